This design comes from an exercise in tuning for small area, a short achievable clock period and few clock cycles per item on the open sky130 flow, not from production work. At most, simulation tests tie the RTL to the original design; equivalence was not proved. The runs stand in the order in which they began. Some may have run side by side, so a run need not build on the results above it, and the first need not be the original design. Some runs may be left out. An edit can pass the tests and still lose a function that they never use. The RTL of runs 2 to 10, 15, 23 to 27, 51 and 53 was laid out without a check of its function.

File: flow/run.sh
#!/bin/bash
# synth_recipe.tcl (not shown) runs the flow's synth.tcl, then flattens the netlist and writes it again
# the make line also repeats each setting of config.mk as NAME=value (left out here)
make -C /OpenROAD-flow-scripts/flow DESIGN_CONFIG=/design/flow/config.mk WORK_HOME=/design/flow/orfs CLKGATE_MAP_FILE= SYNTH_SCRIPT=/design/flow/synth_recipe.tcl finish
File: flow/config.mk
export PLATFORM = sky130hd
export DESIGN_NAME = AES
export DESIGN_NICKNAME = AES
export VERILOG_FILES = /design/flow/design.v
export SDC_FILE = /design/flow/constraint.sdc
export NUM_CORES = 4
export LEC_CHECK = 0
export CAP_MARGIN = 20
export CORE_MARGIN = 2
export CORE_UTILIZATION = 40
export SLEW_MARGIN = 20
File: flow/design.v
module NibbleSub(
    input  [3:0] a,
    output reg [3:0] b
    );
    always @(*) begin
        case (a)
            4'h0: b = 4'he; 4'h1: b = 4'h4; 4'h2: b = 4'hd; 4'h3: b = 4'h1;
            4'h4: b = 4'h2; 4'h5: b = 4'hf; 4'h6: b = 4'hb; 4'h7: b = 4'h8;
            4'h8: b = 4'h3; 4'h9: b = 4'ha; 4'ha: b = 4'h6; 4'hb: b = 4'hc;
            4'hc: b = 4'h5; 4'hd: b = 4'h9; 4'he: b = 4'h0; default: b = 4'h7;
        endcase
    end
endmodule
module AES(
    input clk,nrst,load,
    input [15:0] data_input,input_vector,key,
    input  [3:0] round_number,
    output [15:0] data_output,
    output finish
    );
    reg [15:0] s, k;
    reg [3:0]  r;
    reg        last, busy, fin;
    wire [15:0] sb;
    NibbleSub ns0(.a(s[15:12]), .b(sb[15:12]));
    NibbleSub ns1(.a(s[11:8]),  .b(sb[11:8]));
    NibbleSub ns2(.a(s[7:4]),   .b(sb[7:4]));
    NibbleSub ns3(.a(s[3:0]),   .b(sb[3:0]));
    wire [3:0] t0 = sb[15:12], t1 = sb[3:0], t2 = sb[7:4], t3 = sb[11:8];
    function [3:0] x2(input [3:0] a);
        x2 = {a[2:0], 1'b0} ^ {2'b00, a[3], a[3]};
    endfunction
    wire [15:0] t  = {t0, t1, t2, t3};
    wire [15:0] mc = {x2(t0) ^ t0 ^ x2(t1), x2(t0) ^ x2(t1) ^ t1,
                      x2(t2) ^ t2 ^ x2(t3), x2(t2) ^ x2(t3) ^ t3};
    wire [3:0] sk;
    NibbleSub ns4(.a(k[3:0]), .b(sk));
    wire [3:0] w4 = k[15:12] ^ sk ^ r;
    wire [3:0] w5 = k[11:8] ^ w4;
    wire [3:0] w6 = k[7:4] ^ w5;
    wire [3:0] w7 = k[3:0] ^ w6;
    wire [15:0] kn = {w4, w5, w6, w7};
    wire [15:0] sn = (last ? t : mc) ^ kn;
    wire [3:0]  rn1 = load ? 4'd1 : r + 4'd1;
    always @(posedge clk) begin
        if (load) begin
            s <= data_input ^ input_vector ^ key;
            k <= key;
        end else begin
            if (busy) s <= sn;
            k <= kn;
        end
        r    <= rn1;
        last <= (rn1 == round_number);
    end
    always @(posedge clk or negedge nrst) begin
        if (!nrst) begin
            busy <= 1'b0;
            fin  <= 1'b0;
        end else if (load) begin
            busy <= 1'b1;
            fin  <= 1'b0;
        end else if (busy & last) begin
            busy <= 1'b0;
            fin  <= 1'b1;
        end
    end
    assign data_output = s;
    assign finish = fin;
endmodule
File: flow/constraint.sdc
create_clock -name core_clock -period 5.0 [get_ports {clk}]
set_input_delay 1.0000 -clock core_clock [delete_from_list [all_inputs] [get_ports {clk}]]
set_output_delay 1.0000 -clock core_clock [all_outputs]
set_load 0.01 [all_outputs]
==> out/metrics.yaml, run 1 <==
core-area_sq_um: 10700
timing.rr.start: "busy"
synth_compound_gate_area_share_pct: 13.2
cts_root_buf: "clkbuf_8"
drt-vias-per-instance: 5.03
max_freq_mhz: 306
fin_nets: 587
ctsHtreeMaxLevel: 3
cts.clk_slew.worst_paths_ns: 0.07
clock_sinks: 59
netlist-cell-type-count: 67
fin_tns_setup_ns: 0
r2r_end: "t1[0]"
synth_top_family_by_area: "XOR/XNOR gates"
vias: 3287
die-area_sq_um: 11800
muxShareOfSynthArea_pct: 7.94
cp-end-kind: "flop"
drive_gt1_share_pct: 10.5
finalHoldViolCount: 0
ys_ff_latch: 59
holdCritStartpoint: "fin"
worst_r2r_path_depth: 9
synthArstFlopShare_pct: 3.39
timing.critical_path.from: "busy"
io_pins: 72
synthesis.nets: 516
cts_buffer_depth: 2
start_kind: "flop"
ys_warn_count: 2
first_pass_iters: 4
synth_ff_type: "dfxtp_1"
cts_hold_buf: 0
min_period_ns: 3.27
final_common_cell: "clkdlybuf4s50_1"
skew_ns: 0.0153
cts_setup_buffers: 0
overflow: 0
rows: 38
finalSetupViolCount: 0
period_share_pct: 65.3
antenna_found_initial: 0
fillers: 1023
synthSimpleGateAreaFrac_pct: 12.4
rsz0062_at_grt: "no"
relSlewSlack_pct: 36.3
avgSynthCellArea_sq_um: 9.97
port_buffers: 71
final_cells: 654
start_util_pct: 40.6
placed_cells: 638
die-width_microns: 108
grt_pass1_vias: 3251
gp_congestion: 0.835
grt_usage_pct: 18.7
critical_path_required_ns: 5.22
synthAdderAreaFrac_pct: 6.59
path_class: "reg -> reg"
wl_per_cell_microns: 15.8
grt_max_degree: 34
dp_hpwl_microns: 7860
area.growth.synth_to_final_pct: 23.6
syn_inst: 438
drcViolationCount: 0
cp.arrival_ns: 3.48
antenna_left: 0
cts_made_buffers: 9
critPathMaxFanout: 17
final_core_util_pct: 50.2
post_cts_resized: 0
endpoint: "t1[0]"
multi_input_area_sq_um: 2880
r2r_setup_slack_ns: 1.73
cts_tree: "done"
die_h_microns: 108
hp-class: "reg -> reg"
synth-xor-area-share_pct: 25.9
antenna_cells: 0
tightest_slew_ns: 0.953
grt_pass1_wl_microns: 16500
synth_area_sq_um: 4370
mostFrequentLayoutCells: "70 x clkdlybuf4s50_1, 44 x xnor2_1, 41 x dfxtp_1"
wirelength_microns: 10400
slew_violations: 0
maxCapViolCount: 0
seq_area_sq_um: 1350
drt_iter0_markers: 99
status: "complete, no violations"
synth_edf_count: 16
clock_latency_ns: 0.35
synth_sequential_area_ratio_pct: 31.0
[through the flow]
step / hold WS (ns) / setup WS, ns / cell area [sq um]
floorplan: 0.438 / 2.21 / 4370
global placement: 0.480 / 1.67 / 5200
detailed placement: 0.490 / 1.65 / 5200
CTS: 0.510 / 1.75 / 5400
global route: 0.542 / 1.51 / 5400
finish: 0.502 / 1.73 / 5400
[cells by family (layout without fill, tap and decap cells)]
group           count (synthesis)  count (layout)
simple gates                  114             114
xor+xnor                       97              97
compound gates                 82              82
flops                          59              59
mux                            32              32
buf+inv                        31             107
fa+ha+maj                      23              23
[worst max-delay path, cell delays in order (launching register included)]
cell and delay [ns]:
dfrtp_1 0.79, inv_1 0.52, nor2_1 0.45, o21ai_1 0.20, nand2_1 0.21, inv_1 0.11
ha_1 0.34, and3_1 0.18, o31ai_1 0.23, o211ai_1 0.11
[area by class of cell]
type / instances / share of cell area, %
multi-input combinational: 348 / 53.4
sequential: 59 / 25.0
timing repair buffer: 73 / 13.4
tap: 140 / 3.25
clock buffer: 10 / 2.76
inverter: 18 / 1.34
clock inverter: 6 / 0.858
[cells in the mapped netlist, drive strengths merged, types with 4 or more instances]
library cell  number  area (sq um)
o21ai             27           143
buf                6          33.8
mux2i             20           204
edfxtp            16           480
xnor3             12           273
and3               6          37.5
xor3               5           120
nand2             42           168
and2               6          40.0
a211oi             7          52.6
ha                23           288
dfxtp             41           821
xnor2             47           434
xor2              33           304
a21o               5          37.5
nor3              10          50.1
clkbuf             7          26.3
a21oi             16          83.8
nor2b              4          25.0
inv               16          60.1
nor2              27           101
or3                4          25.0
mux2              12           143
nand3              7          35.0
[how the worst min path moves through the flow]
stage	end	cells past startpoint
3_5_place_dp	fin	2
3_3_place_gp	fin	2
6_report	fin	2
2_1_floorplan	r[0]	1
4_1_cts	fin	2
5_1_grt	r[0]	1
[per-layer routing]
| metal | GRT usage (%) | routed length (microns) |
|---|---|---|
| met5 | 0 | 0 |
| met4 | 6.78 | 146 |
| met3 | 2.77 | 420 |
| met2 | 31.5 | 4950 |
| met1 | 24.2 | 4830 |
[registers in the layout, indices dropped and copies added (netlist names)]
signal and cells:
k 16, s 16, r 4, sk 4
t0 4, t1 4, t2 4, t3 4
busy 1, fin 1, last 1
Testbench counts, summed over its fixed seeds: cycles 1,935, items 192.
Power of run 1 is not shown: default switching activity piles up to over one toggle a cycle in this logic, so the estimate is an artifact.
==> run 2, diff against run 1 <==
--- a/flow/design.v
+++ b/flow/design.v
@@ -1,14 +1,8 @@
 module NibbleSub(
     input  [3:0] a,
-    output reg [3:0] b
+    output [3:0] b
     );
-    always @(*) begin
-        case (a)
-            4'h0: b = 4'he; 4'h1: b = 4'h4; 4'h2: b = 4'hd; 4'h3: b = 4'h1;
-            4'h4: b = 4'h2; 4'h5: b = 4'hf; 4'h6: b = 4'hb; 4'h7: b = 4'h8;
-            4'h8: b = 4'h3; 4'h9: b = 4'ha; 4'ha: b = 4'h6; 4'hb: b = 4'hc;
-            4'hc: b = 4'h5; 4'hd: b = 4'h9; 4'he: b = 4'h0; default: b = 4'h7;
-        endcase
-    end
+    localparam [63:0] SBOX = 64'h7_0_9_5_C_6_A_3_8_B_F_2_1_D_4_E;
+    assign b = SBOX >> {a, 2'b00};
 endmodule
 module AES(
==> run 2 against run 1 <==
Net effect:
- area after synthesis fell by 21%
- sequential cell count fell by 20
- maximum frequency rose by 7.2%
- non-clock buffer count fell by 1
- synthesized cell count fell by 21%
- final area fell by 20%
- worst hold slack improved by 0.0068 ns
- via count fell by 21%
- register-to-register slack improved by 0.22 ns
- final cell count fell by 21%
- critical path depth did not move
- clock skew fell by 0.0047 ns
- critical path type unchanged
- highest routed layer unchanged
==> out/metrics.yaml, run 2 <==
setup_slack_ns: 1.95
synth_common_cells: "60 x xnor2_1, 27 x ha_1, 27 x xor2_1"
synth_edf_count: 16
yosysTopAreaCellShare_pct: 15.3
fin_nets: 494
synthesis.nets: 429
clock_latency_ns: 0.30
wirelength_microns: 7790
antenna_cells: 0
mostFrequentLayoutCells: "70 x clkdlybuf4s50_1, 60 x xnor2_1, 27 x xor2_1, 27 x ha_1, 24 x nand2_1"
critical_path_required_ns: 5.15
netlist-cell-type-count: 49
core-area_sq_um: 8260
overflow: 0
hp-class: "reg -> reg"
antenna_found_initial: 0
syn_inst: 347
cts_buffer_depth: 2
place_ws_ns: 1.98
ys_ff_latch: 39
finalSetupViolCount: 0
dp_hpwl_microns: 6190
synth_sequential_area_ratio_pct: 27.7
wl_per_cell_microns: 15.0
path_cells: "inv_1, ha_1, or2_2, mux4_2, xor2_1, xnor3_1, nor2_2, xnor3_1, o21ai_1"
synth_most_common_cell: "xnor2_1"
relSlewSlack_pct: 58.5
max_freq_mhz: 328
slew_violations: 0
drcViolationCount: 0
drive_gt1_share_pct: 7.26
cts_root_buf: "clkbuf_8"
cts_setup_buffers: 0
fillers: 781
path_class: "reg -> reg"
cts.clk_slew.worst_paths_ns: 0.09
first_pass_iters: 4
period_share_pct: 60.9
fin_tns_setup_ns: 0
grt_pass1_wl_microns: 12900
yosys.area.top_type: "xnor2_1"
ctsHtreeMaxLevel: 2
area.growth.synth_to_final_pct: 25.0
tightest_slew_ns: 0.622
grt_usage_pct: 16.9
avgSynthCellArea_sq_um: 9.89
cp_common_cell: "xnor3_1"
post_cts_resized: 0
die_h_microns: 96.6
drt-vias-per-instance: 5.03
finalHoldViolCount: 0
cts_tree: "done"
port_buffers: 71
rows: 33
critPathMaxFanout: 6
maxCapViolCount: 0
cts_hold_buf: 0
start_kind: "flop"
ys_warn_count: 1
reg_top3: "k (16), s (16), r (4)"
status: "complete, no violations"
io_pins: 72
die-width_microns: 96.6
die-area_sq_um: 9340
cp-end-kind: "flop"
start_util_pct: 41.6
cts_made_buffers: 5
drt_iter0_markers: 59
min_period_ns: 3.05
cp_slowest_cell: "edfxtp_1"
synthArstFlopShare_pct: 5.13
skew_ns: 0.0106
rsz0062_at_grt: "no"
grt_pass1_vias: 2609
cp.arrival_ns: 3.20
vias: 2606
gp_congestion: 0.770
max_stage_delay_ns: 0.53
synth_ff_type: "dfxtp_1"
final_common_cell: "clkdlybuf4s50_1"
grt_max_degree: 33
ys_top_cells_by_area: "xnor2_1 15%, edfxtp_1 14%, dfxtp_1 12%, ha_1 9.8%, xor2_1 6.9%"
synth_area_sq_um: 3430
antenna_left: 0
clock_sinks: 39
==> run 2: cell count changes after synthesis, moves of 6 or more <==
cell | previous run | this run
and3_1 | 6 | 0
o21ai_1 | 7 | 1
dfxtp_1 | 41 | 21
xnor2_1 | 44 | 60
nor3_1 | 10 | 4
nand2_1 | 40 | 24
mux2i_1 | 19 | 5
nor2_1 | 27 | 18
==> run 2: final timing paths <==
path / end / startpoint / slack [ns] / depth (start not counted)
worst max-delay path: s[5] / s[9] / 1.95 / 9
worst min-delay path: r[0] / r[0] / 0.51 / 1
worst max register to register: s[5] / s[9] / 1.95 / 9
worst min register to register: r[0] / r[0] / 0.51 / 1
max in group asynchronous: fin / nrst / 4.04 / 1
min in group asynchronous: busy / nrst / 0.85 / 1
==> run 2: layer usage <==
layer	GRT usage [%]	wire, microns
met2	27.6	3590
met3	3.40	281
met5	0	0
met4	5.63	174
met1	22.5	3750
==> run 2: worst max-delay path, delay by kind of cell (launching register included) <==
kind | cells | cell delay [ns]
buffers and inverters | 1 | 0.12
multiplexers | 1 | 0.51
flip-flops | 1 | 0.53
AO/OA/AOI/OAI | 1 | 0.12
AND/OR/NAND/NOR | 2 | 0.44
XOR/XNOR | 3 | 0.95
adder cells (fa/ha/maj) | 1 | 0.23
==> run 2: cell families (layout without fill, tap and decap cells) <==
family / Yosys count / in the layout / synth area share (%)
buf+inv: 32 / 98 / 4.41
fa+ha+maj: 27 / 27 / 9.84
compound gates: 62 / 62 / 11.2
mux: 16 / 16 / 6.38
simple gates: 71 / 71 / 9.81
flops: 39 / 39 / 27.7
xor+xnor: 100 / 100 / 30.7
==> run 2: stage by stage <==
step	instances	utilization (%)	area, sq um	hold WS (ns)
after floorplan	347	-	3430	0.452
final	518	52.0	4290	0.509
after global placement	510	50.9	4210	0.476
after detailed placement	510	50.9	4210	0.496
after global routing	518	52.0	4290	0.531
after CTS	518	52.0	4290	0.516
==> run 2: layout make-up <==
type	instances	area, sq um	area share, %
Multi-Input combinational cell	276	2330	54.3
Timing Repair Buffer	72	713	16.6
Tap cell	105	131	3.06
Inverter	18	80.1	1.87
Clock inverter	3	17.5	0.408
Clock buffer	5	68.8	1.60
Sequential cell	39	951	22.2
Power of run 2 is not shown: the default activity estimate is doubtful for this run.
==> run 3, diff against run 2 <==
--- a/flow/config.mk
+++ b/flow/config.mk
@@ -9,3 +9,4 @@
 export CORE_MARGIN = 2
 export CORE_UTILIZATION = 40
+export SETUP_SLACK_MARGIN = 3.0
 export SLEW_MARGIN = 20
==> run 3 against run 2 <==
Net effect:
- still clean
- clock skew decreased by 0.0054 ns
- routed wire length increased by 12%
- sequential share of layout area decreased by 3.6 points
- core utilization increased by 11 points
- sequential cell count unchanged
- register-to-register slack improved by 0.51 ns
- via count increased by 11%
- final area increased by 21%
- highest routed layer unchanged
==> out/metrics.yaml, run 3 <==
dp_hpwl_microns: 5840
syn_inst: 347
fin_tns_setup_ns: 0
vias: 2898
drt_iter0_markers: 130
first_pass_iters: 4
cp.depth: 9
cts_buffer_depth: 2
synth_area_sq_um: 3430
hp-class: "reg -> reg"
cp_slowest_cell: "mux4_2"
port_buffers: 71
yosys.area.top_type: "xnor2_1"
start_kind: "flop"
ys_warn_count: 1
path_class: "reg -> reg"
clock_sinks: 39
drt-vias-per-instance: 4.94
holdPathEnd: "fin"
slew_violations: 0
finalSetupViolCount: 0
holdCritStartpoint: "fin"
worst_r2r_path_depth: 9
grt_max_degree: 40
synth_edf_count: 16
cts_made_buffers: 5
r2r_end: "s[9]"
netlist-cell-type-count: 49
relSlewSlack_pct: 63.7
clock_latency_ns: 0.29
grt_pass1_vias: 2888
avgSynthCellArea_sq_um: 9.89
yosysTopAreaCellShare_pct: 15.3
max_freq_mhz: 393
timing.rr.start: "s[0]"
wl_per_cell_microns: 14.9
reg_top3: "k (16), s (16), r (4)"
die-width_microns: 96.6
synth_sequential_area_ratio_pct: 27.7
grt_pass1_wl_microns: 14100
ys_ff_latch: 39
core-area_sq_um: 8260
grt_busiest_layer: "met2"
antenna_left: 0
antenna_found_initial: 0
drcViolationCount: 0
grt_usage_pct: 18.4
cts_tree: "done"
max_stage_delay_ns: 0.50
status: "complete, no violations"
path_cells: "inv_2, ha_2, or2_4, mux4_2, xor2_2, xnor3_1, nor2_2, xnor2_1, o21ai_2"
tightest_slew_ns: 0.544
fin_nets: 563
r2r_setup_slack_ns: 2.46
ctsHtreeMaxLevel: 2
mostFrequentLayoutCells: "54 x xnor2_1, 54 x clkdlybuf4s50_1, 50 x buf_4"
synthesis.nets: 429
grt_use_met2_pct: 31.6
period_share_pct: 50.8
die-area_sq_um: 9340
die_h_microns: 96.6
met1_usage_pct: 23.9
hold_path_depth: 2
synth_common_cells: "60 x xnor2_1, 27 x ha_1, 27 x xor2_1"
rsz0062_at_grt: "yes"
cp.arrival_ns: 2.58
rows: 33
start_util_pct: 41.6
overflow: 0
skew_ns: 0.00516
io_pins: 72
area.growth.synth_to_final_pct: 51.0
min_period_ns: 2.54
ys_top_cells_by_area: "xnor2_1 15%, edfxtp_1 14%, dfxtp_1 12%, ha_1 9.8%, xor2_1 6.9%"
drive_gt1_share_pct: 35.3
antenna_cells: 0
fillers: 691
cp-end-kind: "flop"
cpLargestDelayFamily: "XOR/XNOR gates"
maxCapViolCount: 0
cts.clk_slew.worst_paths_ns: 0.08
synth_ff_type: "dfxtp_1"
cts_root_buf: "clkbuf_8"
synthArstFlopShare_pct: 5.13
grt_use_met3_pct: 3.61
finalHoldViolCount: 0
critical_path_required_ns: 5.04
gp_congestion: 0.835
critPathBufInv: 1
synth_most_common_cell: "xnor2_1"
critPathMaxFanout: 5
wirelength_microns: 8730
==> run 3: changes by cell type in the layout (fill, tap and decap cells not counted), sizes merged <==
cell,previous run,this run
buf,2,82
clkdlybuf4s15,0,1
inv,19,17
dlygate4sd2,0,2
clkdlybuf4s50,70,54
clkbuf,5,6
clkinv,2,4
or2,5,6
==> run 3: through the flow <==
stage               setup slack (ns)  utilization, %  std cells  hold slack, ns  instance area [sq um]
global route                    2.34            62.7        587           0.527                   5180
detailed placement              2.23            52.0        510           0.491                   4290
floorplan                       2.47               -        347           0.452                   3520
global placement                2.28            52.0        510           0.474                   4290
finish                          2.46            62.7        587           0.500                   5180
CTS                             2.49            59.8        567           0.509                   4940
==> run 3: metal layers <==
| metal | routed length, microns | part of all wire (%) |
|---|---|---|
| met1 | 4000 | 46 |
| met5 | 0 | 0 |
| met4 | 98 | 1.1 |
| met3 | 313 | 3.6 |
| met2 | 4320 | 49 |
==> run 3: area by class of cell <==
type | instances | area, sq um | area share (%)
timing repair buffer | 140 | 1290 | 24.9
clock inverter | 3 | 15.0 | 0.290
sequential | 39 | 960 | 18.5
tap | 105 | 131 | 2.54
inverter | 18 | 85.1 | 1.64
multi-input combinational | 277 | 2630 | 50.7
clock buffer | 5 | 68.8 | 1.33
==> run 3: logic make-up after synthesis <==
group	count (synthesis)	share of synthesized area (%)
buffers and inverters	32	4.41
DFF	39	27.7
AOI/OAI and AO/OA	62	11.2
xor gates and xnor gates	100	30.7
adders and majority gates	27	9.84
muxes	16	6.38
and+or+nand+nor	71	9.81
==> run 3: repair_timing <==
| action | 4_1_cts | 5_1_grt |
|---|---|---|
| gates cloned | 0 | 1 |
| setup endpoints to repair | 53 | 48 |
| hold endpoints to repair | 0 | 0 |
| setup buffers | 49 | 19 |
| hold buffers | 0 | 0 |
| gates resized for setup | 101 | 29 |
| pin swaps | 24 | 18 |
==> run 3: worst max path at each step <==
stage             to  startpoint  slack [ns]
5_1_grt         s[9]        s[0]        2.34
4_1_cts         s[9]        s[1]        2.49
2_1_floorplan  s[13]       s[12]        2.47
6_report        s[9]        s[0]        2.46
3_5_place_dp    s[9]       s[12]        2.23
3_3_place_gp    s[1]        s[8]        2.28
==> run 3: worst register-to-register path, cell delays in order, from the launching register on <==
cell and delay [ns]:
edfxtp_1 0.40, inv_2 0.09, ha_2 0.19, or2_4 0.23
mux4_2 0.50, xor2_2 0.21, xnor3_1 0.27, nor2_2 0.15
xnor2_1 0.15, o21ai_2 0.10
Power of run 3 is not shown: the default activity estimate is doubtful for this run.
==> run 4, diff against run 3 <==
--- a/flow/config.mk
+++ b/flow/config.mk
@@ -6,4 +6,5 @@
 export NUM_CORES = 4
 export LEC_CHECK = 0
+export ABC_CLOCK_PERIOD_IN_PS = 1500
 export CAP_MARGIN = 20
 export CORE_MARGIN = 2
==> run 4 against run 3 <==
Net effect:
- final area is the same
- final cell count stayed put
- global-route usage did not move
- critical endpoint unchanged
- highest routed layer unchanged
- synthesized cell count is the same
==> out/metrics.yaml, run 4 <==
status: "complete, no violations"
clock_latency_ns: 0.29
antenna_found_initial: 0
port_buffers: 71
gp_congestion: 0.835
max_freq_mhz: 393
cts_tree: "done"
synthArstFlopShare_pct: 5.13
wl_per_cell_microns: 14.9
cts_buffer_depth: 2
synth_ff_type: "dfxtp_1"
die-width_microns: 96.6
io_pins: 72
placed_cells: 510
die_h_microns: 96.6
overflow: 0
drive_gt1_share_pct: 35.3
synth_area_sq_um: 3430
die-area_sq_um: 9340
path_class: "reg -> reg"
cp.arrival_ns: 2.58
antenna_left: 0
finalHoldViolCount: 0
grt_pass1_vias: 2888
grt_usage_pct: 18.4
synth_most_common_cell: "xnor2_1"
ctsHtreeMaxLevel: 2
critPathMaxFanout: 5
drt-vias-per-instance: 4.94
grt_max_degree: 40
yosys.area.top_type: "xnor2_1"
avgSynthCellArea_sq_um: 9.89
worst_r2r_path_depth: 9
start_util_pct: 41.6
rsz0062_at_grt: "yes"
finalSetupViolCount: 0
maxCapViolCount: 0
cp-end-kind: "flop"
area.growth.synth_to_final_pct: 51.0
yosysTopAreaCellShare_pct: 15.3
fin_nets: 563
reg_top3: "k (16), s (16), r (4)"
tightest_slew_ns: 0.544
ys_top_cells_by_area: "xnor2_1 15%, edfxtp_1 14%, dfxtp_1 12%, ha_1 9.8%, xor2_1 6.9%"
clock_sinks: 39
drcViolationCount: 0
syn_inst: 347
min_period_ns: 2.54
rows: 33
antenna_cells: 0
fin_tns_setup_ns: 0
synth_edf_count: 16
critical_path_required_ns: 5.04
grt_pass1_wl_microns: 14100
ys_warn_count: 1
mostFrequentLayoutCells: "54 x xnor2_1, 54 x clkdlybuf4s50_1, 50 x buf_4"
core-area_sq_um: 8260
cts_made_buffers: 5
wirelength_microns: 8730
synth_sequential_area_ratio_pct: 27.7
ys_ff_latch: 39
final_cells: 587
vias: 2898
relSlewSlack_pct: 63.7
skew_ns: 0.00516
hold_path_depth: 2
cts_root_buf: "clkbuf_8"
slew_violations: 0
synthesis.nets: 429
hp-class: "reg -> reg"
drt_iter0_markers: 130
netlist-cell-type-count: 49
period_share_pct: 50.8
dp_hpwl_microns: 5840
start_kind: "flop"
cts.clk_slew.worst_paths_ns: 0.08
synth_common_cells: "60 x xnor2_1, 27 x ha_1, 27 x xor2_1"
first_pass_iters: 4
run 4: cell counts in the layout (fill, tap and decap cells not counted):
No cell type changed its count.
run 4: layout make-up:
class / count / area [sq um]
clock buffer: 5 / 68.8
clock inverter: 3 / 15.0
fill: 691 / 3080
inverter: 18 / 85.1
multi-input combinational: 277 / 2630
sequential: 39 / 960
tap: 105 / 131
timing repair buffer: 140 / 1290
run 4: metal layers:
layer | up-vias | GRT usage [%] | part of all wire [%]
li1 | 1449 | - | -
met1 | 1379 | 23.9 | 46
met2 | 61 | 31.6 | 49
met3 | 9 | 3.61 | 3.6
met4 | 0 | 4.44 | 1.1
met5 | - | 0 | 0
run 4: per-stage QoR:
step | utilization (%) | setup slack (ns) | area (sq um) | hold WS [ns]
final | 62.7 | 2.46 | 5180 | 0.500
after CTS | 59.8 | 2.49 | 4940 | 0.509
after global placement | 52.0 | 2.28 | 4290 | 0.474
after detailed placement | 52.0 | 2.23 | 4290 | 0.491
after floorplan | - | 2.47 | 3520 | 0.452
after global routing | 62.7 | 2.34 | 5180 | 0.527
run 4: worst max-delay path: stages (launching register included):
cell and delay (ns):
edfxtp_1 0.40, inv_2 0.09, ha_2 0.19, or2_4 0.23, mux4_2 0.50, xor2_2 0.21
xnor3_1 0.27, nor2_2 0.15, xnor2_1 0.15, o21ai_2 0.10
run 4: what timing repair did:
action,4_1_cts,5_1_grt
setup endpoints to repair,53,48
hold buffers,0,0
pin swaps,24,18
buffers inserted,49,19
cloned,0,1
gates resized for setup,101,29
run 4: cells by family (layout without fill, tap and decap cells):
kind of cell | count (synthesis) | count (layout) | share of synthesized area [%]
multiplexers | 16 | 16 | 6.38
flip-flops | 39 | 39 | 27.7
XOR/XNOR | 100 | 100 | 30.7
buffers and inverters | 32 | 166 | 4.41
AO/OA/AOI/OAI | 62 | 62 | 11.2
adder cells (fa/ha/maj) | 27 | 27 | 9.84
AND/OR/NAND/NOR | 71 | 72 | 9.81
run 4: worst paths after layout:
path	start	slack (ns)	end
max	s[0]	2.46	s[9]
min	fin	0.50	fin
max reg2reg	s[0]	2.46	s[9]
min reg2reg	fin	0.50	fin
max in group asynchronous	nrst	4.00	busy
min in group asynchronous	nrst	0.87	fin
Power of run 4 is not shown: the default activity estimate is doubtful for this run.
==> run 5, diff against run 4 <==
==> flow/design.v (replaced) <==
module NibbleSub(
    input  [3:0] a,
    output [3:0] b
    );
    assign b[0] = (~a[3] & ~a[2] & a[1] & ~a[0])
                 | (~a[3] & ~a[2] & a[1] & a[0])
                 | (~a[3] & a[2] & ~a[1] & a[0])
                 | (~a[3] & a[2] & a[1] & ~a[0])
                 | (a[3] & ~a[2] & ~a[1] & ~a[0])
                 | (a[3] & a[2] & ~a[1] & ~a[0])
                 | (a[3] & a[2] & ~a[1] & a[0])
                 | (a[3] & a[2] & a[1] & a[0]);
    assign b[1] = (~a[3] & ~a[2] & ~a[1] & ~a[0])
                 | (~a[3] & a[2] & ~a[1] & ~a[0])
                 | (~a[3] & a[2] & ~a[1] & a[0])
                 | (~a[3] & a[2] & a[1] & ~a[0])
                 | (a[3] & ~a[2] & ~a[1] & ~a[0])
                 | (a[3] & ~a[2] & ~a[1] & a[0])
                 | (a[3] & ~a[2] & a[1] & ~a[0])
                 | (a[3] & a[2] & a[1] & a[0]);
    assign b[2] = (~a[3] & ~a[2] & ~a[1] & ~a[0])
                 | (~a[3] & ~a[2] & ~a[1] & a[0])
                 | (~a[3] & ~a[2] & a[1] & ~a[0])
                 | (~a[3] & a[2] & ~a[1] & a[0])
                 | (a[3] & ~a[2] & a[1] & ~a[0])
                 | (a[3] & ~a[2] & a[1] & a[0])
                 | (a[3] & a[2] & ~a[1] & ~a[0])
                 | (a[3] & a[2] & a[1] & a[0]);
    assign b[3] = (~a[3] & ~a[2] & ~a[1] & ~a[0])
                 | (~a[3] & ~a[2] & a[1] & ~a[0])
                 | (~a[3] & a[2] & ~a[1] & a[0])
                 | (~a[3] & a[2] & a[1] & ~a[0])
                 | (~a[3] & a[2] & a[1] & a[0])
                 | (a[3] & ~a[2] & ~a[1] & a[0])
                 | (a[3] & ~a[2] & a[1] & a[0])
                 | (a[3] & a[2] & ~a[1] & a[0]);
endmodule
module key_generation(
    input  [15:0] k,
    input  [3:0]  r,
    output [15:0] p
    );
    wire [3:0] p4 = k[15:12] ^ r;
    wire [3:0] p5 = p4 ^ k[11:8];
    wire [3:0] p6 = p5 ^ k[7:4];
    wire [3:0] p7 = p6 ^ k[3:0];
    assign p = {p4, p5, p6, p7};
endmodule
module AES_datapath(
    input         load, last,
    input  [15:0] t, p,
    input  [3:0]  sk,
    input  [15:0] data_input, input_vector, key,
    output [15:0] s_d, k_d
    );
    function [3:0] x2(input [3:0] a);
        x2 = {a[2:0], 1'b0} ^ {2'b00, a[3], a[3]};
    endfunction
    wire [3:0] u01 = x2(t[15:12] ^ t[11:8]) & {4{~last}};
    wire [3:0] u23 = x2(t[7:4] ^ t[3:0]) & {4{~last}};
    wire [15:0] kn = p ^ {4{sk}};
    wire [15:0] sn = t ^ kn ^ {u01, u01, u23, u23};
    assign k_d = load ? key : kn;
    assign s_d = load ? (data_input ^ input_vector ^ key) : sn;
endmodule
module AES(
    input clk,nrst,load,
    input [15:0] data_input,input_vector,key,
    input  [3:0] round_number,
    output [15:0] data_output,
    output finish
    );
    reg [15:0] s, k;
    reg [3:0]  r;
    reg        last, busy, fin;
    wire [3:0] t0, t1, t2, t3;
    NibbleSub ns0(.a(s[15:12]), .b(t0));
    NibbleSub ns1(.a(s[3:0]),   .b(t1));
    NibbleSub ns2(.a(s[7:4]),   .b(t2));
    NibbleSub ns3(.a(s[11:8]),  .b(t3));
    wire [3:0] sk;
    NibbleSub ns4(.a(k[3:0]), .b(sk));
    wire [15:0] p;
    key_generation kp(.k(k), .r(r), .p(p));
    wire [15:0] s_d, k_d;
    AES_datapath dp(.load(load), .last(last), .t({t0, t1, t2, t3}), .sk(sk), .p(p),
                    .data_input(data_input), .input_vector(input_vector), .key(key),
                    .s_d(s_d), .k_d(k_d));
    wire [3:0]  r_d = load ? 4'd1 : r + 4'd1;
    always @(posedge clk) begin
        if (load | busy) s <= s_d;
        k    <= k_d;
        r    <= r_d;
        last <= (r_d == round_number);
    end
    always @(posedge clk or negedge nrst) begin
        if (!nrst) begin
            busy <= 1'b0;
            fin  <= 1'b0;
        end else if (load) begin
            busy <= 1'b1;
            fin  <= 1'b0;
        end else if (busy & last) begin
            busy <= 1'b0;
            fin  <= 1'b1;
        end
    end
    assign data_output = s;
    assign finish = fin;
endmodule
--- a/flow/config.mk
+++ b/flow/config.mk
@@ -6,8 +6,8 @@
 export NUM_CORES = 4
 export LEC_CHECK = 0
-export ABC_CLOCK_PERIOD_IN_PS = 1500
 export CAP_MARGIN = 20
 export CORE_MARGIN = 2
 export CORE_UTILIZATION = 40
-export SETUP_SLACK_MARGIN = 3.0
 export SLEW_MARGIN = 20
+export SYNTH_HIERARCHICAL = 1
+export SYNTH_MINIMUM_KEEP_SIZE = 0
==> run 5 against run 4 <==
Net effect:
- synthesized cell count shrank 0.58%
- worst hold slack gained 0.0024 ns
- non-clock buffer count shrank 68
- sequential cell count is the same
- global-route usage shrank 1.4 points
- setup slack gained 0.0053 ns
- clock skew shrank 0.0011 ns
- maximum frequency grew 0.21%
- sequential share of layout area grew 4.7 points
- critical path type unchanged
- highest routed layer unchanged
==> out/metrics.yaml, run 5 <==
status: "complete, no violations"
antenna_found_initial: 0
yosys.area.top_type: "xnor2_1"
synth_ff_type: "dfxtp_1"
ys_ff_latch: 39
gp_congestion: 0.778
maxCapViolCount: 0
core-area_sq_um: 7810
path_class: "reg -> reg"
io_pins: 72
cp.arrival_ns: 2.66
start_util_pct: 41.8
antenna_cells: 0
cts_root_buf: "clkbuf_8"
cts_setup_buffers: 0
cts_hold_buf: 0
grt_pass1_vias: 2404
clock_sinks: 39
grt_max_degree: 53
synth_edf_count: 16
drive_gt1_share_pct: 9.09
synthesis.nets: 401
ctsHtreeMaxLevel: 2
drcViolationCount: 0
area.growth.synth_to_final_pct: 25.2
ys_warn_count: 8
die_h_microns: 94.4
post_cts_resized: 0
netlist-cell-type-count: 38
dp_hpwl_microns: 5650
cts.clk_slew.worst_paths_ns: 0.08
drt-vias-per-instance: 4.96
first_pass_iters: 4
clock_latency_ns: 0.28
skew_ns: 0.00404
finalHoldViolCount: 0
slew_violations: 0
synthArstFlopShare_pct: 5.13
mostFrequentLayoutCells: "71 x clkdlybuf4s50_1, 68 x xnor2_1, 43 x xor2_1"
overflow: 0
max_freq_mhz: 394
start_kind: "flop"
synth_area_sq_um: 3270
period_share_pct: 50.7
rsz0062_at_grt: "no"
fin_nets: 462
cts_tree: "done"
critical_path_required_ns: 5.13
ys_top_cells_by_area: "xnor2_1 18%, edfxtp_1 15%, dfxtp_1 13%, xor2_1 12%, a21oi_1 4.1%"
final_common_cell: "clkdlybuf4s50_1"
syn_inst: 345
port_buffers: 71
grt_usage_pct: 17.0
grt_pass1_wl_microns: 11700
drt_iter0_markers: 91
yosysTopAreaCellShare_pct: 18.2
cts_made_buffers: 5
reg_top3: "k (16), s (16), r (4)"
die-width_microns: 94.4
avgSynthCellArea_sq_um: 9.47
min_period_ns: 2.54
fin_tns_setup_ns: 0
rows: 32
cp-end-kind: "flop"
wirelength_microns: 7160
tightest_slew_ns: 0.845
hold_path_depth: 1
synth_most_common_cell: "xnor2_1"
relSlewSlack_pct: 43.4
worst_r2r_path_depth: 7
synth_common_cells: "68 x xnor2_1, 43 x xor2_1, 31 x nor2_1"
die-area_sq_um: 8900
synth_sequential_area_ratio_pct: 29.1
finalSetupViolCount: 0
hp-class: "reg -> reg"
vias: 2523
critPathMaxFanout: 10
cts_buffer_depth: 2
antenna_left: 0
wl_per_cell_microns: 14.1
==> run 5: cells by family (layout without fill, tap and decap cells) <==
family / Yosys count / in the layout / share of synthesized area (%)
fa+ha+maj: 1 / 1 / 0.383
mux: 18 / 18 / 6.13
xor+xnor: 120 / 120 / 35.0
buf+inv: 25 / 87 / 3.95
simple gates: 83 / 83 / 14.3
flops: 39 / 39 / 29.1
compound gates: 59 / 59 / 11.1
==> run 5: critical path: stages, from the launching register on <==
cell      delay [ns]
dfxtp_1         0.52
nand2_1         0.11
xor2_1          0.15
a211oi_1        0.67
xnor2_1         0.22
xnor2_1         0.18
or4_1           0.42
o211ai_1        0.11
==> run 5: final cells by class <==
type | instances | area (sq um)
multi-input cells | 281 | 2190
clock buffers | 7 | 76.3
clock inverters | 1 | 5.00
inverters | 7 | 26.3
repair buffers | 72 | 718
fillers | 721 | 3720
well taps | 102 | 128
flip-flops and latches | 39 | 951
==> run 5: Yosys stat by module, one instance, submodules excluded <==
module	times used	flip-flops and latches	cells inside	area [sq um]
AES_datapath	1	0	156	1180
AES	1	39	64	1130
NibbleSub	5	0	21	139
key_generation	1	0	20	260
==> run 5: worst paths after layout <==
kind,endpoint,startpoint,slack [ns]
worst min register to register,busy,busy,0.50
worst max register to register,s[5],k[2],2.46
worst min-delay path,busy,busy,0.50
worst max-delay path,s[5],k[2],2.46
min in group asynchronous,fin,nrst,0.88
max in group asynchronous,busy,nrst,4.00
==> run 5: metal layers <==
metal	track usage (%)	vias up	wire length, microns
li1	-	1285	-
met4	5.19	0	97
met2	29.5	52	3470
met1	22.3	1178	3360
met3	2.08	8	227
met5	0	-	0
==> run 5: through the flow <==
| stage | cell area, sq um | setup WS [ns] | utilization [%] | cells | hold slack, ns |
|---|---|---|---|---|---|
| CTS | 4090 | 2.44 | 52.4 | 509 | 0.510 |
| floorplan | 3270 | 2.95 | - | 345 | 0.467 |
| finish | 4090 | 2.46 | 52.4 | 509 | 0.503 |
| detailed placement | 4010 | 2.18 | 51.3 | 501 | 0.493 |
| global placement | 4010 | 2.22 | 51.3 | 501 | 0.481 |
| global route | 4090 | 2.23 | 52.4 | 509 | 0.542 |
Power of run 5 is not shown: the default activity estimate is doubtful for this run.
==> run 6, diff against run 5 <==
--- a/flow/design.v
+++ b/flow/design.v
@@ -36,32 +36,4 @@
                  | (a[3] & a[2] & ~a[1] & a[0]);
 endmodule
-module key_generation(
-    input  [15:0] k,
-    input  [3:0]  r,
-    output [15:0] p
-    );
-    wire [3:0] p4 = k[15:12] ^ r;
-    wire [3:0] p5 = p4 ^ k[11:8];
-    wire [3:0] p6 = p5 ^ k[7:4];
-    wire [3:0] p7 = p6 ^ k[3:0];
-    assign p = {p4, p5, p6, p7};
-endmodule
-module AES_datapath(
-    input         load, last,
-    input  [15:0] t, p,
-    input  [3:0]  sk,
-    input  [15:0] data_input, input_vector, key,
-    output [15:0] s_d, k_d
-    );
-    function [3:0] x2(input [3:0] a);
-        x2 = {a[2:0], 1'b0} ^ {2'b00, a[3], a[3]};
-    endfunction
-    wire [3:0] u01 = x2(t[15:12] ^ t[11:8]) & {4{~last}};
-    wire [3:0] u23 = x2(t[7:4] ^ t[3:0]) & {4{~last}};
-    wire [15:0] kn = p ^ {4{sk}};
-    wire [15:0] sn = t ^ kn ^ {u01, u01, u23, u23};
-    assign k_d = load ? key : kn;
-    assign s_d = load ? (data_input ^ input_vector ^ key) : sn;
-endmodule
 module AES(
     input clk,nrst,load,
@@ -79,12 +51,19 @@
     NibbleSub ns2(.a(s[7:4]),   .b(t2));
     NibbleSub ns3(.a(s[11:8]),  .b(t3));
+    function [3:0] x2(input [3:0] a);
+        x2 = {a[2:0], 1'b0} ^ {2'b00, a[3], a[3]};
+    endfunction
+    wire [3:0] u01 = x2(t0 ^ t1) & {4{~last}};
+    wire [3:0] u23 = x2(t2 ^ t3) & {4{~last}};
+    wire [15:0] m = {t0 ^ u01, t1 ^ u01, t2 ^ u23, t3 ^ u23};
     wire [3:0] sk;
     NibbleSub ns4(.a(k[3:0]), .b(sk));
-    wire [15:0] p;
-    key_generation kp(.k(k), .r(r), .p(p));
-    wire [15:0] s_d, k_d;
-    AES_datapath dp(.load(load), .last(last), .t({t0, t1, t2, t3}), .sk(sk), .p(p),
-                    .data_input(data_input), .input_vector(input_vector), .key(key),
-                    .s_d(s_d), .k_d(k_d));
+    wire [3:0] p4 = k[15:12] ^ r;
+    wire [3:0] p5 = p4 ^ k[11:8];
+    wire [3:0] p6 = p5 ^ k[7:4];
+    wire [3:0] p7 = p6 ^ k[3:0];
+    wire [15:0] kn = {p4 ^ sk, p5 ^ sk, p6 ^ sk, p7 ^ sk};
+    wire [15:0] k_d = load ? key : kn;
+    wire [15:0] s_d = (load ? (data_input ^ input_vector) : m) ^ k_d;
     wire [3:0]  r_d = load ? 4'd1 : r + 4'd1;
     always @(posedge clk) begin
==> run 6 against run 5 <==
Net effect:
- sequential cell count did not move
- non-clock buffer count unchanged
- sequential share of layout area increased by 1.4 points
- core utilization grew 0.46 points
- global-route usage decreased by 0.75 points
- critical endpoint is now s[6]
- die area decreased by 7.0%
- critical path depth is 1 higher
- clock-buffer cell count stayed put
- register-to-register slack lost 0.07 ns
==> out/metrics.yaml, run 6 <==
status: "complete, no violations"
holdCritStartpoint: "fin"
cts_made_buffers: 5
wl_per_cell_microns: 13.3
rsz0062_at_grt: "no"
port_buffers: 71
synth_sequential_area_ratio_pct: 31.4
cp_common_cell: "xnor2_1"
skew_ns: 0.00567
start_kind: "flop"
final_common_cell: "clkdlybuf4s50_1"
final_cells: 490
drive_gt1_share_pct: 7.42
synth_common_cells: "65 x xnor2_1, 33 x xor2_1, 28 x nand2_1"
path_class: "reg -> reg"
post_cts_resized: 0
max_freq_mhz: 383
max_stage_delay_ns: 0.54
maxCapViolCount: 0
synthArstFlopShare_pct: 5.13
core-area_sq_um: 7290
cts_root_buf: "clkbuf_8"
finalHoldViolCount: 0
timing.rr.start: "k[1]"
rows: 31
clock_sinks: 39
grt_pass1_vias: 2242
min_period_ns: 2.61
reg_top3: "k (16), s (16), r (4)"
grt_usage_pct: 16.3
finalSetupViolCount: 0
hp-class: "reg -> reg"
fin_tns_setup_ns: 0
start_util_pct: 41.5
netlist-cell-type-count: 37
critPathBufInv: 0
area.growth.synth_to_final_pct: 27.3
timing.critical_path.from: "k[1]"
synthesis.nets: 385
cts_setup_buffers: 0
synth_most_common_cell: "xnor2_1"
ys_top_cells_by_area: "xnor2_1 19%, edfxtp_1 16%, dfxtp_1 14%, xor2_1 9.5%, nand2b_1 4.1%"
placed_cells: 482
ys_warn_count: 7
drt_iter0_markers: 110
cp_slowest_cell: "dfxtp_1"
synth_ff_type: "dfxtp_1"
cp-end-kind: "flop"
fin_nets: 446
cts_tree: "done"
wirelength_microns: 6500
first_pass_iters: 4
antenna_left: 0
vias: 2382
synth_area_sq_um: 3030
period_share_pct: 52.2
grt_pass1_wl_microns: 10800
tightest_slew_ns: 0.821
setup_slack_ns: 2.39
drcViolationCount: 0
place_ws_ns: 2.22
yosys.area.top_type: "xnor2_1"
path_cells: "nand2b_1, mux2i_1, a21oi_1, xor2_1, xor3_1, xnor2_1, xnor2_1, o21ai_0"
clock_latency_ns: 0.29
die_h_microns: 91.0
relSlewSlack_pct: 45.3
cts_hold_buf: 0
die-width_microns: 91.0
yosysTopAreaCellShare_pct: 18.8
critPathMaxFanout: 9
cts.clk_slew.worst_paths_ns: 0.08
die-area_sq_um: 8280
cpLargestDelayFamily: "XOR/XNOR gates"
dp_hpwl_microns: 5100
overflow: 0
whs_ns: 0.509
ctsHtreeMaxLevel: 2
cp.arrival_ns: 2.65
grt_max_degree: 50
cts_buffer_depth: 2
slew_violations: 0
avgSynthCellArea_sq_um: 9.20
antenna_found_initial: 0
synth_edf_count: 16
antenna_cells: 0
gp_congestion: 0.768
critical_path_required_ns: 5.04
ys_ff_latch: 39
syn_inst: 329
mostFrequentLayoutCells: "70 x clkdlybuf4s50_1, 65 x xnor2_1, 33 x xor2_1"
io_pins: 72
drt-vias-per-instance: 4.86
## run 6: cell types whose count changed in the layout (fill, tap and decap cells not counted), sizes merged, moves of 4 or more
cell / before / now
xor2: 47 / 33
mux2: 13 / 7
o211ai: 13 / 5
o21ai: 2 / 20
or4: 4 / 0
a21oi: 27 / 11
nand2: 10 / 33
nor3: 0 / 4
nor2: 31 / 17
## run 6: kinds of logic after synthesis
group,synth area share [%]
AND/OR/NAND/NOR,15.1
XOR/XNOR,32.1
multiplexers,5.25
adder cells (fa/ha/maj),0.413
AO/OA/AOI/OAI,11.7
buffers and inverters,3.93
flip-flops,31.4
## run 6: worst register-to-register path: stages, from the launching register on
cell and delay, ns:
dfxtp_1 0.54, nand2b_1 0.18, mux2i_1 0.08, a21oi_1 0.19
xor2_1 0.39, xor3_1 0.46, xnor2_1 0.29, xnor2_1 0.15
o21ai_0 0.08
## run 6: cell type report
cell class,count,area (sq um)
multi-input combinational,265,1960
clock buffer,7,76.3
tap,99,124
fill,722,3440
inverter,7,26.3
sequential,39,951
timing repair buffer,72,713
clock inverter,1,5.00
## run 6: metrics by stage
stage	instance area (sq um)	util, %
after global placement	3770	51.7
after global routing	3850	52.8
after CTS	3850	52.8
after floorplan	3030	-
final	3850	52.8
after detailed placement	3770	51.7
## run 6: Yosys stat by module (local to each module, per instance)
module     cell area, sq um  cells
AES                    2330    224
NibbleSub               139     21
## run 6: path summary, 6_finish.rpt
path                         to  slack [ns]  cells after the start
setup / recovery           s[6]        2.39                      8
hold / removal              fin        0.51                      2
setup reg to reg           s[6]        2.39                      8
hold reg to reg             fin        0.51                      2
max in group asynchronous   fin        4.02                      1
min in group asynchronous  busy        0.87                      1
## run 6: routing by layer
layer,global-route usage [%],vias up,share of wire (%)
li1,-,1222,-
met1,22.9,1101,48
met2,25.7,57,47
met3,3.32,2,5.2
met4,3.79,0,0.45
met5,0,-,0
Power of run 6 is not shown: the default activity estimate is doubtful for this run.
==> run 7, diff against run 6 <==
==> flow/flow/run.sh (new file) <==
#!/bin/bash
# The standard layout (standard.sh, standard synthesis included), with the
# ports buffered by plain buffers instead of the delay buffers buffer_ports picks.
set -euo pipefail
export BUFFER_PORTS_ARGS="-buffer_cell sky130_fd_sc_hd__buf_1"
bash standard.sh > standard.log 2>&1
==> flow/standard.sh (new file) <==
#!/bin/bash
# synth_recipe.tcl (not shown) runs the flow's synth.tcl, then flattens the netlist and writes it again
# the make line also repeats each setting of config.mk as NAME=value (left out here)
make -C /OpenROAD-flow-scripts/flow DESIGN_CONFIG=/design/flow/config.mk WORK_HOME=/design/flow/orfs CLKGATE_MAP_FILE= SYNTH_SCRIPT=/design/flow/synth_recipe.tcl "${@:-finish}"
removed: flow/run.sh
==> run 7 against run 6 <==
Net effect:
- still clean on timing, DRC and antenna
- routed wire length decreased by 1.4%
- sequential share of layout area increased by 3.1 points
- clock skew increased by 0.00081 ns
- via count decreased by 2.0%
- worst hold slack got worse by 0.041 ns
- core utilization decreased by 6.0 points
- setup slack got worse by 0.060 ns
- synthesized cell count unchanged
- clock-buffer cell count decreased by 1
- critical path type unchanged
==> out/metrics.yaml, run 7 <==
status: "complete, no violations"
cts_setup_buffers: 0
r2r_end: "s[2]"
wirelength_microns: 6410
clock_sinks: 39
die-area_sq_um: 8280
yosys.area.top_type: "xnor2_1"
path_class: "reg -> reg"
start_util_pct: 41.5
synth_area_sq_um: 3030
fin_nets: 446
post_cts_resized: 0
clock_latency_ns: 0.30
cts_root_buf: "clkbuf_8"
first_pass_iters: 4
min_period_ns: 2.67
synth_most_common_cell: "xnor2_1"
whs_ns: 0.468
hp-class: "in -> async"
synth_common_cells: "65 x xnor2_1, 33 x xor2_1, 28 x nand2_1"
timing.rr.start: "k[1]"
ys_ff_latch: 39
cts_buffer_depth: 2
timing.critical_path.from: "k[1]"
grt_pass1_wl_microns: 10600
relSlewSlack_pct: 45.8
cts_tree: "done"
worst_r2r_path_depth: 8
cts_made_buffers: 5
avgSynthCellArea_sq_um: 9.20
finalSetupViolCount: 0
drive_gt1_share_pct: 7.67
synth_sequential_area_ratio_pct: 31.4
synthArstFlopShare_pct: 5.13
core-area_sq_um: 7290
syn_inst: 329
io_pins: 72
drt-vias-per-instance: 4.76
cp-end-kind: "flop"
maxCapViolCount: 0
mostFrequentLayoutCells: "70 x buf_1, 65 x xnor2_1, 33 x xor2_1"
antenna_left: 0
dp_hpwl_microns: 4930
die-width_microns: 91.0
wl_per_cell_microns: 13.1
endpoint: "s[2]"
drcViolationCount: 0
start_kind: "flop"
path_cells: "nand2b_1, mux2i_1, a21oi_1, xor2_1, xor3_1, xnor2_1, xnor2_1, mux2i_1"
die_h_microns: 91.0
cp.arrival_ns: 2.69
final_common_cell: "buf_1"
yosysTopAreaCellShare_pct: 18.8
finalHoldViolCount: 0
overflow: 0
skew_ns: 0.00648
final_core_util_pct: 46.9
vias: 2334
max_freq_mhz: 375
drt_iter0_markers: 89
grt_usage_pct: 16.1
reg_top3: "k (16), s (16), r (4)"
synth_ff_type: "dfxtp_1"
area.growth.synth_to_final_pct: 12.9
period_share_pct: 53.4
cts_hold_buf: 0
antenna_found_initial: 0
cts.clk_slew.worst_paths_ns: 0.08
max_stage_delay_ns: 0.54
ctsHtreeMaxLevel: 2
rows: 31
rsz0062_at_grt: "no"
gp_congestion: 0.793
r2r_setup_slack_ns: 2.33
netlist-cell-type-count: 37
synthesis.nets: 385
ys_warn_count: 7
ys_top_cells_by_area: "xnor2_1 19%, edfxtp_1 16%, dfxtp_1 14%, xor2_1 9.5%, nand2b_1 4.1%"
slew_violations: 0
synth_edf_count: 16
dpl_cell_area_sq_um: 3330
critical_path_required_ns: 5.02
fin_tns_setup_ns: 0
grt_pass1_vias: 2256
port_buffers: 71
tightest_slew_ns: 0.813
grt_max_degree: 47
antenna_cells: 0
finalInstanceArea_sq_um: 3420
critPathMaxFanout: 9
cp_slowest_cell: "dfxtp_1"
-- run 7: final cells by class --
| class | instances | area (sq um) |
|---|---|---|
| timing repair buffer | 72 | 275 |
| inverter | 7 | 26.3 |
| multi-input combinational | 265 | 1960 |
| clock inverter | 2 | 12.5 |
| sequential | 39 | 951 |
| fill | 748 | 3870 |
| tap | 99 | 124 |
| clock buffer | 6 | 72.6 |
-- run 7: routing by layer --
metal / track usage [%] / vias up / routed length, microns / part of all wire, %
met4: 4.55 / 0 / 74 / 1.2
met1: 22.2 / 1059 / 3170 / 49
met3: 3.07 / 6 / 266 / 4.2
met5: 0 / - / 0 / 0
li1: - / 1219 / - / -
met2: 25.6 / 50 / 2900 / 45
-- run 7: how the worst min path moves through the flow --
stage,start,cells past startpoint,to
2_1_floorplan,busy,1,busy
3_3_place_gp,busy,1,busy
3_5_place_dp,busy,1,busy
4_1_cts,nrst,1,fin
5_1_grt,nrst,1,fin
6_report,nrst,1,fin
-- run 7: Yosys stat by module, one instance, submodules excluded --
module / cells inside / flops+latches / area, sq um
AES: 224 / 39 / 2330
NibbleSub: 21 / 0 / 139
-- run 7: kinds of logic (layout without fill, tap and decap cells) --
| family | after synthesis | count (layout) | share of synthesized area (%) |
|---|---|---|---|
| buffers and inverters | 25 | 87 | 3.93 |
| muxes | 15 | 15 | 5.25 |
| adders and majority gates | 1 | 1 | 0.413 |
| and+or+nand+nor | 88 | 88 | 15.1 |
| DFF | 39 | 39 | 31.4 |
| xor gates and xnor gates | 103 | 103 | 32.1 |
| AOI/OAI and AO/OA | 58 | 58 | 11.7 |
-- run 7: stage by stage --
stage	cells	setup slack [ns]
global route	490	2.09
floorplan	329	2.67
CTS	490	2.31
detailed placement	482	2.22
finish	490	2.33
global placement	482	2.23
-- run 7: worst max-delay path: cells and delay by family, from the launching register on --
| kind | cells | cell delay, ns |
|---|---|---|
| XOR/XNOR | 4 | 1.34 |
| AO/OA/AOI/OAI | 1 | 0.17 |
| multiplexers | 2 | 0.17 |
| flip-flops | 1 | 0.54 |
| AND/OR/NAND/NOR | 1 | 0.18 |
Power of run 7 is left out: the tool's default activity adds up to more than one toggle a clock period on the data nets, which glitch-free logic cannot reach.
==> run 8, diff against run 7 <==
--- a/flow/config.mk
+++ b/flow/config.mk
@@ -9,4 +9,5 @@
 export CORE_MARGIN = 2
 export CORE_UTILIZATION = 40
+export SETUP_SLACK_MARGIN = 2.6
 export SLEW_MARGIN = 20
 export SYNTH_HIERARCHICAL = 1
==> run 8 against run 7 <==
Net effect:
- final cell count grew 3.9%
- final area rose by 6.5%
- area after synthesis unchanged
- largest cell class unchanged
==> out/metrics.yaml, run 8 <==
wl_per_cell_microns: 13.0
ys_top_cells_by_area: "xnor2_1 19%, edfxtp_1 16%, dfxtp_1 14%, xor2_1 9.5%, nand2b_1 4.1%"
cts.clk_slew.worst_paths_ns: 0.08
status: "complete, no violations"
synth_area_sq_um: 3030
rows: 31
clock_sinks: 39
synth_sequential_area_ratio_pct: 31.4
final_cells: 509
path_cells: "nand2b_1, mux2i_1, a21oi_1, xor2_2, xor3_2, xnor2_2, xnor2_1, mux2i_1"
relSlewSlack_pct: 66.2
max_freq_mhz: 428
start_kind: "flop"
place_ws_ns: 2.22
syn_inst: 329
critPathMaxFanout: 9
die_h_microns: 91.0
antenna_found_initial: 0
synth_common_cells: "65 x xnor2_1, 33 x xor2_1, 28 x nand2_1"
first_pass_iters: 6
ys_warn_count: 7
critPathBufInv: 0
avgSynthCellArea_sq_um: 9.20
area.growth.synth_to_final_pct: 20.2
finalHoldViolCount: 0
maxCapViolCount: 0
yosysTopAreaCellShare_pct: 18.8
fillers: 737
synthesis.nets: 385
grt_max_degree: 47
final_common_cell: "buf_1"
cp_slowest_cell: "xor3_2"
ctsHtreeMaxLevel: 2
period_share_pct: 46.7
antenna_left: 0
yosys.area.top_type: "xnor2_1"
dp_hpwl_microns: 4930
setup_slack_ns: 2.67
start_util_pct: 41.5
path_class: "reg -> reg"
synthArstFlopShare_pct: 5.13
cp_common_cell: "mux2i_1"
fin_nets: 465
cts_tree: "done"
skew_ns: 0.00754
fin_tns_setup_ns: 0
cts_root_buf: "clkbuf_8"
placed_cells: 482
io_pins: 72
critical_path_required_ns: 5.04
hp-class: "in -> async"
die-area_sq_um: 8280
drcViolationCount: 0
clock_latency_ns: 0.30
antenna_cells: 0
die-width_microns: 91.0
mostFrequentLayoutCells: "70 x buf_1, 60 x xnor2_1, 31 x xor2_1"
grt_pass1_wl_microns: 10700
grt_pass1_vias: 2260
reg_top3: "k (16), s (16), r (4)"
wirelength_microns: 6630
netlist-cell-type-count: 37
cts_buffer_depth: 2
cp.arrival_ns: 2.37
final_core_util_pct: 49.9
min_period_ns: 2.33
ys_ff_latch: 39
max_stage_delay_ns: 0.44
finalSetupViolCount: 0
tightest_slew_ns: 0.507
drt-vias-per-instance: 4.72
overflow: 0
rsz0062_at_grt: "yes"
slew_violations: 0
port_buffers: 71
drive_gt1_share_pct: 15.4
synth_most_common_cell: "xnor2_1"
gp_congestion: 0.793
cpLargestDelayFamily: "XOR/XNOR gates"
grt_usage_pct: 16.1
synth_edf_count: 16
vias: 2402
drt_iter0_markers: 65
cp-end-kind: "flop"
core-area_sq_um: 7290
synth_ff_type: "dfxtp_1"
cts_made_buffers: 5
[run 8: cell counts after synthesis]
No cell type changed its count.
[run 8: worst paths after layout]
path	from	to	slack, ns	cells past startpoint
max	k[1]	s[2]	2.67	8
min	nrst	fin	0.47	1
max reg2reg	k[1]	s[2]	2.67	8
min reg2reg	fin	fin	0.51	2
max in group asynchronous	nrst	busy	4.41	1
min in group core_clock	fin	fin	0.51	2
[run 8: cell families (layout without fill, tap and decap cells)]
family	Yosys count	count (layout)	synth area share (%)
buffers and inverters	25	106	3.93
flip-flops	39	39	31.4
multiplexers	15	15	5.25
AO/OA/AOI/OAI	58	58	11.7
XOR/XNOR	103	103	32.1
AND/OR/NAND/NOR	88	88	15.1
adder cells (fa/ha/maj)	1	1	0.413
[run 8: metrics by stage]
stage | hold WS [ns] | cell area, sq um
CTS | 0.462 | 3470
global placement | 0.490 | 3330
global route | 0.461 | 3640
floorplan | 0.468 | 3030
detailed placement | 0.495 | 3330
finish | 0.466 | 3640
[run 8: area by class of cell]
type                       count  area, sq um  area share [%]
clock inverter                 2         12.5           0.344
clock buffer                   6         72.6            1.99
tap                           99          124            3.40
inverter                       7         26.3           0.722
sequential                    39          963            26.5
multi-input combinational    265         2020            55.5
timing repair buffer          91          420            11.5
[run 8: what timing repair did]
action,in CTS,in global routing
resized for setup,8,10
endpoints found under the setup margin,12,11
setup buffers,2,17
pin swaps,2,4
hold buffers,0,0
[run 8: routing by layer]
layer  GRT usage (%)  wire [microns]  part of all wire, %
met5               0               0                    0
met4            4.55              74                  1.1
met3            3.07             240                  3.6
met2            25.6            3040                   46
met1            22.3            3270                   49
[run 8: per-module statistics from Yosys (local to each module, per instance)]
module	area [sq um]	cells	flip-flops and latches	times used
AES	2330	224	39	1
NibbleSub	139	21	0	5
[run 8: worst reg2reg max path, stage by stage (launching register included)]
cell and delay [ns]:
dfxtp_4 0.39, nand2b_1 0.16, mux2i_1 0.12, a21oi_1 0.22, xor2_2 0.28, xor3_2 0.44
xnor2_2 0.24, xnor2_1 0.15, mux2i_1 0.09
Power of run 8 is left out for the same reason.
==> run 9, diff against run 8 <==
--- a/flow/config.mk
+++ b/flow/config.mk
@@ -9,5 +9,5 @@
 export CORE_MARGIN = 2
 export CORE_UTILIZATION = 40
-export SETUP_SLACK_MARGIN = 2.6
+export SETUP_SLACK_MARGIN = 2.9
 export SLEW_MARGIN = 20
 export SYNTH_HIERARCHICAL = 1
==> run 9 against run 8 <==
Net effect:
- sequential share of layout area fell by 3.7 points
- still clean on timing, DRC and antenna
- first-iteration DRC count up 82%
- largest cell class unchanged
- routed wire length grew 12%
- critical endpoint is now s[9]
- critical path type unchanged
==> out/metrics.yaml, run 9 <==
clock_latency_ns: 0.29
fin_nets: 513
drcViolationCount: 0
rows: 31
cts_tree: "done"
path_class: "reg -> reg"
hp-class: "in -> async"
fin_tns_setup_ns: 0
tightest_slew_ns: 0.632
grt_max_degree: 54
start_kind: "flop"
overflow: 0
routed-wl-met2_microns: 3660
avgSynthCellArea_sq_um: 9.20
timing.critical_path.from: "s[15]"
synth_ff_type: "dfxtp_1"
wl_met1_microns: 3430
synth_most_common_cell: "xnor2_1"
top_layer_used: "met4"
synth_edf_count: 16
cp_common_cell: "xor2_1"
synthArstFlopShare_pct: 5.13
dp_hpwl_microns: 4900
slew_violations: 0
path_cells: "buf_4, xor2_1, nand2b_1, o211ai_1, xnor2_1, xnor2_2, nor3_1, o31a_1, xor2_1"
relSlewSlack_pct: 57.8
synth_area_sq_um: 3030
max_stage_delay_ns: 0.50
port_buffers: 71
cp.arrival_ns: 2.36
die-width_microns: 91.0
period_share_pct: 46.3
worst_r2r_path_depth: 9
finalHoldViolCount: 0
min_period_ns: 2.31
timing.rr.start: "s[15]"
final_common_cell: "buf_1"
wirelength_microns: 7400
cts_hold_buf: 0
drt_iter0_markers: 118
io_pins: 72
ys_ff_latch: 39
synthesis.nets: 385
cts_made_buffers: 5
synth_sequential_area_ratio_pct: 31.4
r2r_setup_slack_ns: 2.69
area.growth.synth_to_final_pct: 40.3
critPathMaxFanout: 6
status: "complete, no violations"
die-area_sq_um: 8280
ys_top_cells_by_area: "xnor2_1 19%, edfxtp_1 16%, dfxtp_1 14%, xor2_1 9.5%, nand2b_1 4.1%"
maxCapViolCount: 0
endpoint: "s[9]"
route.met3.wl_microns: 213
clock_sinks: 39
cp-end-kind: "flop"
skew_ns: 0.00379
rsz0062_at_grt: "yes"
finalSetupViolCount: 0
cts_root_buf: "clkbuf_8"
antenna_left: 0
cp_slowest_cell: "edfxtp_1"
drt-vias-per-instance: 4.70
grt_pass1_wl_microns: 11400
die_h_microns: 91.0
ctsHtreeMaxLevel: 2
drive_gt1_share_pct: 31.7
max_freq_mhz: 432
antenna_found_initial: 0
ys_warn_count: 7
vias: 2618
wl_per_cell_microns: 13.3
synth_common_cells: "65 x xnor2_1, 33 x xor2_1, 28 x nand2_1"
r2r_end: "s[9]"
yosys.area.top_type: "xnor2_1"
antenna_cells: 0
first_pass_iters: 4
core-area_sq_um: 7290
grt_pass1_vias: 2491
cts_buffer_depth: 2
yosysTopAreaCellShare_pct: 18.8
reg_top3: "k (16), s (16), r (4)"
syn_inst: 329
netlist-cell-type-count: 37
gp_congestion: 0.812
critical_path_required_ns: 5.05
cts.clk_slew.worst_paths_ns: 0.08
grt_usage_pct: 17.3
mostFrequentLayoutCells: "66 x buf_1, 58 x buf_4, 54 x xnor2_1"
start_util_pct: 41.5
run 9: cell counts after synthesis:
No cell type changed its count.
run 9: what timing repair did:
action                                 CTS  global route
pin swaps                               25            25
endpoints found under the hold margin    0             0
setup endpoints to repair               36            41
setup buffers                           49            18
gates resized for setup                 33            39
run 9: worst min-delay path by stage:
stage,slack (ns),from,depth (start not counted),end
finish,0.47,nrst,1,fin
global route,0.46,nrst,1,fin
CTS,0.47,nrst,1,fin
global placement,0.51,fin,2,fin
floorplan,0.48,busy,1,busy
detailed placement,0.50,fin,2,fin
run 9: critical path, delay by kind of cell, from the launching register on:
family | cells | cell delay (ns)
compound gates | 2 | 0.47
simple gates | 2 | 0.16
xor+xnor | 4 | 0.74
flops | 1 | 0.50
buf+inv | 1 | 0.19
run 9: final cells by class:
cell class                      count  area, sq um
Clock inverter                      1         5.00
Clock buffer                        7         86.3
Inverter                            7         26.3
Timing Repair Buffer              139          840
Multi-Input combinational cell    265         2200
Tap cell                           99          124
Fill cell                         656         3040
Sequential cell                    39          966
run 9: kinds of logic (layout without fill, tap and decap cells):
family	after synthesis	in the layout	share of synthesized area, %
DFF	39	39	31.4
AOI/OAI and AO/OA	58	58	11.7
muxes	15	15	5.25
xor gates and xnor gates	103	103	32.1
buffers and inverters	25	154	3.93
and+or+nand+nor	88	88	15.1
adders and majority gates	1	1	0.413
run 9: Yosys stat by module (local to each module, per instance):
module,area (sq um),copies in the design,flip-flops and latches,cells inside
AES,2330,1,39,224
NibbleSub,139,5,0,21
run 9: layer usage:
metal	global-route usage [%]	vias up
met1	21.7	1209
li1	-	1356
met5	0	-
met3	3.57	9
met4	4.92	0
met2	29.9	44
run 9: stage by stage:
step	utilization [%]	cells	hold WS (ns)	instance area [sq um]	setup WS, ns
floorplan	-	329	0.477	3080	2.85
global placement	46.2	482	0.508	3370	2.37
detailed placement	46.2	482	0.496	3370	2.35
CTS	54.3	539	0.469	3960	2.75
global route	58.3	557	0.461	4250	2.54
finish	58.3	557	0.472	4250	2.69
Power of run 9 is left out for the same reason.
==> run 10, diff against run 9 <==
--- a/flow/design.v
+++ b/flow/design.v
@@ -36,4 +36,32 @@
                  | (a[3] & a[2] & ~a[1] & a[0]);
 endmodule
+module key_generation(
+    input  [15:0] k,
+    input  [3:0]  r,
+    output [15:0] p
+    );
+    wire [3:0] p4 = k[15:12] ^ r;
+    wire [3:0] p5 = p4 ^ k[11:8];
+    wire [3:0] p6 = p5 ^ k[7:4];
+    wire [3:0] p7 = p6 ^ k[3:0];
+    assign p = {p4, p5, p6, p7};
+endmodule
+module AES_datapath(
+    input         load, last,
+    input  [15:0] t, p,
+    input  [3:0]  sk,
+    input  [15:0] data_input, input_vector, key,
+    output [15:0] s_d, k_d
+    );
+    function [3:0] x2(input [3:0] a);
+        x2 = {a[2:0], 1'b0} ^ {2'b00, a[3], a[3]};
+    endfunction
+    wire [3:0] u01 = x2(t[15:12] ^ t[11:8]) & {4{~last}};
+    wire [3:0] u23 = x2(t[7:4] ^ t[3:0]) & {4{~last}};
+    wire [15:0] kn = p ^ {4{sk}};
+    wire [15:0] sn = t ^ kn ^ {u01, u01, u23, u23};
+    assign k_d = load ? key : kn;
+    assign s_d = load ? (data_input ^ input_vector ^ key) : sn;
+endmodule
 module AES(
     input clk,nrst,load,
@@ -51,19 +79,12 @@
     NibbleSub ns2(.a(s[7:4]),   .b(t2));
     NibbleSub ns3(.a(s[11:8]),  .b(t3));
-    function [3:0] x2(input [3:0] a);
-        x2 = {a[2:0], 1'b0} ^ {2'b00, a[3], a[3]};
-    endfunction
-    wire [3:0] u01 = x2(t0 ^ t1) & {4{~last}};
-    wire [3:0] u23 = x2(t2 ^ t3) & {4{~last}};
-    wire [15:0] m = {t0 ^ u01, t1 ^ u01, t2 ^ u23, t3 ^ u23};
     wire [3:0] sk;
     NibbleSub ns4(.a(k[3:0]), .b(sk));
-    wire [3:0] p4 = k[15:12] ^ r;
-    wire [3:0] p5 = p4 ^ k[11:8];
-    wire [3:0] p6 = p5 ^ k[7:4];
-    wire [3:0] p7 = p6 ^ k[3:0];
-    wire [15:0] kn = {p4 ^ sk, p5 ^ sk, p6 ^ sk, p7 ^ sk};
-    wire [15:0] k_d = load ? key : kn;
-    wire [15:0] s_d = (load ? (data_input ^ input_vector) : m) ^ k_d;
+    wire [15:0] p;
+    key_generation kp(.k(k), .r(r), .p(p));
+    wire [15:0] s_d, k_d;
+    AES_datapath dp(.load(load), .last(last), .t({t0, t1, t2, t3}), .sk(sk), .p(p),
+                    .data_input(data_input), .input_vector(input_vector), .key(key),
+                    .s_d(s_d), .k_d(k_d));
     wire [3:0]  r_d = load ? 4'd1 : r + 4'd1;
     always @(posedge clk) begin
--- a/flow/config.mk
+++ b/flow/config.mk
@@ -9,5 +9,5 @@
 export CORE_MARGIN = 2
 export CORE_UTILIZATION = 40
-export SETUP_SLACK_MARGIN = 2.9
+export SETUP_SLACK_MARGIN = 2.6
 export SLEW_MARGIN = 20
 export SYNTH_HIERARCHICAL = 1
==> run 10 against run 9 <==
Net effect:
- setup slack gained 0.066 ns
- first-iteration DRC count shrank 34%
- die area grew 7.5%
- final cell count shrank 8.6%
- core utilization shrank 11 points
- via count shrank 4.9%
- synthesized cell count grew 4.9%
- clock-buffer cell count grew 1
- sequential cell count is the same
- critical endpoint is now s[5]
- highest routed layer unchanged
- register-to-register slack gained 0.07 ns
==> out/metrics.yaml, run 10 <==
status: "complete, no violations"
cts_setup_buffers: 0
critPathMaxFanout: 9
synthesis.nets: 401
drt-vias-per-instance: 4.89
grt_max_degree: 44
min_period_ns: 2.25
start_util_pct: 41.8
skew_ns: 0.00671
cp-end-kind: "flop"
finalSetupViolCount: 0
slew_violations: 0
clock_latency_ns: 0.29
yosys.area.top_type: "xnor2_1"
path_class: "reg -> reg"
overflow: 0
first_pass_iters: 4
core-area_sq_um: 7810
gp_congestion: 0.765
fillers: 776
final_common_cell: "buf_1"
avgSynthCellArea_sq_um: 9.47
synth_edf_count: 16
die-area_sq_um: 8900
ys_ff_latch: 39
critical_path_required_ns: 5.13
drcViolationCount: 0
dp_hpwl_microns: 5630
wirelength_microns: 7150
cts_root_buf: "clkbuf_8"
synth_most_common_cell: "xnor2_1"
timing.critical_path.from: "s[11]"
ctsHtreeMaxLevel: 2
antenna_left: 0
syn_inst: 345
finalHoldViolCount: 0
ys_top_cells_by_area: "xnor2_1 18%, edfxtp_1 15%, dfxtp_1 13%, xor2_1 12%, a21oi_1 4.1%"
synthArstFlopShare_pct: 5.13
yosysTopAreaCellShare_pct: 18.2
start_kind: "flop"
synth_sequential_area_ratio_pct: 29.1
die-width_microns: 94.4
relSlewSlack_pct: 58.1
synth_common_cells: "68 x xnor2_1, 43 x xor2_1, 31 x nor2_1"
area.growth.synth_to_final_pct: 12.8
port_buffers: 71
hp-class: "in -> async"
cts_hold_buf: 0
io_pins: 72
clock_sinks: 39
synth_area_sq_um: 3270
cts_buffer_depth: 2
grt_pass1_wl_microns: 12000
ys_warn_count: 8
period_share_pct: 44.9
timing.rr.start: "s[11]"
synth_ff_type: "dfxtp_1"
maxCapViolCount: 0
fin_tns_setup_ns: 0
vias: 2491
drt_iter0_markers: 78
reg_top3: "k (16), s (16), r (4)"
fin_nets: 462
cts_tree: "done"
netlist-cell-type-count: 38
cts.clk_slew.worst_paths_ns: 0.08
grt_pass1_vias: 2491
antenna_cells: 0
antenna_found_initial: 0
rows: 32
drive_gt1_share_pct: 10.1
cp.arrival_ns: 2.38
cts_made_buffers: 5
rsz0062_at_grt: "no"
tightest_slew_ns: 0.625
die_h_microns: 94.4
grt_usage_pct: 17.5
wl_per_cell_microns: 14.0
mostFrequentLayoutCells: "70 x buf_1, 68 x xnor2_1, 43 x xor2_1"
max_freq_mhz: 445
run 10: worst max-delay path: stages, from the launching register on:
cell	delay, ns
edfxtp_1	0.53
nand2b_1	0.23
o211ai_1	0.36
xnor2_1	0.14
xnor2_1	0.21
or4_1	0.50
o211ai_1	0.11
run 10: worst paths after layout:
path | endpoint | depth (start not counted) | slack [ns]
max | s[5] | 6 | 2.75
min | fin | 1 | 0.48
max reg2reg | s[5] | 6 | 2.75
min reg2reg | fin | 2 | 0.50
max in group asynchronous | busy | 1 | 4.39
min in group core_clock | fin | 2 | 0.50
run 10: through the flow:
step | std cells | setup slack, ns | instance area, sq um | hold slack [ns] | utilization, %
final | 509 | 2.75 | 3680 | 0.480 | 47.2
after global routing | 509 | 2.62 | 3680 | 0.481 | 47.2
after CTS | 509 | 2.74 | 3670 | 0.472 | 47.0
after detailed placement | 501 | 2.21 | 3560 | 0.487 | 45.7
after global placement | 501 | 2.34 | 3560 | 0.483 | 45.7
after floorplan | 345 | 2.95 | 3270 | 0.467 | -
run 10: Yosys stat by module, one instance, submodules excluded:
module,flops+latches,copies in the design,cell area (sq um)
AES,39,1,1130
AES_datapath,0,1,1180
NibbleSub,0,5,139
key_generation,0,1,260
run 10: final cells by class:
| cell class | instances | area [sq um] | share of cell area, % |
|---|---|---|---|
| Inverter | 7 | 26.3 | 0.714 |
| Multi-Input combinational cell | 281 | 2200 | 59.8 |
| Tap cell | 102 | 128 | 3.47 |
| Timing Repair Buffer | 72 | 275 | 7.48 |
| Clock buffer | 8 | 100 | 2.72 |
| Sequential cell | 39 | 951 | 25.8 |
run 10: kinds of logic after synthesis:
| kind of cell | share of synthesized area [%] |
|---|---|
| adder cells (fa/ha/maj) | 0.383 |
| AO/OA/AOI/OAI | 11.1 |
| multiplexers | 6.13 |
| buffers and inverters | 3.95 |
| flip-flops | 29.1 |
| AND/OR/NAND/NOR | 14.3 |
| XOR/XNOR | 35.0 |
run 10: per-layer routing:
metal / GRT usage [%] / up-vias / wire (microns)
met3: 2.47 / 6 / 200
li1: - / 1278 / -
met1: 22.7 / 1165 / 3350
met5: 0 / - / 0
met4: 5.19 / 0 / 85
met2: 30.3 / 42 / 3510
run 10: what timing repair did:
item                                    4_1_cts  5_1_grt
endpoints found under the hold margin         0        0
resized for setup                             2        2
endpoints found under the setup margin       11        5
Power of run 10 is left out for the same reason.
==> run 11, diff against run 10 <==
--- a/flow/design.v
+++ b/flow/design.v
@@ -59,8 +59,8 @@
     wire [3:0] u01 = x2(t[15:12] ^ t[11:8]) & {4{~last}};
     wire [3:0] u23 = x2(t[7:4] ^ t[3:0]) & {4{~last}};
+    wire [15:0] m = t ^ {u01, u01, u23, u23};
     wire [15:0] kn = p ^ {4{sk}};
-    wire [15:0] sn = t ^ kn ^ {u01, u01, u23, u23};
     assign k_d = load ? key : kn;
-    assign s_d = load ? (data_input ^ input_vector ^ key) : sn;
+    assign s_d = (load ? (data_input ^ input_vector) : m) ^ k_d;
 endmodule
 module AES(
==> run 11 against run 10 <==
Net effect:
- via count is 2.9% lower
- sequential share of layout area is 0.96 points higher
- final cell count is 0.20% lower
==> out/metrics.yaml, run 11 <==
max_freq_mhz: 445
antenna_cells: 0
slew_violations: 0
avgSynthCellArea_sq_um: 9.01
drive_gt1_share_pct: 9.61
cts.clk_slew.worst_paths_ns: 0.08
period_share_pct: 44.9
final_core_util_pct: 46.2
wirelength_microns: 6560
start_util_pct: 40.9
grt_pass1_wl_microns: 10100
max_stage_delay_ns: 0.53
synthesis.nets: 405
die-area_sq_um: 8590
cp_common_cell: "xnor2_1"
grt_use_met2_pct: 23.8
critical_path_required_ns: 5.05
met1_usage_pct: 21.7
dp_hpwl_microns: 5030
cts_tree: "done"
clock_latency_ns: 0.30
ys_warn_count: 8
drt-vias-per-instance: 4.76
ys_top_cells_by_area: "xnor2_1 18%, edfxtp_1 15%, dfxtp_1 13%, xor2_1 7.5%, o21ai_0 4.6%"
path_cells: "nand2b_1, mux2i_1, a21oi_1, xnor2_1, nor2_1, xor2_1, o21ai_0, xnor2_1"
die-width_microns: 92.7
hp-class: "in -> async"
netlist-cell-type-count: 38
clock_sinks: 39
io_pins: 72
critPathBufInv: 0
ctsHtreeMaxLevel: 2
yosysTopAreaCellShare_pct: 18.4
synth_common_cells: "66 x xnor2_1, 37 x nand2_1, 29 x o21ai_0"
ys_ff_latch: 39
final_cells: 508
cts_root_buf: "clkbuf_8"
start_kind: "flop"
cts_setup_buffers: 0
vias: 2419
skew_ns: 0.00818
cts_hold_buf: 0
grt_busiest_layer: "met2"
antenna_left: 0
placed_cells: 500
gp_congestion: 0.771
port_buffers: 71
finalSetupViolCount: 0
fin_tns_setup_ns: 0
grt_usage_pct: 15.1
antenna_found_initial: 0
finalHoldViolCount: 0
reg_top3: "k (16), s (16), r (4)"
status: "complete, no violations"
cts_made_buffers: 5
maxCapViolCount: 0
area.growth.synth_to_final_pct: 12.9
synth_sequential_area_ratio_pct: 30.2
synth_most_common_cell: "xnor2_1"
synth_ff_type: "dfxtp_1"
final_common_cell: "buf_1"
synth_area_sq_um: 3140
wl_per_cell_microns: 12.9
drcViolationCount: 0
yosys.area.top_type: "xnor2_1"
rsz0062_at_grt: "yes"
core-area_sq_um: 7690
min_period_ns: 2.25
relSlewSlack_pct: 58.0
cp_slowest_cell: "edfxtp_1"
cp.arrival_ns: 2.29
synth_edf_count: 16
fin_nets: 461
cpLargestDelayFamily: "flip-flops"
drt_iter0_markers: 89
mostFrequentLayoutCells: "70 x buf_1, 65 x xnor2_1, 37 x nand2_1"
grt_max_degree: 40
first_pass_iters: 4
cp-end-kind: "flop"
cts_buffer_depth: 2
syn_inst: 349
critPathMaxFanout: 8
die_h_microns: 92.7
path_class: "reg -> reg"
overflow: 0
tightest_slew_ns: 0.629
synthArstFlopShare_pct: 5.13
grt_pass1_vias: 2131
rows: 32
grt_use_met3_pct: 2.85
[run 11: modules after synthesis, one instance, submodules excluded]
module          cells inside  times used  flip-flops and latches
NibbleSub                 21           5                       0
AES_datapath             160           1                       0
key_generation            20           1                       0
AES                       64           1                      39
[run 11: logic make-up after synthesis]
| group | count (synthesis) | synth area share, % |
|---|---|---|
| AOI/OAI and AO/OA | 71 | 14.1 |
| muxes | 6 | 2.07 |
| xor gates and xnor gates | 104 | 32.4 |
| buffers and inverters | 29 | 4.38 |
| DFF | 39 | 30.2 |
| adders and majority gates | 1 | 0.398 |
| and+or+nand+nor | 99 | 16.4 |
[run 11: final timing paths]
| path | startpoint | endpoint | slack [ns] | cells past startpoint |
|---|---|---|---|---|
| worst min-delay path | nrst | fin | 0.48 | 1 |
| worst min register to register | busy | busy | 0.51 | 1 |
| worst max-delay path | s[13] | s[15] | 2.75 | 8 |
| max in group asynchronous | nrst | busy | 4.39 | 1 |
| min in group core_clock | busy | busy | 0.51 | 1 |
| worst max register to register | s[13] | s[15] | 2.75 | 8 |
[run 11: timing repair]
action	CTS	global route
pin swaps	0	0
setup endpoints to repair	1	6
gates resized for setup	1	5
[run 11: final cells by class]
type | instances | area [sq um]
tap | 102 | 128
timing repair buffer | 72 | 278
sequential | 39 | 951
fill | 754 | 4140
clock buffer | 5 | 68.8
inverter | 6 | 22.5
clock inverter | 3 | 20.0
multi-input combinational | 281 | 2080
[run 11: stage by stage]
step	hold slack, ns	setup slack (ns)	cell area [sq um]
6_report	0.479	2.75	3550
5_1_grt	0.471	2.57	3550
4_1_cts	0.469	2.64	3520
3_5_place_dp	0.488	2.25	3430
3_3_place_gp	0.480	2.28	3430
2_1_floorplan	0.467	2.94	3140
[run 11: worst register-to-register path: cells and delay by family (launching register included)]
family,cells,cell delay [ns]
multiplexers,1,0.13
XOR/XNOR,3,0.51
AO/OA/AOI/OAI,2,0.41
flip-flops,1,0.53
AND/OR/NAND/NOR,2,0.41
[run 11: layer usage]
layer	up-vias	routed length (microns)	share of wire, %
met1	1093	3280	50
met5	-	0	0
li1	1268	-	-
met2	54	2990	46
met3	4	255	3.9
met4	0	36	0.55
Testbench counts for the RTL of run 11, summed over its fixed seeds: cycles 1,935, items 192.
Power of run 11 is not shown: the default activity estimate is doubtful for this run.
==> run 12, diff against run 11 <==
--- a/flow/config.mk
+++ b/flow/config.mk
@@ -9,5 +9,5 @@
 export CORE_MARGIN = 2
 export CORE_UTILIZATION = 40
-export SETUP_SLACK_MARGIN = 2.6
+export SETUP_SLACK_MARGIN = 2.8
 export SLEW_MARGIN = 20
 export SYNTH_HIERARCHICAL = 1
==> run 12 against run 11 <==
Net effect:
- still clean on timing, DRC and antenna
- core utilization is 5.6 points higher
- routed wire length is 9.4% higher
- area after synthesis stayed put
- synthesized cell count stayed put
- sequential share of layout area is 2.9 points lower
- sequential cell count stayed put
- final cell count is 8.9% higher
- global-route usage is 0.68 points higher
==> out/metrics.yaml, run 12 <==
rsz0062_at_grt: "yes"
cts.clk_slew.worst_paths_ns: 0.08
final_common_cell: "buf_1"
synth_sequential_area_ratio_pct: 30.2
r2r_setup_slack_ns: 2.77
avgSynthCellArea_sq_um: 9.01
grt_pass1_wl_microns: 10600
wirelength_microns: 7180
ctsHtreeMaxLevel: 2
gp_congestion: 0.771
cp.arrival_ns: 2.28
path_class: "reg -> reg"
start_util_pct: 40.9
grt_max_degree: 40
relSlewSlack_pct: 55.4
first_pass_iters: 4
dp_hpwl_microns: 5030
drcViolationCount: 0
finalHoldViolCount: 0
slew_violations: 0
critical_path_required_ns: 5.05
io_pins: 72
drive_gt1_share_pct: 21.5
die-area_sq_um: 8590
synth_ff_type: "dfxtp_1"
cts_buffer_depth: 2
grt_pass1_vias: 2211
yosys.area.top_type: "xnor2_1"
period_share_pct: 44.5
maxCapViolCount: 0
setup_slack_ns: 2.77
hp-class: "in -> async"
max_freq_mhz: 449
synth_most_common_cell: "xnor2_1"
ys_top_cells_by_area: "xnor2_1 18%, edfxtp_1 15%, dfxtp_1 13%, xor2_1 7.5%, o21ai_0 4.6%"
yosysTopAreaCellShare_pct: 18.4
tightest_slew_ns: 0.668
finalSetupViolCount: 0
synthArstFlopShare_pct: 5.13
port_buffers: 71
antenna_found_initial: 0
core-area_sq_um: 7690
cp-end-kind: "flop"
seq_area_sq_um: 951
die-width_microns: 92.7
wl_per_cell_microns: 13.0
place_ws_ns: 2.25
start_kind: "flop"
antenna_left: 0
synth_area_sq_um: 3140
synth_edf_count: 16
clock_latency_ns: 0.30
overflow: 0
area.growth.synth_to_final_pct: 26.7
cts_root_buf: "clkbuf_8"
drt_iter0_markers: 110
synthesis.nets: 405
mostFrequentLayoutCells: "70 x buf_1, 64 x xnor2_1, 41 x buf_4"
skew_ns: 0.00803
antenna_cells: 0
cts_hold_buf: 0
netlist-cell-type-count: 38
status: "complete, no violations"
reg_top3: "k (16), s (16), r (4)"
cts_tree: "done"
synth_common_cells: "66 x xnor2_1, 37 x nand2_1, 29 x o21ai_0"
critPathMaxFanout: 5
die_h_microns: 92.7
clock_sinks: 39
fin_tns_setup_ns: 0
min_period_ns: 2.23
rows: 32
syn_inst: 349
cts_made_buffers: 5
fillers: 730
fin_nets: 506
drt-vias-per-instance: 4.73
multi_input_area_sq_um: 2160
ys_warn_count: 8
ys_ff_latch: 39
vias: 2617
grt_usage_pct: 15.7
==> run 12: cell counts after synthesis <==
Identical to the previous run, type by type.
==> run 12: cell type report <==
class / count / area share, %
Clock inverter: 3 / 0.503
Timing Repair Buffer: 117 / 15.8
Clock buffer: 5 / 1.73
Tap cell: 102 / 3.20
Sequential cell: 39 / 23.9
Inverter: 6 / 0.566
Multi-Input combinational cell: 281 / 54.4
==> run 12: through the flow <==
stage	hold WS, ns	std cells	instance area, sq um	utilization, %
3_3_place_gp	0.480	500	3430	44.6
4_1_cts	0.469	517	3630	47.2
5_1_grt	0.471	553	3980	51.8
2_1_floorplan	0.467	349	3140	-
3_5_place_dp	0.488	500	3430	44.6
6_report	0.480	553	3980	51.8
==> run 12: kinds of logic after synthesis <==
| logic type | share of synthesized area [%] |
|---|---|
| DFF | 30.2 |
| adders and majority gates | 0.398 |
| buffers and inverters | 4.38 |
| and+or+nand+nor | 16.4 |
| muxes | 2.07 |
| xor gates and xnor gates | 32.4 |
| AOI/OAI and AO/OA | 14.1 |
==> run 12: final timing paths <==
| check | endpoint | from | depth (start not counted) |
|---|---|---|---|
| setup / recovery | s[13] | s[15] | 9 |
| hold reg to reg | busy | busy | 1 |
| max in group asynchronous | busy | nrst | 1 |
| setup reg to reg | s[13] | s[15] | 9 |
| min in group core_clock | busy | busy | 1 |
| hold / removal | fin | nrst | 1 |
==> run 12: metal layers <==
| metal | vias up | routed length [microns] | GRT usage (%) |
|---|---|---|---|
| li1 | 1359 | - | - |
| met1 | 1193 | 3370 | 22.4 |
| met2 | 58 | 3430 | 25.3 |
| met3 | 7 | 336 | 2.85 |
| met4 | 0 | 42 | 2.94 |
| met5 | - | 0 | 0 |
==> run 12: critical path, stage by stage (launching register included) <==
cell and delay, ns:
edfxtp_1 0.49, buf_4 0.19, xor2_2 0.15, nand2b_1 0.08, o211ai_1 0.14, xnor2_1 0.30
xnor2_2 0.19, nor3_1 0.09, o31ai_2 0.28, xnor2_1 0.09
==> run 12: timing repair <==
item / CTS / global route
setup buffers: 9 / 36
pin swaps: 6 / 19
resized for setup: 8 / 24
endpoints found under the setup margin: 15 / 17
==> run 12: Yosys stat by module, one instance, submodules excluded <==
module / cells / area, sq um / flops+latches / copies in the design
AES_datapath: 160 / 1060 / 0 / 1
AES: 64 / 1130 / 39 / 1
key_generation: 20 / 260 / 0 / 1
NibbleSub: 21 / 139 / 0 / 5
Power of run 12 is not shown: the default activity estimate is doubtful for this run.
==> run 13, diff against run 12 <==
==> flow/flow/run.sh (replaced) <==
#!/bin/bash
# The standard layout (standard.sh, with the standard flow's synthesis script), except:
#  - ports are buffered by plain buffers instead of the delay buffers buffer_ports picks;
#  - ABC maps the logic with flow/abc.script instead of ORFS's abc_speed.script
#    (a copy of ORFS's scripts folder with only that file replaced).
set -euo pipefail
cp -r "$FLOW_HOME/scripts" scripts_abc
cp flow/abc.script scripts_abc/abc_speed.script
export SCRIPTS_DIR="$PWD/scripts_abc"
export BUFFER_PORTS_ARGS="-buffer_cell sky130_fd_sc_hd__buf_1"
bash standard.sh > standard.log 2>&1
==> flow/flow/abc.script (new file) <==
&get -n
&st
&dch
&nf
&st
&syn2
&if -g -K 6
&synch2
&nf
&st
&syn2
&if -g -K 6
&synch2
&nf
&put
--- a/flow/config.mk
+++ b/flow/config.mk
@@ -9,5 +9,5 @@
 export CORE_MARGIN = 2
 export CORE_UTILIZATION = 40
-export SETUP_SLACK_MARGIN = 2.8
+export SETUP_SLACK_MARGIN = 2.6
 export SLEW_MARGIN = 20
 export SYNTH_HIERARCHICAL = 1
==> run 13 against run 12 <==
Net effect:
- global-route usage increased by 1.1 points
- clock-buffer cell count rose by 3
- worst hold slack better by 0.011 ns
- die area fell by 7.2%
- area after synthesis decreased by 7.5%
- sequential share of layout area rose by 2.3 points
==> out/metrics.yaml, run 13 <==
area.growth.synth_to_final_pct: 24.9
avgSynthCellArea_sq_um: 8.92
final_core_util_pct: 50.9
clock_sinks: 39
fin_tns_setup_ns: 0
die-area_sq_um: 7970
whs_ns: 0.491
hp-class: "in -> async"
cts.clk_slew.worst_paths_ns: 0.07
cp-end-kind: "flop"
cts_hold_buf: 0
drt_iter0_markers: 72
fin_nets: 484
relSlewSlack_pct: 57.0
reg_top3: "k (16), s (16), r (4)"
synth_sequential_area_ratio_pct: 32.7
clock_latency_ns: 0.29
grt_usage_pct: 16.8
ctsHtreeMaxLevel: 2
die_h_microns: 89.3
finalSetupViolCount: 0
cts_tree: "done"
antenna_left: 0
wl_per_cell_microns: 12.7
maxCapViolCount: 0
port_buffers: 71
synthesis.nets: 382
synth_area_sq_um: 2910
cts_made_buffers: 5
core-area_sq_um: 7140
dp_hpwl_microns: 4770
yosysTopAreaCellShare_pct: 20.8
gp_congestion: 0.802
min_period_ns: 2.30
final_common_cell: "buf_1"
netlist-cell-type-count: 28
tightest_slew_ns: 0.644
finalHoldViolCount: 0
critical_path_required_ns: 5.04
cp.arrival_ns: 2.34
overflow: 0
critPathMaxFanout: 8
synth_edf_count: 16
slew_violations: 0
max_freq_mhz: 435
start_kind: "flop"
io_pins: 72
grt_pass1_wl_microns: 10300
synthArstFlopShare_pct: 5.13
mostFrequentLayoutCells: "70 x buf_1, 65 x xnor2_1, 42 x nand2_1"
grt_max_degree: 75
antenna_cells: 0
ys_top_cells_by_area: "xnor2_1 21%, edfxtp_1 17%, dfxtp_1 14%, xor2_1 9.3%, nand2_1 5.4%"
drt-vias-per-instance: 4.77
synth_ff_type: "dfxtp_1"
synth_common_cells: "69 x xnor2_1, 42 x nand2_1, 31 x xor2_1"
syn_inst: 326
first_pass_iters: 4
final_cells: 528
cts_root_buf: "clkbuf_8"
wirelength_microns: 6690
status: "complete, no violations"
placed_cells: 497
vias: 2519
die-width_microns: 89.3
antenna_found_initial: 0
drcViolationCount: 0
cts_buffer_depth: 2
rsz0062_at_grt: "yes"
ys_ff_latch: 39
synth_most_common_cell: "xnor2_1"
path_class: "reg -> reg"
start_util_pct: 40.8
ys_warn_count: 8
period_share_pct: 46.0
skew_ns: 0.00812
drive_gt1_share_pct: 10.3
fillers: 731
rows: 31
yosys.area.top_type: "xnor2_1"
grt_pass1_vias: 2272
## run 13: changes by cell type after synthesis, moves of 5 or more
cell | previous run | this run
buf_2 | 8 | 0
nor3b_2 | 5 | 0
buf_4 | 5 | 0
clkbuf_1 | 9 | 0
nor3b_1 | 0 | 5
nand2_1 | 37 | 42
clkinv_1 | 0 | 6
nand2_2 | 5 | 0
inv_1 | 6 | 0
## run 13: cells by family (layout without fill, tap and decap cells)
logic type / after synthesis / count (layout) / synth area share, %
xor gates and xnor gates: 104 / 104 / 33.2
and+or+nand+nor: 99 / 99 / 16.3
AOI/OAI and AO/OA: 71 / 71 / 14.5
DFF: 39 / 39 / 32.7
muxes: 6 / 6 / 2.11
buffers and inverters: 6 / 109 / 0.774
adders and majority gates: 1 / 1 / 0.430
## run 13: worst max-delay path: stages (launching register included)
cell and delay [ns]:
edfxtp_1 0.49, nand2_1 0.10, xor2_1 0.17, a211oi_1 0.46
xnor2_1 0.14, nor2_1 0.20, xor2_1 0.19, o21ai_0 0.13
xnor2_1 0.16
## run 13: final cells by class
class | instances | area, sq um | area share [%]
Clock buffer | 8 | 80.1 | 2.20
Inverter | 6 | 22.5 | 0.620
Multi-Input combinational cell | 281 | 2010 | 55.3
Sequential cell | 39 | 951 | 26.2
Tap cell | 99 | 124 | 3.41
Timing Repair Buffer | 95 | 445 | 12.3
## run 13: what timing repair did
action	CTS	global route
endpoints found under the setup margin	16	26
resized for setup	1	14
gates cloned	0	0
pin swaps	0	2
buffers inserted	0	23
## run 13: modules after synthesis, one instance, submodules excluded
module          times used  cell area [sq um]
AES                      1               1110
AES_datapath             1                976
NibbleSub                5                119
key_generation           1                230
## run 13: path summary, 6_finish.rpt
path	startpoint	to	slack, ns	depth (start not counted)
worst max-delay path	s[1]	s[14]	2.70	8
worst min register to register	fin	fin	0.51	2
min in group core_clock	fin	fin	0.51	2
worst min-delay path	nrst	busy	0.49	1
max in group asynchronous	nrst	fin	4.38	1
worst max register to register	s[1]	s[14]	2.70	8
## run 13: routing by layer
layer  part of all wire (%)  GRT usage [%]  wire length (microns)  vias up
li1                       -              -                      -     1320
met1                     48           22.4                   3230     1145
met2                     47           27.9                   3140       44
met3                    3.6           3.23                    239       10
met4                    1.3           4.75                     89        0
met5                      0              0                      0        -
## run 13: stage by stage
stage	setup slack [ns]	instance area, sq um
6_report	2.70	3630
4_1_cts	2.61	3390
3_5_place_dp	2.06	3310
2_1_floorplan	2.88	2910
5_1_grt	2.53	3630
3_3_place_gp	2.12	3310
Power of run 13 is not shown: the default activity estimate is doubtful for this run.
==> run 14, diff against run 13 <==
==> flow/flow/abc.script (replaced) <==
strash
dch -f
map -a
topo
==> run 14 against run 13 <==
Net effect:
- via count increased by 9.6%
- sequential share of layout area decreased by 1.1 points
- clock skew about the same
- setup slack got worse by 0.058 ns
- final cell count increased by 7.6%
- area after synthesis decreased by 3.2%
- critical path depth decreased by 1
- worst hold slack got worse by 0.012 ns
- non-clock buffer count increased by 8
- sequential cell count unchanged
- clock-buffer cell count decreased by 1
- global-route usage increased by 0.18 points
==> out/metrics.yaml, run 14 <==
synth_common_cells: "66 x xor2_1, 50 x nand2_1, 48 x o21ai_0"
clock_sinks: 39
drt_iter0_markers: 99
start_util_pct: 41.5
rsz0062_at_grt: "yes"
cts_made_buffers: 5
reg_top3: "k (16), s (16), r (4)"
critPathMaxFanout: 4
ys_ff_latch: 39
fin_tns_setup_ns: 0
period_share_pct: 47.2
cts.clk_slew.worst_paths_ns: 0.08
syn_inst: 361
port_buffers: 71
synth_edf_count: 16
die-width_microns: 87.9
slew_violations: 0
grt_pass1_vias: 2312
ys_warn_count: 8
synth_sequential_area_ratio_pct: 33.8
cts_root_buf: "clkbuf_8"
critical_path_required_ns: 5.02
avgSynthCellArea_sq_um: 7.80
maxCapViolCount: 0
drcViolationCount: 0
final_common_cell: "buf_1"
ys_top_cells_by_area: "xor2_1 21%, edfxtp_1 17%, dfxtp_1 15%, o21ai_0 8.5%, xnor2_1 8.4%"
finalSetupViolCount: 0
die-area_sq_um: 7730
r2r_setup_slack_ns: 2.64
synth_area_sq_um: 2820
mostFrequentLayoutCells: "70 x buf_1, 63 x xor2_1, 48 x nand2_1"
status: "complete, no violations"
hp-class: "in -> async"
rows: 30
start_kind: "flop"
fin_nets: 527
wirelength_microns: 7120
cp-end-kind: "flop"
drt-vias-per-instance: 4.86
wl_per_cell_microns: 12.5
grt_pass1_wl_microns: 10400
vias: 2762
antenna_found_initial: 0
die_h_microns: 87.9
finalHoldViolCount: 0
clock_latency_ns: 0.29
synth_ff_type: "dfxtp_1"
core-area_sq_um: 6790
synthArstFlopShare_pct: 5.13
overflow: 0
ctsHtreeMaxLevel: 2
antenna_left: 0
cts_buffer_depth: 2
relSlewSlack_pct: 61.4
netlist-cell-type-count: 17
cts_tree: "done"
io_pins: 72
skew_ns: 0.00789
tightest_slew_ns: 0.578
cp.arrival_ns: 2.38
grt_max_degree: 68
grt_usage_pct: 17.0
drive_gt1_share_pct: 18.0
yosys.area.top_type: "xor2_1"
synth_most_common_cell: "xor2_1"
gp_congestion: 0.911
path_class: "reg -> reg"
dp_hpwl_microns: 5020
area.growth.synth_to_final_pct: 34.9
cts_hold_buf: 0
yosysTopAreaCellShare_pct: 20.5
synthesis.nets: 417
max_freq_mhz: 424
min_period_ns: 2.36
antenna_cells: 0
first_pass_iters: 4
fillers: 640
run 14: cell types whose count changed after synthesis, sizes merged, moves of 18 or more:
cell	previous run	this run
nand2b	21	0
clkinv	6	37
o21ai	30	48
xor2	31	66
xnor2	69	27
nor2	15	43
run 14: final timing paths:
path | cells past startpoint | from | to
hold / removal | 1 | nrst | fin
setup reg to reg | 7 | r[2] | s[2]
max in group asynchronous | 1 | nrst | busy
min in group core_clock | 2 | fin | fin
setup / recovery | 7 | r[2] | s[2]
hold reg to reg | 2 | fin | fin
run 14: per-layer routing:
layer,global-route usage (%),wire [microns],vias to the layer above
met4,3.36,111,0
met5,0,0,-
li1,-,-,1435
met2,28.2,3310,76
met1,23.6,3390,1234
met3,2.54,313,17
run 14: cell families after synthesis:
group,share of synthesized area (%)
buffers and inverters,4.93
adders and majority gates,0.444
DFF,33.8
AOI/OAI and AO/OA,13.6
and+or+nand+nor,18.3
xor gates and xnor gates,28.9
run 14: repair_timing:
action	CTS	global route
resized for setup	5	66
gates cloned	0	0
endpoints found under the setup margin	25	32
pin swaps	3	15
setup buffers	12	20
run 14: worst max-delay path, cell delays in order (launching register included):
cell,delay [ns]
dfxtp_1,0.39
xor2_1,0.26
xor2_1,0.32
xor2_1,0.28
xor2_1,0.22
xnor2_1,0.08
o21ai_0,0.42
xor2_1,0.13
run 14: modules after synthesis (local to each module, per instance):
module	copies in the design	area, sq um	cells inside
key_generation	1	140	16
AES	1	1070	62
NibbleSub	5	126	26
AES_datapath	1	970	153
run 14: cell type report:
type	instances	area [sq um]	area share [%]
Clock buffer	7	119	3.13
Clock inverter	1	6.26	0.165
Timing Repair Buffer	103	510	13.4
Sequential cell	39	951	25.0
Inverter	37	139	3.66
Tap cell	96	120	3.16
Multi-Input combinational cell	285	1950	51.4
run 14: stage by stage:
step	cell area [sq um]	utilization [%]	setup WS (ns)	std cells	hold slack, ns
4_1_cts	3430	50.5	2.58	548	0.472
5_1_grt	3800	55.9	2.54	568	0.468
6_report	3800	55.9	2.64	568	0.479
3_5_place_dp	3200	47.2	1.78	528	0.488
2_1_floorplan	2820	-	2.79	361	0.444
3_3_place_gp	3200	47.2	1.87	528	0.481
Power of run 14 is not shown: the default activity estimate is doubtful for this run.
==> run 15, diff against run 14 <==
--- a/flow/design.v
+++ b/flow/design.v
@@ -36,18 +36,8 @@
                  | (a[3] & a[2] & ~a[1] & a[0]);
 endmodule
-module key_generation(
-    input  [15:0] k,
-    input  [3:0]  r,
-    output [15:0] p
-    );
-    wire [3:0] p4 = k[15:12] ^ r;
-    wire [3:0] p5 = p4 ^ k[11:8];
-    wire [3:0] p6 = p5 ^ k[7:4];
-    wire [3:0] p7 = p6 ^ k[3:0];
-    assign p = {p4, p5, p6, p7};
-endmodule
 module AES_datapath(
     input         load, last,
-    input  [15:0] t, p,
+    input  [15:0] t, k,
+    input  [3:0]  r,
     input  [3:0]  sk,
     input  [15:0] data_input, input_vector, key,
@@ -60,5 +50,9 @@
     wire [3:0] u23 = x2(t[7:4] ^ t[3:0]) & {4{~last}};
     wire [15:0] m = t ^ {u01, u01, u23, u23};
-    wire [15:0] kn = p ^ {4{sk}};
+    wire [3:0] w4 = k[15:12] ^ r ^ sk;
+    wire [3:0] w5 = w4 ^ k[11:8];
+    wire [3:0] w6 = w5 ^ k[7:4];
+    wire [3:0] w7 = w6 ^ k[3:0];
+    wire [15:0] kn = {w4, w5, w6, w7};
     assign k_d = load ? key : kn;
     assign s_d = (load ? (data_input ^ input_vector) : m) ^ k_d;
@@ -81,8 +75,6 @@
     wire [3:0] sk;
     NibbleSub ns4(.a(k[3:0]), .b(sk));
-    wire [15:0] p;
-    key_generation kp(.k(k), .r(r), .p(p));
     wire [15:0] s_d, k_d;
-    AES_datapath dp(.load(load), .last(last), .t({t0, t1, t2, t3}), .sk(sk), .p(p),
+    AES_datapath dp(.load(load), .last(last), .t({t0, t1, t2, t3}), .sk(sk), .k(k), .r(r),
                     .data_input(data_input), .input_vector(input_vector), .key(key),
                     .s_d(s_d), .k_d(k_d));
==> flow/flow/run.sh (replaced) <==
#!/bin/bash
# The standard layout (standard.sh, standard synthesis included), with the
# ports buffered by plain buffers instead of the delay buffers buffer_ports picks.
set -euo pipefail
export BUFFER_PORTS_ARGS="-buffer_cell sky130_fd_sc_hd__buf_1"
bash standard.sh > standard.log 2>&1
removed: flow/flow/abc.script
==> run 15 against run 14 <==
Net effect:
- final cell count fell by 12%
- synthesized cell count fell by 8.9%
- global-route usage fell by 1.3 points
- clock-buffer cell count fell by 2
- area after synthesis rose by 8.4%
- largest cell class unchanged
- non-clock buffer count fell by 19
- still clean on timing, DRC and antenna
==> out/metrics.yaml, run 15 <==
die_h_microns: 91.4
rows: 31
final_cells: 502
first_pass_iters: 4
antenna_found_initial: 0
die-area_sq_um: 8350
critPathMaxFanout: 8
cp.arrival_ns: 2.36
cp_slowest_cell: "dfxtp_2"
grt_pass1_wl_microns: 10500
clock_latency_ns: 0.30
finalHoldViolCount: 0
wirelength_microns: 6640
area.growth.synth_to_final_pct: 19.8
synth_most_common_cell: "xnor2_1"
setup_slack_ns: 2.69
avgSynthCellArea_sq_um: 9.28
skew_ns: 0.00818
port_buffers: 71
start_kind: "flop"
cts.clk_slew.worst_paths_ns: 0.08
ys_warn_count: 8
cts_made_buffers: 5
dp_hpwl_microns: 5030
max_freq_mhz: 433
cts_root_buf: "clkbuf_8"
whs_ns: 0.477
dpl_cell_area_sq_um: 3360
ctsHtreeMaxLevel: 2
maxCapViolCount: 0
relSlewSlack_pct: 67.1
antenna_left: 0
grt_max_degree: 38
synthAdderAreaFrac_pct: 0.410
gp_congestion: 0.782
overflow: 0
io_pins: 72
synthSimpleGateAreaFrac_pct: 15.5
ys_ff_latch: 39
final_common_cell: "buf_1"
core-area_sq_um: 7330
synth_ff_type: "dfxtp_1"
cp-end-kind: "flop"
path_cells: "nor3b_2, a31oi_1, o21a_1, xnor2_1, xnor2_1, xnor2_1, xnor2_1, mux2_2"
seq_area_sq_um: 958
fin_tns_setup_ns: 0
synthArstFlopShare_pct: 5.13
mostFrequentLayoutCells: "70 x buf_1, 63 x xnor2_1, 27 x nand2_1"
placed_cells: 482
synth_top_family_by_area: "XOR/XNOR gates"
grt_pass1_vias: 2207
synth_edf_count: 16
clock_sinks: 39
drt_iter0_markers: 96
die-width_microns: 91.4
cts_tree: "done"
critical_path_required_ns: 5.05
status: "complete, no violations"
yosys.area.top_type: "xnor2_1"
fin_nets: 458
start_util_pct: 41.7
grt_usage_pct: 15.7
yosysTopAreaCellShare_pct: 19.5
synth_sequential_area_ratio_pct: 31.1
synth_area_sq_um: 3050
path_class: "reg -> reg"
synthesis.nets: 385
drcViolationCount: 0
slew_violations: 0
antenna_cells: 0
final_core_util_pct: 49.9
tightest_slew_ns: 0.493
syn_inst: 329
reg_top3: "k (16), s (16), r (4)"
drt-vias-per-instance: 4.78
netlist-cell-type-count: 38
finalInstanceArea_sq_um: 3660
cts_hold_buf: 0
multi_input_area_sq_um: 2080
rsz0062_at_grt: "yes"
period_share_pct: 46.2
fillers: 709
hp-class: "in -> async"
synth_compound_gate_area_share_pct: 11.6
finalSetupViolCount: 0
drive_gt1_share_pct: 15.6
cp_common_cell: "xnor2_1"
muxShareOfSynthArea_pct: 5.69
ys_top_cells_by_area: "xnor2_1 20%, edfxtp_1 16%, dfxtp_1 14%, xor2_1 7.7%, nand2b_1 4.1%"
min_period_ns: 2.31
cts_buffer_depth: 2
synth-xor-area-share_pct: 31.9
vias: 2402
synth_common_cells: "68 x xnor2_1, 27 x nand2_1, 27 x xor2_1"
place_ws_ns: 2.30
wl_per_cell_microns: 13.2
max_stage_delay_ns: 0.43
==> run 15: cell types whose count changed in the layout (fill, tap and decap cells not counted), sizes merged, moves of 6 or more <==
cell / change
nand4: -15
mux2i: +8
buf: -21
o21a: +7
xnor2: +43
o21ai: -26
nand2b: +20
nor2: -27
a31oi: +6
clkinv: -26
nand2: -18
xor2: -38
mux2: +8
==> run 15: layer usage <==
| layer | GRT usage [%] | part of all wire, % |
|---|---|---|
| met2 | 25.4 | 46 |
| met1 | 21.7 | 48 |
| met5 | 0 | 0 |
| met4 | 3.79 | 1.0 |
| met3 | 2.82 | 4.4 |
==> run 15: worst paths after layout <==
path,startpoint,endpoint,slack [ns],depth (start not counted)
max in group asynchronous,nrst,busy,4.40,1
worst max-delay path,k[0],s[3],2.69,8
worst max register to register,k[0],s[3],2.69,8
worst min-delay path,nrst,fin,0.48,1
worst min register to register,fin,fin,0.50,2
min in group core_clock,fin,fin,0.50,2
==> run 15: worst max-delay path, delay by kind of cell (launching register included) <==
kind,cells,cell delay [ns]
xor+xnor,4,0.90
mux,1,0.26
flops,1,0.43
simple gates,1,0.24
compound gates,2,0.23
==> run 15: Yosys stat by module, one instance, submodules excluded <==
module	flops+latches	cell area (sq um)	cells
AES_datapath	0	1230	160
AES	39	1130	64
NibbleSub	0	139	21
==> run 15: timing repair <==
action | CTS | global route
pin swaps | 0 | 4
gates resized for setup | 7 | 15
endpoints found under the setup margin | 6 | 30
setup buffers | 0 | 12
==> run 15: kinds of logic after synthesis <==
| kind of cell | Yosys count |
|---|---|
| buf+inv | 24 |
| fa+ha+maj | 1 |
| mux | 16 |
| simple gates | 88 |
| flops | 39 |
| xor+xnor | 102 |
| compound gates | 59 |
==> run 15: layout make-up <==
| type | instances | share of cell area [%] |
|---|---|---|
| Multi-Input combinational cell | 266 | 56.7 |
| Sequential cell | 39 | 26.2 |
| Timing Repair Buffer | 84 | 9.99 |
| Tap cell | 99 | 3.39 |
| Clock buffer | 5 | 1.88 |
| Clock inverter | 3 | 1.20 |
| Inverter | 6 | 0.616 |
Power of run 15 is not shown: default switching activity piles up to over one toggle a cycle in this logic, so the estimate is an artifact.
==> run 16, diff against run 15 <==
--- a/flow/design.v
+++ b/flow/design.v
@@ -36,8 +36,18 @@
                  | (a[3] & a[2] & ~a[1] & a[0]);
 endmodule
+module key_generation(
+    input  [15:0] k,
+    input  [3:0]  r,
+    output [15:0] p
+    );
+    wire [3:0] p4 = k[15:12] ^ r;
+    wire [3:0] p5 = p4 ^ k[11:8];
+    wire [3:0] p6 = p5 ^ k[7:4];
+    wire [3:0] p7 = p6 ^ k[3:0];
+    assign p = {p4, p5, p6, p7};
+endmodule
 module AES_datapath(
     input         load, last,
-    input  [15:0] t, k,
-    input  [3:0]  r,
+    input  [15:0] t, p,
     input  [3:0]  sk,
     input  [15:0] data_input, input_vector, key,
@@ -50,9 +60,5 @@
     wire [3:0] u23 = x2(t[7:4] ^ t[3:0]) & {4{~last}};
     wire [15:0] m = t ^ {u01, u01, u23, u23};
-    wire [3:0] w4 = k[15:12] ^ r ^ sk;
-    wire [3:0] w5 = w4 ^ k[11:8];
-    wire [3:0] w6 = w5 ^ k[7:4];
-    wire [3:0] w7 = w6 ^ k[3:0];
-    wire [15:0] kn = {w4, w5, w6, w7};
+    wire [15:0] kn = p ^ {4{sk}};
     assign k_d = load ? key : kn;
     assign s_d = (load ? (data_input ^ input_vector) : m) ^ k_d;
@@ -75,6 +81,8 @@
     wire [3:0] sk;
     NibbleSub ns4(.a(k[3:0]), .b(sk));
+    wire [15:0] p;
+    key_generation kp(.k(k), .r(r), .p(p));
     wire [15:0] s_d, k_d;
-    AES_datapath dp(.load(load), .last(last), .t({t0, t1, t2, t3}), .sk(sk), .k(k), .r(r),
+    AES_datapath dp(.load(load), .last(last), .t({t0, t1, t2, t3}), .sk(sk), .p(p),
                     .data_input(data_input), .input_vector(input_vector), .key(key),
                     .s_d(s_d), .k_d(k_d));
--- a/flow/config.mk
+++ b/flow/config.mk
@@ -9,5 +9,5 @@
 export CORE_MARGIN = 2
 export CORE_UTILIZATION = 40
-export SETUP_SLACK_MARGIN = 2.6
+export SETUP_SLACK_MARGIN = 2.4
 export SLEW_MARGIN = 20
 export SYNTH_HIERARCHICAL = 1
==> run 16 against run 15 <==
Net effect:
- non-clock buffer count is 12 lower
- via count is 0.79% higher
- synthesized cell count is 6.1% higher
- area after synthesis is 2.9% higher
- core utilization is 4.0 points lower
- first-iteration DRC count is 10% higher
- global-route usage is 0.62 points lower
- clock skew is 0.00083 ns lower
- sequential cell count stayed put
- sequential share of layout area is 0.77 points higher
- routed wire length is 2.4% lower
==> out/metrics.yaml, run 16 <==
grt_max_degree: 40
clock_sinks: 39
ctsHtreeMaxLevel: 2
status: "complete, no violations"
drt-vias-per-instance: 4.77
post_cts_resized: 0
synth_sequential_area_ratio_pct: 30.2
drive_gt1_share_pct: 8.62
rsz0062_at_grt: "no"
netlist-cell-type-count: 38
area.growth.synth_to_final_pct: 12.1
overflow: 0
io_pins: 72
yosys.area.top_type: "xnor2_1"
vias: 2421
path_class: "in -> reg"
yosysTopAreaCellShare_pct: 18.4
synth_edf_count: 16
start_kind: "input pin"
hp-class: "in -> async"
synth_common_cells: "66 x xnor2_1, 37 x nand2_1, 29 x o21ai_0"
first_pass_iters: 4
antenna_found_initial: 0
ys_top_cells_by_area: "xnor2_1 18%, edfxtp_1 15%, dfxtp_1 13%, xor2_1 7.5%, o21ai_0 4.6%"
cp_slowest_cell: "clkbuf_2"
critPathMaxFanout: 39
die-area_sq_um: 8590
synth-xor-area-share_pct: 32.4
dp_hpwl_microns: 5030
die_h_microns: 92.7
drcViolationCount: 0
grt_usage_pct: 15.1
avgSynthCellArea_sq_um: 9.01
min_period_ns: 2.43
muxShareOfSynthArea_pct: 2.07
cts_buffer_depth: 2
reg_top3: "k (16), s (16), r (4)"
maxCapViolCount: 0
core-area_sq_um: 7690
cts_tree: "done"
cts.clk_slew.worst_paths_ns: 0.08
fin_nets: 461
wirelength_microns: 6480
ys_warn_count: 8
path_cells: "clkbuf_2, buf_4, nor2_1, mux2_4, xnor2_2, and3_1"
synthArstFlopShare_pct: 5.13
period_share_pct: 48.5
synth_top_family_by_area: "XOR/XNOR gates"
port_buffers: 71
synth_ff_type: "dfxtp_1"
cts_setup_buffers: 0
final_common_cell: "buf_1"
start_util_pct: 40.9
gp_congestion: 0.771
antenna_cells: 0
max_stage_delay_ns: 0.48
finalSetupViolCount: 0
critical_path_required_ns: 5.19
skew_ns: 0.00735
synthSimpleGateAreaFrac_pct: 16.4
cp-end-kind: "flop"
drt_iter0_markers: 106
ys_ff_latch: 39
max_freq_mhz: 412
fin_tns_setup_ns: 0
timing.rr.start: "s[2]"
cp.arrival_ns: 2.62
slew_violations: 0
relSlewSlack_pct: 45.5
synth_area_sq_um: 3140
syn_inst: 349
clock_latency_ns: 0.29
synthesis.nets: 405
cts_hold_buf: 0
synth_most_common_cell: "xnor2_1"
wl_per_cell_microns: 12.8
synthAdderAreaFrac_pct: 0.398
fillers: 758
antenna_left: 0
timing.critical_path.from: "load"
mostFrequentLayoutCells: "70 x buf_1, 66 x xnor2_1, 37 x nand2_1"
finalHoldViolCount: 0
die-width_microns: 92.7
r2r_setup_slack_ns: 2.73
grt_pass1_vias: 2131
rows: 32
cts_root_buf: "clkbuf_8"
cts_made_buffers: 5
synth_compound_gate_area_share_pct: 14.1
tightest_slew_ns: 0.813
grt_pass1_wl_microns: 10100
==> run 16: cell types whose count changed after synthesis, moves of 3 or more <==
cell,previous run,this run
nand2_1,27,37
o21ai_0,22,29
xor2_2,1,4
o31ai_2,0,4
xnor3_1,1,4
mux2i_1,8,5
xor3_1,3,0
mux2_2,7,0
==> run 16: cells by family (layout without fill, tap and decap cells) <==
kind of cell	count (synthesis)	after routing
muxes	6	6
buffers and inverters	29	86
and+or+nand+nor	99	99
AOI/OAI and AO/OA	71	71
xor gates and xnor gates	104	104
adders and majority gates	1	1
DFF	39	39
==> run 16: area by class of cell <==
type / count / area, sq um / area share, %
clock buffer: 5 / 68.8 / 1.95
clock inverter: 3 / 20.0 / 0.568
inverter: 6 / 22.5 / 0.639
multi-input combinational: 281 / 2060 / 58.4
sequential: 39 / 951 / 27.0
tap: 102 / 128 / 3.62
timing repair buffer: 72 / 275 / 7.81
==> run 16: per-layer routing <==
metal,part of all wire [%],track usage (%),vias to the layer above
met5,0,0,-
met4,0.15,2.94,0
met3,4.5,2.85,2
met2,46,23.8,52
met1,50,21.7,1096
li1,-,-,1271
==> run 16: final timing paths <==
| path | to | depth (start not counted) |
|---|---|---|
| max | last | 6 |
| min reg2reg | busy | 1 |
| max in group asynchronous | busy | 1 |
| min | fin | 1 |
| max reg2reg | s[14] | 8 |
| min in group core_clock | busy | 1 |
==> run 16: worst max-delay path, delay by kind of cell <==
| family | cells | cell delay, ns |
|---|---|---|
| XOR/XNOR | 1 | 0.13 |
| buffers and inverters | 2 | 0.93 |
| multiplexers | 1 | 0.29 |
| AND/OR/NAND/NOR | 2 | 0.26 |
==> run 16: Yosys stat by module (local to each module, per instance) <==
module	area, sq um	cells	flip-flops and latches
AES_datapath	1060	160	0
AES	1130	64	39
NibbleSub	139	21	0
key_generation	260	20	0
==> run 16: stage by stage <==
step / setup WS [ns] / std cells / hold WS, ns / util [%] / area [sq um]
finish: 2.57 / 508 / 0.483 / 45.9 / 3530
global route: 2.47 / 508 / 0.471 / 45.9 / 3530
CTS: 2.57 / 508 / 0.469 / 45.8 / 3520
detailed placement: 2.25 / 500 / 0.488 / 44.6 / 3430
global placement: 2.28 / 500 / 0.480 / 44.6 / 3430
floorplan: 2.94 / 349 / 0.467 / - / 3140
Testbench counts for the RTL of run 16, summed over its fixed seeds: cycles 1,935, items 192.
Power of run 16 is not shown: the default activity estimate is doubtful for this run.
==> run 17, diff against run 16 <==
--- a/flow/config.mk
+++ b/flow/config.mk
@@ -6,8 +6,9 @@
 export NUM_CORES = 4
 export LEC_CHECK = 0
+export ABC_AREA = 1
 export CAP_MARGIN = 20
 export CORE_MARGIN = 2
 export CORE_UTILIZATION = 40
-export SETUP_SLACK_MARGIN = 2.4
+export SETUP_SLACK_MARGIN = 2.6
 export SLEW_MARGIN = 20
 export SYNTH_HIERARCHICAL = 1
==> run 17 against run 16 <==
Net effect:
- non-clock buffer count down 1
- critical path depth fell by 3
- worst hold slack got worse by 0.014 ns
- die area is 24% higher
- critical path type unchanged
==> out/metrics.yaml, run 17 <==
clock_latency_ns: 0.30
synth_area_sq_um: 3930
reg_top3: "k (16), s (16), r (4)"
path_class: "in -> reg"
cts_root_buf: "clkbuf_8"
min_period_ns: 2.22
status: "complete, no violations"
drive_gt1_share_pct: 16.2
die-area_sq_um: 10600
yosysTopAreaCellShare_pct: 20.2
core-area_sq_um: 9640
grt_pass1_vias: 3520
critPathMaxFanout: 39
seq_area_sq_um: 951
max_freq_mhz: 450
area.growth.synth_to_final_pct: 10.8
setup_slack_ns: 2.78
relSlewSlack_pct: 52.7
dp_hpwl_microns: 7650
netlist-cell-type-count: 28
drcViolationCount: 0
first_pass_iters: 5
cts.clk_slew.worst_paths_ns: 0.08
final_common_cell: "nand2_1"
hp-class: "in -> async"
finalInstanceArea_sq_um: 4350
wl_per_cell_microns: 11.3
synth_edf_count: 16
drt-vias-per-instance: 4.80
antenna_left: 0
synth_most_common_cell: "nand2_1"
ys_ff_latch: 39
mostFrequentLayoutCells: "211 x nand2_1, 99 x nand3_1, 70 x buf_1"
cts_setup_buffers: 0
tightest_slew_ns: 0.707
synth_common_cells: "211 x nand2_1, 99 x nand3_1, 57 x inv_1"
grt_usage_pct: 18.1
synth_ff_type: "dfxtp_1"
grt_pass1_wl_microns: 15300
drt_iter0_markers: 168
grt_max_degree: 45
slew_violations: 0
cts_buffer_depth: 2
gp_congestion: 0.847
cp.arrival_ns: 2.15
final_cells: 830
rsz0062_at_grt: "no"
syn_inst: 631
period_share_pct: 44.4
fillers: 1030
start_kind: "input pin"
antenna_found_initial: 0
ys_top_cells_by_area: "nand2_1 20%, nand3_1 13%, edfxtp_1 12%, dfxtp_1 11%, xnor2_1 7.1%"
critical_path_required_ns: 4.92
synthesis.nets: 687
fin_nets: 752
port_buffers: 71
skew_ns: 0.0100
die-width_microns: 103
cp-end-kind: "flop"
vias: 3984
yosys.area.top_type: "nand2_1"
antenna_cells: 0
io_pins: 72
ys_warn_count: 8
cts_tree: "done"
rows: 36
multi_input_area_sq_um: 2540
wirelength_microns: 9400
maxCapViolCount: 0
placed_cells: 822
overflow: 0
ctsHtreeMaxLevel: 2
clock_sinks: 39
finalSetupViolCount: 0
synthArstFlopShare_pct: 5.13
place_ws_ns: 2.04
start_util_pct: 40.7
die_h_microns: 103
finalHoldViolCount: 0
fin_tns_setup_ns: 0
dpl_cell_area_sq_um: 4260
cts_hold_buf: 0
synth_sequential_area_ratio_pct: 24.2
avgSynthCellArea_sq_um: 6.22
cts_made_buffers: 5
[run 17: cell count changes in the layout (fill, tap and decap cells not counted), sizes merged, moves of 6 or more]
cell	previous run	this run
a21oi	11	1
a31oi	6	0
inv	6	90
nand2	42	250
nand2b	20	0
nand3	6	109
nand3b	0	6
nor2	15	38
o21a	9	0
xnor2	69	32
xor2	31	9
[run 17: path summary, 6_finish.rpt]
path | from | cells after the start | endpoint | slack, ns
worst max-delay path | load | 3 | s[8] | 2.78
worst min-delay path | nrst | 1 | fin | 0.47
worst max register to register | s[9] | 13 | s[1] | 2.86
worst min register to register | fin | 2 | fin | 0.50
max in group asynchronous | nrst | 1 | busy | 4.41
min in group core_clock | fin | 2 | fin | 0.50
[run 17: through the flow]
step | hold WS, ns | util [%]
2_1_floorplan | 0.485 | -
5_1_grt | 0.467 | 45.1
3_3_place_gp | 0.483 | 44.2
6_report | 0.469 | 45.1
4_1_cts | 0.465 | 45.1
3_5_place_dp | 0.488 | 44.2
[run 17: layer usage]
layer | global-route usage [%] | routed length [microns]
met1 | 23.5 | 4480
met5 | 0 | 0
met4 | 2.94 | 63
met2 | 32.5 | 4510
met3 | 2.37 | 344
[run 17: final cells by class]
| type | count | area share (%) |
|---|---|---|
| clock buffers | 6 | 1.67 |
| clock inverters | 2 | 0.259 |
| inverters | 89 | 7.79 |
| multi-input cells | 490 | 58.4 |
| flip-flops and latches | 39 | 21.9 |
| well taps | 133 | 3.83 |
| repair buffers | 71 | 6.21 |
[run 17: modules after synthesis (local to each module, per instance)]
| module | area (sq um) | flops+latches |
|---|---|---|
| AES_datapath | 1540 | 0 |
| AES | 1130 | 39 |
| NibbleSub | 151 | 0 |
| key_generation | 503 | 0 |
[run 17: repair_timing]
action	CTS	global route
hold endpoints to repair	0	0
setup endpoints to repair	32	0
gates resized for setup	1	0
[run 17: kinds of logic after synthesis]
logic type,after synthesis,synth area share (%)
AO/OA/AOI/OAI,38,7.07
XOR/XNOR,41,9.14
adder cells (fa/ha/maj),1,0.319
buffers and inverters,102,11.1
flip-flops,39,24.2
AND/OR/NAND/NOR,410,48.1
[run 17: worst max-delay path, cell delays in order]
cell and delay [ns]:
clkbuf_4 0.45, inv_4 0.12, nand2_1 0.56
Power of run 17 is not shown: the default activity estimate is doubtful for this run.
==> run 18, diff against run 17 <==
--- a/flow/design.v
+++ b/flow/design.v
@@ -48,6 +48,6 @@
 endmodule
 module AES_datapath(
-    input         load, last,
-    input  [15:0] t, p,
+    input         load, busy, last,
+    input  [15:0] s, t, p,
     input  [3:0]  sk,
     input  [15:0] data_input, input_vector, key,
@@ -62,5 +62,6 @@
     wire [15:0] kn = p ^ {4{sk}};
     assign k_d = load ? key : kn;
-    assign s_d = (load ? (data_input ^ input_vector) : m) ^ k_d;
+    wire [15:0] sn = (load ? (data_input ^ input_vector) : m) ^ k_d;
+    assign s_d = (load | busy) ? sn : s;
 endmodule
 module AES(
@@ -84,10 +85,10 @@
     key_generation kp(.k(k), .r(r), .p(p));
     wire [15:0] s_d, k_d;
-    AES_datapath dp(.load(load), .last(last), .t({t0, t1, t2, t3}), .sk(sk), .p(p),
+    AES_datapath dp(.load(load), .busy(busy), .last(last), .s(s), .t({t0, t1, t2, t3}), .sk(sk), .p(p),
                     .data_input(data_input), .input_vector(input_vector), .key(key),
                     .s_d(s_d), .k_d(k_d));
     wire [3:0]  r_d = load ? 4'd1 : r + 4'd1;
     always @(posedge clk) begin
-        if (load | busy) s <= s_d;
+        s    <= s_d;
         k    <= k_d;
         r    <= r_d;
--- a/flow/config.mk
+++ b/flow/config.mk
@@ -6,5 +6,4 @@
 export NUM_CORES = 4
 export LEC_CHECK = 0
-export ABC_AREA = 1
 export CAP_MARGIN = 20
 export CORE_MARGIN = 2
==> run 18 against run 17 <==
Net effect:
- still clean on timing, DRC and antenna
- critical path depth grew 4
- final cell count fell by 38%
- routed wire length is 24% lower
- maximum frequency is 2.4% higher
- global-route usage is 1.2 points lower
- final area is 18% lower
- first-iteration DRC count down 43%
- via count fell by 36%
- clock-buffer cell count unchanged
- synthesized cell count is 43% lower
- sequential share of layout area grew 0.28 points
- critical path type is now reg -> reg
==> out/metrics.yaml, run 18 <==
ctsHtreeMaxLevel: 2
max_stage_delay_ns: 0.56
clock_sinks: 39
grt_pass1_vias: 2440
antenna_cells: 0
yosysTopAreaCellShare_pct: 23.5
maxCapViolCount: 0
drcViolationCount: 0
worst_r2r_path_depth: 7
syn_inst: 358
relSlewSlack_pct: 57.6
fin_tns_setup_ns: 0
hp-class: "in -> async"
synthesis.nets: 414
synth_ff_type: "dfxtp_1"
synthArstFlopShare_pct: 5.13
cts.clk_slew.worst_paths_ns: 0.08
cp_common_cell: "xor2_1"
slew_violations: 0
min_period_ns: 2.17
cts_tree: "done"
cts_buffer_depth: 2
grt_usage_pct: 16.9
io_pins: 72
die_h_microns: 92.8
start_util_pct: 41.1
drive_gt1_share_pct: 7.69
wirelength_microns: 7100
start_kind: "flop"
endpoint: "s[13]"
critPathBufInv: 0
r2r_end: "s[13]"
drt-vias-per-instance: 4.96
cts_hold_buf: 0
max_freq_mhz: 461
status: "complete, no violations"
tightest_slew_ns: 0.637
overflow: 0
rsz0062_at_grt: "no"
finalSetupViolCount: 0
dp_hpwl_microns: 5440
whs_ns: 0.489
cp.arrival_ns: 2.32
path_class: "reg -> reg"
first_pass_iters: 4
rows: 32
timing.rr.start: "k[2]"
skew_ns: 0.0100
cp.depth: 7
gp_congestion: 0.743
die-width_microns: 92.8
ys_top_cells_by_area: "dfxtp_1 23%, xnor2_1 21%, xor2_1 11%, nand2b_1 4.2%, a22oi_1 3.8%"
cp-end-kind: "flop"
ys_warn_count: 8
fin_nets: 471
antenna_found_initial: 0
dpl_cell_area_sq_um: 3430
reg_top3: "k (16), s (16), r (4)"
port_buffers: 71
synth_sequential_area_ratio_pct: 25.0
grt_max_degree: 56
synth_area_sq_um: 3160
mostFrequentLayoutCells: "77 x xnor2_1, 70 x buf_1, 39 x xor2_1"
synth_most_common_cell: "xnor2_1"
grt_pass1_wl_microns: 11600
cpLargestDelayFamily: "XOR/XNOR gates"
path_cells: "nand2_1, xor2_1, a211oi_2, xor2_1, xor2_1, xnor2_1, o21ai_1"
final_common_cell: "xnor2_1"
antenna_left: 0
r2r_setup_slack_ns: 2.83
cp_slowest_cell: "dfxtp_1"
avgSynthCellArea_sq_um: 8.82
finalInstanceArea_sq_um: 3580
finalHoldViolCount: 0
synth_common_cells: "77 x xnor2_1, 39 x xor2_1, 37 x dfxtp_1"
timing.critical_path.from: "k[2]"
critPathMaxFanout: 10
core-area_sq_um: 7690
die-area_sq_um: 8620
yosys.area.top_type: "dfxtp_1"
drt_iter0_markers: 95
cts_made_buffers: 5
cts_setup_buffers: 0
synth_edf_count: 0
ys_ff_latch: 39
critical_path_required_ns: 5.15
vias: 2567
clock_latency_ns: 0.29
period_share_pct: 43.4
area.growth.synth_to_final_pct: 13.3
netlist-cell-type-count: 38
wl_per_cell_microns: 13.7
cts_root_buf: "clkbuf_8"
==> run 18: cell types whose count changed after synthesis, sizes merged, moves of 21 or more <==
cell | previous run | this run
nand2b | 0 | 21
nand2 | 250 | 22
xnor2 | 32 | 77
nand3 | 109 | 6
xor2 | 9 | 43
inv | 89 | 6
nor2 | 38 | 16
==> run 18: Yosys stat by module (local to each module, per instance) <==
module | cells inside | area (sq um)
NibbleSub | 21 | 139
AES_datapath | 170 | 1240
key_generation | 20 | 260
AES | 63 | 957
==> run 18: kinds of logic after synthesis <==
family          Yosys count  synth area share [%]
xor+xnor                124                  37.1
compound gates           79                  15.3
simple gates             78                  14.0
flops                    39                  25.0
buf+inv                  27                  4.64
mux                      10                  3.49
fa+ha+maj                 1                 0.396
==> run 18: worst min path at each step <==
stage          start  endpoint  slack, ns  depth (start not counted)
2_1_floorplan   busy      busy       0.50                          1
3_3_place_gp     fin       fin       0.49                          2
3_5_place_dp     fin       fin       0.50                          2
4_1_cts         nrst       fin       0.48                          1
5_1_grt         nrst      busy       0.48                          1
6_report        nrst       fin       0.49                          1
==> run 18: what timing repair did <==
item | in CTS | in global routing
resized for setup | 4 | 1
cloned | 0 | 0
hold endpoints to repair | 0 | 0
setup endpoints to repair | 16 | 1
pin swaps | 0 | 0
==> run 18: layer usage <==
| layer | vias to the layer above | track usage, % | wire length, microns |
|---|---|---|---|
| met2 | 67 | 28.7 | 3330 |
| met1 | 1184 | 22.3 | 3340 |
| met5 | - | 0 | 0 |
| li1 | 1312 | - | - |
| met3 | 4 | 3.01 | 385 |
| met4 | 0 | 4.04 | 41 |
==> run 18: through the flow <==
step	worst slack [ns]	cells	util [%]
2_1_floorplan	3.08	358	-
3_3_place_gp	1.94	510	44.6
3_5_place_dp	1.78	510	44.6
4_1_cts	2.78	518	46.5
5_1_grt	2.64	518	46.5
6_report	2.83	518	46.5
==> run 18: area by class of cell <==
type	count	area [sq um]
Tap cell	102	128
Timing Repair Buffer	71	270
Sequential cell	39	792
Clock buffer	6	72.6
Inverter	6	22.5
Fill cell	801	4110
Clock inverter	2	60.1
Multi-Input combinational cell	292	2230
==> run 18: worst register-to-register path: cells and delay by family, from the launching register on <==
| kind | cells | cell delay [ns] |
|---|---|---|
| AOI/OAI and AO/OA | 2 | 0.54 |
| and+or+nand+nor | 1 | 0.14 |
| DFF | 1 | 0.56 |
| xor gates and xnor gates | 4 | 0.79 |
Testbench counts for the RTL of run 18, summed over its fixed seeds: cycles 1,935, items 192.
Power of run 18 is not shown: the default activity estimate is doubtful for this run.
==> run 19, diff against run 18 <==
--- a/flow/config.mk
+++ b/flow/config.mk
@@ -9,5 +9,5 @@
 export CORE_MARGIN = 2
 export CORE_UTILIZATION = 40
-export SETUP_SLACK_MARGIN = 2.6
+export SETUP_SLACK_MARGIN = 2.8
 export SLEW_MARGIN = 20
 export SYNTH_HIERARCHICAL = 1
==> run 19 against run 18 <==
Net effect:
- still clean
- final area increased by 0.80%
- synthesized cell count unchanged
- sequential share of layout area increased by 0.066 points
==> out/metrics.yaml, run 19 <==
status: "complete, no violations"
ys_top_cells_by_area: "dfxtp_1 23%, xnor2_1 21%, xor2_1 11%, nand2b_1 4.2%, a22oi_1 3.8%"
ys_ff_latch: 39
syn_inst: 358
period_share_pct: 41.4
core-area_sq_um: 7690
critPathMaxFanout: 8
max_stage_delay_ns: 0.57
start_util_pct: 41.1
rows: 32
slew_violations: 0
yosys.area.top_type: "dfxtp_1"
fillers: 796
cts.clk_slew.worst_paths_ns: 0.08
synth_edf_count: 0
maxCapViolCount: 0
grt_pass1_vias: 2437
skew_ns: 0.00895
drt-vias-per-instance: 4.97
clock_sinks: 39
area.growth.synth_to_final_pct: 14.2
finalHoldViolCount: 0
path_cells: "nand2b_1, mux2i_1, a21oi_1, xnor2_1, o21ai_1, xnor2_1, o21ai_0"
final_common_cell: "xnor2_1"
cp_common_cell: "xnor2_1"
reg_top3: "k (16), s (16), r (4)"
rsz0062_at_grt: "yes"
synthArstFlopShare_pct: 5.13
drcViolationCount: 0
synth_ff_type: "dfxtp_1"
cts_tree: "done"
antenna_cells: 0
first_pass_iters: 4
start_kind: "flop"
synth_common_cells: "77 x xnor2_1, 39 x xor2_1, 37 x dfxtp_1"
ys_warn_count: 8
critical_path_required_ns: 5.16
synthesis.nets: 414
cp.arrival_ns: 2.23
grt_pass1_wl_microns: 11600
port_buffers: 71
min_period_ns: 2.07
cts_setup_buffers: 0
ctsHtreeMaxLevel: 2
path_class: "reg -> reg"
cp-end-kind: "flop"
mostFrequentLayoutCells: "77 x xnor2_1, 70 x buf_1, 39 x xor2_1"
synth_area_sq_um: 3160
grt_max_degree: 56
dp_hpwl_microns: 5440
relSlewSlack_pct: 60.4
fin_nets: 471
cts_root_buf: "clkbuf_8"
drive_gt1_share_pct: 10.1
die-area_sq_um: 8620
grt_usage_pct: 17.0
gp_congestion: 0.743
cts_buffer_depth: 2
wl_per_cell_microns: 13.7
multi_input_area_sq_um: 2250
antenna_found_initial: 0
cp_slowest_cell: "dfxtp_1"
antenna_left: 0
die_h_microns: 92.8
synth_most_common_cell: "xnor2_1"
seq_area_sq_um: 801
netlist-cell-type-count: 38
cts_made_buffers: 5
vias: 2573
synth_sequential_area_ratio_pct: 25.0
tightest_slew_ns: 0.595
drt_iter0_markers: 84
overflow: 0
avgSynthCellArea_sq_um: 8.82
clock_latency_ns: 0.29
yosysTopAreaCellShare_pct: 23.5
finalSetupViolCount: 0
die-width_microns: 92.8
wirelength_microns: 7110
hp-class: "in -> async"
max_freq_mhz: 483
fin_tns_setup_ns: 0
io_pins: 72
==> run 19: timing repair <==
action,CTS,global route
pin swaps,0,0
hold endpoints to repair,0,0
hold buffers,0,0
gates cloned,0,0
setup endpoints to repair,21,8
resized for setup,6,10
==> run 19: logic make-up (layout without fill, tap and decap cells) <==
family                     count (synthesis)  in the layout  synth area share (%)
xor gates and xnor gates                 124            124                  37.1
AOI/OAI and AO/OA                         79             79                  15.3
and+or+nand+nor                           78             78                  14.0
DFF                                       39             39                  25.0
buffers and inverters                     27             85                  4.64
muxes                                     10             10                  3.49
adders and majority gates                  1              1                 0.396
==> run 19: per-module statistics from Yosys, one instance, submodules excluded <==
module / cells inside / cell area, sq um / flip-flops and latches / times used
AES: 63 / 957 / 39 / 1
NibbleSub: 21 / 139 / 0 / 5
key_generation: 20 / 260 / 0 / 1
AES_datapath: 170 / 1240 / 0 / 1
==> run 19: critical path: cells and delay by family, from the launching register on <==
kind | cells | cell delay, ns
flops | 1 | 0.57
simple gates | 1 | 0.18
compound gates | 3 | 0.80
mux | 1 | 0.07
xor+xnor | 2 | 0.32
==> run 19: final cells by class <==
class	count	area share, %
Tap cell	102	3.54
Sequential cell	39	22.2
Clock inverter	2	1.67
Inverter	6	0.625
Multi-Input combinational cell	292	62.5
Clock buffer	6	2.01
Timing Repair Buffer	71	7.49
==> run 19: metrics by stage <==
stage | worst slack (ns) | util (%) | std cells | hold slack [ns] | cell area, sq um
after detailed placement | 1.78 | 44.6 | 510 | 0.496 | 3430
after floorplan | 3.08 | - | 358 | 0.499 | 3160
after CTS | 2.82 | 46.6 | 518 | 0.481 | 3580
after global placement | 1.94 | 44.6 | 510 | 0.493 | 3430
after global routing | 2.79 | 46.9 | 518 | 0.478 | 3610
final | 2.93 | 46.9 | 518 | 0.485 | 3610
==> run 19: worst paths after layout <==
check | start | end | slack [ns] | depth (start not counted)
min reg2reg | fin | fin | 0.51 | 2
min in group core_clock | fin | fin | 0.51 | 2
max reg2reg | k[1] | s[14] | 2.93 | 7
max | k[1] | s[14] | 2.93 | 7
max in group asynchronous | nrst | busy | 4.39 | 1
min | nrst | fin | 0.48 | 1
==> run 19: metal layers <==
layer	part of all wire, %	track usage [%]
met4	1.9	3.92
met2	46	29.0
met5	0	0
met1	47	22.3
met3	5.3	3.01
Power of run 19 is not shown: the default activity estimate is doubtful for this run.
==> run 20, diff against run 19 <==
--- a/flow/config.mk
+++ b/flow/config.mk
@@ -9,5 +9,5 @@
 export CORE_MARGIN = 2
 export CORE_UTILIZATION = 40
-export SETUP_SLACK_MARGIN = 2.8
+export SETUP_SLACK_MARGIN = 3.2
 export SLEW_MARGIN = 20
 export SYNTH_HIERARCHICAL = 1
==> run 20 against run 19 <==
Net effect:
- synthesized cell count stayed put
- setup slack better by 0.16 ns
- critical endpoint is now s[13]
- clock-buffer cell count is 1 lower
- clock skew is 0.0030 ns lower
==> out/metrics.yaml, run 20 <==
status: "complete, no violations"
max_freq_mhz: 524
clock_latency_ns: 0.29
relSlewSlack_pct: 61.2
grt_pass1_vias: 2631
finalHoldViolCount: 0
fin_tns_setup_ns: 0
skew_ns: 0.00596
min_period_ns: 1.91
cts_made_buffers: 5
synth_sequential_area_ratio_pct: 25.0
grt_usage_pct: 18.5
grt_max_degree: 56
hp-class: "in -> async"
synthArstFlopShare_pct: 5.13
yosys.area.top_type: "dfxtp_1"
ys_ff_latch: 39
die-width_microns: 92.8
final_core_util_pct: 58.7
drive_gt1_share_pct: 36.5
start_util_pct: 41.1
final_common_cell: "xnor2_1"
synth_most_common_cell: "xnor2_1"
reg_top3: "k (16), s (16), r (4)"
cts_tree: "done"
cp-end-kind: "flop"
ys_warn_count: 8
overflow: 0
synth_common_cells: "77 x xnor2_1, 39 x xor2_1, 37 x dfxtp_1"
path_class: "reg -> reg"
grt_pass1_wl_microns: 12600
yosysTopAreaCellShare_pct: 23.5
setup_slack_ns: 3.09
ctsHtreeMaxLevel: 2
routed-wl-met2_microns: 4380
slew_violations: 0
top_layer_used: "met4"
timing.rr.start: "k[1]"
mostFrequentLayoutCells: "73 x xnor2_1, 53 x buf_1, 43 x buf_4"
ys_top_cells_by_area: "dfxtp_1 23%, xnor2_1 21%, xor2_1 11%, nand2b_1 4.2%, a22oi_1 3.8%"
port_buffers: 71
dp_hpwl_microns: 5470
gp_congestion: 0.781
antenna_found_initial: 0
area.growth.synth_to_final_pct: 43.0
drt-vias-per-instance: 4.88
place_ws_ns: 2.19
maxCapViolCount: 0
timing.critical_path.from: "k[1]"
cp.arrival_ns: 2.08
avgSynthCellArea_sq_um: 8.82
cts_buffer_depth: 2
die-area_sq_um: 8620
tightest_slew_ns: 0.582
cts_root_buf: "clkbuf_8"
antenna_cells: 0
synth_edf_count: 0
wirelength_microns: 8450
critPathMaxFanout: 8
rsz0062_at_grt: "yes"
first_pass_iters: 4
whs_ns: 0.484
synth_ff_type: "dfxtp_1"
netlist-cell-type-count: 38
period_share_pct: 38.2
critical_path_required_ns: 5.17
clock_sinks: 39
antenna_left: 0
io_pins: 72
drt_iter0_markers: 97
rows: 32
wl_met1_microns: 3630
syn_inst: 358
drcViolationCount: 0
core-area_sq_um: 7690
cts.clk_slew.worst_paths_ns: 0.08
fillers: 669
synth_area_sq_um: 3160
wl_per_cell_microns: 14.7
start_kind: "flop"
vias: 2799
synthesis.nets: 414
finalSetupViolCount: 0
fin_nets: 526
route.met3.wl_microns: 312
die_h_microns: 92.8
==> run 20: through the flow <==
step / cells / area (sq um)
global placement: 510 / 3460
finish: 573 / 4510
floorplan: 358 / 3210
global route: 573 / 4510
detailed placement: 510 / 3460
CTS: 554 / 4140
==> run 20: logic make-up after synthesis <==
group | count (synthesis) | share of synthesized area [%]
compound gates | 79 | 15.3
buf+inv | 27 | 4.64
fa+ha+maj | 1 | 0.396
xor+xnor | 124 | 37.1
mux | 10 | 3.49
flops | 39 | 25.0
simple gates | 78 | 14.0
==> run 20: metal layers <==
layer	global-route usage, %	up-vias
met5	0	-
met4	4.41	0
met3	2.69	14
met2	33.1	65
met1	23.3	1314
li1	-	1406
==> run 20: path summary, 6_finish.rpt <==
path                       cells past startpoint  slack (ns)     to
hold / removal                                 1        0.48    fin
max in group asynchronous                      1        4.39   busy
setup reg to reg                               8        3.09  s[13]
min in group core_clock                        2        0.57   s[8]
hold reg to reg                                2        0.57   s[8]
setup / recovery                               8        3.09  s[13]
==> run 20: critical path, cell delays in order (launching register included) <==
cell	delay, ns
dfxtp_4	0.41
nand2_2	0.07
xor2_1	0.18
a211oi_4	0.22
buf_6	0.19
xor2_1	0.27
xor2_1	0.23
xnor2_1	0.14
o21ai_1	0.07
==> run 20: area by class of cell <==
class,count,area [sq um],area share [%]
repair buffers,126,846,18.7
inverters,6,22.5,0.499
well taps,102,128,2.83
clock inverters,3,15.0,0.333
flip-flops and latches,39,871,19.3
multi-input cells,292,2560,56.8
clock buffers,5,68.8,1.52
==> run 20: modules after synthesis, one instance, submodules excluded <==
module / cells inside / copies in the design
NibbleSub: 21 / 5
AES: 63 / 1
AES_datapath: 170 / 1
key_generation: 20 / 1
==> run 20: what timing repair did <==
item,4_1_cts,5_1_grt
pin swaps,14,31
endpoints found under the setup margin,53,33
setup buffers,36,19
hold buffers,0,0
resized for setup,100,51
Power of run 20 is not shown: default switching activity piles up to over one toggle a cycle in this logic, so the estimate is an artifact.
==> run 21, diff against run 20 <==
--- a/flow/config.mk
+++ b/flow/config.mk
@@ -9,5 +9,5 @@
 export CORE_MARGIN = 2
 export CORE_UTILIZATION = 40
-export SETUP_SLACK_MARGIN = 3.2
+export SETUP_SLACK_MARGIN = 3.4
 export SLEW_MARGIN = 20
 export SYNTH_HIERARCHICAL = 1
==> run 21 against run 20 <==
Net effect:
- still clean on timing, DRC and antenna
- synthesized cell count unchanged
- final area grew 4.1%
- register-to-register slack lost 0.02 ns
- maximum frequency down 1.2%
- worst hold slack got worse by 0.015 ns
- die area unchanged
==> out/metrics.yaml, run 21 <==
status: "complete, no violations"
start_util_pct: 41.1
reg_top3: "k (16), s (16), r (4)"
skew_ns: 0.0101
tightest_slew_ns: 0.563
dp_hpwl_microns: 5520
drt_iter0_markers: 82
synthesis.nets: 414
synthArstFlopShare_pct: 5.13
dpl_cell_area_sq_um: 3540
antenna_found_initial: 0
port_buffers: 71
yosysTopAreaCellShare_pct: 23.5
path_class: "reg -> reg"
r2r_setup_slack_ns: 3.07
clock_latency_ns: 0.30
grt_pass1_vias: 2806
grt_max_degree: 28
cts_made_buffers: 5
grt_usage_pct: 20.8
timing.critical_path.from: "s[11]"
finalHoldViolCount: 0
synth_sequential_area_ratio_pct: 25.0
yosys.area.top_type: "dfxtp_1"
max_freq_mhz: 518
period_share_pct: 38.6
antenna_cells: 0
hp-class: "in -> async"
syn_inst: 358
relSlewSlack_pct: 62.4
antenna_left: 0
cp.arrival_ns: 2.10
finalInstanceArea_sq_um: 4700
cts_tree: "done"
cts.clk_slew.worst_paths_ns: 0.09
timing.rr.start: "s[11]"
cp_common_cell: "xor2_2"
gp_congestion: 0.774
path_cells: "buf_6, a31oi_1, o21a_1, xor2_2, and2b_2, xor2_2, xnor2_1, o21ai_1"
critPathMaxFanout: 6
rows: 32
fin_nets: 529
overflow: 0
maxCapViolCount: 0
synth_most_common_cell: "xnor2_1"
synth_common_cells: "77 x xnor2_1, 39 x xor2_1, 37 x dfxtp_1"
ctsHtreeMaxLevel: 2
cts_root_buf: "clkbuf_8"
r2r_end: "s[0]"
cp-end-kind: "flop"
endpoint: "s[0]"
first_pass_iters: 4
ys_ff_latch: 39
cts_buffer_depth: 2
io_pins: 72
final_core_util_pct: 61.1
synth_area_sq_um: 3160
drcViolationCount: 0
clock_sinks: 39
rsz0062_at_grt: "yes"
finalSetupViolCount: 0
avgSynthCellArea_sq_um: 8.82
final_common_cell: "xnor2_1"
mostFrequentLayoutCells: "74 x xnor2_1, 55 x buf_1, 39 x buf_4"
ys_top_cells_by_area: "dfxtp_1 23%, xnor2_1 21%, xor2_1 11%, nand2b_1 4.2%, a22oi_1 3.8%"
cp_slowest_cell: "dfxtp_4"
area.growth.synth_to_final_pct: 48.9
worst_r2r_path_depth: 8
vias: 2853
grt_pass1_wl_microns: 14000
cts_hold_buf: 0
synth_edf_count: 0
synth_ff_type: "dfxtp_1"
die_h_microns: 92.8
netlist-cell-type-count: 38
core-area_sq_um: 7690
max_stage_delay_ns: 0.40
whs_ns: 0.469
critical_path_required_ns: 5.17
die-width_microns: 92.8
wl_per_cell_microns: 16.0
min_period_ns: 1.93
fillers: 679
die-area_sq_um: 8620
drt-vias-per-instance: 4.95
slew_violations: 0
wirelength_microns: 9210
fin_tns_setup_ns: 0
drive_gt1_share_pct: 39.0
ys_warn_count: 8
start_kind: "flop"
run 21: cell counts after synthesis:
No cell type changed its count.
run 21: cell type report:
class	instances	area, sq um	share of cell area, %
Multi-Input combinational cell	292	2620	55.8
Inverter	6	22.5	0.479
Clock inverter	2	35.0	0.745
Timing Repair Buffer	129	940	20.0
Tap cell	102	128	2.72
Clock buffer	6	82.6	1.76
Sequential cell	39	868	18.5
run 21: worst min-delay path by stage:
stage                     start    end  slack (ns)
after global placement      fin    fin        0.49
after global routing       nrst   busy        0.46
final                      nrst   busy        0.47
after CTS                  nrst   busy        0.46
after floorplan           s[14]  s[14]        0.51
after detailed placement    fin    fin        0.49
run 21: kinds of logic after synthesis:
| kind of cell | share of synthesized area, % |
|---|---|
| AOI/OAI and AO/OA | 15.3 |
| xor gates and xnor gates | 37.1 |
| adders and majority gates | 0.396 |
| buffers and inverters | 4.64 |
| DFF | 25.0 |
| muxes | 3.49 |
| and+or+nand+nor | 14.0 |
run 21: per-stage QoR:
step	worst slack [ns]	cells
after global routing	3.03	576
after global placement	2.58	511
after floorplan	3.22	358
after CTS	3.13	566
after detailed placement	2.51	511
final	3.07	576
run 21: modules after synthesis (local to each module, per instance):
module          flops+latches  cells inside  times used
AES                        39            63           1
AES_datapath                0           170           1
NibbleSub                   0            21           5
key_generation              0            20           1
run 21: routing by layer:
layer / GRT usage [%] / share of wire (%)
met5: 0 / 0
met3: 3.34 / 4.2
met4: 6.25 / 2.4
met1: 25.6 / 41
met2: 37.3 / 53
run 21: what timing repair did:
item	in CTS	in global routing
buffers inserted	46	9
resized for setup	88	43
setup endpoints to repair	47	40
hold endpoints to repair	0	0
pin swaps	35	34
gates cloned	1	1
run 21: worst max-delay path: cells and delay by family, from the launching register on:
family | cells | cell delay [ns]
buffers and inverters | 1 | 0.15
DFF | 1 | 0.40
AOI/OAI and AO/OA | 3 | 0.47
xor gates and xnor gates | 3 | 0.56
and+or+nand+nor | 1 | 0.24
Power of run 21 is left out for the same reason.
==> run 22, diff against run 21 <==
--- a/flow/config.mk
+++ b/flow/config.mk
@@ -9,5 +9,5 @@
 export CORE_MARGIN = 2
 export CORE_UTILIZATION = 40
-export SETUP_SLACK_MARGIN = 3.4
+export SETUP_SLACK_MARGIN = 3.0
 export SLEW_MARGIN = 20
 export SYNTH_HIERARCHICAL = 1
==> run 22 against run 21 <==
Net effect:
- routed wire length fell by 21%
- global-route usage decreased by 3.7 points
- first-iteration DRC count decreased by 3.7%
- sequential cell count unchanged
- non-clock buffer count shrank 57
- final area fell by 21%
- critical path depth is 7 lower
- synthesized cell count unchanged
==> out/metrics.yaml, run 22 <==
grt_pass1_vias: 2480
start_kind: "flop"
synth_common_cells: "77 x xnor2_1, 39 x xor2_1, 37 x dfxtp_1"
r2r_setup_slack_ns: 3.15
synthesis.nets: 414
wirelength_microns: 7230
cp_slowest_cell: "dfxtp_2"
grt_usage_pct: 17.2
rsz0062_at_grt: "yes"
ctsHtreeMaxLevel: 2
area.growth.synth_to_final_pct: 17.2
fillers: 785
synth_sequential_area_ratio_pct: 25.0
critical_path_required_ns: 4.00
antenna_found_initial: 0
netlist-cell-type-count: 38
period_share_pct: 38.8
io_pins: 72
drt-vias-per-instance: 4.99
final_common_cell: "xnor2_1"
max_stage_delay_ns: 0.44
tightest_slew_ns: 0.531
dp_hpwl_microns: 5440
finalSetupViolCount: 0
relSlewSlack_pct: 64.4
gp_congestion: 0.743
wl_per_cell_microns: 13.9
yosys.area.top_type: "dfxtp_1"
cpLargestDelayFamily: "flip-flops"
r2r_end: "s[2]"
reg_top3: "k (16), s (16), r (4)"
critPathBufInv: 1
status: "complete, no violations"
start_util_pct: 41.1
worst_r2r_path_depth: 6
ys_warn_count: 8
grt_pass1_wl_microns: 11800
skew_ns: 0.00748
cts_root_buf: "clkbuf_8"
overflow: 0
die_h_microns: 92.8
synth_most_common_cell: "xnor2_1"
synth_area_sq_um: 3160
fin_tns_setup_ns: 0
die-width_microns: 92.8
timing.critical_path.from: "s[3]"
drcViolationCount: 0
avgSynthCellArea_sq_um: 8.82
drive_gt1_share_pct: 15.3
yosysTopAreaCellShare_pct: 23.5
first_pass_iters: 4
cts_tree: "done"
mostFrequentLayoutCells: "77 x xnor2_1, 70 x buf_1, 37 x xor2_1"
synth_edf_count: 0
critPathMaxFanout: 10
dpl_cell_area_sq_um: 3430
grt_max_degree: 56
path_class: "reg -> out"
cts_buffer_depth: 2
maxCapViolCount: 0
vias: 2590
synth_ff_type: "dfxtp_1"
timing.rr.start: "r[2]"
cp-end-kind: "primary output"
syn_inst: 358
clock_sinks: 39
ys_top_cells_by_area: "dfxtp_1 23%, xnor2_1 21%, xor2_1 11%, nand2b_1 4.2%, a22oi_1 3.8%"
cp.arrival_ns: 0.94
cts_made_buffers: 5
synthArstFlopShare_pct: 5.13
clock_latency_ns: 0.29
finalInstanceArea_sq_um: 3700
antenna_cells: 0
final_core_util_pct: 48.1
ys_ff_latch: 39
fin_nets: 472
port_buffers: 71
antenna_left: 0
cts.clk_slew.worst_paths_ns: 0.08
path_cells: "buf_1"
core-area_sq_um: 7690
slew_violations: 0
rows: 32
die-area_sq_um: 8620
max_freq_mhz: 516
finalHoldViolCount: 0
min_period_ns: 1.94
drt_iter0_markers: 79
hp-class: "in -> async"
-- run 22: layout make-up --
| cell class | count | area, sq um | share of cell area, % |
|---|---|---|---|
| multi-input cells | 292 | 2300 | 62.1 |
| flip-flops and latches | 39 | 836 | 22.6 |
| repair buffers | 72 | 284 | 7.67 |
| well taps | 102 | 128 | 3.45 |
| clock buffers | 6 | 72.6 | 1.96 |
| clock inverters | 2 | 60.1 | 1.62 |
| inverters | 6 | 22.5 | 0.609 |
-- run 22: cells by family after synthesis --
logic type / Yosys count / synth area share [%]
mux: 10 / 3.49
simple gates: 78 / 14.0
fa+ha+maj: 1 / 0.396
compound gates: 79 / 15.3
flops: 39 / 25.0
buf+inv: 27 / 4.64
xor+xnor: 124 / 37.1
-- run 22: how the worst max path moves through the flow --
stage                      to  slack (ns)  cells past startpoint
2_1_floorplan           k[13]        3.08                      4
3_3_place_gp             s[5]        1.94                      4
3_5_place_dp             s[4]        1.78                      4
4_1_cts        data_output[5]        2.99                      1
5_1_grt                  s[0]        2.97                      8
6_report       data_output[3]        3.06                      1
-- run 22: metrics by stage --
step / std cells / worst slack, ns / hold slack (ns)
2_1_floorplan: 358 / 3.08 / 0.499
3_3_place_gp: 510 / 1.94 / 0.493
3_5_place_dp: 510 / 1.78 / 0.496
4_1_cts: 518 / 2.99 / 0.481
5_1_grt: 519 / 2.97 / 0.478
6_report: 519 / 3.06 / 0.487
-- run 22: per-module statistics from Yosys (local to each module, per instance) --
module          copies in the design  cell area (sq um)
AES                                1                957
key_generation                     1                260
NibbleSub                          5                139
AES_datapath                       1               1240
-- run 22: worst reg2reg max path: cells and delay by family, from the launching register on --
kind	cells	cell delay, ns
DFF	1	0.43
AOI/OAI and AO/OA	2	0.30
xor gates and xnor gates	4	1.00
-- run 22: what timing repair did --
action,in CTS,in global routing
endpoints found under the setup margin,38,18
gates resized for setup,27,21
pin swaps,0,2
buffers inserted,0,1
hold buffers,0,0
-- run 22: layer usage --
| layer | GRT usage [%] | share of wire, % |
|---|---|---|
| met4 | 5.02 | 1.5 |
| met1 | 22.5 | 47 |
| met2 | 28.8 | 46 |
| met5 | 0 | 0 |
| met3 | 3.09 | 5.8 |
Power of run 22 is not shown: the default activity estimate is doubtful for this run.
==> run 23, diff against run 22 <==
--- a/flow/design.v
+++ b/flow/design.v
@@ -1,38 +1,52 @@
+module g_a21oi(input A1, A2, B1, output Y);
+    assign Y = (~A1&~B1) | (~A2&~B1);
+endmodule
+module g_a32oi(input A1, A2, A3, B1, B2, output Y);
+    assign Y = (~A1&~B1) | (~A1&~B2) | (~A2&~B1) | (~A3&~B1) | (~A2&~B2) | (~A3&~B2);
+endmodule
+module g_clkinv(input A, output Y);
+    assign Y = (~A);
+endmodule
+module g_nand2(input A, B, output Y);
+    assign Y = (~A) | (~B);
+endmodule
+module g_nand2b(input A_N, B, output Y);
+    assign Y = (A_N) | (~B);
+endmodule
+module g_nor2(input A, B, output Y);
+    assign Y = (~A&~B);
+endmodule
+module g_o21ai(input A1, A2, B1, output Y);
+    assign Y = (~A1&~A2) | (~B1);
+endmodule
+module g_o22ai(input A1, A2, B1, B2, output Y);
+    assign Y = (~B1&~B2) | (~A1&~A2);
+endmodule
+module g_xor2(input A, B, output X);
+    assign X = A ^ B;
+endmodule
 module NibbleSub(
-    input  [3:0] a,
+    input [3:0] a,
     output [3:0] b
     );
-    assign b[0] = (~a[3] & ~a[2] & a[1] & ~a[0])
-                 | (~a[3] & ~a[2] & a[1] & a[0])
-                 | (~a[3] & a[2] & ~a[1] & a[0])
-                 | (~a[3] & a[2] & a[1] & ~a[0])
-                 | (a[3] & ~a[2] & ~a[1] & ~a[0])
-                 | (a[3] & a[2] & ~a[1] & ~a[0])
-                 | (a[3] & a[2] & ~a[1] & a[0])
-                 | (a[3] & a[2] & a[1] & a[0]);
-    assign b[1] = (~a[3] & ~a[2] & ~a[1] & ~a[0])
-                 | (~a[3] & a[2] & ~a[1] & ~a[0])
-                 | (~a[3] & a[2] & ~a[1] & a[0])
-                 | (~a[3] & a[2] & a[1] & ~a[0])
-                 | (a[3] & ~a[2] & ~a[1] & ~a[0])
-                 | (a[3] & ~a[2] & ~a[1] & a[0])
-                 | (a[3] & ~a[2] & a[1] & ~a[0])
-                 | (a[3] & a[2] & a[1] & a[0]);
-    assign b[2] = (~a[3] & ~a[2] & ~a[1] & ~a[0])
-                 | (~a[3] & ~a[2] & ~a[1] & a[0])
-                 | (~a[3] & ~a[2] & a[1] & ~a[0])
-                 | (~a[3] & a[2] & ~a[1] & a[0])
-                 | (a[3] & ~a[2] & a[1] & ~a[0])
-                 | (a[3] & ~a[2] & a[1] & a[0])
-                 | (a[3] & a[2] & ~a[1] & ~a[0])
-                 | (a[3] & a[2] & a[1] & a[0]);
-    assign b[3] = (~a[3] & ~a[2] & ~a[1] & ~a[0])
-                 | (~a[3] & ~a[2] & a[1] & ~a[0])
-                 | (~a[3] & a[2] & ~a[1] & a[0])
-                 | (~a[3] & a[2] & a[1] & ~a[0])
-                 | (~a[3] & a[2] & a[1] & a[0])
-                 | (a[3] & ~a[2] & ~a[1] & a[0])
-                 | (a[3] & ~a[2] & a[1] & a[0])
-                 | (a[3] & a[2] & ~a[1] & a[0]);
+    wire _00_, _01_, _02_, _03_, _04_, _05_, _06_, _07_, _08_, _09_, _10_, _11_, _12_, _13_;
+    g_nand2b u0(.A_N(a[1]), .B(a[3]), .Y(_13_));
+    g_clkinv u1(.A(a[0]), .Y(_00_));
+    g_nand2 u2(.A(_00_), .B(a[2]), .Y(_01_));
+    g_clkinv u3(.A(a[3]), .Y(_02_));
+    g_nand2 u4(.A(_02_), .B(a[1]), .Y(_03_));
+    g_nor2 u5(.A(_00_), .B(_03_), .Y(_04_));
+    g_nand2 u6(.A(_13_), .B(_01_), .Y(_05_));
+    g_o22ai u7(.A1(_13_), .A2(_01_), .B1(_04_), .B2(_05_), .Y(b[2]));
+    g_nor2 u8(.A(_00_), .B(a[2]), .Y(_06_));
+    g_a21oi u9(.A1(_00_), .A2(_13_), .B1(_06_), .Y(_07_));
+    g_a21oi u10(.A1(_02_), .A2(a[1]), .B1(_07_), .Y(_08_));
+    g_a21oi u11(.A1(a[2]), .A2(_04_), .B1(_08_), .Y(b[0]));
+    g_o21ai u12(.A1(_00_), .A2(a[2]), .B1(_03_), .Y(_09_));
+    g_o22ai u13(.A1(a[3]), .A2(a[2]), .B1(_00_), .B2(a[1]), .Y(_10_));
+    g_nor2 u14(.A(_09_), .B(_10_), .Y(_11_));
+    g_a21oi u15(.A1(_02_), .A2(_06_), .B1(_11_), .Y(b[3]));
+    g_clkinv u16(.A(_05_), .Y(_12_));
+    g_a32oi u17(.A1(a[3]), .A2(a[2]), .A3(_05_), .B1(_12_), .B2(_09_), .Y(b[1]));
 endmodule
 module key_generation(
@@ -41,8 +55,10 @@
     output [15:0] p
     );
-    wire [3:0] p4 = k[15:12] ^ r;
-    wire [3:0] p5 = p4 ^ k[11:8];
-    wire [3:0] p6 = p5 ^ k[7:4];
-    wire [3:0] p7 = p6 ^ k[3:0];
+    wire [3:0] p4, p5, p6, p7, q23;
+    g_xor2 x0[3:0] (.A(k[15:12]), .B(r),       .X(p4));
+    g_xor2 x1[3:0] (.A(p4),       .B(k[11:8]), .X(p5));
+    g_xor2 x2[3:0] (.A(p5),       .B(k[7:4]),  .X(p6));
+    g_xor2 x3[3:0] (.A(k[7:4]),   .B(k[3:0]),  .X(q23));
+    g_xor2 x4[3:0] (.A(p5),       .B(q23),     .X(p7));
     assign p = {p4, p5, p6, p7};
 endmodule
==> run 23 against run 22 <==
Net effect:
- still clean
- clock skew grew 0.0022 ns
- non-clock buffer count grew 5
- final area shrank 1.4%
- register-to-register slack lost 0.12 ns
- sequential share of layout area shrank 0.23 points
- global-route usage grew 0.24 points
- via count shrank 2.0%
- critical endpoint is now s[12]
- highest routed layer unchanged
==> out/metrics.yaml, run 23 <==
status: "complete, no violations"
max_freq_mhz: 509
synth_edf_count: 0
antenna_found_initial: 0
cts_tree: "done"
synth_ff_type: "dfxtp_1"
grt_busiest_layer: "met2"
hp-class: "in -> async"
met1_usage_pct: 24.4
cts.clk_slew.worst_paths_ns: 0.09
antenna_left: 0
area.growth.synth_to_final_pct: 26.6
setup_slack_ns: 3.03
critical_path_required_ns: 5.18
cts_made_buffers: 5
clock_latency_ns: 0.30
critPathMaxFanout: 6
synth_most_common_cell: "xnor2_1"
placed_cells: 500
fin_tns_setup_ns: 0
synth_sequential_area_ratio_pct: 27.4
timing.critical_path.from: "s[15]"
die_h_microns: 88.9
clock_sinks: 39
drt-vias-per-instance: 4.95
drt_iter0_markers: 78
yosys.area.top_type: "dfxtp_1"
place_ws_ns: 2.22
port_buffers: 71
maxCapViolCount: 0
cp.arrival_ns: 2.15
skew_ns: 0.00968
tightest_slew_ns: 0.499
cp_slowest_cell: "dfxtp_2"
cts_root_buf: "clkbuf_8"
final_common_cell: "buf_1"
drcViolationCount: 0
grt_use_met3_pct: 3.14
rsz0062_at_grt: "yes"
relSlewSlack_pct: 66.7
critPathBufInv: 1
finalHoldViolCount: 0
syn_inst: 343
reg_top3: "k (16), s (16), r (4)"
wl_per_cell_microns: 13.6
finalSetupViolCount: 0
cp.depth: 10
min_period_ns: 1.97
avgSynthCellArea_sq_um: 8.41
overflow: 0
synthesis.nets: 399
slew_violations: 0
timing.rr.start: "s[15]"
cp-end-kind: "flop"
ys_ff_latch: 39
synth_area_sq_um: 2880
yosysTopAreaCellShare_pct: 25.7
wirelength_microns: 7000
worst_r2r_path_depth: 10
path_cells: "inv_1, nand2_1, o21ai_1, nor2_1, a21oi_2, xor2_1, and2b_2, xor2_2, xnor2_1, o21ai_1"
path_class: "reg -> reg"
cp_common_cell: "o21ai_1"
grt_pass1_vias: 2250
mostFrequentLayoutCells: "70 x buf_1, 69 x xnor2_1, 30 x xor2_1"
antenna_cells: 0
first_pass_iters: 5
drive_gt1_share_pct: 24.2
io_pins: 72
start_util_pct: 42.0
whs_ns: 0.466
netlist-cell-type-count: 32
core-area_sq_um: 6870
start_kind: "flop"
grt_use_met2_pct: 28.4
final_cells: 513
vias: 2538
ys_warn_count: 8
die-area_sq_um: 7900
cpLargestDelayFamily: "XOR/XNOR gates"
gp_congestion: 0.788
synthArstFlopShare_pct: 5.13
cts_buffer_depth: 2
period_share_pct: 39.3
fin_nets: 472
fillers: 657
ctsHtreeMaxLevel: 2
grt_max_degree: 56
die-width_microns: 88.9
synth_common_cells: "69 x xnor2_1, 45 x xor2_1, 37 x dfxtp_1"
grt_pass1_wl_microns: 10500
grt_usage_pct: 17.4
ys_top_cells_by_area: "dfxtp_1 26%, xnor2_1 21%, xor2_1 14%, a21oi_2 6.1%, a22oi_1 4.2%"
dp_hpwl_microns: 5290
max_stage_delay_ns: 0.36
rows: 30
==> run 23: per-layer routing <==
metal  vias to the layer above  wire length [microns]
li1                       1289                      -
met1                      1190                   3280
met2                        57                   3410
met3                         2                    298
met4                         0                     17
met5                         -                      0
==> run 23: path summary, 6_finish.rpt <==
kind	to	slack [ns]
setup / recovery	s[12]	3.03
hold / removal	busy	0.47
setup reg to reg	s[12]	3.03
hold reg to reg	fin	0.50
max in group asynchronous	fin	4.40
min in group core_clock	fin	0.50
==> run 23: logic make-up (layout without fill, tap and decap cells) <==
logic type / after synthesis / in the layout / synth area share [%]
AND/OR/NAND/NOR: 68 / 68 / 10.6
buffers and inverters: 27 / 101 / 4.21
AO/OA/AOI/OAI: 89 / 89 / 20.7
adder cells (fa/ha/maj): 1 / 1 / 0.434
multiplexers: 5 / 5 / 2.08
XOR/XNOR: 114 / 114 / 34.6
flip-flops: 39 / 39 / 27.4
==> run 23: through the flow <==
stage	utilization, %	instance area, sq um
floorplan	-	2880
global placement	46.8	3220
detailed placement	46.8	3220
CTS	49.1	3370
global route	53.1	3650
finish	53.1	3650
==> run 23: cell type report <==
class	count	area (sq um)	share of cell area, %
multi-input combinational	277	2220	60.9
sequential	39	816	22.4
timing repair buffer	77	329	9.02
tap	96	120	3.29
clock buffer	7	96.3	2.64
inverter	16	60.1	1.65
clock inverter	1	7.51	0.206
==> run 23: timing repair <==
action,CTS,global route
hold buffers,0,0
buffers inserted,0,5
hold endpoints to repair,0,0
gates resized for setup,11,58
setup endpoints to repair,17,20
pin swaps,0,7
==> run 23: Yosys stat by module (local to each module, per instance), a selection <==
module,flip-flops and latches,copies in the design
g_nand2b,0,5
g_nor2,0,15
AES,39,1
g_a21oi,0,20
g_xor2,0,20
g_nand2,0,15
g_clkinv,0,15
g_o22ai,0,10
AES_datapath,0,1
g_a32oi,0,5
g_o21ai,0,5
Power of run 23 is not shown: the default activity estimate is doubtful for this run.
==> run 24, diff against run 23 <==
--- a/flow/config.mk
+++ b/flow/config.mk
@@ -9,5 +9,5 @@
 export CORE_MARGIN = 2
 export CORE_UTILIZATION = 40
-export SETUP_SLACK_MARGIN = 3.0
+export SETUP_SLACK_MARGIN = 3.1
 export SLEW_MARGIN = 20
 export SYNTH_HIERARCHICAL = 1
==> run 24 against run 23 <==
Net effect:
- core utilization is 5.9 points higher
- via count is 1.3% higher
- final cell count is 2.7% higher
- maximum frequency is 3.9% higher
- register-to-register slack better by 0.09 ns
- highest routed layer unchanged
==> out/metrics.yaml, run 24 <==
relSlewSlack_pct: 68.0
cts_made_buffers: 5
cts_root_buf: "clkbuf_8"
grt_pass1_wl_microns: 11400
seq_area_sq_um: 855
drive_gt1_share_pct: 38.7
reg_top3: "k (16), s (16), r (4)"
fin_tns_setup_ns: 0
grt_usage_pct: 19.1
timing.rr.start: "s[9]"
placed_cells: 500
min_period_ns: 1.89
status: "complete, no violations"
start_kind: "flop"
port_buffers: 71
cp.arrival_ns: 0.89
ys_ff_latch: 39
slew_violations: 0
grt_max_degree: 56
avgSynthCellArea_sq_um: 8.41
rsz0062_at_grt: "yes"
die_h_microns: 88.9
cpLargestDelayFamily: "flip-flops"
final_common_cell: "xnor2_1"
antenna_left: 0
critPathBufInv: 1
ctsHtreeMaxLevel: 2
ys_top_cells_by_area: "dfxtp_1 26%, xnor2_1 21%, xor2_1 14%, a21oi_2 6.1%, a22oi_1 4.2%"
skew_ns: 0.0106
grt_pass1_vias: 2307
antenna_found_initial: 0
max_stage_delay_ns: 0.42
netlist-cell-type-count: 32
io_pins: 72
drcViolationCount: 0
dp_hpwl_microns: 5450
maxCapViolCount: 0
fin_nets: 486
finalSetupViolCount: 0
hp-class: "in -> async"
synth_common_cells: "69 x xnor2_1, 45 x xor2_1, 37 x dfxtp_1"
syn_inst: 343
synthArstFlopShare_pct: 5.13
clock_latency_ns: 0.31
area.growth.synth_to_final_pct: 40.6
cp-end-kind: "primary output"
synth_most_common_cell: "xnor2_1"
critPathMaxFanout: 6
cts_hold_buf: 0
drt_iter0_markers: 100
yosysTopAreaCellShare_pct: 25.7
vias: 2572
timing.critical_path.from: "s[1]"
die-width_microns: 88.9
wirelength_microns: 7660
ys_warn_count: 8
yosys.area.top_type: "dfxtp_1"
path_class: "reg -> out"
core-area_sq_um: 6870
cts.clk_slew.worst_paths_ns: 0.09
period_share_pct: 37.9
wl_per_cell_microns: 14.5
rows: 30
fillers: 609
critical_path_required_ns: 4.00
tightest_slew_ns: 0.480
max_freq_mhz: 528
mostFrequentLayoutCells: "68 x xnor2_1, 64 x buf_1, 22 x xor2_1"
cts_tree: "done"
path_cells: "buf_1"
cts_buffer_depth: 2
synth_ff_type: "dfxtp_1"
cp_slowest_cell: "dfxtp_2"
synth_sequential_area_ratio_pct: 27.4
synth_area_sq_um: 2880
first_pass_iters: 4
clock_sinks: 39
overflow: 0
multi_input_area_sq_um: 2460
antenna_cells: 0
synth_edf_count: 0
gp_congestion: 0.746
synthesis.nets: 399
start_util_pct: 42.0
final_cells: 527
die-area_sq_um: 7900
finalHoldViolCount: 0
drt-vias-per-instance: 4.88
## run 24: changes by cell type in the layout (fill, tap and decap cells not counted), moves of 8 or more
cell and change:
nand2_2 +10, nand2_1 -12, xor2_1 -8, dfxtp_4 +13
buf_4 +14, dfxtp_2 -8
## run 24: worst paths after layout
path                       slack [ns]  cells after the start             end
max reg2reg                      3.12                      9            s[2]
min reg2reg                      0.50                      2             fin
min in group core_clock          0.50                      2             fin
max                              3.11                      1  data_output[1]
min                              0.47                      1             fin
max in group asynchronous        4.40                      1            busy
## run 24: modules after synthesis, one instance, submodules excluded, a selection
module | flops+latches | copies in the design
AES_datapath | 0 | 1
g_a32oi | 0 | 5
g_xor2 | 0 | 20
g_nand2b | 0 | 5
g_nor2 | 0 | 15
g_nand2 | 0 | 15
g_clkinv | 0 | 15
## run 24: logic make-up after synthesis
kind of cell / share of synthesized area [%]
xor gates and xnor gates: 34.6
AOI/OAI and AO/OA: 20.7
and+or+nand+nor: 10.6
DFF: 27.4
buffers and inverters: 4.21
muxes: 2.08
adders and majority gates: 0.434
## run 24: what timing repair did
item                       in CTS  in global routing
pin swaps                       7                 27
gates resized for setup        57                103
cloned                          0                  0
setup endpoints to repair      33                 26
setup buffers                   7                 12
## run 24: layout make-up
cell class | instances | area share, %
multi-input combinational | 277 | 60.6
tap | 96 | 2.96
timing repair buffer | 91 | 11.4
sequential | 39 | 21.1
clock buffer | 5 | 1.70
clock inverter | 3 | 0.370
inverter | 16 | 1.85
## run 24: metal layers
layer	up-vias	track usage (%)	routed length, microns
li1	1319	-	-
met1	1196	27.0	3580
met2	49	30.6	3760
met3	8	2.31	222
met4	0	6.20	96
met5	-	0	0
## run 24: stage by stage
stage,hold WS [ns],util [%],cell area [sq um],setup slack [ns]
3_3_place_gp,0.491,46.8,3220,2.38
6_report,0.474,59.0,4060,3.11
3_5_place_dp,0.493,46.8,3220,2.26
2_1_floorplan,0.499,-,2890,3.12
5_1_grt,0.471,59.0,4060,3.00
4_1_cts,0.473,52.2,3590,3.06
## run 24: worst register-to-register path, stage by stage (launching register included)
cell and delay (ns):
dfxtp_4 0.38, nand2b_2 0.23, nand2_4 0.09, inv_1 0.06
a32oi_2 0.25, xnor2_1 0.14, nor2_2 0.19, xor2_1 0.23
xnor2_1 0.15, o21ai_1 0.07
Power of run 24 is left out: the tool's default activity adds up to more than one toggle a clock period on the data nets, which glitch-free logic cannot reach.
==> run 25, diff against run 24 <==
--- a/flow/config.mk
+++ b/flow/config.mk
@@ -9,5 +9,5 @@
 export CORE_MARGIN = 2
 export CORE_UTILIZATION = 40
-export SETUP_SLACK_MARGIN = 3.1
+export SETUP_SLACK_MARGIN = 2.8
 export SLEW_MARGIN = 20
 export SYNTH_HIERARCHICAL = 1
==> run 25 against run 24 <==
Net effect:
- still clean
- area after synthesis did not move
- clock skew fell by 0.0037 ns
- sequential share of layout area rose by 2.5 points
- register-to-register slack got worse by 0.17 ns
- critical path depth rose by 9
- routed wire length fell by 12%
- core utilization fell by 10 points
- highest routed layer unchanged
==> out/metrics.yaml, run 25 <==
synth_area_sq_um: 2880
path_class: "reg -> reg"
clock_latency_ns: 0.30
clock_sinks: 39
synth_edf_count: 0
drt-vias-per-instance: 4.94
ys_top_cells_by_area: "dfxtp_1 26%, xnor2_1 21%, xor2_1 14%, a21oi_2 6.1%, a22oi_1 4.2%"
syn_inst: 343
antenna_left: 0
synth_most_common_cell: "xnor2_1"
cts_setup_buffers: 0
die_h_microns: 88.9
cp_slowest_cell: "dfxtp_1"
first_pass_iters: 5
wirelength_microns: 6750
period_share_pct: 41.0
antenna_cells: 0
critical_path_required_ns: 5.18
max_stage_delay_ns: 0.37
grt_max_degree: 56
critPathMaxFanout: 6
mostFrequentLayoutCells: "70 x buf_1, 69 x xnor2_1, 44 x xor2_1"
cts_made_buffers: 5
ys_warn_count: 8
start_util_pct: 42.0
reg_top3: "k (16), s (16), r (4)"
min_period_ns: 2.05
antenna_found_initial: 0
place_ws_ns: 2.22
finalSetupViolCount: 0
hp-class: "in -> async"
slew_violations: 0
grt_usage_pct: 17.2
grt_pass1_wl_microns: 10500
worst_r2r_path_depth: 10
placed_cells: 500
dp_hpwl_microns: 5290
drt_iter0_markers: 94
relSlewSlack_pct: 64.5
ys_ff_latch: 39
gp_congestion: 0.788
drive_gt1_share_pct: 10.2
vias: 2511
core-area_sq_um: 6870
synthesis.nets: 399
max_freq_mhz: 487
netlist-cell-type-count: 32
r2r_setup_slack_ns: 2.95
avgSynthCellArea_sq_um: 8.41
fin_nets: 467
area.growth.synth_to_final_pct: 16.3
drcViolationCount: 0
synth_sequential_area_ratio_pct: 27.4
final_common_cell: "buf_1"
yosys.area.top_type: "dfxtp_1"
cts.clk_slew.worst_paths_ns: 0.08
finalHoldViolCount: 0
synth_ff_type: "dfxtp_1"
io_pins: 72
post_cts_resized: 1
synth_common_cells: "69 x xnor2_1, 45 x xor2_1, 37 x dfxtp_1"
cts_tree: "done"
cts_hold_buf: 0
setup_slack_ns: 2.95
cts_buffer_depth: 2
final_cells: 508
port_buffers: 71
die-width_microns: 88.9
grt_pass1_vias: 2237
rows: 30
overflow: 0
maxCapViolCount: 0
yosysTopAreaCellShare_pct: 25.7
wl_per_cell_microns: 13.3
path_cells: "inv_1, nand2_1, o21ai_1, nor2_1, a21oi_2, xor2_1, and2b_1, xor2_1, xnor2_1, o21ai_1"
synthArstFlopShare_pct: 5.13
tightest_slew_ns: 0.532
ctsHtreeMaxLevel: 2
cp-end-kind: "flop"
fin_tns_setup_ns: 0
start_kind: "flop"
rsz0062_at_grt: "yes"
cp.arrival_ns: 2.23
skew_ns: 0.00685
status: "complete, no violations"
die-area_sq_um: 7900
cts_root_buf: "clkbuf_8"
-- run 25: kinds of logic (layout without fill, tap and decap cells) --
| kind of cell | Yosys count | in the layout | synth area share [%] |
|---|---|---|---|
| AO/OA/AOI/OAI | 89 | 89 | 20.7 |
| multiplexers | 5 | 5 | 2.08 |
| XOR/XNOR | 114 | 114 | 34.6 |
| buffers and inverters | 27 | 96 | 4.21 |
| flip-flops | 39 | 39 | 27.4 |
| AND/OR/NAND/NOR | 68 | 68 | 10.6 |
| adder cells (fa/ha/maj) | 1 | 1 | 0.434 |
-- run 25: layout make-up --
| cell class | instances | area, sq um |
|---|---|---|
| fillers | 693 | 3510 |
| well taps | 96 | 120 |
| inverters | 16 | 60.1 |
| repair buffers | 72 | 275 |
| clock buffers | 7 | 96.3 |
| multi-input cells | 277 | 2000 |
| clock inverters | 1 | 7.51 |
| flip-flops and latches | 39 | 791 |
-- run 25: per-stage QoR --
stage / hold slack [ns] / util, % / instance area, sq um
finish: 0.467 / 48.8 / 3350
global placement: 0.495 / 46.8 / 3220
CTS: 0.467 / 48.4 / 3320
detailed placement: 0.498 / 46.8 / 3220
floorplan: 0.499 / - / 2880
global route: 0.478 / 48.8 / 3350
-- run 25: path summary, 6_finish.rpt --
| path | startpoint | end |
|---|---|---|
| setup / recovery | s[11] | s[4] |
| hold / removal | nrst | busy |
| setup reg to reg | s[11] | s[4] |
| hold reg to reg | fin | fin |
| max in group asynchronous | nrst | fin |
| min in group core_clock | fin | fin |
-- run 25: per-module statistics from Yosys, one instance, submodules excluded, a selection --
module / times used / cells inside / flip-flops and latches / cell area [sq um]
AES_datapath: 1 / 170 / 0 / 1240
g_xor2: 20 / 1 / 0 / 8.76
g_a21oi: 20 / 1 / 0 / 8.76
AES: 1 / 63 / 39 / 957
g_o22ai: 10 / 1 / 0 / 6.26
g_nand2: 15 / 1 / 0 / 3.75
g_o21ai: 5 / 1 / 0 / 5.00
g_nand2b: 5 / 1 / 0 / 6.26
-- run 25: critical path: cells and delay by family, from the launching register on --
family                 cells  cell delay (ns)
buffers and inverters      1             0.14
AND/OR/NAND/NOR            3             0.37
AO/OA/AOI/OAI              3             0.39
flip-flops                 1             0.37
XOR/XNOR                   3             0.67
-- run 25: metal layers --
metal / GRT usage, % / vias up / share of wire (%)
li1: - / 1294 / -
met2: 28.0 / 55 / 48
met5: 0 / - / 0
met1: 24.2 / 1158 / 47
met4: 3.31 / 0 / 0.53
met3: 3.14 / 4 / 4.3
Power of run 25 is not shown: the default activity estimate is doubtful for this run.
==> run 26, diff against run 25 <==
--- a/flow/config.mk
+++ b/flow/config.mk
@@ -9,5 +9,5 @@
 export CORE_MARGIN = 2
 export CORE_UTILIZATION = 40
-export SETUP_SLACK_MARGIN = 2.8
+export SETUP_SLACK_MARGIN = 2.6
 export SLEW_MARGIN = 20
 export SYNTH_HIERARCHICAL = 1
==> run 26 against run 25 <==
Net effect:
- global-route usage unchanged
- clock-buffer cell count did not move
- sequential cell count stayed put
- routed wire length is 0.22% lower
- clock skew grew 0.0035 ns
- non-clock buffer count unchanged
- worst hold slack got worse by 0.0028 ns
- setup slack got worse by 0.11 ns
- final area decreased by 0.67%
- die area did not move
- largest cell class unchanged
==> out/metrics.yaml, run 26 <==
status: "complete, no violations"
vias: 2501
cts_tree: "done"
first_pass_iters: 4
cp-end-kind: "flop"
cts_setup_buffers: 0
die-width_microns: 88.9
gp_congestion: 0.788
maxCapViolCount: 0
finalHoldViolCount: 0
io_pins: 72
rsz0062_at_grt: "no"
grt_pass1_wl_microns: 10500
die_h_microns: 88.9
cts_made_buffers: 5
skew_ns: 0.0103
grt_pass1_vias: 2237
start_util_pct: 42.0
drt_iter0_markers: 104
synth_ff_type: "dfxtp_1"
final_common_cell: "buf_1"
antenna_found_initial: 0
ys_ff_latch: 39
critPathMaxFanout: 55
area.growth.synth_to_final_pct: 15.5
hp-class: "in -> async"
reg_top3: "k (16), s (16), r (4)"
relSlewSlack_pct: 50.8
yosys.area.top_type: "dfxtp_1"
syn_inst: 343
avgSynthCellArea_sq_um: 8.41
tightest_slew_ns: 0.737
drcViolationCount: 0
cp.arrival_ns: 2.32
grt_max_degree: 56
grt_usage_pct: 17.2
period_share_pct: 43.2
clock_sinks: 39
rows: 30
critical_path_required_ns: 5.16
fin_nets: 467
synthesis.nets: 399
cts_hold_buf: 0
core-area_sq_um: 6870
path_class: "in -> reg"
start_kind: "input pin"
ys_warn_count: 8
r2r_setup_slack_ns: 2.87
wirelength_microns: 6730
synth_area_sq_um: 2880
ctsHtreeMaxLevel: 2
finalSetupViolCount: 0
cts_buffer_depth: 2
dp_hpwl_microns: 5290
ys_top_cells_by_area: "dfxtp_1 26%, xnor2_1 21%, xor2_1 14%, a21oi_2 6.1%, a22oi_1 4.2%"
slew_violations: 0
yosysTopAreaCellShare_pct: 25.7
synth_edf_count: 0
synthArstFlopShare_pct: 5.13
drive_gt1_share_pct: 9.47
die-area_sq_um: 7900
clock_latency_ns: 0.30
cts_root_buf: "clkbuf_8"
wl_per_cell_microns: 13.3
fin_tns_setup_ns: 0
netlist-cell-type-count: 32
synth_sequential_area_ratio_pct: 27.4
synth_common_cells: "69 x xnor2_1, 45 x xor2_1, 37 x dfxtp_1"
antenna_left: 0
max_freq_mhz: 463
mostFrequentLayoutCells: "70 x buf_1, 69 x xnor2_1, 44 x xor2_1"
seq_area_sq_um: 791
multi_input_area_sq_um: 1980
overflow: 0
cts.clk_slew.worst_paths_ns: 0.09
min_period_ns: 2.16
port_buffers: 71
drt-vias-per-instance: 4.92
fillers: 688
antenna_cells: 0
synth_most_common_cell: "xnor2_1"
-- run 26: critical path, stage by stage --
cell	delay (ns)
clkbuf_2	0.08
buf_4	0.43
nand2b_1	0.59
o21ai_0	0.21
-- run 26: logic make-up after synthesis --
logic type / count (synthesis) / synth area share (%)
AOI/OAI and AO/OA: 89 / 20.7
xor gates and xnor gates: 114 / 34.6
adders and majority gates: 1 / 0.434
buffers and inverters: 27 / 4.21
DFF: 39 / 27.4
muxes: 5 / 2.08
and+or+nand+nor: 68 / 10.6
-- run 26: worst paths after layout --
check / start / end / cells past startpoint
setup / recovery: load / s[14] / 4
hold / removal: nrst / busy / 1
setup reg to reg: k[1] / s[13] / 7
hold reg to reg: fin / fin / 2
max in group asynchronous: nrst / fin / 1
min in group core_clock: fin / fin / 2
-- run 26: final cells by class --
type | count | area share, %
multi-input combinational | 277 | 59.5
sequential | 39 | 23.7
timing repair buffer | 72 | 8.26
tap | 96 | 3.60
clock buffer | 7 | 2.89
inverter | 16 | 1.80
clock inverter | 1 | 0.225
-- run 26: repair_timing --
item / CTS / global route
endpoints found under the setup margin: 15 / 1
gates resized for setup: 1 / 1
hold endpoints to repair: 0 / 0
-- run 26: per-module statistics from Yosys, one instance, submodules excluded, excerpt --
module | cell area (sq um) | copies in the design | flops+latches | cells
AES_datapath | 1240 | 1 | 0 | 170
AES | 957 | 1 | 39 | 63
g_xor2 | 8.76 | 20 | 0 | 1
g_a32oi | 8.76 | 5 | 0 | 1
g_nand2b | 6.26 | 5 | 0 | 1
g_o22ai | 6.26 | 10 | 0 | 1
g_o21ai | 5.00 | 5 | 0 | 1
g_nor2 | 3.75 | 15 | 0 | 1
g_clkinv | 3.75 | 15 | 0 | 1
-- run 26: stage by stage --
step                hold slack (ns)  setup WS, ns  util [%]  cell area, sq um  cells
finish                        0.464          2.84      48.5              3330    508
global placement              0.495          2.32      46.8              3220    500
detailed placement            0.498          2.22      46.8              3220    500
CTS                           0.467          2.83      48.4              3320    508
floorplan                     0.499          3.08         -              2880    343
global route                  0.478          2.65      48.5              3330    508
-- run 26: metal layers --
metal	track usage, %	wire (microns)
met5	0	0
met4	3.31	39
met3	3.14	275
met2	28.0	3200
met1	24.2	3220
Power of run 26 is not shown: the default activity estimate is doubtful for this run.
==> run 27, diff against run 26 <==
--- a/flow/config.mk
+++ b/flow/config.mk
@@ -9,5 +9,5 @@
 export CORE_MARGIN = 2
 export CORE_UTILIZATION = 40
-export SETUP_SLACK_MARGIN = 2.6
+export SETUP_SLACK_MARGIN = 2.9
 export SLEW_MARGIN = 20
 export SYNTH_HIERARCHICAL = 1
==> run 27 against run 26 <==
Net effect:
- register-to-register slack improved by 0.15 ns
- die area unchanged
- critical path type is now reg -> out
- sequential cell count unchanged
- first-iteration DRC count decreased by 25%
- final area increased by 3.9%
- clock-buffer cell count unchanged
- non-clock buffer count unchanged
- sequential share of layout area decreased by 0.67 points
- still clean on timing, DRC and antenna
- via count increased by 0.72%
==> out/metrics.yaml, run 27 <==
status: "complete, no violations"
synthesis.nets: 399
fin_nets: 467
synth_common_cells: "69 x xnor2_1, 45 x xor2_1, 37 x dfxtp_1"
timing.rr.start: "s[8]"
tightest_slew_ns: 0.537
rows: 30
whs_ns: 0.468
cts_root_buf: "clkbuf_8"
synthArstFlopShare_pct: 5.13
final_cells: 508
max_freq_mhz: 491
cts_setup_buffers: 0
die-area_sq_um: 7900
clock_latency_ns: 0.30
grt_max_degree: 56
finalSetupViolCount: 0
ys_ff_latch: 39
final_common_cell: "buf_1"
synthAdderAreaFrac_pct: 0.434
cts_made_buffers: 5
slew_violations: 0
wirelength_microns: 6810
r2r_setup_slack_ns: 3.02
muxShareOfSynthArea_pct: 2.08
period_share_pct: 40.7
core-area_sq_um: 6870
io_pins: 72
synth_sequential_area_ratio_pct: 27.4
final_core_util_pct: 50.4
area.growth.synth_to_final_pct: 20.0
grt_pass1_vias: 2244
path_class: "reg -> out"
cp_slowest_cell: "dfxtp_1"
ctsHtreeMaxLevel: 2
cpLargestDelayFamily: "flip-flops"
port_buffers: 71
synth-xor-area-share_pct: 34.6
clock_sinks: 39
critPathMaxFanout: 8
drt-vias-per-instance: 4.96
wl_per_cell_microns: 13.4
overflow: 0
drive_gt1_share_pct: 15.0
vias: 2519
relSlewSlack_pct: 64.2
placed_cells: 500
die-width_microns: 88.9
synthSimpleGateAreaFrac_pct: 10.6
hp-class: "in -> async"
synth_ff_type: "dfxtp_1"
cts_hold_buf: 0
yosys.area.top_type: "dfxtp_1"
grt_usage_pct: 17.3
avgSynthCellArea_sq_um: 8.41
synth_compound_gate_area_share_pct: 20.7
dp_hpwl_microns: 5290
ys_top_cells_by_area: "dfxtp_1 26%, xnor2_1 21%, xor2_1 14%, a21oi_2 6.1%, a22oi_1 4.2%"
cp.arrival_ns: 1.04
maxCapViolCount: 0
die_h_microns: 88.9
mostFrequentLayoutCells: "70 x buf_1, 69 x xnor2_1, 37 x xor2_1"
synth_edf_count: 0
start_util_pct: 42.0
skew_ns: 0.00688
ys_warn_count: 8
antenna_cells: 0
finalHoldViolCount: 0
fin_tns_setup_ns: 0
antenna_found_initial: 0
yosysTopAreaCellShare_pct: 25.7
fillers: 680
path_cells: "buf_1"
max_stage_delay_ns: 0.53
synth_most_common_cell: "xnor2_1"
start_kind: "flop"
cp-end-kind: "primary output"
first_pass_iters: 4
cts_tree: "done"
gp_congestion: 0.788
netlist-cell-type-count: 32
synth_area_sq_um: 2880
drt_iter0_markers: 78
drcViolationCount: 0
min_period_ns: 2.04
cts.clk_slew.worst_paths_ns: 0.08
timing.critical_path.from: "s[2]"
critPathBufInv: 1
grt_pass1_wl_microns: 10500
synth_top_family_by_area: "XOR/XNOR gates"
reg_top3: "k (16), s (16), r (4)"
critical_path_required_ns: 4.00
syn_inst: 343
rsz0062_at_grt: "yes"
antenna_left: 0
cts_buffer_depth: 2
## run 27: layout make-up
| type | count | area [sq um] | share of cell area (%) |
|---|---|---|---|
| multi-input cells | 277 | 2100 | 60.8 |
| flip-flops and latches | 39 | 798 | 23.1 |
| repair buffers | 72 | 275 | 7.95 |
| well taps | 96 | 120 | 3.47 |
| clock buffers | 7 | 96.3 | 2.78 |
| inverters | 16 | 60.1 | 1.74 |
| clock inverters | 1 | 7.51 | 0.217 |
## run 27: timing repair
action                     CTS  global route
gates cloned                 0             0
gates resized for setup      4            25
pin swaps                    0             1
setup endpoints to repair   16            16
## run 27: modules after synthesis (local to each module, per instance), a selection
module	flip-flops and latches	area [sq um]	copies in the design	cells inside
g_nand2b	0	6.26	5	1
g_clkinv	0	3.75	15	1
g_nand2	0	3.75	15	1
g_nor2	0	3.75	15	1
g_o21ai	0	5.00	5	1
g_a32oi	0	8.76	5	1
AES	39	957	1	63
AES_datapath	0	1240	1	170
g_o22ai	0	6.26	10	1
g_xor2	0	8.76	20	1
## run 27: cells by family (layout without fill, tap and decap cells)
| kind of cell | count (synthesis) | count (layout) |
|---|---|---|
| xor gates and xnor gates | 114 | 114 |
| AOI/OAI and AO/OA | 89 | 89 |
| and+or+nand+nor | 68 | 68 |
| DFF | 39 | 39 |
| buffers and inverters | 27 | 96 |
| muxes | 5 | 5 |
| adders and majority gates | 1 | 1 |
## run 27: worst paths after layout
| kind | end | depth (start not counted) |
|---|---|---|
| worst max register to register | s[4] | 9 |
| worst max-delay path | data_output[2] | 1 |
| min in group core_clock | fin | 2 |
| worst min-delay path | busy | 1 |
| max in group asynchronous | fin | 1 |
| worst min register to register | fin | 2 |
## run 27: per-stage QoR
| step | instance area [sq um] | setup slack, ns |
|---|---|---|
| after floorplan | 2880 | 3.08 |
| after global placement | 3220 | 2.32 |
| after detailed placement | 3220 | 2.22 |
| after CTS | 3340 | 2.91 |
| after global routing | 3460 | 2.86 |
| final | 3460 | 2.96 |
## run 27: metal layers
metal	vias to the layer above	part of all wire (%)	global-route usage, %	wire [microns]
met4	0	0.71	3.31	48
li1	1287	-	-	-
met3	4	3.9	3.14	267
met1	1178	48	24.3	3250
met2	50	48	28.2	3250
met5	-	0	0	0
Power of run 27 is not shown: the default activity estimate is doubtful for this run.
==> run 28, diff against run 27 <==
--- a/flow/design.v
+++ b/flow/design.v
@@ -77,7 +77,8 @@
     wire [15:0] m = t ^ {u01, u01, u23, u23};
     wire [15:0] kn = p ^ {4{sk}};
-    assign k_d = load ? key : kn;
-    wire [15:0] sn = (load ? (data_input ^ input_vector) : m) ^ k_d;
-    assign s_d = (load | busy) ? sn : s;
+    wire        run = load | busy;
+    assign k_d = (load ? key : kn) & {16{run}};
+    wire [15:0] x = load ? (data_input ^ input_vector) : (busy ? m : s);
+    assign s_d = x ^ k_d;
 endmodule
 module AES(
==> run 28 against run 27 <==
Net effect:
- non-clock buffer count grew 6
- sequential share of layout area rose by 0.091 points
- core utilization increased by 0.79 points
- register-to-register slack is essentially flat
- routed wire length is 6.1% higher
- maximum frequency up 2.1%
- still clean
- global-route usage grew 1.0 points
- worst hold slack better by 0.020 ns
- synthesized cell count rose by 0.87%
- clock-buffer cell count fell by 1
- die area fell by 1.5%
==> out/metrics.yaml, run 28 <==
fin_tns_setup_ns: 0
ys_warn_count: 8
relSlewSlack_pct: 58.8
critPathMaxFanout: 6
die_h_microns: 88.2
core-area_sq_um: 6830
die-area_sq_um: 7780
grt_pass1_vias: 2335
synthSimpleGateAreaFrac_pct: 15.0
syn_inst: 346
clock_sinks: 39
synth_sequential_area_ratio_pct: 27.9
io_pins: 72
cts_root_buf: "clkbuf_8"
synth_ff_type: "dfxtp_1"
start_util_pct: 41.5
cts_buffer_depth: 2
wl_per_cell_microns: 14.1
synth_top_family_by_area: "XOR/XNOR gates"
muxShareOfSynthArea_pct: 0.529
first_pass_iters: 4
yosysTopAreaCellShare_pct: 26.1
cp_common_cell: "xnor2_1"
critical_path_required_ns: 5.17
reg_top3: "k (16), s (16), r (4)"
cp.arrival_ns: 2.16
path_cells: "nand2b_1, nand2_2, inv_1, a32oi_4, xnor2_1, nor2_1, xor2_1, o221ai_1, xnor2_1"
antenna_found_initial: 0
drive_gt1_share_pct: 20.9
seq_area_sq_um: 810
skew_ns: 0.00438
synth-xor-area-share_pct: 29.0
die-width_microns: 88.2
path_class: "reg -> reg"
synth_area_sq_um: 2840
ys_ff_latch: 39
start_kind: "flop"
cts_tree: "done"
max_stage_delay_ns: 0.36
drt_iter0_markers: 100
max_freq_mhz: 502
overflow: 0
ys_top_cells_by_area: "dfxtp_1 26%, xnor2_1 17%, xor2_1 12%, nand2_1 6.9%, a21oi_2 6.2%"
cp_slowest_cell: "dfxtp_2"
multi_input_area_sq_um: 2100
netlist-cell-type-count: 35
synthArstFlopShare_pct: 5.13
min_period_ns: 1.99
drcViolationCount: 0
maxCapViolCount: 0
hp-class: "in -> async"
synth_most_common_cell: "xnor2_1"
clock_latency_ns: 0.28
finalSetupViolCount: 0
antenna_left: 0
slew_violations: 0
synthAdderAreaFrac_pct: 0.441
grt_usage_pct: 18.4
fillers: 700
period_share_pct: 39.9
yosys.area.top_type: "dfxtp_1"
antenna_cells: 0
rsz0062_at_grt: "yes"
avgSynthCellArea_sq_um: 8.20
rows: 30
synth_compound_gate_area_share_pct: 21.2
cts_made_buffers: 5
drt-vias-per-instance: 5.00
gp_congestion: 0.821
synthesis.nets: 402
dp_hpwl_microns: 5340
status: "complete, no violations"
final_common_cell: "buf_1"
mostFrequentLayoutCells: "70 x buf_1, 53 x xnor2_1, 50 x nand2_1"
synth_edf_count: 0
ctsHtreeMaxLevel: 2
synth_common_cells: "55 x xnor2_1, 52 x nand2_1, 39 x xor2_1"
wirelength_microns: 7230
vias: 2563
port_buffers: 71
finalHoldViolCount: 0
cp-end-kind: "flop"
cts.clk_slew.worst_paths_ns: 0.07
tightest_slew_ns: 0.618
grt_max_degree: 49
grt_pass1_wl_microns: 11200
fin_nets: 473
area.growth.synth_to_final_pct: 23.2
run 28: cell count changes after synthesis, sizes merged, moves of 3 or more:
| cell | delta |
|---|---|
| a22oi | -16 |
| clkbuf | +3 |
| mux2 | -4 |
| nand2 | +25 |
| nor2 | -3 |
| nor3b | +4 |
| o21ai | -8 |
| o221ai | +12 |
| o22ai | +4 |
| o311ai | +4 |
| xnor2 | -14 |
| xor2 | -6 |
run 28: final timing paths:
path / startpoint / end / slack (ns) / cells after the start
min in group core_clock: fin / fin / 0.51 / 2
setup reg to reg: s[13] / s[10] / 3.01 / 9
max in group asynchronous: nrst / busy / 4.39 / 1
setup / recovery: s[13] / s[10] / 3.01 / 9
hold / removal: nrst / fin / 0.49 / 1
hold reg to reg: fin / fin / 0.51 / 2
run 28: logic make-up after synthesis:
group,Yosys count
flops,39
simple gates,95
compound gates,85
buf+inv,31
mux,1
fa+ha+maj,1
xor+xnor,94
run 28: routing by layer:
layer / GRT usage (%) / vias to the layer above / part of all wire [%]
li1: - / 1316 / -
met1: 27.3 / 1174 / 49
met2: 28.1 / 66 / 44
met3: 2.99 / 7 / 5.9
met4: 3.86 / 0 / 0.83
met5: 0 / - / 0
run 28: area by class of cell:
class,count,share of cell area [%]
clock buffers,6,2.36
clock inverters,1,0.143
inverters,16,1.72
multi-input cells,277,59.9
flip-flops and latches,39,23.2
well taps,96,3.44
repair buffers,78,9.23
run 28: critical path: cells and delay by family (launching register included):
family | cells | cell delay [ns]
xor gates and xnor gates | 3 | 0.44
and+or+nand+nor | 3 | 0.55
AOI/OAI and AO/OA | 2 | 0.44
buffers and inverters | 1 | 0.08
DFF | 1 | 0.36
run 28: metrics by stage:
step | hold slack, ns | setup slack (ns) | cell area (sq um) | util (%) | std cells
after global placement | 0.485 | 2.04 | 3120 | 45.6 | 498
after global routing | 0.479 | 2.87 | 3500 | 51.2 | 513
final | 0.488 | 3.01 | 3500 | 51.2 | 513
after detailed placement | 0.494 | 2.02 | 3120 | 45.6 | 498
after CTS | 0.482 | 2.91 | 3260 | 47.7 | 507
after floorplan | 0.470 | 3.05 | 2840 | - | 346
run 28: repair_timing:
action / 4_1_cts / 5_1_grt
gates cloned: 1 / 0
pin swaps: 1 / 3
gates resized for setup: 6 / 48
setup endpoints to repair: 33 / 16
hold buffers: 0 / 0
setup buffers: 1 / 6
Testbench counts for the RTL of run 28, summed over its fixed seeds: cycles 1,935, items 192.
Power of run 28 is not shown: the default activity estimate is doubtful for this run.
==> run 29, diff against run 28 <==
--- a/flow/config.mk
+++ b/flow/config.mk
@@ -8,6 +8,6 @@
 export CAP_MARGIN = 20
 export CORE_MARGIN = 2
-export CORE_UTILIZATION = 40
-export SETUP_SLACK_MARGIN = 2.9
+export CORE_UTILIZATION = 60
+export SETUP_SLACK_MARGIN = 2.8
 export SLEW_MARGIN = 20
 export SYNTH_HIERARCHICAL = 1
==> run 29 against run 28 <==
Net effect:
- maximum frequency shrank 4.6%
- die area shrank 32%
- first-iteration DRC count grew 70%
- global-route usage grew 8.3 points
- critical path depth is the same
- final area shrank 7.1%
- still clean
==> out/metrics.yaml, run 29 <==
status: "complete, no violations"
drcViolationCount: 0
cts_made_buffers: 5
finalHoldViolCount: 0
ctsHtreeMaxLevel: 2
r2r_setup_slack_ns: 2.91
first_pass_iters: 4
fin_nets: 466
relSlewSlack_pct: 59.8
timing.rr.start: "s[3]"
netlist-cell-type-count: 35
max_freq_mhz: 479
start_util_pct: 61.3
synthesis.nets: 402
reg_top3: "k (16), s (16), r (4)"
drt_iter0_markers: 170
area.growth.synth_to_final_pct: 14.4
rsz0062_at_grt: "yes"
synth_edf_count: 0
synth_area_sq_um: 2840
dp_hpwl_microns: 4960
port_buffers: 71
antenna_cells: 0
cp.arrival_ns: 2.27
finalSetupViolCount: 0
ys_ff_latch: 39
cts_hold_buf: 0
final_common_cell: "buf_1"
ys_top_cells_by_area: "dfxtp_1 26%, xnor2_1 17%, xor2_1 12%, nand2_1 6.9%, a21oi_2 6.2%"
finalInstanceArea_sq_um: 3250
period_share_pct: 41.8
cts.clk_slew.worst_paths_ns: 0.08
wirelength_microns: 6880
synthArstFlopShare_pct: 5.13
die-width_microns: 72.8
cts_setup_buffers: 0
yosys.area.top_type: "dfxtp_1"
yosysTopAreaCellShare_pct: 26.1
drive_gt1_share_pct: 12.4
endpoint: "s[10]"
path_class: "reg -> reg"
antenna_found_initial: 0
critical_path_required_ns: 5.18
core-area_sq_um: 4630
die-area_sq_um: 5300
cts_root_buf: "clkbuf_8"
avgSynthCellArea_sq_um: 8.20
overflow: 0
syn_inst: 346
cp-end-kind: "flop"
antenna_left: 0
worst_r2r_path_depth: 9
ys_warn_count: 8
rows: 25
synth_common_cells: "55 x xnor2_1, 52 x nand2_1, 39 x xor2_1"
synth_sequential_area_ratio_pct: 27.9
timing.critical_path.from: "s[3]"
start_kind: "flop"
synth_ff_type: "dfxtp_1"
clock_sinks: 39
min_period_ns: 2.09
skew_ns: 0.00305
die_h_microns: 72.8
maxCapViolCount: 0
fin_tns_setup_ns: 0
grt_pass1_vias: 2297
grt_usage_pct: 26.7
vias: 2561
tightest_slew_ns: 0.603
cts_tree: "done"
cts_buffer_depth: 2
hp-class: "in -> async"
slew_violations: 0
dpl_cell_area_sq_um: 3060
io_pins: 72
wl_per_cell_microns: 14.8
critPathMaxFanout: 6
drt-vias-per-instance: 5.51
r2r_end: "s[10]"
synth_most_common_cell: "xnor2_1"
grt_pass1_wl_microns: 10900
clock_latency_ns: 0.29
grt_max_degree: 49
mostFrequentLayoutCells: "70 x buf_1, 55 x xnor2_1, 52 x nand2_1"
gp_congestion: 0.930
[run 29: repair_timing]
action                     in CTS  in global routing
setup endpoints to repair      33                 10
cloned                          1                  0
pin swaps                       0                  0
resized for setup               2                 17
[run 29: critical path, cell delays in order (launching register included)]
cell and delay [ns]:
dfxtp_1 0.50, nand2b_1 0.15, nand2_1 0.15, inv_1 0.07, a32oi_2 0.27, xnor2_1 0.11
nor2_1 0.19, xor2_1 0.19, o221ai_1 0.18, xnor2_1 0.16
[run 29: per-stage QoR]
stage                     util (%)  cells  setup WS, ns  hold WS, ns
after floorplan                  -    346          3.05        0.470
final                         70.1    465          2.91        0.475
after detailed placement      66.2    456          1.94        0.484
after global routing          70.1    465          2.77        0.475
after CTS                     68.8    465          2.87        0.474
after global placement        66.2    456          2.05        0.484
[run 29: per-module statistics from Yosys (local to each module, per instance), excerpt]
module	copies in the design	cells	cell area, sq um	flops+latches
g_nand2	15	1	3.75	0
g_nor2	15	1	3.75	0
g_o21ai	5	1	5.00	0
g_nand2b	5	1	6.26	0
g_xor2	20	1	8.76	0
AES_datapath	1	173	1200	0
g_clkinv	15	1	3.75	0
AES	1	63	957	39
g_a32oi	5	1	8.76	0
g_a21oi	20	1	8.76	0
[run 29: kinds of logic (layout without fill, tap and decap cells)]
family | Yosys count | count (layout) | share of synthesized area, %
AOI/OAI and AO/OA | 85 | 85 | 21.2
adders and majority gates | 1 | 1 | 0.441
buffers and inverters | 31 | 95 | 5.95
xor gates and xnor gates | 94 | 94 | 29.0
and+or+nand+nor | 95 | 96 | 15.0
DFF | 39 | 39 | 27.9
muxes | 1 | 1 | 0.529
[run 29: how the worst min path moves through the flow]
stage                     start  endpoint  slack (ns)  cells after the start
after floorplan            last      busy        0.47                      2
after global placement      fin       fin        0.48                      2
after detailed placement    fin       fin        0.48                      2
after CTS                  nrst       fin        0.47                      1
after global routing       nrst       fin        0.47                      1
final                      nrst       fin        0.48                      1
[run 29: layout make-up]
type	count	area [sq um]
Clock buffer	7	96.3
Tap cell	54	67.6
Inverter	16	60.1
Sequential cell	39	797
Timing Repair Buffer	71	270
Multi-Input combinational cell	277	1950
Clock inverter	1	7.51
Fill cell	413	1380
[run 29: metal layers]
layer  up-vias  global-route usage (%)  share of wire, %
met5         -                       0                 0
met4         0                    8.85               1.3
met3         7                    4.56               6.2
met2        94                    39.3                46
met1      1157                    39.4                47
li1       1303                       -                 -
Power of run 29 is not shown: the default activity estimate is doubtful for this run.
==> run 30, diff against run 29 <==
--- a/flow/config.mk
+++ b/flow/config.mk
@@ -8,5 +8,5 @@
 export CAP_MARGIN = 20
 export CORE_MARGIN = 2
-export CORE_UTILIZATION = 60
+export CORE_UTILIZATION = 75
 export SETUP_SLACK_MARGIN = 2.8
 export SLEW_MARGIN = 20
==> run 30 against run 29 <==
Net effect:
- clock-buffer cell count shrank 2
- maximum frequency shrank 3.3%
- largest cell class unchanged
- worst hold slack worse by 0.014 ns
- still clean on timing, DRC and antenna
==> out/metrics.yaml, run 30 <==
drcViolationCount: 0
yosys.area.top_type: "dfxtp_1"
synth_edf_count: 0
final_common_cell: "buf_1"
r2r_end: "s[11]"
synth_ff_type: "dfxtp_1"
cts_root_buf: "clkbuf_8"
ys_top_cells_by_area: "dfxtp_1 26%, xnor2_1 17%, xor2_1 12%, nand2_1 6.9%, a21oi_2 6.2%"
skew_ns: 0.00804
die_h_microns: 65.5
maxCapViolCount: 0
critPathMaxFanout: 6
drive_gt1_share_pct: 13.9
critical_path_required_ns: 5.19
yosysTopAreaCellShare_pct: 26.1
period_share_pct: 43.2
status: "complete, no violations"
clock_sinks: 39
io_pins: 72
min_period_ns: 2.16
overflow: 0
fin_tns_setup_ns: 0
final_core_util_pct: 91.4
slew_violations: 0
ys_ff_latch: 39
port_buffers: 71
path_cells: "nand2b_1, nand2_1, o22ai_1, xnor2_1, nor2_1, xor2_1, o221ai_1, xnor2_1"
vias: 2872
gp_congestion: 0.892
cp-end-kind: "flop"
cp_common_cell: "xnor2_1"
final_cells: 465
ctsHtreeMaxLevel: 2
mostFrequentLayoutCells: "70 x buf_1, 54 x xnor2_1, 52 x nand2_1"
die-area_sq_um: 4290
cts_hold_buf: 0
cp_slowest_cell: "dfxtp_1"
syn_inst: 346
hp-class: "in -> async"
cts.clk_slew.worst_paths_ns: 0.08
grt_pass1_wl_microns: 11600
area.growth.synth_to_final_pct: 17.9
start_kind: "flop"
ys_warn_count: 8
fillers: 156
rows: 22
wl_per_cell_microns: 17.5
synth_most_common_cell: "xnor2_1"
worst_r2r_path_depth: 8
endpoint: "s[11]"
grt_max_degree: 48
drt-vias-per-instance: 6.18
antenna_cells: 0
cts_tree: "done"
cts_made_buffers: 5
grt_pass1_vias: 2494
avgSynthCellArea_sq_um: 8.20
tightest_slew_ns: 0.651
cpLargestDelayFamily: "compound AO/OA/AOI/OAI gates"
rsz0062_at_grt: "yes"
core-area_sq_um: 3660
cts_buffer_depth: 2
fin_nets: 472
path_class: "reg -> reg"
relSlewSlack_pct: 56.6
synth_sequential_area_ratio_pct: 27.9
dp_hpwl_microns: 5050
first_pass_iters: 5
r2r_setup_slack_ns: 2.84
start_util_pct: 77.5
synth_area_sq_um: 2840
netlist-cell-type-count: 35
grt_usage_pct: 35.6
placed_cells: 450
finalSetupViolCount: 0
synth_common_cells: "55 x xnor2_1, 52 x nand2_1, 39 x xor2_1"
reg_top3: "k (16), s (16), r (4)"
timing.critical_path.from: "s[1]"
cp.depth: 8
clock_latency_ns: 0.30
max_freq_mhz: 463
antenna_found_initial: 0
cp.arrival_ns: 2.35
drt_iter0_markers: 225
finalHoldViolCount: 0
synthesis.nets: 402
die-width_microns: 65.5
max_stage_delay_ns: 0.45
timing.rr.start: "s[1]"
synthArstFlopShare_pct: 5.13
antenna_left: 0
critPathBufInv: 0
wirelength_microns: 8150
[run 30: layer usage]
metal  GRT usage, %  wire [microns]  vias to the layer above
li1               -               -                     1314
met1           47.2            3200                     1322
met2           57.5            3880                      195
met3           7.88             779                       41
met4           11.7             287                        0
met5              0               0                        -
[run 30: repair_timing]
item	4_1_cts	5_1_grt
endpoints found under the setup margin	32	14
pin swaps	0	0
cloned	0	1
setup buffers	0	6
resized for setup	2	18
[run 30: how the worst min path moves through the flow]
stage | to | depth (start not counted) | slack (ns) | start
after floorplan | busy | 2 | 0.47 | last
after global placement | fin | 2 | 0.48 | fin
after detailed placement | fin | 2 | 0.50 | fin
after CTS | fin | 1 | 0.46 | nrst
after global routing | fin | 1 | 0.45 | nrst
final | fin | 1 | 0.46 | nrst
[run 30: stage by stage]
stage	setup WS, ns	hold slack, ns	instance area [sq um]
6_report	2.84	0.461	3350
5_1_grt	2.72	0.452	3350
4_1_cts	2.83	0.462	3200
3_5_place_dp	2.03	0.499	3060
3_3_place_gp	2.07	0.478	3060
2_1_floorplan	3.05	0.470	2840
[run 30: Yosys stat by module (local to each module, per instance), excerpt]
module	area, sq um	flops+latches
AES_datapath	1200	0
g_a32oi	8.76	0
g_o22ai	6.26	0
g_nand2b	6.26	0
g_nor2	3.75	0
g_nand2	3.75	0
[run 30: cells by family (layout without fill, tap and decap cells)]
family          count (synthesis)  in the layout  share of synthesized area [%]
fa+ha+maj                       1              1                          0.441
mux                             1              1                          0.529
buf+inv                        31            101                           5.95
xor+xnor                       94             94                           29.0
simple gates                   95             96                           15.0
flops                          39             39                           27.9
compound gates                 85             85                           21.2
[run 30: area by class of cell]
class	count	area (sq um)	share of cell area (%)
Multi-Input combinational cell	277	1960	58.7
Tap cell	48	60.1	1.80
Inverter	16	60.1	1.80
Clock inverter	3	67.6	2.02
Timing Repair Buffer	77	328	9.80
Sequential cell	39	798	23.9
Clock buffer	5	68.8	2.06
Power of run 30 is not shown: the default activity estimate is doubtful for this run.
==> run 31, diff against run 30 <==
--- a/flow/config.mk
+++ b/flow/config.mk
@@ -8,5 +8,5 @@
 export CAP_MARGIN = 20
 export CORE_MARGIN = 2
-export CORE_UTILIZATION = 75
+export CORE_UTILIZATION = 40
 export SETUP_SLACK_MARGIN = 2.8
 export SLEW_MARGIN = 20
==> run 31 against run 30 <==
Net effect:
- maximum frequency grew 5.3%
- final cell count grew 9.7%
- final area shrank 0.26%
- clock-buffer cell count grew 1
- via count shrank 12%
- clock skew shrank 0.0030 ns
- core utilization shrank 43 points
- area after synthesis is the same
- setup slack gained 0.11 ns
==> out/metrics.yaml, run 31 <==
cts_buffer_depth: 2
setup_slack_ns: 2.95
rows: 30
synth_ff_type: "dfxtp_1"
antenna_found_initial: 0
drive_gt1_share_pct: 15.0
die_h_microns: 88.2
wl_per_cell_microns: 13.9
clock_latency_ns: 0.28
tightest_slew_ns: 0.631
skew_ns: 0.00501
drt-vias-per-instance: 4.96
path_cells: "nand2b_1, nand2_1, a32oi_2, xnor2_1, nor2_1, xor2_1, o221ai_1, xnor2_1"
grt_usage_pct: 18.0
vias: 2532
ys_warn_count: 8
critPathBufInv: 0
ctsHtreeMaxLevel: 2
relSlewSlack_pct: 58.0
synthArstFlopShare_pct: 5.13
hp-class: "in -> async"
ys_ff_latch: 39
max_stage_delay_ns: 0.47
fin_tns_setup_ns: 0
cts_made_buffers: 5
r2r_end: "s[10]"
cp-end-kind: "flop"
io_pins: 72
netlist-cell-type-count: 35
cp.arrival_ns: 2.22
synth_area_sq_um: 2840
final_cells: 510
timing.critical_path.from: "s[1]"
core-area_sq_um: 6830
r2r_setup_slack_ns: 2.95
ys_top_cells_by_area: "dfxtp_1 26%, xnor2_1 17%, xor2_1 12%, nand2_1 6.9%, a21oi_2 6.2%"
grt_max_degree: 48
drcViolationCount: 0
yosysTopAreaCellShare_pct: 26.1
die-width_microns: 88.2
fin_nets: 470
first_pass_iters: 4
port_buffers: 71
cpLargestDelayFamily: "simple AND/OR/NAND/NOR gates"
antenna_cells: 0
grt_pass1_vias: 2298
period_share_pct: 41.0
overflow: 0
gp_congestion: 0.821
synth_common_cells: "55 x xnor2_1, 52 x nand2_1, 39 x xor2_1"
cp_slowest_cell: "dfxtp_1"
endpoint: "s[10]"
critPathMaxFanout: 6
area.growth.synth_to_final_pct: 17.6
rsz0062_at_grt: "yes"
antenna_left: 0
cts_root_buf: "clkbuf_8"
finalSetupViolCount: 0
placed_cells: 498
timing.rr.start: "s[1]"
cts_tree: "done"
worst_r2r_path_depth: 8
mostFrequentLayoutCells: "70 x buf_1, 55 x xnor2_1, 52 x nand2_1"
yosys.area.top_type: "dfxtp_1"
dp_hpwl_microns: 5340
die-area_sq_um: 7780
start_util_pct: 41.5
grt_pass1_wl_microns: 11000
min_period_ns: 2.05
path_class: "reg -> reg"
cp.depth: 8
finalInstanceArea_sq_um: 3340
dpl_cell_area_sq_um: 3120
final_common_cell: "buf_1"
synth_most_common_cell: "xnor2_1"
critical_path_required_ns: 5.17
cp_common_cell: "xnor2_1"
clock_sinks: 39
place_ws_ns: 2.02
cts.clk_slew.worst_paths_ns: 0.08
synthesis.nets: 402
finalHoldViolCount: 0
syn_inst: 346
drt_iter0_markers: 167
synth_edf_count: 0
status: "complete, no violations"
max_freq_mhz: 487
avgSynthCellArea_sq_um: 8.20
start_kind: "flop"
wirelength_microns: 7070
maxCapViolCount: 0
cts_hold_buf: 0
synth_sequential_area_ratio_pct: 27.9
slew_violations: 0
reg_top3: "k (16), s (16), r (4)"
==> run 31: Yosys stat by module (local to each module, per instance), a selection <==
module / times used / cells / area (sq um) / flops+latches
AES: 1 / 63 / 957 / 39
AES_datapath: 1 / 173 / 1200 / 0
g_a21oi: 20 / 1 / 8.76 / 0
g_a32oi: 5 / 1 / 8.76 / 0
g_clkinv: 15 / 1 / 3.75 / 0
g_nand2: 15 / 1 / 3.75 / 0
g_nand2b: 5 / 1 / 6.26 / 0
g_nor2: 15 / 1 / 3.75 / 0
g_o21ai: 5 / 1 / 5.00 / 0
g_o22ai: 10 / 1 / 6.26 / 0
g_xor2: 20 / 1 / 8.76 / 0
==> run 31: worst min-delay path by stage <==
| stage | from | to | slack, ns | depth (start not counted) |
|---|---|---|---|---|
| 6_report | nrst | fin | 0.49 | 1 |
| 5_1_grt | nrst | fin | 0.48 | 1 |
| 4_1_cts | nrst | fin | 0.48 | 1 |
| 3_5_place_dp | fin | fin | 0.49 | 2 |
| 3_3_place_gp | fin | fin | 0.48 | 2 |
| 2_1_floorplan | last | busy | 0.47 | 2 |
==> run 31: layer usage <==
layer	GRT usage, %	part of all wire (%)	vias to the layer above
met5	0	0	-
met4	3.31	0.57	0
met3	2.99	4.0	5
met2	27.6	43	56
met1	26.8	52	1167
li1	-	-	1304
==> run 31: area by class of cell <==
cell class                      instances  area [sq um]
Multi-Input combinational cell        277          1960
Clock buffer                            6          82.6
Clock inverter                          1          5.00
Inverter                               16          60.1
Timing Repair Buffer                   75           300
Tap cell                               96           120
Fill cell                             721          3490
Sequential cell                        39           807
==> run 31: kinds of logic after synthesis <==
family | Yosys count | synth area share (%)
AND/OR/NAND/NOR | 95 | 15.0
XOR/XNOR | 94 | 29.0
AO/OA/AOI/OAI | 85 | 21.2
flip-flops | 39 | 27.9
buffers and inverters | 31 | 5.95
multiplexers | 1 | 0.529
adder cells (fa/ha/maj) | 1 | 0.441
==> run 31: stage by stage <==
step | util (%) | hold WS [ns]
2_1_floorplan | - | 0.470
3_3_place_gp | 45.6 | 0.485
3_5_place_dp | 45.6 | 0.494
4_1_cts | 47.0 | 0.482
5_1_grt | 48.8 | 0.479
6_report | 48.8 | 0.489
==> run 31: timing repair <==
action,4_1_cts,5_1_grt
resized for setup,2,26
setup buffers,0,4
endpoints found under the setup margin,32,14
pin swaps,0,2
gates cloned,0,1
Power of run 31 is not shown: the default activity estimate is doubtful for this run.
==> run 32, diff against run 31 <==
==> flow/flow/run.sh (replaced) <==
#!/bin/bash
# The standard layout (standard.sh, with the standard flow's synthesis script), except:
#  - ports are buffered by plain buffers instead of the delay buffers buffer_ports picks;
#  - ABC maps the logic with flow/abc.script instead of ORFS's abc_speed.script
#    (a copy of ORFS's scripts folder with only that file replaced).
set -euo pipefail
cp -r "$FLOW_HOME/scripts" scripts_abc
cp flow/abc.script scripts_abc/abc_speed.script
export SCRIPTS_DIR="$PWD/scripts_abc"
export BUFFER_PORTS_ARGS="-buffer_cell sky130_fd_sc_hd__buf_1"
bash standard.sh > standard.log 2>&1
==> flow/flow/abc.script (new file) <==
&get -n
&st
&dch
&nf
&st
&syn2
&if -g -K 6
&synch2
&nf
&st
&syn2
&if -g -K 6
&synch2
&nf
&st
&syn2
&if -g -K 6
&synch2
&nf
&st
&syn2
&if -g -K 6
&synch2
&nf
&st
&syn2
&if -g -K 6
&synch2
&nf
&put
topo
stime -c
dnsize -c
==> run 32 against run 31 <==
Net effect:
- final cell count fell by 4.1%
- register-to-register slack worse by 0.10 ns
- final area fell by 3.2%
- synthesized cell count down 4.3%
- core utilization increased by 2.0 points
- critical path depth shrank 1
- clock skew rose by 0.0037 ns
- first-iteration DRC count shrank 28%
==> out/metrics.yaml, run 32 <==
antenna_found_initial: 0
synth_area_sq_um: 2640
yosys.area.top_type: "dfxtp_1"
status: "complete, no violations"
cts_made_buffers: 5
critical_path_required_ns: 5.17
start_util_pct: 41.5
rows: 29
timing.critical_path.from: "k[0]"
synth_common_cells: "55 x xnor2_1, 52 x nand2_1, 39 x xor2_1"
grt_pass1_vias: 2479
io_pins: 72
synth_sequential_area_ratio_pct: 30.0
fin_tns_setup_ns: 0
period_share_pct: 43.1
fillers: 642
fin_nets: 467
ys_top_cells_by_area: "dfxtp_1 28%, xnor2_1 18%, xor2_1 13%, nand2_1 7.4%, o21ai_0 5.1%"
synthesis.nets: 387
synth_ff_type: "dfxtp_1"
start_kind: "flop"
slew_violations: 0
cts_hold_buf: 0
tightest_slew_ns: 0.616
die-area_sq_um: 7260
antenna_cells: 0
path_cells: "clkinv_1, o21ai_0, nor2_1, a21oi_1, xnor2_1, o21ai_0, xnor2_1"
cts_root_buf: "clkbuf_8"
wirelength_microns: 7070
mostFrequentLayoutCells: "70 x buf_1, 55 x xnor2_1, 50 x nand2_1"
rsz0062_at_grt: "yes"
seq_area_sq_um: 798
wl_per_cell_microns: 14.5
wl_met1_microns: 3210
ys_ff_latch: 39
drt-vias-per-instance: 5.28
gp_congestion: 0.763
vias: 2583
cp.depth: 7
min_period_ns: 2.16
drcViolationCount: 0
area.growth.synth_to_final_pct: 22.5
multi_input_area_sq_um: 1900
first_pass_iters: 4
drive_gt1_share_pct: 8.25
clock_latency_ns: 0.30
finalHoldViolCount: 0
ys_warn_count: 8
timing.rr.start: "k[0]"
finalSetupViolCount: 0
endpoint: "s[11]"
die-width_microns: 85.2
routed-wl-met2_microns: 3420
cp.arrival_ns: 2.32
die_h_microns: 85.2
r2r_end: "s[11]"
worst_r2r_path_depth: 7
antenna_left: 0
max_stage_delay_ns: 0.45
cts_buffer_depth: 2
grt_usage_pct: 19.4
max_freq_mhz: 464
path_class: "reg -> reg"
skew_ns: 0.00872
cp-end-kind: "flop"
relSlewSlack_pct: 58.9
drt_iter0_markers: 120
netlist-cell-type-count: 24
dp_hpwl_microns: 5150
reg_top3: "k (16), s (16), r (4)"
maxCapViolCount: 0
overflow: 0
synth_edf_count: 0
cp_slowest_cell: "a21oi_1"
synthArstFlopShare_pct: 5.13
syn_inst: 331
core-area_sq_um: 6350
grt_pass1_wl_microns: 11300
synth_most_common_cell: "xnor2_1"
grt_max_degree: 37
cpLargestDelayFamily: "compound AO/OA/AOI/OAI gates"
route.met3.wl_microns: 331
r2r_setup_slack_ns: 2.84
top_layer_used: "met4"
cts_tree: "done"
avgSynthCellArea_sq_um: 7.96
yosysTopAreaCellShare_pct: 28.1
cts.clk_slew.worst_paths_ns: 0.08
critPathBufInv: 1
critPathMaxFanout: 6
hp-class: "in -> async"
final_common_cell: "buf_1"
port_buffers: 71
clock_sinks: 39
ctsHtreeMaxLevel: 2
## run 32: worst register-to-register path, cell delays in order (launching register included)
cell and delay, ns:
dfxtp_1 0.39, clkinv_1 0.18, o21ai_0 0.28, nor2_1 0.07, a21oi_1 0.45, xnor2_1 0.14
o21ai_0 0.39, xnor2_1 0.13
## run 32: cell type report
cell class / instances / share of cell area (%)
Multi-Input combinational cell: 277 / 59.0
Clock inverter: 1 / 0.155
Timing Repair Buffer: 72 / 8.64
Inverter: 16 / 1.86
Tap cell: 77 / 2.98
Sequential cell: 39 / 24.7
Clock buffer: 7 / 2.67
## run 32: repair_timing
item                       CTS  global route
setup endpoints to repair   22            17
resized for setup            5            33
pin swaps                    0             2
gates cloned                 0             1
setup buffers                0             0
## run 32: kinds of logic (layout without fill, tap and decap cells)
family | count (synthesis) | count (layout) | synth area share (%)
flops | 39 | 39 | 30.0
mux | 1 | 1 | 0.427
buf+inv | 16 | 96 | 2.28
compound gates | 85 | 85 | 19.9
xor+xnor | 94 | 94 | 31.2
fa+ha+maj | 1 | 1 | 0.475
simple gates | 95 | 96 | 15.7
## run 32: per-layer routing
layer,up-vias,track usage [%]
met5,-,0
met1,1194,24.7
met2,72,33.7
met4,0,6.64
met3,9,2.53
li1,1308,-
## run 32: modules after synthesis (local to each module, per instance), excerpt
module / flip-flops and latches / times used / area (sq um)
AES: 39 / 1 / 942
AES_datapath: 0 / 1 / 1090
g_a21oi: 0 / 20 / 5.00
g_a32oi: 0 / 5 / 8.76
g_clkinv: 0 / 15 / 3.75
g_nand2: 0 / 15 / 3.75
g_nand2b: 0 / 5 / 6.26
g_nor2: 0 / 15 / 3.75
g_o21ai: 0 / 5 / 5.00
g_o22ai: 0 / 10 / 6.26
g_xor2: 0 / 20 / 8.76
## run 32: how the worst min path moves through the flow
stage	to	slack [ns]
finish	busy	0.47
global route	busy	0.48
CTS	busy	0.47
detailed placement	fin	0.52
global placement	fin	0.50
floorplan	r[0]	0.45
## run 32: through the flow
stage               cells  setup WS (ns)  hold slack [ns]  util (%)  area, sq um
floorplan             331           2.97            0.452         -         2640
global placement      480           2.30            0.501      47.4         3010
detailed placement    480           2.27            0.517      47.4         3010
CTS                   488           2.81            0.470      49.0         3110
global route          489           2.74            0.479      50.9         3230
finish                489           2.84            0.471      50.9         3230
Power of run 32 is not shown: the default activity estimate is doubtful for this run.
==> run 33, diff against run 32 <==
--- a/flow/flow/abc.script
+++ b/flow/flow/abc.script
@@ -29,4 +29,5 @@
 &nf
 &put
+buffer -c
 topo
 stime -c
==> run 33 against run 32 <==
Net effect:
- first-iteration DRC count increased by 54%
- clock-buffer cell count increased by 1
- maximum frequency up 1.0%
- critical path depth grew 2
- non-clock buffer count increased by 5
- synthesized cell count rose by 4.5%
- sequential share of layout area fell by 0.48 points
- global-route usage shrank 0.85 points
- sequential cell count stayed put
- critical endpoint is now s[12]
- highest routed layer unchanged
==> out/metrics.yaml, run 33 <==
status: "complete, no violations"
final_cells: 493
synth_ff_type: "dfxtp_1"
fin_tns_setup_ns: 0
netlist-cell-type-count: 26
ys_ff_latch: 39
drcViolationCount: 0
core-area_sq_um: 6420
start_kind: "flop"
path_class: "reg -> reg"
reg_top3: "k (16), s (16), r (4)"
placed_cells: 480
max_stage_delay_ns: 0.36
ys_warn_count: 8
cp.arrival_ns: 2.31
critPathBufInv: 1
syn_inst: 346
maxCapViolCount: 0
critical_path_required_ns: 5.17
avgSynthCellArea_sq_um: 7.78
wirelength_microns: 7140
grt_busiest_layer: "met2"
timing.critical_path.from: "s[12]"
yosysTopAreaCellShare_pct: 27.5
period_share_pct: 42.7
min_period_ns: 2.13
drt_iter0_markers: 185
drive_gt1_share_pct: 9.86
grt_max_degree: 48
clock_sinks: 39
synthArstFlopShare_pct: 5.13
grt_pass1_wl_microns: 10700
path_cells: "inv_1, o21ai_0, nor2_1, a21oi_2, xor2_1, nor2b_2, xor2_1, o221ai_1, xnor2_1"
dp_hpwl_microns: 5380
grt_usage_pct: 18.6
ys_top_cells_by_area: "dfxtp_1 28%, xnor2_1 18%, xor2_1 13%, nand2_1 7.2%, o21ai_0 5.0%"
synth_common_cells: "55 x xnor2_1, 52 x nand2_1, 39 x xor2_1"
whs_ns: 0.486
mostFrequentLayoutCells: "70 x buf_1, 54 x xnor2_1, 52 x nand2_1"
synthesis.nets: 402
grt_use_met2_pct: 28.6
grt_use_met3_pct: 2.60
cts_root_buf: "clkbuf_8"
yosys.area.top_type: "dfxtp_1"
rows: 29
met1_usage_pct: 26.7
cts.clk_slew.worst_paths_ns: 0.07
cpLargestDelayFamily: "compound AO/OA/AOI/OAI gates"
die-width_microns: 86.0
finalSetupViolCount: 0
port_buffers: 71
area.growth.synth_to_final_pct: 22.1
finalHoldViolCount: 0
drt-vias-per-instance: 5.26
overflow: 0
die_h_microns: 86.0
cp-end-kind: "flop"
fin_nets: 471
tightest_slew_ns: 0.604
hp-class: "in -> async"
io_pins: 72
synth_sequential_area_ratio_pct: 29.4
ctsHtreeMaxLevel: 2
fillers: 648
cts_hold_buf: 0
antenna_cells: 0
cts_buffer_depth: 2
relSlewSlack_pct: 59.7
clock_latency_ns: 0.29
cp_slowest_cell: "dfxtp_1"
multi_input_area_sq_um: 1910
cts_tree: "done"
gp_congestion: 0.778
synth_edf_count: 0
final_common_cell: "buf_1"
cts_made_buffers: 5
synth_most_common_cell: "xnor2_1"
cp_common_cell: "xor2_1"
max_freq_mhz: 469
start_util_pct: 41.9
grt_pass1_vias: 2248
synth_area_sq_um: 2690
timing.rr.start: "s[12]"
skew_ns: 0.00357
antenna_left: 0
antenna_found_initial: 0
vias: 2593
seq_area_sq_um: 797
die-area_sq_um: 7400
slew_violations: 0
critPathMaxFanout: 6
wl_per_cell_microns: 14.5
rsz0062_at_grt: "yes"
first_pass_iters: 4
-- run 33: cell type report --
| cell class | instances | share of cell area, % |
|---|---|---|
| clock buffers | 8 | 3.04 |
| inverters | 16 | 1.83 |
| multi-input cells | 276 | 58.1 |
| flip-flops and latches | 39 | 24.2 |
| well taps | 77 | 2.93 |
| repair buffers | 77 | 9.89 |
-- run 33: cell families after synthesis --
kind of cell / after synthesis / synth area share [%]
and+or+nand+nor: 95 / 15.3
xor gates and xnor gates: 94 / 30.6
AOI/OAI and AO/OA: 85 / 19.5
DFF: 39 / 29.4
buffers and inverters: 31 / 4.32
muxes: 1 / 0.418
adders and majority gates: 1 / 0.465
-- run 33: path summary, 6_finish.rpt --
| kind | end | slack (ns) | depth (start not counted) |
|---|---|---|---|
| min | fin | 0.49 | 1 |
| max reg2reg | s[12] | 2.87 | 9 |
| min in group core_clock | fin | 0.49 | 2 |
| max in group asynchronous | busy | 4.38 | 1 |
| max | s[12] | 2.87 | 9 |
| min reg2reg | fin | 0.49 | 2 |
-- run 33: metal layers --
layer | vias up | wire length, microns
met2 | 78 | 3260
li1 | 1304 | -
met1 | 1205 | 3250
met3 | 6 | 551
met5 | - | 0
met4 | 0 | 70
-- run 33: timing repair --
action | CTS | global route
buffers inserted | 0 | 5
pin swaps | 1 | 4
setup endpoints to repair | 32 | 12
gates resized for setup | 9 | 28
-- run 33: Yosys stat by module (local to each module, per instance), a selection --
module        flops+latches  cells inside  times used  area [sq um]
AES_datapath              0           173           1          1140
AES                      39            63           1           946
g_xor2                    0             1          20          8.76
g_nand2b                  0             1           5          6.26
g_o22ai                   0             1          10          6.26
g_o21ai                   0             1           5          5.00
g_nand2                   0             1          15          3.75
g_clkinv                  0             1          15          3.75
g_nor2                    0             1          15          3.75
-- run 33: metrics by stage --
step	worst slack (ns)	area [sq um]	utilization [%]
after CTS	2.83	3140	48.9
after global placement	1.90	3010	46.8
after floorplan	2.93	2690	-
after global routing	2.74	3290	51.2
final	2.87	3290	51.2
after detailed placement	1.81	3010	46.8
Power of run 33 is not shown: the default activity estimate is doubtful for this run.
==> run 34, diff against run 33 <==
--- a/flow/flow/abc.script
+++ b/flow/flow/abc.script
@@ -29,5 +29,4 @@
 &nf
 &put
-buffer -c
 topo
 stime -c
--- a/flow/config.mk
+++ b/flow/config.mk
@@ -9,5 +9,5 @@
 export CORE_MARGIN = 2
 export CORE_UTILIZATION = 40
-export SETUP_SLACK_MARGIN = 2.8
+export SETUP_SLACK_MARGIN = 3.0
 export SLEW_MARGIN = 20
 export SYNTH_HIERARCHICAL = 1
==> run 34 against run 33 <==
Net effect:
- setup slack gained 0.19 ns
- worst hold slack lost 0.015 ns
- clock-buffer cell count shrank 1
- still clean on timing, DRC and antenna
- sequential cell count is the same
- clock skew grew 0.0033 ns
- area after synthesis shrank 2.1%
- maximum frequency grew 10%
==> out/metrics.yaml, run 34 <==
cts_root_buf: "clkbuf_8"
dp_hpwl_microns: 5150
mostFrequentLayoutCells: "70 x buf_1, 51 x xnor2_1, 46 x nand2_1"
maxCapViolCount: 0
syn_inst: 331
netlist-cell-type-count: 24
seq_area_sq_um: 827
multi_input_area_sq_um: 2130
ys_warn_count: 8
relSlewSlack_pct: 49.1
overflow: 0
first_pass_iters: 4
core-area_sq_um: 6350
critical_path_required_ns: 5.18
start_kind: "flop"
cts.clk_slew.worst_paths_ns: 0.08
drcViolationCount: 0
start_util_pct: 41.5
ys_top_cells_by_area: "dfxtp_1 28%, xnor2_1 18%, xor2_1 13%, nand2_1 7.4%, o21ai_0 5.1%"
drt_iter0_markers: 128
fin_nets: 476
skew_ns: 0.00687
synth_area_sq_um: 2640
critPathBufInv: 1
drive_gt1_share_pct: 21.6
synth_sequential_area_ratio_pct: 30.0
antenna_left: 0
period_share_pct: 38.8
synth_edf_count: 0
wl_per_cell_microns: 15.1
grt_max_degree: 28
synth_common_cells: "55 x xnor2_1, 52 x nand2_1, 39 x xor2_1"
die_h_microns: 85.2
fin_tns_setup_ns: 0
wirelength_microns: 7540
antenna_cells: 0
fillers: 609
yosysTopAreaCellShare_pct: 28.1
vias: 2620
grt_pass1_wl_microns: 11700
critPathMaxFanout: 6
tightest_slew_ns: 0.762
synth_most_common_cell: "xnor2_1"
ys_ff_latch: 39
status: "complete, no violations"
die-width_microns: 85.2
slew_violations: 0
cp_slowest_cell: "dfxtp_4"
grt_pass1_vias: 2536
cpLargestDelayFamily: "XOR/XNOR gates"
reg_top3: "k (16), s (16), r (4)"
finalHoldViolCount: 0
cts_buffer_depth: 2
cts_hold_buf: 0
avgSynthCellArea_sq_um: 7.96
max_freq_mhz: 516
gp_congestion: 0.763
hp-class: "in -> async"
grt_usage_pct: 20.2
io_pins: 72
synthesis.nets: 387
max_stage_delay_ns: 0.38
ctsHtreeMaxLevel: 2
rsz0062_at_grt: "yes"
finalSetupViolCount: 0
cp.arrival_ns: 2.12
min_period_ns: 1.94
clock_latency_ns: 0.30
die-area_sq_um: 7260
antenna_found_initial: 0
path_cells: "clkinvlp_4, nand2_2, o21ai_4, nor2_1, a21oi_2, xor2_2, nor2b_4, xor2_1, o221ai_1, xnor2_1"
path_class: "reg -> reg"
cp-end-kind: "flop"
rows: 29
port_buffers: 71
drt-vias-per-instance: 5.26
final_core_util_pct: 56.3
synth_ff_type: "dfxtp_1"
clock_sinks: 39
synthArstFlopShare_pct: 5.13
area.growth.synth_to_final_pct: 35.6
cts_tree: "done"
cts_made_buffers: 5
final_common_cell: "buf_1"
yosys.area.top_type: "dfxtp_1"
-- run 34: cell count changes after synthesis --
cell      before  now
mux2_2         1    0
buf_1          4    0
clkbuf_1      11    0
or2_2          1    0
clkinv_1       0   16
mux2_1         0    1
inv_1         16    0
or2_0          0    1
-- run 34: area by class of cell --
cell class	instances	area share [%]
clock inverters	1	0.140
flip-flops and latches	39	23.1
repair buffers	81	10.0
clock buffers	7	2.42
well taps	77	2.70
multi-input cells	277	59.5
inverters	16	2.03
-- run 34: metrics by stage --
step	hold WS, ns	instances	setup slack [ns]	area (sq um)
after floorplan	0.452	331	2.97	2640
after global placement	0.501	480	2.30	3010
after detailed placement	0.517	480	2.27	3010
after CTS	0.470	490	2.93	3250
after global routing	0.480	498	2.95	3570
final	0.471	498	3.06	3570
-- run 34: logic make-up (layout without fill, tap and decap cells) --
family,count (synthesis),in the layout,share of synthesized area [%]
buf+inv,16,105,2.28
xor+xnor,94,94,31.2
simple gates,95,96,15.7
mux,1,1,0.427
fa+ha+maj,1,1,0.475
compound gates,85,85,19.9
flops,39,39,30.0
-- run 34: worst paths after layout --
kind,startpoint,end,slack [ns],depth (start not counted)
worst max-delay path,s[15],s[12],3.06,10
worst min-delay path,nrst,busy,0.47,1
worst max register to register,s[15],s[12],3.06,10
worst min register to register,r[0],r[0],0.49,1
max in group asynchronous,nrst,fin,4.40,1
min in group core_clock,r[0],r[0],0.49,1
-- run 34: modules after synthesis, one instance, submodules excluded, excerpt --
module        copies in the design  cells  cell area [sq um]
AES                              1     62                942
AES_datapath                     1    159               1090
g_a21oi                         20      1               5.00
g_a32oi                          5      1               8.76
g_clkinv                        15      1               3.75
g_nand2                         15      1               3.75
g_nand2b                         5      1               6.26
g_nor2                          15      1               3.75
g_o21ai                          5      1               5.00
g_o22ai                         10      1               6.26
g_xor2                          20      1               8.76
-- run 34: layer usage --
metal,vias up,global-route usage [%],part of all wire [%]
met5,-,0,0
met4,0,8.80,1.9
met3,13,2.72,5.2
met2,74,34.2,50
met1,1217,25.5,43
li1,1316,-,-
-- run 34: what timing repair did --
action                     in CTS  in global routing
setup buffers                   1                  8
hold endpoints to repair        0                  0
setup endpoints to repair      33                 23
gates resized for setup        41                 69
pin swaps                       3                 13
gates cloned                    1                  0
Power of run 34 is not shown: the default activity estimate is doubtful for this run.
==> run 35, diff against run 34 <==
--- a/flow/config.mk
+++ b/flow/config.mk
@@ -9,5 +9,5 @@
 export CORE_MARGIN = 2
 export CORE_UTILIZATION = 40
-export SETUP_SLACK_MARGIN = 3.0
+export SETUP_SLACK_MARGIN = 3.2
 export SLEW_MARGIN = 20
 export SYNTH_HIERARCHICAL = 1
==> run 35 against run 34 <==
Net effect:
- clock skew shrank 0.0012 ns
- setup slack improved by 0.022 ns
- sequential cell count did not move
- synthesized cell count unchanged
- worst hold slack better by 0.0095 ns
- routed wire length up 16%
- critical path type unchanged
- largest cell class unchanged
==> out/metrics.yaml, run 35 <==
fin_tns_setup_ns: 0
grt_max_degree: 27
critPathMaxFanout: 6
synth_most_common_cell: "xnor2_1"
first_pass_iters: 4
grt_usage_pct: 21.8
cts.clk_slew.worst_paths_ns: 0.08
clock_latency_ns: 0.29
synthAdderAreaFrac_pct: 0.475
synth_edf_count: 0
synth-xor-area-share_pct: 31.2
cp_slowest_cell: "dfxtp_4"
io_pins: 72
ys_ff_latch: 39
cts_tree: "done"
period_share_pct: 38.4
ys_top_cells_by_area: "dfxtp_1 28%, xnor2_1 18%, xor2_1 13%, nand2_1 7.4%, o21ai_0 5.1%"
placed_cells: 480
avgSynthCellArea_sq_um: 7.96
cts_made_buffers: 5
drt-vias-per-instance: 5.30
area.growth.synth_to_final_pct: 68.2
cp.arrival_ns: 2.09
route.met3.wl_microns: 333
netlist-cell-type-count: 24
endpoint: "s[2]"
yosysTopAreaCellShare_pct: 28.1
cp_common_cell: "xnor2_1"
antenna_cells: 0
cts_root_buf: "clkbuf_8"
cts_buffer_depth: 2
maxCapViolCount: 0
synthSimpleGateAreaFrac_pct: 15.7
synth_sequential_area_ratio_pct: 30.0
die-width_microns: 85.2
path_cells: "nand2b_4, nand2_4, clkinv_1, a32oi_2, xnor2_1, nor2_2, xor2_2, o221ai_2, xnor2_1"
critical_path_required_ns: 5.17
cp-end-kind: "flop"
vias: 2808
hp-class: "in -> async"
wirelength_microns: 8760
rsz0062_at_grt: "yes"
finalHoldViolCount: 0
synth_area_sq_um: 2640
core-area_sq_um: 6350
r2r_end: "s[2]"
final_common_cell: "buf_1"
synth_top_family_by_area: "XOR/XNOR gates"
grt_pass1_wl_microns: 12700
start_util_pct: 41.5
cp.depth: 9
critPathBufInv: 1
overflow: 0
drive_gt1_share_pct: 44.2
yosys.area.top_type: "dfxtp_1"
die-area_sq_um: 7260
slew_violations: 0
max_stage_delay_ns: 0.37
r2r_setup_slack_ns: 3.08
drt_iter0_markers: 171
top_layer_used: "met4"
tightest_slew_ns: 0.847
synth_ff_type: "dfxtp_1"
finalSetupViolCount: 0
mostFrequentLayoutCells: "53 x buf_1, 50 x xnor2_1, 37 x nand2_1"
wl_met1_microns: 3780
dp_hpwl_microns: 5250
port_buffers: 71
fin_nets: 508
status: "complete, no violations"
synthArstFlopShare_pct: 5.13
timing.rr.start: "s[5]"
die_h_microns: 85.2
final_cells: 530
ctsHtreeMaxLevel: 2
gp_congestion: 0.793
synthesis.nets: 387
start_kind: "flop"
antenna_left: 0
relSlewSlack_pct: 43.5
clock_sinks: 39
skew_ns: 0.00570
min_period_ns: 1.92
reg_top3: "k (16), s (16), r (4)"
path_class: "reg -> reg"
muxShareOfSynthArea_pct: 0.427
wl_per_cell_microns: 16.5
timing.critical_path.from: "s[5]"
grt_pass1_vias: 2702
drcViolationCount: 0
synth_compound_gate_area_share_pct: 19.9
worst_r2r_path_depth: 9
rows: 29
max_freq_mhz: 521
cpLargestDelayFamily: "simple AND/OR/NAND/NOR gates"
antenna_found_initial: 0
ys_warn_count: 8
routed-wl-met2_microns: 4480
synth_common_cells: "55 x xnor2_1, 52 x nand2_1, 39 x xor2_1"
syn_inst: 331
run 35: area by class of cell:
class | instances | area, sq um
clock inverter | 3 | 15.0
multi-input combinational | 280 | 2550
tap | 77 | 96.3
timing repair buffer | 110 | 748
inverter | 16 | 103
sequential | 39 | 853
fill | 495 | 1920
clock buffer | 5 | 68.8
run 35: per-module statistics from Yosys (local to each module, per instance), a selection:
module | copies in the design | cell area (sq um) | flops+latches | cells inside
g_clkinv | 15 | 3.75 | 0 | 1
g_o22ai | 10 | 6.26 | 0 | 1
g_nor2 | 15 | 3.75 | 0 | 1
AES_datapath | 1 | 1090 | 0 | 159
g_o21ai | 5 | 5.00 | 0 | 1
g_nand2 | 15 | 3.75 | 0 | 1
g_a32oi | 5 | 8.76 | 0 | 1
g_a21oi | 20 | 5.00 | 0 | 1
g_nand2b | 5 | 6.26 | 0 | 1
g_xor2 | 20 | 8.76 | 0 | 1
AES | 1 | 942 | 39 | 62
run 35: repair_timing:
action                                  CTS  global route
cloned                                    5             0
hold buffers                              0             0
buffers inserted                         19            18
endpoints found under the setup margin   50            38
pin swaps                                20            37
endpoints found under the hold margin     0             0
resized for setup                       145            79
run 35: how the worst min path moves through the flow:
stage,start,slack (ns),endpoint
after floorplan,r[0],0.45,r[0]
after global placement,r[0],0.49,r[0]
after detailed placement,r[0],0.49,r[0]
after CTS,nrst,0.48,busy
after global routing,nrst,0.48,busy
final,nrst,0.48,busy
run 35: layer usage:
metal	global-route usage [%]	vias up
met5	0	-
met4	7.22	0
met3	3.31	10
met2	38.4	84
met1	27.2	1332
li1	-	1382
run 35: worst register-to-register path, delay by kind of cell (launching register included):
kind | cells | cell delay (ns)
xor+xnor | 3 | 0.51
simple gates | 3 | 0.51
flops | 1 | 0.37
compound gates | 2 | 0.35
buf+inv | 1 | 0.07
run 35: metrics by stage:
| step | util, % | setup slack (ns) | cell area [sq um] | hold slack, ns |
|---|---|---|---|---|
| 2_1_floorplan | - | 3.19 | 2730 | 0.452 |
| 3_5_place_dp | 48.8 | 2.23 | 3100 | 0.488 |
| 3_3_place_gp | 48.8 | 2.27 | 3100 | 0.488 |
| 4_1_cts | 62.1 | 3.14 | 3940 | 0.485 |
| 5_1_grt | 69.8 | 2.97 | 4430 | 0.475 |
| 6_report | 69.8 | 3.08 | 4430 | 0.481 |
Power of run 35 is not shown: default switching activity piles up to over one toggle a cycle in this logic, so the estimate is an artifact.
==> run 36, diff against run 35 <==
==> flow/flow/run.sh (replaced) <==
#!/bin/bash
# The standard layout (standard.sh, standard synthesis included), with the
# ports buffered by plain buffers instead of the delay buffers buffer_ports picks.
set -euo pipefail
export BUFFER_PORTS_ARGS="-buffer_cell sky130_fd_sc_hd__buf_1"
bash standard.sh > standard.log 2>&1
--- a/flow/config.mk
+++ b/flow/config.mk
@@ -9,5 +9,7 @@
 export CORE_MARGIN = 2
 export CORE_UTILIZATION = 40
-export SETUP_SLACK_MARGIN = 3.2
+export CTS_CLUSTER_DIAMETER = 500
+export CTS_CLUSTER_SIZE = 50
+export SETUP_SLACK_MARGIN = 3.0
 export SLEW_MARGIN = 20
 export SYNTH_HIERARCHICAL = 1
removed: flow/flow/abc.script
==> run 36 against run 35 <==
Net effect:
- synthesized cell count is 4.5% higher
- global-route usage is 3.1 points lower
- clock skew is 0.0023 ns lower
- critical path type unchanged
- largest cell class unchanged
- highest routed layer unchanged
==> out/metrics.yaml, run 36 <==
slew_violations: 0
ys_ff_latch: 39
yosys.area.top_type: "dfxtp_1"
endpoint: "s[0]"
antenna_found_initial: 0
syn_inst: 346
period_share_pct: 39.5
cts_made_buffers: 5
timing.rr.start: "s[11]"
drt-vias-per-instance: 5.07
status: "complete, no violations"
first_pass_iters: 4
io_pins: 72
final_common_cell: "buf_1"
wl_per_cell_microns: 14.4
max_freq_mhz: 506
finalHoldViolCount: 0
path_cells: "inv_2, nand2_1, o21ai_2, nor2_1, a21oi_2, xor2_1, and2b_2, xor2_2, o221ai_2, xnor2_1"
routed-wl-met2_microns: 3280
fin_tns_setup_ns: 0
rsz0062_at_grt: "yes"
fillers: 685
cts_hold_buf: 0
cp.depth: 10
cts_root_buf: "clkbuf_8"
finalInstanceArea_sq_um: 3650
port_buffers: 71
synth-xor-area-share_pct: 29.0
drive_gt1_share_pct: 26.7
synthesis.nets: 402
ys_top_cells_by_area: "dfxtp_1 26%, xnor2_1 17%, xor2_1 12%, nand2_1 6.9%, a21oi_2 6.2%"
synth_common_cells: "55 x xnor2_1, 52 x nand2_1, 39 x xor2_1"
overflow: 0
die-area_sq_um: 7780
path_class: "reg -> reg"
vias: 2610
synthArstFlopShare_pct: 5.13
antenna_left: 0
mostFrequentLayoutCells: "70 x buf_1, 51 x xnor2_1, 48 x nand2_1"
synthAdderAreaFrac_pct: 0.441
cts_buffer_depth: 2
ctsHtreeMaxLevel: 2
rows: 30
start_kind: "flop"
clock_latency_ns: 0.28
dpl_cell_area_sq_um: 3120
synth_compound_gate_area_share_pct: 21.2
grt_pass1_vias: 2374
ys_warn_count: 8
route.met3.wl_microns: 298
finalSetupViolCount: 0
worst_r2r_path_depth: 10
fin_nets: 475
grt_usage_pct: 18.7
area.growth.synth_to_final_pct: 28.6
drcViolationCount: 0
netlist-cell-type-count: 35
grt_max_degree: 49
clock_sinks: 39
cp_slowest_cell: "dfxtp_4"
hp-class: "in -> async"
placed_cells: 498
cts_tree: "done"
synthSimpleGateAreaFrac_pct: 15.0
maxCapViolCount: 0
drt_iter0_markers: 116
r2r_setup_slack_ns: 3.02
synth_top_family_by_area: "XOR/XNOR gates"
cp.arrival_ns: 2.14
wl_met1_microns: 3760
r2r_end: "s[0]"
start_util_pct: 41.5
synth_edf_count: 0
final_cells: 515
cts.clk_slew.worst_paths_ns: 0.07
dp_hpwl_microns: 5340
final_core_util_pct: 53.4
top_layer_used: "met4"
max_stage_delay_ns: 0.38
muxShareOfSynthArea_pct: 0.529
reg_top3: "k (16), s (16), r (4)"
avgSynthCellArea_sq_um: 8.20
timing.critical_path.from: "s[11]"
core-area_sq_um: 6830
cpLargestDelayFamily: "XOR/XNOR gates"
skew_ns: 0.00341
grt_pass1_wl_microns: 11400
die-width_microns: 88.2
gp_congestion: 0.821
critPathMaxFanout: 6
synth_sequential_area_ratio_pct: 27.9
synth_area_sq_um: 2840
synth_ff_type: "dfxtp_1"
min_period_ns: 1.98
synth_most_common_cell: "xnor2_1"
wirelength_microns: 7400
critical_path_required_ns: 5.17
relSlewSlack_pct: 59.7
critPathBufInv: 1
antenna_cells: 0
cp-end-kind: "flop"
tightest_slew_ns: 0.605
yosysTopAreaCellShare_pct: 26.1
die_h_microns: 88.2
## run 36: cells by family (layout without fill, tap and decap cells)
| logic type | Yosys count | count (layout) |
|---|---|---|
| xor gates and xnor gates | 94 | 94 |
| and+or+nand+nor | 95 | 96 |
| adders and majority gates | 1 | 1 |
| muxes | 1 | 1 |
| AOI/OAI and AO/OA | 85 | 85 |
| DFF | 39 | 39 |
| buffers and inverters | 31 | 103 |
## run 36: worst min path at each step
| stage | slack (ns) | startpoint | cells past startpoint | endpoint |
|---|---|---|---|---|
| floorplan | 0.47 | last | 2 | busy |
| global placement | 0.48 | fin | 2 | fin |
| detailed placement | 0.49 | fin | 2 | fin |
| CTS | 0.48 | nrst | 1 | fin |
| global route | 0.48 | nrst | 1 | fin |
| finish | 0.49 | nrst | 1 | fin |
## run 36: per-stage QoR
| step | hold slack, ns | setup slack [ns] |
|---|---|---|
| final | 0.491 | 3.02 |
| after global routing | 0.480 | 2.94 |
| after CTS | 0.482 | 2.98 |
| after detailed placement | 0.494 | 2.02 |
| after global placement | 0.485 | 2.04 |
| after floorplan | 0.470 | 3.05 |
## run 36: what timing repair did
action / 4_1_cts / 5_1_grt
pin swaps: 5 / 13
buffers inserted: 5 / 4
setup endpoints to repair: 33 / 17
gates resized for setup: 34 / 51
cloned: 1 / 0
endpoints found under the hold margin: 0 / 0
## run 36: layout make-up
cell class                      count  area [sq um]  area share, %
Clock buffer                        6          82.6           2.26
Tap cell                           96           120           3.29
Inverter                           16          62.6           1.71
Clock inverter                      1          5.00          0.137
Sequential cell                    39           826           22.6
Multi-Input combinational cell    277          2210           60.5
Timing Repair Buffer               80           344           9.43
## run 36: modules after synthesis (local to each module, per instance), a selection
module	flops+latches	times used	cells	area, sq um
AES	39	1	63	957
AES_datapath	0	1	173	1200
g_a21oi	0	20	1	8.76
g_a32oi	0	5	1	8.76
g_clkinv	0	15	1	3.75
g_nand2	0	15	1	3.75
g_nand2b	0	5	1	6.26
g_nor2	0	15	1	3.75
g_o21ai	0	5	1	5.00
g_o22ai	0	10	1	6.26
g_xor2	0	20	1	8.76
## run 36: routing by layer
metal	track usage [%]	vias to the layer above
met1	27.6	1221
met4	3.86	0
li1	-	1322
met2	29.0	60
met3	2.99	7
met5	0	-
Power of run 36 is not shown: the default activity estimate is doubtful for this run.
==> run 37, diff against run 36 <==
--- a/flow/config.mk
+++ b/flow/config.mk
@@ -9,6 +9,4 @@
 export CORE_MARGIN = 2
 export CORE_UTILIZATION = 40
-export CTS_CLUSTER_DIAMETER = 500
-export CTS_CLUSTER_SIZE = 50
 export SETUP_SLACK_MARGIN = 3.0
 export SLEW_MARGIN = 20
==> run 37 against run 36 <==
Net effect:
- first-iteration DRC count unchanged
- core utilization stayed put
- area after synthesis unchanged
- clock skew stayed put
- die area is the same
- sequential share of layout area unchanged
- largest cell class unchanged
- clock-buffer cell count unchanged
- still clean
- register-to-register slack hardly changed
- setup slack stayed put
- maximum frequency is the same
- routed wire length did not move
- global-route usage unchanged
==> out/metrics.yaml, run 37 <==
start_util_pct: 41.5
port_buffers: 71
clock_latency_ns: 0.28
synth_ff_type: "dfxtp_1"
antenna_left: 0
synth_area_sq_um: 2840
rows: 30
wl_met1_microns: 3760
core-area_sq_um: 6830
first_pass_iters: 4
finalInstanceArea_sq_um: 3650
wirelength_microns: 7400
synth_sequential_area_ratio_pct: 27.9
r2r_setup_slack_ns: 3.02
top_layer_used: "met4"
relSlewSlack_pct: 59.7
slew_violations: 0
die-width_microns: 88.2
cts_made_buffers: 5
status: "complete, no violations"
max_freq_mhz: 506
grt_max_degree: 49
ys_ff_latch: 39
path_class: "reg -> reg"
final_common_cell: "buf_1"
cp.arrival_ns: 2.14
min_period_ns: 1.98
critPathBufInv: 1
antenna_found_initial: 0
drive_gt1_share_pct: 26.7
netlist-cell-type-count: 35
route.met3.wl_microns: 298
routed-wl-met2_microns: 3280
start_kind: "flop"
mostFrequentLayoutCells: "70 x buf_1, 51 x xnor2_1, 48 x nand2_1"
ys_warn_count: 8
ys_top_cells_by_area: "dfxtp_1 26%, xnor2_1 17%, xor2_1 12%, nand2_1 6.9%, a21oi_2 6.2%"
synth_edf_count: 0
max_stage_delay_ns: 0.38
vias: 2610
cp_slowest_cell: "dfxtp_4"
fillers: 685
seq_area_sq_um: 826
grt_usage_pct: 18.7
synthArstFlopShare_pct: 5.13
drt-vias-per-instance: 5.07
skew_ns: 0.00341
clock_sinks: 39
yosysTopAreaCellShare_pct: 26.1
die-area_sq_um: 7780
path_cells: "inv_2, nand2_1, o21ai_2, nor2_1, a21oi_2, xor2_1, and2b_2, xor2_2, o221ai_2, xnor2_1"
cpLargestDelayFamily: "XOR/XNOR gates"
reg_top3: "k (16), s (16), r (4)"
tightest_slew_ns: 0.605
antenna_cells: 0
finalSetupViolCount: 0
synth_most_common_cell: "xnor2_1"
synthesis.nets: 402
cts_root_buf: "clkbuf_8"
cts_buffer_depth: 2
ctsHtreeMaxLevel: 2
finalHoldViolCount: 0
avgSynthCellArea_sq_um: 8.20
fin_nets: 475
period_share_pct: 39.5
fin_tns_setup_ns: 0
drcViolationCount: 0
critical_path_required_ns: 5.17
grt_pass1_wl_microns: 11400
die_h_microns: 88.2
synth_common_cells: "55 x xnor2_1, 52 x nand2_1, 39 x xor2_1"
multi_input_area_sq_um: 2210
yosys.area.top_type: "dfxtp_1"
wl_per_cell_microns: 14.4
drt_iter0_markers: 116
cts_tree: "done"
overflow: 0
final_core_util_pct: 53.4
cts.clk_slew.worst_paths_ns: 0.07
rsz0062_at_grt: "yes"
gp_congestion: 0.821
cts_hold_buf: 0
cp-end-kind: "flop"
dpl_cell_area_sq_um: 3120
hp-class: "in -> async"
grt_pass1_vias: 2374
critPathMaxFanout: 6
io_pins: 72
syn_inst: 346
maxCapViolCount: 0
area.growth.synth_to_final_pct: 28.6
dp_hpwl_microns: 5340
[run 37: cell counts after synthesis]
No cell type changed its count.
[run 37: logic make-up (layout without fill, tap and decap cells)]
group / after synthesis / after routing / share of synthesized area (%)
and+or+nand+nor: 95 / 96 / 15.0
DFF: 39 / 39 / 27.9
xor gates and xnor gates: 94 / 94 / 29.0
adders and majority gates: 1 / 1 / 0.441
buffers and inverters: 31 / 103 / 5.95
muxes: 1 / 1 / 0.529
AOI/OAI and AO/OA: 85 / 85 / 21.2
[run 37: Yosys stat by module (local to each module, per instance), a selection]
module,cells inside,area [sq um],flip-flops and latches,copies in the design
g_nor2,1,3.75,0,15
g_clkinv,1,3.75,0,15
AES_datapath,173,1200,0,1
g_o21ai,1,5.00,0,5
g_xor2,1,8.76,0,20
g_o22ai,1,6.26,0,10
AES,63,957,39,1
g_nand2,1,3.75,0,15
g_nand2b,1,6.26,0,5
g_a21oi,1,8.76,0,20
g_a32oi,1,8.76,0,5
[run 37: area by class of cell]
class | instances | area share (%)
clock inverters | 1 | 0.137
clock buffers | 6 | 2.26
multi-input cells | 277 | 60.5
repair buffers | 80 | 9.43
inverters | 16 | 1.71
well taps | 96 | 3.29
flip-flops and latches | 39 | 22.6
[run 37: worst paths after layout]
path,start,to,cells past startpoint
min in group core_clock,fin,fin,2
hold reg to reg,fin,fin,2
max in group asynchronous,nrst,busy,1
hold / removal,nrst,fin,1
setup / recovery,s[11],s[0],10
setup reg to reg,s[11],s[0],10
[run 37: per-layer routing]
metal	vias to the layer above	GRT usage (%)
met5	-	0
met4	0	3.86
met3	7	2.99
met2	60	29.0
met1	1221	27.6
li1	1322	-
[run 37: metrics by stage]
stage | setup WS [ns] | std cells | hold slack [ns]
after floorplan | 3.05 | 346 | 0.470
after global placement | 2.04 | 498 | 0.485
after detailed placement | 2.02 | 498 | 0.494
after CTS | 2.98 | 511 | 0.482
after global routing | 2.94 | 515 | 0.480
final | 3.02 | 515 | 0.491
[run 37: worst reg2reg max path: stages (launching register included)]
cell and delay (ns):
dfxtp_4 0.38, inv_2 0.09, nand2_1 0.10, o21ai_2 0.10
nor2_1 0.08, a21oi_2 0.17, xor2_1 0.24, and2b_2 0.24
xor2_2 0.22, o221ai_2 0.12, xnor2_1 0.13
[run 37: repair_timing]
action,CTS,global route
resized for setup,34,51
pin swaps,5,13
setup buffers,5,4
endpoints found under the setup margin,33,17
endpoints found under the hold margin,0,0
cloned,1,0
Power of run 37 is not shown: the default activity estimate is doubtful for this run.
==> run 38, diff against run 37 <==
--- a/flow/config.mk
+++ b/flow/config.mk
@@ -9,5 +9,5 @@
 export CORE_MARGIN = 2
 export CORE_UTILIZATION = 40
-export SETUP_SLACK_MARGIN = 3.0
+export SETUP_SLACK_MARGIN = 2.85
 export SLEW_MARGIN = 20
 export SYNTH_HIERARCHICAL = 1
==> run 38 against run 37 <==
Net effect:
- still clean
- maximum frequency shrank 2.7%
- register-to-register slack lost 0.06 ns
- clock skew is essentially flat
- area after synthesis is the same
- via count shrank 2.3%
- critical path depth shrank 1
- final cell count shrank 0.97%
- die area is the same
- worst hold slack lost 0.0041 ns
- core utilization shrank 3.8 points
- first-iteration DRC count shrank 8.6%
- critical endpoint is now s[10]
==> out/metrics.yaml, run 38 <==
skew_ns: 0.00369
die-area_sq_um: 7780
seq_area_sq_um: 808
ys_top_cells_by_area: "dfxtp_1 26%, xnor2_1 17%, xor2_1 12%, nand2_1 6.9%, a21oi_2 6.2%"
fillers: 717
vias: 2550
ys_warn_count: 8
synth_edf_count: 0
antenna_found_initial: 0
yosysTopAreaCellShare_pct: 26.1
clock_sinks: 39
cts_tree: "done"
fin_nets: 470
synth_most_common_cell: "xnor2_1"
period_share_pct: 40.6
ys_ff_latch: 39
start_kind: "flop"
cp-end-kind: "flop"
finalSetupViolCount: 0
grt_usage_pct: 18.3
drcViolationCount: 0
first_pass_iters: 4
synth_ff_type: "dfxtp_1"
wl_per_cell_microns: 13.8
final_cells: 510
final_common_cell: "buf_1"
grt_busiest_layer: "met2"
tightest_slew_ns: 0.628
grt_pass1_wl_microns: 11100
placed_cells: 498
area.growth.synth_to_final_pct: 19.4
avgSynthCellArea_sq_um: 8.20
grt_use_met2_pct: 28.0
path_class: "reg -> reg"
critical_path_required_ns: 5.17
die-width_microns: 88.2
synth_sequential_area_ratio_pct: 27.9
netlist-cell-type-count: 35
synth_area_sq_um: 2840
synthesis.nets: 402
min_period_ns: 2.03
cts_hold_buf: 0
clock_latency_ns: 0.28
max_freq_mhz: 492
multi_input_area_sq_um: 2010
cp.arrival_ns: 2.20
cts_root_buf: "clkbuf_8"
critPathMaxFanout: 6
final_core_util_pct: 49.6
rows: 30
drt_iter0_markers: 106
antenna_left: 0
syn_inst: 346
cts_buffer_depth: 2
gp_congestion: 0.821
status: "complete, no violations"
mostFrequentLayoutCells: "70 x buf_1, 54 x xnor2_1, 51 x nand2_1"
drive_gt1_share_pct: 17.4
wirelength_microns: 7020
reg_top3: "k (16), s (16), r (4)"
relSlewSlack_pct: 58.1
synthArstFlopShare_pct: 5.13
dp_hpwl_microns: 5340
yosys.area.top_type: "dfxtp_1"
drt-vias-per-instance: 5.00
antenna_cells: 0
start_util_pct: 41.5
hp-class: "in -> async"
finalHoldViolCount: 0
grt_pass1_vias: 2319
die_h_microns: 88.2
overflow: 0
grt_max_degree: 49
io_pins: 72
cts.clk_slew.worst_paths_ns: 0.07
fin_tns_setup_ns: 0
port_buffers: 71
met1_usage_pct: 27.2
ctsHtreeMaxLevel: 2
rsz0062_at_grt: "yes"
synth_common_cells: "55 x xnor2_1, 52 x nand2_1, 39 x xor2_1"
core-area_sq_um: 6830
maxCapViolCount: 0
grt_use_met3_pct: 2.99
whs_ns: 0.487
cts_made_buffers: 5
slew_violations: 0
## run 38: cell types whose count changed in the layout (fill, tap and decap cells not counted), sizes merged
cell / change
buf: -5
## run 38: per-module statistics from Yosys (local to each module, per instance), excerpt
module        times used  cells inside  cell area, sq um  flip-flops and latches
AES                    1            63               957                      39
AES_datapath           1           173              1200                       0
g_a21oi               20             1              8.76                       0
g_a32oi                5             1              8.76                       0
g_clkinv              15             1              3.75                       0
g_nand2b               5             1              6.26                       0
g_nor2                15             1              3.75                       0
g_xor2                20             1              8.76                       0
## run 38: critical path, stage by stage, from the launching register on
cell	delay, ns
dfxtp_2	0.36
nand2b_1	0.21
nand2_1	0.19
inv_1	0.10
a32oi_4	0.26
xnor2_1	0.09
nor2_1	0.18
xor2_1	0.19
o221ai_1	0.18
xnor2_1	0.16
## run 38: kinds of logic (layout without fill, tap and decap cells)
logic type	Yosys count	count (layout)	synth area share, %
and+or+nand+nor	95	96	15.0
buffers and inverters	31	98	5.95
muxes	1	1	0.529
DFF	39	39	27.9
xor gates and xnor gates	94	94	29.0
AOI/OAI and AO/OA	85	85	21.2
adders and majority gates	1	1	0.441
## run 38: area by class of cell
cell class              instances  area share, %
repair buffers                 75           8.86
clock buffers                   6           2.44
multi-input cells             277           59.4
well taps                      96           3.54
flip-flops and latches         39           23.8
clock inverters                 1          0.148
inverters                      16           1.77
## run 38: stage by stage
stage / worst slack [ns] / instance area (sq um)
after global placement: 2.04 / 3120
after global routing: 2.82 / 3390
after detailed placement: 2.02 / 3120
after CTS: 2.86 / 3230
after floorplan: 3.05 / 2840
final: 2.97 / 3390
## run 38: repair_timing
action,CTS,global route
gates resized for setup,3,36
pin swaps,0,2
setup buffers,0,4
setup endpoints to repair,33,13
cloned,1,0
## run 38: path summary, 6_finish.rpt
path	startpoint	to	slack, ns	depth (start not counted)
worst min-delay path	nrst	fin	0.49	1
max in group asynchronous	nrst	busy	4.39	1
worst max-delay path	s[13]	s[10]	2.97	9
min in group core_clock	fin	fin	0.51	2
worst min register to register	fin	fin	0.51	2
worst max register to register	s[13]	s[10]	2.97	9
## run 38: routing by layer
layer  vias up  share of wire (%)
met3         7                4.2
li1       1305                  -
met2        62                 43
met4         0               0.85
met5         -                  0
met1      1176                 52
Power of run 38 is not shown: the default activity estimate is doubtful for this run.
==> run 39, diff against run 38 <==
--- a/flow/config.mk
+++ b/flow/config.mk
@@ -9,5 +9,5 @@
 export CORE_MARGIN = 2
 export CORE_UTILIZATION = 40
-export SETUP_SLACK_MARGIN = 2.85
+export SETUP_SLACK_MARGIN = 2.75
 export SLEW_MARGIN = 20
 export SYNTH_HIERARCHICAL = 1
==> run 39 against run 38 <==
Net effect:
- global-route usage shrank 0.31 points
- synthesized cell count did not move
- core utilization decreased by 1.5 points
- still clean on timing, DRC and antenna
- sequential share of layout area grew 0.35 points
- worst hold slack better by 0.0032 ns
- clock-buffer cell count is the same
- non-clock buffer count fell by 3
- critical endpoint is now s[8]
- routed wire length down 0.13%
==> out/metrics.yaml, run 39 <==
start_kind: "input pin"
antenna_found_initial: 0
muxShareOfSynthArea_pct: 0.529
cts_made_buffers: 5
synth_compound_gate_area_share_pct: 21.2
path_cells: "clkbuf_4, or2_2, o221ai_1, xnor2_1"
port_buffers: 71
drcViolationCount: 0
antenna_left: 0
critical_path_required_ns: 5.21
antenna_cells: 0
ys_top_cells_by_area: "dfxtp_1 26%, xnor2_1 17%, xor2_1 12%, nand2_1 6.9%, a21oi_2 6.2%"
avgSynthCellArea_sq_um: 8.20
cts_tree: "done"
synth_ff_type: "dfxtp_1"
vias: 2543
wl_per_cell_microns: 13.8
synth_common_cells: "55 x xnor2_1, 52 x nand2_1, 39 x xor2_1"
grt_pass1_wl_microns: 11000
critPathBufInv: 1
synth_top_family_by_area: "XOR/XNOR gates"
final_common_cell: "buf_1"
synth-xor-area-share_pct: 29.0
syn_inst: 346
die_h_microns: 88.2
drt_iter0_markers: 164
max_stage_delay_ns: 0.50
first_pass_iters: 5
clock_sinks: 39
cts.clk_slew.worst_paths_ns: 0.07
hp-class: "in -> async"
whs_ns: 0.490
cpLargestDelayFamily: "simple AND/OR/NAND/NOR gates"
synthArstFlopShare_pct: 5.13
clock_latency_ns: 0.28
status: "complete, no violations"
ctsHtreeMaxLevel: 2
ys_ff_latch: 39
path_class: "in -> reg"
cp.arrival_ns: 2.32
critPathMaxFanout: 48
synthAdderAreaFrac_pct: 0.441
fin_nets: 467
reg_top3: "k (16), s (16), r (4)"
skew_ns: 0.00352
synth_sequential_area_ratio_pct: 27.9
period_share_pct: 42.3
grt_max_degree: 48
core-area_sq_um: 6830
tightest_slew_ns: 0.607
synth_edf_count: 0
fin_tns_setup_ns: 0
wirelength_microns: 7010
overflow: 0
dp_hpwl_microns: 5340
area.growth.synth_to_final_pct: 15.9
yosys.area.top_type: "dfxtp_1"
relSlewSlack_pct: 59.5
yosysTopAreaCellShare_pct: 26.1
max_freq_mhz: 472
grt_usage_pct: 18.0
finalHoldViolCount: 0
io_pins: 72
die-width_microns: 88.2
min_period_ns: 2.12
synth_most_common_cell: "xnor2_1"
gp_congestion: 0.821
drt-vias-per-instance: 5.02
rsz0062_at_grt: "yes"
mostFrequentLayoutCells: "70 x buf_1, 55 x xnor2_1, 52 x nand2_1"
drive_gt1_share_pct: 11.7
cts_root_buf: "clkbuf_8"
cp-end-kind: "flop"
finalSetupViolCount: 0
netlist-cell-type-count: 35
ys_warn_count: 8
synthesis.nets: 402
cp_slowest_cell: "or2_2"
cts_buffer_depth: 2
start_util_pct: 41.5
grt_pass1_vias: 2298
rows: 30
synth_area_sq_um: 2840
synthSimpleGateAreaFrac_pct: 15.0
maxCapViolCount: 0
die-area_sq_um: 7780
slew_violations: 0
run 39: path summary, 6_finish.rpt:
| check | from | to | slack [ns] | depth (start not counted) |
|---|---|---|---|---|
| setup reg to reg | s[1] | s[10] | 2.89 | 8 |
| max in group asynchronous | nrst | busy | 4.38 | 1 |
| hold / removal | nrst | fin | 0.49 | 1 |
| hold reg to reg | fin | fin | 0.51 | 2 |
| setup / recovery | load | s[8] | 2.88 | 4 |
| min in group core_clock | fin | fin | 0.51 | 2 |
run 39: final cells by class:
class                           instances  area (sq um)
Clock inverter                          1          5.00
Fill cell                             729          3540
Sequential cell                        39           796
Tap cell                               96           120
Timing Repair Buffer                   72           278
Multi-Input combinational cell        277          1950
Clock buffer                            6          82.6
Inverter                               16          60.1
run 39: through the flow:
step / instance area, sq um / util (%) / setup WS (ns) / cells
3_5_place_dp: 3120 / 45.6 / 2.02 / 498
5_1_grt: 3290 / 48.2 / 2.72 / 507
2_1_floorplan: 2840 / - / 3.05 / 346
3_3_place_gp: 3120 / 45.6 / 2.04 / 498
6_report: 3290 / 48.2 / 2.88 / 507
4_1_cts: 3210 / 47.0 / 2.82 / 505
run 39: cell families after synthesis:
group           count (synthesis)
compound gates                 85
simple gates                   95
xor+xnor                       94
buf+inv                        31
mux                             1
flops                          39
fa+ha+maj                       1
run 39: timing repair:
item | CTS | global route
setup buffers | 0 | 1
hold buffers | 0 | 0
gates resized for setup | 2 | 13
setup endpoints to repair | 32 | 13
pin swaps | 0 | 1
gates cloned | 0 | 1
run 39: metal layers:
| layer | part of all wire, % | vias to the layer above | track usage [%] |
|---|---|---|---|
| li1 | - | 1301 | - |
| met1 | 50 | 1169 | 26.8 |
| met2 | 44 | 71 | 27.6 |
| met3 | 5.8 | 2 | 2.99 |
| met4 | 0.26 | 0 | 3.31 |
| met5 | 0 | - | 0 |
run 39: Yosys stat by module (local to each module, per instance), excerpt:
module,area (sq um),cells inside,flops+latches,copies in the design
g_o22ai,6.26,1,0,10
g_a21oi,8.76,1,0,20
g_xor2,8.76,1,0,20
g_clkinv,3.75,1,0,15
AES,957,63,39,1
g_o21ai,5.00,1,0,5
AES_datapath,1200,173,0,1
g_nand2,3.75,1,0,15
g_nor2,3.75,1,0,15
g_nand2b,6.26,1,0,5
g_a32oi,8.76,1,0,5
Power of run 39 is not shown: the default activity estimate is doubtful for this run.
==> run 40, diff against run 39 <==
--- a/flow/config.mk
+++ b/flow/config.mk
@@ -9,5 +9,6 @@
 export CORE_MARGIN = 2
 export CORE_UTILIZATION = 40
-export SETUP_SLACK_MARGIN = 2.75
+export CTS_BUF_LIST = sky130_fd_sc_hd__clkbuf_2 sky130_fd_sc_hd__clkbuf_4
+export SETUP_SLACK_MARGIN = 2.8
 export SLEW_MARGIN = 20
 export SYNTH_HIERARCHICAL = 1
==> run 40 against run 39 <==
Net effect:
- clock skew rose by 0.0057 ns
- core utilization fell by 0.11 points
- area after synthesis is the same
- sequential cell count is the same
- routed wire length up 0.76%
- final area shrank 0.23%
- global-route usage grew 0.23 points
- maximum frequency rose by 3.7%
- clock-buffer cell count decreased by 1
- register-to-register slack improved by 0.07 ns
- sequential share of layout area rose by 0.40 points
==> out/metrics.yaml, run 40 <==
status: "complete, no violations"
die-width_microns: 88.2
mostFrequentLayoutCells: "70 x buf_1, 54 x xnor2_1, 52 x nand2_1"
critical_path_required_ns: 5.26
synth_top_family_by_area: "XOR/XNOR gates"
gp_congestion: 0.821
dp_hpwl_microns: 5340
grt_pass1_vias: 2303
synthesis.nets: 402
start_util_pct: 41.5
cts_buffer_depth: 2
first_pass_iters: 4
fillers: 740
cp.arrival_ns: 2.30
synth_edf_count: 0
io_pins: 72
die_h_microns: 88.2
hp-class: "in -> async"
fin_tns_setup_ns: 0
cp-end-kind: "flop"
cts_root_buf: "clkbuf_4"
grt_use_met2_pct: 27.5
grt_use_met3_pct: 2.99
r2r_end: "s[12]"
drt-vias-per-instance: 5.02
synthAdderAreaFrac_pct: 0.441
netlist-cell-type-count: 35
clock_sinks: 39
path_class: "in -> reg"
synth-xor-area-share_pct: 29.0
slew_violations: 0
rsz0062_at_grt: "yes"
max_freq_mhz: 490
grt_usage_pct: 18.2
synthArstFlopShare_pct: 5.13
cts_made_buffers: 5
final_cells: 507
maxCapViolCount: 0
start_kind: "input pin"
synth_ff_type: "dfxtp_1"
port_buffers: 71
synth_sequential_area_ratio_pct: 27.9
grt_pass1_wl_microns: 11100
yosys.area.top_type: "dfxtp_1"
wl_per_cell_microns: 13.9
wirelength_microns: 7060
timing.rr.start: "s[12]"
finalInstanceArea_sq_um: 3280
overflow: 0
ctsHtreeMaxLevel: 2
clock_latency_ns: 0.34
die-area_sq_um: 7780
drcViolationCount: 0
muxShareOfSynthArea_pct: 0.529
vias: 2547
period_share_pct: 40.8
antenna_left: 0
placed_cells: 498
critPathMaxFanout: 48
cts.clk_slew.worst_paths_ns: 0.11
grt_max_degree: 48
cts_tree: "done"
ys_warn_count: 8
drive_gt1_share_pct: 14.6
dpl_cell_area_sq_um: 3120
ys_ff_latch: 39
finalSetupViolCount: 0
tightest_slew_ns: 0.602
worst_r2r_path_depth: 9
avgSynthCellArea_sq_um: 8.20
place_ws_ns: 2.02
antenna_found_initial: 0
syn_inst: 346
core-area_sq_um: 6830
finalHoldViolCount: 0
synthSimpleGateAreaFrac_pct: 15.0
synth_area_sq_um: 2840
yosysTopAreaCellShare_pct: 26.1
reg_top3: "k (16), s (16), r (4)"
r2r_setup_slack_ns: 2.96
antenna_cells: 0
drt_iter0_markers: 141
area.growth.synth_to_final_pct: 15.7
final_common_cell: "buf_1"
synth_common_cells: "55 x xnor2_1, 52 x nand2_1, 39 x xor2_1"
met1_usage_pct: 27.1
ys_top_cells_by_area: "dfxtp_1 26%, xnor2_1 17%, xor2_1 12%, nand2_1 6.9%, a21oi_2 6.2%"
synth_most_common_cell: "xnor2_1"
skew_ns: 0.00923
setup_slack_ns: 2.96
min_period_ns: 2.04
relSlewSlack_pct: 59.8
grt_busiest_layer: "met2"
fin_nets: 467
synth_compound_gate_area_share_pct: 21.2
rows: 30
[run 40: repair_timing]
action / CTS / global route
endpoints found under the setup margin: 32 / 13
buffers inserted: 0 / 1
gates cloned: 0 / 1
gates resized for setup: 2 / 26
pin swaps: 0 / 1
hold buffers: 0 / 0
[run 40: cell families after synthesis]
kind of cell             count (synthesis)
XOR/XNOR                                94
multiplexers                             1
adder cells (fa/ha/maj)                  1
AND/OR/NAND/NOR                         95
buffers and inverters                   31
AO/OA/AOI/OAI                           85
flip-flops                              39
[run 40: area by class of cell]
class | instances | area [sq um] | area share (%)
inverters | 16 | 60.1 | 1.83
multi-input cells | 277 | 1970 | 60.0
well taps | 96 | 120 | 3.66
flip-flops and latches | 39 | 807 | 24.6
repair buffers | 72 | 278 | 8.46
clock buffers | 5 | 37.5 | 1.14
clock inverters | 2 | 8.76 | 0.267
[run 40: worst max path at each step]
stage / start / to / slack [ns] / cells after the start
after floorplan: load / s[10] / 3.05 / 5
after global placement: load / s[4] / 2.04 / 4
after detailed placement: load / s[13] / 2.02 / 6
after CTS: s[9] / s[6] / 2.85 / 8
after global routing: s[4] / s[7] / 2.80 / 9
final: load / s[8] / 2.96 / 4
[run 40: per-layer routing]
metal  wire, microns  share of wire, %  up-vias
li1                -                 -     1306
met1            3530                50     1162
met2            3080                44       74
met3             383               5.4        5
met4              65              0.92        0
met5               0                 0        -
[run 40: critical path: stages]
cell and delay (ns):
clkbuf_4 0.32, or2_2 0.50, o221ai_1 0.32, xnor2_1 0.15
[run 40: per-stage QoR]
stage / util, % / hold slack, ns
after floorplan: - / 0.470
after global placement: 45.6 / 0.485
after detailed placement: 45.6 / 0.494
after CTS: 46.4 / 0.425
after global routing: 48.0 / 0.406
final: 48.0 / 0.431
[run 40: per-module statistics from Yosys, one instance, submodules excluded, a selection]
module / times used / cells inside / flip-flops and latches / area, sq um
AES_datapath: 1 / 173 / 0 / 1200
AES: 1 / 63 / 39 / 957
g_a21oi: 20 / 1 / 0 / 8.76
g_xor2: 20 / 1 / 0 / 8.76
g_a32oi: 5 / 1 / 0 / 8.76
g_nand2b: 5 / 1 / 0 / 6.26
g_o22ai: 10 / 1 / 0 / 6.26
g_o21ai: 5 / 1 / 0 / 5.00
g_nand2: 15 / 1 / 0 / 3.75
g_nor2: 15 / 1 / 0 / 3.75
Power of run 40 is not shown: the default activity estimate is doubtful for this run.
==> run 41, diff against run 40 <==
--- a/flow/config.mk
+++ b/flow/config.mk
@@ -9,6 +9,6 @@
 export CORE_MARGIN = 2
 export CORE_UTILIZATION = 40
-export CTS_BUF_LIST = sky130_fd_sc_hd__clkbuf_2 sky130_fd_sc_hd__clkbuf_4
-export SETUP_SLACK_MARGIN = 2.8
+export CTS_BUF_LIST = sky130_fd_sc_hd__clkbuf_4
+export SETUP_SLACK_MARGIN = 2.9
 export SLEW_MARGIN = 20
 export SYNTH_HIERARCHICAL = 1
==> run 41 against run 40 <==
Net effect:
- still clean
- register-to-register slack got worse by 0.04 ns
- critical path type is now reg -> reg
- die area stayed put
- clock-buffer cell count unchanged
- highest routed layer unchanged
==> out/metrics.yaml, run 41 <==
yosysTopAreaCellShare_pct: 26.1
grt_pass1_vias: 2341
synth_area_sq_um: 2840
synth_top_family_by_area: "XOR/XNOR gates"
worst_r2r_path_depth: 8
cts_root_buf: "clkbuf_4"
dp_hpwl_microns: 5340
muxShareOfSynthArea_pct: 0.529
ys_top_cells_by_area: "dfxtp_1 26%, xnor2_1 17%, xor2_1 12%, nand2_1 6.9%, a21oi_2 6.2%"
ys_warn_count: 8
synth_sequential_area_ratio_pct: 27.9
timing.critical_path.from: "s[9]"
finalSetupViolCount: 0
synth_most_common_cell: "xnor2_1"
antenna_left: 0
rsz0062_at_grt: "yes"
critical_path_required_ns: 5.23
drt-vias-per-instance: 5.04
ctsHtreeMaxLevel: 2
grt_pass1_wl_microns: 11300
synth_ff_type: "dfxtp_1"
start_kind: "flop"
grt_max_degree: 49
cp.arrival_ns: 2.31
path_cells: "nand2b_1, nand2_1, a32oi_2, xnor2_1, nor2_2, xor2_1, o221ai_1, xnor2_1"
reg_top3: "k (16), s (16), r (4)"
synth_compound_gate_area_share_pct: 21.2
yosys.area.top_type: "dfxtp_1"
ys_ff_latch: 39
maxCapViolCount: 0
hp-class: "in -> async"
cts_tree: "done"
fin_nets: 473
final_cells: 513
io_pins: 72
place_ws_ns: 2.02
endpoint: "s[6]"
synthAdderAreaFrac_pct: 0.441
grt_busiest_layer: "met2"
grt_use_met3_pct: 2.99
timing.rr.start: "s[9]"
fin_tns_setup_ns: 0
syn_inst: 346
cts_hold_buf: 0
tightest_slew_ns: 0.630
antenna_found_initial: 0
wirelength_microns: 7370
path_class: "reg -> reg"
final_common_cell: "buf_1"
first_pass_iters: 4
drcViolationCount: 0
slew_violations: 0
antenna_cells: 0
avgSynthCellArea_sq_um: 8.20
grt_usage_pct: 18.6
r2r_setup_slack_ns: 2.92
status: "complete, no violations"
max_freq_mhz: 481
cp-end-kind: "flop"
area.growth.synth_to_final_pct: 20.9
port_buffers: 71
cpLargestDelayFamily: "compound AO/OA/AOI/OAI gates"
grt_use_met2_pct: 28.2
synth_common_cells: "55 x xnor2_1, 52 x nand2_1, 39 x xor2_1"
cts_buffer_depth: 2
period_share_pct: 41.6
core-area_sq_um: 6830
synth-xor-area-share_pct: 29.0
start_util_pct: 41.5
critPathMaxFanout: 6
synthSimpleGateAreaFrac_pct: 15.0
skew_ns: 0.0134
die_h_microns: 88.2
mostFrequentLayoutCells: "70 x buf_1, 53 x xnor2_1, 50 x nand2_1"
clock_sinks: 39
synthesis.nets: 402
cts_made_buffers: 5
max_stage_delay_ns: 0.43
vias: 2588
synthArstFlopShare_pct: 5.13
drive_gt1_share_pct: 19.7
critPathBufInv: 0
relSlewSlack_pct: 58.0
rows: 30
placed_cells: 498
gp_congestion: 0.821
cp_common_cell: "xnor2_1"
clock_latency_ns: 0.34
synth_edf_count: 0
wl_per_cell_microns: 14.4
setup_slack_ns: 2.92
r2r_end: "s[6]"
die-width_microns: 88.2
cp.depth: 8
finalHoldViolCount: 0
cts.clk_slew.worst_paths_ns: 0.12
cp_slowest_cell: "dfxtp_2"
met1_usage_pct: 27.5
die-area_sq_um: 7780
netlist-cell-type-count: 35
min_period_ns: 2.08
overflow: 0
drt_iter0_markers: 110
[run 41: per-stage QoR]
stage,util (%),instance area (sq um),hold slack (ns)
floorplan,-,2840,0.470
global placement,45.6,3120,0.485
detailed placement,45.6,3120,0.494
CTS,47.1,3220,0.425
global route,50.2,3430,0.406
finish,50.2,3430,0.429
[run 41: cells by family after synthesis]
group           after synthesis
xor+xnor                     94
buf+inv                      31
simple gates                 95
flops                        39
compound gates               85
mux                           1
fa+ha+maj                     1
[run 41: per-module statistics from Yosys, one instance, submodules excluded, a selection]
| module | area, sq um | flops+latches |
|---|---|---|
| g_a32oi | 8.76 | 0 |
| g_nor2 | 3.75 | 0 |
| g_nand2 | 3.75 | 0 |
| g_nand2b | 6.26 | 0 |
| g_clkinv | 3.75 | 0 |
| AES | 957 | 39 |
| g_o22ai | 6.26 | 0 |
| g_xor2 | 8.76 | 0 |
| g_o21ai | 5.00 | 0 |
| g_a21oi | 8.76 | 0 |
| AES_datapath | 1200 | 0 |
[run 41: worst min-delay path by stage]
stage,to,slack [ns],cells after the start
after global placement,fin,0.48,2
after detailed placement,fin,0.49,2
after floorplan,busy,0.47,2
after global routing,fin,0.41,1
after CTS,fin,0.42,1
final,fin,0.43,1
[run 41: per-layer routing]
metal | vias to the layer above | wire [microns] | part of all wire (%)
met5 | - | 0 | 0
li1 | 1315 | - | -
met4 | 0 | 86 | 1.2
met1 | 1198 | 3720 | 50
met3 | 7 | 331 | 4.5
met2 | 68 | 3240 | 44
[run 41: cell type report]
type,count,area (sq um)
fill,718,3400
multi-input combinational,277,2070
sequential,39,815
timing repair buffer,78,323
tap,96,120
inverter,16,60.1
clock buffer,5,37.5
clock inverter,2,8.76
[run 41: repair_timing]
| action | CTS | global route |
|---|---|---|
| buffers inserted | 1 | 6 |
| pin swaps | 1 | 2 |
| setup endpoints to repair | 32 | 19 |
| cloned | 1 | 0 |
| gates resized for setup | 7 | 42 |
Power of run 41 is not shown: the default activity estimate is doubtful for this run.
==> run 42, diff against run 41 <==
--- a/flow/config.mk
+++ b/flow/config.mk
@@ -10,5 +10,5 @@
 export CORE_UTILIZATION = 40
 export CTS_BUF_LIST = sky130_fd_sc_hd__clkbuf_4
-export SETUP_SLACK_MARGIN = 2.9
+export SETUP_SLACK_MARGIN = 2.8
 export SLEW_MARGIN = 20
 export SYNTH_HIERARCHICAL = 1
==> run 42 against run 41 <==
Net effect:
- register-to-register slack better by 0.04 ns
- clock-buffer cell count is the same
- still clean on timing, DRC and antenna
- core utilization shrank 2.2 points
- worst hold slack gained 0.0016 ns
- final area is 4.4% lower
- synthesized cell count unchanged
- area after synthesis stayed put
- die area did not move
- via count fell by 1.6%
- clock skew is 0.0041 ns lower
==> out/metrics.yaml, run 42 <==
fillers: 740
drt-vias-per-instance: 5.02
place_ws_ns: 2.02
synth_ff_type: "dfxtp_1"
hp-class: "in -> async"
die-area_sq_um: 7780
skew_ns: 0.00923
die_h_microns: 88.2
yosysTopAreaCellShare_pct: 26.1
netlist-cell-type-count: 35
clock_latency_ns: 0.34
first_pass_iters: 4
wirelength_microns: 7060
synth_sequential_area_ratio_pct: 27.9
cp-end-kind: "flop"
final_common_cell: "buf_1"
ys_top_cells_by_area: "dfxtp_1 26%, xnor2_1 17%, xor2_1 12%, nand2_1 6.9%, a21oi_2 6.2%"
critPathMaxFanout: 48
synthesis.nets: 402
status: "complete, no violations"
gp_congestion: 0.821
seq_area_sq_um: 807
fin_tns_setup_ns: 0
cts_buffer_depth: 2
port_buffers: 71
synth_most_common_cell: "xnor2_1"
rsz0062_at_grt: "yes"
period_share_pct: 40.8
start_util_pct: 41.5
multi_input_area_sq_um: 1970
cp.arrival_ns: 2.30
placed_cells: 498
min_period_ns: 2.04
antenna_left: 0
area.growth.synth_to_final_pct: 15.7
max_freq_mhz: 490
antenna_cells: 0
syn_inst: 346
path_class: "in -> reg"
antenna_found_initial: 0
ys_ff_latch: 39
tightest_slew_ns: 0.602
yosys.area.top_type: "dfxtp_1"
synth_area_sq_um: 2840
dp_hpwl_microns: 5340
vias: 2547
grt_max_degree: 48
ys_warn_count: 8
cpLargestDelayFamily: "simple AND/OR/NAND/NOR gates"
critPathBufInv: 1
finalSetupViolCount: 0
grt_pass1_vias: 2303
drt_iter0_markers: 141
ctsHtreeMaxLevel: 2
drcViolationCount: 0
reg_top3: "k (16), s (16), r (4)"
cp_slowest_cell: "or2_2"
avgSynthCellArea_sq_um: 8.20
grt_pass1_wl_microns: 11100
setup_slack_ns: 2.96
cts.clk_slew.worst_paths_ns: 0.11
die-width_microns: 88.2
rows: 30
maxCapViolCount: 0
clock_sinks: 39
slew_violations: 0
start_kind: "input pin"
synthArstFlopShare_pct: 5.13
cts_made_buffers: 5
finalHoldViolCount: 0
max_stage_delay_ns: 0.50
overflow: 0
path_cells: "clkbuf_4, or2_2, o221ai_1, xnor2_1"
relSlewSlack_pct: 59.8
final_cells: 507
mostFrequentLayoutCells: "70 x buf_1, 54 x xnor2_1, 52 x nand2_1"
cts_tree: "done"
synth_common_cells: "55 x xnor2_1, 52 x nand2_1, 39 x xor2_1"
synth_edf_count: 0
drive_gt1_share_pct: 14.6
io_pins: 72
wl_per_cell_microns: 13.9
fin_nets: 467
cts_root_buf: "clkbuf_4"
grt_usage_pct: 18.2
core-area_sq_um: 6830
critical_path_required_ns: 5.26
-- run 42: changes by cell type in the layout (fill, tap and decap cells not counted), sizes merged --
cell / delta
buf: -6
-- run 42: layout make-up --
cell class	count	share of cell area, %
multi-input combinational	277	60.0
clock inverter	2	0.267
inverter	16	1.83
tap	96	3.66
clock buffer	5	1.14
timing repair buffer	72	8.46
sequential	39	24.6
-- run 42: metal layers --
| metal | GRT usage [%] | routed length (microns) | vias up |
|---|---|---|---|
| met5 | 0 | 0 | - |
| met4 | 4.55 | 65 | 0 |
| met2 | 27.5 | 3080 | 74 |
| met1 | 27.1 | 3530 | 1162 |
| met3 | 2.99 | 383 | 5 |
| li1 | - | - | 1306 |
-- run 42: cell families after synthesis --
kind of cell | after synthesis | synth area share (%)
mux | 1 | 0.529
buf+inv | 31 | 5.95
simple gates | 95 | 15.0
fa+ha+maj | 1 | 0.441
xor+xnor | 94 | 29.0
flops | 39 | 27.9
compound gates | 85 | 21.2
-- run 42: final timing paths --
check,start,endpoint,slack [ns],cells after the start
min reg2reg,fin,fin,0.52,2
max,load,s[8],2.96,4
min in group core_clock,fin,fin,0.52,2
max in group asynchronous,nrst,busy,4.44,1
max reg2reg,s[12],s[12],2.96,9
min,nrst,fin,0.43,1
-- run 42: repair_timing --
item                       4_1_cts  5_1_grt
setup endpoints to repair       32       13
gates resized for setup          2       26
hold buffers                     0        0
gates cloned                     0        1
setup buffers                    0        1
pin swaps                        0        1
hold endpoints to repair         0        0
-- run 42: Yosys stat by module, one instance, submodules excluded, a selection --
module        times used  flip-flops and latches  cells  cell area, sq um
AES                    1                      39     63               957
g_clkinv              15                       0      1              3.75
g_nand2b               5                       0      1              6.26
g_xor2                20                       0      1              8.76
g_nand2               15                       0      1              3.75
g_a21oi               20                       0      1              8.76
g_a32oi                5                       0      1              8.76
g_o21ai                5                       0      1              5.00
g_o22ai               10                       0      1              6.26
AES_datapath           1                       0    173              1200
g_nor2                15                       0      1              3.75
-- run 42: through the flow --
| stage | hold slack (ns) | utilization (%) | area (sq um) |
|---|---|---|---|
| 2_1_floorplan | 0.470 | - | 2840 |
| 3_3_place_gp | 0.485 | 45.6 | 3120 |
| 3_5_place_dp | 0.494 | 45.6 | 3120 |
| 4_1_cts | 0.425 | 46.4 | 3170 |
| 5_1_grt | 0.406 | 48.0 | 3280 |
| 6_report | 0.431 | 48.0 | 3280 |
Power of run 42 is not shown: the default activity estimate is doubtful for this run.
==> run 43, diff against run 42 <==
--- a/flow/design.v
+++ b/flow/design.v
@@ -1,7 +1,4 @@
-module g_a21oi(input A1, A2, B1, output Y);
-    assign Y = (~A1&~B1) | (~A2&~B1);
-endmodule
-module g_a32oi(input A1, A2, A3, B1, B2, output Y);
-    assign Y = (~A1&~B1) | (~A1&~B2) | (~A2&~B1) | (~A3&~B1) | (~A2&~B2) | (~A3&~B2);
+module g_a22oi(input A1, A2, B1, B2, output Y);
+    assign Y = (~A1&~B1) | (~A1&~B2) | (~A2&~B1) | (~A2&~B2);
 endmodule
 module g_clkinv(input A, output Y);
@@ -20,4 +17,7 @@
     assign Y = (~A1&~A2) | (~B1);
 endmodule
+module g_o22a(input A1, A2, B1, B2, output X);
+    assign X = (A1&B1) | (A2&B1) | (A1&B2) | (A2&B2);
+endmodule
 module g_o22ai(input A1, A2, B1, B2, output Y);
     assign Y = (~B1&~B2) | (~A1&~A2);
@@ -31,22 +31,22 @@
     );
     wire _00_, _01_, _02_, _03_, _04_, _05_, _06_, _07_, _08_, _09_, _10_, _11_, _12_, _13_;
-    g_nand2b u0(.A_N(a[1]), .B(a[3]), .Y(_13_));
-    g_clkinv u1(.A(a[0]), .Y(_00_));
-    g_nand2 u2(.A(_00_), .B(a[2]), .Y(_01_));
-    g_clkinv u3(.A(a[3]), .Y(_02_));
-    g_nand2 u4(.A(_02_), .B(a[1]), .Y(_03_));
-    g_nor2 u5(.A(_00_), .B(_03_), .Y(_04_));
-    g_nand2 u6(.A(_13_), .B(_01_), .Y(_05_));
-    g_o22ai u7(.A1(_13_), .A2(_01_), .B1(_04_), .B2(_05_), .Y(b[2]));
-    g_nor2 u8(.A(_00_), .B(a[2]), .Y(_06_));
-    g_a21oi u9(.A1(_00_), .A2(_13_), .B1(_06_), .Y(_07_));
-    g_a21oi u10(.A1(_02_), .A2(a[1]), .B1(_07_), .Y(_08_));
-    g_a21oi u11(.A1(a[2]), .A2(_04_), .B1(_08_), .Y(b[0]));
-    g_o21ai u12(.A1(_00_), .A2(a[2]), .B1(_03_), .Y(_09_));
-    g_o22ai u13(.A1(a[3]), .A2(a[2]), .B1(_00_), .B2(a[1]), .Y(_10_));
-    g_nor2 u14(.A(_09_), .B(_10_), .Y(_11_));
-    g_a21oi u15(.A1(_02_), .A2(_06_), .B1(_11_), .Y(b[3]));
-    g_clkinv u16(.A(_05_), .Y(_12_));
-    g_a32oi u17(.A1(a[3]), .A2(a[2]), .A3(_05_), .B1(_12_), .B2(_09_), .Y(b[1]));
+    g_clkinv u0(.A(a[3]), .Y(_13_));
+    g_nor2 u1(.A(_13_), .B(a[1]), .Y(_00_));
+    g_clkinv u2(.A(_00_), .Y(_01_));
+    g_clkinv u3(.A(a[0]), .Y(_02_));
+    g_nand2 u4(.A(_02_), .B(a[2]), .Y(_03_));
+    g_nand2 u5(.A(_13_), .B(a[1]), .Y(_04_));
+    g_nor2 u6(.A(_02_), .B(_04_), .Y(_05_));
+    g_nand2 u7(.A(_01_), .B(_03_), .Y(_06_));
+    g_o22ai u8(.A1(_01_), .A2(_03_), .B1(_05_), .B2(_06_), .Y(b[2]));
+    g_nand2b u9(.A_N(a[2]), .B(a[0]), .Y(_07_));
+    g_o21ai u10(.A1(a[0]), .A2(_00_), .B1(_07_), .Y(_08_));
+    g_a22oi u11(.A1(_04_), .A2(_08_), .B1(a[2]), .B2(_05_), .Y(b[0]));
+    g_nand2 u12(.A(_04_), .B(_07_), .Y(_09_));
+    g_o22ai u13(.A1(a[3]), .A2(a[2]), .B1(_02_), .B2(a[1]), .Y(_10_));
+    g_o22a u14(.A1(a[3]), .A2(_07_), .B1(_09_), .B2(_10_), .X(b[3]));
+    g_nand2 u15(.A(a[3]), .B(a[2]), .Y(_11_));
+    g_nand2 u16(.A(_06_), .B(_11_), .Y(_12_));
+    g_o21ai u17(.A1(_06_), .A2(_09_), .B1(_12_), .Y(b[1]));
 endmodule
 module key_generation(
==> run 43 against run 42 <==
Net effect:
- highest routed layer unchanged
- first-iteration DRC count grew 0.71%
- non-clock buffer count shrank 1
- sequential share of layout area is 0.90 points higher
- setup slack got worse by 0.012 ns
- sequential cell count did not move
- still clean
==> out/metrics.yaml, run 43 <==
cts_root_buf: "clkbuf_4"
tightest_slew_ns: 0.669
first_pass_iters: 5
ctsHtreeMaxLevel: 2
start_kind: "input pin"
overflow: 0
timing.critical_path.from: "load"
cts_setup_buffers: 0
synthArstFlopShare_pct: 5.13
maxCapViolCount: 0
synthAdderAreaFrac_pct: 0.449
netlist-cell-type-count: 35
antenna_cells: 0
critPathMaxFanout: 48
core-area_sq_um: 6760
cp.arrival_ns: 2.32
ys_warn_count: 8
max_stage_delay_ns: 0.50
path_class: "in -> reg"
status: "complete, no violations"
fin_tns_setup_ns: 0
synth_ff_type: "dfxtp_1"
wirelength_microns: 6800
synth_area_sq_um: 2790
r2r_setup_slack_ns: 2.96
yosys.area.top_type: "dfxtp_1"
path_cells: "clkbuf_4, or2_2, o221ai_1, xnor2_1"
cts_made_buffers: 5
whs_ns: 0.416
syn_inst: 346
endpoint: "s[3]"
drcViolationCount: 0
synth_sequential_area_ratio_pct: 28.4
place_ws_ns: 1.99
setup_slack_ns: 2.95
synth_compound_gate_area_share_pct: 18.4
drive_gt1_share_pct: 6.81
hp-class: "in -> async"
slew_violations: 0
clock_sinks: 39
ys_ff_latch: 39
drt_iter0_markers: 142
timing.rr.start: "s[2]"
critical_path_required_ns: 5.27
cp_slowest_cell: "or2_2"
max_freq_mhz: 487
critPathBufInv: 1
reg_top3: "k (16), s (16), r (4)"
fin_nets: 466
synth-xor-area-share_pct: 29.5
yosysTopAreaCellShare_pct: 26.6
finalSetupViolCount: 0
min_period_ns: 2.05
start_util_pct: 41.3
die-area_sq_um: 7650
synthesis.nets: 402
cts_buffer_depth: 2
synthSimpleGateAreaFrac_pct: 16.7
skew_ns: 0.0108
die-width_microns: 87.5
mostFrequentLayoutCells: "70 x buf_1, 67 x nand2_1, 55 x xnor2_1"
antenna_found_initial: 0
die_h_microns: 87.5
drt-vias-per-instance: 5.06
finalHoldViolCount: 0
final_common_cell: "buf_1"
wl_per_cell_microns: 13.8
antenna_left: 0
relSlewSlack_pct: 55.4
port_buffers: 71
r2r_end: "s[12]"
grt_pass1_wl_microns: 10900
area.growth.synth_to_final_pct: 12.3
gp_congestion: 0.775
dp_hpwl_microns: 5230
cp-end-kind: "flop"
muxShareOfSynthArea_pct: 0.539
grt_max_degree: 48
synth_edf_count: 0
synth_most_common_cell: "nand2_1"
ys_top_cells_by_area: "dfxtp_1 27%, xnor2_1 17%, xor2_1 12%, nand2_1 9.0%, o21ai_1 4.7%"
cpLargestDelayFamily: "simple AND/OR/NAND/NOR gates"
rsz0062_at_grt: "yes"
avgSynthCellArea_sq_um: 8.06
cts.clk_slew.worst_paths_ns: 0.11
vias: 2485
clock_latency_ns: 0.34
io_pins: 72
rows: 30
worst_r2r_path_depth: 8
grt_usage_pct: 17.9
grt_pass1_vias: 2246
cp.depth: 4
synth_common_cells: "67 x nand2_1, 55 x xnor2_1, 39 x xor2_1"
synth_top_family_by_area: "XOR/XNOR gates"
cts_tree: "done"
period_share_pct: 41.1
==> run 43: final cells by class <==
class | count | area, sq um
fillers | 723 | 3620
multi-input cells | 277 | 1850
flip-flops and latches | 39 | 798
repair buffers | 71 | 270
well taps | 80 | 100
inverters | 16 | 60.1
clock buffers | 7 | 52.6
clock inverters | 1 | 5.00
==> run 43: cells by family (layout without fill, tap and decap cells) <==
logic type               after synthesis  count (layout)
AO/OA/AOI/OAI                         75              75
AND/OR/NAND/NOR                      105             106
buffers and inverters                 31              95
XOR/XNOR                              94              94
flip-flops                            39              39
multiplexers                           1               1
adder cells (fa/ha/maj)                1               1
==> run 43: per-module statistics from Yosys, one instance, submodules excluded, a selection <==
module	area (sq um)	cells
g_nand2b	6.26	1
g_o22a	8.76	1
g_xor2	8.76	1
g_o21ai	5.00	1
AES	957	63
AES_datapath	1200	173
g_a22oi	12.5	1
g_o22ai	6.26	1
g_nor2	3.75	1
==> run 43: metal layers <==
layer  global-route usage (%)  up-vias  routed length [microns]
met1                     26.0     1116                     3360
met2                     27.8       72                     3020
met3                     2.84        7                      354
met5                        0        -                        0
li1                         -     1290                        -
met4                     3.78        0                       63
==> run 43: how the worst min path moves through the flow <==
| stage | end | from | depth (start not counted) |
|---|---|---|---|
| after floorplan | busy | last | 2 |
| after global routing | fin | nrst | 1 |
| final | fin | nrst | 1 |
| after global placement | fin | fin | 2 |
| after detailed placement | fin | fin | 2 |
| after CTS | fin | nrst | 1 |
==> run 43: what timing repair did <==
action | 4_1_cts | 5_1_grt
gates resized for setup | 2 | 7
setup endpoints to repair | 32 | 11
hold buffers | 0 | 0
cloned | 0 | 1
==> run 43: through the flow <==
step / util, % / instance area (sq um) / instances
final: 46.4 / 3130 / 491
after global routing: 46.4 / 3130 / 491
after CTS: 46.1 / 3110 / 490
after detailed placement: 45.1 / 3050 / 482
after global placement: 45.1 / 3050 / 482
after floorplan: - / 2790 / 346
Testbench counts for the RTL of run 43, summed over its fixed seeds: cycles 1,935, items 192.
Power of run 43 is not shown: the default activity estimate is doubtful for this run.
==> run 44, diff against run 43 <==
--- a/flow/config.mk
+++ b/flow/config.mk
@@ -10,5 +10,5 @@
 export CORE_UTILIZATION = 40
 export CTS_BUF_LIST = sky130_fd_sc_hd__clkbuf_4
-export SETUP_SLACK_MARGIN = 2.8
+export SETUP_SLACK_MARGIN = 3.0
 export SLEW_MARGIN = 20
 export SYNTH_HIERARCHICAL = 1
==> run 44 against run 43 <==
Net effect:
- still clean
- sequential cell count unchanged
- maximum frequency up 3.3%
- routed wire length up 2.1%
- clock-buffer cell count unchanged
- core utilization up 2.2 points
- non-clock buffer count unchanged
- area after synthesis unchanged
- critical path type is now reg -> reg
- largest cell class unchanged
- highest routed layer unchanged
==> out/metrics.yaml, run 44 <==
tightest_slew_ns: 0.521
max_freq_mhz: 503
grt_pass1_vias: 2244
die_h_microns: 87.5
dpl_cell_area_sq_um: 3050
finalInstanceArea_sq_um: 3280
min_period_ns: 1.99
cts_buffer_depth: 2
synthAdderAreaFrac_pct: 0.449
cts_root_buf: "clkbuf_4"
overflow: 0
path_cells: "inv_1, nand2_1, nand2_1, o22a_1, xor2_2, and2b_2, xor2_1, o221ai_2, xnor2_1"
clock_sinks: 39
critPathBufInv: 1
maxCapViolCount: 0
antenna_left: 0
die-area_sq_um: 7650
hp-class: "in -> async"
synthesis.nets: 402
start_util_pct: 41.3
vias: 2505
dp_hpwl_microns: 5230
clock_latency_ns: 0.34
drt_iter0_markers: 91
first_pass_iters: 5
synth_ff_type: "dfxtp_1"
cp_common_cell: "nand2_1"
rows: 30
wl_per_cell_microns: 14.1
mostFrequentLayoutCells: "70 x buf_1, 67 x nand2_1, 54 x xnor2_1"
finalHoldViolCount: 0
cts_tree: "done"
critical_path_required_ns: 5.24
netlist-cell-type-count: 35
path_class: "reg -> reg"
cp-end-kind: "flop"
antenna_found_initial: 0
rsz0062_at_grt: "yes"
cp_slowest_cell: "dfxtp_4"
cts_hold_buf: 0
fin_tns_setup_ns: 0
gp_congestion: 0.775
skew_ns: 0.00991
fin_nets: 466
ys_ff_latch: 39
slew_violations: 0
cts_made_buffers: 5
relSlewSlack_pct: 65.2
max_stage_delay_ns: 0.40
grt_usage_pct: 18.1
synth-xor-area-share_pct: 29.5
drcViolationCount: 0
yosysTopAreaCellShare_pct: 26.6
finalSetupViolCount: 0
ys_warn_count: 8
critPathMaxFanout: 6
synth_most_common_cell: "nand2_1"
synthArstFlopShare_pct: 5.13
io_pins: 72
final_common_cell: "buf_1"
muxShareOfSynthArea_pct: 0.539
avgSynthCellArea_sq_um: 8.06
antenna_cells: 0
grt_pass1_wl_microns: 11000
cts_setup_buffers: 0
drt-vias-per-instance: 5.10
cts.clk_slew.worst_paths_ns: 0.11
status: "complete, no violations"
ctsHtreeMaxLevel: 2
core-area_sq_um: 6760
syn_inst: 346
die-width_microns: 87.5
start_kind: "flop"
synth_area_sq_um: 2790
period_share_pct: 39.8
synthSimpleGateAreaFrac_pct: 16.7
wirelength_microns: 6940
synth_sequential_area_ratio_pct: 28.4
ys_top_cells_by_area: "dfxtp_1 27%, xnor2_1 17%, xor2_1 12%, nand2_1 9.0%, o21ai_1 4.7%"
area.growth.synth_to_final_pct: 17.6
cpLargestDelayFamily: "XOR/XNOR gates"
synth_compound_gate_area_share_pct: 18.4
reg_top3: "k (16), s (16), r (4)"
grt_max_degree: 49
yosys.area.top_type: "dfxtp_1"
synth_top_family_by_area: "XOR/XNOR gates"
synth_common_cells: "67 x nand2_1, 55 x xnor2_1, 39 x xor2_1"
drive_gt1_share_pct: 12.9
synth_edf_count: 0
port_buffers: 71
cp.arrival_ns: 2.23
[run 44: cell counts after synthesis]
No cell type changed its count.
[run 44: worst paths after layout]
kind,cells past startpoint,start,end,slack [ns]
max in group asynchronous,1,nrst,busy,4.45
min reg2reg,2,fin,fin,0.51
max,9,s[3],s[12],3.01
max reg2reg,9,s[3],s[12],3.01
min,1,nrst,fin,0.42
min in group core_clock,2,fin,fin,0.51
[run 44: final cells by class]
type | count | area (sq um)
clock inverters | 1 | 5.00
multi-input cells | 277 | 1960
fillers | 714 | 3480
repair buffers | 71 | 274
well taps | 80 | 100
inverters | 16 | 60.1
flip-flops and latches | 39 | 830
clock buffers | 7 | 52.6
[run 44: timing repair]
| item | in CTS | in global routing |
|---|---|---|
| pin swaps | 0 | 8 |
| gates resized for setup | 14 | 33 |
| setup endpoints to repair | 39 | 19 |
| gates cloned | 1 | 0 |
| hold endpoints to repair | 0 | 0 |
[run 44: modules after synthesis, one instance, submodules excluded, excerpt]
| module | area (sq um) | flip-flops and latches | cells inside |
|---|---|---|---|
| g_clkinv | 3.75 | 0 | 1 |
| g_o22ai | 6.26 | 0 | 1 |
| g_nand2 | 3.75 | 0 | 1 |
| g_o22a | 8.76 | 0 | 1 |
| AES_datapath | 1200 | 0 | 173 |
| g_nand2b | 6.26 | 0 | 1 |
[run 44: logic make-up (layout without fill, tap and decap cells)]
| group | after synthesis | in the layout |
|---|---|---|
| buffers and inverters | 31 | 95 |
| multiplexers | 1 | 1 |
| AO/OA/AOI/OAI | 75 | 75 |
| AND/OR/NAND/NOR | 105 | 106 |
| adder cells (fa/ha/maj) | 1 | 1 |
| flip-flops | 39 | 39 |
| XOR/XNOR | 94 | 94 |
[run 44: through the flow]
stage,hold WS [ns],util (%),setup WS (ns),instances
2_1_floorplan,0.470,-,3.05,346
3_3_place_gp,0.482,45.1,2.05,482
3_5_place_dp,0.484,45.1,1.99,482
4_1_cts,0.411,46.5,3.00,491
5_1_grt,0.400,48.5,2.94,491
6_report,0.418,48.5,3.01,491
[run 44: routing by layer]
layer  GRT usage [%]  vias to the layer above  wire length, microns
li1                -                     1282                     -
met1            26.7                     1146                  3310
met2            27.9                       71                  3160
met3            2.84                        6                   402
met4            3.78                        0                    62
met5               0                        -                     0
Power of run 44 is not shown: the default activity estimate is doubtful for this run.
==> run 45, diff against run 44 <==
--- a/flow/config.mk
+++ b/flow/config.mk
@@ -10,5 +10,5 @@
 export CORE_UTILIZATION = 40
 export CTS_BUF_LIST = sky130_fd_sc_hd__clkbuf_4
-export SETUP_SLACK_MARGIN = 3.0
+export SETUP_SLACK_MARGIN = 2.9
 export SLEW_MARGIN = 20
 export SYNTH_HIERARCHICAL = 1
==> run 45 against run 44 <==
Net effect:
- routed wire length fell by 2.1%
- critical path type unchanged
- critical endpoint unchanged
- via count shrank 0.52%
- synthesized cell count unchanged
==> out/metrics.yaml, run 45 <==
max_freq_mhz: 500
cts_tree: "done"
grt_pass1_wl_microns: 11000
dp_hpwl_microns: 5230
path_class: "reg -> reg"
synth_ff_type: "dfxtp_1"
synthesis.nets: 402
cts_made_buffers: 5
netlist-cell-type-count: 35
finalHoldViolCount: 0
vias: 2492
final_common_cell: "buf_1"
fin_tns_setup_ns: 0
cts_root_buf: "clkbuf_4"
start_util_pct: 41.3
reg_top3: "k (16), s (16), r (4)"
skew_ns: 0.0106
rsz0062_at_grt: "yes"
cts_hold_buf: 0
synth_sequential_area_ratio_pct: 28.4
wirelength_microns: 6790
drt_iter0_markers: 132
cp_common_cell: "nand2_1"
r2r_setup_slack_ns: 3.00
critPathBufInv: 1
start_kind: "flop"
placed_cells: 482
cts_setup_buffers: 0
synth_most_common_cell: "nand2_1"
clock_sinks: 39
maxCapViolCount: 0
die_h_microns: 87.5
critical_path_required_ns: 5.28
drive_gt1_share_pct: 8.52
antenna_left: 0
yosys.area.top_type: "dfxtp_1"
max_stage_delay_ns: 0.41
cp_slowest_cell: "dfxtp_2"
port_buffers: 71
io_pins: 72
cts_buffer_depth: 2
die-area_sq_um: 7650
tightest_slew_ns: 0.660
path_cells: "inv_1, nand2_1, nand2_1, o22a_1, xor2_2, and2b_2, xor2_1, o221ai_1, xnor2_1"
syn_inst: 346
ctsHtreeMaxLevel: 2
drcViolationCount: 0
min_period_ns: 2.00
clock_latency_ns: 0.34
cp.arrival_ns: 2.28
status: "complete, no violations"
gp_congestion: 0.775
first_pass_iters: 5
antenna_cells: 0
area.growth.synth_to_final_pct: 13.5
synth_edf_count: 0
rows: 30
cp-end-kind: "flop"
slew_violations: 0
overflow: 0
final_core_util_pct: 46.8
avgSynthCellArea_sq_um: 8.06
grt_usage_pct: 18.2
grt_max_degree: 49
final_cells: 491
mostFrequentLayoutCells: "70 x buf_1, 67 x nand2_1, 55 x xnor2_1"
relSlewSlack_pct: 56.0
dpl_cell_area_sq_um: 3050
period_share_pct: 40.0
synthArstFlopShare_pct: 5.13
drt-vias-per-instance: 5.08
fin_nets: 466
finalSetupViolCount: 0
ys_top_cells_by_area: "dfxtp_1 27%, xnor2_1 17%, xor2_1 12%, nand2_1 9.0%, o21ai_1 4.7%"
antenna_found_initial: 0
ys_warn_count: 8
synth_area_sq_um: 2790
core-area_sq_um: 6760
hp-class: "in -> async"
wl_per_cell_microns: 13.8
die-width_microns: 87.5
synth_common_cells: "67 x nand2_1, 55 x xnor2_1, 39 x xor2_1"
cpLargestDelayFamily: "compound AO/OA/AOI/OAI gates"
finalInstanceArea_sq_um: 3160
critPathMaxFanout: 6
cts.clk_slew.worst_paths_ns: 0.11
ys_ff_latch: 39
grt_pass1_vias: 2254
yosysTopAreaCellShare_pct: 26.6
-- run 45: kinds of logic (layout without fill, tap and decap cells) --
logic type      Yosys count  count (layout)  share of synthesized area [%]
xor+xnor                 94              94                           29.5
fa+ha+maj                 1               1                          0.449
simple gates            105             106                           16.7
flops                    39              39                           28.4
mux                       1               1                          0.538
compound gates           75              75                           18.4
buf+inv                  31              95                           6.06
-- run 45: through the flow --
stage	setup WS (ns)	hold WS, ns
floorplan	3.05	0.470
global placement	2.05	0.482
detailed placement	1.99	0.484
CTS	2.92	0.411
global route	2.86	0.400
finish	3.00	0.420
-- run 45: repair_timing --
item	4_1_cts	5_1_grt
resized for setup	3	15
gates cloned	1	0
hold endpoints to repair	0	0
setup endpoints to repair	33	16
-- run 45: area by class of cell --
class                      count  area [sq um]
fill                         729          3590
multi-input combinational    277          1870
sequential                    39           802
timing repair buffer          71           270
tap                           80           100
inverter                      16          60.1
clock buffer                   7          52.6
clock inverter                 1          5.00
-- run 45: path summary, 6_finish.rpt --
path / from / end / cells past startpoint
hold reg to reg: fin / fin / 2
max in group asynchronous: nrst / busy / 1
min in group core_clock: fin / fin / 2
setup reg to reg: s[15] / s[12] / 9
setup / recovery: s[15] / s[12] / 9
hold / removal: nrst / fin / 1
-- run 45: per-layer routing --
metal / wire [microns] / vias up / track usage (%) / share of wire (%)
met5: 0 / - / 0 / 0
met4: 62 / 0 / 3.78 / 0.91
met3: 328 / 6 / 2.84 / 4.8
met2: 3060 / 72 / 28.0 / 45
met1: 3340 / 1123 / 26.8 / 49
li1: - / 1291 / - / -
-- run 45: per-module statistics from Yosys, one instance, submodules excluded, a selection --
| module | copies in the design | cells | area, sq um | flops+latches |
|---|---|---|---|---|
| AES_datapath | 1 | 173 | 1200 | 0 |
| AES | 1 | 63 | 957 | 39 |
| g_a22oi | 5 | 1 | 12.5 | 0 |
| g_xor2 | 20 | 1 | 8.76 | 0 |
| g_nand2b | 5 | 1 | 6.26 | 0 |
| g_o22ai | 10 | 1 | 6.26 | 0 |
| g_o21ai | 10 | 1 | 5.00 | 0 |
| g_clkinv | 15 | 1 | 3.75 | 0 |
| g_nor2 | 10 | 1 | 3.75 | 0 |
Power of run 45 is not shown: the default activity estimate is doubtful for this run.
==> run 46, diff against run 45 <==
--- a/flow/config.mk
+++ b/flow/config.mk
@@ -6,10 +6,10 @@
 export NUM_CORES = 4
 export LEC_CHECK = 0
-export CAP_MARGIN = 20
+export CAP_MARGIN = 0
 export CORE_MARGIN = 2
 export CORE_UTILIZATION = 40
 export CTS_BUF_LIST = sky130_fd_sc_hd__clkbuf_4
 export SETUP_SLACK_MARGIN = 2.9
-export SLEW_MARGIN = 20
+export SLEW_MARGIN = 0
 export SYNTH_HIERARCHICAL = 1
 export SYNTH_MINIMUM_KEEP_SIZE = 0
==> run 46 against run 45 <==
Net effect:
- routed wire length did not move
- final cell count unchanged
- clock skew unchanged
- global-route usage unchanged
- sequential share of layout area is the same
- non-clock buffer count unchanged
- setup slack unchanged
- maximum frequency did not move
- register-to-register slack hardly changed
- via count stayed put
==> out/metrics.yaml, run 46 <==
drive_gt1_share_pct: 8.52
rows: 30
ys_warn_count: 8
antenna_found_initial: 0
worst_r2r_path_depth: 9
cp.arrival_ns: 2.28
seq_area_sq_um: 802
r2r_end: "s[12]"
synth_edf_count: 0
finalInstanceArea_sq_um: 3160
synth_most_common_cell: "nand2_1"
start_util_pct: 41.3
synth_common_cells: "67 x nand2_1, 55 x xnor2_1, 39 x xor2_1"
die_h_microns: 87.5
fillers: 729
drcViolationCount: 0
synthArstFlopShare_pct: 5.13
area.growth.synth_to_final_pct: 13.5
path_cells: "inv_1, nand2_1, nand2_1, o22a_1, xor2_2, and2b_2, xor2_1, o221ai_1, xnor2_1"
synth_ff_type: "dfxtp_1"
final_common_cell: "buf_1"
start_kind: "flop"
cts_root_buf: "clkbuf_4"
cts_tree: "done"
port_buffers: 71
syn_inst: 346
hp-class: "in -> async"
die-width_microns: 87.5
yosys.area.top_type: "dfxtp_1"
fin_nets: 466
final_cells: 491
finalSetupViolCount: 0
ys_ff_latch: 39
whs_ns: 0.420
first_pass_iters: 5
skew_ns: 0.0106
multi_input_area_sq_um: 1870
status: "complete, no violations"
critPathBufInv: 1
relSlewSlack_pct: 56.0
synth_area_sq_um: 2790
min_period_ns: 2.00
ctsHtreeMaxLevel: 2
rsz0062_at_grt: "yes"
maxCapViolCount: 0
wirelength_microns: 6790
antenna_cells: 0
max_freq_mhz: 500
clock_latency_ns: 0.34
vias: 2492
grt_pass1_vias: 2254
netlist-cell-type-count: 35
dp_hpwl_microns: 5230
cp-end-kind: "flop"
overflow: 0
cp_common_cell: "nand2_1"
gp_congestion: 0.775
dpl_cell_area_sq_um: 3050
grt_usage_pct: 18.2
synth_sequential_area_ratio_pct: 28.4
cts_made_buffers: 5
max_stage_delay_ns: 0.41
yosysTopAreaCellShare_pct: 26.6
cp_slowest_cell: "dfxtp_2"
timing.rr.start: "s[15]"
finalHoldViolCount: 0
grt_max_degree: 49
cts.clk_slew.worst_paths_ns: 0.11
synthesis.nets: 402
die-area_sq_um: 7650
grt_pass1_wl_microns: 11000
avgSynthCellArea_sq_um: 8.06
reg_top3: "k (16), s (16), r (4)"
period_share_pct: 40.0
cts_setup_buffers: 0
drt-vias-per-instance: 5.08
core-area_sq_um: 6760
cts_hold_buf: 0
tightest_slew_ns: 0.660
clock_sinks: 39
fin_tns_setup_ns: 0
ys_top_cells_by_area: "dfxtp_1 27%, xnor2_1 17%, xor2_1 12%, nand2_1 9.0%, o21ai_1 4.7%"
mostFrequentLayoutCells: "70 x buf_1, 67 x nand2_1, 55 x xnor2_1"
critPathMaxFanout: 6
critical_path_required_ns: 5.28
placed_cells: 482
io_pins: 72
cpLargestDelayFamily: "compound AO/OA/AOI/OAI gates"
wl_per_cell_microns: 13.8
slew_violations: 0
antenna_left: 0
path_class: "reg -> reg"
r2r_setup_slack_ns: 3.00
drt_iter0_markers: 132
cts_buffer_depth: 2
-- run 46: kinds of logic after synthesis --
group | Yosys count | share of synthesized area, %
AOI/OAI and AO/OA | 75 | 18.4
buffers and inverters | 31 | 6.06
adders and majority gates | 1 | 0.449
and+or+nand+nor | 105 | 16.7
DFF | 39 | 28.4
xor gates and xnor gates | 94 | 29.5
muxes | 1 | 0.538
-- run 46: layout make-up --
| class | count | area share [%] |
|---|---|---|
| multi-input combinational | 277 | 59.2 |
| sequential | 39 | 25.3 |
| timing repair buffer | 71 | 8.54 |
| tap | 80 | 3.16 |
| inverter | 16 | 1.90 |
| clock buffer | 7 | 1.66 |
| clock inverter | 1 | 0.158 |
-- run 46: per-module statistics from Yosys (local to each module, per instance), excerpt --
module / copies in the design / flip-flops and latches / cell area, sq um
g_o22a: 5 / 0 / 8.76
AES: 1 / 39 / 957
AES_datapath: 1 / 0 / 1200
g_clkinv: 15 / 0 / 3.75
g_a22oi: 5 / 0 / 12.5
g_o22ai: 10 / 0 / 6.26
-- run 46: repair_timing --
| action | CTS | global route |
|---|---|---|
| setup endpoints to repair | 33 | 16 |
| hold endpoints to repair | 0 | 0 |
| gates cloned | 1 | 0 |
| pin swaps | 0 | 0 |
| gates resized for setup | 3 | 15 |
-- run 46: how the worst max path moves through the flow --
| stage | depth (start not counted) | slack [ns] | startpoint | end |
|---|---|---|---|---|
| floorplan | 5 | 3.05 | load | s[10] |
| global placement | 6 | 2.05 | load | s[5] |
| detailed placement | 6 | 1.99 | load | s[5] |
| CTS | 9 | 2.92 | s[15] | s[12] |
| global route | 9 | 2.86 | s[15] | s[12] |
| finish | 9 | 3.00 | s[15] | s[12] |
-- run 46: metrics by stage --
step	setup slack (ns)	utilization, %
final	3.00	46.8
after global routing	2.86	46.8
after CTS	2.92	46.3
after detailed placement	1.99	45.1
after global placement	2.05	45.1
after floorplan	3.05	-
-- run 46: worst register-to-register path: cells and delay by family, from the launching register on --
family | cells | cell delay (ns)
xor+xnor | 3 | 0.51
buf+inv | 1 | 0.07
compound gates | 2 | 0.54
simple gates | 3 | 0.42
flops | 1 | 0.41
-- run 46: metal layers --
metal	vias to the layer above	wire, microns	share of wire (%)	track usage, %
li1	1291	-	-	-
met1	1123	3340	49	26.8
met2	72	3060	45	28.0
met3	6	328	4.8	2.84
met4	0	62	0.91	3.78
met5	-	0	0	0
Power of run 46 is not shown: the default activity estimate is doubtful for this run.
==> run 47, diff against run 46 <==
--- a/flow/config.mk
+++ b/flow/config.mk
@@ -6,10 +6,11 @@
 export NUM_CORES = 4
 export LEC_CHECK = 0
-export CAP_MARGIN = 0
+export CAP_MARGIN = 20
 export CORE_MARGIN = 2
 export CORE_UTILIZATION = 40
 export CTS_BUF_LIST = sky130_fd_sc_hd__clkbuf_4
 export SETUP_SLACK_MARGIN = 2.9
-export SLEW_MARGIN = 0
+export SLEW_MARGIN = 20
 export SYNTH_HIERARCHICAL = 1
 export SYNTH_MINIMUM_KEEP_SIZE = 0
+export TNS_END_PERCENT = 5
==> run 47 against run 46 <==
Net effect:
- largest cell class unchanged
- synthesized cell count is the same
- core utilization up 0.43 points
- via count up 0.60%
- global-route usage decreased by 0.27 points
- final cell count rose by 1.0%
- final area is 0.91% higher
- still clean on timing, DRC and antenna
- sequential share of layout area decreased by 0.23 points
==> out/metrics.yaml, run 47 <==
maxCapViolCount: 0
antenna_cells: 0
start_kind: "input pin"
cts_hold_buf: 0
synthesis.nets: 402
vias: 2507
synth_sequential_area_ratio_pct: 28.4
max_freq_mhz: 488
core-area_sq_um: 6760
clock_latency_ns: 0.35
ys_top_cells_by_area: "dfxtp_1 27%, xnor2_1 17%, xor2_1 12%, nand2_1 9.0%, o21ai_1 4.7%"
critical_path_required_ns: 5.24
place_ws_ns: 1.99
antenna_left: 0
wirelength_microns: 6910
tightest_slew_ns: 0.669
cts.clk_slew.worst_paths_ns: 0.12
synthArstFlopShare_pct: 5.13
first_pass_iters: 4
ys_ff_latch: 39
r2r_setup_slack_ns: 2.97
gp_congestion: 0.775
io_pins: 72
drive_gt1_share_pct: 9.38
synth_edf_count: 0
hp-class: "in -> async"
area.growth.synth_to_final_pct: 14.5
rows: 30
yosys.area.top_type: "dfxtp_1"
cts_made_buffers: 5
cp_slowest_cell: "nand2b_2"
path_class: "in -> reg"
avgSynthCellArea_sq_um: 8.06
clock_sinks: 39
whs_ns: 0.412
final_common_cell: "buf_1"
r2r_end: "s[15]"
slew_violations: 0
worst_r2r_path_depth: 9
path_cells: "clkbuf_4, nand2b_2, o221ai_1, xnor2_1"
min_period_ns: 2.05
fin_nets: 471
port_buffers: 71
max_stage_delay_ns: 0.47
die-width_microns: 87.5
period_share_pct: 41.0
grt_pass1_wl_microns: 10900
mostFrequentLayoutCells: "70 x buf_1, 67 x nand2_1, 55 x xnor2_1"
grt_pass1_vias: 2249
reg_top3: "k (16), s (16), r (4)"
yosysTopAreaCellShare_pct: 26.6
die_h_microns: 87.5
cpLargestDelayFamily: "simple AND/OR/NAND/NOR gates"
overflow: 0
cp.arrival_ns: 2.29
drt-vias-per-instance: 5.05
cp-end-kind: "flop"
cts_buffer_depth: 2
status: "complete, no violations"
synth_most_common_cell: "nand2_1"
critPathMaxFanout: 48
finalHoldViolCount: 0
relSlewSlack_pct: 55.4
cts_root_buf: "clkbuf_4"
cts_tree: "done"
fin_tns_setup_ns: 0
syn_inst: 346
antenna_found_initial: 0
fillers: 726
setup_slack_ns: 2.95
ctsHtreeMaxLevel: 2
critPathBufInv: 1
wl_per_cell_microns: 13.9
netlist-cell-type-count: 35
timing.rr.start: "s[12]"
synth_common_cells: "67 x nand2_1, 55 x xnor2_1, 39 x xor2_1"
drt_iter0_markers: 161
dp_hpwl_microns: 5230
die-area_sq_um: 7650
drcViolationCount: 0
ys_warn_count: 8
synth_area_sq_um: 2790
start_util_pct: 41.3
grt_max_degree: 48
finalSetupViolCount: 0
grt_usage_pct: 17.9
rsz0062_at_grt: "yes"
synth_ff_type: "dfxtp_1"
skew_ns: 0.0125
[run 47: cell counts after synthesis]
No cell type changed its count.
[run 47: area by class of cell]
| cell class | instances | area (sq um) | area share (%) |
|---|---|---|---|
| Inverter | 16 | 60.1 | 1.88 |
| Multi-Input combinational cell | 277 | 1870 | 58.4 |
| Sequential cell | 39 | 802 | 25.1 |
| Clock buffer | 7 | 52.6 | 1.65 |
| Clock inverter | 1 | 5.00 | 0.157 |
| Tap cell | 80 | 100 | 3.13 |
| Timing Repair Buffer | 76 | 308 | 9.64 |
[run 47: per-stage QoR]
stage                     util, %  cell area [sq um]  instances
final                        47.3               3190        496
after global routing         47.3               3190        496
after CTS                    46.1               3110        490
after detailed placement     45.1               3050        482
after global placement       45.1               3050        482
after floorplan                 -               2790        346
[run 47: kinds of logic after synthesis]
logic type / count (synthesis) / synth area share (%)
AND/OR/NAND/NOR: 105 / 16.7
XOR/XNOR: 94 / 29.5
AO/OA/AOI/OAI: 75 / 18.4
flip-flops: 39 / 28.4
buffers and inverters: 31 / 6.06
multiplexers: 1 / 0.538
adder cells (fa/ha/maj): 1 / 0.449
[run 47: worst max path at each step]
stage | startpoint | endpoint | slack (ns) | cells past startpoint
global route | s[15] | s[12] | 2.85 | 9
finish | load | s[15] | 2.95 | 4
floorplan | load | s[10] | 3.05 | 5
CTS | load | s[5] | 2.89 | 6
detailed placement | load | s[5] | 1.99 | 6
global placement | load | s[5] | 2.05 | 6
[run 47: timing repair]
action                     4_1_cts  5_1_grt
resized for setup                2       14
cloned                           0        1
setup endpoints to repair       33       16
buffers inserted                 0        5
[run 47: metal layers]
layer	global-route usage, %	vias up	share of wire (%)
met2	27.9	63	45
met5	0	-	0
met4	3.78	0	0.90
met1	26.0	1140	50
li1	-	1298	-
met3	2.84	6	4.3
[run 47: modules after synthesis (local to each module, per instance), a selection]
| module | cells | copies in the design | area, sq um | flip-flops and latches |
|---|---|---|---|---|
| g_o22a | 1 | 5 | 8.76 | 0 |
| g_nand2 | 1 | 30 | 3.75 | 0 |
| g_a22oi | 1 | 5 | 12.5 | 0 |
| g_xor2 | 1 | 20 | 8.76 | 0 |
| g_nand2b | 1 | 5 | 6.26 | 0 |
| AES_datapath | 173 | 1 | 1200 | 0 |
| AES | 63 | 1 | 957 | 39 |
| g_o22ai | 1 | 10 | 6.26 | 0 |
| g_o21ai | 1 | 10 | 5.00 | 0 |
| g_nor2 | 1 | 10 | 3.75 | 0 |
| g_clkinv | 1 | 15 | 3.75 | 0 |
Power of run 47 is not shown: the default activity estimate is doubtful for this run.
==> run 48, diff against run 47 <==
--- a/flow/config.mk
+++ b/flow/config.mk
@@ -14,3 +14,3 @@
 export SYNTH_HIERARCHICAL = 1
 export SYNTH_MINIMUM_KEEP_SIZE = 0
-export TNS_END_PERCENT = 5
+export TNS_END_PERCENT = 20
==> run 48 against run 47 <==
Net effect:
- critical path type unchanged
- clock-buffer cell count unchanged
- worst hold slack better by 0.0067 ns
- critical path depth stayed put
- largest cell class unchanged
==> out/metrics.yaml, run 48 <==
rows: 30
synthArstFlopShare_pct: 5.13
synth_sequential_area_ratio_pct: 28.4
cts_setup_buffers: 0
hp-class: "in -> async"
cts_made_buffers: 5
synth_edf_count: 0
max_freq_mhz: 487
ys_warn_count: 8
cts_buffer_depth: 2
gp_congestion: 0.775
synth_top_family_by_area: "XOR/XNOR gates"
start_kind: "input pin"
grt_pass1_vias: 2254
ctsHtreeMaxLevel: 2
area.growth.synth_to_final_pct: 13.2
wl_per_cell_microns: 13.9
yosysTopAreaCellShare_pct: 26.6
grt_pass1_wl_microns: 11000
path_class: "in -> reg"
antenna_left: 0
critical_path_required_ns: 5.27
start_util_pct: 41.3
status: "complete, no violations"
finalHoldViolCount: 0
met1_usage_pct: 26.8
antenna_cells: 0
maxCapViolCount: 0
tightest_slew_ns: 0.660
period_share_pct: 41.1
die-area_sq_um: 7650
synth_common_cells: "67 x nand2_1, 55 x xnor2_1, 39 x xor2_1"
clock_sinks: 39
clock_latency_ns: 0.34
drt-vias-per-instance: 5.02
synth_compound_gate_area_share_pct: 18.4
synth-xor-area-share_pct: 29.5
cp.arrival_ns: 2.32
rsz0062_at_grt: "yes"
dp_hpwl_microns: 5230
min_period_ns: 2.05
netlist-cell-type-count: 35
io_pins: 72
synth_ff_type: "dfxtp_1"
drive_gt1_share_pct: 8.03
die_h_microns: 87.5
final_core_util_pct: 46.7
drt_iter0_markers: 137
yosys.area.top_type: "dfxtp_1"
grt_use_met2_pct: 28.0
muxShareOfSynthArea_pct: 0.539
mostFrequentLayoutCells: "70 x buf_1, 67 x nand2_1, 55 x xnor2_1"
cts_root_buf: "clkbuf_4"
avgSynthCellArea_sq_um: 8.06
grt_busiest_layer: "met2"
first_pass_iters: 5
fin_nets: 466
core-area_sq_um: 6760
ys_ff_latch: 39
port_buffers: 71
drcViolationCount: 0
synthSimpleGateAreaFrac_pct: 16.7
synth_most_common_cell: "nand2_1"
synthAdderAreaFrac_pct: 0.449
cts_tree: "done"
grt_use_met3_pct: 2.84
die-width_microns: 87.5
antenna_found_initial: 0
fin_tns_setup_ns: 0
slew_violations: 0
grt_usage_pct: 18.2
syn_inst: 346
cts.clk_slew.worst_paths_ns: 0.11
critPathMaxFanout: 48
cts_hold_buf: 0
vias: 2466
final_common_cell: "buf_1"
synth_area_sq_um: 2790
reg_top3: "k (16), s (16), r (4)"
cp-end-kind: "flop"
synthesis.nets: 402
wirelength_microns: 6820
overflow: 0
relSlewSlack_pct: 56.0
skew_ns: 0.0111
ys_top_cells_by_area: "dfxtp_1 27%, xnor2_1 17%, xor2_1 12%, nand2_1 9.0%, o21ai_1 4.7%"
grt_max_degree: 49
finalSetupViolCount: 0
==> run 48: Yosys stat by module (local to each module, per instance), excerpt <==
module	flops+latches	copies in the design
g_o21ai	0	10
AES_datapath	0	1
g_o22a	0	5
g_xor2	0	20
g_a22oi	0	5
g_nand2b	0	5
g_clkinv	0	15
g_nor2	0	10
g_o22ai	0	10
AES	39	1
==> run 48: final timing paths <==
check                           start    end  slack (ns)  cells after the start
max in group asynchronous        nrst   busy        4.46                      1
worst max-delay path             load   s[3]        2.95                      4
worst min-delay path             nrst    fin        0.42                      1
worst max register to register  s[15]  s[12]        2.99                      9
worst min register to register    fin    fin        0.50                      2
min in group core_clock           fin    fin        0.50                      2
==> run 48: through the flow <==
stage	setup WS, ns	instances	hold slack (ns)	cell area (sq um)
global route	2.83	491	0.400	3160
CTS	2.92	491	0.411	3130
global placement	2.05	482	0.482	3050
floorplan	3.05	346	0.470	2790
detailed placement	1.99	482	0.484	3050
finish	2.95	491	0.419	3160
==> run 48: logic make-up after synthesis <==
| kind of cell | count (synthesis) |
|---|---|
| AOI/OAI and AO/OA | 75 |
| xor gates and xnor gates | 94 |
| adders and majority gates | 1 |
| buffers and inverters | 31 |
| DFF | 39 |
| muxes | 1 |
| and+or+nand+nor | 105 |
==> run 48: layout make-up <==
class	instances	area, sq um
inverters	16	60.1
fillers	727	3600
well taps	80	100
repair buffers	71	270
clock buffers	7	52.6
flip-flops and latches	39	801
clock inverters	1	5.00
multi-input cells	277	1870
==> run 48: what timing repair did <==
item | in CTS | in global routing
gates resized for setup | 3 | 12
pin swaps | 0 | 0
endpoints found under the setup margin | 33 | 16
gates cloned | 1 | 0
hold endpoints to repair | 0 | 0
==> run 48: layer usage <==
metal | wire, microns | part of all wire (%)
met2 | 3050 | 45
met3 | 297 | 4.4
met1 | 3420 | 50
met4 | 62 | 0.91
met5 | 0 | 0
==> run 48: worst max-delay path: stages <==
cell and delay (ns):
clkbuf_4 0.33, or2_2 0.50, o221ai_1 0.33, xnor2_1 0.15
Power of run 48 is not shown: the default activity estimate is doubtful for this run.
==> run 49, diff against run 48 <==
==> flow/flow/run.sh (replaced) <==
#!/bin/bash
# The standard layout (standard.sh, with the standard flow's synthesis script), except:
#  - ports are buffered by plain buffers instead of the delay buffers buffer_ports picks;
#  - ABC maps the logic with flow/abc.script instead of ORFS's abc_speed.script
#    (a copy of ORFS's scripts folder with only that file replaced).
set -euo pipefail
cp -r "$FLOW_HOME/scripts" scripts_abc
cp flow/abc.script scripts_abc/abc_speed.script
export SCRIPTS_DIR="$PWD/scripts_abc"
export BUFFER_PORTS_ARGS="-buffer_cell sky130_fd_sc_hd__buf_1"
bash standard.sh > standard.log 2>&1
==> flow/flow/abc.script (new file) <==
&get -n
&st
&dch
&nf
&st
&syn2
&if -g -K 6
&synch2
&nf
&st
&syn2
&if -g -K 6
&synch2
&nf
&st
&syn2
&if -g -K 6
&synch2
&nf
&st
&syn2
&if -g -K 6
&synch2
&nf
&st
&syn2
&if -g -K 6
&synch2
&nf
&put
topo
stime -c
dnsize -c
--- a/flow/config.mk
+++ b/flow/config.mk
@@ -14,3 +14,2 @@
 export SYNTH_HIERARCHICAL = 1
 export SYNTH_MINIMUM_KEEP_SIZE = 0
-export TNS_END_PERCENT = 20
==> run 49 against run 48 <==
Net effect:
- clock skew down 0.0029 ns
- core utilization up 4.4 points
- still clean on timing, DRC and antenna
- sequential cell count unchanged
- die area down 5.2%
- maximum frequency up 1.6%
- first-iteration DRC count down 24%
- worst hold slack worse by 0.0039 ns
- critical path depth up 4
- global-route usage up 0.44 points
- sequential share of layout area down 0.38 points
- final area up 2.8%
==> out/metrics.yaml, run 49 <==
status: "complete, no violations"
cts_buffer_depth: 2
rows: 29
antenna_cells: 0
clock_sinks: 39
final_cells: 491
fin_nets: 470
cp-end-kind: "flop"
overflow: 0
die-area_sq_um: 7260
yosysTopAreaCellShare_pct: 28.1
path_class: "reg -> reg"
avgSynthCellArea_sq_um: 7.96
slew_violations: 0
gp_congestion: 0.808
ys_ff_latch: 39
timing.rr.start: "s[12]"
maxCapViolCount: 0
start_kind: "flop"
cts_tree: "done"
finalHoldViolCount: 0
tightest_slew_ns: 0.657
fin_tns_setup_ns: 0
synth_common_cells: "67 x nand2_1, 55 x xnor2_1, 39 x xor2_1"
ctsHtreeMaxLevel: 2
finalInstanceArea_sq_um: 3240
final_core_util_pct: 51.1
netlist-cell-type-count: 25
critPathMaxFanout: 5
synth_edf_count: 0
start_util_pct: 41.5
worst_r2r_path_depth: 8
whs_ns: 0.415
dp_hpwl_microns: 5160
grt_max_degree: 42
grt_pass1_vias: 2316
synth_most_common_cell: "nand2_1"
synth_ff_type: "dfxtp_1"
cp.arrival_ns: 2.26
die_h_microns: 85.2
skew_ns: 0.00823
final_common_cell: "buf_1"
relSlewSlack_pct: 56.2
mostFrequentLayoutCells: "70 x buf_1, 67 x nand2_1, 53 x xnor2_1"
vias: 2500
core-area_sq_um: 6350
dpl_cell_area_sq_um: 3010
port_buffers: 71
antenna_found_initial: 0
critical_path_required_ns: 5.24
min_period_ns: 2.02
first_pass_iters: 4
place_ws_ns: 2.47
synth_area_sq_um: 2640
drt_iter0_markers: 104
grt_usage_pct: 18.6
setup_slack_ns: 2.98
placed_cells: 480
synthesis.nets: 387
area.growth.synth_to_final_pct: 23.1
cts_made_buffers: 5
cts_root_buf: "clkbuf_4"
reg_top3: "k (16), s (16), r (4)"
max_freq_mhz: 495
hp-class: "in -> async"
syn_inst: 331
clock_latency_ns: 0.35
yosys.area.top_type: "dfxtp_1"
wl_per_cell_microns: 13.6
antenna_left: 0
drcViolationCount: 0
drive_gt1_share_pct: 10.4
period_share_pct: 40.4
finalSetupViolCount: 0
synthArstFlopShare_pct: 5.13
wirelength_microns: 6670
grt_pass1_wl_microns: 10800
io_pins: 72
r2r_setup_slack_ns: 2.98
drt-vias-per-instance: 5.09
cts.clk_slew.worst_paths_ns: 0.11
die-width_microns: 85.2
synth_sequential_area_ratio_pct: 30.0
rsz0062_at_grt: "yes"
ys_top_cells_by_area: "dfxtp_1 28%, xnor2_1 18%, xor2_1 13%, nand2_1 9.5%, o21ai_0 6.1%"
r2r_end: "s[12]"
ys_warn_count: 8
[run 49: changes by cell type in the layout (fill, tap and decap cells not counted), sizes merged]
cell | before | now
inv | 16 | 0
clkinv | 1 | 16
buf | 70 | 75
and2b | 2 | 0
nor2b | 3 | 5
bufinv | 0 | 1
clkbuf | 8 | 7
or2b | 1 | 0
[run 49: routing by layer]
| metal | vias to the layer above | wire length [microns] | global-route usage (%) |
|---|---|---|---|
| met4 | 0 | 62 | 4.62 |
| met5 | - | 0 | 0 |
| met3 | 6 | 328 | 3.60 |
| met2 | 56 | 3040 | 29.0 |
| met1 | 1132 | 3240 | 26.6 |
| li1 | 1306 | - | - |
[run 49: layout make-up]
cell class / instances / area [sq um]
well taps: 77 / 96.3
flip-flops and latches: 39 / 811
multi-input cells: 276 / 1890
clock inverters: 1 / 30.0
clock buffers: 6 / 45.0
fillers: 640 / 3110
inverters: 16 / 60.1
repair buffers: 76 / 309
[run 49: cell families (layout without fill, tap and decap cells)]
kind of cell,after synthesis,count (layout),synth area share [%]
AOI/OAI and AO/OA,75,75,18.5
muxes,1,1,0.427
adders and majority gates,1,1,0.475
xor gates and xnor gates,94,94,31.2
and+or+nand+nor,105,105,17.1
buffers and inverters,16,99,2.28
DFF,39,39,30.0
[run 49: what timing repair did]
action,4_1_cts,5_1_grt
pin swaps,0,4
resized for setup,9,37
hold buffers,0,0
setup buffers,0,4
endpoints found under the setup margin,13,18
[run 49: worst max-delay path by stage]
stage | startpoint | to | slack, ns | cells after the start
after global placement | load | s[7] | 2.52 | 4
after global routing | s[11] | s[5] | 2.86 | 9
after floorplan | load | s[13] | 2.97 | 3
after detailed placement | load | s[13] | 2.47 | 4
final | s[12] | s[12] | 2.98 | 8
after CTS | s[7] | s[0] | 2.88 | 9
[run 49: modules after synthesis (local to each module, per instance), excerpt]
module	flops+latches	times used	cell area, sq um
AES	39	1	942
AES_datapath	0	1	1090
g_a22oi	0	5	7.51
g_clkinv	0	15	3.75
g_nand2b	0	5	6.26
g_nor2	0	10	3.75
g_o21ai	0	10	5.00
g_o22a	0	5	8.76
g_o22ai	0	10	6.26
g_xor2	0	20	8.76
[run 49: critical path, stage by stage, from the launching register on]
cell      delay, ns
dfxtp_1        0.42
clkinv_1       0.14
o22ai_1        0.16
o22a_1         0.26
xor2_2         0.23
nor2b_4        0.20
xor2_1         0.16
o221ai_1       0.18
xnor2_1        0.16
Power of run 49 is not shown: the default activity estimate is doubtful for this run.
==> run 50, diff against run 49 <==
--- a/flow/config.mk
+++ b/flow/config.mk
@@ -10,5 +10,5 @@
 export CORE_UTILIZATION = 40
 export CTS_BUF_LIST = sky130_fd_sc_hd__clkbuf_4
-export SETUP_SLACK_MARGIN = 2.9
+export SETUP_SLACK_MARGIN = 3.0
 export SLEW_MARGIN = 20
 export SYNTH_HIERARCHICAL = 1
==> run 50 against run 49 <==
Net effect:
- final area grew 7.3%
- clock-buffer cell count is the same
- via count grew 3.0%
- non-clock buffer count grew 12
- worst hold slack gained 0.0014 ns
- setup slack gained 0.026 ns
- global-route usage grew 0.14 points
- core utilization grew 3.7 points
- clock skew grew 0.0011 ns
- first-iteration DRC count shrank 7.7%
- die area is the same
- critical path depth shrank 7
- critical path type is now reg -> out
==> out/metrics.yaml, run 50 <==
status: "complete, no violations"
seq_area_sq_um: 835
relSlewSlack_pct: 54.7
overflow: 0
max_stage_delay_ns: 0.46
synth_most_common_cell: "nand2_1"
critical_path_required_ns: 4.00
drcViolationCount: 0
worst_r2r_path_depth: 9
yosys.area.top_type: "dfxtp_1"
grt_pass1_vias: 2339
port_buffers: 71
die-area_sq_um: 7260
cp-end-kind: "primary output"
yosysTopAreaCellShare_pct: 28.1
vias: 2574
min_period_ns: 2.00
dp_hpwl_microns: 5160
grt_max_degree: 42
clock_latency_ns: 0.35
skew_ns: 0.00937
synth_area_sq_um: 2640
area.growth.synth_to_final_pct: 32.0
r2r_setup_slack_ns: 3.03
cp.arrival_ns: 1.00
reg_top3: "k (16), s (16), r (4)"
r2r_end: "s[0]"
fin_nets: 482
cts_root_buf: "clkbuf_4"
period_share_pct: 39.9
core-area_sq_um: 6350
clock_sinks: 39
tightest_slew_ns: 0.679
final_common_cell: "buf_1"
cts.clk_slew.worst_paths_ns: 0.11
cts_buffer_depth: 2
synth_sequential_area_ratio_pct: 30.0
rows: 29
hp-class: "in -> async"
antenna_cells: 0
critPathMaxFanout: 5
avgSynthCellArea_sq_um: 7.96
critPathBufInv: 1
multi_input_area_sq_um: 1990
wirelength_microns: 7090
cp_slowest_cell: "dfxtp_1"
die_h_microns: 85.2
mostFrequentLayoutCells: "69 x buf_1, 58 x nand2_1, 53 x xnor2_1"
netlist-cell-type-count: 25
rsz0062_at_grt: "yes"
cts_made_buffers: 5
maxCapViolCount: 0
gp_congestion: 0.808
fin_tns_setup_ns: 0
drt_iter0_markers: 96
max_freq_mhz: 501
fillers: 622
finalSetupViolCount: 0
wl_per_cell_microns: 14.1
cts_tree: "done"
io_pins: 72
cts_hold_buf: 0
start_util_pct: 41.5
antenna_found_initial: 0
antenna_left: 0
cpLargestDelayFamily: "flip-flops"
grt_pass1_wl_microns: 10900
timing.rr.start: "s[7]"
finalHoldViolCount: 0
ys_ff_latch: 39
synth_ff_type: "dfxtp_1"
path_cells: "buf_1"
slew_violations: 0
drt-vias-per-instance: 5.12
synthArstFlopShare_pct: 5.13
first_pass_iters: 4
synth_common_cells: "67 x nand2_1, 55 x xnor2_1, 39 x xor2_1"
die-width_microns: 85.2
ctsHtreeMaxLevel: 2
start_kind: "flop"
drive_gt1_share_pct: 21.4
ys_warn_count: 8
ys_top_cells_by_area: "dfxtp_1 28%, xnor2_1 18%, xor2_1 13%, nand2_1 9.5%, o21ai_0 6.1%"
grt_usage_pct: 18.8
path_class: "reg -> out"
synthesis.nets: 387
syn_inst: 331
synth_edf_count: 0
-- run 50: cell counts after synthesis --
Identical to the previous run, type by type.
-- run 50: worst max-delay path by stage --
stage / startpoint / endpoint / slack (ns) / cells past startpoint
after CTS: s[11] / s[2] / 2.97 / 11
after floorplan: load / s[13] / 2.97 / 3
after global routing: s[12] / s[13] / 2.92 / 8
after detailed placement: load / s[13] / 2.47 / 4
final: s[13] / data_output[13] / 3.00 / 1
after global placement: load / s[7] / 2.52 / 4
-- run 50: cells by family after synthesis --
kind of cell,after synthesis,synth area share [%]
multiplexers,1,0.427
flip-flops,39,30.0
buffers and inverters,16,2.28
AND/OR/NAND/NOR,105,17.1
AO/OA/AOI/OAI,75,18.5
XOR/XNOR,94,31.2
adder cells (fa/ha/maj),1,0.475
-- run 50: area by class of cell --
| type | count | area share, % |
|---|---|---|
| Tap cell | 77 | 2.77 |
| Clock buffer | 6 | 1.29 |
| Timing Repair Buffer | 88 | 12.0 |
| Sequential cell | 39 | 24.0 |
| Inverter | 16 | 1.73 |
| Clock inverter | 1 | 0.863 |
| Multi-Input combinational cell | 276 | 57.3 |
-- run 50: through the flow --
step | area, sq um | hold slack [ns] | setup slack, ns | utilization, % | cells
after floorplan | 2640 | 0.452 | 2.97 | - | 331
after global placement | 3010 | 0.496 | 2.52 | 47.4 | 480
after detailed placement | 3010 | 0.504 | 2.47 | 47.4 | 480
after CTS | 3140 | 0.406 | 2.97 | 49.4 | 488
after global routing | 3480 | 0.386 | 2.92 | 54.8 | 503
final | 3480 | 0.417 | 3.00 | 54.8 | 503
-- run 50: Yosys stat by module, one instance, submodules excluded, a selection --
module	area, sq um	cells inside
g_o22ai	6.26	1
AES	942	62
g_o22a	8.76	1
g_clkinv	3.75	1
g_xor2	8.76	1
g_nand2b	6.26	1
g_nor2	3.75	1
g_nand2	3.75	1
AES_datapath	1090	159
g_o21ai	5.00	1
g_a22oi	7.51	1
-- run 50: metal layers --
metal | part of all wire, % | wire [microns] | vias up | GRT usage, %
li1 | - | - | 1326 | -
met1 | 48 | 3410 | 1184 | 26.3
met2 | 47 | 3350 | 62 | 29.8
met3 | 4.4 | 314 | 2 | 3.60
met4 | 0.30 | 21 | 0 | 4.76
met5 | 0 | 0 | - | 0
-- run 50: repair_timing --
item | 4_1_cts | 5_1_grt
setup endpoints to repair | 23 | 26
gates resized for setup | 30 | 66
hold endpoints to repair | 0 | 0
buffers inserted | 1 | 15
pin swaps | 1 | 15
Power of run 50 is not shown: the default activity estimate is doubtful for this run.
==> run 51, diff against run 50 <==
--- a/flow/design.v
+++ b/flow/design.v
@@ -77,8 +77,6 @@
     wire [15:0] m = t ^ {u01, u01, u23, u23};
     wire [15:0] kn = p ^ {4{sk}};
-    wire        run = load | busy;
-    assign k_d = (load ? key : kn) & {16{run}};
-    wire [15:0] x = load ? (data_input ^ input_vector) : (busy ? m : s);
-    assign s_d = x ^ k_d;
+    assign k_d = busy ? kn : key;
+    assign s_d = busy ? (m ^ kn) : (load ? (data_input ^ input_vector ^ key) : s);
 endmodule
 module AES(
@@ -105,5 +103,5 @@
                     .data_input(data_input), .input_vector(input_vector), .key(key),
                     .s_d(s_d), .k_d(k_d));
-    wire [3:0]  r_d = load ? 4'd1 : r + 4'd1;
+    wire [3:0]  r_d = busy ? r + 4'd1 : 4'd1;
     always @(posedge clk) begin
         s    <= s_d;
==> flow/flow/run.sh (replaced) <==
#!/bin/bash
# The standard layout (standard.sh, standard synthesis included), with the
# ports buffered by plain buffers instead of the delay buffers buffer_ports picks.
set -euo pipefail
export BUFFER_PORTS_ARGS="-buffer_cell sky130_fd_sc_hd__buf_1"
bash standard.sh > standard.log 2>&1
--- a/flow/config.mk
+++ b/flow/config.mk
@@ -10,5 +10,5 @@
 export CORE_UTILIZATION = 40
 export CTS_BUF_LIST = sky130_fd_sc_hd__clkbuf_4
-export SETUP_SLACK_MARGIN = 3.0
+export SETUP_SLACK_MARGIN = 3.1
 export SLEW_MARGIN = 20
 export SYNTH_HIERARCHICAL = 1
removed: flow/flow/abc.script
==> run 51 against run 50 <==
Net effect:
- via count up 3.2%
- still clean
- die area up 13%
- largest cell class unchanged
- register-to-register slack better by 0.13 ns
- global-route usage down 0.92 points
- first-iteration DRC count up 3.1%
- core utilization down 0.39 points
- non-clock buffer count up 2
- critical path type unchanged
==> out/metrics.yaml, run 51 <==
drive_gt1_share_pct: 26.2
fin_tns_setup_ns: 0
synthArstFlopShare_pct: 5.13
maxCapViolCount: 0
max_freq_mhz: 532
clock_latency_ns: 0.35
reg_top3: "k (16), s (16), r (4)"
finalHoldViolCount: 0
synth_sequential_area_ratio_pct: 26.4
first_pass_iters: 4
drcViolationCount: 0
synth_common_cells: "80 x xnor2_1, 37 x dfxtp_1, 33 x nor2_1"
synth_area_sq_um: 2990
cp_slowest_cell: "dfrtp_1"
area.growth.synth_to_final_pct: 31.8
grt_max_degree: 40
cpLargestDelayFamily: "flip-flops"
cts_hold_buf: 0
overflow: 0
ys_ff_latch: 39
final_common_cell: "xnor2_1"
wl_per_cell_microns: 13.6
ys_top_cells_by_area: "dfxtp_1 25%, xnor2_1 23%, xor2_1 7.3%, a211oi_1 5.0%, a21oi_1 4.8%"
status: "complete, no violations"
gp_congestion: 0.781
cp-end-kind: "primary output"
seq_area_sq_um: 877
finalSetupViolCount: 0
avgSynthCellArea_sq_um: 8.27
port_buffers: 71
drt_iter0_markers: 99
path_class: "reg -> out"
syn_inst: 362
cp.arrival_ns: 0.88
cts_buffer_depth: 2
critPathBufInv: 1
mostFrequentLayoutCells: "70 x xnor2_1, 54 x buf_1, 30 x nor2_1"
cts_root_buf: "clkbuf_4"
synthesis.nets: 418
synth_edf_count: 0
worst_r2r_path_depth: 9
grt_usage_pct: 17.9
clock_sinks: 39
fin_nets: 502
rsz0062_at_grt: "yes"
period_share_pct: 37.6
drt-vias-per-instance: 4.87
vias: 2657
grt_pass1_vias: 2449
path_cells: "clkbuf_2"
cts_made_buffers: 5
start_util_pct: 41.3
netlist-cell-type-count: 33
skew_ns: 0.00885
antenna_left: 0
max_stage_delay_ns: 0.40
critical_path_required_ns: 4.00
die-width_microns: 90.5
ys_warn_count: 8
tightest_slew_ns: 0.416
grt_pass1_wl_microns: 11800
io_pins: 72
cts_tree: "done"
dp_hpwl_microns: 5600
rows: 31
cp.depth: 1
hp-class: "in -> async"
ctsHtreeMaxLevel: 2
core-area_sq_um: 7250
start_kind: "flop"
min_period_ns: 1.88
fillers: 698
antenna_cells: 0
antenna_found_initial: 0
synth_ff_type: "dfxtp_1"
yosysTopAreaCellShare_pct: 24.7
multi_input_area_sq_um: 2330
relSlewSlack_pct: 72.3
synth_most_common_cell: "xnor2_1"
yosys.area.top_type: "dfxtp_1"
slew_violations: 0
wirelength_microns: 7430
critPathMaxFanout: 2
die-area_sq_um: 8190
die_h_microns: 90.5
cts.clk_slew.worst_paths_ns: 0.11
[run 51: kinds of logic (layout without fill, tap and decap cells)]
kind of cell / Yosys count / count (layout) / share of synthesized area (%)
mux: 5 / 5 / 2.09
compound gates: 83 / 83 / 18.2
xor+xnor: 110 / 110 / 33.4
fa+ha+maj: 1 / 1 / 0.418
flops: 39 / 39 / 26.4
simple gates: 92 / 92 / 14.7
buf+inv: 32 / 117 / 4.81
[run 51: area by class of cell]
class,instances,area share [%]
Multi-Input combinational cell,291,59.0
Sequential cell,39,22.2
Timing Repair Buffer,90,12.5
Tap cell,99,3.14
Inverter,19,1.81
Clock buffer,6,1.14
Clock inverter,2,0.190
[run 51: metal layers]
metal  track usage [%]  part of all wire (%)  vias to the layer above
met5                 0                     0                        -
met4              4.62                   1.2                        0
met3              2.42                   3.5                        8
met2              29.4                    48                       49
met1              24.6                    47                     1222
li1                  -                     -                     1378
[run 51: what timing repair did]
action / in CTS / in global routing
buffers inserted: 4 / 13
resized for setup: 49 / 66
pin swaps: 2 / 16
endpoints found under the setup margin: 27 / 31
[run 51: through the flow]
step / setup slack [ns] / hold WS [ns] / util [%] / instance area [sq um] / std cells
after floorplan: 3.13 / 0.457 / - / 3000 / 362
after global placement: 2.95 / 0.475 / 46.0 / 3340 / 521
after detailed placement: 2.86 / 0.499 / 46.0 / 3340 / 521
after CTS: 3.05 / 0.401 / 49.0 / 3560 / 533
after global routing: 3.06 / 0.388 / 54.4 / 3950 / 546
final: 3.12 / 0.408 / 54.4 / 3950 / 546
[run 51: worst paths after layout]
kind | from | endpoint | slack (ns)
setup / recovery | fin | finish | 3.12
min in group core_clock | r[0] | r[0] | 0.49
setup reg to reg | k[3] | s[12] | 3.16
max in group asynchronous | nrst | busy | 4.45
hold / removal | nrst | busy | 0.41
hold reg to reg | r[0] | r[0] | 0.49
[run 51: Yosys stat by module (local to each module, per instance), excerpt]
module / cells / times used / cell area [sq um]
g_nand2b: 1 / 5 / 6.26
g_o22ai: 1 / 10 / 6.26
AES_datapath: 191 / 1 / 1390
g_xor2: 1 / 20 / 8.76
g_o22a: 1 / 5 / 8.76
g_clkinv: 1 / 15 / 3.75
AES: 61 / 1 / 976
g_nor2: 1 / 10 / 3.75
g_o21ai: 1 / 10 / 5.00
g_nand2: 1 / 30 / 3.75
g_a22oi: 1 / 5 / 12.5
Power of run 51 is left out: the tool's default activity adds up to more than one toggle a clock period on the data nets, which glitch-free logic cannot reach.
==> run 52, diff against run 51 <==
--- a/flow/design.v
+++ b/flow/design.v
@@ -77,6 +77,8 @@
     wire [15:0] m = t ^ {u01, u01, u23, u23};
     wire [15:0] kn = p ^ {4{sk}};
-    assign k_d = busy ? kn : key;
-    assign s_d = busy ? (m ^ kn) : (load ? (data_input ^ input_vector ^ key) : s);
+    wire        run = load | busy;
+    assign k_d = (load ? key : kn) & {16{run}};
+    wire [15:0] x = load ? (data_input ^ input_vector) : (busy ? m : s);
+    assign s_d = x ^ k_d;
 endmodule
 module AES(
@@ -103,5 +105,5 @@
                     .data_input(data_input), .input_vector(input_vector), .key(key),
                     .s_d(s_d), .k_d(k_d));
-    wire [3:0]  r_d = busy ? r + 4'd1 : 4'd1;
+    wire [3:0]  r_d = load ? 4'd1 : r + 4'd1;
     always @(posedge clk) begin
         s    <= s_d;
--- a/flow/config.mk
+++ b/flow/config.mk
@@ -10,5 +10,5 @@
 export CORE_UTILIZATION = 40
 export CTS_BUF_LIST = sky130_fd_sc_hd__clkbuf_4
-export SETUP_SLACK_MARGIN = 3.1
+export SETUP_SLACK_MARGIN = 2.95
 export SLEW_MARGIN = 20
 export SYNTH_HIERARCHICAL = 1
==> run 52 against run 51 <==
Net effect:
- register-to-register slack worse by 0.15 ns
- clock skew barely moved
- critical path type is now reg -> reg
- largest cell class unchanged
- still clean on timing, DRC and antenna
- non-clock buffer count is 19 lower
- core utilization down 6.6 points
- routed wire length shrank 6.5%
- worst hold slack improved by 0.0099 ns
- clock-buffer cell count up 1
==> out/metrics.yaml, run 52 <==
dp_hpwl_microns: 5230
critical_path_required_ns: 5.24
yosys.area.top_type: "dfxtp_1"
drt-vias-per-instance: 5.05
grt_pass1_wl_microns: 11000
period_share_pct: 39.8
reg_top3: "k (16), s (16), r (4)"
tightest_slew_ns: 0.493
min_period_ns: 1.99
finalHoldViolCount: 0
skew_ns: 0.00860
avgSynthCellArea_sq_um: 8.06
path_class: "reg -> reg"
drt_iter0_markers: 133
wirelength_microns: 6940
antenna_found_initial: 0
synth_top_family_by_area: "XOR/XNOR gates"
first_pass_iters: 6
start_util_pct: 41.3
mostFrequentLayoutCells: "70 x buf_1, 67 x nand2_1, 54 x xnor2_1"
cts_root_buf: "clkbuf_4"
rows: 30
die-area_sq_um: 7650
synth-xor-area-share_pct: 29.5
start_kind: "flop"
clock_sinks: 39
die-width_microns: 87.5
wl_per_cell_microns: 14.1
critPathMaxFanout: 6
synth_compound_gate_area_share_pct: 18.4
synth_area_sq_um: 2790
final_common_cell: "buf_1"
synth_ff_type: "dfxtp_1"
synthesis.nets: 402
synthSimpleGateAreaFrac_pct: 16.7
cp-end-kind: "flop"
finalSetupViolCount: 0
cts.clk_slew.worst_paths_ns: 0.11
syn_inst: 346
synthAdderAreaFrac_pct: 0.449
ys_ff_latch: 39
drive_gt1_share_pct: 10.9
muxShareOfSynthArea_pct: 0.539
area.growth.synth_to_final_pct: 16.0
ctsHtreeMaxLevel: 2
cts_hold_buf: 0
synth_most_common_cell: "nand2_1"
synth_common_cells: "67 x nand2_1, 55 x xnor2_1, 39 x xor2_1"
cts_buffer_depth: 2
overflow: 0
fillers: 719
clock_latency_ns: 0.34
vias: 2482
io_pins: 72
maxCapViolCount: 0
synth_sequential_area_ratio_pct: 28.4
yosysTopAreaCellShare_pct: 26.6
gp_congestion: 0.775
antenna_cells: 0
grt_pass1_vias: 2254
relSlewSlack_pct: 66.9
max_freq_mhz: 502
cp.arrival_ns: 2.23
hp-class: "in -> async"
ys_warn_count: 8
cts_made_buffers: 5
grt_usage_pct: 18.2
synth_edf_count: 0
port_buffers: 71
drcViolationCount: 0
grt_max_degree: 49
fin_nets: 466
rsz0062_at_grt: "yes"
antenna_left: 0
cts_tree: "done"
die_h_microns: 87.5
status: "complete, no violations"
netlist-cell-type-count: 35
ys_top_cells_by_area: "dfxtp_1 27%, xnor2_1 17%, xor2_1 12%, nand2_1 9.0%, o21ai_1 4.7%"
cts_setup_buffers: 0
fin_tns_setup_ns: 0
core-area_sq_um: 6760
slew_violations: 0
synthArstFlopShare_pct: 5.13
run 52: layout make-up:
cell class              count  area, sq um  share of cell area (%)
clock inverters             1         5.00                   0.155
multi-input cells         277         1920                    59.4
flip-flops and latches     39          820                    25.3
clock buffers               7         52.6                    1.63
repair buffers             71          274                    8.48
well taps                  80          100                    3.10
inverters                  16         60.1                    1.86
run 52: modules after synthesis (local to each module, per instance), a selection:
module	flip-flops and latches	area (sq um)
AES_datapath	0	1200
g_clkinv	0	3.75
g_o22ai	0	6.26
g_nand2b	0	6.26
AES	39	957
g_xor2	0	8.76
g_nand2	0	3.75
g_o21ai	0	5.00
g_nor2	0	3.75
g_o22a	0	8.76
g_a22oi	0	12.5
run 52: per-stage QoR:
stage | worst slack, ns | utilization (%) | std cells | instance area [sq um] | hold slack (ns)
floorplan | 3.05 | - | 346 | 2790 | 0.470
global placement | 2.05 | 45.1 | 482 | 3050 | 0.482
detailed placement | 1.99 | 45.1 | 482 | 3050 | 0.484
CTS | 2.96 | 46.3 | 491 | 3130 | 0.411
global route | 2.89 | 47.9 | 491 | 3230 | 0.400
finish | 3.01 | 47.9 | 491 | 3230 | 0.417
run 52: critical path: stages, from the launching register on:
cell      delay (ns)
dfxtp_4         0.41
inv_1           0.06
nand2_1         0.11
nand2_1         0.09
o22a_1          0.27
xor2_2          0.25
and2b_2         0.21
xor2_1          0.21
o221ai_2        0.15
xnor2_1         0.14
run 52: worst paths after layout:
kind	slack [ns]	end	cells after the start	from
max	3.01	s[12]	9	s[3]
max in group asynchronous	4.45	busy	1	nrst
min	0.42	fin	1	nrst
min reg2reg	0.51	fin	2	fin
max reg2reg	3.01	s[12]	9	s[3]
min in group core_clock	0.51	fin	2	fin
run 52: what timing repair did:
action / CTS / global route
endpoints found under the hold margin: 0 / 0
pin swaps: 0 / 3
cloned: 1 / 0
resized for setup: 5 / 30
setup endpoints to repair: 33 / 20
run 52: kinds of logic after synthesis:
group | count (synthesis)
simple gates | 105
xor+xnor | 94
compound gates | 75
flops | 39
buf+inv | 31
mux | 1
fa+ha+maj | 1
run 52: metal layers:
layer | global-route usage [%] | up-vias | part of all wire, %
met3 | 2.84 | 6 | 4.3
met2 | 28.0 | 56 | 46
met5 | 0 | - | 0
met4 | 3.78 | 0 | 0.89
li1 | - | 1289 | -
met1 | 26.8 | 1131 | 49
Testbench counts for the RTL of run 52, summed over its fixed seeds: cycles 1,935, items 192.
Power of run 52 is not shown: the default activity estimate is doubtful for this run.
==> run 53, diff against run 52 <==
--- a/flow/design.v
+++ b/flow/design.v
@@ -105,5 +105,5 @@
                     .data_input(data_input), .input_vector(input_vector), .key(key),
                     .s_d(s_d), .k_d(k_d));
-    wire [3:0]  r_d = load ? 4'd1 : r + 4'd1;
+    wire [3:0]  r_d = busy ? r + 4'd1 : 4'd1;
     always @(posedge clk) begin
         s    <= s_d;
--- a/flow/config.mk
+++ b/flow/config.mk
@@ -10,5 +10,5 @@
 export CORE_UTILIZATION = 40
 export CTS_BUF_LIST = sky130_fd_sc_hd__clkbuf_4
-export SETUP_SLACK_MARGIN = 2.95
+export SETUP_SLACK_MARGIN = 2.9
 export SLEW_MARGIN = 20
 export SYNTH_HIERARCHICAL = 1
==> run 53 against run 52 <==
Net effect:
- global-route usage grew 0.72 points
- setup slack worse by 0.052 ns
- clock skew increased by 0.0022 ns
- worst hold slack better by 0.012 ns
- die area increased by 0.64%
- clock-buffer cell count is 2 lower
- highest routed layer unchanged
==> out/metrics.yaml, run 53 <==
status: "complete, no violations"
cp.arrival_ns: 2.27
port_buffers: 71
rows: 30
clock_sinks: 39
grt_pass1_vias: 2340
syn_inst: 344
cts_made_buffers: 5
die-area_sq_um: 7700
synthesis.nets: 400
critPathMaxFanout: 5
fin_nets: 466
timing.rr.start: "s[12]"
r2r_setup_slack_ns: 2.96
dpl_cell_area_sq_um: 3100
io_pins: 72
fin_tns_setup_ns: 0
final_cells: 507
ys_warn_count: 8
worst_r2r_path_depth: 9
rsz0062_at_grt: "yes"
ys_ff_latch: 39
drcViolationCount: 0
grt_usage_pct: 18.9
synth_compound_gate_area_share_pct: 18.5
synth_area_sq_um: 2810
gp_congestion: 0.818
critical_path_required_ns: 5.23
synthSimpleGateAreaFrac_pct: 16.5
place_ws_ns: 2.25
start_kind: "flop"
hp-class: "in -> async"
vias: 2528
synth_common_cells: "69 x nand2_1, 52 x xnor2_1, 41 x xor2_1"
relSlewSlack_pct: 56.3
synth_ff_type: "dfxtp_1"
drt-vias-per-instance: 4.99
final_core_util_pct: 47.6
synthAdderAreaFrac_pct: 0.446
drt_iter0_markers: 148
slew_violations: 0
ctsHtreeMaxLevel: 2
antenna_left: 0
final_common_cell: "buf_1"
antenna_cells: 0
period_share_pct: 40.9
cts_setup_buffers: 0
cp-end-kind: "flop"
min_period_ns: 2.04
muxShareOfSynthArea_pct: 0.802
finalHoldViolCount: 0
max_freq_mhz: 489
maxCapViolCount: 0
finalSetupViolCount: 0
synth_sequential_area_ratio_pct: 28.2
synth_top_family_by_area: "XOR/XNOR gates"
reg_top3: "k (16), s (16), r (4)"
finalInstanceArea_sq_um: 3230
grt_pass1_wl_microns: 11300
core-area_sq_um: 6790
die_h_microns: 87.8
ys_top_cells_by_area: "dfxtp_1 26%, xnor2_1 16%, xor2_1 13%, nand2_1 9.2%, o21ai_1 4.6%"
wl_per_cell_microns: 13.9
dp_hpwl_microns: 5250
drive_gt1_share_pct: 8.76
r2r_end: "s[15]"
yosysTopAreaCellShare_pct: 26.4
grt_max_degree: 42
cts_tree: "done"
area.growth.synth_to_final_pct: 15.2
synth_most_common_cell: "nand2_1"
tightest_slew_ns: 0.656
placed_cells: 498
synth-xor-area-share_pct: 29.6
setup_slack_ns: 2.96
yosys.area.top_type: "dfxtp_1"
path_class: "reg -> reg"
clock_latency_ns: 0.34
cts.clk_slew.worst_paths_ns: 0.12
die-width_microns: 87.8
mostFrequentLayoutCells: "71 x buf_1, 69 x nand2_1, 51 x xnor2_1"
synthArstFlopShare_pct: 5.13
synth_edf_count: 0
overflow: 0
wirelength_microns: 7040
whs_ns: 0.429
avgSynthCellArea_sq_um: 8.16
netlist-cell-type-count: 35
cts_buffer_depth: 2
first_pass_iters: 4
start_util_pct: 41.3
cts_root_buf: "clkbuf_4"
antenna_found_initial: 0
skew_ns: 0.0108
-- run 53: cell types whose count changed after synthesis, moves of 2 or more --
cell     change
nor2_1       -3
nor2b_1      -3
xnor2_1      -3
and2_1       +2
nand2_1      +2
xor2_1       +2
-- run 53: repair_timing --
item                       CTS  global route
setup endpoints to repair   32            17
hold buffers                 0             0
cloned                       1             0
gates resized for setup      1            14
hold endpoints to repair     0             0
-- run 53: layer usage --
layer | wire length [microns] | global-route usage [%] | share of wire, %
met1 | 3520 | 26.5 | 50
met2 | 3190 | 30.4 | 45
met3 | 303 | 3.39 | 4.3
met4 | 31 | 4.20 | 0.44
met5 | 0 | 0 | 0
-- run 53: cell families after synthesis --
logic type / Yosys count
buf+inv: 31
compound gates: 75
fa+ha+maj: 1
flops: 39
mux: 1
simple gates: 103
xor+xnor: 94
-- run 53: worst max-delay path by stage --
stage	to	slack, ns	from	depth (start not counted)
after global routing	s[0]	2.85	s[8]	8
after CTS	s[13]	2.92	load	5
after detailed placement	s[5]	2.25	load	7
after floorplan	s[10]	3.05	load	5
final	s[15]	2.96	s[12]	9
after global placement	s[13]	2.30	load	7
-- run 53: layout make-up --
class | count | area, sq um
fill | 679 | 3560
sequential | 39 | 801
clock buffer | 5 | 37.5
tap | 96 | 120
inverter | 17 | 63.8
clock inverter | 3 | 38.8
timing repair buffer | 72 | 278
multi-input combinational | 275 | 1890
-- run 53: critical path: stages, from the launching register on --
cell	delay (ns)
dfxtp_1	0.44
inv_1	0.10
nand2_1	0.10
nand2_1	0.09
o22ai_1	0.31
xnor2_1	0.11
nor2_1	0.19
xor2_1	0.25
o221ai_1	0.19
xnor2_1	0.15
-- run 53: per-module statistics from Yosys (local to each module, per instance), excerpt --
module        cells  flops+latches  cell area, sq um  times used
g_nand2b          1              0              6.26           5
g_nand2           1              0              3.75          30
g_xor2            1              0              8.76          20
g_clkinv          1              0              3.75          15
AES_datapath    173              0              1200           1
g_a22oi           1              0              12.5           5
AES              61             39               976           1
g_nor2            1              0              3.75          10
g_o22a            1              0              8.76           5
g_o21ai           1              0              5.00          10
Power of run 53 is not shown: default switching activity piles up to over one toggle a cycle in this logic, so the estimate is an artifact.

[separate check: timing with driven ports]
In the flow no input, the clock included, has a driving cell. The finished layouts below were timed again as built, in two steps.
Step 1, drivers: a clkbuf_16 drives clk and a buf_2 each remaining input, both assumed.
Step 2, shift: input delay + t, output delay - t, t = (earliest + latest rising clock arrival at the registers) / 2. This alone moves slack from input paths to output paths.
Three values: ideal ports, drivers, drivers and shift; two values: the first two.
run | shift t [ns] | slack for setup (ns) | hold WS [ns] | latest minus earliest clock arrival (ns) | worst register clock-pin slew, ns
run 1 | 0.371 | 1.735 / 1.735 / 1.654 | 0.502 / 0.502 / 0.502 | 0.015 / 0.015 | 0.08 / 0.08
run 2 | 0.323 | 1.953 / 1.953 / 1.953 | 0.509 / 0.509 / 0.509 | 0.010 / 0.011 | 0.09 / 0.09
run 3 | 0.318 | 2.459 / 2.459 / 2.459 | 0.500 / 0.500 / 0.500 | 0.005 / 0.005 | 0.08 / 0.08
run 4 | 0.318 | 2.459 / 2.459 / 2.459 | 0.500 / 0.500 / 0.500 | 0.005 / 0.005 | 0.08 / 0.08
run 5 | 0.312 | 2.464 / 2.464 / 2.177 | 0.503 / 0.503 / 0.503 | 0.005 / 0.004 | 0.08 / 0.08
run 6 | 0.310 | 2.392 / 2.392 / 2.259 | 0.509 / 0.509 / 0.509 | 0.005 / 0.006 | 0.08 / 0.08
run 7 | 0.323 | 2.332 / 2.332 / 2.222 | 0.468 / 0.462 / 0.508 | 0.006 / 0.007 | 0.08 / 0.08
run 8 | 0.326 | 2.665 / 2.665 / 2.471 | 0.466 / 0.460 / 0.508 | 0.007 / 0.007 | 0.08 / 0.08
run 9 | 0.319 | 2.687 / 2.687 / 2.677 | 0.472 / 0.465 / 0.509 | 0.004 / 0.004 | 0.08 / 0.08
run 10 | 0.322 | 2.753 / 2.753 / 2.551 | 0.480 / 0.472 / 0.498 | 0.007 / 0.007 | 0.08 / 0.08
run 11 | 0.317 | 2.753 / 2.753 / 2.456 | 0.479 / 0.477 / 0.508 | 0.008 / 0.008 | 0.08 / 0.08
run 12 | 0.318 | 2.775 / 2.773 / 2.531 | 0.480 / 0.477 / 0.508 | 0.008 / 0.008 | 0.08 / 0.08
run 13 | 0.311 | 2.699 / 2.699 / 2.528 | 0.491 / 0.485 / 0.509 | 0.008 / 0.008 | 0.07 / 0.07
run 14 | 0.306 | 2.641 / 2.641 / 2.470 | 0.479 / 0.476 / 0.504 | 0.008 / 0.008 | 0.08 / 0.08
run 15 | 0.320 | 2.688 / 2.688 / 2.480 | 0.477 / 0.471 / 0.501 | 0.009 / 0.008 | 0.08 / 0.08
run 16 | 0.314 | 2.574 / 2.577 / 2.263 | 0.483 / 0.481 / 0.507 | 0.008 / 0.008 | 0.08 / 0.08
run 17 | 0.322 | 2.779 / 2.784 / 2.462 | 0.469 / 0.463 / 0.498 | 0.010 / 0.010 | 0.09 / 0.09
run 18 | 0.315 | 2.832 / 2.832 / 2.541 | 0.489 / 0.483 / 0.509 | 0.010 / 0.010 | 0.08 / 0.08
run 19 | 0.319 | 2.928 / 2.928 / 2.678 | 0.485 / 0.479 / 0.508 | 0.009 / 0.009 | 0.08 / 0.08
run 20 | 0.313 | 3.092 / 3.074 / 2.900 | 0.484 / 0.488 / 0.574 | 0.006 / 0.006 | 0.08 / 0.08
run 21 | 0.320 | 3.069 / 3.043 / 3.007 | 0.469 / 0.462 / 0.512 | 0.010 / 0.010 | 0.09 / 0.09
run 22 | 0.315 | 3.061 / 3.032 / 2.860 | 0.487 / 0.482 / 0.505 | 0.007 / 0.007 | 0.08 / 0.08
run 23 | 0.319 | 3.034 / 3.034 / 2.787 | 0.466 / 0.464 / 0.502 | 0.009 / 0.010 | 0.09 / 0.09
run 24 | 0.329 | 3.107 / 3.079 / 2.861 | 0.474 / 0.471 / 0.501 | 0.010 / 0.011 | 0.09 / 0.09
run 25 | 0.320 | 2.948 / 2.948 / 2.676 | 0.467 / 0.464 / 0.502 | 0.007 / 0.006 | 0.08 / 0.08
run 26 | 0.319 | 2.842 / 2.844 / 2.525 | 0.464 / 0.462 / 0.502 | 0.010 / 0.010 | 0.09 / 0.09
run 27 | 0.320 | 2.965 / 2.937 / 2.675 | 0.468 / 0.465 / 0.502 | 0.007 / 0.007 | 0.08 / 0.08
run 28 | 0.304 | 3.007 / 3.007 / 2.722 | 0.488 / 0.493 / 0.514 | 0.004 / 0.004 | 0.07 / 0.07
run 29 | 0.322 | 2.911 / 2.911 / 2.664 | 0.475 / 0.468 / 0.501 | 0.003 / 0.003 | 0.08 / 0.08
run 30 | 0.318 | 2.841 / 2.841 / 2.556 | 0.461 / 0.461 / 0.529 | 0.008 / 0.008 | 0.08 / 0.08
run 31 | 0.307 | 2.949 / 2.949 / 2.675 | 0.489 / 0.495 / 0.514 | 0.005 / 0.005 | 0.08 / 0.08
run 32 | 0.322 | 2.844 / 2.844 / 2.551 | 0.471 / 0.469 / 0.537 | 0.009 / 0.008 | 0.08 / 0.08
run 33 | 0.313 | 2.866 / 2.866 / 2.639 | 0.486 / 0.482 / 0.493 | 0.004 / 0.004 | 0.07 / 0.07
run 34 | 0.323 | 3.060 / 3.060 / 2.765 | 0.471 / 0.468 / 0.486 | 0.007 / 0.007 | 0.08 / 0.08
run 35 | 0.307 | 3.082 / 3.062 / 2.805 | 0.481 / 0.479 / 0.535 | 0.006 / 0.006 | 0.08 / 0.08
run 36 | 0.303 | 3.023 / 3.023 / 2.811 | 0.491 / 0.497 / 0.514 | 0.004 / 0.003 | 0.07 / 0.07
run 37 | 0.303 | 3.023 / 3.023 / 2.811 | 0.491 / 0.497 / 0.514 | 0.004 / 0.003 | 0.07 / 0.07
run 38 | 0.305 | 2.968 / 2.968 / 2.669 | 0.487 / 0.493 / 0.514 | 0.004 / 0.003 | 0.07 / 0.07
run 39 | 0.305 | 2.883 / 2.886 / 2.584 | 0.490 / 0.496 / 0.513 | 0.004 / 0.004 | 0.07 / 0.07
run 40 | 0.357 | 2.958 / 2.956 / 2.607 | 0.431 / 0.437 / 0.522 | 0.009 / 0.009 | 0.11 / 0.11
run 41 | 0.359 | 2.921 / 2.921 / 2.596 | 0.429 / 0.435 / 0.522 | 0.014 / 0.013 | 0.12 / 0.12
run 42 | 0.357 | 2.958 / 2.956 / 2.607 | 0.431 / 0.437 / 0.522 | 0.009 / 0.009 | 0.11 / 0.11
run 43 | 0.361 | 2.947 / 2.950 / 2.588 | 0.416 / 0.413 / 0.504 | 0.011 / 0.011 | 0.11 / 0.11
run 44 | 0.361 | 3.012 / 3.012 / 2.798 | 0.418 / 0.415 / 0.505 | 0.010 / 0.010 | 0.11 / 0.11
run 45 | 0.360 | 3.000 / 2.997 / 2.712 | 0.420 / 0.417 / 0.504 | 0.010 / 0.011 | 0.11 / 0.11
run 46 | 0.360 | 3.000 / 2.997 / 2.712 | 0.420 / 0.417 / 0.504 | 0.010 / 0.011 | 0.11 / 0.11
run 47 | 0.363 | 2.951 / 2.952 / 2.589 | 0.412 / 0.410 / 0.505 | 0.012 / 0.012 | 0.12 / 0.12
run 48 | 0.361 | 2.946 / 2.951 / 2.589 | 0.419 / 0.416 / 0.504 | 0.011 / 0.011 | 0.11 / 0.11
run 49 | 0.368 | 2.978 / 2.978 / 2.654 | 0.415 / 0.415 / 0.528 | 0.008 / 0.008 | 0.11 / 0.11
run 50 | 0.366 | 3.005 / 2.980 / 2.717 | 0.417 / 0.416 / 0.528 | 0.009 / 0.010 | 0.12 / 0.12
run 51 | 0.373 | 3.120 / 3.093 / 3.028 | 0.408 / 0.402 / 0.493 | 0.009 / 0.009 | 0.12 / 0.12
run 52 | 0.362 | 3.009 / 2.999 / 2.789 | 0.417 / 0.415 / 0.506 | 0.009 / 0.009 | 0.11 / 0.11
run 53 | 0.361 | 2.957 / 2.957 / 2.699 | 0.429 / 0.424 / 0.512 | 0.010 / 0.011 | 0.13 / 0.13
After both steps every run listed still meets setup and hold. For run 47, which loses most, drivers alone change the setup slack by +0.001 ns; drivers and shift together by -0.362 ns.
